This is an optimization exercise on Yosys and OpenROAD, whose aim is small area, not a production implementation. At most, simulation tests tie the RTL to the original design; equivalence was not proved. The runs stand in the order in which they began. Some may have run side by side, so a run need not build on the results above it, and the first need not be the original design. Not every run is shown, and edits may drop behaviour that the tests do not exercise. No functional check of the RTL was part of runs 5 to 8 and 15. Power figures rest on the tool's default switching activity, not on a simulated workload.

<file path="flow/config.mk">
export PLATFORM = sky130hd
export DESIGN_NAME = MSDFDotProductModule
export DESIGN_NICKNAME = MSDFDotProductModule
export VERILOG_FILES = /design/flow/design.v
export SDC_FILE = /design/flow/constraint.sdc
export NUM_CORES = 4
export LEC_CHECK = 0
export CAP_MARGIN = 20
export CORE_MARGIN = 2
export CORE_UTILIZATION = 40
export SLEW_MARGIN = 20
</file>
<file path="flow/constraint.sdc">
create_clock -name core_clock -period 8.0 [get_ports {clk}]
set_input_delay 1.6000 -clock core_clock [delete_from_list [all_inputs] [get_ports {clk}]]
set_output_delay 1.6000 -clock core_clock [all_outputs]
set_load 0.01 [all_outputs]
</file>
<file path="flow/design.v">
module SDOnlineConversionModule2(input clk, input reset,
    input [1:0] io_a,
    input  io_start,
    output[13:0] io_o
);
  wire[13:0] T637;
  wire[11:0] nextQ;
  wire[11:0] T0;
  wire[11:0] T1;
  wire[11:0] T2;
  wire[11:0] T3;
  wire[11:0] T4;
  wire[5:0] T5;
  wire[2:0] T6;
  wire[1:0] T7;
  wire T8;
  wire T9;
  wire T10;
  wire[11:0] inQM;
  reg [11:0] qm;
  wire[11:0] T638;
  wire[11:0] nextQM;
  wire[11:0] T11;
  wire[11:0] T12;
  wire[11:0] T13;
  wire[11:0] T14;
  wire[11:0] T15;
  wire[5:0] T16;
  wire[2:0] T17;
  wire[1:0] T18;
  wire T19;
  wire T20;
  wire T21;
  wire T22;
  wire T23;
  wire[11:0] T24;
  wire[11:0] mask;
  reg [11:0] nextMask;
  wire[11:0] T639;
  wire[12:0] T640;
  wire[12:0] T25;
  wire T26;
  wire T27;
  wire T28;
  wire[11:0] T29;
  wire T30;
  wire T31;
  wire[11:0] T32;
  wire T33;
  wire T34;
  wire[11:0] T35;
  wire T36;
  wire T37;
  wire[11:0] T38;
  wire T39;
  wire T40;
  wire[11:0] T41;
  wire T42;
  wire T43;
  wire[11:0] T44;
  wire T45;
  wire T46;
  wire[11:0] T47;
  wire T48;
  wire T49;
  wire[11:0] T50;
  wire T51;
  wire T52;
  wire[11:0] T53;
  wire T54;
  wire T55;
  wire[11:0] T56;
  wire T57;
  wire[11:0] T58;
  wire T59;
  wire T60;
  wire T61;
  wire T62;
  wire T63;
  wire T64;
  wire T65;
  wire T66;
  wire T67;
  wire T68;
  wire[2:0] T69;
  wire[1:0] T70;
  wire T71;
  wire T72;
  wire T73;
  wire T74;
  wire T75;
  wire T76;
  wire T77;
  wire T78;
  wire T79;
  wire T80;
  wire T81;
  wire T82;
  wire T83;
  wire T84;
  wire T85;
  wire[5:0] T86;
  wire[2:0] T87;
  wire[1:0] T88;
  wire T89;
  wire T90;
  wire T91;
  wire T92;
  wire T93;
  wire T94;
  wire T95;
  wire T96;
  wire T97;
  wire T98;
  wire T99;
  wire T100;
  wire T101;
  wire T102;
  wire T103;
  wire[2:0] T104;
  wire[1:0] T105;
  wire T106;
  wire T107;
  wire T108;
  wire T109;
  wire T110;
  wire T111;
  wire T112;
  wire T113;
  wire T114;
  wire T115;
  wire T116;
  wire T117;
  wire T118;
  wire[11:0] T119;
  wire[11:0] T120;
  wire[11:0] T121;
  wire[5:0] T122;
  wire[2:0] T123;
  wire[1:0] T124;
  wire T125;
  wire T126;
  wire T127;
  wire T128;
  wire T129;
  wire[11:0] T130;
  wire T131;
  wire T132;
  wire T133;
  wire[11:0] T134;
  wire T135;
  wire T136;
  wire[11:0] T137;
  wire T138;
  wire T139;
  wire[11:0] T140;
  wire T141;
  wire T142;
  wire[11:0] T143;
  wire T144;
  wire T145;
  wire[11:0] T146;
  wire T147;
  wire T148;
  wire[11:0] T149;
  wire T150;
  wire T151;
  wire[11:0] T152;
  wire T153;
  wire T154;
  wire[11:0] T155;
  wire T156;
  wire T157;
  wire[11:0] T158;
  wire T159;
  wire T160;
  wire[11:0] T161;
  wire T162;
  wire[11:0] T163;
  wire T164;
  wire T165;
  wire T166;
  wire T167;
  wire T168;
  wire T169;
  wire T170;
  wire T171;
  wire T172;
  wire T173;
  wire[2:0] T174;
  wire[1:0] T175;
  wire T176;
  wire T177;
  wire T178;
  wire T179;
  wire T180;
  wire T181;
  wire T182;
  wire T183;
  wire T184;
  wire T185;
  wire T186;
  wire T187;
  wire T188;
  wire T189;
  wire T190;
  wire[5:0] T191;
  wire[2:0] T192;
  wire[1:0] T193;
  wire T194;
  wire T195;
  wire T196;
  wire T197;
  wire T198;
  wire T199;
  wire T200;
  wire T201;
  wire T202;
  wire T203;
  wire T204;
  wire T205;
  wire T206;
  wire T207;
  wire T208;
  wire[2:0] T209;
  wire[1:0] T210;
  wire T211;
  wire T212;
  wire T213;
  wire T214;
  wire T215;
  wire T216;
  wire T217;
  wire T218;
  wire T219;
  wire T220;
  wire T221;
  wire T222;
  wire T223;
  wire[11:0] T224;
  wire[11:0] T225;
  wire[11:0] T226;
  wire[5:0] T227;
  wire[2:0] T228;
  wire[1:0] T229;
  wire T230;
  wire T231;
  wire T232;
  wire[11:0] inQ;
  reg [11:0] q;
  wire[11:0] T641;
  wire T233;
  wire T234;
  wire[11:0] T235;
  wire T236;
  wire T237;
  wire T238;
  wire[11:0] T239;
  wire T240;
  wire T241;
  wire[11:0] T242;
  wire T243;
  wire T244;
  wire[11:0] T245;
  wire T246;
  wire T247;
  wire[11:0] T248;
  wire T249;
  wire T250;
  wire[11:0] T251;
  wire T252;
  wire T253;
  wire[11:0] T254;
  wire T255;
  wire T256;
  wire[11:0] T257;
  wire T258;
  wire T259;
  wire[11:0] T260;
  wire T261;
  wire T262;
  wire[11:0] T263;
  wire T264;
  wire T265;
  wire[11:0] T266;
  wire T267;
  wire[11:0] T268;
  wire T269;
  wire T270;
  wire T271;
  wire T272;
  wire T273;
  wire T274;
  wire T275;
  wire T276;
  wire T277;
  wire T278;
  wire[2:0] T279;
  wire[1:0] T280;
  wire T281;
  wire T282;
  wire T283;
  wire T284;
  wire T285;
  wire T286;
  wire T287;
  wire T288;
  wire T289;
  wire T290;
  wire T291;
  wire T292;
  wire T293;
  wire T294;
  wire T295;
  wire[5:0] T296;
  wire[2:0] T297;
  wire[1:0] T298;
  wire T299;
  wire T300;
  wire T301;
  wire T302;
  wire T303;
  wire T304;
  wire T305;
  wire T306;
  wire T307;
  wire T308;
  wire T309;
  wire T310;
  wire T311;
  wire T312;
  wire T313;
  wire[2:0] T314;
  wire[1:0] T315;
  wire T316;
  wire T317;
  wire T318;
  wire T319;
  wire T320;
  wire T321;
  wire T322;
  wire T323;
  wire T324;
  wire T325;
  wire T326;
  wire T327;
  wire T328;
  wire T329;
  wire T330;
  wire[11:0] T331;
  wire T332;
  wire T333;
  wire T334;
  wire[11:0] T335;
  wire T336;
  wire T337;
  wire[11:0] T338;
  wire T339;
  wire T340;
  wire[11:0] T341;
  wire T342;
  wire T343;
  wire[11:0] T344;
  wire T345;
  wire T346;
  wire[11:0] T347;
  wire T348;
  wire T349;
  wire[11:0] T350;
  wire T351;
  wire T352;
  wire[11:0] T353;
  wire T354;
  wire T355;
  wire[11:0] T356;
  wire T357;
  wire T358;
  wire[11:0] T359;
  wire T360;
  wire T361;
  wire[11:0] T362;
  wire T363;
  wire[11:0] T364;
  wire T365;
  wire T366;
  wire T367;
  wire T368;
  wire T369;
  wire T370;
  wire T371;
  wire T372;
  wire T373;
  wire T374;
  wire[2:0] T375;
  wire[1:0] T376;
  wire T377;
  wire T378;
  wire T379;
  wire T380;
  wire T381;
  wire T382;
  wire T383;
  wire T384;
  wire T385;
  wire T386;
  wire T387;
  wire T388;
  wire T389;
  wire T390;
  wire T391;
  wire[5:0] T392;
  wire[2:0] T393;
  wire[1:0] T394;
  wire T395;
  wire T396;
  wire T397;
  wire T398;
  wire T399;
  wire T400;
  wire T401;
  wire T402;
  wire T403;
  wire T404;
  wire T405;
  wire T406;
  wire T407;
  wire T408;
  wire T409;
  wire[2:0] T410;
  wire[1:0] T411;
  wire T412;
  wire T413;
  wire T414;
  wire T415;
  wire T416;
  wire T417;
  wire T418;
  wire T419;
  wire T420;
  wire T421;
  wire T422;
  wire T423;
  wire T424;
  wire negOne;
  wire[11:0] T425;
  wire[11:0] T426;
  wire[11:0] T427;
  wire[5:0] T428;
  wire[2:0] T429;
  wire[1:0] T430;
  wire T431;
  wire T432;
  wire T433;
  wire T434;
  wire T435;
  wire[11:0] T436;
  wire T437;
  wire T438;
  wire T439;
  wire[11:0] T440;
  wire T441;
  wire T442;
  wire[11:0] T443;
  wire T444;
  wire T445;
  wire[11:0] T446;
  wire T447;
  wire T448;
  wire[11:0] T449;
  wire T450;
  wire T451;
  wire[11:0] T452;
  wire T453;
  wire T454;
  wire[11:0] T455;
  wire T456;
  wire T457;
  wire[11:0] T458;
  wire T459;
  wire T460;
  wire[11:0] T461;
  wire T462;
  wire T463;
  wire[11:0] T464;
  wire T465;
  wire T466;
  wire[11:0] T467;
  wire T468;
  wire[11:0] T469;
  wire T470;
  wire T471;
  wire T472;
  wire T473;
  wire T474;
  wire T475;
  wire T476;
  wire T477;
  wire T478;
  wire T479;
  wire[2:0] T480;
  wire[1:0] T481;
  wire T482;
  wire T483;
  wire T484;
  wire T485;
  wire T486;
  wire T487;
  wire T488;
  wire T489;
  wire T490;
  wire T491;
  wire T492;
  wire T493;
  wire T494;
  wire T495;
  wire T496;
  wire[5:0] T497;
  wire[2:0] T498;
  wire[1:0] T499;
  wire T500;
  wire T501;
  wire T502;
  wire T503;
  wire T504;
  wire T505;
  wire T506;
  wire T507;
  wire T508;
  wire T509;
  wire T510;
  wire T511;
  wire T512;
  wire T513;
  wire T514;
  wire[2:0] T515;
  wire[1:0] T516;
  wire T517;
  wire T518;
  wire T519;
  wire T520;
  wire T521;
  wire T522;
  wire T523;
  wire T524;
  wire T525;
  wire T526;
  wire T527;
  wire T528;
  wire T529;
  wire zero;
  wire T530;
  wire T531;
  wire[11:0] T532;
  wire[11:0] T533;
  wire[11:0] T534;
  wire[5:0] T535;
  wire[2:0] T536;
  wire[1:0] T537;
  wire T538;
  wire T539;
  wire T540;
  wire T541;
  wire T542;
  wire[11:0] T543;
  wire T544;
  wire T545;
  wire T546;
  wire[11:0] T547;
  wire T548;
  wire T549;
  wire[11:0] T550;
  wire T551;
  wire T552;
  wire[11:0] T553;
  wire T554;
  wire T555;
  wire[11:0] T556;
  wire T557;
  wire T558;
  wire[11:0] T559;
  wire T560;
  wire T561;
  wire[11:0] T562;
  wire T563;
  wire T564;
  wire[11:0] T565;
  wire T566;
  wire T567;
  wire[11:0] T568;
  wire T569;
  wire T570;
  wire[11:0] T571;
  wire T572;
  wire T573;
  wire[11:0] T574;
  wire T575;
  wire[11:0] T576;
  wire T577;
  wire T578;
  wire T579;
  wire T580;
  wire T581;
  wire T582;
  wire T583;
  wire T584;
  wire T585;
  wire T586;
  wire[2:0] T587;
  wire[1:0] T588;
  wire T589;
  wire T590;
  wire T591;
  wire T592;
  wire T593;
  wire T594;
  wire T595;
  wire T596;
  wire T597;
  wire T598;
  wire T599;
  wire T600;
  wire T601;
  wire T602;
  wire T603;
  wire[5:0] T604;
  wire[2:0] T605;
  wire[1:0] T606;
  wire T607;
  wire T608;
  wire T609;
  wire T610;
  wire T611;
  wire T612;
  wire T613;
  wire T614;
  wire T615;
  wire T616;
  wire T617;
  wire T618;
  wire T619;
  wire T620;
  wire T621;
  wire[2:0] T622;
  wire[1:0] T623;
  wire T624;
  wire T625;
  wire T626;
  wire T627;
  wire T628;
  wire T629;
  wire T630;
  wire T631;
  wire T632;
  wire T633;
  wire T634;
  wire T635;
  wire T636;
  wire one;
  assign io_o = T637;
  assign T637 = {2'h0, nextQ};
  assign nextQ = one ? T532 : T0;
  assign T0 = zero ? T425 : T1;
  assign T1 = negOne ? T2 : 12'h0;
  assign T2 = T3;
  assign T3 = T4;
  assign T4 = {T392, T5};
  assign T5 = {T375, T6};
  assign T6 = {T370, T7};
  assign T7 = {T365, T8};
  assign T8 = T9;
  assign T9 = T329 ? 1'h1 : T10;
  assign T10 = inQM[1'h0:1'h0];
  assign inQM = io_start ? 12'h0 : qm;
  assign T638 = reset ? 12'h0 : nextQM;
  assign nextQM = one ? T224 : T11;
  assign T11 = zero ? T119 : T12;
  assign T12 = negOne ? T13 : 12'h0;
  assign T13 = T14;
  assign T14 = T15;
  assign T15 = {T86, T16};
  assign T16 = {T69, T17};
  assign T17 = {T64, T18};
  assign T18 = {T59, T19};
  assign T19 = T20;
  assign T20 = T22 ? 1'h0 : T21;
  assign T21 = inQM[1'h0:1'h0];
  assign T22 = T26 & T23;
  assign T23 = ^ T24;
  assign T24 = mask & 12'h800;
  assign mask = io_start ? 12'h1 : nextMask;
  assign T639 = T640[4'hb:1'h0];
  assign T640 = reset ? 13'h1 : T25;
  assign T25 = mask << 1'h1;
  assign T26 = T27 ^ 1'h1;
  assign T27 = T30 | T28;
  assign T28 = ^ T29;
  assign T29 = mask & 12'h400;
  assign T30 = T33 | T31;
  assign T31 = ^ T32;
  assign T32 = mask & 12'h200;
  assign T33 = T36 | T34;
  assign T34 = ^ T35;
  assign T35 = mask & 12'h100;
  assign T36 = T39 | T37;
  assign T37 = ^ T38;
  assign T38 = mask & 12'h80;
  assign T39 = T42 | T40;
  assign T40 = ^ T41;
  assign T41 = mask & 12'h40;
  assign T42 = T45 | T43;
  assign T43 = ^ T44;
  assign T44 = mask & 12'h20;
  assign T45 = T48 | T46;
  assign T46 = ^ T47;
  assign T47 = mask & 12'h10;
  assign T48 = T51 | T49;
  assign T49 = ^ T50;
  assign T50 = mask & 12'h8;
  assign T51 = T54 | T52;
  assign T52 = ^ T53;
  assign T53 = mask & 12'h4;
  assign T54 = T57 | T55;
  assign T55 = ^ T56;
  assign T56 = mask & 12'h2;
  assign T57 = ^ T58;
  assign T58 = mask & 12'h1;
  assign T59 = T60;
  assign T60 = T62 ? 1'h0 : T61;
  assign T61 = inQM[1'h1:1'h1];
  assign T62 = T63 & T28;
  assign T63 = T30 ^ 1'h1;
  assign T64 = T65;
  assign T65 = T67 ? 1'h0 : T66;
  assign T66 = inQM[2'h2:2'h2];
  assign T67 = T68 & T31;
  assign T68 = T33 ^ 1'h1;
  assign T69 = {T81, T70};
  assign T70 = {T76, T71};
  assign T71 = T72;
  assign T72 = T74 ? 1'h0 : T73;
  assign T73 = inQM[2'h3:2'h3];
  assign T74 = T75 & T34;
  assign T75 = T36 ^ 1'h1;
  assign T76 = T77;
  assign T77 = T79 ? 1'h0 : T78;
  assign T78 = inQM[3'h4:3'h4];
  assign T79 = T80 & T37;
  assign T80 = T39 ^ 1'h1;
  assign T81 = T82;
  assign T82 = T84 ? 1'h0 : T83;
  assign T83 = inQM[3'h5:3'h5];
  assign T84 = T85 & T40;
  assign T85 = T42 ^ 1'h1;
  assign T86 = {T104, T87};
  assign T87 = {T99, T88};
  assign T88 = {T94, T89};
  assign T89 = T90;
  assign T90 = T92 ? 1'h0 : T91;
  assign T91 = inQM[3'h6:3'h6];
  assign T92 = T93 & T43;
  assign T93 = T45 ^ 1'h1;
  assign T94 = T95;
  assign T95 = T97 ? 1'h0 : T96;
  assign T96 = inQM[3'h7:3'h7];
  assign T97 = T98 & T46;
  assign T98 = T48 ^ 1'h1;
  assign T99 = T100;
  assign T100 = T102 ? 1'h0 : T101;
  assign T101 = inQM[4'h8:4'h8];
  assign T102 = T103 & T49;
  assign T103 = T51 ^ 1'h1;
  assign T104 = {T116, T105};
  assign T105 = {T111, T106};
  assign T106 = T107;
  assign T107 = T109 ? 1'h0 : T108;
  assign T108 = inQM[4'h9:4'h9];
  assign T109 = T110 & T52;
  assign T110 = T54 ^ 1'h1;
  assign T111 = T112;
  assign T112 = T114 ? 1'h0 : T113;
  assign T113 = inQM[4'ha:4'ha];
  assign T114 = T115 & T55;
  assign T115 = T57 ^ 1'h1;
  assign T116 = T117;
  assign T117 = T57 ? 1'h0 : T118;
  assign T118 = inQM[4'hb:4'hb];
  assign T119 = T120;
  assign T120 = T121;
  assign T121 = {T191, T122};
  assign T122 = {T174, T123};
  assign T123 = {T169, T124};
  assign T124 = {T164, T125};
  assign T125 = T126;
  assign T126 = T128 ? 1'h1 : T127;
  assign T127 = inQM[1'h0:1'h0];
  assign T128 = T131 & T129;
  assign T129 = ^ T130;
  assign T130 = mask & 12'h800;
  assign T131 = T132 ^ 1'h1;
  assign T132 = T135 | T133;
  assign T133 = ^ T134;
  assign T134 = mask & 12'h400;
  assign T135 = T138 | T136;
  assign T136 = ^ T137;
  assign T137 = mask & 12'h200;
  assign T138 = T141 | T139;
  assign T139 = ^ T140;
  assign T140 = mask & 12'h100;
  assign T141 = T144 | T142;
  assign T142 = ^ T143;
  assign T143 = mask & 12'h80;
  assign T144 = T147 | T145;
  assign T145 = ^ T146;
  assign T146 = mask & 12'h40;
  assign T147 = T150 | T148;
  assign T148 = ^ T149;
  assign T149 = mask & 12'h20;
  assign T150 = T153 | T151;
  assign T151 = ^ T152;
  assign T152 = mask & 12'h10;
  assign T153 = T156 | T154;
  assign T154 = ^ T155;
  assign T155 = mask & 12'h8;
  assign T156 = T159 | T157;
  assign T157 = ^ T158;
  assign T158 = mask & 12'h4;
  assign T159 = T162 | T160;
  assign T160 = ^ T161;
  assign T161 = mask & 12'h2;
  assign T162 = ^ T163;
  assign T163 = mask & 12'h1;
  assign T164 = T165;
  assign T165 = T167 ? 1'h1 : T166;
  assign T166 = inQM[1'h1:1'h1];
  assign T167 = T168 & T133;
  assign T168 = T135 ^ 1'h1;
  assign T169 = T170;
  assign T170 = T172 ? 1'h1 : T171;
  assign T171 = inQM[2'h2:2'h2];
  assign T172 = T173 & T136;
  assign T173 = T138 ^ 1'h1;
  assign T174 = {T186, T175};
  assign T175 = {T181, T176};
  assign T176 = T177;
  assign T177 = T179 ? 1'h1 : T178;
  assign T178 = inQM[2'h3:2'h3];
  assign T179 = T180 & T139;
  assign T180 = T141 ^ 1'h1;
  assign T181 = T182;
  assign T182 = T184 ? 1'h1 : T183;
  assign T183 = inQM[3'h4:3'h4];
  assign T184 = T185 & T142;
  assign T185 = T144 ^ 1'h1;
  assign T186 = T187;
  assign T187 = T189 ? 1'h1 : T188;
  assign T188 = inQM[3'h5:3'h5];
  assign T189 = T190 & T145;
  assign T190 = T147 ^ 1'h1;
  assign T191 = {T209, T192};
  assign T192 = {T204, T193};
  assign T193 = {T199, T194};
  assign T194 = T195;
  assign T195 = T197 ? 1'h1 : T196;
  assign T196 = inQM[3'h6:3'h6];
  assign T197 = T198 & T148;
  assign T198 = T150 ^ 1'h1;
  assign T199 = T200;
  assign T200 = T202 ? 1'h1 : T201;
  assign T201 = inQM[3'h7:3'h7];
  assign T202 = T203 & T151;
  assign T203 = T153 ^ 1'h1;
  assign T204 = T205;
  assign T205 = T207 ? 1'h1 : T206;
  assign T206 = inQM[4'h8:4'h8];
  assign T207 = T208 & T154;
  assign T208 = T156 ^ 1'h1;
  assign T209 = {T221, T210};
  assign T210 = {T216, T211};
  assign T211 = T212;
  assign T212 = T214 ? 1'h1 : T213;
  assign T213 = inQM[4'h9:4'h9];
  assign T214 = T215 & T157;
  assign T215 = T159 ^ 1'h1;
  assign T216 = T217;
  assign T217 = T219 ? 1'h1 : T218;
  assign T218 = inQM[4'ha:4'ha];
  assign T219 = T220 & T160;
  assign T220 = T162 ^ 1'h1;
  assign T221 = T222;
  assign T222 = T162 ? 1'h1 : T223;
  assign T223 = inQM[4'hb:4'hb];
  assign T224 = T225;
  assign T225 = T226;
  assign T226 = {T296, T227};
  assign T227 = {T279, T228};
  assign T228 = {T274, T229};
  assign T229 = {T269, T230};
  assign T230 = T231;
  assign T231 = T233 ? 1'h0 : T232;
  assign T232 = inQ[1'h0:1'h0];
  assign inQ = io_start ? 12'h0 : q;
  assign T641 = reset ? 12'h0 : nextQ;
  assign T233 = T236 & T234;
  assign T234 = ^ T235;
  assign T235 = mask & 12'h800;
  assign T236 = T237 ^ 1'h1;
  assign T237 = T240 | T238;
  assign T238 = ^ T239;
  assign T239 = mask & 12'h400;
  assign T240 = T243 | T241;
  assign T241 = ^ T242;
  assign T242 = mask & 12'h200;
  assign T243 = T246 | T244;
  assign T244 = ^ T245;
  assign T245 = mask & 12'h100;
  assign T246 = T249 | T247;
  assign T247 = ^ T248;
  assign T248 = mask & 12'h80;
  assign T249 = T252 | T250;
  assign T250 = ^ T251;
  assign T251 = mask & 12'h40;
  assign T252 = T255 | T253;
  assign T253 = ^ T254;
  assign T254 = mask & 12'h20;
  assign T255 = T258 | T256;
  assign T256 = ^ T257;
  assign T257 = mask & 12'h10;
  assign T258 = T261 | T259;
  assign T259 = ^ T260;
  assign T260 = mask & 12'h8;
  assign T261 = T264 | T262;
  assign T262 = ^ T263;
  assign T263 = mask & 12'h4;
  assign T264 = T267 | T265;
  assign T265 = ^ T266;
  assign T266 = mask & 12'h2;
  assign T267 = ^ T268;
  assign T268 = mask & 12'h1;
  assign T269 = T270;
  assign T270 = T272 ? 1'h0 : T271;
  assign T271 = inQ[1'h1:1'h1];
  assign T272 = T273 & T238;
  assign T273 = T240 ^ 1'h1;
  assign T274 = T275;
  assign T275 = T277 ? 1'h0 : T276;
  assign T276 = inQ[2'h2:2'h2];
  assign T277 = T278 & T241;
  assign T278 = T243 ^ 1'h1;
  assign T279 = {T291, T280};
  assign T280 = {T286, T281};
  assign T281 = T282;
  assign T282 = T284 ? 1'h0 : T283;
  assign T283 = inQ[2'h3:2'h3];
  assign T284 = T285 & T244;
  assign T285 = T246 ^ 1'h1;
  assign T286 = T287;
  assign T287 = T289 ? 1'h0 : T288;
  assign T288 = inQ[3'h4:3'h4];
  assign T289 = T290 & T247;
  assign T290 = T249 ^ 1'h1;
  assign T291 = T292;
  assign T292 = T294 ? 1'h0 : T293;
  assign T293 = inQ[3'h5:3'h5];
  assign T294 = T295 & T250;
  assign T295 = T252 ^ 1'h1;
  assign T296 = {T314, T297};
  assign T297 = {T309, T298};
  assign T298 = {T304, T299};
  assign T299 = T300;
  assign T300 = T302 ? 1'h0 : T301;
  assign T301 = inQ[3'h6:3'h6];
  assign T302 = T303 & T253;
  assign T303 = T255 ^ 1'h1;
  assign T304 = T305;
  assign T305 = T307 ? 1'h0 : T306;
  assign T306 = inQ[3'h7:3'h7];
  assign T307 = T308 & T256;
  assign T308 = T258 ^ 1'h1;
  assign T309 = T310;
  assign T310 = T312 ? 1'h0 : T311;
  assign T311 = inQ[4'h8:4'h8];
  assign T312 = T313 & T259;
  assign T313 = T261 ^ 1'h1;
  assign T314 = {T326, T315};
  assign T315 = {T321, T316};
  assign T316 = T317;
  assign T317 = T319 ? 1'h0 : T318;
  assign T318 = inQ[4'h9:4'h9];
  assign T319 = T320 & T262;
  assign T320 = T264 ^ 1'h1;
  assign T321 = T322;
  assign T322 = T324 ? 1'h0 : T323;
  assign T323 = inQ[4'ha:4'ha];
  assign T324 = T325 & T265;
  assign T325 = T267 ^ 1'h1;
  assign T326 = T327;
  assign T327 = T267 ? 1'h0 : T328;
  assign T328 = inQ[4'hb:4'hb];
  assign T329 = T332 & T330;
  assign T330 = ^ T331;
  assign T331 = mask & 12'h800;
  assign T332 = T333 ^ 1'h1;
  assign T333 = T336 | T334;
  assign T334 = ^ T335;
  assign T335 = mask & 12'h400;
  assign T336 = T339 | T337;
  assign T337 = ^ T338;
  assign T338 = mask & 12'h200;
  assign T339 = T342 | T340;
  assign T340 = ^ T341;
  assign T341 = mask & 12'h100;
  assign T342 = T345 | T343;
  assign T343 = ^ T344;
  assign T344 = mask & 12'h80;
  assign T345 = T348 | T346;
  assign T346 = ^ T347;
  assign T347 = mask & 12'h40;
  assign T348 = T351 | T349;
  assign T349 = ^ T350;
  assign T350 = mask & 12'h20;
  assign T351 = T354 | T352;
  assign T352 = ^ T353;
  assign T353 = mask & 12'h10;
  assign T354 = T357 | T355;
  assign T355 = ^ T356;
  assign T356 = mask & 12'h8;
  assign T357 = T360 | T358;
  assign T358 = ^ T359;
  assign T359 = mask & 12'h4;
  assign T360 = T363 | T361;
  assign T361 = ^ T362;
  assign T362 = mask & 12'h2;
  assign T363 = ^ T364;
  assign T364 = mask & 12'h1;
  assign T365 = T366;
  assign T366 = T368 ? 1'h1 : T367;
  assign T367 = inQM[1'h1:1'h1];
  assign T368 = T369 & T334;
  assign T369 = T336 ^ 1'h1;
  assign T370 = T371;
  assign T371 = T373 ? 1'h1 : T372;
  assign T372 = inQM[2'h2:2'h2];
  assign T373 = T374 & T337;
  assign T374 = T339 ^ 1'h1;
  assign T375 = {T387, T376};
  assign T376 = {T382, T377};
  assign T377 = T378;
  assign T378 = T380 ? 1'h1 : T379;
  assign T379 = inQM[2'h3:2'h3];
  assign T380 = T381 & T340;
  assign T381 = T342 ^ 1'h1;
  assign T382 = T383;
  assign T383 = T385 ? 1'h1 : T384;
  assign T384 = inQM[3'h4:3'h4];
  assign T385 = T386 & T343;
  assign T386 = T345 ^ 1'h1;
  assign T387 = T388;
  assign T388 = T390 ? 1'h1 : T389;
  assign T389 = inQM[3'h5:3'h5];
  assign T390 = T391 & T346;
  assign T391 = T348 ^ 1'h1;
  assign T392 = {T410, T393};
  assign T393 = {T405, T394};
  assign T394 = {T400, T395};
  assign T395 = T396;
  assign T396 = T398 ? 1'h1 : T397;
  assign T397 = inQM[3'h6:3'h6];
  assign T398 = T399 & T349;
  assign T399 = T351 ^ 1'h1;
  assign T400 = T401;
  assign T401 = T403 ? 1'h1 : T402;
  assign T402 = inQM[3'h7:3'h7];
  assign T403 = T404 & T352;
  assign T404 = T354 ^ 1'h1;
  assign T405 = T406;
  assign T406 = T408 ? 1'h1 : T407;
  assign T407 = inQM[4'h8:4'h8];
  assign T408 = T409 & T355;
  assign T409 = T357 ^ 1'h1;
  assign T410 = {T422, T411};
  assign T411 = {T417, T412};
  assign T412 = T413;
  assign T413 = T415 ? 1'h1 : T414;
  assign T414 = inQM[4'h9:4'h9];
  assign T415 = T416 & T358;
  assign T416 = T360 ^ 1'h1;
  assign T417 = T418;
  assign T418 = T420 ? 1'h1 : T419;
  assign T419 = inQM[4'ha:4'ha];
  assign T420 = T421 & T361;
  assign T421 = T363 ^ 1'h1;
  assign T422 = T423;
  assign T423 = T363 ? 1'h1 : T424;
  assign T424 = inQM[4'hb:4'hb];
  assign negOne = io_a == 2'h1;
  assign T425 = T426;
  assign T426 = T427;
  assign T427 = {T497, T428};
  assign T428 = {T480, T429};
  assign T429 = {T475, T430};
  assign T430 = {T470, T431};
  assign T431 = T432;
  assign T432 = T434 ? 1'h0 : T433;
  assign T433 = inQ[1'h0:1'h0];
  assign T434 = T437 & T435;
  assign T435 = ^ T436;
  assign T436 = mask & 12'h800;
  assign T437 = T438 ^ 1'h1;
  assign T438 = T441 | T439;
  assign T439 = ^ T440;
  assign T440 = mask & 12'h400;
  assign T441 = T444 | T442;
  assign T442 = ^ T443;
  assign T443 = mask & 12'h200;
  assign T444 = T447 | T445;
  assign T445 = ^ T446;
  assign T446 = mask & 12'h100;
  assign T447 = T450 | T448;
  assign T448 = ^ T449;
  assign T449 = mask & 12'h80;
  assign T450 = T453 | T451;
  assign T451 = ^ T452;
  assign T452 = mask & 12'h40;
  assign T453 = T456 | T454;
  assign T454 = ^ T455;
  assign T455 = mask & 12'h20;
  assign T456 = T459 | T457;
  assign T457 = ^ T458;
  assign T458 = mask & 12'h10;
  assign T459 = T462 | T460;
  assign T460 = ^ T461;
  assign T461 = mask & 12'h8;
  assign T462 = T465 | T463;
  assign T463 = ^ T464;
  assign T464 = mask & 12'h4;
  assign T465 = T468 | T466;
  assign T466 = ^ T467;
  assign T467 = mask & 12'h2;
  assign T468 = ^ T469;
  assign T469 = mask & 12'h1;
  assign T470 = T471;
  assign T471 = T473 ? 1'h0 : T472;
  assign T472 = inQ[1'h1:1'h1];
  assign T473 = T474 & T439;
  assign T474 = T441 ^ 1'h1;
  assign T475 = T476;
  assign T476 = T478 ? 1'h0 : T477;
  assign T477 = inQ[2'h2:2'h2];
  assign T478 = T479 & T442;
  assign T479 = T444 ^ 1'h1;
  assign T480 = {T492, T481};
  assign T481 = {T487, T482};
  assign T482 = T483;
  assign T483 = T485 ? 1'h0 : T484;
  assign T484 = inQ[2'h3:2'h3];
  assign T485 = T486 & T445;
  assign T486 = T447 ^ 1'h1;
  assign T487 = T488;
  assign T488 = T490 ? 1'h0 : T489;
  assign T489 = inQ[3'h4:3'h4];
  assign T490 = T491 & T448;
  assign T491 = T450 ^ 1'h1;
  assign T492 = T493;
  assign T493 = T495 ? 1'h0 : T494;
  assign T494 = inQ[3'h5:3'h5];
  assign T495 = T496 & T451;
  assign T496 = T453 ^ 1'h1;
  assign T497 = {T515, T498};
  assign T498 = {T510, T499};
  assign T499 = {T505, T500};
  assign T500 = T501;
  assign T501 = T503 ? 1'h0 : T502;
  assign T502 = inQ[3'h6:3'h6];
  assign T503 = T504 & T454;
  assign T504 = T456 ^ 1'h1;
  assign T505 = T506;
  assign T506 = T508 ? 1'h0 : T507;
  assign T507 = inQ[3'h7:3'h7];
  assign T508 = T509 & T457;
  assign T509 = T459 ^ 1'h1;
  assign T510 = T511;
  assign T511 = T513 ? 1'h0 : T512;
  assign T512 = inQ[4'h8:4'h8];
  assign T513 = T514 & T460;
  assign T514 = T462 ^ 1'h1;
  assign T515 = {T527, T516};
  assign T516 = {T522, T517};
  assign T517 = T518;
  assign T518 = T520 ? 1'h0 : T519;
  assign T519 = inQ[4'h9:4'h9];
  assign T520 = T521 & T463;
  assign T521 = T465 ^ 1'h1;
  assign T522 = T523;
  assign T523 = T525 ? 1'h0 : T524;
  assign T524 = inQ[4'ha:4'ha];
  assign T525 = T526 & T466;
  assign T526 = T468 ^ 1'h1;
  assign T527 = T528;
  assign T528 = T468 ? 1'h0 : T529;
  assign T529 = inQ[4'hb:4'hb];
  assign zero = T531 & T530;
  assign T530 = one ^ 1'h1;
  assign T531 = negOne ^ 1'h1;
  assign T532 = T533;
  assign T533 = T534;
  assign T534 = {T604, T535};
  assign T535 = {T587, T536};
  assign T536 = {T582, T537};
  assign T537 = {T577, T538};
  assign T538 = T539;
  assign T539 = T541 ? 1'h1 : T540;
  assign T540 = inQ[1'h0:1'h0];
  assign T541 = T544 & T542;
  assign T542 = ^ T543;
  assign T543 = mask & 12'h800;
  assign T544 = T545 ^ 1'h1;
  assign T545 = T548 | T546;
  assign T546 = ^ T547;
  assign T547 = mask & 12'h400;
  assign T548 = T551 | T549;
  assign T549 = ^ T550;
  assign T550 = mask & 12'h200;
  assign T551 = T554 | T552;
  assign T552 = ^ T553;
  assign T553 = mask & 12'h100;
  assign T554 = T557 | T555;
  assign T555 = ^ T556;
  assign T556 = mask & 12'h80;
  assign T557 = T560 | T558;
  assign T558 = ^ T559;
  assign T559 = mask & 12'h40;
  assign T560 = T563 | T561;
  assign T561 = ^ T562;
  assign T562 = mask & 12'h20;
  assign T563 = T566 | T564;
  assign T564 = ^ T565;
  assign T565 = mask & 12'h10;
  assign T566 = T569 | T567;
  assign T567 = ^ T568;
  assign T568 = mask & 12'h8;
  assign T569 = T572 | T570;
  assign T570 = ^ T571;
  assign T571 = mask & 12'h4;
  assign T572 = T575 | T573;
  assign T573 = ^ T574;
  assign T574 = mask & 12'h2;
  assign T575 = ^ T576;
  assign T576 = mask & 12'h1;
  assign T577 = T578;
  assign T578 = T580 ? 1'h1 : T579;
  assign T579 = inQ[1'h1:1'h1];
  assign T580 = T581 & T546;
  assign T581 = T548 ^ 1'h1;
  assign T582 = T583;
  assign T583 = T585 ? 1'h1 : T584;
  assign T584 = inQ[2'h2:2'h2];
  assign T585 = T586 & T549;
  assign T586 = T551 ^ 1'h1;
  assign T587 = {T599, T588};
  assign T588 = {T594, T589};
  assign T589 = T590;
  assign T590 = T592 ? 1'h1 : T591;
  assign T591 = inQ[2'h3:2'h3];
  assign T592 = T593 & T552;
  assign T593 = T554 ^ 1'h1;
  assign T594 = T595;
  assign T595 = T597 ? 1'h1 : T596;
  assign T596 = inQ[3'h4:3'h4];
  assign T597 = T598 & T555;
  assign T598 = T557 ^ 1'h1;
  assign T599 = T600;
  assign T600 = T602 ? 1'h1 : T601;
  assign T601 = inQ[3'h5:3'h5];
  assign T602 = T603 & T558;
  assign T603 = T560 ^ 1'h1;
  assign T604 = {T622, T605};
  assign T605 = {T617, T606};
  assign T606 = {T612, T607};
  assign T607 = T608;
  assign T608 = T610 ? 1'h1 : T609;
  assign T609 = inQ[3'h6:3'h6];
  assign T610 = T611 & T561;
  assign T611 = T563 ^ 1'h1;
  assign T612 = T613;
  assign T613 = T615 ? 1'h1 : T614;
  assign T614 = inQ[3'h7:3'h7];
  assign T615 = T616 & T564;
  assign T616 = T566 ^ 1'h1;
  assign T617 = T618;
  assign T618 = T620 ? 1'h1 : T619;
  assign T619 = inQ[4'h8:4'h8];
  assign T620 = T621 & T567;
  assign T621 = T569 ^ 1'h1;
  assign T622 = {T634, T623};
  assign T623 = {T629, T624};
  assign T624 = T625;
  assign T625 = T627 ? 1'h1 : T626;
  assign T626 = inQ[4'h9:4'h9];
  assign T627 = T628 & T570;
  assign T628 = T572 ^ 1'h1;
  assign T629 = T630;
  assign T630 = T632 ? 1'h1 : T631;
  assign T631 = inQ[4'ha:4'ha];
  assign T632 = T633 & T573;
  assign T633 = T575 ^ 1'h1;
  assign T634 = T635;
  assign T635 = T575 ? 1'h1 : T636;
  assign T636 = inQ[4'hb:4'hb];
  assign one = io_a == 2'h2;
  always @(posedge clk) begin
    if(reset) begin
      qm <= 12'h0;
    end else if(one) begin
      qm <= T224;
    end else if(zero) begin
      qm <= T119;
    end else if(negOne) begin
      qm <= T13;
    end else begin
      qm <= 12'h0;
    end
    nextMask <= T639;
    if(reset) begin
      q <= 12'h0;
    end else if(one) begin
      q <= T532;
    end else if(zero) begin
      q <= T425;
    end else if(negOne) begin
      q <= T2;
    end else begin
      q <= 12'h0;
    end
  end
endmodule
module FullAdderModule(
    input  io_a,
    input  io_b,
    input  io_cin,
    output io_o,
    output io_cout
);
  wire T0;
  wire T1;
  wire T2;
  wire T3;
  wire T4;
  wire T5;
  wire T6;
  assign io_cout = T0;
  assign T0 = T2 | T1;
  assign T1 = io_b & io_cin;
  assign T2 = T4 | T3;
  assign T3 = io_a & io_cin;
  assign T4 = io_a & io_b;
  assign io_o = T5;
  assign T5 = T6 ^ io_cin;
  assign T6 = io_a ^ io_b;
endmodule
module fourToTwoAdderModule(
    input [13:0] io_a,
    input [13:0] io_b,
    input [13:0] io_c,
    input [13:0] io_d,
    input  io_cin1,
    input  io_cin2,
    output[13:0] io_o,
    output[13:0] io_cout
);
  wire cT_13;
  wire T0;
  wire T1;
  wire T2;
  wire T3;
  wire cT_12;
  wire T4;
  wire T5;
  wire T6;
  wire T7;
  wire cT_11;
  wire T8;
  wire T9;
  wire T10;
  wire T11;
  wire cT_10;
  wire T12;
  wire T13;
  wire T14;
  wire T15;
  wire cT_9;
  wire T16;
  wire T17;
  wire T18;
  wire T19;
  wire cT_8;
  wire T20;
  wire T21;
  wire T22;
  wire T23;
  wire cT_7;
  wire T24;
  wire T25;
  wire T26;
  wire T27;
  wire cT_6;
  wire T28;
  wire T29;
  wire T30;
  wire T31;
  wire cT_5;
  wire T32;
  wire T33;
  wire T34;
  wire T35;
  wire cT_4;
  wire T36;
  wire T37;
  wire T38;
  wire T39;
  wire cT_3;
  wire T40;
  wire T41;
  wire T42;
  wire T43;
  wire cT_2;
  wire T44;
  wire T45;
  wire T46;
  wire T47;
  wire cT_1;
  wire T48;
  wire T49;
  wire T50;
  wire T51;
  wire cT_0;
  wire T52;
  wire T53;
  wire T54;
  wire T55;
  wire[13:0] T56;
  wire[13:0] T57;
  wire[13:0] T58;
  wire[6:0] T59;
  wire[3:0] T60;
  wire[1:0] T61;
  wire vcF_0;
  wire vc_0;
  wire vcF_1;
  wire vc_1;
  wire[1:0] T62;
  wire vcF_2;
  wire vc_2;
  wire vcF_3;
  wire vc_3;
  wire[2:0] T63;
  wire[1:0] T64;
  wire vcF_4;
  wire vc_4;
  wire vcF_5;
  wire vc_5;
  wire vcF_6;
  wire vc_6;
  wire[6:0] T65;
  wire[3:0] T66;
  wire[1:0] T67;
  wire vcF_7;
  wire vc_7;
  wire vcF_8;
  wire vc_8;
  wire[1:0] T68;
  wire vcF_9;
  wire vc_9;
  wire vcF_10;
  wire vc_10;
  wire[2:0] T69;
  wire[1:0] T70;
  wire vcF_11;
  wire vc_11;
  wire vcF_12;
  wire vc_12;
  wire vcF_13;
  wire vc_13;
  wire[13:0] T71;
  wire[13:0] T72;
  wire[13:0] T73;
  wire[6:0] T74;
  wire[3:0] T75;
  wire[1:0] T76;
  wire vs_0;
  wire vs_1;
  wire[1:0] T77;
  wire vs_2;
  wire vs_3;
  wire[2:0] T78;
  wire[1:0] T79;
  wire vs_4;
  wire vs_5;
  wire vs_6;
  wire[6:0] T80;
  wire[3:0] T81;
  wire[1:0] T82;
  wire vs_7;
  wire vs_8;
  wire[1:0] T83;
  wire vs_9;
  wire vs_10;
  wire[2:0] T84;
  wire[1:0] T85;
  wire vs_11;
  wire vs_12;
  wire vs_13;
  wire FullAdderModule_io_o;
  wire FullAdderModule_io_cout;
  wire FullAdderModule_1_io_o;
  wire FullAdderModule_1_io_cout;
  wire FullAdderModule_2_io_o;
  wire FullAdderModule_2_io_cout;
  wire FullAdderModule_3_io_o;
  wire FullAdderModule_3_io_cout;
  wire FullAdderModule_4_io_o;
  wire FullAdderModule_4_io_cout;
  wire FullAdderModule_5_io_o;
  wire FullAdderModule_5_io_cout;
  wire FullAdderModule_6_io_o;
  wire FullAdderModule_6_io_cout;
  wire FullAdderModule_7_io_o;
  wire FullAdderModule_7_io_cout;
  wire FullAdderModule_8_io_o;
  wire FullAdderModule_8_io_cout;
  wire FullAdderModule_9_io_o;
  wire FullAdderModule_9_io_cout;
  wire FullAdderModule_10_io_o;
  wire FullAdderModule_10_io_cout;
  wire FullAdderModule_11_io_o;
  wire FullAdderModule_11_io_cout;
  wire FullAdderModule_12_io_o;
  wire FullAdderModule_12_io_cout;
  wire FullAdderModule_13_io_o;
  wire FullAdderModule_13_io_cout;
  wire FullAdderModule_14_io_o;
  wire FullAdderModule_14_io_cout;
  wire FullAdderModule_15_io_o;
  wire FullAdderModule_15_io_cout;
  wire FullAdderModule_16_io_o;
  wire FullAdderModule_16_io_cout;
  wire FullAdderModule_17_io_o;
  wire FullAdderModule_17_io_cout;
  wire FullAdderModule_18_io_o;
  wire FullAdderModule_18_io_cout;
  wire FullAdderModule_19_io_o;
  wire FullAdderModule_19_io_cout;
  wire FullAdderModule_20_io_o;
  wire FullAdderModule_20_io_cout;
  wire FullAdderModule_21_io_o;
  wire FullAdderModule_21_io_cout;
  wire FullAdderModule_22_io_o;
  wire FullAdderModule_22_io_cout;
  wire FullAdderModule_23_io_o;
  wire FullAdderModule_23_io_cout;
  wire FullAdderModule_24_io_o;
  wire FullAdderModule_24_io_cout;
  wire FullAdderModule_25_io_o;
  wire FullAdderModule_25_io_cout;
  wire FullAdderModule_26_io_o;
  wire FullAdderModule_27_io_o;
  assign cT_13 = FullAdderModule_24_io_cout;
  assign T0 = io_d[4'hd:4'hd];
  assign T1 = io_c[4'hd:4'hd];
  assign T2 = io_b[4'hd:4'hd];
  assign T3 = io_a[4'hd:4'hd];
  assign cT_12 = FullAdderModule_22_io_cout;
  assign T4 = io_d[4'hc:4'hc];
  assign T5 = io_c[4'hc:4'hc];
  assign T6 = io_b[4'hc:4'hc];
  assign T7 = io_a[4'hc:4'hc];
  assign cT_11 = FullAdderModule_20_io_cout;
  assign T8 = io_d[4'hb:4'hb];
  assign T9 = io_c[4'hb:4'hb];
  assign T10 = io_b[4'hb:4'hb];
  assign T11 = io_a[4'hb:4'hb];
  assign cT_10 = FullAdderModule_18_io_cout;
  assign T12 = io_d[4'ha:4'ha];
  assign T13 = io_c[4'ha:4'ha];
  assign T14 = io_b[4'ha:4'ha];
  assign T15 = io_a[4'ha:4'ha];
  assign cT_9 = FullAdderModule_16_io_cout;
  assign T16 = io_d[4'h9:4'h9];
  assign T17 = io_c[4'h9:4'h9];
  assign T18 = io_b[4'h9:4'h9];
  assign T19 = io_a[4'h9:4'h9];
  assign cT_8 = FullAdderModule_14_io_cout;
  assign T20 = io_d[4'h8:4'h8];
  assign T21 = io_c[4'h8:4'h8];
  assign T22 = io_b[4'h8:4'h8];
  assign T23 = io_a[4'h8:4'h8];
  assign cT_7 = FullAdderModule_12_io_cout;
  assign T24 = io_d[3'h7:3'h7];
  assign T25 = io_c[3'h7:3'h7];
  assign T26 = io_b[3'h7:3'h7];
  assign T27 = io_a[3'h7:3'h7];
  assign cT_6 = FullAdderModule_10_io_cout;
  assign T28 = io_d[3'h6:3'h6];
  assign T29 = io_c[3'h6:3'h6];
  assign T30 = io_b[3'h6:3'h6];
  assign T31 = io_a[3'h6:3'h6];
  assign cT_5 = FullAdderModule_8_io_cout;
  assign T32 = io_d[3'h5:3'h5];
  assign T33 = io_c[3'h5:3'h5];
  assign T34 = io_b[3'h5:3'h5];
  assign T35 = io_a[3'h5:3'h5];
  assign cT_4 = FullAdderModule_6_io_cout;
  assign T36 = io_d[3'h4:3'h4];
  assign T37 = io_c[3'h4:3'h4];
  assign T38 = io_b[3'h4:3'h4];
  assign T39 = io_a[3'h4:3'h4];
  assign cT_3 = FullAdderModule_4_io_cout;
  assign T40 = io_d[2'h3:2'h3];
  assign T41 = io_c[2'h3:2'h3];
  assign T42 = io_b[2'h3:2'h3];
  assign T43 = io_a[2'h3:2'h3];
  assign cT_2 = FullAdderModule_2_io_cout;
  assign T44 = io_d[2'h2:2'h2];
  assign T45 = io_c[2'h2:2'h2];
  assign T46 = io_b[2'h2:2'h2];
  assign T47 = io_a[2'h2:2'h2];
  assign cT_1 = FullAdderModule_io_cout;
  assign T48 = io_d[1'h1:1'h1];
  assign T49 = io_c[1'h1:1'h1];
  assign T50 = io_b[1'h1:1'h1];
  assign T51 = io_a[1'h1:1'h1];
  assign cT_0 = io_cin2;
  assign T52 = io_d[1'h0:1'h0];
  assign T53 = io_c[1'h0:1'h0];
  assign T54 = io_b[1'h0:1'h0];
  assign T55 = io_a[1'h0:1'h0];
  assign io_cout = T56;
  assign T56 = T57;
  assign T57 = T58;
  assign T58 = {T65, T59};
  assign T59 = {T63, T60};
  assign T60 = {T62, T61};
  assign T61 = {vcF_1, vcF_0};
  assign vcF_0 = vc_0;
  assign vc_0 = io_cin1;
  assign vcF_1 = vc_1;
  assign vc_1 = FullAdderModule_1_io_cout;
  assign T62 = {vcF_3, vcF_2};
  assign vcF_2 = vc_2;
  assign vc_2 = FullAdderModule_3_io_cout;
  assign vcF_3 = vc_3;
  assign vc_3 = FullAdderModule_5_io_cout;
  assign T63 = {vcF_6, T64};
  assign T64 = {vcF_5, vcF_4};
  assign vcF_4 = vc_4;
  assign vc_4 = FullAdderModule_7_io_cout;
  assign vcF_5 = vc_5;
  assign vc_5 = FullAdderModule_9_io_cout;
  assign vcF_6 = vc_6;
  assign vc_6 = FullAdderModule_11_io_cout;
  assign T65 = {T69, T66};
  assign T66 = {T68, T67};
  assign T67 = {vcF_8, vcF_7};
  assign vcF_7 = vc_7;
  assign vc_7 = FullAdderModule_13_io_cout;
  assign vcF_8 = vc_8;
  assign vc_8 = FullAdderModule_15_io_cout;
  assign T68 = {vcF_10, vcF_9};
  assign vcF_9 = vc_9;
  assign vc_9 = FullAdderModule_17_io_cout;
  assign vcF_10 = vc_10;
  assign vc_10 = FullAdderModule_19_io_cout;
  assign T69 = {vcF_13, T70};
  assign T70 = {vcF_12, vcF_11};
  assign vcF_11 = vc_11;
  assign vc_11 = FullAdderModule_21_io_cout;
  assign vcF_12 = vc_12;
  assign vc_12 = FullAdderModule_23_io_cout;
  assign vcF_13 = vc_13;
  assign vc_13 = FullAdderModule_25_io_cout;
  assign io_o = T71;
  assign T71 = T72;
  assign T72 = T73;
  assign T73 = {T80, T74};
  assign T74 = {T78, T75};
  assign T75 = {T77, T76};
  assign T76 = {vs_1, vs_0};
  assign vs_0 = FullAdderModule_1_io_o;
  assign vs_1 = FullAdderModule_3_io_o;
  assign T77 = {vs_3, vs_2};
  assign vs_2 = FullAdderModule_5_io_o;
  assign vs_3 = FullAdderModule_7_io_o;
  assign T78 = {vs_6, T79};
  assign T79 = {vs_5, vs_4};
  assign vs_4 = FullAdderModule_9_io_o;
  assign vs_5 = FullAdderModule_11_io_o;
  assign vs_6 = FullAdderModule_13_io_o;
  assign T80 = {T84, T81};
  assign T81 = {T83, T82};
  assign T82 = {vs_8, vs_7};
  assign vs_7 = FullAdderModule_15_io_o;
  assign vs_8 = FullAdderModule_17_io_o;
  assign T83 = {vs_10, vs_9};
  assign vs_9 = FullAdderModule_19_io_o;
  assign vs_10 = FullAdderModule_21_io_o;
  assign T84 = {vs_13, T85};
  assign T85 = {vs_12, vs_11};
  assign vs_11 = FullAdderModule_23_io_o;
  assign vs_12 = FullAdderModule_25_io_o;
  assign vs_13 = FullAdderModule_27_io_o;
  FullAdderModule FullAdderModule(
       .io_a( T55 ),
       .io_b( T54 ),
       .io_cin( T53 ),
       .io_o( FullAdderModule_io_o ),
       .io_cout( FullAdderModule_io_cout )
  );
  FullAdderModule FullAdderModule_1(
       .io_a( FullAdderModule_io_o ),
       .io_b( T52 ),
       .io_cin( cT_0 ),
       .io_o( FullAdderModule_1_io_o ),
       .io_cout( FullAdderModule_1_io_cout )
  );
  FullAdderModule FullAdderModule_2(
       .io_a( T51 ),
       .io_b( T50 ),
       .io_cin( T49 ),
       .io_o( FullAdderModule_2_io_o ),
       .io_cout( FullAdderModule_2_io_cout )
  );
  FullAdderModule FullAdderModule_3(
       .io_a( FullAdderModule_2_io_o ),
       .io_b( T48 ),
       .io_cin( cT_1 ),
       .io_o( FullAdderModule_3_io_o ),
       .io_cout( FullAdderModule_3_io_cout )
  );
  FullAdderModule FullAdderModule_4(
       .io_a( T47 ),
       .io_b( T46 ),
       .io_cin( T45 ),
       .io_o( FullAdderModule_4_io_o ),
       .io_cout( FullAdderModule_4_io_cout )
  );
  FullAdderModule FullAdderModule_5(
       .io_a( FullAdderModule_4_io_o ),
       .io_b( T44 ),
       .io_cin( cT_2 ),
       .io_o( FullAdderModule_5_io_o ),
       .io_cout( FullAdderModule_5_io_cout )
  );
  FullAdderModule FullAdderModule_6(
       .io_a( T43 ),
       .io_b( T42 ),
       .io_cin( T41 ),
       .io_o( FullAdderModule_6_io_o ),
       .io_cout( FullAdderModule_6_io_cout )
  );
  FullAdderModule FullAdderModule_7(
       .io_a( FullAdderModule_6_io_o ),
       .io_b( T40 ),
       .io_cin( cT_3 ),
       .io_o( FullAdderModule_7_io_o ),
       .io_cout( FullAdderModule_7_io_cout )
  );
  FullAdderModule FullAdderModule_8(
       .io_a( T39 ),
       .io_b( T38 ),
       .io_cin( T37 ),
       .io_o( FullAdderModule_8_io_o ),
       .io_cout( FullAdderModule_8_io_cout )
  );
  FullAdderModule FullAdderModule_9(
       .io_a( FullAdderModule_8_io_o ),
       .io_b( T36 ),
       .io_cin( cT_4 ),
       .io_o( FullAdderModule_9_io_o ),
       .io_cout( FullAdderModule_9_io_cout )
  );
  FullAdderModule FullAdderModule_10(
       .io_a( T35 ),
       .io_b( T34 ),
       .io_cin( T33 ),
       .io_o( FullAdderModule_10_io_o ),
       .io_cout( FullAdderModule_10_io_cout )
  );
  FullAdderModule FullAdderModule_11(
       .io_a( FullAdderModule_10_io_o ),
       .io_b( T32 ),
       .io_cin( cT_5 ),
       .io_o( FullAdderModule_11_io_o ),
       .io_cout( FullAdderModule_11_io_cout )
  );
  FullAdderModule FullAdderModule_12(
       .io_a( T31 ),
       .io_b( T30 ),
       .io_cin( T29 ),
       .io_o( FullAdderModule_12_io_o ),
       .io_cout( FullAdderModule_12_io_cout )
  );
  FullAdderModule FullAdderModule_13(
       .io_a( FullAdderModule_12_io_o ),
       .io_b( T28 ),
       .io_cin( cT_6 ),
       .io_o( FullAdderModule_13_io_o ),
       .io_cout( FullAdderModule_13_io_cout )
  );
  FullAdderModule FullAdderModule_14(
       .io_a( T27 ),
       .io_b( T26 ),
       .io_cin( T25 ),
       .io_o( FullAdderModule_14_io_o ),
       .io_cout( FullAdderModule_14_io_cout )
  );
  FullAdderModule FullAdderModule_15(
       .io_a( FullAdderModule_14_io_o ),
       .io_b( T24 ),
       .io_cin( cT_7 ),
       .io_o( FullAdderModule_15_io_o ),
       .io_cout( FullAdderModule_15_io_cout )
  );
  FullAdderModule FullAdderModule_16(
       .io_a( T23 ),
       .io_b( T22 ),
       .io_cin( T21 ),
       .io_o( FullAdderModule_16_io_o ),
       .io_cout( FullAdderModule_16_io_cout )
  );
  FullAdderModule FullAdderModule_17(
       .io_a( FullAdderModule_16_io_o ),
       .io_b( T20 ),
       .io_cin( cT_8 ),
       .io_o( FullAdderModule_17_io_o ),
       .io_cout( FullAdderModule_17_io_cout )
  );
  FullAdderModule FullAdderModule_18(
       .io_a( T19 ),
       .io_b( T18 ),
       .io_cin( T17 ),
       .io_o( FullAdderModule_18_io_o ),
       .io_cout( FullAdderModule_18_io_cout )
  );
  FullAdderModule FullAdderModule_19(
       .io_a( FullAdderModule_18_io_o ),
       .io_b( T16 ),
       .io_cin( cT_9 ),
       .io_o( FullAdderModule_19_io_o ),
       .io_cout( FullAdderModule_19_io_cout )
  );
  FullAdderModule FullAdderModule_20(
       .io_a( T15 ),
       .io_b( T14 ),
       .io_cin( T13 ),
       .io_o( FullAdderModule_20_io_o ),
       .io_cout( FullAdderModule_20_io_cout )
  );
  FullAdderModule FullAdderModule_21(
       .io_a( FullAdderModule_20_io_o ),
       .io_b( T12 ),
       .io_cin( cT_10 ),
       .io_o( FullAdderModule_21_io_o ),
       .io_cout( FullAdderModule_21_io_cout )
  );
  FullAdderModule FullAdderModule_22(
       .io_a( T11 ),
       .io_b( T10 ),
       .io_cin( T9 ),
       .io_o( FullAdderModule_22_io_o ),
       .io_cout( FullAdderModule_22_io_cout )
  );
  FullAdderModule FullAdderModule_23(
       .io_a( FullAdderModule_22_io_o ),
       .io_b( T8 ),
       .io_cin( cT_11 ),
       .io_o( FullAdderModule_23_io_o ),
       .io_cout( FullAdderModule_23_io_cout )
  );
  FullAdderModule FullAdderModule_24(
       .io_a( T7 ),
       .io_b( T6 ),
       .io_cin( T5 ),
       .io_o( FullAdderModule_24_io_o ),
       .io_cout( FullAdderModule_24_io_cout )
  );
  FullAdderModule FullAdderModule_25(
       .io_a( FullAdderModule_24_io_o ),
       .io_b( T4 ),
       .io_cin( cT_12 ),
       .io_o( FullAdderModule_25_io_o ),
       .io_cout( FullAdderModule_25_io_cout )
  );
  FullAdderModule FullAdderModule_26(
       .io_a( T3 ),
       .io_b( T2 ),
       .io_cin( T1 ),
       .io_o( FullAdderModule_26_io_o )
  );
  FullAdderModule FullAdderModule_27(
       .io_a( FullAdderModule_26_io_o ),
       .io_b( T0 ),
       .io_cin( cT_13 ),
       .io_o( FullAdderModule_27_io_o )
  );
endmodule
module MulSEL(
    input [2:0] io_a,
    output[1:0] io_o
);
  wire[1:0] T0;
  wire[1:0] T1;
  wire T2;
  wire[1:0] T3;
  wire T4;
  wire T5;
  wire T6;
  wire T7;
  wire T8;
  wire[1:0] T9;
  wire T10;
  wire T11;
  wire T12;
  wire T13;
  assign io_o = T0;
  assign T0 = T8 ? 2'h2 : T1;
  assign T1 = T2 ? 2'h1 : 2'h0;
  assign T2 = T3 == 2'h2;
  assign T3 = {T7, T4};
  assign T4 = T6 & T5;
  assign T5 = io_a[1'h0:1'h0];
  assign T6 = io_a[1'h1:1'h1];
  assign T7 = io_a[2'h2:2'h2];
  assign T8 = T9 == 2'h1;
  assign T9 = {T13, T10};
  assign T10 = T12 | T11;
  assign T11 = io_a[1'h0:1'h0];
  assign T12 = io_a[1'h1:1'h1];
  assign T13 = io_a[2'h2:2'h2];
endmodule
module MSDFDotProductModule(input clk, input reset,
    input [1:0] io_a_3,
    input [1:0] io_a_2,
    input [1:0] io_a_1,
    input [1:0] io_a_0,
    input [1:0] io_b_3,
    input [1:0] io_b_2,
    input [1:0] io_b_1,
    input [1:0] io_b_0,
    input  io_start,
    output[1:0] io_c
);
  wire T0;
  wire T1;
  reg  R2;
  wire T235;
  wire T3;
  wire[1:0] T4;
  wire[1:0] T5;
  wire[1:0] T6;
  wire T7;
  wire T8;
  wire T9;
  wire T10;
  reg  R11;
  reg  R12;
  reg  R13;
  reg  R14;
  wire T15;
  reg  R16;
  wire T236;
  reg  R17;
  wire T237;
  wire T18;
  wire T19;
  wire T20;
  wire T21;
  wire T22;
  wire[1:0] T23;
  wire[1:0] T24;
  wire[1:0] T25;
  wire T26;
  wire T27;
  wire T28;
  wire T29;
  reg  R30;
  wire T31;
  reg  R32;
  wire T238;
  wire T33;
  wire T34;
  wire T35;
  wire T36;
  reg  R37;
  wire T239;
  wire T38;
  reg  R39;
  wire T240;
  wire T40;
  wire T41;
  wire T42;
  wire T43;
  wire T44;
  wire T45;
  wire T46;
  wire T47;
  wire T48;
  reg  R49;
  wire T241;
  wire T50;
  reg  R51;
  wire T242;
  wire T52;
  wire T53;
  wire T54;
  wire T55;
  wire T56;
  wire T57;
  wire T58;
  wire[2:0] T59;
  wire[3:0] T60;
  wire[3:0] T61;
  wire[3:0] T62;
  wire T63;
  wire T64;
  wire[13:0] T65;
  reg [13:0] R66;
  wire[13:0] T243;
  wire[13:0] T244;
  wire[10:0] T67;
  wire[9:0] T68;
  wire T69;
  wire[13:0] T70;
  wire[13:0] T71;
  wire[13:0] T72;
  wire[13:0] T73;
  wire[13:0] T245;
  wire[10:0] T74;
  wire T75;
  wire[13:0] T76;
  wire T77;
  wire[13:0] T78;
  wire[13:0] T79;
  wire[13:0] T80;
  wire[13:0] T81;
  reg [13:0] R82;
  wire[13:0] T246;
  wire[13:0] T247;
  wire[10:0] T83;
  wire T84;
  wire[13:0] T85;
  wire T86;
  wire[13:0] T87;
  reg [13:0] R88;
  wire[13:0] T248;
  wire[14:0] T249;
  wire[14:0] T89;
  wire[13:0] T90;
  wire[13:0] T91;
  wire[11:0] T92;
  wire[9:0] T93;
  wire[1:0] T94;
  wire[1:0] T95;
  wire T96;
  wire T97;
  wire T98;
  wire T99;
  wire[2:0] T100;
  wire[3:0] T101;
  wire[3:0] T102;
  wire[3:0] T103;
  wire T104;
  wire T105;
  wire[13:0] T106;
  reg [13:0] R107;
  wire[13:0] T250;
  wire[13:0] T251;
  wire[10:0] T108;
  wire[9:0] T109;
  wire T110;
  wire[13:0] T111;
  wire[13:0] T112;
  wire[13:0] T113;
  wire[13:0] T114;
  wire[13:0] T252;
  wire[10:0] T115;
  wire T116;
  wire[13:0] T117;
  wire T118;
  wire[13:0] T119;
  wire[13:0] T120;
  wire[13:0] T121;
  wire[13:0] T122;
  reg [13:0] R123;
  wire[13:0] T253;
  wire[13:0] T254;
  wire[10:0] T124;
  wire T125;
  wire[13:0] T126;
  wire T127;
  wire[13:0] T128;
  reg [13:0] R129;
  wire[13:0] T255;
  wire[14:0] T256;
  wire[14:0] T130;
  wire[13:0] T131;
  wire[13:0] T132;
  wire[11:0] T133;
  wire[9:0] T134;
  wire[1:0] T135;
  wire[1:0] T136;
  wire T137;
  wire T138;
  wire T139;
  wire T140;
  wire[2:0] T141;
  wire[3:0] T142;
  wire[3:0] T143;
  wire[3:0] T144;
  wire T145;
  wire T146;
  wire[13:0] T147;
  reg [13:0] R148;
  wire[13:0] T257;
  wire[13:0] T258;
  wire[10:0] T149;
  wire[9:0] T150;
  wire T151;
  wire[13:0] T152;
  wire[13:0] T153;
  wire[13:0] T154;
  wire[13:0] T155;
  wire[13:0] T259;
  wire[10:0] T156;
  wire T157;
  wire[13:0] T158;
  wire T159;
  wire[13:0] T160;
  wire[13:0] T161;
  wire[13:0] T162;
  wire[13:0] T163;
  reg [13:0] R164;
  wire[13:0] T260;
  wire[13:0] T261;
  wire[10:0] T165;
  wire T166;
  wire[13:0] T167;
  wire T168;
  wire[13:0] T169;
  reg [13:0] R170;
  wire[13:0] T262;
  wire[14:0] T263;
  wire[14:0] T171;
  wire[13:0] T172;
  wire[13:0] T173;
  wire[11:0] T174;
  wire[9:0] T175;
  wire[1:0] T176;
  wire[1:0] T177;
  wire T178;
  wire T179;
  wire T180;
  wire T181;
  wire[2:0] T182;
  wire[3:0] T183;
  wire[3:0] T184;
  wire[3:0] T185;
  wire T186;
  wire T187;
  wire[13:0] T188;
  reg [13:0] R189;
  wire[13:0] T264;
  wire[13:0] T265;
  wire[10:0] T190;
  wire[9:0] T191;
  wire T192;
  wire[13:0] T193;
  wire[13:0] T194;
  wire[13:0] T195;
  wire[13:0] T196;
  wire[13:0] T266;
  wire[10:0] T197;
  wire T198;
  wire[13:0] T199;
  wire T200;
  wire[13:0] T201;
  wire[13:0] T202;
  wire[13:0] T203;
  wire[13:0] T204;
  reg [13:0] R205;
  wire[13:0] T267;
  wire[13:0] T268;
  wire[10:0] T206;
  wire T207;
  wire[13:0] T208;
  wire T209;
  wire[13:0] T210;
  reg [13:0] R211;
  wire[13:0] T269;
  wire[14:0] T270;
  wire[14:0] T212;
  wire[13:0] T213;
  wire[13:0] T214;
  wire[11:0] T215;
  wire[9:0] T216;
  wire[1:0] T217;
  wire[1:0] T218;
  wire T219;
  wire T220;
  wire T221;
  wire T222;
  wire[1:0] T223;
  wire[1:0] T224;
  wire[1:0] T225;
  wire T226;
  wire T227;
  wire T228;
  wire T229;
  reg  R230;
  reg  R231;
  reg  R232;
  wire T233;
  reg  R234;
  wire T271;
  wire[13:0] SDOnlineConversionModule2_io_o;
  wire[13:0] SDOnlineConversionModule2_1_io_o;
  wire[1:0] MulSEL_io_o;
  wire[13:0] SDOnlineConversionModule2_2_io_o;
  wire[13:0] SDOnlineConversionModule2_3_io_o;
  wire[1:0] MulSEL_1_io_o;
  wire[13:0] SDOnlineConversionModule2_4_io_o;
  wire[13:0] SDOnlineConversionModule2_5_io_o;
  wire[1:0] MulSEL_2_io_o;
  wire[13:0] SDOnlineConversionModule2_6_io_o;
  wire[13:0] SDOnlineConversionModule2_7_io_o;
  wire[1:0] MulSEL_3_io_o;
  wire FullAdderModule_io_o;
  wire FullAdderModule_io_cout;
  wire FullAdderModule_1_io_o;
  wire FullAdderModule_1_io_cout;
  wire FullAdderModule_2_io_o;
  wire FullAdderModule_2_io_cout;
  wire FullAdderModule_3_io_o;
  wire FullAdderModule_3_io_cout;
  wire FullAdderModule_4_io_o;
  wire FullAdderModule_4_io_cout;
  wire FullAdderModule_5_io_o;
  wire FullAdderModule_5_io_cout;
  wire[13:0] fourToTwoAdderModule_io_o;
  wire[13:0] fourToTwoAdderModule_io_cout;
  wire[13:0] fourToTwoAdderModule_1_io_o;
  wire[13:0] fourToTwoAdderModule_1_io_cout;
  wire[13:0] fourToTwoAdderModule_2_io_o;
  wire[13:0] fourToTwoAdderModule_2_io_cout;
  wire[13:0] fourToTwoAdderModule_3_io_o;
  wire[13:0] fourToTwoAdderModule_3_io_cout;
  assign T0 = FullAdderModule_4_io_cout;
  assign T1 = ~ R2;
  assign T235 = reset ? 1'h0 : T3;
  assign T3 = T4[1'h0:1'h0];
  assign T4 = T5;
  assign T5 = T6;
  assign T6 = {T15, T7};
  assign T7 = T8;
  assign T8 = R11 ? 1'h0 : T9;
  assign T9 = T10;
  assign T10 = ~ FullAdderModule_3_io_cout;
  assign T15 = R16;
  assign T236 = reset ? 1'h0 : FullAdderModule_3_io_o;
  assign T237 = reset ? 1'h0 : FullAdderModule_4_io_o;
  assign T18 = T19;
  assign T19 = T4[1'h1:1'h1];
  assign T20 = ~ T21;
  assign T21 = T22;
  assign T22 = T23[1'h0:1'h0];
  assign T23 = T24;
  assign T24 = T25;
  assign T25 = {T31, T26};
  assign T26 = T27;
  assign T27 = R30 ? 1'h0 : T28;
  assign T28 = T29;
  assign T29 = ~ FullAdderModule_1_io_cout;
  assign T31 = R32;
  assign T238 = reset ? 1'h0 : FullAdderModule_1_io_o;
  assign T33 = T34;
  assign T34 = T23[1'h1:1'h1];
  assign T35 = FullAdderModule_2_io_cout;
  assign T36 = ~ R37;
  assign T239 = reset ? 1'h0 : T38;
  assign T38 = MulSEL_3_io_o[1'h0:1'h0];
  assign T240 = reset ? 1'h0 : FullAdderModule_2_io_o;
  assign T40 = T41;
  assign T41 = MulSEL_3_io_o[1'h1:1'h1];
  assign T42 = ~ T43;
  assign T43 = T44;
  assign T44 = MulSEL_2_io_o[1'h0:1'h0];
  assign T45 = T46;
  assign T46 = MulSEL_2_io_o[1'h1:1'h1];
  assign T47 = FullAdderModule_io_cout;
  assign T48 = ~ R49;
  assign T241 = reset ? 1'h0 : T50;
  assign T50 = MulSEL_1_io_o[1'h0:1'h0];
  assign T242 = reset ? 1'h0 : FullAdderModule_io_o;
  assign T52 = T53;
  assign T53 = MulSEL_1_io_o[1'h1:1'h1];
  assign T54 = ~ T55;
  assign T55 = T56;
  assign T56 = MulSEL_io_o[1'h0:1'h0];
  assign T57 = T58;
  assign T58 = MulSEL_io_o[1'h1:1'h1];
  assign T59 = T60[2'h3:1'h1];
  assign T60 = T62 + T61;
  assign T61 = fourToTwoAdderModule_3_io_cout[4'hd:4'ha];
  assign T62 = fourToTwoAdderModule_3_io_o[4'hd:4'ha];
  assign T63 = io_b_3 == 2'h1;
  assign T64 = io_a_3 == 2'h1;
  assign T65 = T69 ? 14'h0 : R66;
  assign T243 = reset ? 14'h0 : T244;
  assign T244 = {3'h0, T67};
  assign T67 = T68 << 1'h1;
  assign T68 = fourToTwoAdderModule_3_io_cout[4'h9:1'h0];
  assign T69 = io_start;
  assign T70 = T71;
  assign T71 = T77 ? T76 : T72;
  assign T72 = T75 ? T73 : 14'h0;
  assign T73 = T245;
  assign T245 = {3'h0, T74};
  assign T74 = SDOnlineConversionModule2_7_io_o >> 2'h3;
  assign T75 = io_a_3 == 2'h2;
  assign T76 = ~ T73;
  assign T77 = io_a_3 == 2'h1;
  assign T78 = T79;
  assign T79 = io_start ? 14'h0 : T80;
  assign T80 = T86 ? T85 : T81;
  assign T81 = T84 ? R82 : 14'h0;
  assign T246 = reset ? 14'h0 : T247;
  assign T247 = {3'h0, T83};
  assign T83 = SDOnlineConversionModule2_6_io_o >> 2'h3;
  assign T84 = io_b_3 == 2'h2;
  assign T85 = ~ R82;
  assign T86 = io_b_3 == 2'h1;
  assign T87 = T69 ? 14'h0 : R88;
  assign T248 = T249[4'hd:1'h0];
  assign T249 = reset ? 15'h0 : T89;
  assign T89 = T90 << 1'h1;
  assign T90 = T91;
  assign T91 = {T95, T92};
  assign T92 = {T94, T93};
  assign T93 = fourToTwoAdderModule_3_io_o[4'h9:1'h0];
  assign T94 = T60[1'h1:1'h0];
  assign T95 = {1'h1, T96};
  assign T96 = T98 ^ T97;
  assign T97 = T60[2'h2:2'h2];
  assign T98 = T99 == 1'h0;
  assign T99 = MulSEL_3_io_o == 2'h0;
  assign T100 = T101[2'h3:1'h1];
  assign T101 = T103 + T102;
  assign T102 = fourToTwoAdderModule_2_io_cout[4'hd:4'ha];
  assign T103 = fourToTwoAdderModule_2_io_o[4'hd:4'ha];
  assign T104 = io_b_2 == 2'h1;
  assign T105 = io_a_2 == 2'h1;
  assign T106 = T110 ? 14'h0 : R107;
  assign T250 = reset ? 14'h0 : T251;
  assign T251 = {3'h0, T108};
  assign T108 = T109 << 1'h1;
  assign T109 = fourToTwoAdderModule_2_io_cout[4'h9:1'h0];
  assign T110 = io_start;
  assign T111 = T112;
  assign T112 = T118 ? T117 : T113;
  assign T113 = T116 ? T114 : 14'h0;
  assign T114 = T252;
  assign T252 = {3'h0, T115};
  assign T115 = SDOnlineConversionModule2_5_io_o >> 2'h3;
  assign T116 = io_a_2 == 2'h2;
  assign T117 = ~ T114;
  assign T118 = io_a_2 == 2'h1;
  assign T119 = T120;
  assign T120 = io_start ? 14'h0 : T121;
  assign T121 = T127 ? T126 : T122;
  assign T122 = T125 ? R123 : 14'h0;
  assign T253 = reset ? 14'h0 : T254;
  assign T254 = {3'h0, T124};
  assign T124 = SDOnlineConversionModule2_4_io_o >> 2'h3;
  assign T125 = io_b_2 == 2'h2;
  assign T126 = ~ R123;
  assign T127 = io_b_2 == 2'h1;
  assign T128 = T110 ? 14'h0 : R129;
  assign T255 = T256[4'hd:1'h0];
  assign T256 = reset ? 15'h0 : T130;
  assign T130 = T131 << 1'h1;
  assign T131 = T132;
  assign T132 = {T136, T133};
  assign T133 = {T135, T134};
  assign T134 = fourToTwoAdderModule_2_io_o[4'h9:1'h0];
  assign T135 = T101[1'h1:1'h0];
  assign T136 = {1'h1, T137};
  assign T137 = T139 ^ T138;
  assign T138 = T101[2'h2:2'h2];
  assign T139 = T140 == 1'h0;
  assign T140 = MulSEL_2_io_o == 2'h0;
  assign T141 = T142[2'h3:1'h1];
  assign T142 = T144 + T143;
  assign T143 = fourToTwoAdderModule_1_io_cout[4'hd:4'ha];
  assign T144 = fourToTwoAdderModule_1_io_o[4'hd:4'ha];
  assign T145 = io_b_1 == 2'h1;
  assign T146 = io_a_1 == 2'h1;
  assign T147 = T151 ? 14'h0 : R148;
  assign T257 = reset ? 14'h0 : T258;
  assign T258 = {3'h0, T149};
  assign T149 = T150 << 1'h1;
  assign T150 = fourToTwoAdderModule_1_io_cout[4'h9:1'h0];
  assign T151 = io_start;
  assign T152 = T153;
  assign T153 = T159 ? T158 : T154;
  assign T154 = T157 ? T155 : 14'h0;
  assign T155 = T259;
  assign T259 = {3'h0, T156};
  assign T156 = SDOnlineConversionModule2_3_io_o >> 2'h3;
  assign T157 = io_a_1 == 2'h2;
  assign T158 = ~ T155;
  assign T159 = io_a_1 == 2'h1;
  assign T160 = T161;
  assign T161 = io_start ? 14'h0 : T162;
  assign T162 = T168 ? T167 : T163;
  assign T163 = T166 ? R164 : 14'h0;
  assign T260 = reset ? 14'h0 : T261;
  assign T261 = {3'h0, T165};
  assign T165 = SDOnlineConversionModule2_2_io_o >> 2'h3;
  assign T166 = io_b_1 == 2'h2;
  assign T167 = ~ R164;
  assign T168 = io_b_1 == 2'h1;
  assign T169 = T151 ? 14'h0 : R170;
  assign T262 = T263[4'hd:1'h0];
  assign T263 = reset ? 15'h0 : T171;
  assign T171 = T172 << 1'h1;
  assign T172 = T173;
  assign T173 = {T177, T174};
  assign T174 = {T176, T175};
  assign T175 = fourToTwoAdderModule_1_io_o[4'h9:1'h0];
  assign T176 = T142[1'h1:1'h0];
  assign T177 = {1'h1, T178};
  assign T178 = T180 ^ T179;
  assign T179 = T142[2'h2:2'h2];
  assign T180 = T181 == 1'h0;
  assign T181 = MulSEL_1_io_o == 2'h0;
  assign T182 = T183[2'h3:1'h1];
  assign T183 = T185 + T184;
  assign T184 = fourToTwoAdderModule_io_cout[4'hd:4'ha];
  assign T185 = fourToTwoAdderModule_io_o[4'hd:4'ha];
  assign T186 = io_b_0 == 2'h1;
  assign T187 = io_a_0 == 2'h1;
  assign T188 = T192 ? 14'h0 : R189;
  assign T264 = reset ? 14'h0 : T265;
  assign T265 = {3'h0, T190};
  assign T190 = T191 << 1'h1;
  assign T191 = fourToTwoAdderModule_io_cout[4'h9:1'h0];
  assign T192 = io_start;
  assign T193 = T194;
  assign T194 = T200 ? T199 : T195;
  assign T195 = T198 ? T196 : 14'h0;
  assign T196 = T266;
  assign T266 = {3'h0, T197};
  assign T197 = SDOnlineConversionModule2_1_io_o >> 2'h3;
  assign T198 = io_a_0 == 2'h2;
  assign T199 = ~ T196;
  assign T200 = io_a_0 == 2'h1;
  assign T201 = T202;
  assign T202 = io_start ? 14'h0 : T203;
  assign T203 = T209 ? T208 : T204;
  assign T204 = T207 ? R205 : 14'h0;
  assign T267 = reset ? 14'h0 : T268;
  assign T268 = {3'h0, T206};
  assign T206 = SDOnlineConversionModule2_io_o >> 2'h3;
  assign T207 = io_b_0 == 2'h2;
  assign T208 = ~ R205;
  assign T209 = io_b_0 == 2'h1;
  assign T210 = T192 ? 14'h0 : R211;
  assign T269 = T270[4'hd:1'h0];
  assign T270 = reset ? 15'h0 : T212;
  assign T212 = T213 << 1'h1;
  assign T213 = T214;
  assign T214 = {T218, T215};
  assign T215 = {T217, T216};
  assign T216 = fourToTwoAdderModule_io_o[4'h9:1'h0];
  assign T217 = T183[1'h1:1'h0];
  assign T218 = {1'h1, T219};
  assign T219 = T221 ^ T220;
  assign T220 = T183[2'h2:2'h2];
  assign T221 = T222 == 1'h0;
  assign T222 = MulSEL_io_o == 2'h0;
  assign io_c = T223;
  assign T223 = T224;
  assign T224 = T225;
  assign T225 = {T233, T226};
  assign T226 = T227;
  assign T227 = R230 ? 1'h0 : T228;
  assign T228 = T229;
  assign T229 = ~ FullAdderModule_5_io_cout;
  assign T233 = R234;
  assign T271 = reset ? 1'h0 : FullAdderModule_5_io_o;
  SDOnlineConversionModule2 SDOnlineConversionModule2(.clk(clk), .reset(reset),
       .io_a( io_a_0 ),
       .io_start( io_start ),
       .io_o( SDOnlineConversionModule2_io_o )
  );
  SDOnlineConversionModule2 SDOnlineConversionModule2_1(.clk(clk), .reset(reset),
       .io_a( io_b_0 ),
       .io_start( io_start ),
       .io_o( SDOnlineConversionModule2_1_io_o )
  );
  fourToTwoAdderModule fourToTwoAdderModule(
       .io_a( T210 ),
       .io_b( T201 ),
       .io_c( T193 ),
       .io_d( T188 ),
       .io_cin1( T187 ),
       .io_cin2( T186 ),
       .io_o( fourToTwoAdderModule_io_o ),
       .io_cout( fourToTwoAdderModule_io_cout )
  );
  MulSEL MulSEL(
       .io_a( T182 ),
       .io_o( MulSEL_io_o )
  );
  SDOnlineConversionModule2 SDOnlineConversionModule2_2(.clk(clk), .reset(reset),
       .io_a( io_a_1 ),
       .io_start( io_start ),
       .io_o( SDOnlineConversionModule2_2_io_o )
  );
  SDOnlineConversionModule2 SDOnlineConversionModule2_3(.clk(clk), .reset(reset),
       .io_a( io_b_1 ),
       .io_start( io_start ),
       .io_o( SDOnlineConversionModule2_3_io_o )
  );
  fourToTwoAdderModule fourToTwoAdderModule_1(
       .io_a( T169 ),
       .io_b( T160 ),
       .io_c( T152 ),
       .io_d( T147 ),
       .io_cin1( T146 ),
       .io_cin2( T145 ),
       .io_o( fourToTwoAdderModule_1_io_o ),
       .io_cout( fourToTwoAdderModule_1_io_cout )
  );
  MulSEL MulSEL_1(
       .io_a( T141 ),
       .io_o( MulSEL_1_io_o )
  );
  SDOnlineConversionModule2 SDOnlineConversionModule2_4(.clk(clk), .reset(reset),
       .io_a( io_a_2 ),
       .io_start( io_start ),
       .io_o( SDOnlineConversionModule2_4_io_o )
  );
  SDOnlineConversionModule2 SDOnlineConversionModule2_5(.clk(clk), .reset(reset),
       .io_a( io_b_2 ),
       .io_start( io_start ),
       .io_o( SDOnlineConversionModule2_5_io_o )
  );
  fourToTwoAdderModule fourToTwoAdderModule_2(
       .io_a( T128 ),
       .io_b( T119 ),
       .io_c( T111 ),
       .io_d( T106 ),
       .io_cin1( T105 ),
       .io_cin2( T104 ),
       .io_o( fourToTwoAdderModule_2_io_o ),
       .io_cout( fourToTwoAdderModule_2_io_cout )
  );
  MulSEL MulSEL_2(
       .io_a( T100 ),
       .io_o( MulSEL_2_io_o )
  );
  SDOnlineConversionModule2 SDOnlineConversionModule2_6(.clk(clk), .reset(reset),
       .io_a( io_a_3 ),
       .io_start( io_start ),
       .io_o( SDOnlineConversionModule2_6_io_o )
  );
  SDOnlineConversionModule2 SDOnlineConversionModule2_7(.clk(clk), .reset(reset),
       .io_a( io_b_3 ),
       .io_start( io_start ),
       .io_o( SDOnlineConversionModule2_7_io_o )
  );
  fourToTwoAdderModule fourToTwoAdderModule_3(
       .io_a( T87 ),
       .io_b( T78 ),
       .io_c( T70 ),
       .io_d( T65 ),
       .io_cin1( T64 ),
       .io_cin2( T63 ),
       .io_o( fourToTwoAdderModule_3_io_o ),
       .io_cout( fourToTwoAdderModule_3_io_cout )
  );
  MulSEL MulSEL_3(
       .io_a( T59 ),
       .io_o( MulSEL_3_io_o )
  );
  FullAdderModule FullAdderModule(
       .io_a( T57 ),
       .io_b( T54 ),
       .io_cin( T52 ),
       .io_o( FullAdderModule_io_o ),
       .io_cout( FullAdderModule_io_cout )
  );
  FullAdderModule FullAdderModule_1(
       .io_a( R51 ),
       .io_b( T48 ),
       .io_cin( T47 ),
       .io_o( FullAdderModule_1_io_o ),
       .io_cout( FullAdderModule_1_io_cout )
  );
  FullAdderModule FullAdderModule_2(
       .io_a( T45 ),
       .io_b( T42 ),
       .io_cin( T40 ),
       .io_o( FullAdderModule_2_io_o ),
       .io_cout( FullAdderModule_2_io_cout )
  );
  FullAdderModule FullAdderModule_3(
       .io_a( R39 ),
       .io_b( T36 ),
       .io_cin( T35 ),
       .io_o( FullAdderModule_3_io_o ),
       .io_cout( FullAdderModule_3_io_cout )
  );
  FullAdderModule FullAdderModule_4(
       .io_a( T33 ),
       .io_b( T20 ),
       .io_cin( T18 ),
       .io_o( FullAdderModule_4_io_o ),
       .io_cout( FullAdderModule_4_io_cout )
  );
  FullAdderModule FullAdderModule_5(
       .io_a( R17 ),
       .io_b( T1 ),
       .io_cin( T0 ),
       .io_o( FullAdderModule_5_io_o ),
       .io_cout( FullAdderModule_5_io_cout )
  );
  always @(posedge clk) begin
    if(reset) begin
      R2 <= 1'h0;
    end else begin
      R2 <= T3;
    end
    R11 <= R12;
    R12 <= R13;
    R13 <= R14;
    R14 <= io_start;
    if(reset) begin
      R16 <= 1'h0;
    end else begin
      R16 <= FullAdderModule_3_io_o;
    end
    if(reset) begin
      R17 <= 1'h0;
    end else begin
      R17 <= FullAdderModule_4_io_o;
    end
    R30 <= R12;
    if(reset) begin
      R32 <= 1'h0;
    end else begin
      R32 <= FullAdderModule_1_io_o;
    end
    if(reset) begin
      R37 <= 1'h0;
    end else begin
      R37 <= T38;
    end
    if(reset) begin
      R39 <= 1'h0;
    end else begin
      R39 <= FullAdderModule_2_io_o;
    end
    if(reset) begin
      R49 <= 1'h0;
    end else begin
      R49 <= T50;
    end
    if(reset) begin
      R51 <= 1'h0;
    end else begin
      R51 <= FullAdderModule_io_o;
    end
    if(reset) begin
      R66 <= 14'h0;
    end else begin
      R66 <= T244;
    end
    if(reset) begin
      R82 <= 14'h0;
    end else begin
      R82 <= T247;
    end
    R88 <= T248;
    if(reset) begin
      R107 <= 14'h0;
    end else begin
      R107 <= T251;
    end
    if(reset) begin
      R123 <= 14'h0;
    end else begin
      R123 <= T254;
    end
    R129 <= T255;
    if(reset) begin
      R148 <= 14'h0;
    end else begin
      R148 <= T258;
    end
    if(reset) begin
      R164 <= 14'h0;
    end else begin
      R164 <= T261;
    end
    R170 <= T262;
    if(reset) begin
      R189 <= 14'h0;
    end else begin
      R189 <= T265;
    end
    if(reset) begin
      R205 <= 14'h0;
    end else begin
      R205 <= T268;
    end
    R211 <= T269;
    R230 <= R231;
    R231 <= R232;
    R232 <= R12;
    if(reset) begin
      R234 <= 1'h0;
    end else begin
      R234 <= FullAdderModule_5_io_o;
    end
  end
endmodule
</file>
<file path="flow/run.sh">
#!/bin/bash
# synth_recipe.tcl (not shown) runs the flow's synth.tcl, then flattens the netlist and writes it again
# the make line also repeats each setting of config.mk as NAME=value (left out here)
make -C /OpenROAD-flow-scripts/flow DESIGN_CONFIG=/design/flow/config.mk WORK_HOME=/design/flow/orfs CLKGATE_MAP_FILE= SYNTH_SCRIPT=/design/flow/synth_recipe.tcl finish
</file>
==> results of run 1 <==
[worst max-delay path, cell delays in order]
cell and delay [ns]:
dlygate4sd2_1 0.27, inv_1 0.06, ha_2 0.19, buf_4 0.14, nor2b_1 0.16, buf_4 0.19, fa_1 0.54, inv_1 0.06
fa_1 0.41, inv_1 0.07, ha_1 0.16, inv_1 0.07, fa_2 0.37, xor2_2 0.16, nand2_2 0.09, a31oi_2 0.10
a2bb2oi_2 0.14, fa_1 0.35, nand2b_1 0.09, fa_1 0.16, inv_1 0.05, fa_1 0.34, nor2b_1 0.13, dlygate4sd2_1 0.27
[kinds of logic (layout without fill, tap and decap cells)]
logic type | after synthesis | in the layout
and+or+nand+nor | 655 | 655
AOI/OAI and AO/OA | 440 | 440
buffers and inverters | 263 | 251
DFF | 260 | 260
adders and majority gates | 141 | 141
muxes | 73 | 73
xor gates and xnor gates | 24 | 24
[synthesized netlist by cell type (36+ instances only)]
library cell	count
a21oi_1	161
a31oi_1	77
clkbuf_1	131
dfxtp_1	260
fa_1	96
ha_1	44
inv_1	100
mux2_2	36
mux2i_1	37
nand2_1	137
nand3_1	37
nor2_1	199
nor2b_1	193
o21ai_0	58
[worst max path at each step]
stage	from	end	slack, ns	depth (start not counted)
5_1_grt	io_b_1[1]	io_c[0]	0.0008	24
2_1_floorplan	io_start	io_c[0]	0.005	21
3_5_place_dp	io_b_1[0]	io_c[0]	-0.54	25
6_report	io_b_1[1]	io_c[0]	0.23	24
3_3_place_gp	io_b_1[0]	io_c[0]	-0.47	25
4_1_cts	io_b_0[0]	io_c[0]	0.01	23
[per-layer routing]
layer / share of wire [%] / up-vias / GRT usage [%]
met4: 2.6 / 0 / 5.76
met2: 44 / 371 / 32.6
met3: 5.6 / 73 / 3.18
met1: 47 / 6256 / 29.6
met5: 0 / - / 0
li1: - / 6214 / -
[cell type report]
type                            instances  area (um^2)
Clock inverter                         13          145
Inverter                              101          382
Fill cell                            3806        21100
Timing Repair Buffer                   95          778
Sequential cell                       260         5200
Clock buffer                           42          887
Tap cell                              518          648
Multi-Input combinational cell       1333         9560
[through the flow]
step           hold WS (ns)  worst slack [ns]  cells
3_3_place_gp          0.313            -0.466   2306
4_1_cts               0.328            0.0114   2362
5_1_grt               0.329          0.000807   2362
6_report              0.326             0.233   2362
3_5_place_dp          0.314            -0.541   2306
2_1_floorplan         0.310           0.00491   1856
[timing repair]
action                                  4_1_cts  5_1_grt
setup buffers                                 1        0
hold endpoints to repair                      0        0
gates resized for setup                      11        9
endpoints found under the setup margin        1        1
pin swaps                                     3        1
[registers in the layout, summed over array words and instances, names as in the netlist, 10 cells and up]
signal	count
R129	13
R170	13
R211	13
R88	13
R107	10
R148	10
R189	10
R66	10
[power by group]
group / leakage [nW] / switching [mW] / internal (mW) / total, mW
Sequential: 2.12 / 0.0342 / 1.37 / 1.41
Combinational: 4.56 / 0.381 / 0.271 / 0.651
Clock: 0.511 / 0.578 / 0.864 / 1.44
==> summary.txt, run 1 <==
Final Instance Area=~0.018 mm^2; Mapped Area=~0.016 mm^2; chip height=~200 um; total wire length=a little over 40 mm; startpoint types=input port; GRT Total Usage=between 20% and 30%; final hold vios=0; number of distinct library cells after synthesis=66; max cap viols=0; first-pass GRT wire length=roughly 69 mm; VDD IR max=roughly 170 uV; commonest cells after routing, fill and taps aside=260 x dfxtp_1, 198 x nor2_1, 192 x nor2b_1; Vias/cell=5.47; worst reg2reg path endpoint=R2; grt ovf=0; Num CTS Buffers=30; PwrDens=199 mW/mm^2; Final TNS setup=0 ns; Synth Area per Inst=roughly 8.5 um^2; # setup viols final=0; Seq cells post-synth=between 200 and 300; Hold EP=R12; Root Buffer=clkbuf_16; diodes inserted=0; number of enable flip-flop cells after synthesis=0; I/O Buffers=20; # IOs=21; Adder-Cell Fraction of Synth Area=roughly 16%; Die ar.=0.0409 mm^2; Rows=72; R2R Setup Slk=3.21 ns; origin of the critical flop-to-flop path=SDOnlineConversionModule2.nextMask[0]; number of remaining DRC errors=0; WP data required=around 6.4 ns; Worst R2R Path Depth=17; kind of critical path=in -> out; Post-CTS Hold Fix Bufs=0; Area contributors post-synth=dfxtp_1 33%, fa_1 12%, nor2b_1 7.7%, a21oi_1 5.1%, nor2_1 4.8%; Max Fclk=between 100 and 150 MHz; drt first pass iters=8; Final Wtd Congestion=0.811; Nets=1980; crit end category=primary output; commonest non-fill, non-tap cell in the layout=dfxtp_1; Slew Limit Fails=0; Max FO, Critical Path=3; CTS max path bufs=3; register area share after synthesis=about a third; status=timing/DRC/antenna clean; most common flop cell mapped by yosys=dfxtp_1; initial antenna violation count=0; hold_sp=R13; Synth Area in XOR/XNOR=roughly 1.7%; worst-margin pin slew=1.05 ns; Synth Area in Compound Gates=17.4%; Post-Synth Simple-Gate Area=20.5%; die span in x=202 um; Hold Path Class=reg -> reg; P_leak=~7 nW; final core occ=a little under half; Worst Hold Depth=0; Clock Latency Late Sink=between 0.5 and 0.6 ns; Max transition margin=a little under a third; unrepaired setup endpoints after global routing=no; leading area contributor after synthesis=dfxtp_1; # clock sinks=between 200 and 300; mux contribution to synthesized area=just under 5%; Initial Util=between 40% and 50%; Worst Skew=around 0.021 ns; largest family of logic cells by synthesized area=simple AND/OR/NAND/NOR gates; total power=between 3 and 4 mW; pin count of the biggest net entering global routing=108; DP Area=0.0165 mm^2; CTS tree=built; Final ANT Viol Nets=0; wire per inst=~18 um; fraction of registers with async set/reset=0%; clock slew at the register clock pins of the worst setup and hold paths=about 0.06 ns; DR vias=about 13000; post-synth top area share=about 33%; Synthesis Warnings=2; Worst Path Arrival=around 6.2 ns; core footprint=a little under 0.04 mm^2; Synth Instances=1856; H-tree depth=1; DP HPWL=around 27 mm; First DRT Iteration DRCs=1094; vias in the first global route=between 10000 and 15000; crit path time final=7.77 ns; fin crit share=between 90% and 100%; layout cells sized above 1=a little over a tenth; Syn Nets=between 2000 and 2500; Syn-to-layout area delta=12.0%
==> run 2: changes to the inputs <==
==> flow/design.v (replaced) <==
module msdf_conv(
    input        start,
    input  [1:0] d,
    input  [3:0] j,        
    input  [8:0] hi,       
    input        lz,       
    output [8:0] hi_eff,   
    output [8:0] hi_nxt,   
    output       lz_nxt
);
  wire pos = (d == 2'b10);
  wire neg = (d == 2'b01);
  wire nz  = pos | neg;
  assign hi_eff = start ? 9'd0 : hi;
  wire lz_eff = start | lz;
  wire [9:0] z;            
  assign z[0] = lz_eff;
  genvar n;
  generate
    for (n = 0; n < 9; n = n + 1) begin : g
      assign z[n+1] = z[n] & ~hi_eff[n];
      wire eq = (j == 4'd8 - n);
      wire gt = (j >  4'd8 - n);
      assign hi_nxt[n] = (hi_eff[n] ^ (neg & gt & z[n])) | (nz & eq);
    end
  endgenerate
  assign lz_nxt = lz_eff & ~(nz & (j >= 4'd9) & (j <= 4'd11));
endmodule
module msdf_fa(input a, input b, input c, output s, output co);
  assign s = a ^ b ^ c;
  assign co = (a & b) | (a & c) | (b & c);
endmodule
module msdf_mul(
    input         start,
    input  [1:0]  x,       
    input  [1:0]  y,       
    input  [8:0]  av,      
    input  [8:0]  bv,      
    input  [13:1] s,       
    input  [10:1] c,       
    output [13:1] s_nxt,
    output [10:1] c_nxt,
    output [1:0]  p        
);
  wire xpos = (x == 2'b10), xneg = (x == 2'b01);
  wire ypos = (y == 2'b10), yneg = (y == 2'b01);
  wire [13:0] ia = start ? 14'd0 : {s, 1'b0};
  wire [13:0] id = start ? 14'd0 : {3'd0, c, 1'b0};
  wire [13:0] ib = start ? 14'd0 : yneg ? ~{5'd0, av} : ypos ? {5'd0, av} : 14'd0;
  wire [13:0] ic = xneg ? ~{5'd0, bv} : xpos ? {5'd0, bv} : 14'd0;
  wire [13:0] s1, t1, o, t2;
  wire [13:0] t1s = {t1[12:0], yneg};
  genvar n;
  generate
    for (n = 0; n < 14; n = n + 1) begin : fa
      msdf_fa f1(.a(ia[n]), .b(ib[n]), .c(ic[n]), .s(s1[n]), .co(t1[n]));
      msdf_fa f2(.a(s1[n]), .b(id[n]), .c(t1s[n]), .s(o[n]), .co(t2[n]));
    end
  endgenerate
  wire [13:0] co = {t2[12:0], xneg};
  wire [3:0] e = o[13:10] + co[13:10];
  wire sp = ~e[3] & (e[2] | e[1]);
  wire sn =  e[3] & ~(e[2] & e[1]);
  assign p = {sp, sn};
  assign s_nxt = {e[2] ^ (sp | sn), e[1:0], o[9:0]};
  assign c_nxt = co[9:0];
endmodule
module MSDFDotProductModule(input clk, input reset,
    input [1:0] io_a_3,
    input [1:0] io_a_2,
    input [1:0] io_a_1,
    input [1:0] io_a_0,
    input [1:0] io_b_3,
    input [1:0] io_b_2,
    input [1:0] io_b_1,
    input [1:0] io_b_0,
    input  io_start,
    output[1:0] io_c
);
  reg  [3:0] cnt;
  wire [3:0] j = io_start ? 4'd0 : cnt;
  always @(posedge clk) cnt <= j + {3'd0, j != 4'd15};
  wire [1:0] xa [0:3];
  wire [1:0] yb [0:3];
  assign xa[0] = io_a_0; assign xa[1] = io_a_1; assign xa[2] = io_a_2; assign xa[3] = io_a_3;
  assign yb[0] = io_b_0; assign yb[1] = io_b_1; assign yb[2] = io_b_2; assign yb[3] = io_b_3;
  wire [1:0] m [0:3];
  genvar i;
  generate
    for (i = 0; i < 4; i = i + 1) begin : pr
      reg  [8:0]  qa, qb;
      reg         la, lb;
      reg  [13:1] rs;
      reg  [10:1] rc;
      wire [8:0]  qa_eff, qa_nxt, qb_eff, qb_nxt;
      wire        la_nxt, lb_nxt;
      wire [13:1] rs_nxt;
      wire [10:1] rc_nxt;
      msdf_conv ca(.start(io_start), .d(xa[i]), .j(j), .hi(qa), .lz(la),
                   .hi_eff(qa_eff), .hi_nxt(qa_nxt), .lz_nxt(la_nxt));
      msdf_conv cb(.start(io_start), .d(yb[i]), .j(j), .hi(qb), .lz(lb),
                   .hi_eff(qb_eff), .hi_nxt(qb_nxt), .lz_nxt(lb_nxt));
      msdf_mul mu(.start(io_start), .x(xa[i]), .y(yb[i]), .av(qa_eff), .bv(qb_nxt),
                  .s(rs), .c(rc), .s_nxt(rs_nxt), .c_nxt(rc_nxt), .p(m[i]));
      always @(posedge clk) begin
        qa <= qa_nxt; la <= la_nxt;
        qb <= qb_nxt; lb <= lb_nxt;
        rs <= rs_nxt; rc <= rc_nxt;
      end
    end
  endgenerate
  wire f4 = (j == 4'd4);    
  wire f6 = (j == 4'd6);    
  reg r51, r49, r32, r39, r37, r16, r17, r2, r234;
  wire fo0 = m[0][1] ^ ~m[0][0] ^ m[1][1];
  wire fc0 = (m[0][1] & ~m[0][0]) | (m[0][1] & m[1][1]) | (~m[0][0] & m[1][1]);
  wire fo1 = r51 ^ ~r49 ^ fc0;
  wire fc1 = (r51 & ~r49) | (r51 & fc0) | (~r49 & fc0);
  wire fo2 = m[2][1] ^ ~m[2][0] ^ m[3][1];
  wire fc2 = (m[2][1] & ~m[2][0]) | (m[2][1] & m[3][1]) | (~m[2][0] & m[3][1]);
  wire fo3 = r39 ^ ~r37 ^ fc2;
  wire fc3 = (r39 & ~r37) | (r39 & fc2) | (~r37 & fc2);
  wire z01n = ~f4 & ~fc1;
  wire z23n = ~f4 & ~fc3;
  wire fo4 = r32 ^ ~z01n ^ r16;
  wire fc4 = (r32 & ~z01n) | (r32 & r16) | (~z01n & r16);
  wire fo5 = r17 ^ ~r2 ^ fc4;
  wire fc5 = (r17 & ~r2) | (r17 & fc4) | (~r2 & fc4);
  always @(posedge clk) begin
    r51 <= fo0; r49 <= m[1][0];
    r39 <= fo2; r37 <= m[3][0];
    if (reset) begin
      r32 <= 1'b0; r16 <= 1'b0; r17 <= 1'b0; r2 <= 1'b0; r234 <= 1'b0;
    end else begin
      r32 <= fo1; r16 <= fo3; r17 <= fo4; r2 <= z23n; r234 <= fo5;
    end
  end
  assign io_c = {r234, ~f6 & ~fc5};
endmodule
==> run 2 against run 1 <==
Still clean. Register-to-register slack worse by 2.2 ns. Sequential cell count down 75. Area after synthesis down 27%. Total power down 4.9%. Combinational power up 95%. Clock skew down 0.011 ns. Core utilization up 1.3 points. Wire length down 31%. Global-route usage down 1.0 points. Sequential power down 14%. Sequential share of layout area down 1.7 points. Largest cell class unchanged.
==> summary.txt, run 2 <==
status=timing/DRC/antenna clean; I/O Buffers=20; drt first pass iters=6; mux contribution to synthesized area=under 10%; Final Wtd Congestion=0.840; Root Buffer=clkbuf_16; # clock sinks=between 150 and 200; PwrDens=250 mW/mm^2; Hold Path Class=reg -> reg; Largest register FFs=between 50 and 60; hold_sp=pr[1].la; worst reg2reg path endpoint=r51; diodes inserted=0; origin of the critical flop-to-flop path=pr[0].lb; number of distinct library cells after synthesis=between 70 and 80; wire per inst=about 17 um; # setup viols final=0; Reg with most FFs=pr.rs; first-pass GRT wire length=between 40 and 50 mm; kind of critical path=in -> out; post-synth top area share=roughly a third; pin count of the biggest net entering global routing=55; Syn-to-layout area delta=15.7%; Slew Limit Fails=0; Final TNS setup=0 ns; number of remaining DRC errors=0; # IOs=21; Adder-Cell Fraction of Synth Area=about 22%; DR vias=~8600; Rows=between 60 and 70; worst-margin pin slew=roughly 1.2 ns; grt ovf=0; number of enable flip-flop cells after synthesis=0; Max Fclk=129 MHz; Nets=approximately 1400; crit path time final=just under 8 ns; Synth Area per Inst=a little under 10 um^2; Num CTS Buffers=17; Synth Instances=approximately 1200; H-tree depth=4; most common flop cell mapped by yosys=dfxtp_1; Synth Area in Compound Gates=a little over a tenth; Worst Path Arrival=approximately 6.2 ns; setup slack after layout=between 0.2 and 0.25 ns; Worst Hold Depth=1; register area share after synthesis=about 32%; Hold EP=pr[1].la; layout cells sized above 1=approximately 18%; GRT Total Usage=just under 20%; Mapped Area=approximately 0.011 mm^2; Worst R2R Path Depth=43; max cap viols=0; synth cell count leaders=185 x dfxtp_1, 117 x inv_1, 96 x fa_1, 96 x nand2_1, 86 x nor2b_1; leading area contributor after synthesis=dfxtp_1; fin crit share=around 97%; Max transition margin=a little over a fifth; DP HPWL=approximately 20 mm; commonest cells after routing, fill and taps aside=185 x dfxtp_1, 111 x inv_1, 96 x nand2_1; P_leak=around 5.7 nW; CTS tree=built; Worst Skew=just over 0.01 ns; Synth Area in XOR/XNOR=between 5 and 6%; total wire length=between 20 and 30 mm; biggest regs=pr.rs: 52 flops, pr.rc: 40 flops; Seq cells post-synth=185; crit end category=primary output; WP data required=6.40 ns; Syn Nets=between 1000 and 1500; Max FO, Critical Path=5; initial antenna violation count=0; Synthesis Warnings=1; VDD IR max=~190 uV; CTS max path bufs=2; unrepaired setup endpoints after global routing=no; DP Worst Slack=-1.04 ns; fraction of registers with async set/reset=0%; clock slew at the register clock pins of the worst setup and hold paths=~0.060 ns; Clock Latency Late Sink=between 0.4 and 0.5 ns; final hold vios=0; Area contributors post-synth=dfxtp_1 32%, fa_1 17%, ha_1 5.0%, nor2b_1 4.7%, inv_1 3.8%; vias in the first global route=~9000; die span in x=between 150 and 200 um; Die ar.=~0.03 mm^2; total power=roughly 3.3 mW; First DRT Iteration DRCs=688; R2R Setup Slk=between 1 and 1.5 ns; largest family of logic cells by synthesized area=adder cells; Final ANT Viol Nets=0; commonest non-fill, non-tap cell in the layout=dfxtp_1; Vias/cell=between 5 and 6; chip height=around 170 um; Initial Util=40.4%; top-count cell post-synth=dfxtp_1; startpoint types=input port; Post-Synth Simple-Gate Area=around 16%; core footprint=about 0.028 mm^2
==> run 2: cell count changes after synthesis, moves of 36 or more <==
cell / delta
nor2b_1: -107
a31oi_1: -72
o21ai_0: -36
a21oi_1: -124
nand2_1: -41
clkbuf_1: -95
dfxtp_1: -75
nor2_1: -144
==> run 2: worst max path at each step <==
| stage | startpoint | endpoint | slack [ns] | depth (start not counted) |
|---|---|---|---|---|
| after global placement | io_b_0[0] | io_c[0] | -1.02 | 23 |
| final | io_a_0[1] | io_c[0] | 0.24 | 20 |
| after global routing | io_a_0[1] | io_c[0] | 0.009 | 20 |
| after detailed placement | io_b_1[0] | io_c[0] | -1.04 | 21 |
| after floorplan | io_b_0[1] | io_c[0] | 0.02 | 22 |
| after CTS | io_b_1[1] | io_c[0] | -0.12 | 22 |
==> run 2: metrics by stage <==
stage / area [um^2] / utilization (%) / cells / hold slack (ns)
2_1_floorplan: 11500 / - / 1193 / 0.461
3_3_place_gp: 12300 / 43.3 / 1585 / 0.482
3_5_place_dp: 12300 / 43.3 / 1585 / 0.494
4_1_cts: 13300 / 46.6 / 1649 / 0.506
5_1_grt: 13300 / 46.7 / 1648 / 0.532
6_report: 13300 / 46.7 / 1648 / 0.514
==> run 2: critical path, stage by stage <==
cell	delay [ns]
clkdlybuf4s50_1	0.47
inv_1	0.04
ha_1	0.18
buf_4	0.17
fa_1	0.44
fa_1	0.60
ha_4	0.15
inv_2	0.04
fa_2	0.36
xor2_2	0.24
inv_2	0.06
buf_4	0.13
o21ai_2	0.13
a21oi_2	0.08
fa_2	0.34
nand2b_4	0.14
fa_2	0.37
fa_2	0.35
nor2b_1	0.11
buf_2	0.14
==> run 2: cell families (layout without fill, tap and decap cells) <==
family	after synthesis	after routing
buffers and inverters	194	265
XOR/XNOR	66	66
adder cells (fa/ha/maj)	146	146
AO/OA/AOI/OAI	176	176
AND/OR/NAND/NOR	353	353
multiplexers	73	73
flip-flops	185	185
==> run 2: final cells by class <==
type                    instances  area [um^2]
fillers                      2692        15200
multi-input cells             814         7190
flip-flops and latches        185         3700
repair buffers                115          897
well taps                     384          480
clock buffers                  21          470
inverters                     118          443
clock inverters                11          114
==> run 2: report_power, final <==
group	internal [mW]	switching (mW)	total, mW
clock network	0.460	0.395	0.855
logic	0.617	0.649	1.27
registers	1.12	0.0852	1.21
==> run 2: per-layer routing <==
layer	GRT usage (%)	share of wire, %
met1	27.2	46
met2	31.7	47
met3	2.98	4.4
met4	6.53	2.3
met5	0	0
==> run 2: timing repair <==
action / in CTS / in global routing
buffers inserted: 32 / 2
pin swaps: 16 / 20
endpoints found under the setup margin: 1 / 3
hold buffers: 0 / 0
gates cloned: 0 / 0
resized for setup: 39 / 20
hold endpoints to repair: 0 / 0
==> run 3: changes to the inputs <==
--- a/flow/config.mk
+++ b/flow/config.mk
@@ -9,3 +9,5 @@
 export CORE_MARGIN = 2
 export CORE_UTILIZATION = 40
+export CTS_BUF_LIST = sky130_fd_sc_hd__clkbuf_4 sky130_fd_sc_hd__clkbuf_8
+export CTS_CLUSTER_SIZE = 30
 export SLEW_MARGIN = 20
==> run 3 against run 2 <==
Area after synthesis did not move. Final area fell by 0.97%. Clock skew rose by 0.0056 ns. Sequential share of layout area rose by 0.27 points. Non-clock buffer count rose by 3. Largest power group unchanged. Highest routed layer unchanged.
==> summary.txt, run 3 <==
status=timing/DRC/antenna clean; Reg with most FFs=pr.rs; PwrDens=around 240 mW/mm^2; startpoint types=input port; leading area contributor after synthesis=dfxtp_1; First DRT Iteration DRCs=about 730; Syn Nets=~1400; crit end category=primary output; Mapped Area=between 0.01 and 0.015 mm^2; origin of the critical flop-to-flop path=pr[0].lb; Max transition margin=between 30% and 40%; R2R Setup Slk=roughly 0.96 ns; kind of critical path=in -> out; grt ovf=0; Vias/cell=between 5 and 6; chip height=around 170 um; commonest non-fill, non-tap cell in the layout=dfxtp_1; hold_sp=pr[1].la; Largest register FFs=52; DP HPWL=approximately 20 mm; drt first pass iters=5; Final ANT Viol Nets=0; GRT Total Usage=between 10% and 20%; die span in x=174 um; Worst Skew=0.0159 ns; post-synth top area share=~32%; worst reg2reg path endpoint=r51; Num CTS Buffers=17; total wire length=roughly 28 mm; Synth Area per Inst=around 9.6 um^2; Max FO, Critical Path=3; # IOs=21; # clock sinks=185; Syn-to-layout area delta=14.5%; first-pass GRT wire length=47.3 mm; initial antenna violation count=0; pin count of the biggest net entering global routing=55; number of distinct library cells after synthesis=73; max cap viols=0; register area share after synthesis=32.2%; Nets=around 1400; total power=3.14 mW; worst-margin pin slew=slightly above 1 ns; Root Buffer=clkbuf_8; vias in the first global route=8916; diodes inserted=0; CTS max path bufs=2; Worst R2R Path Depth=44; Die ar.=between 0.03 and 0.04 mm^2; fin crit share=a little over nine tenths; Area contributors post-synth=dfxtp_1 32%, fa_1 17%, ha_1 5.0%, nor2b_1 4.7%, inv_1 3.8%; Initial Util=40.4%; I/O Buffers=20; fraction of registers with async set/reset=0%; Post-CTS Hold Fix Bufs=0; Rows=62; Clock Latency Late Sink=about 0.48 ns; Slew Limit Fails=0; CTS tree=built; Worst Path Arrival=approximately 6.2 ns; biggest regs=pr.rs: 52 flops, pr.rc: 40 flops; top-count cell post-synth=dfxtp_1; synth cell count leaders=185 x dfxtp_1, 117 x inv_1, 96 x fa_1, 96 x nand2_1, 86 x nor2b_1; Max Fclk=129 MHz; Final Wtd Congestion=~0.84; commonest cells after routing, fill and taps aside=185 x dfxtp_1, 110 x inv_1, 98 x buf_4; Non-Filler Instances=between 1500 and 2000; # setup viols final=0; number of enable flip-flop cells after synthesis=0; core footprint=about 0.028 mm^2; wire per inst=about 17 um; number of remaining DRC errors=0; final hold vios=0; Hold Path Class=reg -> reg; P_leak=approximately 5.6 nW; VDD IR max=~180 uV; Synth Instances=~1200; clock slew at the register clock pins of the worst setup and hold paths=0.09 ns; DR vias=8584; crit path time final=between 7 and 8 ns; most common flop cell mapped by yosys=dfxtp_1; Hold EP=pr[1].la; Worst Hold Depth=1; layout cells sized above 1=a little under a fifth; WP data required=6.40 ns; H-tree depth=4; Cell Count Post-Placement=about 1600; Seq cells post-synth=between 150 and 200; Synthesis Warnings=1
==> run 3: changes by cell type in the layout (fill, tap and decap cells not counted), moves of 2 or more <==
| cell | previous run | this run |
|---|---|---|
| clkbuf_16 | 17 | 0 |
| clkbuf_8 | 3 | 20 |
| buf_4 | 95 | 98 |
| clkdlybuf4s15_1 | 0 | 2 |
| ha_2 | 2 | 0 |
| ha_4 | 2 | 4 |
==> run 3: critical path, cell delays in order <==
cell and delay (ns):
clkbuf_2 0.09, inv_2 0.06, ha_4 0.13, nor2b_4 0.15, o2111ai_2 0.11, o211a_1 0.24, a311oi_2 0.32, mux2_4 0.34
fa_2 0.33, inv_2 0.06, fa_2 0.19, inv_2 0.05, ha_4 0.15, buf_4 0.12, a21o_1 0.17, a21oi_2 0.12
xnor3_2 0.31, nor2_2 0.14, a21oi_2 0.05, fa_2 0.34, nand2b_4 0.14, fa_2 0.35, fa_2 0.35, nor2b_1 0.11
buf_2 0.14
==> run 3: cell families (layout without fill, tap and decap cells) <==
kind of cell,Yosys count,after routing,share of synthesized area [%]
AO/OA/AOI/OAI,176,176,10.4
multiplexers,73,73,6.76
XOR/XNOR,66,66,5.51
flip-flops,185,185,32.2
AND/OR/NAND/NOR,353,353,16.3
adder cells (fa/ha/maj),146,146,22.1
buffers and inverters,194,268,6.72
==> run 3: timing repair <==
action                     CTS  global route
setup buffers               32             4
setup endpoints to repair    1             3
pin swaps                   19            24
gates cloned                 0             0
resized for setup           45            20
==> run 3: final cells by class <==
cell class                      count  area [um^2]
Fill cell                        2720        15300
Multi-Input combinational cell    814         7220
Sequential cell                   185         3700
Timing Repair Buffer              118          922
Tap cell                          384          480
Inverter                          118          443
Clock buffer                       21          283
Clock inverter                     11          114
==> run 3: how the worst max path moves through the flow <==
stage / from / endpoint / slack (ns) / cells after the start
2_1_floorplan: io_b_0[1] / io_c[0] / 0.02 / 22
3_3_place_gp: io_b_0[0] / io_c[0] / -1.02 / 23
3_5_place_dp: io_b_1[0] / io_c[0] / -1.04 / 21
4_1_cts: io_b_0[1] / io_c[0] / 0.06 / 25
5_1_grt: io_b_1[1] / io_c[0] / -0.003 / 22
6_report: io_b_0[1] / io_c[0] / 0.22 / 25
==> run 3: through the flow <==
step            TNS, ns  area (um^2)  setup WS [ns]  util [%]  hold WS (ns)
2_1_floorplan         0        11500         0.0231         -         0.461
3_3_place_gp      -1.02        12300          -1.02      43.3         0.482
3_5_place_dp      -1.04        12300          -1.04      43.3         0.494
4_1_cts               0        13100         0.0636      46.0         0.512
5_1_grt        -0.00307        13200       -0.00307      46.3         0.539
6_report              0        13200          0.218      46.3         0.511
==> run 3: routing by layer <==
layer,track usage (%),share of wire [%],vias to the layer above
li1,-,-,4108
met1,27.5,46,4217
met2,31.9,48,218
met3,2.17,3.9,41
met4,6.07,2.0,0
met5,0,0,-
==> run 3: power by group <==
| part | internal (mW) | total (mW) | switching (mW) |
|---|---|---|---|
| registers | 1.12 | 1.21 | 0.0851 |
| clock network | 0.280 | 0.654 | 0.374 |
| logic | 0.627 | 1.27 | 0.647 |
| total | 2.03 | 3.14 | 1.11 |
==> run 4: changes to the inputs <==
--- a/flow/config.mk
+++ b/flow/config.mk
@@ -9,5 +9,4 @@
 export CORE_MARGIN = 2
 export CORE_UTILIZATION = 40
-export CTS_BUF_LIST = sky130_fd_sc_hd__clkbuf_4 sky130_fd_sc_hd__clkbuf_8
-export CTS_CLUSTER_SIZE = 30
+export GPL_TIMING_DRIVEN = 0
 export SLEW_MARGIN = 20
==> run 4 against run 3 <==
Wire length grew 9.4%. Combinational power shrank about 10%. Register-to-register slack gained 1.5 ns. Hold slack lost 0.013 ns. First-iteration DRC count shrank 21%. Global-route usage grew 1.9 points. Critical path type unchanged. Highest routed layer unchanged. Sequential cell count is the same. Core utilization grew 0.088 points.
==> summary.txt, run 4 <==
status=timing/DRC/antenna clean; crit path time final=7.91 ns; setup slack after layout=0.0911 ns; net switching power=~1.1 mW; DP Worst Slack=-2.11 ns; number of enable flip-flop cells after synthesis=0; layout cells sized above 1=15.0%; Post-CTS Hold Fix Bufs=0; origin of the critical flop-to-flop path=cnt[2]; commonest cells after routing, fill and taps aside=185 x dfxtp_1, 109 x inv_1, 96 x nand2_1; # IOs=21; DR vias=between 8000 and 9000; Num CTS Buffers=17; Synthesis Warnings=1; sw frac=between 30% and 40%; Max Fclk=126 MHz; Largest register FFs=between 50 and 60; Cell Count Post-Placement=1596; Initial Util=about 40%; initial antenna violation count=0; Non-Filler Instances=1638; I/O Buffers=19; Worst R2R Path Depth=21; Reg with most FFs=pr.rs; Worst Path Arrival=6.31 ns; Rows=62; Final Wtd Congestion=roughly 0.88; Hold Path Class=reg -> reg; total wire length=between 30 and 40 mm; number of distinct library cells after synthesis=73; commonest non-fill, non-tap cell in the layout=dfxtp_1; cell-internal power=roughly 2.1 mW; startpoint types=input port; clock power share=about a quarter; hold slack final=between 0.4 and 0.5 ns; DP HPWL=between 20 and 25 mm; Max FO, Critical Path=10; drt first pass iters=6; First DRT Iteration DRCs=roughly 580; Setup crit end=io_c[0]; wire per inst=between 15 and 20 um; final core occ=between 40% and 50%; worst reg2reg path endpoint=r234; WP data required=~6.4 ns; # clock sinks=approximately 190; P_leak=between 5 and 6 nW; DP Area=approximately 0.012 mm^2; Fill cells=2749; VDD IR max=around 160 uV; Synth Instances=1193; chip height=approximately 170 um; clock slew at the register clock pins of the worst setup and hold paths=roughly 0.070 ns; PwrDens=approximately 240 mW/mm^2; Syn-to-layout area delta=14.8%; top-count cell post-synth=dfxtp_1; Root Buffer=clkbuf_16; leading area contributor after synthesis=dfxtp_1; max cap viols=0; unrepaired setup endpoints after global routing=yes; fraction of registers with async set/reset=0%; Synth Area per Inst=9.64 um^2; Max transition margin=between 20% and 30%; register area share after synthesis=between 30% and 40%; grt ovf=0; worst-margin pin slew=~1.1 ns; most common flop cell mapped by yosys=dfxtp_1; post-synth top area share=32.2%; # setup viols final=0; pin count of the biggest net entering global routing=20; total power=~3.2 mW; CTS max path bufs=2; die span in x=roughly 170 um; Final TNS setup=0 ns; fin crit share=98.9%; diodes inserted=0; kind of critical path=in -> out; Final ANT Viol Nets=0; Die ar.=0.0301 mm^2; Seq cells post-synth=roughly 190; Mapped Area=0.0115 mm^2; vias in the first global route=slightly below 9000; Syn Nets=roughly 1400; Worst Skew=around 0.010 ns; CTS tree=built; Worst Setup SP=io_start; Area contributors post-synth=dfxtp_1 32%, fa_1 17%, ha_1 5.0%, nor2b_1 4.7%, inv_1 3.8%; first-pass GRT wire length=49.9 mm; synth cell count leaders=185 x dfxtp_1, 117 x inv_1, 96 x fa_1, 96 x nand2_1, 86 x nor2b_1; Vias/cell=around 5.3; Final Instance Area=0.0132 mm^2; crit end category=primary output; sequential power share=a little under two fifths; biggest regs=pr.rs: 52 flops, pr.rc: 40 flops; number of remaining DRC errors=0; GRT Total Usage=21.5%; Clock Latency Late Sink=0.44 ns; Nets=between 1000 and 1500; R2R Setup Slk=2.42 ns; final hold vios=0; Comb pwr share=a little over a third; core footprint=~0.028 mm^2; H-tree depth=4; Slew Limit Fails=0
[run 4: critical path, cell delays in order]
cell and delay (ns):
buf_6 0.13, clkinv_1 0.21, clkbuf_2 0.38, buf_2 0.41, clkbuf_2 0.39, nand2_1 0.18
fa_2 0.39, inv_1 0.06, ha_2 0.18, inv_2 0.04, fa_2 0.58, inv_2 0.06
o21ai_4 0.16, a21oi_4 0.08, fa_2 0.35, nand2b_4 0.15, fa_2 0.36, fa_2 0.32
nor2b_1 0.11, buf_2 0.14
[run 4: power by group through the flow]
stage | registers [mW] | clock network (mW) | logic (mW)
global placement | 1.22 | 0 | 0.981
floorplan | 1.20 | 0 | 0.728
global route | 1.23 | 0.870 | 1.29
CTS | 1.21 | 0.833 | 1.11
finish | 1.21 | 0.823 | 1.14
detailed placement | 1.22 | 0 | 0.996
[run 4: cells by family (layout without fill, tap and decap cells)]
| family | after synthesis | count (layout) | share of synthesized area (%) |
|---|---|---|---|
| AND/OR/NAND/NOR | 353 | 353 | 16.3 |
| buffers and inverters | 194 | 255 | 6.72 |
| flip-flops | 185 | 185 | 32.2 |
| AO/OA/AOI/OAI | 176 | 176 | 10.4 |
| adder cells (fa/ha/maj) | 146 | 146 | 22.1 |
| multiplexers | 73 | 73 | 6.76 |
| XOR/XNOR | 66 | 66 | 5.51 |
[run 4: repair_timing]
| item | in CTS | in global routing |
|---|---|---|
| pin swaps | 24 | 18 |
| buffers inserted | 12 | 7 |
| gates resized for setup | 113 | 18 |
| hold endpoints to repair | 0 | 0 |
| setup endpoints to repair | 1 | 1 |
[run 4: how the worst min path moves through the flow]
stage	start	to	slack, ns	cells past startpoint
floorplan	pr[1].la	pr[1].la	0.46	1
global placement	pr[1].la	pr[1].la	0.48	1
detailed placement	pr[1].la	pr[1].la	0.48	1
CTS	pr[1].la	pr[1].la	0.50	1
global route	pr[1].la	pr[1].la	0.53	1
finish	pr[1].la	pr[1].la	0.50	1
[run 4: metal layers]
metal	routed length, um	up-vias	global-route usage (%)	part of all wire (%)
met3	1680	58	3.90	5.4
met4	932	0	8.33	3.0
li1	-	4104	-	-
met1	13900	4233	28.6	45
met2	14500	243	34.7	47
met5	0	-	0	0
[run 4: cell type report]
type,instances,area [um^2],share of cell area (%)
inverter,118,445,3.38
sequential,185,3700,28.1
timing repair buffer,38,318,2.41
buffer,70,400,3.03
clock buffer,19,453,3.43
clock inverter,10,97.6,0.740
tap,384,480,3.64
multi-input combinational,814,7300,55.3
==> run 5: changes to the inputs <==
--- a/flow/design.v
+++ b/flow/design.v
@@ -47,5 +47,6 @@
   wire [13:0] ia = start ? 14'd0 : {s, 1'b0};
   wire [13:0] id = start ? 14'd0 : {3'd0, c, 1'b0};
-  wire [13:0] ib = start ? 14'd0 : yneg ? ~{5'd0, av} : ypos ? {5'd0, av} : 14'd0;
+  wire ybneg = yneg & ~start;    
+  wire [13:0] ib = ybneg ? ~{5'd0, av} : ypos ? {5'd0, av} : 14'd0;
   wire [13:0] ic = xneg ? ~{5'd0, bv} : xpos ? {5'd0, bv} : 14'd0;
   wire [13:0] s1, t1, o, t2;
@@ -115,16 +116,18 @@
   wire fo0 = m[0][1] ^ ~m[0][0] ^ m[1][1];
   wire fc0 = (m[0][1] & ~m[0][0]) | (m[0][1] & m[1][1]) | (~m[0][0] & m[1][1]);
+  wire g1 = r51 & ~r49, p1 = r51 | ~r49;
+  wire fc1 = g1 | (p1 & fc0);
   wire fo1 = r51 ^ ~r49 ^ fc0;
-  wire fc1 = (r51 & ~r49) | (r51 & fc0) | (~r49 & fc0);
   wire fo2 = m[2][1] ^ ~m[2][0] ^ m[3][1];
   wire fc2 = (m[2][1] & ~m[2][0]) | (m[2][1] & m[3][1]) | (~m[2][0] & m[3][1]);
   wire fo3 = r39 ^ ~r37 ^ fc2;
   wire fc3 = (r39 & ~r37) | (r39 & fc2) | (~r37 & fc2);
-  wire z01n = ~f4 & ~fc1;
+  wire z01 = f4 | fc1;      
   wire z23n = ~f4 & ~fc3;
-  wire fo4 = r32 ^ ~z01n ^ r16;
-  wire fc4 = (r32 & ~z01n) | (r32 & r16) | (~z01n & r16);
-  wire fo5 = r17 ^ ~r2 ^ fc4;
-  wire fc5 = (r17 & ~r2) | (r17 & fc4) | (~r2 & fc4);
+  wire g4 = r32 & r16, p4 = r32 | r16;
+  wire fo4 = r32 ^ z01 ^ r16;
+  wire g5 = r17 & ~r2, p5 = r17 | ~r2;
+  wire fc5 = g5 | (p5 & g4) | (p5 & p4 & f4) | (p5 & p4 & g1) | (p5 & p4 & p1 & fc0);
+  wire fo5 = r17 ^ ~r2 ^ (g4 | (p4 & z01));
   always @(posedge clk) begin
     r51 <= fo0; r49 <= m[1][0];
--- a/flow/config.mk
+++ b/flow/config.mk
@@ -9,4 +9,3 @@
 export CORE_MARGIN = 2
 export CORE_UTILIZATION = 40
-export GPL_TIMING_DRIVEN = 0
 export SLEW_MARGIN = 20
==> run 5 against run 4 <==
Die area decreased by 1.7%. Still clean. Critical path type unchanged. Non-clock buffer count is 52 lower. Synthesized cell count is 5.2% lower. Via count decreased by 7.7%. Final cell count decreased by 6.8%. Hold slack worse by 0.020 ns. Count of clock-buffer cells in the layout is the same. Setup slack better by 0.13 ns.
==> summary.txt, run 5 <==
startpoint types=input port; number of enable flip-flop cells after synthesis=0; hold slack final=between 0.4 and 0.5 ns; crit end category=primary output; Worst Path Arrival=between 6 and 7 ns; Largest register FFs=52; total wire length=around 25 mm; origin of the critical flop-to-flop path=cnt[2]; P_leak=5.11 nW; Vias/cell=5.22; # clock sinks=roughly 190; top-count cell post-synth=dfxtp_1; most common flop cell mapped by yosys=dfxtp_1; VDD IR max=between 150 and 200 uV; vias in the first global route=around 7700; Synth Instances=roughly 1100; fin crit share=~97%; CTS max path bufs=2; core footprint=around 0.028 mm^2; Hold Path Class=reg -> reg; # IOs=21; Rows=61; synth cell count leaders=185 x dfxtp_1, 105 x nor2b_1, 95 x fa_1; Root Buffer=clkbuf_16; # setup viols final=0; biggest regs=pr.rs: 52 flops, pr.rc: 40 flops; post-synth top area share=32.8%; final hold vios=0; setup slack after layout=around 0.22 ns; worst reg2reg path endpoint=r234; drt first pass iters=5; Worst R2R Path Depth=23; Max FO, Critical Path=4; Seq cells post-synth=around 190; Die ar.=~0.030 mm^2; first-pass GRT wire length=41.4 mm; WP data required=6.40 ns; DP Worst Slack=-0.456 ns; commonest cells after routing, fill and taps aside=185 x dfxtp_1, 105 x nor2b_1, 93 x fa_1; I/O Buffers=20; worst-margin pin slew=between 1 and 1.5 ns; max cap viols=0; sw frac=between 30 and 40%; Synthesis Warnings=1; Nets=between 1000 and 1500; Fill cells=approximately 2700; commonest non-fill, non-tap cell in the layout=dfxtp_1; clock slew at the register clock pins of the worst setup and hold paths=roughly 0.070 ns; wire per inst=approximately 17 um; R2R Setup Slk=2.50 ns; hold_sp=pr[3].qb[8]; crit path time final=7.78 ns; net switching power=1.03 mW; DP HPWL=approximately 18 mm; initial antenna violation count=0; Max Fclk=about 130 MHz; layout cells sized above 1=approximately 12%; H-tree depth=4; die span in x=172 um; First DRT Iteration DRCs=588; Reg with most FFs=pr.rs; Clock Latency Late Sink=approximately 0.44 ns; DR vias=7970; number of distinct library cells after synthesis=67; Initial Util=approximately two fifths; Worst Skew=a little over 0.01 ns; CTS tree=built; Num CTS Buffers=17; Mapped Area=0.0113 mm^2; status=timing/DRC/antenna clean; Hold EP=pr[3].qb[8]; PwrDens=between 200 and 250 mW/mm^2; kind of critical path=in -> out; clock power share=28.3%; pin count of the biggest net entering global routing=74; Worst Hold Depth=1; unrepaired setup endpoints after global routing=no; number of remaining DRC errors=0; Final ANT Viol Nets=0; Max transition margin=between 20% and 30%; sequential power share=between 30% and 40%; fraction of registers with async set/reset=0%; Slew Limit Fails=0; Comb pwr share=between 30% and 40%; Final Wtd Congestion=0.799; cell-internal power=between 2 and 2.5 mW; Syn Nets=roughly 1300; leading area contributor after synthesis=dfxtp_1; grt ovf=0; GRT Total Usage=18.1%; diodes inserted=0; chip height=approximately 170 um; Area contributors post-synth=dfxtp_1 33%, fa_1 17%, nor2b_1 5.8%, ha_1 5.5%, mux2_2 4.0%; Synth Area per Inst=between 9 and 10 um^2; Syn-to-layout area delta=11.4%; Post-CTS Hold Fix Bufs=0; register area share after synthesis=about a third
-- run 5: how the worst max path moves through the flow --
stage               cells past startpoint      start      end  slack, ns
floorplan                              19  io_b_1[1]  io_c[0]       0.72
global placement                       20  io_b_1[0]  io_c[0]      -0.39
detailed placement                     20  io_b_1[0]  io_c[0]      -0.46
CTS                                    19  io_b_1[0]  io_c[0]       0.02
global route                           19  io_b_1[0]  io_c[0]      0.007
finish                                 19  io_b_1[0]  io_c[0]       0.22
-- run 5: area by class of cell --
| type | instances | area (um^2) | area share (%) |
|---|---|---|---|
| multi-input cells | 825 | 7140 | 56.8 |
| clock inverters | 13 | 160 | 1.27 |
| well taps | 378 | 473 | 3.76 |
| flip-flops and latches | 185 | 3700 | 29.4 |
| clock buffers | 19 | 443 | 3.52 |
| inverters | 51 | 191 | 1.52 |
| repair buffers | 56 | 467 | 3.71 |
-- run 5: per-stage QoR --
step                cells  power [mW]  cell area, um^2  util [%]  TNS [ns]
finish               1527        3.12            12600      45.3         0
global route         1527        3.34            12600      45.3         0
CTS                  1526        3.14            12500      45.1         0
detailed placement   1494        2.25            11900      42.9    -0.456
global placement     1494        2.23            11900      42.9    -0.389
floorplan            1131        1.97            11300         -         0
-- run 5: routing by layer --
layer	up-vias	part of all wire [%]	global-route usage (%)
met1	3908	46	24.5
met5	-	0	0
met3	38	3.7	2.45
met4	0	2.3	5.55
li1	3872	-	-
met2	152	48	30.2
-- run 5: power groups by stage --
stage               logic, mW  clock network, mW  registers, mW
finish                   1.01              0.881           1.22
CTS                      1.02              0.901           1.22
global route             1.16              0.931           1.24
detailed placement       1.01                  0           1.24
floorplan               0.764                  0           1.20
global placement        0.990                  0           1.24
-- run 5: cell families (layout without fill, tap and decap cells) --
group                    Yosys count  after routing  share of synthesized area (%)
XOR/XNOR                          77             77                           6.21
adder cells (fa/ha/maj)          146            146                           22.5
AND/OR/NAND/NOR                  359            359                           17.3
AO/OA/AOI/OAI                    170            170                           9.86
multiplexers                      73             73                           6.96
flip-flops                       185            185                           32.8
buffers and inverters            121            139                           4.46
-- run 5: repair_timing --
action,CTS,global route
pin swaps,3,5
setup buffers,0,1
setup endpoints to repair,1,1
gates resized for setup,2,14
-- run 5: critical path, stage by stage --
cell and delay, ns:
clkdlybuf4s50_1 0.50, ha_2 0.21, nand4bb_1 0.13, or3_4 0.36
nor4_4 0.30, xnor2_2 0.17, mux2i_1 0.09, a311o_1 0.31
fa_2 0.40, inv_2 0.07, fa_1 0.16, inv_1 0.05
ha_1 0.22, fa_2 0.41, xor2_2 0.17, o211ai_1 0.16
o211ai_1 0.23, a2111oi_2 0.43, buf_2 0.20
==> run 6: changes to the inputs <==
--- a/flow/config.mk
+++ b/flow/config.mk
@@ -9,3 +9,5 @@
 export CORE_MARGIN = 2
 export CORE_UTILIZATION = 40
+export CTS_BUF_LIST = sky130_fd_sc_hd__clkbuf_4 sky130_fd_sc_hd__clkbuf_8
+export CTS_CLUSTER_SIZE = 30
 export SLEW_MARGIN = 20
==> run 6 against run 5 <==
Still clean on timing, DRC and antenna. Setup slack improved by 0.0073 ns. Total power fell by 6.7%. Count of clock-buffer cells in the layout did not move. Largest power group unchanged.
==> summary.txt, run 6 <==
layout cells sized above 1=roughly an eighth; Die ar.=approximately 0.03 mm^2; R2R Setup Slk=between 2 and 3 ns; crit end category=primary output; number of distinct library cells after synthesis=67; Area contributors post-synth=dfxtp_1 33%, fa_1 17%, nor2b_1 5.8%, ha_1 5.5%, mux2_2 4.0%; GR peak layer=met2; DR vias=approximately 7900; status=timing/DRC/antenna clean; grt ovf=0; Max Fclk=approximately 130 MHz; Adder-Cell Fraction of Synth Area=between 20% and 30%; commonest non-fill, non-tap cell in the layout=dfxtp_1; Slew Limit Fails=0; most common flop cell mapped by yosys=dfxtp_1; drt first pass iters=4; P_leak=around 5.0 nW; biggest regs=pr.rs: 52 flops, pr.rc: 40 flops; CTS max path bufs=2; Fill cells=approximately 2700; Hold Path Class=reg -> reg; number of remaining DRC errors=0; final hold vios=0; Synth Area in XOR/XNOR=6.21%; Worst Skew=~0.017 ns; hold slack final=0.481 ns; Synth Area in Compound Gates=under 10%; Syn-to-layout area delta=9.78%; Worst path slowest cell=clkdlybuf4s50_1; register area share after synthesis=32.8%; pin count of the biggest net entering global routing=74; Synthesis Warnings=1; met1 Use GR=24.4%; Synth Area per Inst=~10 um^2; initial antenna violation count=0; diodes inserted=0; Max FO, Critical Path=3; Max transition margin=27.7%; met2 Track Usage GR=between 30 and 40%; max cap viols=0; I/O Buffers=20; Clock Latency Late Sink=approximately 0.48 ns; largest family of logic cells by synthesized area=adder cells; H-tree depth=4; post-synth top area share=roughly a third; # clock sinks=185; Vias/cell=between 5 and 6; Post-Synth Simple-Gate Area=between 15 and 20%; mux contribution to synthesized area=between 6 and 7%; kind of critical path=in -> out; Worst Path Arrival=about 6 ns; wire per inst=about 16 um; synth cell count leaders=185 x dfxtp_1, 105 x nor2b_1, 95 x fa_1; Seq cells post-synth=about 190; WP data required=roughly 6.4 ns; Root Buffer=clkbuf_8; First DRT Iteration DRCs=roughly 630; GRT Total Usage=roughly 18%; leading area contributor after synthesis=dfxtp_1; total wire length=25.2 mm; Final ANT Viol Nets=0; commonest cells after routing, fill and taps aside=185 x dfxtp_1, 105 x nor2b_1, 93 x fa_1; top-count cell post-synth=dfxtp_1; Reg with most FFs=pr.rs; Synth Instances=about 1100; Largest register FFs=52; Cell Chain, Critical Path=clkdlybuf4s50_1, ha_4, nand4bb_1, or3_4, nor4_4, xnor2_2, mux2i_1, a311o_1, fa_2, inv_2, fa_1, inv_1, ha_1, a21o_1, a21oi_2, xnor3_2, o211ai_1, o211ai_1, a2111oi_2, buf_2; CTS tree=built; slowest stage delay, CP=0.53 ns; startpoint types=input port; first-pass GRT wire length=41.2 mm; CP most frequent cell=o211ai_1; DP Worst Slack=-0.456 ns; fraction of registers with async set/reset=0%; Mapped Area=around 0.011 mm^2; VDD IR max=around 110 uV; # setup viols final=0; Nets=1300; met3 usage=2.95%; vias in the first global route=approximately 7600; Num CTS Buffers=17; worst-margin pin slew=about 1.1 ns; DP HPWL=roughly 18 mm; crit path time final=between 7 and 8 ns; multi-input logic area=between 0.007 and 0.008 mm^2; number of enable flip-flop cells after synthesis=0; Post-CTS Hold Fix Bufs=0; PwrDens=between 200 and 250 mW/mm^2; Initial Util=between 40% and 50%; Final Wtd Congestion=0.799; die span in x=around 170 um; clock slew at the register clock pins of the worst setup and hold paths=around 0.090 ns; # IOs=21; Syn Nets=between 1000 and 1500; chip height=around 170 um; fin crit share=97.2%; Rows=just over 60; area of all sequential standard cells=about 0.0037 mm^2; core footprint=between 0.02 and 0.03 mm^2; unrepaired setup endpoints after global routing=no; setup slack after layout=0.228 ns
-- run 6: cell counts after synthesis --
No cell type changed its count.
-- run 6: cell type report --
| type | instances | share of cell area [%] |
|---|---|---|
| clock buffers | 19 | 2.06 |
| multi-input cells | 825 | 57.7 |
| flip-flops and latches | 185 | 29.9 |
| clock inverters | 13 | 1.29 |
| well taps | 378 | 3.81 |
| repair buffers | 56 | 3.76 |
| inverters | 51 | 1.54 |
-- run 6: path summary, 6_finish.rpt --
kind                                  start           to  cells after the start
worst max-delay path              io_b_1[0]      io_c[0]                     20
worst min-delay path            pr[3].qb[8]  pr[3].qb[8]                      1
worst max register to register       cnt[2]         r234                     23
worst min register to register  pr[3].qb[8]  pr[3].qb[8]                      1
-- run 6: what timing repair did --
| action | in CTS | in global routing |
|---|---|---|
| setup buffers | 0 | 1 |
| resized for setup | 2 | 15 |
| pin swaps | 3 | 7 |
| hold endpoints to repair | 0 | 0 |
| endpoints found under the setup margin | 1 | 1 |
-- run 6: report_power, final --
part	internal [mW]	switching, mW	leakage, nW
Sequential	1.12	0.0975	1.53
Combinational	0.485	0.527	3.29
Clock	0.301	0.375	0.208
Total	1.91	1.00	5.03
-- run 6: critical path, delay by kind of cell --
kind	cells	cell delay (ns)
mux	1	0.09
simple gates	3	0.78
compound gates	6	1.42
xor+xnor	2	0.47
buf+inv	4	0.84
fa+ha+maj	4	0.94
-- run 6: routing by layer --
| metal | vias to the layer above | part of all wire (%) |
|---|---|---|
| met3 | 25 | 4.3 |
| met2 | 149 | 48 |
| met1 | 3866 | 46 |
| met4 | 0 | 1.4 |
| li1 | 3873 | - |
| met5 | - | 0 |
-- run 6: logic make-up (layout without fill, tap and decap cells) --
kind of cell             Yosys count  after routing
adder cells (fa/ha/maj)          146            146
AO/OA/AOI/OAI                    170            170
multiplexers                      73             73
XOR/XNOR                          77             77
flip-flops                       185            185
AND/OR/NAND/NOR                  359            359
buffers and inverters            121            139
-- run 6: metrics by stage --
stage / setup TNS [ns] / util, % / area [um^2] / power, mW / std cells
2_1_floorplan: 0 / - / 11300 / 1.97 / 1131
3_3_place_gp: -0.389 / 42.9 / 11900 / 2.23 / 1494
3_5_place_dp: -0.456 / 42.9 / 11900 / 2.25 / 1494
4_1_cts: 0 / 44.4 / 12300 / 2.93 / 1526
5_1_grt: 0 / 44.6 / 12400 / 3.13 / 1527
6_report: 0 / 44.6 / 12400 / 2.91 / 1527
==> run 7: changes to the inputs <==
--- a/flow/design.v
+++ b/flow/design.v
@@ -15,12 +15,12 @@
   wire lz_eff = start | lz;
   wire [9:0] z;            
-  assign z[0] = lz_eff;
+  assign z[0] = lz;
   genvar n;
   generate
     for (n = 0; n < 9; n = n + 1) begin : g
-      assign z[n+1] = z[n] & ~hi_eff[n];
+      assign z[n+1] = z[n] & ~hi[n];
       wire eq = (j == 4'd8 - n);
       wire gt = (j >  4'd8 - n);
-      assign hi_nxt[n] = (hi_eff[n] ^ (neg & gt & z[n])) | (nz & eq);
+      assign hi_nxt[n] = eq ? nz : (hi_eff[n] ^ (neg & gt & z[n]));
     end
   endgenerate
==> run 7 against run 6 <==
Combinational power increased by 6%. Final cell count decreased by 2.2%. Clock power is essentially flat. Count of clock-buffer cells in the layout down 1. Register-to-register slack gained 0.08 ns. Sequential cell count stayed put. Via count down 5.0%. Maximum frequency shrank 0.80%. Setup slack got worse by 0.063 ns. Global-route usage rose by 0.30 points. Critical path depth grew 1. Core utilization rose by 1.1 points. Critical path type unchanged. Critical endpoint unchanged.
==> summary.txt, run 7 <==
VDD IR max=around 180 uV; Worst Setup SP=io_b_0[0]; diodes inserted=0; Max transition margin=about 28%; wire per inst=16.7 um; # setup viols final=0; post-synth top area share=around 33%; worst reg2reg path endpoint=r234; P_leak=between 5 and 6 nW; status=timing/DRC/antenna clean; H-tree depth=4; GRT Total Usage=between 10% and 20%; Final Wtd Congestion=between 0.8 and 0.9; Max Fclk=about 130 MHz; Synth Area per Inst=around 10 um^2; Nets=between 1000 and 1500; PwrDens=240 mW/mm^2; commonest non-fill, non-tap cell in the layout=dfxtp_1; drt first pass iters=5; crit end category=primary output; origin of the critical flop-to-flop path=pr[1].qb[1]; Num CTS Buffers=17; grt ovf=0; Syn-to-layout area delta=11.7%; synth cell count leaders=185 x dfxtp_1, 123 x nor2b_1, 95 x fa_1; DR vias=between 7000 and 8000; CTS tree=built; Post-CTS Hold Fix Bufs=0; pin count of the biggest net entering global routing=between 60 and 70; core footprint=0.0271 mm^2; Largest register FFs=52; register area share after synthesis=roughly a third; Final Instance Area=roughly 0.012 mm^2; hold_sp=pr[2].lb; kind of critical path=in -> out; fraction of registers with async set/reset=0%; DP Area=0.0119 mm^2; biggest regs=pr.rs: 52 flops, pr.rc: 40 flops; Seq cells post-synth=185; Vias/cell=5.03; R2R Setup Slk=between 2 and 3 ns; number of enable flip-flop cells after synthesis=0; Clock Latency Late Sink=0.49 ns; Synthesis Warnings=1; Worst R2R Path Depth=22; first-pass GRT wire length=a little over 40 mm; max cap viols=0; # IOs=21; number of remaining DRC errors=0; DP HPWL=17.9 mm; startpoint types=input port; Hold EP=pr[2].lb; Worst Path Arrival=~6.2 ns; chip height=between 150 and 200 um; Mapped Area=~0.011 mm^2; clock slew at the register clock pins of the worst setup and hold paths=0.09 ns; DP Worst Slack=-0.592 ns; Root Buffer=clkbuf_8; Initial Util=41.0%; Area contributors post-synth=dfxtp_1 33%, fa_1 17%, nor2b_1 6.9%, mux2i_1 5.8%, ha_1 5.6%; WP data required=6.40 ns; First DRT Iteration DRCs=352; commonest cells after routing, fill and taps aside=185 x dfxtp_1, 123 x nor2b_1, 92 x fa_1; crit path time final=roughly 7.8 ns; Syn Nets=around 1300; leading area contributor after synthesis=dfxtp_1; Reg with most FFs=pr.rs; Synth Instances=roughly 1100; Final TNS setup=0 ns; Hold Path Class=reg -> reg; vias in the first global route=7774; top-count cell post-synth=dfxtp_1; # clock sinks=about 190; Die ar.=slightly below 0.03 mm^2; number of distinct library cells after synthesis=56; Worst Hold Depth=1; Worst Skew=0.0200 ns; final core occ=a little under half; total wire length=around 25 mm; Final ANT Viol Nets=0; initial antenna violation count=0; die span in x=171 um; fin crit share=between 90% and 100%; CTS max path bufs=2; worst-margin pin slew=1.08 ns; final hold vios=0; Slew Limit Fails=0; most common flop cell mapped by yosys=dfxtp_1; I/O Buffers=20; layout cells sized above 1=12.5%; Max FO, Critical Path=4; setup slack after layout=roughly 0.17 ns; total power=2.98 mW; Rows=60
## run 7: power by group
group          internal [mW]  total [mW]  switching, mW  leakage [nW]
logic                  0.532        1.07          0.541          3.43
clock network          0.315       0.675          0.361         0.204
registers               1.13        1.23         0.0930          1.53
total                   1.98        2.98          0.994          5.16
## run 7: cell families after synthesis
logic type               count (synthesis)  share of synthesized area [%]
flip-flops                             185                           33.3
XOR/XNOR                                87                           7.11
multiplexers                           100                           9.42
AND/OR/NAND/NOR                        357                           17.5
buffers and inverters                  111                           3.88
AO/OA/AOI/OAI                           98                           5.76
adder cells (fa/ha/maj)                148                           23.0
## run 7: per-stage QoR
step | hold slack [ns] | std cells
detailed placement | 0.484 | 1461
global route | 0.520 | 1494
CTS | 0.506 | 1493
finish | 0.502 | 1494
floorplan | 0.469 | 1086
global placement | 0.483 | 1461
## run 7: what timing repair did
item                                    4_1_cts  5_1_grt
pin swaps                                     4       12
endpoints found under the setup margin        1        1
gates resized for setup                      10       21
buffers inserted                              2        1
## run 7: worst max-delay path by stage
stage | endpoint | slack (ns) | cells past startpoint
final | io_c[0] | 0.17 | 21
after CTS | io_c[0] | 0.003 | 20
after detailed placement | io_c[0] | -0.59 | 21
after global routing | io_c[0] | -0.001 | 21
after floorplan | io_c[0] | 0.42 | 18
after global placement | io_c[0] | -0.46 | 21
## run 7: layout make-up
class	instances	area, um^2
Sequential cell	185	3700
Multi-Input combinational cell	790	7090
Clock inverter	12	164
Timing Repair Buffer	62	532
Tap cell	372	465
Clock buffer	18	241
Fill cell	2547	14700
Inverter	55	206
## run 7: routing by layer
metal	vias up	track usage, %	wire [um]
li1	3651	-	-
met1	3700	24.3	11400
met2	134	29.9	11900
met3	34	4.00	1110
met4	0	5.87	499
met5	-	0	0
## run 7: critical path, stage by stage
cell	delay (ns)
clkdlybuf4s50_1	0.48
ha_2	0.18
nand4bb_1	0.17
or3_4	0.45
nor3_4	0.12
xor2_1	0.09
mux2i_1	0.20
mux2_2	0.38
fa_1	0.41
inv_1	0.09
fa_1	0.17
inv_1	0.04
ha_2	0.18
a21o_1	0.15
a21oi_1	0.14
xnor3_2	0.30
a21o_1	0.10
o211ai_1	0.17
a2111oi_2	0.42
buf_4	0.18
clkdlybuf4s15_2	0.22
==> run 8: changes to the inputs <==
--- a/flow/config.mk
+++ b/flow/config.mk
@@ -11,3 +11,4 @@
 export CTS_BUF_LIST = sky130_fd_sc_hd__clkbuf_4 sky130_fd_sc_hd__clkbuf_8
 export CTS_CLUSTER_SIZE = 30
+export GPL_TIMING_DRIVEN = 0
 export SLEW_MARGIN = 20
==> run 8 against run 7 <==
Critical endpoint unchanged. Non-clock buffer count is 17 higher. Hold slack better by 0.021 ns. Final area is 0.39% lower. Register-to-register slack worse by 0.33 ns. Clock skew hardly changed. Sequential cell count stayed put. Sequential power hardly changed. Combinational power hardly changed.
==> summary.txt, run 8 <==
status=timing/DRC/antenna clean; kind of critical path=in -> out; WP data required=6.40 ns; commonest cells after routing, fill and taps aside=185 x dfxtp_1, 123 x nor2b_1, 92 x fa_1; Clock Latency Late Sink=approximately 0.48 ns; synth cell count leaders=185 x dfxtp_1, 123 x nor2b_1, 95 x fa_1; number of remaining DRC errors=0; sw frac=approximately a third; Cell Chain, Critical Path=buf_2, clkbuf_1, clkbuf_2, buf_1, buf_2, nor2_1, fa_1, inv_1, fa_1, inv_1, ha_1, inv_1, fa_2, xor2_4, nor2_1, o211ai_1, o211ai_1, a2111oi_2, buf_2; multi-input logic area=slightly above 0.007 mm^2; top-count cell post-synth=dfxtp_1; Synth Instances=1086; VDD IR max=188 uV; diodes inserted=0; initial antenna violation count=0; Fill cells=approximately 2600; Rows=60; number of enable flip-flop cells after synthesis=0; Syn Nets=roughly 1300; worst-margin pin slew=slightly below 1 ns; slowest stage delay, CP=roughly 0.46 ns; Worst Path Arrival=approximately 6.2 ns; mux contribution to synthesized area=under 10%; final core occ=approximately 46%; first-pass GRT wire length=43.7 mm; Synth Area per Inst=10.2 um^2; Synthesis Warnings=1; Max transition margin=between 30% and 40%; layout cells sized above 1=about a tenth; number of distinct library cells after synthesis=56; vias in the first global route=approximately 7900; largest family of logic cells by synthesized area=adder cells; Synth Area in XOR/XNOR=~7.1%; CTS max path bufs=2; Synth Area in Compound Gates=under 10%; # setup viols final=0; Mapped Area=between 0.01 and 0.015 mm^2; # clock sinks=between 150 and 200; P_leak=a little over 5 nW; family with the most delay on the worst path=buffers and inverters; leading area contributor after synthesis=dfxtp_1; CP bufs+invs=9; Syn-to-layout area delta=11.2%; crit end category=primary output; First DRT Iteration DRCs=approximately 380; Initial Util=41.0%; Die ar.=0.0291 mm^2; Final ANT Viol Nets=0; CTS tree=built; pin count of the biggest net entering global routing=19; Adder-Cell Fraction of Synth Area=23.0%; fin crit share=97.0%; commonest non-fill, non-tap cell in the layout=dfxtp_1; GRT Total Usage=20.0%; crit path time final=between 7 and 8 ns; chip height=around 170 um; sequential power share=a little over two fifths; PwrDens=about 240 mW/mm^2; final hold vios=0; Nets=~1300; biggest regs=pr.rs: 52 flops, pr.rc: 40 flops; startpoint types=input port; H-tree depth=4; DR vias=between 7000 and 8000; Vias/cell=between 5 and 6; net switching power=1.03 mW; Worst Skew=about 0.020 ns; core footprint=between 0.02 and 0.03 mm^2; cell-internal power=1.90 mW; Seq cells post-synth=~190; Max FO, Critical Path=10; clock slew at the register clock pins of the worst setup and hold paths=0.10 ns; area of all sequential standard cells=~0.0037 mm^2; Final Wtd Congestion=around 0.87; Reg with most FFs=pr.rs; register area share after synthesis=33.3%; drt first pass iters=5; DP HPWL=around 20 mm; Root Buffer=clkbuf_8; Max Fclk=around 130 MHz; wire per inst=roughly 18 um; DP Area=0.0118 mm^2; Hold Path Class=reg -> reg; die span in x=171 um; Slew Limit Fails=0; Post-CTS Hold Fix Bufs=0; Worst path slowest cell=clkbuf_1; total wire length=between 20 and 30 mm; fraction of registers with async set/reset=0%; Area contributors post-synth=dfxtp_1 33%, fa_1 17%, nor2b_1 6.9%, mux2i_1 5.8%, ha_1 5.6%; most common flop cell mapped by yosys=dfxtp_1; Final Instance Area=between 0.01 and 0.015 mm^2; I/O Buffers=19; Largest register FFs=52; clock power share=between 20 and 25%; # IOs=21; Post-Synth Simple-Gate Area=roughly 17%; max cap viols=0; grt ovf=0; Num CTS Buffers=17; Comb pwr share=a little over a third; post-synth top area share=between 30% and 40%
==> run 8: cell counts after synthesis <==
Identical to the previous run, type by type.
==> run 8: worst paths after layout <==
path                               start  endpoint  slack [ns]  cells past startpoint
worst max-delay path            io_start   io_c[0]        0.24                     19
worst min-delay path            pr[2].lb  pr[2].lb        0.52                      1
worst max register to register    cnt[3]      r234        2.28                     22
worst min register to register  pr[2].lb  pr[2].lb        0.52                      1
==> run 8: power by group through the flow <==
stage	Combinational, mW	Sequential [mW]	Clock (mW)
global route	1.20	1.24	0.709
finish	1.05	1.22	0.657
global placement	0.991	1.24	0
detailed placement	1.01	1.24	0
floorplan	0.760	1.21	0
CTS	1.05	1.22	0.671
==> run 8: repair_timing <==
action | in CTS | in global routing
endpoints found under the setup margin | 1 | 1
resized for setup | 28 | 14
pin swaps | 5 | 11
setup buffers | 2 | 1
==> run 8: cell type report <==
| type | count | area share (%) |
|---|---|---|
| inverters | 55 | 1.67 |
| clock buffers | 18 | 2.01 |
| multi-input cells | 790 | 57.7 |
| plain buffers | 56 | 1.89 |
| repair buffers | 23 | 1.78 |
| well taps | 372 | 3.77 |
| flip-flops and latches | 185 | 30.0 |
| clock inverters | 14 | 1.23 |
==> run 8: cells by family (layout without fill, tap and decap cells) <==
group / count (synthesis) / after routing
simple gates: 357 / 357
mux: 100 / 100
fa+ha+maj: 148 / 148
flops: 185 / 185
buf+inv: 111 / 166
compound gates: 98 / 98
xor+xnor: 87 / 87
==> run 8: metal layers <==
| metal | part of all wire (%) | global-route usage, % | wire [um] |
|---|---|---|---|
| met3 | 4.3 | 2.57 | 1150 |
| met5 | 0 | 0 | 0 |
| met4 | 2.5 | 7.21 | 668 |
| met1 | 48 | 28.6 | 12900 |
| met2 | 46 | 30.9 | 12400 |
==> run 8: worst reg2reg max path: stages, from the launching register on <==
cell and delay, ns:
dfxtp_1 0.31, buf_2 0.19, or2_2 0.29, buf_2 0.21
nand2_1 0.26, nand3_2 0.42, mux2i_1 0.40, mux2_4 0.35
fa_2 0.39, inv_2 0.07, fa_1 0.16, inv_1 0.04
ha_2 0.19, fa_2 0.38, xor2_4 0.22, o211ai_1 0.19
o211ai_1 0.21, buf_4 0.19, fa_1 0.35, nand2b_1 0.16
fa_1 0.41, xnor2_1 0.17, nor2_1 0.06
==> run 8: metrics by stage <==
stage               hold slack (ns)  cells  total power [mW]  setup TNS (ns)  setup slack (ns)
floorplan                     0.469   1086              1.97               0             0.418
global placement              0.486   1477              2.23           -1.25             -1.25
detailed placement            0.494   1478              2.24           -1.24             -1.24
CTS                           0.521   1512              2.94               0           0.00212
global route                  0.531   1513              3.16         -0.0141           -0.0141
finish                        0.523   1513              2.93               0             0.241
==> run 9: changes to the inputs <==
--- a/flow/design.v
+++ b/flow/design.v
@@ -1,9 +1,11 @@
 module msdf_conv(
+    input  [1:0] d,
+    input  [8:0] eq,       
+    input  [8:0] keep,     
+    input  [8:0] gt,       
+    input        lo,       
     input        start,
-    input  [1:0] d,
-    input  [3:0] j,        
     input  [8:0] hi,       
     input        lz,       
-    output [8:0] hi_eff,   
     output [8:0] hi_nxt,   
     output       lz_nxt
@@ -12,7 +14,5 @@
   wire neg = (d == 2'b01);
   wire nz  = pos | neg;
-  assign hi_eff = start ? 9'd0 : hi;
-  wire lz_eff = start | lz;
-  wire [9:0] z;            
+  wire [9:0] z;
   assign z[0] = lz;
   genvar n;
@@ -20,10 +20,8 @@
     for (n = 0; n < 9; n = n + 1) begin : g
       assign z[n+1] = z[n] & ~hi[n];
-      wire eq = (j == 4'd8 - n);
-      wire gt = (j >  4'd8 - n);
-      assign hi_nxt[n] = eq ? nz : (hi_eff[n] ^ (neg & gt & z[n]));
+      assign hi_nxt[n] = (eq[n] & nz) | (keep[n] & (hi[n] ^ (neg & gt[n] & z[n])));
     end
   endgenerate
-  assign lz_nxt = lz_eff & ~(nz & (j >= 4'd9) & (j <= 4'd11));
+  assign lz_nxt = (start | lz) & ~(nz & lo);
 endmodule
 module msdf_fa(input a, input b, input c, output s, output co);
@@ -37,7 +35,7 @@
     input  [8:0]  av,      
     input  [8:0]  bv,      
-    input  [13:1] s,       
+    input  [12:1] s,       
     input  [10:1] c,       
-    output [13:1] s_nxt,
+    output [12:1] s_nxt,
     output [10:1] c_nxt,
     output [1:0]  p        
@@ -45,12 +43,18 @@
   wire xpos = (x == 2'b10), xneg = (x == 2'b01);
   wire ypos = (y == 2'b10), yneg = (y == 2'b01);
-  wire [13:0] ia = start ? 14'd0 : {s, 1'b0};
+  wire ybpos = ypos & ~start, ybneg = yneg & ~start;
+  wire [13:0] ia = start ? 14'd0 : {s[12], s, 1'b0};
   wire [13:0] id = start ? 14'd0 : {3'd0, c, 1'b0};
-  wire ybneg = yneg & ~start;    
-  wire [13:0] ib = ybneg ? ~{5'd0, av} : ypos ? {5'd0, av} : 14'd0;
+  wire [13:0] ib;
+  genvar n;
+  generate
+    for (n = 0; n < 9; n = n + 1) begin : bsel
+      assign ib[n] = av[n] ? ybpos : ybneg;
+    end
+  endgenerate
+  assign ib[13:9] = {5{ybneg}};
   wire [13:0] ic = xneg ? ~{5'd0, bv} : xpos ? {5'd0, bv} : 14'd0;
   wire [13:0] s1, t1, o, t2;
   wire [13:0] t1s = {t1[12:0], yneg};
-  genvar n;
   generate
     for (n = 0; n < 14; n = n + 1) begin : fa
@@ -64,5 +68,5 @@
   wire sn =  e[3] & ~(e[2] & e[1]);
   assign p = {sp, sn};
-  assign s_nxt = {e[2] ^ (sp | sn), e[1:0], o[9:0]};
+  assign s_nxt = {e[1:0], o[9:0]};
   assign c_nxt = co[9:0];
 endmodule
@@ -82,4 +86,14 @@
   wire [3:0] j = io_start ? 4'd0 : cnt;
   always @(posedge clk) cnt <= j + {3'd0, j != 4'd15};
+  wire [8:0] eq, gt, keep;
+  genvar n;
+  generate
+    for (n = 0; n < 9; n = n + 1) begin : dec
+      assign eq[n]   = (j == 4'd8 - n);
+      assign gt[n]   = (j >  4'd8 - n);
+      assign keep[n] = ~eq[n] & ~io_start;
+    end
+  endgenerate
+  wire lo = (j >= 4'd9);
   wire [1:0] xa [0:3];
   wire [1:0] yb [0:3];
@@ -92,15 +106,15 @@
       reg  [8:0]  qa, qb;
       reg         la, lb;
-      reg  [13:1] rs;
+      reg  [12:1] rs;
       reg  [10:1] rc;
-      wire [8:0]  qa_eff, qa_nxt, qb_eff, qb_nxt;
+      wire [8:0]  qa_nxt, qb_nxt;
       wire        la_nxt, lb_nxt;
-      wire [13:1] rs_nxt;
+      wire [12:1] rs_nxt;
       wire [10:1] rc_nxt;
-      msdf_conv ca(.start(io_start), .d(xa[i]), .j(j), .hi(qa), .lz(la),
-                   .hi_eff(qa_eff), .hi_nxt(qa_nxt), .lz_nxt(la_nxt));
-      msdf_conv cb(.start(io_start), .d(yb[i]), .j(j), .hi(qb), .lz(lb),
-                   .hi_eff(qb_eff), .hi_nxt(qb_nxt), .lz_nxt(lb_nxt));
-      msdf_mul mu(.start(io_start), .x(xa[i]), .y(yb[i]), .av(qa_eff), .bv(qb_nxt),
+      msdf_conv ca(.d(xa[i]), .eq(eq), .keep(keep), .gt(gt), .lo(lo), .start(io_start),
+                   .hi(qa), .lz(la), .hi_nxt(qa_nxt), .lz_nxt(la_nxt));
+      msdf_conv cb(.d(yb[i]), .eq(eq), .keep(keep), .gt(gt), .lo(lo), .start(io_start),
+                   .hi(qb), .lz(lb), .hi_nxt(qb_nxt), .lz_nxt(lb_nxt));
+      msdf_mul mu(.start(io_start), .x(xa[i]), .y(yb[i]), .av(qa), .bv(qb_nxt),
                   .s(rs), .c(rc), .s_nxt(rs_nxt), .c_nxt(rc_nxt), .p(m[i]));
       always @(posedge clk) begin
==> run 9 against run 8 <==
Area after synthesis down 1.4%. Total power down 2.8%. Sequential cell count down 4. Final cell count down 2.2%. Still clean. Sequential share of layout area about the same. Non-clock buffer count up 4. Final area down 2.0%. Global-route usage up 0.93 points. Critical endpoint unchanged.
==> summary.txt, run 9 <==
Final ANT Viol Nets=0; Cell Chain, Critical Path=clkdlybuf4s50_1, ha_1, or4bb_4, nor4_4, xnor2_1, mux2i_1, mux2_2, fa_1, inv_1, fa_1, inv_1, ha_1, inv_1, fa_1, xor2_1, and2_1, o2bb2ai_1, a31oi_1, clkdlybuf4s50_1; Hold Path Class=reg -> reg; H-tree depth=4; fin crit share=a little over nine tenths; Final Wtd Congestion=a little over 0.9; chip height=roughly 170 um; DR vias=about 8000; kind of critical path=in -> out; startpoint types=input port; R2R Setup Slk=2.63 ns; cell-internal power=~1.8 mW; layout cells sized above 1=9.49%; max cap viols=0; core footprint=roughly 0.027 mm^2; total power=between 2 and 3 mW; Largest register FFs=48; unrepaired setup endpoints after global routing=no; CTS max path bufs=2; WP data required=between 6 and 7 ns; Die ar.=between 0.02 and 0.03 mm^2; worst-margin pin slew=about 0.93 ns; Worst Path Arrival=slightly above 6 ns; Root Buffer=clkbuf_8; Syn-to-layout area delta=10.5%; P_leak=4.87 nW; PwrDens=235 mW/mm^2; vias in the first global route=roughly 8000; crit end category=primary output; leading area contributor after synthesis=dfxtp_1; DP HPWL=~20 mm; Comb pwr share=36.0%; commonest cells after routing, fill and taps aside=181 x dfxtp_1, 95 x nor2b_1, 95 x fa_1; die span in x=about 170 um; clock slew at the register clock pins of the worst setup and hold paths=roughly 0.090 ns; I/O Buffers=20; grt ovf=0; Max Fclk=roughly 130 MHz; Seq cells post-synth=181; wire per inst=19.2 um; Rows=60; Setup crit end=io_c[0]; Mapped Area=0.0110 mm^2; First DRT Iteration DRCs=728; commonest non-fill, non-tap cell in the layout=dfxtp_1; DP Area=around 0.012 mm^2; final hold vios=0; origin of the critical flop-to-flop path=cnt[0]; # clock sinks=~180; # IOs=21; Synthesis Warnings=1; Nets=~1300; VDD IR max=112 uV; Reg with most FFs=pr.rs; fraction of registers with async set/reset=0%; clock power share=a little under a quarter; Slew Limit Fails=0; setup slack after layout=approximately 0.23 ns; top-count cell post-synth=dfxtp_1; slowest stage delay, CP=between 0.5 and 0.6 ns; net switching power=approximately 1.0 mW; register area share after synthesis=~33%; Final TNS setup=0 ns; most common flop cell mapped by yosys=dfxtp_1; DP Worst Slack=-0.934 ns; sequential power share=between 40% and 50%; Initial Util=about 41%; synth cell count leaders=181 x dfxtp_1, 97 x nor2b_1, 95 x fa_1; Synth Area per Inst=roughly 10 um^2; GRT Total Usage=20.9%; Max transition margin=a little under two fifths; initial antenna violation count=0; CTS tree=built; final core occ=between 40% and 50%; total wire length=28.3 mm; Post-CTS Hold Fix Bufs=0; Num CTS Buffers=17; Max FO, Critical Path=7; Worst Skew=around 0.019 ns; crit path time final=just under 8 ns; drt first pass iters=5; Syn Nets=about 1200; status=timing/DRC/antenna clean; worst reg2reg path endpoint=r234; Clock Latency Late Sink=0.48 ns; biggest regs=pr.rs: 48 flops, pr.rc: 40 flops; diodes inserted=0; Worst path slowest cell=or4bb_4; number of remaining DRC errors=0; Vias/cell=5.40; first-pass GRT wire length=45.8 mm; number of distinct library cells after synthesis=74; Worst R2R Path Depth=20; pin count of the biggest net entering global routing=17; Fill cells=between 2000 and 3000; Area contributors post-synth=dfxtp_1 33%, fa_1 17%, ha_1 5.7%, nor2b_1 5.5%, xnor2_1 4.8%; sw frac=around a third; Final Instance Area=about 0.012 mm^2; post-synth top area share=between 30% and 40%; number of enable flip-flop cells after synthesis=0; Synth Instances=around 1100; # setup viols final=0; Worst Setup SP=io_b_0[0]
[run 9: power by group through the flow]
stage               clock [mW]  combinational, mW  sequential (mW)
finish                   0.646               1.02             1.18
global route             0.699               1.17             1.20
CTS                      0.661               1.04             1.18
detailed placement           0               1.02             1.19
global placement             0               1.00             1.19
floorplan                    0              0.746             1.17
[run 9: worst min path at each step]
stage                         from        to  slack [ns]  cells past startpoint
after CTS                 pr[3].la  pr[3].la        0.49                      1
after global placement    pr[3].la  pr[3].la        0.46                      1
after global routing      pr[3].la  pr[3].la        0.52                      1
after floorplan           pr[3].la  pr[3].la        0.45                      1
final                     pr[3].la  pr[3].la        0.50                      1
after detailed placement  pr[3].la  pr[3].la        0.47                      1
[run 9: logic make-up after synthesis]
group | Yosys count | synth area share [%]
buf+inv | 115 | 4.09
compound gates | 143 | 9.23
xor+xnor | 77 | 6.16
flops | 181 | 33.1
mux | 75 | 7.12
simple gates | 348 | 17.2
fa+ha+maj | 145 | 23.1
[run 9: critical path, delay by kind of cell]
kind	cells	cell delay [ns]
buffers and inverters	5	1.23
xor gates and xnor gates	2	0.38
muxes	2	0.39
and+or+nand+nor	3	1.04
AOI/OAI and AO/OA	2	0.24
adders and majority gates	5	1.30
[run 9: routing by layer]
layer,global-route usage (%),routed length [um],up-vias
met5,0,0,-
met4,6.65,780,0
met3,3.75,1720,48
met2,32.4,12700,238
met1,29.6,13200,3901
li1,-,-,3804
[run 9: cell type report]
| class | instances | area [um^2] | area share (%) |
|---|---|---|---|
| multi-input combinational | 788 | 6950 | 57.5 |
| sequential | 181 | 3620 | 29.9 |
| tap | 341 | 427 | 3.53 |
| buffer | 59 | 260 | 2.15 |
| clock buffer | 19 | 249 | 2.06 |
| timing repair buffer | 24 | 233 | 1.92 |
| inverter | 55 | 210 | 1.74 |
| clock inverter | 12 | 146 | 1.21 |
[run 9: through the flow]
stage	std cells	hold slack [ns]
after floorplan	1084	0.448
after global placement	1445	0.458
after detailed placement	1445	0.465
after CTS	1476	0.487
after global routing	1479	0.521
final	1479	0.497
[run 9: repair_timing]
action                     in CTS  in global routing
setup endpoints to repair       1                  1
setup buffers                   0                  4
gates resized for setup        15                 12
==> run 10: changes to the inputs <==
--- a/flow/config.mk
+++ b/flow/config.mk
@@ -11,4 +11,3 @@
 export CTS_BUF_LIST = sky130_fd_sc_hd__clkbuf_4 sky130_fd_sc_hd__clkbuf_8
 export CTS_CLUSTER_SIZE = 30
-export GPL_TIMING_DRIVEN = 0
 export SLEW_MARGIN = 20
==> run 10 against run 9 <==
Register-to-register slack worse by 0.16 ns. Clock power down 3%. Combinational power barely moved. Die area stayed put. Clock skew fell by 0.0033 ns. Wire length decreased by 9.6%. Total power down 1.6%. First-iteration DRC count decreased by 40%. Count of clock-buffer cells in the layout rose by 1. Highest routed layer unchanged. Still clean on timing, DRC and antenna. Maximum frequency increased by 2.0%.
==> summary.txt, run 10 <==
commonest cells after routing, fill and taps aside=181 x dfxtp_1, 97 x nor2b_1, 95 x fa_1; first-pass GRT wire length=41.9 mm; diodes inserted=0; # clock sinks=~180; CP most frequent cell=inv_1; PwrDens=235 mW/mm^2; WL met3=1.19 mm; WP data required=approximately 6.4 ns; clock slew at the register clock pins of the worst setup and hold paths=roughly 0.1 ns; Worst Path Arrival=6.01 ns; wire per inst=between 15 and 20 um; Slew Limit Fails=0; Root Buffer=clkbuf_8; Syn-to-layout area delta=8.64%; leading area contributor after synthesis=dfxtp_1; Comb pwr share=between 30% and 40%; origin of the critical flop-to-flop path=cnt[1]; status=timing/DRC/antenna clean; max cap viols=0; die span in x=~170 um; synth cell count leaders=181 x dfxtp_1, 97 x nor2b_1, 95 x fa_1; worst-margin pin slew=roughly 1.0 ns; Final ANT Viol Nets=0; Worst Setup SP=io_b_0[1]; Nets=~1200; biggest regs=pr.rs: 48 flops, pr.rc: 40 flops; # setup viols final=0; total wire length=25.6 mm; sw frac=a little over a third; # IOs=21; register area share after synthesis=between 30% and 40%; unrepaired setup endpoints after global routing=no; Final TNS setup=0 ns; fraction of registers with async set/reset=0%; slowest stage delay, CP=around 0.52 ns; drt first pass iters=5; DP HPWL=~18 mm; Mapped Area=~0.011 mm^2; Final Wtd Congestion=around 0.85; Fill cells=2528; vias in the first global route=~7800; Max Fclk=between 100 and 150 MHz; initial antenna violation count=0; Area contributors post-synth=dfxtp_1 33%, fa_1 17%, ha_1 5.7%, nor2b_1 5.5%, xnor2_1 4.8%; Hold Path Class=reg -> reg; Die ar.=about 0.029 mm^2; startpoint types=input port; Seq cells post-synth=about 180; post-synth top area share=33.1%; H-tree depth=4; fin crit share=between 90% and 100%; hold_sp=pr[3].la; Clock Latency Late Sink=0.48 ns; Worst Hold Depth=1; P_leak=about 4.8 nW; sequential power share=42.4%; M1 wire length=12.4 mm; net switching power=roughly 1.0 mW; Largest register FFs=48; Synthesis Warnings=1; Num CTS Buffers=17; DR vias=around 7700; top-count cell post-synth=dfxtp_1; First DRT Iteration DRCs=approximately 440; routed wl met2=approximately 12 mm; Worst path slowest cell=or4bb_4; VDD IR max=111 uV; commonest non-fill, non-tap cell in the layout=dfxtp_1; clock power share=22.4%; kind of critical path=in -> out; final hold vios=0; pin count of the biggest net entering global routing=between 80 and 90; crit path time final=roughly 7.6 ns; Cell Chain, Critical Path=clkdlybuf4s50_1, inv_1, ha_1, or4bb_4, nor4_4, xnor2_1, mux2i_1, mux2_2, fa_1, inv_1, fa_1, inv_1, ha_1, inv_1, fa_1, and2_1, o2bb2ai_1, a31oi_1, clkdlybuf4s50_1; CTS max path bufs=2; number of enable flip-flop cells after synthesis=0; Syn Nets=around 1200; Top Layer Used=met4; Synth Area per Inst=about 10 um^2; Worst Skew=0.0156 ns; core footprint=roughly 0.027 mm^2; Vias/cell=approximately 5.4; Initial Util=between 40% and 50%; hold slack final=between 0.4 and 0.5 ns; CTS tree=built; I/O Buffers=20; number of remaining DRC errors=0; GRT Total Usage=between 10% and 20%; grt ovf=0; Reg with most FFs=pr.rs; Max FO, Critical Path=4; Worst R2R Path Depth=22; Synth Instances=roughly 1100; cell-internal power=~1.8 mW; chip height=approximately 170 um; number of distinct library cells after synthesis=74; Rows=60; layout cells sized above 1=9.11%; most common flop cell mapped by yosys=dfxtp_1; Max transition margin=between 30% and 40%; crit end category=primary output
## run 10: final cells by class
| cell class | instances | area [um^2] | area share (%) |
|---|---|---|---|
| Clock buffer | 20 | 275 | 2.31 |
| Inverter | 55 | 206 | 1.74 |
| Tap cell | 341 | 427 | 3.59 |
| Sequential cell | 181 | 3620 | 30.5 |
| Clock inverter | 12 | 110 | 0.925 |
| Multi-Input combinational cell | 788 | 6890 | 57.9 |
| Timing Repair Buffer | 42 | 363 | 3.05 |
## run 10: path summary, 6_finish.rpt
kind                   end  slack (ns)
setup / recovery   io_c[0]        0.39
hold / removal    pr[3].la        0.49
setup reg to reg      r234        2.47
hold reg to reg   pr[3].la        0.49
## run 10: layer usage
layer | vias to the layer above | track usage [%]
met3 | 21 | 3.24
li1 | 3718 | -
met2 | 175 | 29.4
met1 | 3833 | 26.9
met4 | 0 | 4.50
met5 | - | 0
## run 10: power by group through the flow
stage,Sequential (mW),Clock [mW],Combinational (mW)
2_1_floorplan,1.17,0,0.746
3_3_place_gp,1.20,0,0.979
3_5_place_dp,1.20,0,0.991
4_1_cts,1.19,0.643,1.00
5_1_grt,1.21,0.678,1.13
6_report,1.19,0.628,0.987
## run 10: logic make-up (layout without fill, tap and decap cells)
kind of cell / after synthesis / count (layout) / share of synthesized area, %
adders and majority gates: 145 / 145 / 23.1
and+or+nand+nor: 348 / 348 / 17.2
buffers and inverters: 115 / 129 / 4.09
DFF: 181 / 181 / 33.1
AOI/OAI and AO/OA: 143 / 143 / 9.23
muxes: 75 / 75 / 7.12
xor gates and xnor gates: 77 / 77 / 6.16
## run 10: through the flow
step	area, um^2	power (mW)	instances	worst slack (ns)	utilization, %
2_1_floorplan	11000	1.92	1084	1.24	-
3_3_place_gp	11500	2.18	1405	0.319	42.6
6_report	11900	2.80	1439	0.386	44.2
3_5_place_dp	11500	2.19	1405	0.310	42.6
5_1_grt	11900	3.02	1439	0.0252	44.2
4_1_cts	11900	2.83	1437	0.270	44.0
## run 10: repair_timing
| action | in CTS | in global routing |
|---|---|---|
| setup buffers | 0 | 2 |
| setup endpoints to repair | 0 | 1 |
| resized for setup | 0 | 3 |
| hold buffers | 0 | 0 |
## run 10: critical path, delay by kind of cell
family	cells	cell delay, ns
adder cells (fa/ha/maj)	5	1.37
buffers and inverters	6	1.17
AND/OR/NAND/NOR	3	0.94
multiplexers	2	0.58
AO/OA/AOI/OAI	2	0.26
XOR/XNOR	1	0.10
==> run 11: changes to the inputs <==
==> flow/flow/run.sh (new file) <==
#!/bin/bash
# The standard layout (standard.sh, unchanged synthesis and steps),
# except that buffer_ports builds the input and output port buffers from
# sky130_fd_sc_hd__buf_1 cells instead of the delay cells it picks by default;
# later repair steps may still resize them.  The output of make (all ORFS
# steps) goes to make_finish.log; each step's own log stays in orfs/logs/.
set -euo pipefail
cd "$(dirname "${BASH_SOURCE[0]}")/.."
export BUFFER_PORTS_ARGS="-buffer_cell sky130_fd_sc_hd__buf_1"
bash standard.sh finish > make_finish.log 2>&1
==> flow/standard.sh (new file) <==
#!/bin/bash
# synth_recipe.tcl (not shown) runs the flow's synth.tcl, then flattens the netlist and writes it again
# the make line also repeats each setting of config.mk as NAME=value (left out here)
make -C /OpenROAD-flow-scripts/flow DESIGN_CONFIG=/design/flow/config.mk WORK_HOME=/design/flow/orfs CLKGATE_MAP_FILE= SYNTH_SCRIPT=/design/flow/synth_recipe.tcl "${@:-finish}"
removed: flow/run.sh
==> run 11 against run 10 <==
Still clean on timing, DRC and antenna. Wire length rose by 0.69%. Sequential share of layout area rose by 0.42 points. Non-clock buffer count fell by 5. Global-route usage rose by 0.30 points. Largest power group unchanged.
==> summary.txt, run 11 <==
Post-CTS Hold Fix Bufs=0; Syn-to-layout area delta=7.15%; Vias/cell=between 5 and 6; DP Area=roughly 0.011 mm^2; Max FO, Critical Path=13; P_leak=about 4.7 nW; family with the most delay on the worst path=adder cells; First DRT Iteration DRCs=628; crit path time final=between 7 and 8 ns; Hold Path Class=reg -> reg; kind of critical path=in -> out; diodes inserted=0; fraction of registers with async set/reset=0%; grt ovf=0; Post-CTS Setup Inserts=0; core footprint=0.0270 mm^2; GRT Total Usage=roughly a fifth; hold_sp=pr[3].la; leading area contributor after synthesis=dfxtp_1; post-synth top area share=between 30% and 40%; Worst Hold Depth=1; routed wl met2=about 11 mm; Largest register FFs=48; commonest non-fill, non-tap cell in the layout=dfxtp_1; Syn Nets=1248; number of enable flip-flop cells after synthesis=0; origin of the critical flop-to-flop path=cnt[1]; Initial Util=about two fifths; DP Worst Slack=0.857 ns; Top Layer Used=met4; # IOs=21; VDD IR max=slightly above 90 uV; final hold vios=0; hold slack final=around 0.49 ns; Reg with most FFs=pr.rs; vias in the first global route=between 7000 and 8000; Final ANT Viol Nets=0; die span in x=about 170 um; Max Fclk=140 MHz; worst reg2reg path endpoint=r16; number of remaining DRC errors=0; status=timing/DRC/antenna clean; biggest regs=pr.rs: 48 flops, pr.rc: 40 flops; Root Buffer=clkbuf_8; initial antenna violation count=0; WP data required=around 6.4 ns; Max transition margin=30.1%; CP most frequent cell=inv_1; total wire length=about 26 mm; clock slew at the register clock pins of the worst setup and hold paths=roughly 0.1 ns; commonest cells after routing, fill and taps aside=181 x dfxtp_1, 97 x nor2b_1, 95 x fa_1; WL met3=around 1.3 mm; Synth Area per Inst=around 10 um^2; PwrDens=~240 mW/mm^2; Worst Path Arrival=between 5 and 6 ns; worst-margin pin slew=1.05 ns; register area share after synthesis=33.1%; Final Instance Area=roughly 0.012 mm^2; Worst path slowest cell=or4bb_1; Final Wtd Congestion=around 0.85; Cell Chain, Critical Path=buf_1, inv_1, ha_1, buf_4, or4bb_1, nor4_2, xnor2_1, mux2i_1, mux2_2, fa_1, inv_1, fa_1, inv_1, ha_1, inv_1, fa_1, and2_1, o2bb2ai_1, a31oi_1, buf_1; Post-CTS Resized=0; startpoint types=input port; Die ar.=about 0.029 mm^2; Worst Skew=0.0184 ns; Rows=60; DP HPWL=approximately 18 mm; CTS max path bufs=2; most common flop cell mapped by yosys=dfxtp_1; Slew Limit Fails=0; # setup viols final=0; Seq cells post-synth=181; H-tree depth=4; Synth Instances=1084; drt first pass iters=6; number of distinct library cells after synthesis=between 70 and 80; M1 wire length=about 13 mm; # clock sinks=between 150 and 200; wire per inst=between 15 and 20 um; CP bufs+invs=7; Final TNS setup=0 ns; setup slack after layout=approximately 0.84 ns; Mapped Area=between 0.01 and 0.015 mm^2; DR vias=7730; Clock Latency Late Sink=around 0.49 ns; first-pass GRT wire length=approximately 42 mm; max cap viols=0; Worst R2R Path Depth=18; crit end category=primary output; chip height=roughly 170 um; CTS tree=built; synth cell count leaders=181 x dfxtp_1, 97 x nor2b_1, 95 x fa_1; Nets=1244; final core occ=between 40 and 50%; Synthesis Warnings=1; pin count of the biggest net entering global routing=44; slowest stage delay, CP=between 0.5 and 0.6 ns; I/O Buffers=20; layout cells sized above 1=under 10%; Hold EP=pr[3].la; fin crit share=89.6%; Num CTS Buffers=17; R2R Setup Slk=~2.4 ns; top-count cell post-synth=dfxtp_1; Area contributors post-synth=dfxtp_1 33%, fa_1 17%, ha_1 5.7%, nor2b_1 5.5%, xnor2_1 4.8%; unrepaired setup endpoints after global routing=no
## run 11: through the flow
stage / power [mW] / instances
floorplan: 1.92 / 1084
CTS: 2.82 / 1434
global placement: 2.17 / 1402
finish: 2.79 / 1434
detailed placement: 2.19 / 1402
global route: 3.00 / 1434
## run 11: routing by layer
layer,up-vias,track usage [%]
met5,-,0
met3,29,3.43
li1,3708,-
met4,0,4.83
met2,192,28.7
met1,3801,28.2
## run 11: worst register-to-register path: cells and delay by family, from the launching register on
| kind | cells | cell delay [ns] |
|---|---|---|
| xor gates and xnor gates | 1 | 0.17 |
| AOI/OAI and AO/OA | 1 | 0.28 |
| DFF | 1 | 0.84 |
| adders and majority gates | 5 | 1.83 |
| buffers and inverters | 3 | 0.39 |
| and+or+nand+nor | 6 | 1.32 |
| muxes | 2 | 0.70 |
## run 11: final cells by class
cell class | count | area [um^2]
flip-flops and latches | 181 | 3620
clock buffers | 20 | 256
multi-input cells | 788 | 6890
repair buffers | 37 | 206
fillers | 2569 | 15200
well taps | 341 | 427
inverters | 55 | 206
clock inverters | 12 | 124
## run 11: power breakdown
group | switching (mW) | internal [mW]
combinational | 0.534 | 0.440
clock | 0.367 | 0.262
sequential | 0.0934 | 1.09
total | 0.995 | 1.80
## run 11: worst max path at each step
| stage | start | cells after the start | endpoint | slack (ns) |
|---|---|---|---|---|
| CTS | io_b_0[1] | 20 | io_c[0] | 0.82 |
| global route | io_b_0[1] | 20 | io_c[0] | 0.47 |
| global placement | io_b_0[1] | 20 | io_c[0] | 0.93 |
| detailed placement | io_b_0[1] | 20 | io_c[0] | 0.86 |
| floorplan | io_start | 13 | io_c[0] | 1.24 |
| finish | io_b_0[1] | 20 | io_c[0] | 0.84 |
## run 11: logic make-up (layout without fill, tap and decap cells)
kind of cell | after synthesis | in the layout | synth area share [%]
AO/OA/AOI/OAI | 143 | 143 | 9.23
AND/OR/NAND/NOR | 348 | 348 | 17.2
buffers and inverters | 115 | 124 | 4.09
adder cells (fa/ha/maj) | 145 | 145 | 23.1
XOR/XNOR | 77 | 77 | 6.16
multiplexers | 75 | 75 | 7.12
flip-flops | 181 | 181 | 33.1
==> run 12: changes to the inputs <==
--- a/flow/flow/run.sh
+++ b/flow/flow/run.sh
@@ -8,3 +8,4 @@
 cd "$(dirname "${BASH_SOURCE[0]}")/.."
 export BUFFER_PORTS_ARGS="-buffer_cell sky130_fd_sc_hd__buf_1"
+export CTS_ARGS="-sink_clustering_enable -repair_clock_nets -sink_clustering_size 30 -buf_list {sky130_fd_sc_hd__clkbuf_4 sky130_fd_sc_hd__clkbuf_8} -dont_use_dummy_load"
 bash standard.sh finish > make_finish.log 2>&1
==> run 12 against run 11 <==
Register-to-register slack hardly changed. Via count shrank 1.7%. Critical path depth unchanged. Final area fell by 1.2%. Die area did not move. Sequential share of layout area up 0.39 points. Setup slack worse by 0.0083 ns. Combinational power is essentially flat. Area after synthesis unchanged. Critical path type unchanged.
==> summary.txt, run 12 <==
CTS max path bufs=2; Largest register FFs=48; fraction of registers with async set/reset=0%; max cap viols=0; Slew Limit Fails=0; diodes inserted=0; pin count of the biggest net entering global routing=between 40 and 50; GRT Total Usage=a little under a fifth; leading area contributor after synthesis=dfxtp_1; Rows=60; Initial Util=around 41%; Mapped Area=around 0.011 mm^2; Die ar.=0.0287 mm^2; I/O Buffers=20; Max Fclk=139 MHz; fin crit share=about 90%; crit end category=primary output; final hold vios=0; cell-internal power=1.72 mW; Max FO, Critical Path=13; crit path time final=around 7.2 ns; Final TNS setup=0 ns; wire per inst=18.2 um; Hold Path Class=reg -> reg; Final Instance Area=about 0.012 mm^2; startpoint types=input port; Seq cells post-synth=between 150 and 200; VDD IR max=91.8 uV; sequential power share=44.8%; net switching power=between 0.9 and 1 mW; top-count cell post-synth=dfxtp_1; vias in the first global route=around 7500; Num CTS Buffers=17; H-tree depth=4; commonest cells after routing, fill and taps aside=181 x dfxtp_1, 97 x nor2b_1, 95 x fa_1; post-synth top area share=approximately 33%; total wire length=roughly 26 mm; DP Area=around 0.011 mm^2; drt first pass iters=5; Reg with most FFs=pr.rs; Root Buffer=clkbuf_8; R2R Setup Slk=between 2 and 2.5 ns; Synth Area per Inst=slightly above 10 um^2; biggest regs=pr.rs: 48 flops, pr.rc: 40 flops; clock slew at the register clock pins of the worst setup and hold paths=~0.080 ns; DR vias=7600; unrepaired setup endpoints after global routing=no; commonest non-fill, non-tap cell in the layout=dfxtp_1; most common flop cell mapped by yosys=dfxtp_1; die span in x=between 150 and 200 um; Syn-to-layout area delta=5.81%; PwrDens=approximately 230 mW/mm^2; core footprint=0.0270 mm^2; First DRT Iteration DRCs=635; initial antenna violation count=0; # clock sinks=181; Worst Path Arrival=around 5.6 ns; status=timing/DRC/antenna clean; synth cell count leaders=181 x dfxtp_1, 97 x nor2b_1, 95 x fa_1; first-pass GRT wire length=42.2 mm; Post-CTS Resized=0; Worst Skew=between 0.02 and 0.03 ns; Synthesis Warnings=1; Syn Nets=around 1200; register area share after synthesis=about a third; Post-CTS Setup Inserts=0; Post-CTS Hold Fix Bufs=0; Final Wtd Congestion=between 0.8 and 0.9; CTS tree=built; Nets=1244; number of enable flip-flop cells after synthesis=0; Area contributors post-synth=dfxtp_1 33%, fa_1 17%, ha_1 5.7%, nor2b_1 5.5%, xnor2_1 4.8%; Clock Latency Late Sink=between 0.4 and 0.5 ns; worst-margin pin slew=between 1 and 1.5 ns; Max transition margin=a little under a third; grt ovf=0; number of remaining DRC errors=0; WP data required=around 6.4 ns; number of distinct library cells after synthesis=74; # setup viols final=0; DP HPWL=approximately 18 mm; Synth Instances=~1100; final core occ=43.0%; Fill cells=2573; # IOs=21; chip height=between 150 and 200 um; sw frac=a little over a third; Comb pwr share=36.7%; Final ANT Viol Nets=0; layout cells sized above 1=approximately 7.3%; P_leak=4.66 nW; kind of critical path=in -> out; clock power share=between 10% and 20%; Vias/cell=~5.4
## run 12: metrics by stage
stage | setup WS, ns | cells | hold WS [ns] | power [mW]
floorplan | 1.24 | 1084 | 0.448 | 1.92
global placement | 0.926 | 1402 | 0.459 | 2.17
detailed placement | 0.857 | 1402 | 0.463 | 2.19
CTS | 0.816 | 1419 | 0.481 | 2.68
global route | 0.467 | 1419 | 0.491 | 2.86
finish | 0.827 | 1419 | 0.487 | 2.65
## run 12: worst max-delay path: stages
cell	delay [ns]
buf_1	0.09
inv_1	0.06
ha_1	0.13
buf_4	0.18
or4bb_1	0.57
nor4_2	0.30
xnor2_1	0.11
mux2i_1	0.19
mux2_2	0.36
fa_1	0.37
inv_1	0.08
fa_1	0.16
inv_1	0.05
ha_1	0.19
inv_1	0.07
fa_1	0.45
and2_1	0.18
o2bb2ai_1	0.18
a31oi_1	0.11
buf_1	0.14
## run 12: routing by layer
layer	up-vias	track usage, %	routed length, um
met1	3709	28.0	12600
li1	3689	-	-
met5	-	0	0
met3	28	3.85	1340
met2	174	28.5	11400
met4	0	3.94	339
## run 12: area by class of cell
class | count | area, um^2 | area share, %
tap | 341 | 427 | 3.68
clock buffer | 17 | 234 | 2.02
inverter | 55 | 206 | 1.78
timing repair buffer | 37 | 206 | 1.78
multi-input combinational | 788 | 6890 | 59.5
sequential | 181 | 3620 | 31.3
## run 12: cells by family (layout without fill, tap and decap cells)
| family | after synthesis | count (layout) | synth area share (%) |
|---|---|---|---|
| flops | 181 | 181 | 33.1 |
| fa+ha+maj | 145 | 145 | 23.1 |
| compound gates | 143 | 143 | 9.23 |
| mux | 75 | 75 | 7.12 |
| simple gates | 348 | 348 | 17.2 |
| xor+xnor | 77 | 77 | 6.16 |
| buf+inv | 115 | 109 | 4.09 |
## run 12: power by group through the flow
| stage | Sequential, mW | Combinational (mW) | Clock [mW] |
|---|---|---|---|
| final | 1.19 | 0.973 | 0.493 |
| after global routing | 1.21 | 1.12 | 0.540 |
| after CTS | 1.19 | 0.994 | 0.504 |
| after detailed placement | 1.20 | 0.981 | 0 |
| after global placement | 1.20 | 0.967 | 0 |
| after floorplan | 1.17 | 0.746 | 0 |
## run 12: worst paths after layout
check,endpoint,cells after the start,start
max,io_c[0],20,io_b_0[1]
min,pr[3].la,1,pr[3].la
max reg2reg,r234,21,cnt[1]
min reg2reg,pr[3].la,1,pr[3].la
==> run 13: changes to the inputs <==
--- a/flow/flow/run.sh
+++ b/flow/flow/run.sh
@@ -8,4 +8,3 @@
 cd "$(dirname "${BASH_SOURCE[0]}")/.."
 export BUFFER_PORTS_ARGS="-buffer_cell sky130_fd_sc_hd__buf_1"
-export CTS_ARGS="-sink_clustering_enable -repair_clock_nets -sink_clustering_size 30 -buf_list {sky130_fd_sc_hd__clkbuf_4 sky130_fd_sc_hd__clkbuf_8} -dont_use_dummy_load"
 bash standard.sh finish > make_finish.log 2>&1
--- a/flow/config.mk
+++ b/flow/config.mk
@@ -11,3 +11,4 @@
 export CTS_BUF_LIST = sky130_fd_sc_hd__clkbuf_4 sky130_fd_sc_hd__clkbuf_8
 export CTS_CLUSTER_SIZE = 30
+export GPL_TIMING_DRIVEN = 0
 export SLEW_MARGIN = 20
==> run 13 against run 12 <==
Still clean on timing, DRC and antenna. Global-route usage up 1.9 points. Core utilization up 1.1 points. Via count up 5.6%. Sequential share of layout area down 0.76 points. First-iteration DRC count up 12%. Wire length up 10%. Non-clock buffer count up 41. Maximum frequency down 4.7%. Register-to-register slack better by 0.24 ns. Total power up 6.6%. Critical path type unchanged. Highest routed layer unchanged.
==> summary.txt, run 13 <==
CTS tree=built; fin crit share=a little over nine tenths; number of remaining DRC errors=0; die span in x=between 150 and 200 um; First DRT Iteration DRCs=about 710; crit end category=primary output; most common flop cell mapped by yosys=dfxtp_1; DR vias=8022; I/O Buffers=20; R2R Setup Slk=roughly 2.6 ns; Non-Filler Instances=around 1500; H-tree depth=4; PwrDens=about 240 mW/mm^2; worst-margin pin slew=between 0.9 and 1 ns; CTS max path bufs=2; Setup crit end=io_c[0]; wire per inst=just under 20 um; Final Wtd Congestion=approximately 0.9; Worst Path Arrival=a little under 6 ns; biggest regs=pr.rs: 48 flops, pr.rc: 40 flops; leading area contributor after synthesis=dfxtp_1; # IOs=21; Worst R2R Path Depth=20; Vias/cell=~5.4; VDD IR max=108 uV; total wire length=roughly 28 mm; Root Buffer=clkbuf_8; diodes inserted=0; Nets=around 1300; Worst Hold Depth=1; Final Instance Area=between 0.01 and 0.015 mm^2; chip height=about 170 um; Area contributors post-synth=dfxtp_1 33%, fa_1 17%, ha_1 5.7%, nor2b_1 5.5%, xnor2_1 4.8%; P_leak=around 4.8 nW; post-synth top area share=around 33%; DP Area=about 0.011 mm^2; fraction of registers with async set/reset=0%; unrepaired setup endpoints after global routing=no; Reg with most FFs=pr.rs; grt ovf=0; DP HPWL=around 21 mm; layout cells sized above 1=around 8.2%; Num CTS Buffers=17; Synth Area per Inst=a little over 10 um^2; drt first pass iters=5; first-pass GRT wire length=between 40 and 50 mm; number of distinct library cells after synthesis=74; commonest cells after routing, fill and taps aside=181 x dfxtp_1, 97 x nor2b_1, 95 x fa_1; Clock Latency Late Sink=0.49 ns; Die ar.=~0.029 mm^2; WP data required=~6.4 ns; Initial Util=between 40% and 50%; top-count cell post-synth=dfxtp_1; Worst Skew=approximately 0.019 ns; Seq cells post-synth=181; total power=between 2 and 3 mW; Mapped Area=0.0110 mm^2; commonest non-fill, non-tap cell in the layout=dfxtp_1; pin count of the biggest net entering global routing=20; # setup viols final=0; status=timing/DRC/antenna clean; Rows=60; final hold vios=0; Syn-to-layout area delta=8.44%; register area share after synthesis=about a third; Hold Path Class=reg -> reg; GRT Total Usage=about a fifth; Synth Instances=1084; Largest register FFs=48; synth cell count leaders=181 x dfxtp_1, 97 x nor2b_1, 95 x fa_1; Max Fclk=133 MHz; initial antenna violation count=0; vias in the first global route=7992; startpoint types=input port; Worst Setup SP=io_a_1[1]; origin of the critical flop-to-flop path=cnt[0]; Final ANT Viol Nets=0; Syn Nets=between 1000 and 1500; Max transition margin=between 30% and 40%; Cell Count Post-Placement=1445; clock slew at the register clock pins of the worst setup and hold paths=~0.10 ns; Slew Limit Fails=0; Post-CTS Hold Fix Bufs=0; kind of critical path=in -> out; worst reg2reg path endpoint=r234; core footprint=approximately 0.027 mm^2; number of enable flip-flop cells after synthesis=0; # clock sinks=between 150 and 200; Max FO, Critical Path=12; Synthesis Warnings=1; max cap viols=0; crit path time final=~7.5 ns
## run 13: cell counts after synthesis
No cell type changed its count.
## run 13: timing repair
| action | in CTS | in global routing |
|---|---|---|
| setup endpoints to repair | 1 | 1 |
| hold endpoints to repair | 0 | 0 |
| pin swaps | 0 | 0 |
| gates resized for setup | 2 | 6 |
| setup buffers | 0 | 0 |
## run 13: worst min-delay path by stage
stage | from | to | slack [ns]
6_report | pr[3].la | pr[3].la | 0.50
5_1_grt | pr[3].la | pr[3].la | 0.52
4_1_cts | pr[3].la | pr[3].la | 0.49
3_5_place_dp | pr[3].la | pr[3].la | 0.47
3_3_place_gp | pr[3].la | pr[3].la | 0.46
2_1_floorplan | pr[3].la | pr[3].la | 0.45
## run 13: layout make-up
type                       instances  area (um^2)
fill                            2606        15100
multi-input combinational        788         6900
sequential                       181         3620
tap                              341          427
clock buffer                      18          241
buffer                            58          241
inverter                          55          206
clock inverter                    14          159
timing repair buffer              20         75.1
## run 13: worst max-delay path, stage by stage
cell	delay, ns
buf_1	0.10
inv_1	0.06
ha_1	0.60
clkinv_1	0.55
nand2_1	0.53
mux2i_1	0.20
fa_1	0.44
inv_1	0.09
fa_1	0.16
inv_1	0.04
ha_1	0.22
fa_1	0.43
xor2_1	0.16
or2_2	0.28
o2bb2ai_1	0.14
a31oi_1	0.14
buf_1	0.17
## run 13: cell families after synthesis
group	synth area share [%]
mux	7.12
xor+xnor	6.16
compound gates	9.23
buf+inv	4.09
simple gates	17.2
flops	33.1
fa+ha+maj	23.1
## run 13: report_power, final
group          internal, mW  switching, mW
clock                 0.265          0.383
combinational         0.443          0.558
sequential             1.09         0.0835
## run 13: stage by stage
step                      setup slack, ns  hold slack [ns]  TNS [ns]  utilization, %
final                               0.475            0.499         0            44.1
after global placement             -0.149            0.458    -0.149            42.5
after floorplan                      1.24            0.448         0               -
after global routing                0.179            0.523         0            44.1
after CTS                          0.0644            0.493         0            44.1
after detailed placement           -0.190            0.470    -0.190            42.6
## run 13: metal layers
layer  vias up  part of all wire, %  track usage (%)
li1       3789                    -                -
met1      3938                   46             29.3
met2       255                   46             33.2
met3        40                  5.8             3.68
met4         0                  1.8             5.69
met5         -                    0                0
==> run 14: changes to the inputs <==
==> flow/flow/run.sh (replaced) <==
#!/bin/bash
# The standard layout (standard.sh: ORFS synthesis and all later steps),
# with three changes to how the layout is made:
#  - synthesis maps the logic with an area-oriented ABC script
#    (flow/abc_area.script) instead of ORFS's delay-oriented one; everything
#    else in synthesis (registers, their names and cells) is unchanged.  ORFS's
#    scripts are copied to ./orfs_scripts and only abc_speed.script is replaced.
#  - buffer_ports builds the port buffers from sky130_fd_sc_hd__buf_1 cells
#    instead of the delay cells it picks by default (repair may resize them).
#  - CTS does not add dummy loads.
# The output of make (all ORFS steps) goes to make_finish.log; each step's own
# log stays in orfs/logs/.
set -euo pipefail
cd "$(dirname "${BASH_SOURCE[0]}")/.."
rm -rf orfs_scripts
cp -r "$FLOW_HOME/scripts" orfs_scripts
cp flow/abc_area.script orfs_scripts/abc_speed.script
export SCRIPTS_DIR="$PWD/orfs_scripts"
export BUFFER_PORTS_ARGS="-buffer_cell sky130_fd_sc_hd__buf_1"
export CTS_ARGS="-sink_clustering_enable -repair_clock_nets -sink_clustering_size 30 -buf_list {sky130_fd_sc_hd__clkbuf_4 sky130_fd_sc_hd__clkbuf_8} -dont_use_dummy_load"
bash standard.sh finish > make_finish.log 2>&1
==> flow/flow/abc_area.script (new file) <==
&get -n
&st
&dch
&nf -R 1000 -p
&st
&syn2
&dch
&nf -R 1000 -p
&st
&syn2
&dch
&nf -R 1000 -p
&put
--- a/flow/config.mk
+++ b/flow/config.mk
@@ -11,4 +11,3 @@
 export CTS_BUF_LIST = sky130_fd_sc_hd__clkbuf_4 sky130_fd_sc_hd__clkbuf_8
 export CTS_CLUSTER_SIZE = 30
-export GPL_TIMING_DRIVEN = 0
 export SLEW_MARGIN = 20
==> run 14 against run 13 <==
Register-to-register slack better by 0.23 ns. Clock power fell by 27%. Die area decreased by 8.5%. Total power shrank 7.3%. Final area fell by 8.4%. Synthesized cell count fell by 12%. Count of clock-buffer cells in the layout decreased by 1. Global-route usage down 3.1 points. Largest power group unchanged. Highest routed layer unchanged.
==> summary.txt, run 14 <==
Fill cells=about 2400; Synth Instances=approximately 960; Mapped Area=roughly 0.010 mm^2; startpoint types=input port; sequential power share=~45%; I/O Buffers=20; top-count cell post-synth=dfxtp_1; origin of the critical flop-to-flop path=pr[1].lb; Worst Setup SP=io_b_1[1]; Final ANT Viol Nets=0; Post-CTS Hold Fix Bufs=0; Area contributors post-synth=dfxtp_1 36%, fa_1 19%, ha_1 6.3%, nor2b_1 6.2%, mux2_1 4.1%; number of remaining DRC errors=0; # IOs=21; Seq cells post-synth=between 150 and 200; max cap viols=0; cell-internal power=1.73 mW; Vias/cell=5.13; initial antenna violation count=0; hold slack final=approximately 0.48 ns; WP data required=about 6.4 ns; Root Buffer=clkbuf_8; total wire length=21.9 mm; chip height=162 um; Reg with most FFs=pr.rs; Top Layer Used=met4; worst-margin pin slew=0.889 ns; Clock Latency Late Sink=roughly 0.45 ns; P_leak=~4.3 nW; leading area contributor after synthesis=dfxtp_1; GRT Total Usage=about 18%; sw frac=between 30% and 40%; H-tree depth=4; Final Instance Area=0.0109 mm^2; DP Worst Slack=~0.21 ns; Synthesis Warnings=1; PwrDens=~240 mW/mm^2; First DRT Iteration DRCs=around 400; most common flop cell mapped by yosys=dfxtp_1; synth cell count leaders=181 x dfxtp_1, 99 x nor2b_1, 95 x fa_1; diodes inserted=0; Syn Nets=1123; Worst Skew=~0.03 ns; commonest non-fill, non-tap cell in the layout=dfxtp_1; Die ar.=about 0.026 mm^2; Nets=between 1000 and 1500; drt first pass iters=4; Rows=57; Max transition margin=40.5%; setup slack after layout=around 0.38 ns; CTS tree=built; DP HPWL=~16 mm; # clock sinks=181; Initial Util=about 41%; final hold vios=0; Max FO, Critical Path=5; Final TNS setup=0 ns; VDD IR max=99.7 uV; status=timing/DRC/antenna clean; number of enable flip-flop cells after synthesis=0; clock power share=roughly 18%; # setup viols final=0; crit path time final=~7.6 ns; fin crit share=a little over nine tenths; Slew Limit Fails=0; number of distinct library cells after synthesis=37; layout cells sized above 1=between 4 and 5%; core footprint=0.0245 mm^2; commonest cells after routing, fill and taps aside=181 x dfxtp_1, 99 x nor2b_1, 94 x fa_1; Num CTS Buffers=17; crit end category=primary output; die span in x=162 um; fraction of registers with async set/reset=0%; vias in the first global route=about 7300; biggest regs=pr.rs: 48 flops, pr.rc: 40 flops; routed wl met2=10.6 mm; register area share after synthesis=roughly 36%; WL met3=approximately 1 mm; Synth Area per Inst=around 10 um^2; DP Area=0.0106 mm^2; Hold Path Class=reg -> reg; Syn-to-layout area delta=8.83%; pin count of the biggest net entering global routing=50; Max Fclk=between 100 and 150 MHz; CTS max path bufs=2; first-pass GRT wire length=36.6 mm; Final Wtd Congestion=0.829; kind of critical path=in -> out; clock slew at the register clock pins of the worst setup and hold paths=about 0.090 ns; Largest register FFs=48; Worst Path Arrival=roughly 6 ns; grt ovf=0; DR vias=between 6000 and 7000; M1 wire length=about 9.8 mm; wire per inst=~16 um; Comb pwr share=roughly 36%; net switching power=about 0.89 mW; post-synth top area share=between 30% and 40%; hold_sp=pr[2].lb
run 14: cell types whose count changed after synthesis, moves of 16 or more:
cell      delta
mux2i_1     -52
inv_1       -53
xnor2_1     -16
nand2b_1    +20
mux2_1      +36
clkbuf_1    -36
a21oi_1     +41
mux2_2      -23
clkinv_1    +46
run 14: metrics by stage:
stage	std cells	power, mW	util (%)
2_1_floorplan	959	1.91	-
3_3_place_gp	1315	2.13	43.2
3_5_place_dp	1315	2.16	43.2
4_1_cts	1332	2.65	44.2
5_1_grt	1335	2.85	44.5
6_report	1335	2.62	44.5
run 14: path summary, 6_finish.rpt:
| check | to | depth (start not counted) | slack (ns) |
|---|---|---|---|
| hold reg to reg | pr[2].lb | 1 | 0.48 |
| setup / recovery | io_c[0] | 25 | 0.38 |
| hold / removal | pr[2].lb | 1 | 0.48 |
| setup reg to reg | r234 | 24 | 2.86 |
run 14: cells by family (layout without fill, tap and decap cells):
| group | Yosys count | in the layout | synth area share (%) |
|---|---|---|---|
| compound gates | 169 | 169 | 10.4 |
| xor+xnor | 72 | 72 | 6.30 |
| simple gates | 308 | 308 | 15.9 |
| flops | 181 | 181 | 36.2 |
| mux | 36 | 36 | 4.05 |
| fa+ha+maj | 145 | 145 | 25.3 |
| buf+inv | 48 | 100 | 1.84 |
run 14: area by class of cell:
type	instances	area, um^2	share of cell area, %
flip-flops and latches	181	3620	33.3
well taps	324	405	3.72
clock buffers	17	234	2.15
inverters	47	176	1.62
repair buffers	36	199	1.83
multi-input cells	730	6250	57.4
run 14: per-layer routing:
metal | vias to the layer above | track usage (%)
met5 | - | 0
met4 | 0 | 4.99
met3 | 27 | 4.11
met2 | 121 | 30.3
met1 | 3318 | 22.7
li1 | 3381 | -
run 14: power by group through the flow:
stage	registers, mW	clock network [mW]	logic, mW
6_report	1.19	0.476	0.954
5_1_grt	1.21	0.526	1.11
4_1_cts	1.19	0.495	0.960
3_5_place_dp	1.21	0	0.952
3_3_place_gp	1.21	0	0.926
2_1_floorplan	1.19	0	0.722
run 14: worst max-delay path, cell delays in order:
cell and delay (ns):
buf_1 0.09, clkinv_1 0.05, ha_1 0.17, nand2_1 0.10
nor3_2 0.14, nand2b_1 0.09, or2_0 0.30, nor3_2 0.23
xor2_1 0.16, nand2_1 0.06, o21ai_0 0.12, mux2_1 0.38
fa_1 0.42, clkinv_1 0.07, fa_1 0.17, clkinv_1 0.07
ha_1 0.24, fa_1 0.47, xor2_2 0.17, o21a_2 0.19
nand2_1 0.08, a21oi_1 0.18, nor3b_2 0.06, o311a_1 0.29
buf_1 0.13
run 14: repair_timing:
action | in CTS | in global routing
hold endpoints to repair | 0 | 0
resized for setup | 0 | 14
buffers inserted | 0 | 3
setup endpoints to repair | 0 | 1
==> run 15: changes to the inputs <==
--- a/flow/design.v
+++ b/flow/design.v
@@ -20,5 +20,6 @@
     for (n = 0; n < 9; n = n + 1) begin : g
       assign z[n+1] = z[n] & ~hi[n];
-      assign hi_nxt[n] = (eq[n] & nz) | (keep[n] & (hi[n] ^ (neg & gt[n] & z[n])));
+      wire tz = gt[n] & z[n];
+      assign hi_nxt[n] = (eq[n] & nz) | (keep[n] & (hi[n] ^ (neg & tz)));
     end
   endgenerate
@@ -54,5 +55,11 @@
   endgenerate
   assign ib[13:9] = {5{ybneg}};
-  wire [13:0] ic = xneg ? ~{5'd0, bv} : xpos ? {5'd0, bv} : 14'd0;
+  wire [13:0] ic;
+  generate
+    for (n = 0; n < 9; n = n + 1) begin : csel
+      assign ic[n] = bv[n] ? xpos : xneg;
+    end
+  endgenerate
+  assign ic[13:9] = {5{xneg}};
   wire [13:0] s1, t1, o, t2;
   wire [13:0] t1s = {t1[12:0], yneg};
==> run 15 against run 14 <==
Clock power about the same. Core utilization up 0.21 points. Critical endpoint unchanged. Hold slack about the same. Clock skew down 0.0056 ns. Maximum frequency down 1.5%. Combinational power about the same. Still clean. Final area down 0.10%. Via count down 2.6%. Die area down 0.88%.
==> summary.txt, run 15 <==
Mapped Area=0.00991 mm^2; Slew Limit Fails=0; synth cell count leaders=181 x dfxtp_1, 99 x nor2b_1, 95 x fa_1; Root Buffer=clkbuf_8; first-pass GRT wire length=between 30 and 40 mm; commonest non-fill, non-tap cell in the layout=dfxtp_1; DP Worst Slack=about 0.057 ns; die span in x=161 um; mux contribution to synthesized area=under 10%; Largest register FFs=between 40 and 50; register area share after synthesis=between 30% and 40%; grt ovf=0; CTS max path bufs=2; biggest regs=pr.rs: 48 flops, pr.rc: 40 flops; kind of critical path=in -> out; hold_sp=pr[0].la; Die ar.=~0.026 mm^2; worst reg2reg path endpoint=r2; GRT Total Usage=~17%; sequential power share=roughly 45%; Max transition margin=41.7%; # IOs=21; final hold vios=0; Post-CTS Hold Fix Bufs=0; cell-internal power=1.74 mW; most common flop cell mapped by yosys=dfxtp_1; fin crit share=a little over nine tenths; top-count cell post-synth=dfxtp_1; commonest cells after routing, fill and taps aside=181 x dfxtp_1, 99 x nor2b_1, 93 x fa_1; Nets=approximately 1200; Worst R2R Path Depth=19; Clock Latency Late Sink=between 0.4 and 0.5 ns; Reg with most FFs=pr.rs; P_leak=4.28 nW; Adder-Cell Fraction of Synth Area=approximately 25%; max cap viols=0; origin of the critical flop-to-flop path=pr[3].qb[0]; setup slack after layout=approximately 0.26 ns; clock power share=between 10% and 20%; total power=about 2.6 mW; number of remaining DRC errors=0; number of distinct library cells after synthesis=32; Synth Instances=approximately 940; largest family of logic cells by synthesized area=adder cells; net switching power=0.873 mW; Comb pwr share=between 30% and 40%; Hold EP=pr[0].la; chip height=~160 um; Seq cells post-synth=approximately 180; Synth Area per Inst=10.5 um^2; # setup viols final=0; number of enable flip-flop cells after synthesis=0; Initial Util=between 40% and 50%; Syn-to-layout area delta=9.71%; WP data required=between 6 and 7 ns; VDD IR max=approximately 87 uV; wire per inst=15.9 um; Final ANT Viol Nets=0; crit end category=primary output; clock slew at the register clock pins of the worst setup and hold paths=0.07 ns; Area contributors post-synth=dfxtp_1 37%, fa_1 19%, ha_1 6.3%, nor2b_1 6.2%, xnor2_1 5.7%; Max Fclk=~130 MHz; Hold Path Class=reg -> reg; R2R Setup Slk=about 2.7 ns; Syn Nets=1108; Synth Area in Compound Gates=a little under a tenth; total wire length=approximately 21 mm; Synth Area in XOR/XNOR=under 10%; initial antenna violation count=0; worst-margin pin slew=around 0.87 ns; Post-Synth Simple-Gate Area=roughly 15%; Final Wtd Congestion=about 0.86; post-synth top area share=between 30% and 40%; status=timing/DRC/antenna clean; vias in the first global route=roughly 6600; pin count of the biggest net entering global routing=101; Max FO, Critical Path=4; I/O Buffers=20; drt first pass iters=5; Worst Hold Depth=1; startpoint types=input port; # clock sinks=about 180; fraction of registers with async set/reset=0%; layout cells sized above 1=roughly 5.8%; PwrDens=about 240 mW/mm^2; core footprint=around 0.024 mm^2; Vias/cell=5.04; diodes inserted=0; Synthesis Warnings=1; CTS tree=built; Worst Path Arrival=between 6 and 7 ns; DP HPWL=about 15 mm; Worst Skew=about 0.024 ns; sw frac=around a third; Rows=57; First DRT Iteration DRCs=roughly 320; H-tree depth=4; crit path time final=a little under 8 ns; DR vias=around 6700; Num CTS Buffers=17; leading area contributor after synthesis=dfxtp_1
[run 15: changes by cell type in the layout (fill, tap and decap cells not counted), moves of 5 or more]
cell      change
xor2_1        -7
xnor2_1      +20
o22ai_1      +13
a21oi_1      -12
o211ai_1      -6
nand2_1       +9
nand2b_1     -14
nor4_1        +5
nand3_1       -6
o21ai_0       -8
[run 15: cell families (layout without fill, tap and decap cells)]
group                      after synthesis  in the layout
buffers and inverters                   49            105
xor gates and xnor gates                85             85
adders and majority gates              145            145
and+or+nand+nor                        298            298
AOI/OAI and AO/OA                      150            150
muxes                                   36             36
DFF                                    181            181
[run 15: worst max path at each step]
stage / cells past startpoint / from / end / slack (ns)
after global routing: 24 / io_b_1[0] / io_c[0] / -0.02
after floorplan: 18 / io_start / io_c[0] / 0.20
after global placement: 25 / io_b_1[1] / io_c[0] / 0.12
final: 25 / io_b_1[1] / io_c[0] / 0.26
after CTS: 25 / io_b_1[1] / io_c[0] / 0.06
after detailed placement: 25 / io_b_1[1] / io_c[0] / 0.06
[run 15: cell type report]
cell class,instances,area [um^2]
clock buffers,17,234
well taps,324,405
multi-input cells,714,6190
inverters,48,180
fillers,2316,13400
flip-flops and latches,181,3620
repair buffers,40,241
[run 15: power by group through the flow]
| stage | combinational (mW) | clock, mW | sequential (mW) |
|---|---|---|---|
| floorplan | 0.715 | 0 | 1.18 |
| finish | 0.952 | 0.476 | 1.18 |
| detailed placement | 0.925 | 0 | 1.20 |
| global placement | 0.901 | 0 | 1.20 |
| CTS | 0.931 | 0.493 | 1.18 |
| global route | 1.11 | 0.525 | 1.21 |
[run 15: stage by stage]
step	std cells	utilization, %	hold slack (ns)	instance area (um^2)	setup TNS (ns)
floorplan	944	-	0.448	9910	0
global placement	1303	43.3	0.455	10500	0
detailed placement	1303	43.3	0.462	10500	0
CTS	1320	44.2	0.480	10800	0
global route	1324	44.7	0.491	10900	-0.0159
finish	1324	44.7	0.479	10900	0
[run 15: what timing repair did]
action	CTS	global route
resized for setup	0	26
setup endpoints to repair	0	1
setup buffers	0	4
hold endpoints to repair	0	0
[run 15: routing by layer]
| layer | GRT usage [%] | routed length [um] | vias to the layer above | share of wire, % |
|---|---|---|---|---|
| met5 | 0 | 0 | - | 0 |
| met4 | 5.44 | 437 | 0 | 2.1 |
| met3 | 2.52 | 646 | 29 | 3.1 |
| met2 | 25.4 | 9040 | 117 | 43 |
| met1 | 25.9 | 11000 | 3218 | 52 |
| li1 | - | - | 3308 | - |
[run 15: critical path: stages]
cell and delay (ns):
buf_1 0.09, clkinv_1 0.05, ha_2 0.21, nand2_2 0.08, or4_4 0.51, nor4_4 0.24, nand2b_1 0.11, nor2_1 0.13
xor2_1 0.15, nand2_1 0.08, o21ai_2 0.11, mux2_4 0.33, fa_1 0.41, clkinv_1 0.07, fa_1 0.17, clkinv_1 0.07
ha_2 0.20, fa_2 0.41, xor2_2 0.17, o21a_1 0.17, nand2_1 0.09, a21oi_2 0.14, nor3b_2 0.06, o311a_1 0.33
buf_1 0.13
==> run 16: changes to the inputs <==
--- a/flow/design.v
+++ b/flow/design.v
@@ -20,6 +20,5 @@
     for (n = 0; n < 9; n = n + 1) begin : g
       assign z[n+1] = z[n] & ~hi[n];
-      wire tz = gt[n] & z[n];
-      assign hi_nxt[n] = (eq[n] & nz) | (keep[n] & (hi[n] ^ (neg & tz)));
+      assign hi_nxt[n] = (eq[n] & nz) | (keep[n] & (hi[n] ^ (neg & gt[n] & z[n])));
     end
   endgenerate
@@ -55,26 +54,28 @@
   endgenerate
   assign ib[13:9] = {5{ybneg}};
-  wire [13:0] ic;
+  wire [13:0] ic = xneg ? ~{5'd0, bv} : xpos ? {5'd0, bv} : 14'd0;
+  wire [9:0] s1, t1, o, t2;
+  wire [9:0] t1s = {t1[8:0], yneg};
   generate
-    for (n = 0; n < 9; n = n + 1) begin : csel
-      assign ic[n] = bv[n] ? xpos : xneg;
-    end
-  endgenerate
-  assign ic[13:9] = {5{xneg}};
-  wire [13:0] s1, t1, o, t2;
-  wire [13:0] t1s = {t1[12:0], yneg};
-  generate
-    for (n = 0; n < 14; n = n + 1) begin : fa
+    for (n = 0; n < 10; n = n + 1) begin : fa
       msdf_fa f1(.a(ia[n]), .b(ib[n]), .c(ic[n]), .s(s1[n]), .co(t1[n]));
       msdf_fa f2(.a(s1[n]), .b(id[n]), .c(t1s[n]), .s(o[n]), .co(t2[n]));
     end
   endgenerate
-  wire [13:0] co = {t2[12:0], xneg};
-  wire [3:0] e = o[13:10] + co[13:10];
-  wire sp = ~e[3] & (e[2] | e[1]);
-  wire sn =  e[3] & ~(e[2] & e[1]);
+  wire [9:0] co = {t2[8:0], xneg};
+  wire sa, ca, sb, cb, e0, cc;
+  msdf_fa fe1(.a(id[10]), .b(t1[9]), .c(t2[9]), .s(sa), .co(ca));
+  msdf_fa fe2(.a(ia[10]), .b(sa), .c(~xneg), .s(sb), .co(cb));
+  assign e0 = sb ^ ~ybneg;
+  assign cc = sb & ~ybneg;
+  wire k2 = (cb & cc) | (cb & ia[11]) | (cb & ca) | (cc & ia[11]) | (cc & ca) | (ia[11] & ca);
+  wire k4 = cb & cc & ia[11] & ca;
+  wire k1 = cb ^ cc ^ ia[11] ^ ca;
+  wire sp = ia[12] ? k4 : k2;
+  wire sn = ia[12] & ~k2;
+  wire [1:0] e = {~k1, e0};
   assign p = {sp, sn};
   assign s_nxt = {e[1:0], o[9:0]};
-  assign c_nxt = co[9:0];
+  assign c_nxt = co;
 endmodule
 module MSDFDotProductModule(input clk, input reset,
==> run 16 against run 15 <==
Now fails the layout checks on setup timing. Total power up 1.0%. Die area down 3.7%. Sequential cell count unchanged. Critical path depth up 6. Maximum frequency down 11%. Sequential power about the same. Critical path type unchanged.
==> summary.txt, run 16 <==
status=finished with violations; Failed Checks=setup timing; # clock sinks=181; first-pass GRT wire length=about 37 mm; max cap viols=0; P_leak=between 4 and 5 nW; Synth Area per Inst=10.2 um^2; Worst path slowest cell=or4_4; Synthesis Warnings=1; commonest cells after routing, fill and taps aside=181 x dfxtp_1, 91 x nor2b_1, 78 x fa_1; Final Wtd Congestion=a little over 0.8; Max transition margin=~30%; crit end category=primary output; biggest regs=pr.rs: 48 flops, pr.rc: 40 flops; DP Worst Slack=-0.722 ns; DP HPWL=around 16 mm; final core occ=a little under half; synth cell count leaders=181 x dfxtp_1, 91 x nor2b_1, 85 x fa_1; most common flop cell mapped by yosys=dfxtp_1; PwrDens=between 200 and 250 mW/mm^2; Largest register FFs=48; # IOs=21; Worst Skew=0.0278 ns; commonest non-fill, non-tap cell in the layout=dfxtp_1; Hold Path Class=reg -> reg; I/O Buffers=20; grt ovf=0; number of enable flip-flop cells after synthesis=0; CTS max path bufs=2; fin crit share=108%; Die ar.=between 0.02 and 0.03 mm^2; Max FO, Critical Path=2; top-count cell post-synth=dfxtp_1; Final Instance Area=0.0110 mm^2; CTS tree=built; number of distinct library cells after synthesis=31; Area contributors post-synth=dfxtp_1 38%, fa_1 18%, nor2b_1 6.0%, ha_1 5.0%, mux2_1 4.3%; Syn-to-layout area delta=15.2%; setup slack after layout=-0.653 ns; # setup viols final=1; post-synth top area share=a little under two fifths; unrepaired setup endpoints after global routing=yes; Fill cells=between 2000 and 2500; clock slew at the register clock pins of the worst setup and hold paths=approximately 0.070 ns; Rows=56; Mapped Area=between 0.009 and 0.01 mm^2; Nets=between 1000 and 1500; drt first pass iters=7; Final TNS setup=-0.653 ns; wire per inst=~16 um; Seq cells post-synth=181; WP data required=~6.4 ns; Root Buffer=clkbuf_8; layout cells sized above 1=between 10% and 20%; worst-margin pin slew=approximately 1.1 ns; Vias/cell=slightly above 5; multi-input logic area=just under 0.006 mm^2; leading area contributor after synthesis=dfxtp_1; die span in x=approximately 160 um; DP Area=~0.010 mm^2; total power=roughly 2.6 mW; Syn Nets=1072; Initial Util=40.7%; diodes inserted=0; DR vias=roughly 7000; startpoint types=input port; area of all sequential standard cells=about 0.0036 mm^2; kind of critical path=in -> out; Reg with most FFs=pr.rs; fraction of registers with async set/reset=0%; Max Fclk=about 120 MHz; Slew Limit Fails=0; Clock Latency Late Sink=0.47 ns; crit path time final=a little under 9 ns; total wire length=approximately 22 mm; Worst Path Arrival=a little over 7 ns; hold slack final=~0.48 ns; initial antenna violation count=0; Cell Count Post-Placement=1304; H-tree depth=4; final hold vios=0; vias in the first global route=7057; Num CTS Buffers=17; VDD IR max=~110 uV; chip height=158 um; number of remaining DRC errors=0; pin count of the biggest net entering global routing=40; GRT Total Usage=a little under a fifth; Synth Instances=slightly above 900; core footprint=~0.023 mm^2; register area share after synthesis=a little under two fifths; Non-Filler Instances=1355; First DRT Iteration DRCs=370; slowest stage delay, CP=roughly 0.54 ns; Final ANT Viol Nets=0
## run 16: path summary, 6_finish.rpt
path | start | end | cells past startpoint | slack, ns
worst max-delay path | io_b_1[1] | io_c[0] | 31 | -0.65
worst min-delay path | pr[2].la | pr[2].la | 1 | 0.48
worst max register to register | pr[1].lb | pr[1].rs[8] | 41 | 1.15
worst min register to register | pr[2].la | pr[2].la | 1 | 0.48
## run 16: final cells by class
| class | count | area share (%) |
|---|---|---|
| Inverter | 59 | 2.08 |
| Multi-Input combinational cell | 689 | 53.5 |
| Clock buffer | 17 | 2.13 |
| Timing Repair Buffer | 90 | 5.70 |
| Sequential cell | 181 | 33.0 |
| Tap cell | 319 | 3.63 |
## run 16: critical path: cells and delay by family
kind | cells | cell delay [ns]
AO/OA/AOI/OAI | 5 | 0.63
multiplexers | 1 | 0.33
adder cells (fa/ha/maj) | 8 | 2.35
XOR/XNOR | 1 | 0.16
AND/OR/NAND/NOR | 9 | 1.45
buffers and inverters | 7 | 0.55
## run 16: logic make-up (layout without fill, tap and decap cells)
| group | count (synthesis) | in the layout | share of synthesized area (%) |
|---|---|---|---|
| buf+inv | 60 | 166 | 2.40 |
| flops | 181 | 181 | 38.0 |
| xor+xnor | 66 | 66 | 6.06 |
| simple gates | 311 | 311 | 16.5 |
| fa+ha+maj | 123 | 123 | 22.8 |
| mux | 36 | 36 | 4.25 |
| compound gates | 153 | 153 | 9.94 |
## run 16: report_power, final
group / switching, mW / leakage (nW) / internal (mW)
Clock: 0.298 / 0.122 / 0.189
Sequential: 0.0874 / 1.49 / 1.10
Combinational: 0.492 / 2.69 / 0.468
Total: 0.877 / 4.30 / 1.76
## run 16: per-layer routing
metal	global-route usage [%]	routed length (um)	vias to the layer above
li1	-	-	3377
met1	24.0	10000	3312
met2	33.4	11200	137
met3	3.38	766	26
met4	6.05	353	0
met5	0	0	-
## run 16: timing repair
item	CTS	global route
setup buffers	39	4
resized for setup	15	30
pin swaps	8	23
endpoints found under the setup margin	1	5
hold buffers	0	0
cloned	0	0
==> run 17: changes to the inputs <==
--- a/flow/design.v
+++ b/flow/design.v
@@ -64,15 +64,18 @@
   endgenerate
   wire [9:0] co = {t2[8:0], xneg};
-  wire sa, ca, sb, cb, e0, cc;
-  msdf_fa fe1(.a(id[10]), .b(t1[9]), .c(t2[9]), .s(sa), .co(ca));
-  msdf_fa fe2(.a(ia[10]), .b(sa), .c(~xneg), .s(sb), .co(cb));
-  assign e0 = sb ^ ~ybneg;
-  assign cc = sb & ~ybneg;
-  wire k2 = (cb & cc) | (cb & ia[11]) | (cb & ca) | (cc & ia[11]) | (cc & ca) | (ia[11] & ca);
-  wire k4 = cb & cc & ia[11] & ca;
-  wire k1 = cb ^ cc ^ ia[11] ^ ca;
+  wire s0, c1, h0, h1, f0, f1;
+  msdf_fa fe1(.a(ia[10]), .b(id[10]), .c(~xneg), .s(s0), .co(c1));
+  assign h0 = s0 ^ ~ybneg;
+  assign h1 = s0 & ~ybneg;
+  msdf_fa fe2(.a(h0), .b(t1[9]), .c(t2[9]), .s(f0), .co(f1));
+  wire g1 = c1 | h1 | ia[11];                                    
+  wire g2 = (c1 & h1) | (c1 & ia[11]) | (h1 & ia[11]);           
+  wire g3 = c1 & h1 & ia[11];                                    
+  wire gp = c1 ^ h1 ^ ia[11];                                    
+  wire k2 = g2 | (f1 & g1);
+  wire k4 = f1 & g3;
   wire sp = ia[12] ? k4 : k2;
   wire sn = ia[12] & ~k2;
-  wire [1:0] e = {~k1, e0};
+  wire [1:0] e = {~(f1 ^ gp), f0};
   assign p = {sp, sn};
   assign s_nxt = {e[1:0], o[9:0]};
==> run 17 against run 16 <==
Now clean on timing, DRC and antenna. Critical path depth is 6 lower. Sequential cell count is the same. Hold slack worse by 0.0015 ns. Maximum frequency increased by 12%. Synthesized cell count increased by 2.7%. Core utilization shrank 2.8 points. Count of clock-buffer cells in the layout did not move. Wire length decreased by 2.4%. Critical path type unchanged. Highest routed layer unchanged.
==> summary.txt, run 17 <==
Worst Path Arrival=around 6.1 ns; VDD IR max=approximately 110 uV; die span in x=160 um; # clock sinks=181; biggest regs=pr.rs: 48 flops, pr.rc: 40 flops; synth cell count leaders=181 x dfxtp_1, 97 x nor2_1, 89 x fa_1; fin crit share=96.2%; Final Wtd Congestion=roughly 0.8; core footprint=~0.024 mm^2; post-synth top area share=a little under two fifths; Nets=1164; CTS max path bufs=2; total power=2.49 mW; fraction of registers with async set/reset=0%; startpoint types=input port; Max FO, Critical Path=3; crit end category=primary output; First DRT Iteration DRCs=between 400 and 500; Clock Latency Late Sink=~0.46 ns; worst-margin pin slew=between 0.9 and 1 ns; Root Buffer=clkbuf_8; register area share after synthesis=37.3%; leading area contributor after synthesis=dfxtp_1; Synthesis Warnings=1; number of remaining DRC errors=0; wire per inst=around 16 um; Syn-to-layout area delta=9.59%; Vias/cell=around 5; most common flop cell mapped by yosys=dfxtp_1; Hold Path Class=reg -> reg; # IOs=21; first-pass GRT wire length=35.7 mm; Cell Count Post-Placement=1316; number of enable flip-flop cells after synthesis=0; grt ovf=0; Fill cells=2430; Rows=57; chip height=around 160 um; Synth Area per Inst=just over 10 um^2; WP data required=~6.4 ns; multi-input logic area=approximately 0.0059 mm^2; clock slew at the register clock pins of the worst setup and hold paths=approximately 0.090 ns; Die ar.=between 0.02 and 0.03 mm^2; P_leak=between 4 and 5 nW; crit path time final=approximately 7.7 ns; unrepaired setup endpoints after global routing=no; Non-Filler Instances=between 1000 and 1500; Initial Util=40.3%; diodes inserted=0; area of all sequential standard cells=~0.0036 mm^2; initial antenna violation count=0; final hold vios=0; Syn Nets=~1100; pin count of the biggest net entering global routing=between 70 and 80; Mapped Area=between 0.009 and 0.01 mm^2; DP HPWL=around 16 mm; commonest cells after routing, fill and taps aside=181 x dfxtp_1, 95 x nor2_1, 86 x fa_1; PwrDens=approximately 230 mW/mm^2; Synth Instances=approximately 960; top-count cell post-synth=dfxtp_1; GRT Total Usage=17.7%; DR vias=between 6000 and 7000; vias in the first global route=just under 7000; CTS tree=built; layout cells sized above 1=under 10%; Num CTS Buffers=17; Max Fclk=around 130 MHz; H-tree depth=4; status=timing/DRC/antenna clean; # setup viols final=0; Worst Skew=0.0278 ns; kind of critical path=in -> out; Slew Limit Fails=0; Final ANT Viol Nets=0; total wire length=~22 mm; I/O Buffers=20; number of distinct library cells after synthesis=40; drt first pass iters=5; Post-CTS Hold Fix Bufs=0; max cap viols=0; Seq cells post-synth=approximately 180; Reg with most FFs=pr.rs; Largest register FFs=48; commonest non-fill, non-tap cell in the layout=dfxtp_1; Max transition margin=33.9%; Area contributors post-synth=dfxtp_1 37%, fa_1 18%, ha_1 5.4%, nor2b_1 5.4%, xnor2_1 4.2%
-- run 17: changes by cell type in the layout (fill, tap and decap cells not counted), sizes merged, moves of 7 or more --
cell / previous run / this run
buf: 88 / 39
nand2b: 10 / 31
nor2: 79 / 97
mux2: 36 / 27
a21oi: 46 / 53
nor2b: 91 / 84
o22ai: 60 / 53
-- run 17: final timing paths --
| kind | start | to | slack [ns] | cells after the start |
|---|---|---|---|---|
| setup / recovery | io_b_0[1] | io_c[0] | 0.31 | 25 |
| hold / removal | pr[3].rs[12] | r37 | 0.48 | 2 |
| setup reg to reg | pr[0].qb[0] | r234 | 2.71 | 23 |
| hold reg to reg | pr[3].rs[12] | r37 | 0.48 | 2 |
-- run 17: final cells by class --
| class | instances | area share, % |
|---|---|---|
| clock buffers | 17 | 2.20 |
| flip-flops and latches | 181 | 34.1 |
| repair buffers | 41 | 2.36 |
| inverters | 58 | 2.05 |
| multi-input cells | 715 | 55.5 |
| well taps | 324 | 3.81 |
-- run 17: logic make-up (layout without fill, tap and decap cells) --
kind of cell | after synthesis | count (layout) | synth area share, %
simple gates | 335 | 335 | 17.7
flops | 181 | 181 | 37.3
compound gates | 157 | 157 | 9.89
fa+ha+maj | 131 | 131 | 23.8
xor+xnor | 63 | 63 | 5.68
buf+inv | 59 | 116 | 2.32
mux | 29 | 29 | 3.34
-- run 17: report_power, final --
| part | leakage, nW | internal [mW] | switching [mW] | total (mW) |
|---|---|---|---|---|
| clock network | 0.122 | 0.189 | 0.294 | 0.483 |
| registers | 1.49 | 1.10 | 0.0806 | 1.18 |
| logic | 2.46 | 0.373 | 0.452 | 0.825 |
| total | 4.07 | 1.66 | 0.827 | 2.49 |
-- run 17: per-layer routing --
| layer | wire [um] | up-vias | GRT usage, % |
|---|---|---|---|
| li1 | - | 3358 | - |
| met1 | 9990 | 3383 | 23.2 |
| met2 | 10700 | 109 | 30.4 |
| met3 | 966 | 8 | 3.95 |
| met4 | 129 | 0 | 3.24 |
| met5 | 0 | - | 0 |
-- run 17: worst max-delay path: stages --
cell       delay, ns
buf_1           0.09
clkinv_1        0.04
ha_2            0.16
nand2_1         0.07
or4_4           0.42
or4_4           0.45
nor3_4          0.22
xor2_1          0.16
nand2_1         0.09
o21ai_2         0.09
mux2_4          0.33
fa_2            0.38
clkinv_1        0.07
fa_1            0.17
clkinv_1        0.08
fa_2            0.36
nand2_1         0.07
nand2_1         0.09
a2bb2oi_2       0.18
fa_2            0.27
nor2_1          0.06
a211oi_1        0.16
a211oi_1        0.10
nor3b_1         0.23
buf_2           0.17
-- run 17: timing repair --
item	4_1_cts	5_1_grt
setup endpoints to repair	1	1
buffers inserted	0	3
pin swaps	0	7
gates resized for setup	3	15
-- run 17: through the flow --
step | setup TNS [ns] | utilization [%] | instance area, um^2 | hold WS, ns | setup slack (ns)
final | 0 | 44.1 | 10600 | 0.475 | 0.306
after global routing | 0 | 44.1 | 10600 | 0.494 | 0.00359
after CTS | 0 | 43.9 | 10600 | 0.478 | 0.0535
after global placement | 0 | 42.9 | 10300 | 0.454 | 0.00770
after floorplan | 0 | - | 9710 | 0.438 | 0.352
after detailed placement | -0.0829 | 42.9 | 10300 | 0.460 | -0.0829
==> run 18: changes to the inputs <==
==> flow/flow/abc_area.script (replaced) <==
&get -n
&st
&dch
&nf -R 0 -p
&st
&syn2
&dch
&nf -R 0 -p
&st
&syn2
&dch
&nf -R 0 -p
&put
==> run 18 against run 17 <==
Setup slack gained 0.086 ns. Combinational power shrank 2%. Sequential share of layout area is essentially flat. Critical path depth shrank 2. Count of clock-buffer cells in the layout is the same. Sequential cell count is the same. Area after synthesis grew 0.81%. Non-clock buffer count shrank 5. Core utilization shrank 0.15 points. Largest cell class unchanged. Critical path type unchanged.
==> summary.txt, run 18 <==
number of remaining DRC errors=0; origin of the critical flop-to-flop path=cnt[3]; vias in the first global route=6816; Worst Setup SP=io_b_0[1]; kind of critical path=in -> out; Post-CTS Hold Fix Bufs=0; DP HPWL=about 16 mm; P_leak=4.14 nW; Synthesis Warnings=1; Reg with most FFs=pr.rs; commonest cells after routing, fill and taps aside=181 x dfxtp_1, 89 x fa_1, 87 x nor2b_1; Area contributors post-synth=dfxtp_1 37%, fa_1 18%, nor2b_1 5.6%, ha_1 5.4%, mux2_1 3.9%; M1 wire length=10.1 mm; Vias/cell=roughly 5.2; biggest regs=pr.rs: 48 flops, pr.rc: 40 flops; Largest register FFs=48; I/O Buffers=20; crit path time final=around 7.6 ns; PwrDens=between 200 and 250 mW/mm^2; Worst path slowest cell=fa_1; fraction of registers with async set/reset=0%; VDD IR max=just under 100 uV; routed wl met2=between 10 and 15 mm; Post-CTS Resized=0; leading area contributor after synthesis=dfxtp_1; final hold vios=0; number of distinct library cells after synthesis=just under 50; # setup viols final=0; Mapped Area=between 0.009 and 0.01 mm^2; CTS max path bufs=2; Post-CTS Setup Inserts=0; slowest stage delay, CP=between 0.4 and 0.5 ns; Worst R2R Path Depth=18; Initial Util=40.5%; Syn Nets=approximately 1100; die span in x=160 um; Slew Limit Fails=0; Max FO, Critical Path=4; crit end category=primary output; Root Buffer=clkbuf_8; total wire length=~22 mm; Die ar.=0.0257 mm^2; Synth Area per Inst=around 10 um^2; Top Layer Used=met4; register area share after synthesis=a little under two fifths; clock slew at the register clock pins of the worst setup and hold paths=0.09 ns; Worst Path Arrival=6.01 ns; drt first pass iters=5; DR vias=roughly 7000; pin count of the biggest net entering global routing=between 50 and 60; initial antenna violation count=0; unrepaired setup endpoints after global routing=no; post-synth top area share=37.0%; First DRT Iteration DRCs=~470; status=timing/DRC/antenna clean; Final ANT Viol Nets=0; Syn-to-layout area delta=8.67%; H-tree depth=4; commonest non-fill, non-tap cell in the layout=dfxtp_1; total power=roughly 2.5 mW; wire per inst=~17 um; WP data required=roughly 6.4 ns; WL met3=~1.1 mm; Max transition margin=slightly below 40%; grt ovf=0; diodes inserted=0; Synth Instances=around 950; Cell Chain, Critical Path=buf_1, clkinv_1, ha_1, nand4bb_1, nor4_1, nor4b_2, xnor2_1, mux2i_1, mux2_1, fa_1, clkinv_1, fa_1, clkinv_1, fa_1, nand2_1, nand2_1, a2bb2oi_1, fa_1, nor2_1, a211oi_1, a211oi_1, nor3_1, buf_1; Worst Skew=~0.033 ns; most common flop cell mapped by yosys=dfxtp_1; first-pass GRT wire length=35.8 mm; Seq cells post-synth=~180; hold_sp=pr[3].rs[12]; layout cells sized above 1=under 10%; core footprint=between 0.02 and 0.025 mm^2; top-count cell post-synth=dfxtp_1; Final Wtd Congestion=around 0.84; # IOs=21; worst-margin pin slew=0.920 ns; Nets=roughly 1200; number of enable flip-flop cells after synthesis=0; startpoint types=input port; Rows=between 50 and 60; Clock Latency Late Sink=~0.48 ns; Num CTS Buffers=17; CTS tree=built; # clock sinks=between 150 and 200; Max Fclk=131 MHz; Worst Hold Depth=2; fin crit share=95.1%; synth cell count leaders=181 x dfxtp_1, 89 x fa_1, 87 x nor2b_1; Final TNS setup=0 ns; max cap viols=0; chip height=160 um; Hold Path Class=reg -> reg; CP most frequent cell=fa_1; GRT Total Usage=17.8%
run 18: changes by cell type in the layout (fill, tap and decap cells not counted), sizes merged, moves of 4 or more:
cell,before,now
nor4,14,10
o21ai,18,13
nand2b,31,5
a21oi,53,43
buf,39,35
mux2,27,34
nand2,49,76
nor3b,3,8
xor2,17,25
or4,9,4
xnor2,46,41
nor2,97,75
mux2i,2,8
run 18: final cells by class:
class	instances	area, um^2
repair buffers	36	199
well taps	324	405
multi-input cells	709	5950
fillers	2356	13500
inverters	60	225
flip-flops and latches	181	3620
clock buffers	17	234
run 18: path summary, 6_finish.rpt:
| check | to | slack, ns |
|---|---|---|
| worst max register to register | r234 | 2.59 |
| worst min register to register | r37 | 0.45 |
| worst min-delay path | r37 | 0.45 |
| worst max-delay path | io_c[0] | 0.39 |
run 18: where the power goes:
group / leakage (nW) / switching [mW] / total (mW) / internal (mW)
Clock: 0.122 / 0.295 / 0.483 / 0.188
Sequential: 1.49 / 0.0851 / 1.19 / 1.10
Combinational: 2.52 / 0.447 / 0.812 / 0.364
Total: 4.14 / 0.827 / 2.48 / 1.65
run 18: worst max-delay path: cells and delay by family:
family / cells / cell delay [ns]
adders and majority gates: 5 / 1.56
and+or+nand+nor: 7 / 1.22
muxes: 2 / 0.57
AOI/OAI and AO/OA: 3 / 0.49
buffers and inverters: 5 / 0.47
xor gates and xnor gates: 1 / 0.10
run 18: kinds of logic (layout without fill, tap and decap cells):
logic type	Yosys count	in the layout	synth area share (%)
multiplexers	42	42	4.73
buffers and inverters	61	113	2.38
flip-flops	181	181	37.0
AND/OR/NAND/NOR	327	327	17.2
XOR/XNOR	66	66	5.91
AO/OA/AOI/OAI	143	143	9.19
adder cells (fa/ha/maj)	131	131	23.6
run 18: per-layer routing:
layer / up-vias / GRT usage [%]
met1: 3339 / 23.3
met5: - / 0
met3: 27 / 3.95
li1: 3334 / -
met4: 0 / 5.00
met2: 146 / 29.7
run 18: per-stage QoR:
stage | setup WS, ns | utilization [%] | hold slack, ns | cells | instance area (um^2)
3_3_place_gp | 0.364 | 43.0 | 0.441 | 1310 | 10400
5_1_grt | 0.0479 | 44.0 | 0.467 | 1327 | 10600
4_1_cts | 0.234 | 43.9 | 0.450 | 1327 | 10600
3_5_place_dp | 0.246 | 43.0 | 0.452 | 1310 | 10400
6_report | 0.392 | 44.0 | 0.449 | 1327 | 10600
2_1_floorplan | 0.787 | - | 0.432 | 951 | 9790
==> run 19: changes to the inputs <==
--- a/flow/config.mk
+++ b/flow/config.mk
@@ -11,3 +11,4 @@
 export CTS_BUF_LIST = sky130_fd_sc_hd__clkbuf_4 sky130_fd_sc_hd__clkbuf_8
 export CTS_CLUSTER_SIZE = 30
+export GPL_TIMING_DRIVEN = 0
 export SLEW_MARGIN = 20
==> run 19 against run 18 <==
Highest routed layer unchanged. Critical path type unchanged. Die area did not move. Still clean. Core utilization up 0.052 points. Via count fell by 2.4%. Combinational power is essentially flat. Non-clock buffer count is 10 lower. Hold slack better by 0.0099 ns. Final area grew 0.12%. Final cell count shrank 0.75%. Sequential share of layout area barely moved. Critical endpoint unchanged. Maximum frequency fell by 1.1%.
==> summary.txt, run 19 <==
CP most frequent cell=fa_1; max cap viols=0; wire per inst=between 15 and 20 um; Comb pwr share=between 30 and 40%; Worst Path Arrival=roughly 6.1 ns; multi-input logic area=0.00601 mm^2; total wire length=~21 mm; diodes inserted=0; Max Fclk=around 130 MHz; pin count of the biggest net entering global routing=38; H-tree depth=4; Root Buffer=clkbuf_8; Worst Skew=around 0.027 ns; CP bufs+invs=5; vias in the first global route=between 6000 and 7000; first-pass GRT wire length=around 34 mm; cell-internal power=approximately 1.7 mW; DR vias=6681; post-synth top area share=a little under two fifths; total power=between 2 and 2.5 mW; Largest register FFs=between 40 and 50; DP Worst Slack=-0.0808 ns; top-count cell post-synth=dfxtp_1; synth cell count leaders=181 x dfxtp_1, 89 x fa_1, 87 x nor2b_1; setup slack after layout=0.307 ns; Num CTS Buffers=17; Synthesis Warnings=1; area of all sequential standard cells=between 0.003 and 0.004 mm^2; status=timing/DRC/antenna clean; Worst path slowest cell=fa_1; core footprint=0.0242 mm^2; DP HPWL=between 15 and 20 mm; Cell Chain, Critical Path=buf_1, clkinv_1, ha_2, nand4bb_2, nor4_4, nor4b_4, xnor2_1, mux2i_1, mux2_1, fa_1, clkinv_1, fa_1, clkinv_1, fa_1, nand2_1, nand2_1, a2bb2oi_1, fa_1, nor2_1, a211oi_1, a211oi_1, nor3_1, buf_1; register area share after synthesis=approximately 37%; most common flop cell mapped by yosys=dfxtp_1; # setup viols final=0; Area contributors post-synth=dfxtp_1 37%, fa_1 18%, nor2b_1 5.6%, ha_1 5.4%, mux2_1 3.9%; Max FO, Critical Path=4; drt first pass iters=4; First DRT Iteration DRCs=327; P_leak=about 4.1 nW; final hold vios=0; layout cells sized above 1=under 10%; # clock sinks=181; net switching power=between 0.8 and 0.9 mW; CTS max path bufs=2; Nets=between 1000 and 1500; VDD IR max=79.4 uV; crit path time final=just under 8 ns; # IOs=21; initial antenna violation count=0; Reg with most FFs=pr.rs; Hold Path Class=reg -> reg; commonest non-fill, non-tap cell in the layout=dfxtp_1; Synth Area per Inst=between 10 and 15 um^2; Synth Instances=about 950; PwrDens=~230 mW/mm^2; sw frac=between 30 and 40%; Cell Count Post-Placement=1298; sequential power share=a little under half; Worst Hold Depth=2; fraction of registers with async set/reset=0%; Seq cells post-synth=approximately 180; clock slew at the register clock pins of the worst setup and hold paths=0.09 ns; clock power share=roughly a fifth; WP data required=approximately 6.4 ns; Worst R2R Path Depth=18; Initial Util=about two fifths; chip height=160 um; leading area contributor after synthesis=dfxtp_1; Vias/cell=~5.1; die span in x=between 150 and 200 um; Clock Latency Late Sink=around 0.46 ns; crit end category=primary output; Stages on worst setup path=23; fin crit share=96.2%; Die ar.=roughly 0.026 mm^2; biggest regs=pr.rs: 48 flops, pr.rc: 40 flops; Final ANT Viol Nets=0; family with the most delay on the worst path=adder cells; Rows=57; Fill cells=between 2000 and 2500; GRT Total Usage=between 10% and 20%; Syn Nets=about 1100; startpoint types=input port; worst-margin pin slew=around 1 ns; slowest stage delay, CP=between 0.4 and 0.5 ns; Non-Filler Instances=roughly 1300; Max transition margin=approximately a third; Mapped Area=approximately 0.01 mm^2; commonest cells after routing, fill and taps aside=181 x dfxtp_1, 89 x fa_1, 87 x nor2b_1; Final Wtd Congestion=about 0.82; Slew Limit Fails=0; kind of critical path=in -> out; number of remaining DRC errors=0; I/O Buffers=20; number of enable flip-flop cells after synthesis=0; hold slack final=~0.46 ns; grt ovf=0; Syn-to-layout area delta=8.80%; CTS tree=built; number of distinct library cells after synthesis=between 40 and 50
[run 19: power groups by stage]
stage	clock, mW	combinational [mW]	sequential [mW]
finish	0.478	0.811	1.18
global route	0.530	0.940	1.20
CTS	0.495	0.830	1.18
detailed placement	0	0.827	1.20
global placement	0	0.788	1.20
floorplan	0	0.619	1.18
[run 19: kinds of logic (layout without fill, tap and decap cells)]
group	Yosys count	in the layout	share of synthesized area, %
and+or+nand+nor	327	327	17.2
xor gates and xnor gates	66	66	5.91
AOI/OAI and AO/OA	143	143	9.19
muxes	42	42	4.73
buffers and inverters	61	103	2.38
DFF	181	181	37.0
adders and majority gates	131	131	23.6
[run 19: cell type report]
type	count	share of cell area, %
Timing Repair Buffer	25	1.30
Inverter	60	2.14
Tap cell	324	3.81
Multi-Input combinational cell	709	56.5
Clock buffer	17	2.20
Sequential cell	181	34.0
Buffer	1	0.0705
[run 19: final timing paths]
path | startpoint | to | slack (ns)
worst max-delay path | io_b_0[1] | io_c[0] | 0.31
worst min register to register | pr[3].rs[12] | r37 | 0.46
worst max register to register | cnt[3] | r234 | 2.66
worst min-delay path | pr[3].rs[12] | r37 | 0.46
[run 19: metrics by stage]
step | TNS [ns] | cell area (um^2) | util [%]
after floorplan | 0 | 9790 | -
after global placement | -264.27 | 10300 | 42.5
after detailed placement | -0.0808 | 10300 | 42.7
after CTS | 0 | 10600 | 43.7
after global routing | -0.0370 | 10600 | 44.0
final | 0 | 10600 | 44.0
[run 19: layer usage]
metal / wire length [um] / up-vias / GRT usage, %
met2: 9920 / 110 / 27.1
met5: 0 / - / 0
met4: 139 / 0 / 3.36
met1: 10000 / 3230 / 22.9
met3: 944 / 14 / 4.39
li1: - / 3327 / -
[run 19: worst min-delay path, cell delays in order, from the launching register on]
cell	delay, ns
dfxtp_1	0.31
nand2_1	0.07
nor2_1	0.05
[run 19: timing repair]
action | 4_1_cts | 5_1_grt
endpoints found under the setup margin | 1 | 1
hold buffers | 0 | 0
setup buffers | 0 | 2
cloned | 0 | 0
resized for setup | 2 | 10
pin swaps | 0 | 1
==> run 20: changes to the inputs <==
--- a/flow/flow/run.sh
+++ b/flow/flow/run.sh
@@ -18,4 +18,4 @@
 export SCRIPTS_DIR="$PWD/orfs_scripts"
 export BUFFER_PORTS_ARGS="-buffer_cell sky130_fd_sc_hd__buf_1"
-export CTS_ARGS="-sink_clustering_enable -repair_clock_nets -sink_clustering_size 30 -buf_list {sky130_fd_sc_hd__clkbuf_4 sky130_fd_sc_hd__clkbuf_8} -dont_use_dummy_load"
+export CTS_ARGS="-sink_clustering_enable -repair_clock_nets -sink_clustering_size 16 -buf_list {sky130_fd_sc_hd__clkbuf_4 sky130_fd_sc_hd__clkbuf_8} -dont_use_dummy_load"
 bash standard.sh finish > make_finish.log 2>&1
--- a/flow/config.mk
+++ b/flow/config.mk
@@ -11,4 +11,3 @@
 export CTS_BUF_LIST = sky130_fd_sc_hd__clkbuf_4 sky130_fd_sc_hd__clkbuf_8
 export CTS_CLUSTER_SIZE = 30
-export GPL_TIMING_DRIVEN = 0
 export SLEW_MARGIN = 20
==> run 20 against run 19 <==
Still clean on timing, DRC and antenna. Count of clock-buffer cells in the layout unchanged. Sequential cell count unchanged. Non-clock buffer count increased by 10. Clock skew increased by 0.0060 ns. Clock power rose by 1%. Sequential power barely moved. Final area fell by 0.12%. Setup slack improved by 0.085 ns. Core utilization is 0.052 points lower. Critical endpoint unchanged. Largest power group unchanged.
==> summary.txt, run 20 <==
First DRT Iteration DRCs=~470; Final ANT Viol Nets=0; DP HPWL=16.2 mm; vias in the first global route=6816; Nets=1155; Worst path slowest cell=fa_1; number of remaining DRC errors=0; Rows=57; Final Wtd Congestion=roughly 0.84; Root Buffer=clkbuf_8; chip height=around 160 um; Initial Util=approximately two fifths; Fill cells=between 2000 and 2500; Synthesis Warnings=1; # IOs=21; PwrDens=~230 mW/mm^2; kind of critical path=in -> out; leading area contributor after synthesis=dfxtp_1; H-tree depth=4; status=timing/DRC/antenna clean; setup slack after layout=just under 0.4 ns; Largest register FFs=48; max cap viols=0; initial antenna violation count=0; Hold Path Class=reg -> reg; # setup viols final=0; startpoint types=input port; # clock sinks=roughly 180; die span in x=~160 um; DP Worst Slack=between 0.2 and 0.25 ns; fin crit share=a little over nine tenths; Slew Limit Fails=0; layout cells sized above 1=under 10%; number of enable flip-flop cells after synthesis=0; Post-CTS Hold Fix Bufs=0; register area share after synthesis=37.0%; grt ovf=0; Worst Path Arrival=6.01 ns; Mapped Area=between 0.009 and 0.01 mm^2; Synth Instances=951; crit path time final=around 7.6 ns; slowest stage delay, CP=0.48 ns; drt first pass iters=5; CP most frequent cell=fa_1; Reg with most FFs=pr.rs; number of distinct library cells after synthesis=between 40 and 50; unrepaired setup endpoints after global routing=no; Vias/cell=5.16; Area contributors post-synth=dfxtp_1 37%, fa_1 18%, nor2b_1 5.6%, ha_1 5.4%, mux2_1 3.9%; final hold vios=0; WP data required=approximately 6.4 ns; top-count cell post-synth=dfxtp_1; total wire length=about 22 mm; Cell Chain, Critical Path=buf_1, clkinv_1, ha_1, nand4bb_1, nor4_1, nor4b_2, xnor2_1, mux2i_1, mux2_1, fa_1, clkinv_1, fa_1, clkinv_1, fa_1, nand2_1, nand2_1, a2bb2oi_1, fa_1, nor2_1, a211oi_1, a211oi_1, nor3_1, buf_1; CTS max path bufs=2; Syn-to-layout area delta=8.67%; synth cell count leaders=181 x dfxtp_1, 89 x fa_1, 87 x nor2b_1; Max FO, Critical Path=4; Final TNS setup=0 ns; I/O Buffers=20; biggest regs=pr.rs: 48 flops, pr.rc: 40 flops; diodes inserted=0; total power=approximately 2.5 mW; most common flop cell mapped by yosys=dfxtp_1; wire per inst=~17 um; clock slew at the register clock pins of the worst setup and hold paths=0.09 ns; first-pass GRT wire length=about 36 mm; Seq cells post-synth=roughly 180; CTS tree=built; core footprint=0.0242 mm^2; commonest cells after routing, fill and taps aside=181 x dfxtp_1, 89 x fa_1, 87 x nor2b_1; Die ar.=about 0.026 mm^2; crit end category=primary output; GRT Total Usage=between 10% and 20%; Clock Latency Late Sink=0.48 ns; P_leak=~4.1 nW; VDD IR max=between 90 and 100 uV; post-synth top area share=37.0%; Worst Skew=approximately 0.033 ns; Num CTS Buffers=17; commonest non-fill, non-tap cell in the layout=dfxtp_1; Max transition margin=about two fifths; worst-margin pin slew=between 0.9 and 1 ns; pin count of the biggest net entering global routing=slightly below 60; Max Fclk=~130 MHz; fraction of registers with async set/reset=0%; DR vias=slightly below 7000; Synth Area per Inst=slightly above 10 um^2; Syn Nets=approximately 1100
run 20: final cells by class:
| cell class | instances | area, um^2 | area share, % |
|---|---|---|---|
| tap | 324 | 405 | 3.81 |
| clock buffer | 17 | 234 | 2.20 |
| multi-input combinational | 709 | 5950 | 55.9 |
| timing repair buffer | 36 | 199 | 1.87 |
| sequential | 181 | 3620 | 34.1 |
| inverter | 60 | 225 | 2.12 |
run 20: logic make-up after synthesis:
kind of cell    synth area share (%)
fa+ha+maj                       23.6
flops                           37.0
simple gates                    17.2
mux                             4.73
buf+inv                         2.38
compound gates                  9.19
xor+xnor                        5.91
run 20: repair_timing:
item,CTS,global route
endpoints found under the hold margin,0,0
gates resized for setup,0,2
setup endpoints to repair,0,1
setup buffers,0,0
run 20: critical path: cells and delay by family:
kind                       cells  cell delay (ns)
adders and majority gates      5             1.56
and+or+nand+nor                7             1.22
muxes                          2             0.57
AOI/OAI and AO/OA              3             0.49
buffers and inverters          5             0.47
xor gates and xnor gates       1             0.10
run 20: metrics by stage:
| stage | hold slack (ns) | instance area [um^2] | cells | util (%) |
|---|---|---|---|---|
| floorplan | 0.432 | 9790 | 951 | - |
| global placement | 0.441 | 10400 | 1310 | 43.0 |
| global route | 0.467 | 10600 | 1327 | 44.0 |
| finish | 0.449 | 10600 | 1327 | 44.0 |
| detailed placement | 0.452 | 10400 | 1310 | 43.0 |
| CTS | 0.450 | 10600 | 1327 | 43.9 |
run 20: per-layer routing:
metal | track usage, % | routed length [um] | up-vias
met2 | 29.7 | 10600 | 146
met5 | 0 | 0 | -
met3 | 3.95 | 1060 | 27
met4 | 5.00 | 339 | 0
li1 | - | - | 3334
met1 | 23.3 | 10100 | 3339
run 20: report_power, final:
| group | total, mW | switching, mW | internal (mW) |
|---|---|---|---|
| Clock | 0.483 | 0.295 | 0.188 |
| Combinational | 0.812 | 0.447 | 0.364 |
| Sequential | 1.19 | 0.0851 | 1.10 |
| Total | 2.48 | 0.827 | 1.65 |
run 20: worst paths after layout:
check / startpoint / endpoint / slack, ns / depth (start not counted)
worst max-delay path: io_b_0[1] / io_c[0] / 0.39 / 23
worst min-delay path: pr[3].rs[12] / r37 / 0.45 / 2
worst max register to register: cnt[3] / r234 / 2.59 / 18
worst min register to register: pr[3].rs[12] / r37 / 0.45 / 2
==> run 21: changes to the inputs <==
--- a/flow/flow/run.sh
+++ b/flow/flow/run.sh
@@ -18,4 +18,4 @@
 export SCRIPTS_DIR="$PWD/orfs_scripts"
 export BUFFER_PORTS_ARGS="-buffer_cell sky130_fd_sc_hd__buf_1"
-export CTS_ARGS="-sink_clustering_enable -repair_clock_nets -sink_clustering_size 16 -buf_list {sky130_fd_sc_hd__clkbuf_4 sky130_fd_sc_hd__clkbuf_8} -dont_use_dummy_load"
+export CTS_ARGS="-sink_clustering_enable -repair_clock_nets -sink_clustering_size 30 -buf_list {sky130_fd_sc_hd__clkbuf_4 sky130_fd_sc_hd__clkbuf_8} -dont_use_dummy_load"
 bash standard.sh finish > make_finish.log 2>&1
--- a/flow/config.mk
+++ b/flow/config.mk
@@ -8,5 +8,5 @@
 export CAP_MARGIN = 20
 export CORE_MARGIN = 2
-export CORE_UTILIZATION = 40
+export CORE_UTILIZATION = 60
 export CTS_BUF_LIST = sky130_fd_sc_hd__clkbuf_4 sky130_fd_sc_hd__clkbuf_8
 export CTS_CLUSTER_SIZE = 30
==> run 21 against run 20 <==
Still clean. Register-to-register slack improved by 0.06 ns. Non-clock buffer count shrank 1. Combinational power up 1%. Critical path type unchanged.
==> summary.txt, run 21 <==
grt ovf=0; worst-margin pin slew=1.05 ns; DP HPWL=approximately 16 mm; Largest register FFs=between 40 and 50; slowest stage delay, CP=between 0.4 and 0.5 ns; diodes inserted=0; Top Layer Used=met4; number of remaining DRC errors=0; max cap viols=0; VDD IR max=115 uV; Syn-to-layout area delta=7.81%; Synthesis Warnings=1; Num CTS Buffers=17; layout cells sized above 1=around 3.8%; # clock sinks=181; chip height=approximately 130 um; M1 wire length=9.38 mm; clock slew at the register clock pins of the worst setup and hold paths=roughly 0.070 ns; First DRT Iteration DRCs=roughly 600; area of all sequential standard cells=between 0.003 and 0.004 mm^2; CP most frequent cell=fa_1; Cell Chain, Critical Path=buf_1, clkinv_1, ha_2, nand4bb_4, nor4_4, nor4b_4, xnor2_1, mux2i_1, mux2_1, fa_1, clkinv_1, fa_1, clkinv_1, fa_1, nand2_1, nand2_1, a2bb2oi_1, fa_1, nor2_1, a211oi_1, a211oi_1, nor3_1, buf_1; pin count of the biggest net entering global routing=a little over 100; PwrDens=roughly 240 mW/mm^2; initial antenna violation count=0; Final ANT Viol Nets=0; most common flop cell mapped by yosys=dfxtp_1; Initial Util=61.6%; Syn Nets=1101; Worst Skew=roughly 0.027 ns; CTS tree=built; Max FO, Critical Path=4; Final Wtd Congestion=~0.9; Reg with most FFs=pr.rs; routed wl met2=around 11 mm; WP data required=6.40 ns; Hold Path Class=reg -> reg; P_leak=approximately 4.1 nW; crit end category=primary output; number of enable flip-flop cells after synthesis=0; Final TNS setup=0 ns; fraction of registers with async set/reset=0%; Synth Instances=about 950; top-count cell post-synth=dfxtp_1; Max Fclk=134 MHz; Nets=approximately 1200; Worst path slowest cell=fa_1; fin crit share=around 94%; final hold vios=0; # setup viols final=0; Area contributors post-synth=dfxtp_1 37%, fa_1 18%, nor2b_1 5.6%, ha_1 5.4%, mux2_1 3.9%; Synth Area per Inst=between 10 and 15 um^2; hold slack final=0.456 ns; biggest regs=pr.rs: 48 flops, pr.rc: 40 flops; Slew Limit Fails=0; unrepaired setup endpoints after global routing=no; Worst Path Arrival=just under 6 ns; kind of critical path=in -> out; crit path time final=7.48 ns; Fill cells=roughly 1300; vias in the first global route=a little over 7000; commonest cells after routing, fill and taps aside=181 x dfxtp_1, 89 x fa_1, 87 x nor2b_1; I/O Buffers=20; Root Buffer=clkbuf_8; commonest non-fill, non-tap cell in the layout=dfxtp_1; leading area contributor after synthesis=dfxtp_1; startpoint types=input port; drt first pass iters=5; total power=around 2.5 mW; die span in x=between 100 and 150 um; Rows=46; Max transition margin=between 20% and 30%; Seq cells post-synth=approximately 180; # IOs=21; WL met3=1.18 mm; wire per inst=about 18 um; Clock Latency Late Sink=about 0.46 ns; Die ar.=roughly 0.017 mm^2; number of distinct library cells after synthesis=49; post-synth top area share=~37%; GRT Total Usage=25.9%; DR vias=about 7000; first-pass GRT wire length=35.7 mm; CTS max path bufs=2; Vias/cell=5.75; multi-input logic area=0.00599 mm^2; register area share after synthesis=~37%; core footprint=approximately 0.016 mm^2; Mapped Area=0.00979 mm^2; total wire length=21.8 mm; H-tree depth=4; synth cell count leaders=181 x dfxtp_1, 89 x fa_1, 87 x nor2b_1; status=timing/DRC/antenna clean
-- run 21: cell type report --
| cell class | instances | area share [%] |
|---|---|---|
| Multi-Input combinational cell | 709 | 56.8 |
| Tap cell | 216 | 2.56 |
| Sequential cell | 181 | 34.3 |
| Clock buffer | 17 | 2.22 |
| Timing Repair Buffer | 35 | 1.93 |
| Inverter | 60 | 2.13 |
-- run 21: final timing paths --
kind / start / endpoint / slack [ns] / cells past startpoint
worst max-delay path: io_b_0[1] / io_c[0] / 0.52 / 23
worst min-delay path: pr[3].rs[12] / r37 / 0.46 / 2
worst max register to register: cnt[3] / r234 / 2.65 / 20
worst min register to register: pr[3].rs[12] / r37 / 0.46 / 2
-- run 21: cell families (layout without fill, tap and decap cells) --
| group | after synthesis | after routing | synth area share [%] |
|---|---|---|---|
| mux | 42 | 42 | 4.73 |
| flops | 181 | 181 | 37.0 |
| simple gates | 327 | 327 | 17.2 |
| compound gates | 143 | 143 | 9.19 |
| fa+ha+maj | 131 | 131 | 23.6 |
| xor+xnor | 66 | 66 | 5.91 |
| buf+inv | 61 | 112 | 2.38 |
-- run 21: power breakdown --
part	internal, mW	switching (mW)
logic	0.369	0.455
clock network	0.188	0.286
registers	1.10	0.0859
-- run 21: worst max-delay path, delay by kind of cell --
kind	cells	cell delay, ns
fa+ha+maj	5	1.56
simple gates	7	1.08
mux	2	0.59
compound gates	3	0.48
buf+inv	5	0.47
xor+xnor	1	0.09
-- run 21: repair_timing --
action / 4_1_cts / 5_1_grt
hold buffers: 0 / 0
resized for setup: 0 / 9
setup endpoints to repair: 0 / 1
buffers inserted: 0 / 1
-- run 21: per-layer routing --
metal	global-route usage [%]	up-vias
li1	-	3342
met1	33.1	3429
met2	43.2	179
met3	5.79	59
met4	10.2	0
met5	0	-
-- run 21: stage by stage --
stage	utilization (%)	instances	area, um^2	setup slack [ns]
after floorplan	-	951	9790	0.787
after global placement	64.5	1200	10200	0.418
after detailed placement	64.5	1200	10200	0.297
after CTS	66.0	1217	10500	0.210
after global routing	66.4	1218	10600	0.0358
final	66.4	1218	10600	0.517
==> run 22: changes to the inputs <==
--- a/flow/design.v
+++ b/flow/design.v
@@ -20,5 +20,7 @@
     for (n = 0; n < 9; n = n + 1) begin : g
       assign z[n+1] = z[n] & ~hi[n];
-      assign hi_nxt[n] = (eq[n] & nz) | (keep[n] & (hi[n] ^ (neg & gt[n] & z[n])));
+      wire kh  = keep[n] & hi[n];
+      wire khx = keep[n] & (hi[n] ^ (gt[n] & z[n]));
+      assign hi_nxt[n] = (eq[n] & nz) | (neg ? khx : kh);
     end
   endgenerate
@@ -158,8 +160,9 @@
     r51 <= fo0; r49 <= m[1][0];
     r39 <= fo2; r37 <= m[3][0];
+    r32 <= fo1; r16 <= fo3;
     if (reset) begin
-      r32 <= 1'b0; r16 <= 1'b0; r17 <= 1'b0; r2 <= 1'b0; r234 <= 1'b0;
+      r17 <= 1'b0; r2 <= 1'b1; r234 <= 1'b0;
     end else begin
-      r32 <= fo1; r16 <= fo3; r17 <= fo4; r2 <= z23n; r234 <= fo5;
+      r17 <= fo4; r2 <= z23n; r234 <= fo5;
     end
   end
--- a/flow/config.mk
+++ b/flow/config.mk
@@ -8,5 +8,5 @@
 export CAP_MARGIN = 20
 export CORE_MARGIN = 2
-export CORE_UTILIZATION = 60
+export CORE_UTILIZATION = 40
 export CTS_BUF_LIST = sky130_fd_sc_hd__clkbuf_4 sky130_fd_sc_hd__clkbuf_8
 export CTS_CLUSTER_SIZE = 30
==> run 22 against run 21 <==
Core utilization fell by 23 points. Combinational power rose by 2.9%. Global-route usage fell by 8.6 points. Largest power group unchanged. Register-to-register slack barely moved. Sequential cell count did not move. Still clean. Maximum frequency fell by 1.6%. Synthesized cell count fell by 2.5%.
==> summary.txt, run 22 <==
pin count of the biggest net entering global routing=65; # setup viols final=0; number of remaining DRC errors=0; Final ANT Viol Nets=0; net switching power=~0.84 mW; Syn-to-layout area delta=8.30%; final hold vios=0; commonest non-fill, non-tap cell in the layout=dfxtp_1; status=timing/DRC/antenna clean; Worst Path Arrival=between 6 and 7 ns; Worst Skew=around 0.032 ns; R2R Setup Slk=2.65 ns; # clock sinks=between 150 and 200; Die ar.=~0.026 mm^2; initial antenna violation count=0; kind of critical path=in -> out; Hold Path Class=reg -> reg; DP Worst Slack=~0.11 ns; Comb pwr share=around 34%; Fill cells=~2400; die span in x=160 um; crit end category=primary output; First DRT Iteration DRCs=approximately 440; DR vias=6581; GRT Total Usage=about 17%; drt first pass iters=5; Seq cells post-synth=between 150 and 200; worst reg2reg path endpoint=r234; Cell Count Post-Placement=1280; slowest stage delay, CP=~0.47 ns; diodes inserted=0; Reg with most FFs=pr.rs; cell-internal power=approximately 1.7 mW; multi-input logic area=between 0.005 and 0.006 mm^2; Final Wtd Congestion=around 0.82; Slew Limit Fails=0; Mapped Area=between 0.009 and 0.01 mm^2; clock slew at the register clock pins of the worst setup and hold paths=~0.08 ns; Max transition margin=a little over a third; top-count cell post-synth=dfxtp_1; fin crit share=between 90% and 100%; setup slack after layout=just under 0.4 ns; Largest register FFs=between 40 and 50; biggest regs=pr.rs: 48 flops, pr.rc: 40 flops; Final Instance Area=between 0.01 and 0.015 mm^2; Area contributors post-synth=dfxtp_1 37%, fa_1 18%, ha_1 5.4%, nor2b_1 5.3%, xnor2_1 5.2%; Num CTS Buffers=17; Worst path slowest cell=fa_1; PwrDens=239 mW/mm^2; CTS max path bufs=2; Setup crit end=io_c[0]; Clock Latency Late Sink=between 0.4 and 0.5 ns; Max Fclk=between 100 and 150 MHz; worst-margin pin slew=0.953 ns; WP data required=6.40 ns; sequential power share=47.5%; I/O Buffers=20; most common flop cell mapped by yosys=dfxtp_1; Worst Setup SP=io_b_0[1]; Max FO, Critical Path=4; startpoint types=input port; VDD IR max=~93 uV; Synth Area per Inst=roughly 11 um^2; layout cells sized above 1=under 10%; DP HPWL=15.1 mm; number of distinct library cells after synthesis=38; CTS tree=built; Root Buffer=clkbuf_8; # IOs=21; Nets=1125; hold slack final=approximately 0.48 ns; Vias/cell=5.07; max cap viols=0; CP most frequent cell=fa_1; sw frac=33.4%; CP bufs+invs=5; crit path time final=7.61 ns; H-tree depth=4; Non-Filler Instances=about 1300; area of all sequential standard cells=between 0.003 and 0.004 mm^2; Rows=57; Synth Instances=approximately 930; fraction of registers with async set/reset=0%; Synthesis Warnings=1; wire per inst=16.1 um; origin of the critical flop-to-flop path=cnt[3]; total wire length=between 20 and 25 mm; P_leak=approximately 4.0 nW; chip height=160 um; Syn Nets=1077; clock power share=around a fifth; commonest cells after routing, fill and taps aside=181 x dfxtp_1, 89 x fa_1, 82 x nor2b_1; Stages on worst setup path=23; synth cell count leaders=181 x dfxtp_1, 89 x fa_1, 83 x nor2b_1; vias in the first global route=6730; number of enable flip-flop cells after synthesis=0; Cell Chain, Critical Path=buf_1, clkinv_1, ha_1, nand4bb_1, nor4_2, nor4b_1, xnor2_1, mux2i_1, mux2_1, fa_1, clkinv_1, fa_1, clkinv_1, fa_1, and3_1, mux2i_1, fa_1, nor2_1, a211oi_1, a21oi_1, o21ai_0, and3b_1, buf_1; Worst R2R Path Depth=21; Initial Util=about 40%; first-pass GRT wire length=between 30 and 40 mm; leading area contributor after synthesis=dfxtp_1; core footprint=roughly 0.024 mm^2; register area share after synthesis=a little under two fifths; grt ovf=0; post-synth top area share=between 30% and 40%; DP Area=0.0103 mm^2; family with the most delay on the worst path=adder cells
run 22: cell count changes after synthesis, moves of 10 or more:
| cell | previous run | this run |
|---|---|---|
| nand2_1 | 76 | 27 |
| nand2b_1 | 5 | 30 |
| xnor2_1 | 41 | 58 |
| o22ai_1 | 50 | 64 |
| xor2_1 | 25 | 14 |
| nand3_1 | 15 | 5 |
run 22: per-layer routing:
metal / up-vias / share of wire [%] / GRT usage [%]
li1: 3243 / - / -
met1: 3205 / 48 / 23.5
met2: 116 / 47 / 28.6
met3: 17 / 3.3 / 3.17
met4: 0 / 1.1 / 4.42
met5: - / 0 / 0
run 22: worst min path at each step:
stage	from	end	depth (start not counted)	slack, ns
after global placement	pr[1].la	pr[1].la	1	0.46
after detailed placement	pr[3].rs[12]	r37	2	0.46
after global routing	pr[1].la	pr[1].la	1	0.51
after floorplan	pr[3].rs[12]	r37	2	0.44
final	pr[3].rs[12]	r37	2	0.48
after CTS	pr[1].la	pr[1].la	1	0.48
run 22: power groups by stage:
stage | Combinational [mW] | Sequential (mW) | Clock [mW]
floorplan | 0.652 | 1.20 | 0
global placement | 0.848 | 1.22 | 0
detailed placement | 0.858 | 1.22 | 0
CTS | 0.868 | 1.20 | 0.494
global route | 0.996 | 1.23 | 0.531
finish | 0.847 | 1.20 | 0.480
run 22: cell families after synthesis:
| group | Yosys count | synth area share (%) |
|---|---|---|
| AOI/OAI and AO/OA | 134 | 8.29 |
| DFF | 181 | 37.2 |
| muxes | 46 | 5.19 |
| xor gates and xnor gates | 72 | 6.47 |
| adders and majority gates | 131 | 23.7 |
| and+or+nand+nor | 303 | 16.9 |
| buffers and inverters | 60 | 2.35 |
run 22: repair_timing:
action                     4_1_cts  5_1_grt
buffers inserted                 0        0
resized for setup                0        4
hold buffers                     0        0
setup endpoints to repair        0        1
run 22: worst min-delay path, delay by kind of cell (launching register included):
family | cells | cell delay [ns]
DFF | 1 | 0.31
and+or+nand+nor | 2 | 0.13
run 22: layout make-up:
class | instances | share of cell area [%]
Clock buffer | 17 | 2.22
Inverter | 59 | 2.10
Multi-Input combinational cell | 686 | 56.1
Timing Repair Buffer | 30 | 1.46
Sequential cell | 181 | 34.3
Tap cell | 324 | 3.84
run 22: metrics by stage:
step                      util (%)  TNS (ns)  power [mW]
after detailed placement      42.7         0        2.08
after CTS                     43.7         0        2.56
after global routing          43.8  -0.00980        2.75
final                         43.8         0        2.53
after global placement        42.7         0        2.07
after floorplan                  -         0        1.85
==> run 23: changes to the inputs <==
--- a/flow/flow/run.sh
+++ b/flow/flow/run.sh
@@ -18,4 +18,4 @@
 export SCRIPTS_DIR="$PWD/orfs_scripts"
 export BUFFER_PORTS_ARGS="-buffer_cell sky130_fd_sc_hd__buf_1"
-export CTS_ARGS="-sink_clustering_enable -repair_clock_nets -sink_clustering_size 30 -buf_list {sky130_fd_sc_hd__clkbuf_4 sky130_fd_sc_hd__clkbuf_8} -dont_use_dummy_load"
+export CTS_ARGS="-sink_clustering_enable -repair_clock_nets -sink_clustering_size 30 -buf_list {sky130_fd_sc_hd__clkbuf_4 sky130_fd_sc_hd__clkbuf_8} -dont_use_dummy_load -sink_buffer_max_cap_derate 1.5"
 bash standard.sh finish > make_finish.log 2>&1
==> run 23 against run 22 <==
The run now fails in clock tree synthesis. Synthesized cell count did not move. Area after synthesis unchanged.
==> summary.txt, run 23 <==
chip height=between 150 and 200 um; fraction of registers with async set/reset=0%; Halt Stage=clock tree synthesis; post-synth top area share=37.2%; synth cell count leaders=181 x dfxtp_1, 89 x fa_1, 83 x nor2b_1; register area share after synthesis=37.2%; Synthesis Warnings=1; stop err=[ERROR CTS-0109] sink_buffer_max_cap_derate needs to be between 0 and 1.0.; Rows=57; Initial Util=~40%; leading area contributor after synthesis=dfxtp_1; # IOs=21; Synth Area per Inst=roughly 11 um^2; Seq cells post-synth=between 150 and 200; Cell Count Post-Placement=roughly 1300; number of enable flip-flop cells after synthesis=0; die span in x=between 150 and 200 um; I/O Buffers=20; Synth Instances=just over 900; most common flop cell mapped by yosys=dfxtp_1; Final Wtd Congestion=0.824; Mapped Area=0.00975 mm^2; Area contributors post-synth=dfxtp_1 37%, fa_1 18%, ha_1 5.4%, nor2b_1 5.3%, xnor2_1 5.2%; Syn Nets=between 1000 and 1500; status=stopped before the end; top-count cell post-synth=dfxtp_1; DP HPWL=about 15 mm; number of distinct library cells after synthesis=38
run 23: cell counts after synthesis:
No cell type changed its count.
run 23: cells by family after synthesis:
logic type / count (synthesis) / share of synthesized area, %
compound gates: 134 / 8.29
xor+xnor: 72 / 6.47
fa+ha+maj: 131 / 23.7
buf+inv: 60 / 2.35
flops: 181 / 37.2
mux: 46 / 5.19
simple gates: 303 / 16.9
run 23: worst max-delay path by stage:
stage,from,to,slack [ns],depth (start not counted)
3_5_place_dp,io_start,io_c[0],0.11,22
3_3_place_gp,io_start,io_c[0],0.25,22
2_1_floorplan,io_start,io_c[0],0.42,18
run 23: power by group through the flow:
stage	Combinational (mW)	Sequential, mW	Clock (mW)
after detailed placement	0.858	1.22	0
after global placement	0.848	1.22	0
after floorplan	0.652	1.20	0
run 23: per-stage QoR:
step                instance area, um^2  util [%]  hold WS, ns  setup WS (ns)
floorplan                          9750         -        0.438          0.415
detailed placement                10300      42.7        0.462          0.106
global placement                  10300      42.7        0.457          0.252
==> run 24: changes to the inputs <==
--- a/flow/flow/run.sh
+++ b/flow/flow/run.sh
@@ -18,4 +18,4 @@
 export SCRIPTS_DIR="$PWD/orfs_scripts"
 export BUFFER_PORTS_ARGS="-buffer_cell sky130_fd_sc_hd__buf_1"
-export CTS_ARGS="-sink_clustering_enable -repair_clock_nets -sink_clustering_size 30 -buf_list {sky130_fd_sc_hd__clkbuf_4 sky130_fd_sc_hd__clkbuf_8} -dont_use_dummy_load -sink_buffer_max_cap_derate 1.5"
+export CTS_ARGS="-sink_clustering_enable -repair_clock_nets -sink_clustering_size 30 -buf_list {sky130_fd_sc_hd__clkbuf_4 sky130_fd_sc_hd__clkbuf_8} -dont_use_dummy_load -sink_buffer_max_cap_derate 2.5"
 bash standard.sh finish > make_finish.log 2>&1
==> run 24 against run 23 <==
The flow again stops in clock tree synthesis. Area after synthesis stayed put. Synthesized cell count stayed put.
==> summary.txt, run 24 <==
register area share after synthesis=about 37%; number of enable flip-flop cells after synthesis=0; Final Wtd Congestion=just over 0.8; Synthesis Warnings=1; I/O Buffers=20; # IOs=21; status=stopped before the end; top-count cell post-synth=dfxtp_1; Syn Nets=about 1100; Synth Instances=~900; number of distinct library cells after synthesis=38; Mapped Area=about 0.0097 mm^2; synth cell count leaders=181 x dfxtp_1, 89 x fa_1, 83 x nor2b_1; DP Worst Slack=~0.11 ns; die span in x=~160 um; chip height=160 um; stop err=[ERROR CTS-0109] sink_buffer_max_cap_derate needs to be between 0 and 1.0.; DP HPWL=15.1 mm; DP Area=a little over 0.01 mm^2; leading area contributor after synthesis=dfxtp_1; most common flop cell mapped by yosys=dfxtp_1; Halt Stage=clock tree synthesis; Area contributors post-synth=dfxtp_1 37%, fa_1 18%, ha_1 5.4%, nor2b_1 5.3%, xnor2_1 5.2%; fraction of registers with async set/reset=0%; post-synth top area share=~37%; Initial Util=between 40% and 50%; Rows=between 50 and 60; Synth Area per Inst=between 10 and 15 um^2; Seq cells post-synth=between 150 and 200
run 24: cell counts after synthesis:
Identical to the previous run, type by type.
run 24: worst max path at each step:
stage / end / slack, ns / depth (start not counted)
detailed placement: io_c[0] / 0.11 / 22
global placement: io_c[0] / 0.25 / 22
floorplan: io_c[0] / 0.42 / 18
run 24: cells by family after synthesis:
kind of cell / Yosys count / synth area share [%]
mux: 46 / 5.19
simple gates: 303 / 16.9
xor+xnor: 72 / 6.47
flops: 181 / 37.2
buf+inv: 60 / 2.35
compound gates: 134 / 8.29
fa+ha+maj: 131 / 23.7
run 24: metrics by stage:
step                hold WS, ns  utilization [%]  instances
detailed placement        0.462             42.7       1280
global placement          0.457             42.7       1280
floorplan                 0.438                -        927
run 24: power groups by stage:
stage | clock network [mW] | registers [mW] | logic (mW)
global placement | 0 | 1.22 | 0.848
detailed placement | 0 | 1.22 | 0.858
floorplan | 0 | 1.20 | 0.652
==> run 25: changes to the inputs <==
--- a/flow/flow/run.sh
+++ b/flow/flow/run.sh
@@ -18,4 +18,4 @@
 export SCRIPTS_DIR="$PWD/orfs_scripts"
 export BUFFER_PORTS_ARGS="-buffer_cell sky130_fd_sc_hd__buf_1"
-export CTS_ARGS="-sink_clustering_enable -repair_clock_nets -sink_clustering_size 30 -buf_list {sky130_fd_sc_hd__clkbuf_4 sky130_fd_sc_hd__clkbuf_8} -dont_use_dummy_load -sink_buffer_max_cap_derate 2.5"
+export CTS_ARGS="-sink_clustering_enable -repair_clock_nets -sink_clustering_size 30 -buf_list {sky130_fd_sc_hd__clkbuf_4 sky130_fd_sc_hd__clkbuf_8} -dont_use_dummy_load"
 bash standard.sh finish > make_finish.log 2>&1
--- a/flow/config.mk
+++ b/flow/config.mk
@@ -8,5 +8,5 @@
 export CAP_MARGIN = 20
 export CORE_MARGIN = 2
-export CORE_UTILIZATION = 40
+export CORE_UTILIZATION = 30
 export CTS_BUF_LIST = sky130_fd_sc_hd__clkbuf_4 sky130_fd_sc_hd__clkbuf_8
 export CTS_CLUSTER_SIZE = 30
==> run 25 against run 24 <==
The run now finishes clean. Area after synthesis unchanged. Synthesized cell count is the same.
==> summary.txt, run 25 <==
Num CTS Buffers=17; Syn-to-layout area delta=10.4%; max cap viols=0; origin of the critical flop-to-flop path=cnt[3]; Initial Util=30.2%; Final Wtd Congestion=slightly above 0.8; crit path time final=7.55 ns; Fill cells=between 3000 and 4000; PwrDens=roughly 240 mW/mm^2; Root Buffer=clkbuf_8; R2R Setup Slk=about 2.9 ns; GRT Total Usage=13.4%; kind of critical path=in -> out; Largest register FFs=between 40 and 50; Synth Instances=around 930; grt ovf=0; DP HPWL=between 15 and 20 mm; Slew Limit Fails=0; Worst Path Arrival=roughly 6 ns; commonest cells after routing, fill and taps aside=181 x dfxtp_1, 88 x fa_1, 83 x nor2b_1; CTS max path bufs=2; M1 wire length=10.2 mm; die span in x=approximately 180 um; core footprint=0.0323 mm^2; CTS tree=built; diodes inserted=0; leading area contributor after synthesis=dfxtp_1; clock slew at the register clock pins of the worst setup and hold paths=0.09 ns; commonest non-fill, non-tap cell in the layout=dfxtp_1; number of distinct library cells after synthesis=38; status=timing/DRC/antenna clean; wire per inst=between 15 and 20 um; Post-CTS Hold Fix Bufs=0; DP Area=approximately 0.010 mm^2; Vias/cell=between 4 and 5; VDD IR max=82.5 uV; Top Layer Used=met4; routed wl met2=10.3 mm; Mapped Area=0.00975 mm^2; vias in the first global route=between 6000 and 7000; # IOs=21; fraction of registers with async set/reset=0%; drt first pass iters=5; Clock Latency Late Sink=~0.48 ns; chip height=184 um; post-synth top area share=between 30% and 40%; Nets=approximately 1100; total wire length=21.6 mm; Synth Area per Inst=around 11 um^2; pin count of the biggest net entering global routing=53; worst-margin pin slew=1.05 ns; H-tree depth=4; register area share after synthesis=approximately 37%; unrepaired setup endpoints after global routing=no; I/O Buffers=20; Rows=66; # clock sinks=roughly 180; Max transition margin=a little under a third; Synthesis Warnings=1; Die ar.=between 0.03 and 0.04 mm^2; number of enable flip-flop cells after synthesis=0; Reg with most FFs=pr.rs; Final TNS setup=0 ns; crit end category=primary output; hold slack final=~0.47 ns; fin crit share=a little over nine tenths; number of remaining DRC errors=0; DR vias=6673; biggest regs=pr.rs: 48 flops, pr.rc: 40 flops; Max FO, Critical Path=5; synth cell count leaders=181 x dfxtp_1, 89 x fa_1, 83 x nor2b_1; P_leak=between 4 and 5 nW; most common flop cell mapped by yosys=dfxtp_1; Final ANT Viol Nets=0; WL met3=912 um; Max Fclk=roughly 130 MHz; First DRT Iteration DRCs=between 400 and 500; startpoint types=input port; first-pass GRT wire length=between 30 and 40 mm; Worst Hold Depth=2; # setup viols final=0; Syn Nets=1077; WP data required=6.40 ns; worst reg2reg path endpoint=r234; layout cells sized above 1=4.00%; final hold vios=0; Area contributors post-synth=dfxtp_1 37%, fa_1 18%, ha_1 5.4%, nor2b_1 5.3%, xnor2_1 5.2%; Hold Path Class=reg -> reg; Final Instance Area=around 0.011 mm^2; Worst R2R Path Depth=21; top-count cell post-synth=dfxtp_1; Worst Skew=about 0.033 ns; Seq cells post-synth=181; Worst Setup SP=io_b_1[1]; initial antenna violation count=0; Setup crit end=io_c[0]
==> run 25: cell counts after synthesis <==
No cell type changed its count.
==> run 25: power breakdown <==
group	total (mW)	switching, mW	internal (mW)
Combinational	0.865	0.474	0.391
Clock	0.478	0.290	0.188
Sequential	1.20	0.0900	1.11
Total	2.54	0.854	1.69
==> run 25: logic make-up (layout without fill, tap and decap cells) <==
kind of cell / after synthesis / in the layout / synth area share, %
simple gates: 303 / 303 / 16.9
flops: 181 / 181 / 37.2
compound gates: 134 / 134 / 8.29
fa+ha+maj: 131 / 131 / 23.7
xor+xnor: 72 / 72 / 6.47
buf+inv: 60 / 108 / 2.35
mux: 46 / 46 / 5.19
==> run 25: final cells by class <==
type	instances	area (um^2)	share of cell area, %
timing repair buffer	32	169	1.57
clock buffer	17	234	2.17
multi-input combinational	686	5960	55.4
inverter	59	221	2.06
tap	442	553	5.14
sequential	181	3620	33.7
==> run 25: worst max-delay path, cell delays in order <==
cell	delay, ns
buf_1	0.09
clkinv_1	0.05
ha_2	0.20
nand3b_1	0.19
or4b_4	0.57
nor4_4	0.18
xnor2_1	0.09
mux2i_1	0.21
mux2_1	0.36
fa_1	0.38
clkinv_1	0.07
fa_1	0.17
clkinv_1	0.08
fa_1	0.42
nand2_1	0.08
nand2_1	0.08
a21oi_2	0.16
fa_2	0.23
nor2_1	0.04
a211oi_1	0.21
a21oi_1	0.09
o21ai_0	0.10
and3b_1	0.17
buf_1	0.15
==> run 25: what timing repair did <==
item                                    in CTS  in global routing
endpoints found under the setup margin       0                  1
gates resized for setup                      0                  9
buffers inserted                             0                  2
==> run 25: per-stage QoR <==
stage,power (mW),instances,setup slack (ns),utilization [%]
final,2.54,1417,0.447,33.3
after global routing,2.77,1417,0.00699,33.3
after CTS,2.57,1415,0.253,33.1
after detailed placement,2.09,1398,0.288,32.4
after global placement,2.06,1398,0.384,32.4
after floorplan,1.85,927,0.415,-
==> run 25: routing by layer <==
layer  track usage (%)  vias to the layer above
met5                 0                        -
met4              3.49                        0
met3              2.71                       20
met2              21.8                      143
met1              18.2                     3275
li1                  -                     3235
==> run 25: worst min-delay path by stage <==
stage,from,endpoint,slack [ns]
after floorplan,pr[3].rs[12],r37,0.44
after global placement,pr[3].rs[12],r37,0.45
after detailed placement,pr[3].rs[12],r37,0.46
after CTS,pr[3].rs[12],r37,0.47
after global routing,pr[1].la,pr[1].la,0.50
final,pr[3].rs[12],r37,0.47
==> run 26: changes to the inputs <==
--- a/flow/config.mk
+++ b/flow/config.mk
@@ -8,6 +8,7 @@
 export CAP_MARGIN = 20
 export CORE_MARGIN = 2
-export CORE_UTILIZATION = 30
+export CORE_UTILIZATION = 40
 export CTS_BUF_LIST = sky130_fd_sc_hd__clkbuf_4 sky130_fd_sc_hd__clkbuf_8
 export CTS_CLUSTER_SIZE = 30
+export PLACE_DENSITY = 0.75
 export SLEW_MARGIN = 20
==> run 26 against run 25 <==
Non-clock buffer count is 2 lower. Synthesized cell count stayed put. Area after synthesis stayed put. Sequential power hardly changed. Die area is 24% lower. Sequential cell count stayed put. Register-to-register slack worse by 0.21 ns. Critical path type unchanged.
==> summary.txt, run 26 <==
biggest regs=pr.rs: 48 flops, pr.rc: 40 flops; VDD IR max=around 120 uV; Reg with most FFs=pr.rs; leading area contributor after synthesis=dfxtp_1; core footprint=between 0.02 and 0.025 mm^2; register area share after synthesis=approximately 37%; commonest cells after routing, fill and taps aside=181 x dfxtp_1, 89 x fa_1, 82 x nor2b_1; Worst Setup SP=io_b_0[1]; Initial Util=roughly 40%; hold slack final=0.468 ns; Synth Instances=927; CTS tree=built; Worst Path Arrival=6.03 ns; Slew Limit Fails=0; total wire length=20.5 mm; # clock sinks=around 180; top-count cell post-synth=dfxtp_1; fraction of registers with async set/reset=0%; vias in the first global route=6962; diodes inserted=0; kind of critical path=in -> out; routed wl met2=10.3 mm; WP data required=between 6 and 7 ns; number of enable flip-flop cells after synthesis=0; crit end category=primary output; clock slew at the register clock pins of the worst setup and hold paths=0.07 ns; Worst Skew=around 0.023 ns; Root Buffer=clkbuf_8; Max transition margin=33.8%; Die ar.=around 0.026 mm^2; first-pass GRT wire length=about 35 mm; Largest register FFs=between 40 and 50; synth cell count leaders=181 x dfxtp_1, 89 x fa_1, 83 x nor2b_1; Worst Hold Depth=2; Syn Nets=between 1000 and 1500; R2R Setup Slk=around 2.7 ns; P_leak=~4.0 nW; fin crit share=95.4%; H-tree depth=4; number of remaining DRC errors=0; Worst R2R Path Depth=18; initial antenna violation count=0; First DRT Iteration DRCs=~450; Non-Filler Instances=between 1000 and 1500; Area contributors post-synth=dfxtp_1 37%, fa_1 18%, ha_1 5.4%, nor2b_1 5.3%, xnor2_1 5.2%; # IOs=21; commonest non-fill, non-tap cell in the layout=dfxtp_1; Clock Latency Late Sink=approximately 0.47 ns; chip height=160 um; startpoint types=input port; max cap viols=0; # setup viols final=0; Top Layer Used=met4; post-synth top area share=a little under two fifths; Final Wtd Congestion=0.862; layout cells sized above 1=between 3 and 4%; WL met3=952 um; Synthesis Warnings=1; most common flop cell mapped by yosys=dfxtp_1; Mapped Area=0.00975 mm^2; Final Instance Area=0.0106 mm^2; M1 wire length=about 8.8 mm; Syn-to-layout area delta=8.55%; worst-margin pin slew=approximately 1 ns; Vias/cell=~5.2; pin count of the biggest net entering global routing=44; DR vias=a little under 7000; die span in x=160 um; grt ovf=0; worst reg2reg path endpoint=r17; Synth Area per Inst=about 11 um^2; DP Area=around 0.010 mm^2; final hold vios=0; GRT Total Usage=about 17%; Final TNS setup=0 ns; Setup crit end=io_c[0]; Nets=about 1100; wire per inst=15.8 um; number of distinct library cells after synthesis=38; DP Worst Slack=0.258 ns; origin of the critical flop-to-flop path=cnt[3]; Cell Count Post-Placement=1277; crit path time final=7.63 ns; Max Fclk=about 130 MHz; Num CTS Buffers=17; Seq cells post-synth=roughly 180; Hold Path Class=reg -> reg; Rows=57; total power=about 2.5 mW; final core occ=43.9%; DP HPWL=between 15 and 20 mm; I/O Buffers=20; Max FO, Critical Path=4; CTS max path bufs=2; setup slack after layout=about 0.37 ns; Final ANT Viol Nets=0; PwrDens=241 mW/mm^2; drt first pass iters=5; status=timing/DRC/antenna clean
==> run 26: cell types whose count changed in the layout (fill, tap and decap cells not counted), sizes merged <==
cell,before,now
buf,31,29
==> run 26: timing repair <==
item	CTS	global route
buffers inserted	0	3
endpoints found under the setup margin	0	1
hold buffers	0	0
gates resized for setup	0	9
==> run 26: worst min-delay path by stage <==
stage | from | endpoint | slack, ns
floorplan | pr[3].rs[12] | r37 | 0.44
global placement | pr[3].rs[12] | r37 | 0.45
detailed placement | pr[3].rs[12] | r37 | 0.46
CTS | pr[3].rs[12] | r37 | 0.47
global route | pr[3].rs[12] | r37 | 0.49
finish | pr[3].rs[12] | r37 | 0.47
==> run 26: layer usage <==
metal | global-route usage [%] | up-vias
met3 | 3.53 | 36
met1 | 21.0 | 3337
met4 | 5.36 | 0
met5 | 0 | -
met2 | 28.9 | 152
li1 | - | 3233
==> run 26: power breakdown <==
group	internal, mW	switching (mW)	total, mW
registers	1.11	0.0933	1.21
clock network	0.188	0.290	0.478
logic	0.391	0.470	0.861
==> run 26: cell families after synthesis <==
group / count (synthesis) / synth area share (%)
flip-flops: 181 / 37.2
AND/OR/NAND/NOR: 303 / 16.9
XOR/XNOR: 72 / 6.47
buffers and inverters: 60 / 2.35
multiplexers: 46 / 5.19
adder cells (fa/ha/maj): 131 / 23.7
AO/OA/AOI/OAI: 134 / 8.29
==> run 26: area by class of cell <==
type | instances | area, um^2
timing repair buffer | 30 | 154
clock buffer | 17 | 234
multi-input combinational | 686 | 5940
tap | 324 | 405
sequential | 181 | 3620
fill | 2326 | 13500
inverter | 59 | 221
==> run 26: worst max-delay path, stage by stage <==
cell and delay, ns:
buf_1 0.09, clkinv_1 0.05, ha_2 0.21, nand4bb_1 0.19, nor4_2 0.35, nor4b_4 0.26, xnor2_1 0.09, mux2i_1 0.21
mux2_1 0.38, fa_1 0.43, clkinv_1 0.07, fa_1 0.17, clkinv_1 0.08, fa_1 0.47, and3_1 0.18, mux2i_2 0.18
fa_1 0.24, nor2_1 0.05, a211oi_1 0.22, a21oi_1 0.09, o21ai_0 0.09, and3b_1 0.16, buf_1 0.14
==> run 27: changes to the inputs <==
--- a/flow/flow/run.sh
+++ b/flow/flow/run.sh
@@ -18,4 +18,4 @@
 export SCRIPTS_DIR="$PWD/orfs_scripts"
 export BUFFER_PORTS_ARGS="-buffer_cell sky130_fd_sc_hd__buf_1"
-export CTS_ARGS="-sink_clustering_enable -repair_clock_nets -sink_clustering_size 30 -buf_list {sky130_fd_sc_hd__clkbuf_4 sky130_fd_sc_hd__clkbuf_8} -dont_use_dummy_load"
+export CTS_ARGS="-sink_clustering_enable -repair_clock_nets -sink_clustering_size 30 -sink_clustering_max_diameter 150 -buf_list {sky130_fd_sc_hd__clkbuf_4 sky130_fd_sc_hd__clkbuf_8} -dont_use_dummy_load"
 bash standard.sh finish > make_finish.log 2>&1
--- a/flow/config.mk
+++ b/flow/config.mk
@@ -11,4 +11,3 @@
 export CTS_BUF_LIST = sky130_fd_sc_hd__clkbuf_4 sky130_fd_sc_hd__clkbuf_8
 export CTS_CLUSTER_SIZE = 30
-export PLACE_DENSITY = 0.75
 export SLEW_MARGIN = 20
==> run 27 against run 26 <==
Still clean. Sequential cell count is the same. Via count shrank 2.6%. Final area shrank 0.22%. Critical path depth is the same. Die area is the same. Area after synthesis is the same. Sequential power is essentially flat. Wire length grew 1.7%. Combinational power shrank 2%. Largest power group unchanged. Highest routed layer unchanged.
==> summary.txt, run 27 <==
status=timing/DRC/antenna clean; Cell Count Post-Placement=between 1000 and 1500; sequential power share=a little under half; Area contributors post-synth=dfxtp_1 37%, fa_1 18%, ha_1 5.4%, nor2b_1 5.3%, xnor2_1 5.2%; mux contribution to synthesized area=~5.2%; Post-CTS Hold Fix Bufs=0; Die ar.=around 0.026 mm^2; Max transition margin=between 30% and 40%; Synth Area per Inst=around 11 um^2; layout cells sized above 1=3.39%; CTS max path bufs=2; slowest stage delay, CP=0.47 ns; biggest regs=pr.rs: 48 flops, pr.rc: 40 flops; M1 wire length=between 10 and 15 mm; kind of critical path=in -> out; cell-internal power=1.68 mW; Slew Limit Fails=0; commonest non-fill, non-tap cell in the layout=dfxtp_1; CTS tree=built; Max FO, Critical Path=4; wire per inst=16.1 um; sw frac=33.4%; Max Fclk=between 100 and 150 MHz; crit path time final=between 7 and 8 ns; CP most frequent cell=fa_1; Final ANT Viol Nets=0; synth cell count leaders=181 x dfxtp_1, 89 x fa_1, 83 x nor2b_1; routed wl met2=~10 mm; drt first pass iters=5; number of remaining DRC errors=0; final hold vios=0; most common flop cell mapped by yosys=dfxtp_1; Worst path slowest cell=fa_1; Reg with most FFs=pr.rs; Mapped Area=0.00975 mm^2; DR vias=6581; diodes inserted=0; initial antenna violation count=0; total power=around 2.5 mW; Non-Filler Instances=~1300; Seq cells post-synth=roughly 180; largest family of logic cells by synthesized area=adder cells; Largest register FFs=48; multi-input logic area=about 0.0059 mm^2; Top Layer Used=met4; # IOs=21; Worst Skew=0.0321 ns; startpoint types=input port; DP HPWL=approximately 15 mm; Final Wtd Congestion=slightly above 0.8; leading area contributor after synthesis=dfxtp_1; Synth Instances=a little over 900; die span in x=between 150 and 200 um; WP data required=between 6 and 7 ns; Synthesis Warnings=1; GRT Total Usage=17.3%; Comb pwr share=about a third; WL met3=~690 um; max cap viols=0; Synth Area in Compound Gates=~8.3%; core footprint=around 0.024 mm^2; commonest cells after routing, fill and taps aside=181 x dfxtp_1, 89 x fa_1, 82 x nor2b_1; fin crit share=between 90% and 100%; H-tree depth=4; Cell Chain, Critical Path=buf_1, clkinv_1, ha_1, nand4bb_1, nor4_2, nor4b_1, xnor2_1, mux2i_1, mux2_1, fa_1, clkinv_1, fa_1, clkinv_1, fa_1, and3_1, mux2i_1, fa_1, nor2_1, a211oi_1, a21oi_1, o21ai_0, and3b_1, buf_1; VDD IR max=93.2 uV; Initial Util=40.4%; worst-margin pin slew=0.953 ns; number of distinct library cells after synthesis=38; top-count cell post-synth=dfxtp_1; first-pass GRT wire length=roughly 35 mm; fraction of registers with async set/reset=0%; pin count of the biggest net entering global routing=65; Clock Latency Late Sink=~0.45 ns; Nets=1125; Vias/cell=around 5.1; chip height=between 150 and 200 um; clock slew at the register clock pins of the worst setup and hold paths=roughly 0.080 ns; vias in the first global route=6730; clock power share=between 10% and 20%; number of enable flip-flop cells after synthesis=0; # clock sinks=roughly 180; Fill cells=2387; post-synth top area share=approximately 37%; Worst Path Arrival=around 6 ns; Syn Nets=about 1100; register area share after synthesis=a little under two fifths; Adder-Cell Fraction of Synth Area=between 20% and 30%; I/O Buffers=20; total wire length=around 21 mm; crit end category=primary output; Rows=57; # setup viols final=0; First DRT Iteration DRCs=~440; area of all sequential standard cells=0.00362 mm^2; Synth Area in XOR/XNOR=under 10%; P_leak=approximately 4 nW; net switching power=around 0.84 mW; Num CTS Buffers=17; PwrDens=239 mW/mm^2; Root Buffer=clkbuf_8; Syn-to-layout area delta=8.30%; grt ovf=0; Hold Path Class=reg -> reg; Post-Synth Simple-Gate Area=16.9%
## run 27: cell count changes in the layout (fill, tap and decap cells not counted)
cell,change
ha_1,+2
nor4b_1,+1
ha_2,-2
nor4b_4,-1
mux2i_2,-1
mux2i_1,+1
## run 27: logic make-up (layout without fill, tap and decap cells)
family          Yosys count  count (layout)
fa+ha+maj               131             131
compound gates          134             134
simple gates            303             303
mux                      46              46
buf+inv                  60             106
xor+xnor                 72              72
flops                   181             181
## run 27: through the flow
stage	util, %	TNS (ns)	setup WS [ns]	cell area (um^2)	hold slack [ns]
finish	43.8	0	0.393	10600	0.483
global route	43.8	-0.00980	-0.00980	10600	0.513
CTS	43.7	0	0.0971	10500	0.482
detailed placement	42.7	0	0.106	10300	0.462
global placement	42.7	0	0.252	10300	0.457
floorplan	-	0	0.415	9750	0.438
## run 27: area by class of cell
cell class | count | share of cell area (%)
Timing Repair Buffer | 30 | 1.46
Sequential cell | 181 | 34.3
Inverter | 59 | 2.10
Multi-Input combinational cell | 686 | 56.1
Tap cell | 324 | 3.84
Clock buffer | 17 | 2.22
## run 27: timing repair
item	4_1_cts	5_1_grt
gates resized for setup	0	4
setup buffers	0	0
setup endpoints to repair	0	1
## run 27: worst paths after layout
kind | start | endpoint | slack [ns] | cells after the start
setup / recovery | io_b_0[1] | io_c[0] | 0.39 | 23
hold / removal | pr[3].rs[12] | r37 | 0.48 | 2
setup reg to reg | cnt[3] | r234 | 2.65 | 21
hold reg to reg | pr[3].rs[12] | r37 | 0.48 | 2
## run 27: power groups by stage
stage	combinational, mW	sequential, mW	clock [mW]
after floorplan	0.652	1.20	0
after global routing	0.996	1.23	0.531
final	0.847	1.20	0.480
after global placement	0.848	1.22	0
after CTS	0.868	1.20	0.494
after detailed placement	0.858	1.22	0
## run 27: worst max-delay path, delay by kind of cell
family | cells | cell delay (ns)
adders and majority gates | 5 | 1.52
buffers and inverters | 5 | 0.43
and+or+nand+nor | 6 | 1.20
xor gates and xnor gates | 1 | 0.10
AOI/OAI and AO/OA | 3 | 0.38
muxes | 3 | 0.77
## run 27: per-layer routing
| metal | global-route usage (%) | vias up |
|---|---|---|
| met5 | 0 | - |
| met4 | 4.42 | 0 |
| met3 | 3.17 | 17 |
| met2 | 28.6 | 116 |
| met1 | 23.5 | 3205 |
| li1 | - | 3243 |
==> run 28: changes to the inputs <==
--- a/flow/flow/run.sh
+++ b/flow/flow/run.sh
@@ -18,4 +18,4 @@
 export SCRIPTS_DIR="$PWD/orfs_scripts"
 export BUFFER_PORTS_ARGS="-buffer_cell sky130_fd_sc_hd__buf_1"
-export CTS_ARGS="-sink_clustering_enable -repair_clock_nets -sink_clustering_size 30 -sink_clustering_max_diameter 150 -buf_list {sky130_fd_sc_hd__clkbuf_4 sky130_fd_sc_hd__clkbuf_8} -dont_use_dummy_load"
+export CTS_ARGS="-sink_clustering_enable -repair_clock_nets -sink_clustering_size 30 -sink_clustering_levels 1 -balance_levels -buf_list {sky130_fd_sc_hd__clkbuf_4 sky130_fd_sc_hd__clkbuf_8} -dont_use_dummy_load"
 bash standard.sh finish > make_finish.log 2>&1
==> run 28 against run 27 <==
Non-clock buffer count is the same. Total power is the same. Area after synthesis is the same. Clock power is essentially flat. Wire length is the same. Setup slack is the same. Final cell count is the same. Register-to-register slack is essentially flat. First-iteration DRC count is the same. Core utilization is the same. Critical endpoint unchanged. Largest cell class unchanged. Largest power group unchanged.
==> summary.txt, run 28 <==
P_leak=4.03 nW; register area share after synthesis=a little under two fifths; final hold vios=0; # IOs=21; # setup viols final=0; Post-CTS Setup Inserts=0; Mapped Area=just under 0.01 mm^2; total power=around 2.5 mW; # clock sinks=~180; Initial Util=40.4%; Slew Limit Fails=0; Cell Chain, Critical Path=buf_1, clkinv_1, ha_1, nand4bb_1, nor4_2, nor4b_1, xnor2_1, mux2i_1, mux2_1, fa_1, clkinv_1, fa_1, clkinv_1, fa_1, and3_1, mux2i_1, fa_1, nor2_1, a211oi_1, a21oi_1, o21ai_0, and3b_1, buf_1; Fill cells=2387; Syn Nets=1077; commonest cells after routing, fill and taps aside=181 x dfxtp_1, 89 x fa_1, 82 x nor2b_1; Worst Skew=about 0.032 ns; pin count of the biggest net entering global routing=65; CP most frequent cell=fa_1; CTS tree=built; Worst Path Arrival=around 6.0 ns; Hold Path Class=reg -> reg; fraction of registers with async set/reset=0%; top-count cell post-synth=dfxtp_1; clock slew at the register clock pins of the worst setup and hold paths=approximately 0.080 ns; I/O Buffers=20; number of distinct library cells after synthesis=38; total wire length=approximately 21 mm; First DRT Iteration DRCs=439; sequential power share=approximately 48%; wire per inst=between 15 and 20 um; PwrDens=roughly 240 mW/mm^2; crit path time final=between 7 and 8 ns; Max Fclk=131 MHz; vias in the first global route=6730; VDD IR max=93.2 uV; Largest register FFs=48; Synthesis Warnings=1; net switching power=between 0.8 and 0.9 mW; kind of critical path=in -> out; leading area contributor after synthesis=dfxtp_1; fin crit share=between 90% and 100%; most common flop cell mapped by yosys=dfxtp_1; commonest non-fill, non-tap cell in the layout=dfxtp_1; die span in x=about 160 um; post-synth top area share=37.2%; startpoint types=input port; Synth Area per Inst=about 11 um^2; Worst path slowest cell=fa_1; Rows=57; CTS max path bufs=2; clock power share=about a fifth; Die ar.=around 0.026 mm^2; synth cell count leaders=181 x dfxtp_1, 89 x fa_1, 83 x nor2b_1; max cap viols=0; grt ovf=0; slowest stage delay, CP=~0.47 ns; Final Instance Area=0.0106 mm^2; number of remaining DRC errors=0; Num CTS Buffers=17; chip height=between 150 and 200 um; layout cells sized above 1=under 10%; drt first pass iters=5; crit end category=primary output; Syn-to-layout area delta=8.30%; Final ANT Viol Nets=0; Vias/cell=a little over 5; sw frac=around 33%; GRT Total Usage=about 17%; biggest regs=pr.rs: 48 flops, pr.rc: 40 flops; Max FO, Critical Path=4; initial antenna violation count=0; status=timing/DRC/antenna clean; DP HPWL=around 15 mm; Final Wtd Congestion=between 0.8 and 0.9; cell-internal power=1.68 mW; DP Area=between 0.01 and 0.015 mm^2; Comb pwr share=about a third; Clock Latency Late Sink=between 0.4 and 0.5 ns; diodes inserted=0; worst-margin pin slew=about 0.95 ns; final core occ=43.8%; H-tree depth=4; Synth Instances=between 900 and 1000; Max transition margin=between 30% and 40%; Nets=~1100; core footprint=0.0241 mm^2; WP data required=6.40 ns; DR vias=between 6000 and 7000; number of enable flip-flop cells after synthesis=0; Seq cells post-synth=between 150 and 200; hold slack final=~0.48 ns; Root Buffer=clkbuf_8; Area contributors post-synth=dfxtp_1 37%, fa_1 18%, ha_1 5.4%, nor2b_1 5.3%, xnor2_1 5.2%; Reg with most FFs=pr.rs; first-pass GRT wire length=between 30 and 40 mm
-- run 28: routing by layer --
metal,wire [um],GRT usage (%)
met5,0,0
met4,239,4.42
met3,694,3.17
met2,9880,28.6
met1,10000,23.5
-- run 28: per-stage QoR --
step	setup TNS, ns	worst slack (ns)	instances
6_report	0	0.393	1297
5_1_grt	-0.00980	-0.00980	1297
4_1_cts	0	0.0971	1297
3_5_place_dp	0	0.106	1280
3_3_place_gp	0	0.252	1280
2_1_floorplan	0	0.415	927
-- run 28: cell type report --
class,count,area [um^2],share of cell area [%]
Multi-Input combinational cell,686,5920,56.1
Sequential cell,181,3620,34.3
Tap cell,324,405,3.84
Clock buffer,17,234,2.22
Inverter,59,221,2.10
Timing Repair Buffer,30,154,1.46
-- run 28: power by group through the flow --
stage / Sequential [mW] / Clock [mW] / Combinational [mW]
6_report: 1.20 / 0.480 / 0.847
5_1_grt: 1.23 / 0.531 / 0.996
4_1_cts: 1.20 / 0.494 / 0.868
3_5_place_dp: 1.22 / 0 / 0.858
3_3_place_gp: 1.22 / 0 / 0.848
2_1_floorplan: 1.20 / 0 / 0.652
-- run 28: repair_timing --
action                     4_1_cts  5_1_grt
resized for setup                0        4
setup endpoints to repair        0        1
hold buffers                     0        0
-- run 28: worst max-delay path: cells and delay by family --
family          cells  cell delay, ns
compound gates      3            0.38
fa+ha+maj           5            1.52
mux                 3            0.77
simple gates        6            1.20
buf+inv             5            0.43
xor+xnor            1            0.10
-- run 28: final timing paths --
kind / slack (ns) / start / endpoint / cells past startpoint
setup reg to reg: 2.65 / cnt[3] / r234 / 21
hold / removal: 0.48 / pr[3].rs[12] / r37 / 2
hold reg to reg: 0.48 / pr[3].rs[12] / r37 / 2
setup / recovery: 0.39 / io_b_0[1] / io_c[0] / 23
-- run 28: logic make-up after synthesis --
logic type | after synthesis | share of synthesized area, %
buffers and inverters | 60 | 2.35
muxes | 46 | 5.19
adders and majority gates | 131 | 23.7
xor gates and xnor gates | 72 | 6.47
and+or+nand+nor | 303 | 16.9
AOI/OAI and AO/OA | 134 | 8.29
DFF | 181 | 37.2
==> run 29: changes to the inputs <==
--- a/flow/flow/run.sh
+++ b/flow/flow/run.sh
@@ -2,6 +2,9 @@
 # The standard layout (standard.sh: ORFS synthesis and all later steps),
 # with three changes to how the layout is made:
-#  - synthesis maps the logic with an area-oriented ABC script
-#    (flow/abc_area.script) instead of ORFS's delay-oriented one; everything
+#  - synthesis maps the logic with flow/abc_area.script instead of ORFS's
+#    abc_speed.script: three rounds of choice computation and &nf mapping with
+#    area recovery, without the SOP balancing (&if -g) and the buffering and
+#    upsizing against the clock period that ORFS's script does (ORFS passes
+#    the period in ns where abc reads ps, so those aim at 8 ps).  Everything
 #    else in synthesis (registers, their names and cells) is unchanged.  ORFS's
 #    scripts are copied to ./orfs_scripts and only abc_speed.script is replaced.
@@ -18,4 +21,4 @@
 export SCRIPTS_DIR="$PWD/orfs_scripts"
 export BUFFER_PORTS_ARGS="-buffer_cell sky130_fd_sc_hd__buf_1"
-export CTS_ARGS="-sink_clustering_enable -repair_clock_nets -sink_clustering_size 30 -sink_clustering_levels 1 -balance_levels -buf_list {sky130_fd_sc_hd__clkbuf_4 sky130_fd_sc_hd__clkbuf_8} -dont_use_dummy_load"
+export CTS_ARGS="-sink_clustering_enable -repair_clock_nets -sink_clustering_size 30 -buf_list {sky130_fd_sc_hd__clkbuf_4 sky130_fd_sc_hd__clkbuf_8} -dont_use_dummy_load"
 bash standard.sh finish > make_finish.log 2>&1
==> run 29 against run 28 <==
Via count unchanged. Count of clock-buffer cells in the layout unchanged. Non-clock buffer count is the same. Final area unchanged. First-iteration DRC count is the same. Critical endpoint unchanged. Total power unchanged. Core utilization unchanged. Hold slack unchanged. Sequential cell count unchanged. Die area did not move.
==> summary.txt, run 29 <==
origin of the critical flop-to-flop path=cnt[3]; core footprint=approximately 0.024 mm^2; Worst Setup SP=io_b_0[1]; setup slack after layout=0.393 ns; Final Wtd Congestion=about 0.8; clock slew at the register clock pins of the worst setup and hold paths=~0.080 ns; max cap viols=0; crit end category=primary output; sequential power share=a little under half; clock power share=19.0%; total wire length=20.8 mm; Syn Nets=around 1100; Cell Chain, Critical Path=buf_1, clkinv_1, ha_1, nand4bb_1, nor4_2, nor4b_1, xnor2_1, mux2i_1, mux2_1, fa_1, clkinv_1, fa_1, clkinv_1, fa_1, and3_1, mux2i_1, fa_1, nor2_1, a211oi_1, a21oi_1, o21ai_0, and3b_1, buf_1; Root Buffer=clkbuf_8; Worst Path Arrival=about 6.0 ns; fraction of registers with async set/reset=0%; Post-CTS Setup Inserts=0; biggest regs=pr.rs: 48 flops, pr.rc: 40 flops; Synth Area per Inst=~11 um^2; Initial Util=between 40% and 50%; Max Fclk=approximately 130 MHz; WP data required=6.40 ns; layout cells sized above 1=~3.4%; Worst R2R Path Depth=21; Reg with most FFs=pr.rs; initial antenna violation count=0; PwrDens=about 240 mW/mm^2; I/O Buffers=20; slowest stage delay, CP=roughly 0.47 ns; number of distinct library cells after synthesis=38; DR vias=6581; Slew Limit Fails=0; synth cell count leaders=181 x dfxtp_1, 89 x fa_1, 83 x nor2b_1; hold_sp=pr[3].rs[12]; # setup viols final=0; # IOs=21; number of remaining DRC errors=0; status=timing/DRC/antenna clean; most common flop cell mapped by yosys=dfxtp_1; final core occ=a little over two fifths; chip height=160 um; VDD IR max=roughly 93 uV; total power=2.53 mW; Hold Path Class=reg -> reg; hold slack final=0.483 ns; Mapped Area=0.00975 mm^2; Synth Instances=927; Clock Latency Late Sink=approximately 0.45 ns; Max FO, Critical Path=4; diodes inserted=0; Final ANT Viol Nets=0; Seq cells post-synth=181; R2R Setup Slk=2.65 ns; Num CTS Buffers=17; Non-Filler Instances=about 1300; commonest non-fill, non-tap cell in the layout=dfxtp_1; startpoint types=input port; sw frac=approximately a third; Vias/cell=between 5 and 6; Worst Hold Depth=2; crit path time final=~7.6 ns; Rows=57; die span in x=160 um; CTS max path bufs=2; first-pass GRT wire length=35.5 mm; Largest register FFs=48; Area contributors post-synth=dfxtp_1 37%, fa_1 18%, ha_1 5.4%, nor2b_1 5.3%, xnor2_1 5.2%; Worst path slowest cell=fa_1; leading area contributor after synthesis=dfxtp_1; GRT Total Usage=between 10% and 20%; net switching power=0.843 mW; commonest cells after routing, fill and taps aside=181 x dfxtp_1, 89 x fa_1, 82 x nor2b_1; P_leak=4.03 nW; Syn-to-layout area delta=8.30%; fin crit share=around 95%; final hold vios=0; DP HPWL=approximately 15 mm; number of enable flip-flop cells after synthesis=0; Worst Skew=roughly 0.032 ns; register area share after synthesis=between 30% and 40%; DP Worst Slack=about 0.11 ns; # clock sinks=181; wire per inst=between 15 and 20 um; top-count cell post-synth=dfxtp_1; Cell Count Post-Placement=1280; Synthesis Warnings=1; vias in the first global route=6730; pin count of the biggest net entering global routing=65; kind of critical path=in -> out; H-tree depth=4; Max transition margin=between 30% and 40%; worst-margin pin slew=0.953 ns; cell-internal power=between 1.5 and 2 mW; CTS tree=built; First DRT Iteration DRCs=around 440; Fill cells=about 2400; drt first pass iters=5; Nets=between 1000 and 1500; Comb pwr share=between 30% and 40%; CP most frequent cell=fa_1; grt ovf=0; post-synth top area share=about 37%; Die ar.=about 0.026 mm^2
[run 29: kinds of logic (layout without fill, tap and decap cells)]
group	after synthesis	count (layout)	share of synthesized area [%]
compound gates	134	134	8.29
xor+xnor	72	72	6.47
fa+ha+maj	131	131	23.7
buf+inv	60	106	2.35
flops	181	181	37.2
mux	46	46	5.19
simple gates	303	303	16.9
[run 29: area by class of cell]
cell class	count	area (um^2)	area share (%)
flip-flops and latches	181	3620	34.3
repair buffers	30	154	1.46
inverters	59	221	2.10
well taps	324	405	3.84
multi-input cells	686	5920	56.1
clock buffers	17	234	2.22
[run 29: timing repair]
item                                    in CTS  in global routing
endpoints found under the setup margin       0                  1
gates resized for setup                      0                  4
hold buffers                                 0                  0
[run 29: critical path: cells and delay by family]
kind / cells / cell delay [ns]
AOI/OAI and AO/OA: 3 / 0.38
adders and majority gates: 5 / 1.52
muxes: 3 / 0.77
buffers and inverters: 5 / 0.43
xor gates and xnor gates: 1 / 0.10
and+or+nand+nor: 6 / 1.20
[run 29: final timing paths]
| kind | end |
|---|---|
| worst max-delay path | io_c[0] |
| worst min-delay path | r37 |
| worst max register to register | r234 |
| worst min register to register | r37 |
[run 29: power groups by stage]
| stage | Combinational (mW) | Clock (mW) | Sequential [mW] |
|---|---|---|---|
| floorplan | 0.652 | 0 | 1.20 |
| global placement | 0.848 | 0 | 1.22 |
| detailed placement | 0.858 | 0 | 1.22 |
| CTS | 0.868 | 0.494 | 1.20 |
| global route | 0.996 | 0.531 | 1.23 |
| finish | 0.847 | 0.480 | 1.20 |
[run 29: metrics by stage]
stage	area, um^2	setup TNS (ns)
CTS	10500	0
floorplan	9750	0
detailed placement	10300	0
finish	10600	0
global placement	10300	0
global route	10600	-0.00980
[run 29: per-layer routing]
layer  wire (um)  vias up  share of wire, %  track usage, %
met5           0        -                 0               0
met4         239        0               1.1            4.42
met3         694       17               3.3            3.17
met2        9880      116                47            28.6
met1       10000     3205                48            23.5
li1            -     3243                 -               -

re-timing with driven ports:
No port has a modelled driver above. Below, the same layouts with a new extraction and two added sets of constraints. Step 1: set_driving_cell puts a clkbuf_16 on clk and a buf_2 on each other input, an assumption about the parent block. Step 2 adds t to the input delays and takes it off the output delays; t is the mean of the earliest and latest rising clock arrival at the registers after step 1. Input paths then give back, and output paths get back, about the clock's delay inside the block. Three values: no drivers, after step 1, after step 2; two values: the first two.
run | t, ns | slack for setup (ns) | worst setup path after step 2 | worst data-port slew with drivers (ns) | pins driven straight from the clock port
run 1 | 0.617 | 0.233 / 0.209 / 0.209 | input to output | 0.05 | 1
run 2 | 0.477 | 0.241 / 0.214 / -0.120 | input to register | 0.04 | 1
run 3 | 0.518 | 0.218 / 0.195 / -0.199 | input to register | 0.04 | 1
run 4 | 0.488 | 0.091 / 0.056 / 0.056 | input to output | 0.05 | 1
run 5 | 0.484 | 0.220 / 0.190 / 0.190 | input to output | 0.04 | 1
run 6 | 0.520 | 0.228 / 0.199 / 0.199 | input to output | 0.04 | 1
run 7 | 0.518 | 0.165 / 0.136 / 0.136 | input to output | 0.04 | 1
run 8 | 0.522 | 0.241 / 0.221 / 0.221 | input to output | 0.04 | 1
run 9 | 0.512 | 0.230 / 0.203 / 0.203 | input to output | 0.03 | 1
run 10 | 0.515 | 0.386 / 0.362 / 0.362 | input to output | 0.03 | 1
run 11 | 0.524 | 0.835 / 0.813 / 0.813 | input to output | 0.03 | 1
run 12 | 0.512 | 0.827 / 0.805 / 0.805 | input to output | 0.03 | 1
run 13 | 0.524 | 0.475 / 0.454 / 0.454 | input to output | 0.03 | 1
run 14 | 0.480 | 0.379 / 0.359 / 0.359 | input to output | 0.04 | 1
run 15 | 0.486 | 0.263 / 0.244 / 0.244 | input to output | 0.03 | 1
run 16 | 0.494 | -0.653 / -0.694 / -0.694 | input to output | 0.06 | 1
run 17 | 0.486 | 0.306 / 0.286 / 0.286 | input to output | 0.03 | 1
run 18 | 0.498 | 0.392 / 0.372 / 0.372 | input to output | 0.03 | 1
run 19 | 0.494 | 0.307 / 0.285 / 0.285 | input to output | 0.03 | 1
run 20 | 0.498 | 0.392 / 0.372 / 0.372 | input to output | 0.03 | 1
run 21 | 0.490 | 0.517 / 0.491 / 0.491 | input to output | 0.03 | 1
run 22 | 0.480 | 0.393 / 0.372 / 0.372 | input to output | 0.03 | 1
run 25 | 0.504 | 0.447 / 0.427 / 0.427 | input to output | 0.04 | 1
run 26 | 0.502 | 0.369 / 0.348 / 0.348 | input to output | 0.04 | 1
run 27 | 0.480 | 0.393 / 0.372 / 0.372 | input to output | 0.03 | 1
run 28 | 0.480 | 0.393 / 0.372 / 0.372 | input to output | 0.03 | 1
run 29 | 0.480 | 0.393 / 0.372 / 0.372 | input to output | 0.03 | 1
Met with ideal ports but missed after step 2: setup timing in run 2 and run 3. The setup slack of run 3, which loses most, moves by -0.023 ns with the drivers and by -0.417 ns with both steps.
